Background: an optimization exercise with open tools, aiming at small area, a short achievable clock period and few clock cycles per item. Do not read the settings as production practice.
Where RTL was checked, it was by simulation tests only, not by an equivalence proof against the original.
Runs are listed by start time; runs that overlapped did not see each other's results, and the first one shown may already differ from the original design.
The series may have gaps, and a smaller design here may also do less where the tests do not look.
No functional check of the RTL was part of runs 1 to 4, 10 and 16.

`flow/design.v`:
```
module des(ck,rst,keyin,k,datin,p,e,f,ev,rdy);
    input   ck, keyin, datin;
    input   f;
    input   [64:1]  p, k;
    output  [64:1]  e;
    input   rst;
    output  ev, rdy;
    reg ev;
    assign rdy = 1'b1;
    always @(posedge ck) begin
        if (rst) ev <= 1'b0;
        else     ev <= datin & ~keyin;
    end
    reg [4:0] kst;
    reg [48:1] KS01, KS02, KS03, KS04, KS05, KS06, KS07, KS08, KS09, KS10,
               KS11, KS12, KS13, KS14, KS15, KS16;
    reg [56:1] PC1, CD1;
    reg [64:1] IP1, IP2, IP3, IP4, IP5,IP6, IP7, IP8, IP9, IP10, IP11, IP12, IP13, IP14, IP15, IP16,IP17, LR, e;
    always @(posedge ck) begin
        if (keyin == 1) begin
            PC1[56:1] = { k[4],k[12],k[20],k[28],k[5],k[13],k[21],
                          k[29],k[37],k[45],k[53],k[61],k[6],k[14],
                          k[22],k[30],k[38],k[46],k[54],k[62],k[7],
                          k[15],k[23],k[31],k[39],k[47],k[55],k[63],
                          k[36],k[44],k[52],k[60],k[3],k[11],k[19],
                          k[27],k[35],k[43],k[51],k[59],k[2],k[10],
                          k[18],k[26],k[34],k[42],k[50],k[58],k[1],
                          k[9],k[17],k[25],k[33],k[41],k[49],k[57] };
            if (f == 1) begin  
                PC1[56:1] = { PC1[29], PC1[56:30],PC1[1],PC1[28:2] };   KS01[48:1] = PC2(PC1[56:1]);
                PC1[56:1] = { PC1[29], PC1[56:30],PC1[1],PC1[28:2] };   KS02[48:1] = PC2(PC1[56:1]);
                PC1[56:1] = { PC1[30:29], PC1[56:31],PC1[2:1],PC1[28:3] };  KS03[48:1] = PC2(PC1[56:1]);
                PC1[56:1] = { PC1[30:29], PC1[56:31],PC1[2:1],PC1[28:3] };  KS04[48:1] = PC2(PC1[56:1]);
                PC1[56:1] = { PC1[30:29], PC1[56:31],PC1[2:1],PC1[28:3] };  KS05[48:1] = PC2(PC1[56:1]);
                PC1[56:1] = { PC1[30:29], PC1[56:31],PC1[2:1],PC1[28:3] };  KS06[48:1] = PC2(PC1[56:1]);
                PC1[56:1] = { PC1[30:29], PC1[56:31],PC1[2:1],PC1[28:3] };  KS07[48:1] = PC2(PC1[56:1]);
                PC1[56:1] = { PC1[30:29], PC1[56:31],PC1[2:1],PC1[28:3] };  KS08[48:1] = PC2(PC1[56:1]);
                PC1[56:1] = { PC1[29], PC1[56:30],PC1[1],PC1[28:2] };   KS09[48:1] = PC2(PC1[56:1]);
                PC1[56:1] = { PC1[30:29], PC1[56:31],PC1[2:1],PC1[28:3] };  KS10[48:1] = PC2(PC1[56:1]);
                PC1[56:1] = { PC1[30:29], PC1[56:31],PC1[2:1],PC1[28:3] };  KS11[48:1] = PC2(PC1[56:1]);
                PC1[56:1] = { PC1[30:29], PC1[56:31],PC1[2:1],PC1[28:3] };  KS12[48:1] = PC2(PC1[56:1]);
                PC1[56:1] = { PC1[30:29], PC1[56:31],PC1[2:1],PC1[28:3] };  KS13[48:1] = PC2(PC1[56:1]);
                PC1[56:1] = { PC1[30:29], PC1[56:31],PC1[2:1],PC1[28:3] };  KS14[48:1] = PC2(PC1[56:1]);
                PC1[56:1] = { PC1[30:29], PC1[56:31],PC1[2:1],PC1[28:3] };  KS15[48:1] = PC2(PC1[56:1]);
                PC1[56:1] = { PC1[29], PC1[56:30],PC1[1],PC1[28:2] };   KS16[48:1] = PC2(PC1[56:1]);
            end else begin   
                PC1[56:1] = { PC1[29], PC1[56:30],PC1[1],PC1[28:2] };   KS16[48:1] = PC2(PC1[56:1]);
                PC1[56:1] = { PC1[29], PC1[56:30],PC1[1],PC1[28:2] };   KS15[48:1] = PC2(PC1[56:1]);
                PC1[56:1] = { PC1[30:29], PC1[56:31],PC1[2:1],PC1[28:3] };  KS14[48:1] = PC2(PC1[56:1]);
                PC1[56:1] = { PC1[30:29], PC1[56:31],PC1[2:1],PC1[28:3] };  KS13[48:1] = PC2(PC1[56:1]);
                PC1[56:1] = { PC1[30:29], PC1[56:31],PC1[2:1],PC1[28:3] };  KS12[48:1] = PC2(PC1[56:1]);
                PC1[56:1] = { PC1[30:29], PC1[56:31],PC1[2:1],PC1[28:3] };  KS11[48:1] = PC2(PC1[56:1]);
                PC1[56:1] = { PC1[30:29], PC1[56:31],PC1[2:1],PC1[28:3] };  KS10[48:1] = PC2(PC1[56:1]);
                PC1[56:1] = { PC1[30:29], PC1[56:31],PC1[2:1],PC1[28:3] };  KS09[48:1] = PC2(PC1[56:1]);
                PC1[56:1] = { PC1[29], PC1[56:30],PC1[1],PC1[28:2] };   KS08[48:1] = PC2(PC1[56:1]);
                PC1[56:1] = { PC1[30:29], PC1[56:31],PC1[2:1],PC1[28:3] };  KS07[48:1] = PC2(PC1[56:1]);
                PC1[56:1] = { PC1[30:29], PC1[56:31],PC1[2:1],PC1[28:3] };  KS06[48:1] = PC2(PC1[56:1]);
                PC1[56:1] = { PC1[30:29], PC1[56:31],PC1[2:1],PC1[28:3] };  KS05[48:1] = PC2(PC1[56:1]);
                PC1[56:1] = { PC1[30:29], PC1[56:31],PC1[2:1],PC1[28:3] };  KS04[48:1] = PC2(PC1[56:1]);
                PC1[56:1] = { PC1[30:29], PC1[56:31],PC1[2:1],PC1[28:3] };  KS03[48:1] = PC2(PC1[56:1]);
                PC1[56:1] = { PC1[30:29], PC1[56:31],PC1[2:1],PC1[28:3] };  KS02[48:1] = PC2(PC1[56:1]);
                PC1[56:1] = { PC1[29], PC1[56:30],PC1[1],PC1[28:2] };   KS01[48:1] = PC2(PC1[56:1]);
            end
        end else if (datin == 1) begin
            IP1[64:1] = { p[7],  p[15], p[23], p[31], p[39], p[47], p[55], p[63],
                          p[5],  p[13], p[21], p[29], p[37], p[45], p[53], p[61],
                          p[3],  p[11], p[19], p[27], p[35], p[43], p[51], p[59],
                          p[1],  p[9],  p[17], p[25], p[33], p[41], p[49], p[57],
                          p[8],  p[16], p[24], p[32], p[40], p[48], p[56], p[64],
                          p[6],  p[14], p[22], p[30], p[38], p[46], p[54], p[62],
                          p[4],  p[12], p[20], p[28], p[36], p[44], p[52], p[60],
                          p[2],  p[10], p[18], p[26], p[34], p[42], p[50], p[58] };
            IP2 = des1( IP1, KS01 );
            IP3 = des1( IP2, KS02 );
            IP4 = des1( IP3, KS03 );
            IP5 = des1( IP4, KS04 );
            IP6 = des1( IP5, KS05 );
            IP7 = des1( IP6, KS06 );
            IP8 = des1( IP7, KS07 );
            IP9 = des1( IP8, KS08 );
            IP10 = des1( IP9, KS09 );
            IP11 = des1( IP10, KS10 );
            IP12 = des1( IP11, KS11 );
            IP13 = des1( IP12, KS12 );
            IP14 = des1( IP13, KS13 );
            IP15 = des1( IP14, KS14 );
            IP16 = des1( IP15, KS15 );
            IP17 = des1( IP16, KS16 );
            LR = {IP17[32:1], IP17[64:33]};
            e = { LR[25], LR[57], LR[17], LR[49], LR[9], LR[41], LR[1], LR[33],
                  LR[26], LR[58], LR[18], LR[50], LR[10], LR[42], LR[2], LR[34],
                  LR[27], LR[59], LR[19], LR[51], LR[11], LR[43], LR[3], LR[35],
                  LR[28], LR[60], LR[20], LR[52], LR[12], LR[44], LR[4], LR[36],
                  LR[29], LR[61], LR[21], LR[53], LR[13], LR[45], LR[5], LR[37],
                  LR[30], LR[62], LR[22], LR[54], LR[14], LR[46], LR[6], LR[38],
                  LR[31], LR[63], LR[23], LR[55], LR[15], LR[47], LR[7], LR[39],
                  LR[32], LR[64], LR[24], LR[56], LR[16], LR[48], LR[8], LR[40] };
        end
    end
    function [63:0] des1;
        input [64:1] IP;
        input [48:1] KS;
        reg [48:1] R, RK;
        reg [32:1] RS,P;
        begin
            R[48:1] = e2(IP[64:33]);
            RK[48:1] = R^KS;
            RS[4:1]=s1(RK[6:1]);
            RS[8:5]=s2(RK[12:7]);
            RS[12:9]=s3(RK[18:13]);
            RS[16:13]=s4(RK[24:19]);
            RS[20:17]=s5(RK[30:25]);
            RS[24:21]=s6(RK[36:31]);
            RS[28:25]=s7(RK[42:37]);
            RS[32:29]=s8(RK[48:43]);
            P[32:1] = { RS[25], RS[4], RS[11], RS[22], RS[6], RS[30], RS[13], RS[19],
                        RS[9], RS[3], RS[27], RS[32], RS[14], RS[24], RS[8], RS[2],
                        RS[10], RS[31], RS[18], RS[5], RS[26], RS[23], RS[15], RS[1],
                        RS[17], RS[28], RS[12], RS[29], RS[21], RS[20], RS[7], RS[16] };
            des1 = { IP[32:1]^P , IP[64:33] };
        end
    endfunction
    function [3:0] s1;
        input [5:0] in;
        reg [3:0] s;
        begin
            case ({in[0],in[5]})
                0: begin
                    case ({in[1],in[2],in[3],in[4]})
                        0: s = 14;  1: s = 4;   2: s = 13;  3: s = 1;
                        4: s = 2;   5: s = 15;  6: s = 11;  7: s = 8;
                        8: s = 3;   9: s = 10;  10: s = 6;  11: s = 12;
                        12: s = 5;  13: s = 9;  14: s = 0;  15: s = 7;
                    endcase
                end
                1: begin
                    case ({in[1],in[2],in[3],in[4]})
                        0: s = 0;   1: s = 15;  2: s = 7;   3: s = 4;
                        4: s = 14;  5: s = 2;   6: s = 13;  7: s = 1;
                        8: s = 10;  9: s = 6;   10: s = 12;     11: s = 11;
                        12: s = 9;  13: s = 5;  14: s = 3;  15: s = 8;
                    endcase
                end
                2: begin
                    case ({in[1],in[2],in[3],in[4]})
                        0: s = 4;   1: s = 1;   2: s = 14;  3: s = 8;
                        4: s = 13;  5: s = 6;   6: s = 2;   7: s = 11;
                        8: s = 15;  9: s = 12;  10: s = 9;  11: s = 7;
                        12: s = 3;  13: s = 10;     14: s = 5;  15: s = 0;
                    endcase
                end
                3: begin
                    case ({in[1],in[2],in[3],in[4]})
                        0: s = 15;  1: s = 12;  2: s = 8;   3: s = 2;
                        4: s = 4;   5: s = 9;   6: s = 1;   7: s = 7;
                        8: s = 5;   9: s = 11;  10: s = 3;  11: s = 14;
                        12: s = 10;     13: s = 0;  14: s = 6;  15: s = 13;
                    endcase
                end
            endcase
            s1 = {s[0],s[1],s[2],s[3]};
        end
    endfunction
    function [3:0] s2;
        input [5:0] in;
        reg [3:0] s;
        begin
            case ({in[0],in[5]})
                0: begin
                    case ({in[1],in[2],in[3],in[4]})
                        0: s = 15;  1: s = 1;   2: s = 8;   3: s = 14;
                        4: s = 6;   5: s = 11;  6: s = 3;   7: s = 4;
                        8: s = 9;   9: s = 7;   10: s = 2;  11: s = 13;
                        12: s = 12;     13: s = 0;  14: s = 5;  15: s = 10;
                    endcase
                end
                1: begin
                    case ({in[1],in[2],in[3],in[4]})
                        0: s = 3;   1: s = 13;  2: s = 4;   3: s = 7;
                        4: s = 15;  5: s = 2;   6: s = 8;   7: s = 14;
                        8: s = 12;  9: s = 0;   10: s = 1;  11: s = 10;
                        12: s = 6;  13: s = 9;  14: s = 11;     15: s = 5;
                    endcase
                end
                2: begin
                    case ({in[1],in[2],in[3],in[4]})
                        0: s = 0;   1: s = 14;  2: s = 7;   3: s = 11;
                        4: s = 10;  5: s = 4;   6: s = 13;  7: s = 1;
                        8: s = 5;   9: s = 8;   10: s = 12;     11: s = 6;
                        12: s = 9;  13: s = 3;  14: s = 2;  15: s = 15;
                    endcase
                end
                3: begin
                    case ({in[1],in[2],in[3],in[4]})
                        0: s = 13;  1: s = 8;   2: s = 10;  3: s = 1;
                        4: s = 3;   5: s = 15;  6: s = 4;   7: s = 2;
                        8: s = 11;  9: s = 6;   10: s = 7;  11: s = 12;
                        12: s = 0;  13: s = 5;  14: s = 14;     15: s = 9;
                    endcase
                end
            endcase
            s2 = {s[0],s[1],s[2],s[3]};
        end
    endfunction
    function [3:0] s3;
        input [5:0] in;
        reg [3:0] s;
        begin
            case ({in[0],in[5]})
                0: begin
                    case ({in[1],in[2],in[3],in[4]})
                        0: s = 10;  1: s = 0;   2: s = 9;   3: s = 14;
                        4: s = 6;   5: s = 3;   6: s = 15;  7: s = 5;
                        8: s = 1;   9: s = 13;  10: s = 12;     11: s = 7;
                        12: s = 11;     13: s = 4;  14: s = 2;  15: s = 8;
                    endcase
                end
                1: begin
                    case ({in[1],in[2],in[3],in[4]})
                        0: s = 13;  1: s = 7;   2: s = 0;   3: s = 9;
                        4: s = 3;   5: s = 4;   6: s = 6;   7: s = 10;
                        8: s = 2;   9: s = 8;   10: s = 5;  11: s = 14;
                        12: s = 12;     13: s = 11;     14: s = 15;     15: s = 1;
                    endcase
                end
                2: begin
                    case ({in[1],in[2],in[3],in[4]})
                        0: s = 13;  1: s = 6;   2: s = 4;   3: s = 9;
                        4: s = 8;   5: s = 15;  6: s = 3;   7: s = 0;
                        8: s = 11;  9: s = 1;   10: s = 2;  11: s = 12;
                        12: s = 5;  13: s = 10;     14: s = 14;     15: s = 7;
                    endcase
                end
                3: begin
                    case ({in[1],in[2],in[3],in[4]})
                        0: s = 1;   1: s = 10;  2: s = 13;  3: s = 0;
                        4: s = 6;   5: s = 9;   6: s = 8;   7: s = 7;
                        8: s = 4;   9: s = 15;  10: s = 14;     11: s = 3;
                        12: s = 11;     13: s = 5;  14: s = 2;  15: s = 12;
                    endcase
                end
            endcase
            s3 = {s[0],s[1],s[2],s[3]};
        end
    endfunction
    function [3:0] s4;
        input [5:0] in;
        reg [3:0] s;
        begin
            case ({in[0],in[5]})
                0: begin
                    case ({in[1],in[2],in[3],in[4]})
                        0: s = 7;   1: s = 13;  2: s = 14;  3: s = 3;
                        4: s = 0;   5: s = 6;   6: s = 9;   7: s = 10;
                        8: s = 1;   9: s = 2;   10: s = 8;  11: s = 5;
                        12: s = 11;     13: s = 12;     14: s = 4;  15: s = 15;
                    endcase
                end
                1: begin
                    case ({in[1],in[2],in[3],in[4]})
                        0: s = 13;  1: s = 8;   2: s = 11;  3: s = 5;
                        4: s = 6;   5: s = 15;  6: s = 0;   7: s = 3;
                        8: s = 4;   9: s = 7;   10: s = 2;  11: s = 12;
                        12: s = 1;  13: s = 10;     14: s = 14;     15: s = 9;
                    endcase
                end
                2: begin
                    case ({in[1],in[2],in[3],in[4]})
                        0: s = 10;  1: s = 6;   2: s = 9;   3: s = 0;
                        4: s = 12;  5: s = 11;  6: s = 7;   7: s = 13;
                        8: s = 15;  9: s = 1;   10: s = 3;  11: s = 14;
                        12: s = 5;  13: s = 2;  14: s = 8;  15: s = 4;
                    endcase
                end
                3: begin
                    case ({in[1],in[2],in[3],in[4]})
                        0: s = 3;   1: s = 15;  2: s = 0;   3: s = 6;
                        4: s = 10;  5: s = 1;   6: s = 13;  7: s = 8;
                        8: s = 9;   9: s = 4;   10: s = 5;  11: s = 11;
                        12: s = 12;     13: s = 7;  14: s = 2;  15: s = 14;
                    endcase
                end
            endcase
            s4 = {s[0],s[1],s[2],s[3]};
        end
    endfunction
    function [3:0] s5;
        input [5:0] in;
        reg [3:0] s;
        begin
            case ({in[0],in[5]})
                0: begin
                    case ({in[1],in[2],in[3],in[4]})
                        0: s = 2;   1: s = 12;  2: s = 4;   3: s = 1;
                        4: s = 7;   5: s = 10;  6: s = 11;  7: s = 6;
                        8: s = 8;   9: s = 5;   10: s = 3;  11: s = 15;
                        12: s = 13;     13: s = 0;  14: s = 14;     15: s = 9;
                    endcase
                end
                1: begin
                    case ({in[1],in[2],in[3],in[4]})
                        0: s = 14;  1: s = 11;  2: s = 2;   3: s = 12;
                        4: s = 4;   5: s = 7;   6: s = 13;  7: s = 1;
                        8: s = 5;   9: s = 0;   10: s = 15;     11: s = 10;
                        12: s = 3;  13: s = 9;  14: s = 8;  15: s = 6;
                    endcase
                end
                2: begin
                    case ({in[1],in[2],in[3],in[4]})
                        0: s = 4;   1: s = 2;   2: s = 1;   3: s = 11;
                        4: s = 10;  5: s = 13;  6: s = 7;   7: s = 8;
                        8: s = 15;  9: s = 9;   10: s = 12;     11: s = 5;
                        12: s = 6;  13: s = 3;  14: s = 0;  15: s = 14;
                    endcase
                end
                3: begin
                    case ({in[1],in[2],in[3],in[4]})
                        0: s = 11;  1: s = 8;   2: s = 12;  3: s = 7;
                        4: s = 1;   5: s = 14;  6: s = 2;   7: s = 13;
                        8: s = 6;   9: s = 15;  10: s = 0;  11: s = 9;
                        12: s = 10;     13: s = 4;  14: s = 5;  15: s = 3;
                    endcase
                end
            endcase
            s5 = {s[0],s[1],s[2],s[3]};
        end
    endfunction
    function [3:0] s6;
        input [5:0] in;
        reg [3:0] s;
        begin
            case ({in[0],in[5]})
                0: begin
                    case ({in[1],in[2],in[3],in[4]})
                        0: s = 12;  1: s = 1;   2: s = 10;  3: s = 15;
                        4: s = 9;   5: s = 2;   6: s = 6;   7: s = 8;
                        8: s = 0;   9: s = 13;  10: s = 3;  11: s = 4;
                        12: s = 14;     13: s = 7;  14: s = 5;  15: s = 11;
                    endcase
                end
                1: begin
                    case ({in[1],in[2],in[3],in[4]})
                        0: s = 10;  1: s = 15;  2: s = 4;   3: s = 2;
                        4: s = 7;   5: s = 12;  6: s = 9;   7: s = 5;
                        8: s = 6;   9: s = 1;   10: s = 13;     11: s = 14;
                        12: s = 0;  13: s = 11;     14: s = 3;  15: s = 8;
                    endcase
                end
                2: begin
                    case ({in[1],in[2],in[3],in[4]})
                        0: s = 9;   1: s = 14;  2: s = 15;  3: s = 5;
                        4: s = 2;   5: s = 8;   6: s = 12;  7: s = 3;
                        8: s = 7;   9: s = 0;   10: s = 4;  11: s = 10;
                        12: s = 1;  13: s = 13;     14: s = 11;     15: s = 6;
                    endcase
                end
                3: begin
                    case ({in[1],in[2],in[3],in[4]})
                        0: s = 4;   1: s = 3;   2: s = 2;   3: s = 12;
                        4: s = 9;   5: s = 5;   6: s = 15;  7: s = 10;
                        8: s = 11;  9: s = 14;  10: s = 1;  11: s = 7;
                        12: s = 6;  13: s = 0;  14: s = 8;  15: s = 13;
                    endcase
                end
            endcase
            s6 = {s[0],s[1],s[2],s[3]};
        end
    endfunction
    function [3:0] s7;
        input [5:0] in;
        reg [3:0] s;
        begin
            case ({in[0],in[5]})
                0: begin
                    case ({in[1],in[2],in[3],in[4]})
                        0: s = 4;   1: s = 11;  2: s = 2;   3: s = 14;
                        4: s = 15;  5: s = 0;   6: s = 8;   7: s = 13;
                        8: s = 3;   9: s = 12;  10: s = 9;  11: s = 7;
                        12: s = 5;  13: s = 10;     14: s = 6;  15: s = 1;
                    endcase
                end
                1: begin
                    case ({in[1],in[2],in[3],in[4]})
                        0: s = 13;  1: s = 0;   2: s = 11;  3: s = 7;
                        4: s = 4;   5: s = 9;   6: s = 1;   7: s = 10;
                        8: s = 14;  9: s = 3;   10: s = 5;  11: s = 12;
                        12: s = 2;  13: s = 15;     14: s = 8;  15: s = 6;
                    endcase
                end
                2: begin
                    case ({in[1],in[2],in[3],in[4]})
                        0: s = 1;   1: s = 4;   2: s = 11;  3: s = 13;
                        4: s = 12;  5: s = 3;   6: s = 7;   7: s = 14;
                        8: s = 10;  9: s = 15;  10: s = 6;  11: s = 8;
                        12: s = 0;  13: s = 5;  14: s = 9;  15: s = 2;
                    endcase
                end
                3: begin
                    case ({in[1],in[2],in[3],in[4]})
                        0: s = 6;   1: s = 11;  2: s = 13;  3: s = 8;
                        4: s = 1;   5: s = 4;   6: s = 10;  7: s = 7;
                        8: s = 9;   9: s = 5;   10: s = 0;  11: s = 15;
                        12: s = 14;     13: s = 2;  14: s = 3;  15: s = 12;
                    endcase
                end
            endcase
            s7 = {s[0],s[1],s[2],s[3]};
        end
    endfunction
    function [3:0] s8;
        input [5:0] in;
        reg [3:0] s;
        begin
            case ({in[0],in[5]})
                0: begin
                    case ({in[1],in[2],in[3],in[4]})
                        0: s = 13;  1: s = 2;   2: s = 8;   3: s = 4;
                        4: s = 6;   5: s = 15;  6: s = 11;  7: s = 1;
                        8: s = 10;  9: s = 9;   10: s = 3;  11: s = 14;
                        12: s = 5;  13: s = 0;  14: s = 12;     15: s = 7;
                    endcase
                end
                1: begin
                    case ({in[1],in[2],in[3],in[4]})
                        0: s = 1;   1: s = 15;  2: s = 13;  3: s = 8;
                        4: s = 10;  5: s = 3;   6: s = 7;   7: s = 4;
                        8: s = 12;  9: s = 5;   10: s = 6;  11: s = 11;
                        12: s = 0;  13: s = 14;     14: s = 9;  15: s = 2;
                    endcase
                end
                2: begin
                    case ({in[1],in[2],in[3],in[4]})
                        0: s = 7;   1: s = 11;  2: s = 4;   3: s = 1;
                        4: s = 9;   5: s = 12;  6: s = 14;  7: s = 2;
                        8: s = 0;   9: s = 6;   10: s = 10;     11: s = 13;
                        12: s = 15;     13: s = 3;  14: s = 5;  15: s = 8;
                    endcase
                end
                3: begin
                    case ({in[1],in[2],in[3],in[4]})
                        0: s = 2;   1: s = 1;   2: s = 14;  3: s = 7;
                        4: s = 4;   5: s = 10;  6: s = 8;   7: s = 13;
                        8: s = 15;  9: s = 12;  10: s = 9;  11: s = 0;
                        12: s = 3;  13: s = 5;  14: s = 6;  15: s = 11;
                    endcase
                end
            endcase
            s8 = {s[0],s[1],s[2],s[3]};
        end
    endfunction
    function [47:0] e2;
        input [32:1] in;
        e2 = {in[1],in[32:28],in[29:24],in[25:20],in[21:16],in[17:12],in[13:8],in[9:4],in[5:1],in[32]};
    endfunction
    function [47:0] PC2;
        input [56:1] in;
        PC2 = {in[32],in[29],in[36],in[50],in[42],in[46],
               in[53],in[34],in[56],in[39],in[49],in[44],
               in[48],in[33],in[45],in[51],in[40],in[30],
               in[55],in[47],in[37],in[31],in[52],in[41],
               in[2],in[13],in[20],in[27],in[7],in[16],
               in[8],in[26],in[4],in[12],in[19],in[23],
               in[10],in[21],in[6],in[15],in[28],in[3],
               in[5],in[1],in[24],in[11],in[17],in[14] };
    endfunction
endmodule
```
`flow/run.sh`:
```
#!/bin/bash
# synth_recipe.tcl (not shown) runs the flow's synth.tcl, then flattens the netlist and writes it again
# the make line also repeats each setting of config.mk as NAME=value (left out here)
make -C /OpenROAD-flow-scripts/flow DESIGN_CONFIG=/design/flow/config.mk WORK_HOME=/design/flow/orfs CLKGATE_MAP_FILE= SYNTH_SCRIPT=/design/flow/synth_recipe.tcl finish
```
`flow/config.mk`:
```
export PLATFORM = sky130hd
export DESIGN_NAME = des
export DESIGN_NICKNAME = des
export VERILOG_FILES = /design/flow/design.v
export SDC_FILE = /design/flow/constraint.sdc
export NUM_CORES = 8
export LEC_CHECK = 0
export CAP_MARGIN = 20
export CORE_MARGIN = 2
export CORE_UTILIZATION = 40
export SLEW_MARGIN = 20
```
`flow/constraint.sdc`:
```
create_clock -name core_clock -period 60.0 [get_ports {ck}]
set_input_delay 12.0000 -clock core_clock [delete_from_list [all_inputs] [get_ports {ck}]]
set_output_delay 12.0000 -clock core_clock [all_outputs]
set_load 0.01 [all_outputs]
```
==> impl_metrics.tcl, run 1 <==
set metrics [dict create \
    worst_pin_slew_ps 1390 \
    worstPathMaxFanout 15 \
    dp_slack_ps 6560 \
    clkLatencyLatePin_ps 950 \
    root_buffer "clkbuf_16" \
    maxCapViolCount 0 \
    clk_pin_slew_worst_paths_ps 60 \
    ys_seq_elements 753 \
    vias_per_cell 6.97 \
    die_h_um 605 \
    cp-start-kind "input port" \
    io_buffers 189 \
    final_layout_size_suffix_gt1_frac 0.0943 \
    required_ps 60610 \
    max_clock_freq_ghz 0.0185 \
    wirelength_um 778000 \
    synth_top_cell_by_area "edfxtp_1" \
    grt.overflow.total 0 \
    final_area_um2 157000 \
    fillerInstances 36300 \
    cp-startpoint "p[33]" \
    syn_avg_cell_area_um2 7.97 \
    grt_start_max_net_pins 147 \
    rsz0062_at_grt "no" \
    hold_path_class "reg2reg" \
    rows 220 \
    die-area_um2 366000 \
    antenna_found_initial 62 \
    avgRoutedWirePerCell_um 33.9 \
    fin_setup_tns_ps 0 \
    fin_crit_ps 54110 \
    min_period_over_period 0.902 \
    postCtsSetupRepairBufs 0 \
    dr.pass1.iters 7 \
    arrival_ps 54720 \
    place_congestion 1.07 \
    cts_max_level 3 \
    async_flop_share 0 \
    post-synth-top-count-cell "nand2_1" \
    synth_top_area_frac 0.156 \
    dp_hpwl_um 586000 \
    yosys_most_used_dff "edfxtp_1" \
    antenna_left 0 \
    cts_max_path_buffers 4 \
    start_util 0.402 \
    worstHoldStart "KS15[9]" \
    cts_tree "yes" \
    crit_path_end_kind "flip-flop" \
    drv_slew 0 \
    fin_ws_ps 5890 \
    fin_util 0.436 \
    cpMostUsedCell "ha_1" \
    grt_pass1_wl_um 1060000 \
    timing.final.hold_violations 0 \
    vias 160000 \
    slowest_delay_ps 1060 \
    ios 199 \
    path_class "in2reg" \
    place_area_um2 152000 \
    core_area_um2 359000 \
    synth_area_leaders "edfxtp_1 (16%), ha_1 (7.8%), xnor2_1 (7.7%), nand2_1 (5.2%), mux2i_1 (3.7%)" \
    setup_viol 0 \
    cts_resized 0 \
    area_growth_pct 8.44 \
    grt_pass1_vias 136000 \
    synthCells 18100 \
    status "timing/DRC/antenna clean" \
    ys_seq_area_frac 0.156 \
    rr_startpoint "KS09[9]" \
    grtUsageTotal 0.402 \
    numCtsBuffers 114 \
    slowest_stage "xor2_1" \
    synth_warnings 1 \
    skew_ps 57.9 \
    cts_sinks 753 \
    final_net_count 19000 \
    synth_area_um2 145000 \
    synthesis.nets 19200 \
    slew-limit-headroom 0.0667 \
    synth_commonest_cells "nand2_1 (2015), xnor2_1 (1277), nor2_1 (1217)" \
    drc 0 \
    die_w_um 605 \
    synth_cell_types 163 \
    first_iter_violations 26800 \
    synth_edf_count 752 \
    hold_buffers 0 \
]
[per-layer routing]
layer / wire [µm] / up-vias / GRT usage
met3: 109000 / 2139 / 0.134
li1: - / 68900 / -
met4: 65800 / 35 / 0.312
met2: 303000 / 11700 / 0.535
met1: 300000 / 77100 / 0.526
met5: 674 / - / 0.00170
[worst paths after layout]
check	to	slack (ps)	cells past startpoint
setup / recovery	e[54]	5890	136
hold / removal	e[49]	1280	5
setup reg to reg	e[54]	17270	135
hold reg to reg	e[49]	1280	5
[area by class of cell]
| class | instances | area, µm² | area share |
|---|---|---|---|
| diodes | 106 | 265 | 0.00169 |
| well taps | 4773 | 5970 | 0.0381 |
| inverters | 664 | 2490 | 0.0159 |
| clock buffers | 121 | 2880 | 0.0184 |
| multi-input cells | 15700 | 116000 | 0.737 |
| repair buffers | 713 | 5940 | 0.0379 |
| flip-flops and latches | 753 | 22600 | 0.144 |
| clock inverters | 87 | 1010 | 0.00647 |
[registers in the layout (all words and copies together), names as in the netlist]
| name | count |
|---|---|
| KS01 | 9 |
| KS02 | 48 |
| KS03 | 48 |
| KS04 | 48 |
| KS05 | 48 |
| KS06 | 48 |
| KS07 | 48 |
| KS08 | 47 |
| KS09 | 47 |
| KS10 | 48 |
| KS11 | 48 |
| KS12 | 48 |
| KS13 | 48 |
| KS14 | 48 |
| KS15 | 48 |
| KS16 | 9 |
| e | 64 |
| ev | 1 |
[kinds of logic (layout without fill, tap and decap cells)]
kind of cell,count (synthesis),count (layout),synth area share
AOI/OAI and AO/OA,5727,5727,0.292
xor gates and xnor gates,2121,2121,0.161
adders and majority gates,909,909,0.0786
buffers and inverters,1660,1585,0.0497
DFF,753,753,0.156
muxes,693,693,0.0524
other,1,107,0.0000259
and+or+nand+nor,6268,6268,0.209
[critical path: cells and delay by family]
family                     cells  cell delay (ps)
xor gates and xnor gates      11             6330
adders and majority gates     16             6280
AOI/OAI and AO/OA             48            13190
buffers and inverters         16             4160
and+or+nand+nor               40            11540
muxes                          5             1060
[stage by stage]
step	hold WS [ps]	std cells
after floorplan	878	18100
after global placement	1220	22600
after detailed placement	1220	22600
after CTS	1280	22800
after global routing	1350	22800
final	1280	22900
[layout by cell type (no fill, tap or decap), types with 567 or more instances in the layout]
master and instances:
edfxtp_1 752, nor2_1 1216, nor3_1 669, a21oi_1 920, ha_1 904, o21ai_0 794, nand2_1 1970, inv_1 567
xnor2_1 1227, nand3_1 779
Power of run 1 is not shown: default switching activity piles up to over one toggle a cycle in this logic, so the estimate is an artifact.
==> run 2, diff against run 1 <==
==> flow/design.v (replaced) <==
module des(ck,rst,keyin,k,datin,p,e,f,ev,rdy);
    input   ck, keyin, datin;
    input   f;
    input   [64:1]  p, k;
    output  [64:1]  e;
    input   rst;
    output  ev, rdy;
    assign rdy = 1'b1;
    reg [56:1] kE, kD;
    wire [56:1] kp = {k[4],k[12],k[20],k[28],k[5],k[13],k[21],k[29],k[37],k[45],k[53],k[61],k[6],k[14],k[22],k[30],k[38],k[46],k[54],k[62],k[7],k[15],k[23],k[31],k[39],k[47],k[55],k[63],k[36],k[44],k[52],k[60],k[3],k[11],k[19],k[27],k[35],k[43],k[51],k[59],k[2],k[10],k[18],k[26],k[34],k[42],k[50],k[58],k[1],k[9],k[17],k[25],k[33],k[41],k[49],k[57]};
    always @(posedge ck) begin
        if (keyin) begin
            kE <= f ? kp : 56'd0;
            kD <= f ? 56'd0 : kp;
        end
    end
    wire [48:1] ks1 = {kE[33] | kD[32], kE[30] | kD[29], kE[37] | kD[36], kE[51] | kD[50], kE[43] | kD[42], kE[47] | kD[46], kE[54] | kD[53], kE[35] | kD[34], kE[29] | kD[56], kE[40] | kD[39], kE[50] | kD[49], kE[45] | kD[44], kE[49] | kD[48], kE[34] | kD[33], kE[46] | kD[45], kE[52] | kD[51], kE[41] | kD[40], kE[31] | kD[30], kE[56] | kD[55], kE[48] | kD[47], kE[38] | kD[37], kE[32] | kD[31], kE[53] | kD[52], kE[42] | kD[41], kE[3] | kD[2], kE[14] | kD[13], kE[21] | kD[20], kE[28] | kD[27], kE[8] | kD[7], kE[17] | kD[16], kE[9] | kD[8], kE[27] | kD[26], kE[5] | kD[4], kE[13] | kD[12], kE[20] | kD[19], kE[24] | kD[23], kE[11] | kD[10], kE[22] | kD[21], kE[7] | kD[6], kE[16] | kD[15], kE[1] | kD[28], kE[4] | kD[3], kE[6] | kD[5], kE[2] | kD[1], kE[25] | kD[24], kE[12] | kD[11], kE[18] | kD[17], kE[15] | kD[14]};
    wire [48:1] ks2 = {kE[34] | kD[31], kE[31] | kD[56], kE[38] | kD[35], kE[52] | kD[49], kE[44] | kD[41], kE[48] | kD[45], kE[55] | kD[52], kE[36] | kD[33], kE[30] | kD[55], kE[41] | kD[38], kE[51] | kD[48], kE[46] | kD[43], kE[50] | kD[47], kE[35] | kD[32], kE[47] | kD[44], kE[53] | kD[50], kE[42] | kD[39], kE[32] | kD[29], kE[29] | kD[54], kE[49] | kD[46], kE[39] | kD[36], kE[33] | kD[30], kE[54] | kD[51], kE[43] | kD[40], kE[4] | kD[1], kE[15] | kD[12], kE[22] | kD[19], kE[1] | kD[26], kE[9] | kD[6], kE[18] | kD[15], kE[10] | kD[7], kE[28] | kD[25], kE[6] | kD[3], kE[14] | kD[11], kE[21] | kD[18], kE[25] | kD[22], kE[12] | kD[9], kE[23] | kD[20], kE[8] | kD[5], kE[17] | kD[14], kE[2] | kD[27], kE[5] | kD[2], kE[7] | kD[4], kE[3] | kD[28], kE[26] | kD[23], kE[13] | kD[10], kE[19] | kD[16], kE[16] | kD[13]};
    wire [48:1] ks3 = {kE[36] | kD[29], kE[33] | kD[54], kE[40] | kD[33], kE[54] | kD[47], kE[46] | kD[39], kE[50] | kD[43], kE[29] | kD[50], kE[38] | kD[31], kE[32] | kD[53], kE[43] | kD[36], kE[53] | kD[46], kE[48] | kD[41], kE[52] | kD[45], kE[37] | kD[30], kE[49] | kD[42], kE[55] | kD[48], kE[44] | kD[37], kE[34] | kD[55], kE[31] | kD[52], kE[51] | kD[44], kE[41] | kD[34], kE[35] | kD[56], kE[56] | kD[49], kE[45] | kD[38], kE[6] | kD[27], kE[17] | kD[10], kE[24] | kD[17], kE[3] | kD[24], kE[11] | kD[4], kE[20] | kD[13], kE[12] | kD[5], kE[2] | kD[23], kE[8] | kD[1], kE[16] | kD[9], kE[23] | kD[16], kE[27] | kD[20], kE[14] | kD[7], kE[25] | kD[18], kE[10] | kD[3], kE[19] | kD[12], kE[4] | kD[25], kE[7] | kD[28], kE[9] | kD[2], kE[5] | kD[26], kE[28] | kD[21], kE[15] | kD[8], kE[21] | kD[14], kE[18] | kD[11]};
    wire [48:1] ks4 = {kE[38] | kD[55], kE[35] | kD[52], kE[42] | kD[31], kE[56] | kD[45], kE[48] | kD[37], kE[52] | kD[41], kE[31] | kD[48], kE[40] | kD[29], kE[34] | kD[51], kE[45] | kD[34], kE[55] | kD[44], kE[50] | kD[39], kE[54] | kD[43], kE[39] | kD[56], kE[51] | kD[40], kE[29] | kD[46], kE[46] | kD[35], kE[36] | kD[53], kE[33] | kD[50], kE[53] | kD[42], kE[43] | kD[32], kE[37] | kD[54], kE[30] | kD[47], kE[47] | kD[36], kE[8] | kD[25], kE[19] | kD[8], kE[26] | kD[15], kE[5] | kD[22], kE[13] | kD[2], kE[22] | kD[11], kE[14] | kD[3], kE[4] | kD[21], kE[10] | kD[27], kE[18] | kD[7], kE[25] | kD[14], kE[1] | kD[18], kE[16] | kD[5], kE[27] | kD[16], kE[12] | kD[1], kE[21] | kD[10], kE[6] | kD[23], kE[9] | kD[26], kE[11] | kD[28], kE[7] | kD[24], kE[2] | kD[19], kE[17] | kD[6], kE[23] | kD[12], kE[20] | kD[9]};
    wire [48:1] ks5 = {kE[40] | kD[53], kE[37] | kD[50], kE[44] | kD[29], kE[30] | kD[43], kE[50] | kD[35], kE[54] | kD[39], kE[33] | kD[46], kE[42] | kD[55], kE[36] | kD[49], kE[47] | kD[32], kE[29] | kD[42], kE[52] | kD[37], kE[56] | kD[41], kE[41] | kD[54], kE[53] | kD[38], kE[31] | kD[44], kE[48] | kD[33], kE[38] | kD[51], kE[35] | kD[48], kE[55] | kD[40], kE[45] | kD[30], kE[39] | kD[52], kE[32] | kD[45], kE[49] | kD[34], kE[10] | kD[23], kE[21] | kD[6], kE[28] | kD[13], kE[7] | kD[20], kE[15] | kD[28], kE[24] | kD[9], kE[16] | kD[1], kE[6] | kD[19], kE[12] | kD[25], kE[20] | kD[5], kE[27] | kD[12], kE[3] | kD[16], kE[18] | kD[3], kE[1] | kD[14], kE[14] | kD[27], kE[23] | kD[8], kE[8] | kD[21], kE[11] | kD[24], kE[13] | kD[26], kE[9] | kD[22], kE[4] | kD[17], kE[19] | kD[4], kE[25] | kD[10], kE[22] | kD[7]};
    wire [48:1] ks6 = {kE[42] | kD[51], kE[39] | kD[48], kE[46] | kD[55], kE[32] | kD[41], kE[52] | kD[33], kE[56] | kD[37], kE[35] | kD[44], kE[44] | kD[53], kE[38] | kD[47], kE[49] | kD[30], kE[31] | kD[40], kE[54] | kD[35], kE[30] | kD[39], kE[43] | kD[52], kE[55] | kD[36], kE[33] | kD[42], kE[50] | kD[31], kE[40] | kD[49], kE[37] | kD[46], kE[29] | kD[38], kE[47] | kD[56], kE[41] | kD[50], kE[34] | kD[43], kE[51] | kD[32], kE[12] | kD[21], kE[23] | kD[4], kE[2] | kD[11], kE[9] | kD[18], kE[17] | kD[26], kE[26] | kD[7], kE[18] | kD[27], kE[8] | kD[17], kE[14] | kD[23], kE[22] | kD[3], kE[1] | kD[10], kE[5] | kD[14], kE[20] | kD[1], kE[3] | kD[12], kE[16] | kD[25], kE[25] | kD[6], kE[10] | kD[19], kE[13] | kD[22], kE[15] | kD[24], kE[11] | kD[20], kE[6] | kD[15], kE[21] | kD[2], kE[27] | kD[8], kE[24] | kD[5]};
    wire [48:1] ks7 = {kE[44] | kD[49], kE[41] | kD[46], kE[48] | kD[53], kE[34] | kD[39], kE[54] | kD[31], kE[30] | kD[35], kE[37] | kD[42], kE[46] | kD[51], kE[40] | kD[45], kE[51] | kD[56], kE[33] | kD[38], kE[56] | kD[33], kE[32] | kD[37], kE[45] | kD[50], kE[29] | kD[34], kE[35] | kD[40], kE[52] | kD[29], kE[42] | kD[47], kE[39] | kD[44], kE[31] | kD[36], kE[49] | kD[54], kE[43] | kD[48], kE[36] | kD[41], kE[53] | kD[30], kE[14] | kD[19], kE[25] | kD[2], kE[4] | kD[9], kE[11] | kD[16], kE[19] | kD[24], kE[28] | kD[5], kE[20] | kD[25], kE[10] | kD[15], kE[16] | kD[21], kE[24] | kD[1], kE[3] | kD[8], kE[7] | kD[12], kE[22] | kD[27], kE[5] | kD[10], kE[18] | kD[23], kE[27] | kD[4], kE[12] | kD[17], kE[15] | kD[20], kE[17] | kD[22], kE[13] | kD[18], kE[8] | kD[13], kE[23] | kD[28], kE[1] | kD[6], kE[26] | kD[3]};
    wire [48:1] ks8 = {kE[46] | kD[47], kE[43] | kD[44], kE[50] | kD[51], kE[36] | kD[37], kE[56] | kD[29], kE[32] | kD[33], kE[39] | kD[40], kE[48] | kD[49], kE[42] | kD[43], kE[53] | kD[54], kE[35] | kD[36], kE[30] | kD[31], kE[34] | kD[35], kE[47] | kD[48], kE[31] | kD[32], kE[37] | kD[38], kE[54] | kD[55], kE[44] | kD[45], kE[41] | kD[42], kE[33] | kD[34], kE[51] | kD[52], kE[45] | kD[46], kE[38] | kD[39], kE[55] | kD[56], kE[16] | kD[17], kE[27] | kD[28], kE[6] | kD[7], kE[13] | kD[14], kE[21] | kD[22], kE[2] | kD[3], kE[22] | kD[23], kE[12] | kD[13], kE[18] | kD[19], kE[26] | kD[27], kE[5] | kD[6], kE[9] | kD[10], kE[24] | kD[25], kE[7] | kD[8], kE[20] | kD[21], kE[1] | kD[2], kE[14] | kD[15], kE[17] | kD[18], kE[19] | kD[20], kE[15] | kD[16], kE[10] | kD[11], kE[25] | kD[26], kE[3] | kD[4], kE[28] | kD[1]};
    wire [48:1] ks9 = {kE[47] | kD[46], kE[44] | kD[43], kE[51] | kD[50], kE[37] | kD[36], kE[29] | kD[56], kE[33] | kD[32], kE[40] | kD[39], kE[49] | kD[48], kE[43] | kD[42], kE[54] | kD[53], kE[36] | kD[35], kE[31] | kD[30], kE[35] | kD[34], kE[48] | kD[47], kE[32] | kD[31], kE[38] | kD[37], kE[55] | kD[54], kE[45] | kD[44], kE[42] | kD[41], kE[34] | kD[33], kE[52] | kD[51], kE[46] | kD[45], kE[39] | kD[38], kE[56] | kD[55], kE[17] | kD[16], kE[28] | kD[27], kE[7] | kD[6], kE[14] | kD[13], kE[22] | kD[21], kE[3] | kD[2], kE[23] | kD[22], kE[13] | kD[12], kE[19] | kD[18], kE[27] | kD[26], kE[6] | kD[5], kE[10] | kD[9], kE[25] | kD[24], kE[8] | kD[7], kE[21] | kD[20], kE[2] | kD[1], kE[15] | kD[14], kE[18] | kD[17], kE[20] | kD[19], kE[16] | kD[15], kE[11] | kD[10], kE[26] | kD[25], kE[4] | kD[3], kE[1] | kD[28]};
    wire [48:1] ks10 = {kE[49] | kD[44], kE[46] | kD[41], kE[53] | kD[48], kE[39] | kD[34], kE[31] | kD[54], kE[35] | kD[30], kE[42] | kD[37], kE[51] | kD[46], kE[45] | kD[40], kE[56] | kD[51], kE[38] | kD[33], kE[33] | kD[56], kE[37] | kD[32], kE[50] | kD[45], kE[34] | kD[29], kE[40] | kD[35], kE[29] | kD[52], kE[47] | kD[42], kE[44] | kD[39], kE[36] | kD[31], kE[54] | kD[49], kE[48] | kD[43], kE[41] | kD[36], kE[30] | kD[53], kE[19] | kD[14], kE[2] | kD[25], kE[9] | kD[4], kE[16] | kD[11], kE[24] | kD[19], kE[5] | kD[28], kE[25] | kD[20], kE[15] | kD[10], kE[21] | kD[16], kE[1] | kD[24], kE[8] | kD[3], kE[12] | kD[7], kE[27] | kD[22], kE[10] | kD[5], kE[23] | kD[18], kE[4] | kD[27], kE[17] | kD[12], kE[20] | kD[15], kE[22] | kD[17], kE[18] | kD[13], kE[13] | kD[8], kE[28] | kD[23], kE[6] | kD[1], kE[3] | kD[26]};
    wire [48:1] ks11 = {kE[51] | kD[42], kE[48] | kD[39], kE[55] | kD[46], kE[41] | kD[32], kE[33] | kD[52], kE[37] | kD[56], kE[44] | kD[35], kE[53] | kD[44], kE[47] | kD[38], kE[30] | kD[49], kE[40] | kD[31], kE[35] | kD[54], kE[39] | kD[30], kE[52] | kD[43], kE[36] | kD[55], kE[42] | kD[33], kE[31] | kD[50], kE[49] | kD[40], kE[46] | kD[37], kE[38] | kD[29], kE[56] | kD[47], kE[50] | kD[41], kE[43] | kD[34], kE[32] | kD[51], kE[21] | kD[12], kE[4] | kD[23], kE[11] | kD[2], kE[18] | kD[9], kE[26] | kD[17], kE[7] | kD[26], kE[27] | kD[18], kE[17] | kD[8], kE[23] | kD[14], kE[3] | kD[22], kE[10] | kD[1], kE[14] | kD[5], kE[1] | kD[20], kE[12] | kD[3], kE[25] | kD[16], kE[6] | kD[25], kE[19] | kD[10], kE[22] | kD[13], kE[24] | kD[15], kE[20] | kD[11], kE[15] | kD[6], kE[2] | kD[21], kE[8] | kD[27], kE[5] | kD[24]};
    wire [48:1] ks12 = {kE[53] | kD[40], kE[50] | kD[37], kE[29] | kD[44], kE[43] | kD[30], kE[35] | kD[50], kE[39] | kD[54], kE[46] | kD[33], kE[55] | kD[42], kE[49] | kD[36], kE[32] | kD[47], kE[42] | kD[29], kE[37] | kD[52], kE[41] | kD[56], kE[54] | kD[41], kE[38] | kD[53], kE[44] | kD[31], kE[33] | kD[48], kE[51] | kD[38], kE[48] | kD[35], kE[40] | kD[55], kE[30] | kD[45], kE[52] | kD[39], kE[45] | kD[32], kE[34] | kD[49], kE[23] | kD[10], kE[6] | kD[21], kE[13] | kD[28], kE[20] | kD[7], kE[28] | kD[15], kE[9] | kD[24], kE[1] | kD[16], kE[19] | kD[6], kE[25] | kD[12], kE[5] | kD[20], kE[12] | kD[27], kE[16] | kD[3], kE[3] | kD[18], kE[14] | kD[1], kE[27] | kD[14], kE[8] | kD[23], kE[21] | kD[8], kE[24] | kD[11], kE[26] | kD[13], kE[22] | kD[9], kE[17] | kD[4], kE[4] | kD[19], kE[10] | kD[25], kE[7] | kD[22]};
    wire [48:1] ks13 = {kE[55] | kD[38], kE[52] | kD[35], kE[31] | kD[42], kE[45] | kD[56], kE[37] | kD[48], kE[41] | kD[52], kE[48] | kD[31], kE[29] | kD[40], kE[51] | kD[34], kE[34] | kD[45], kE[44] | kD[55], kE[39] | kD[50], kE[43] | kD[54], kE[56] | kD[39], kE[40] | kD[51], kE[46] | kD[29], kE[35] | kD[46], kE[53] | kD[36], kE[50] | kD[33], kE[42] | kD[53], kE[32] | kD[43], kE[54] | kD[37], kE[47] | kD[30], kE[36] | kD[47], kE[25] | kD[8], kE[8] | kD[19], kE[15] | kD[26], kE[22] | kD[5], kE[2] | kD[13], kE[11] | kD[22], kE[3] | kD[14], kE[21] | kD[4], kE[27] | kD[10], kE[7] | kD[18], kE[14] | kD[25], kE[18] | kD[1], kE[5] | kD[16], kE[16] | kD[27], kE[1] | kD[12], kE[10] | kD[21], kE[23] | kD[6], kE[26] | kD[9], kE[28] | kD[11], kE[24] | kD[7], kE[19] | kD[2], kE[6] | kD[17], kE[12] | kD[23], kE[9] | kD[20]};
    wire [48:1] ks14 = {kE[29] | kD[36], kE[54] | kD[33], kE[33] | kD[40], kE[47] | kD[54], kE[39] | kD[46], kE[43] | kD[50], kE[50] | kD[29], kE[31] | kD[38], kE[53] | kD[32], kE[36] | kD[43], kE[46] | kD[53], kE[41] | kD[48], kE[45] | kD[52], kE[30] | kD[37], kE[42] | kD[49], kE[48] | kD[55], kE[37] | kD[44], kE[55] | kD[34], kE[52] | kD[31], kE[44] | kD[51], kE[34] | kD[41], kE[56] | kD[35], kE[49] | kD[56], kE[38] | kD[45], kE[27] | kD[6], kE[10] | kD[17], kE[17] | kD[24], kE[24] | kD[3], kE[4] | kD[11], kE[13] | kD[20], kE[5] | kD[12], kE[23] | kD[2], kE[1] | kD[8], kE[9] | kD[16], kE[16] | kD[23], kE[20] | kD[27], kE[7] | kD[14], kE[18] | kD[25], kE[3] | kD[10], kE[12] | kD[19], kE[25] | kD[4], kE[28] | kD[7], kE[2] | kD[9], kE[26] | kD[5], kE[21] | kD[28], kE[8] | kD[15], kE[14] | kD[21], kE[11] | kD[18]};
    wire [48:1] ks15 = {kE[31] | kD[34], kE[56] | kD[31], kE[35] | kD[38], kE[49] | kD[52], kE[41] | kD[44], kE[45] | kD[48], kE[52] | kD[55], kE[33] | kD[36], kE[55] | kD[30], kE[38] | kD[41], kE[48] | kD[51], kE[43] | kD[46], kE[47] | kD[50], kE[32] | kD[35], kE[44] | kD[47], kE[50] | kD[53], kE[39] | kD[42], kE[29] | kD[32], kE[54] | kD[29], kE[46] | kD[49], kE[36] | kD[39], kE[30] | kD[33], kE[51] | kD[54], kE[40] | kD[43], kE[1] | kD[4], kE[12] | kD[15], kE[19] | kD[22], kE[26] | kD[1], kE[6] | kD[9], kE[15] | kD[18], kE[7] | kD[10], kE[25] | kD[28], kE[3] | kD[6], kE[11] | kD[14], kE[18] | kD[21], kE[22] | kD[25], kE[9] | kD[12], kE[20] | kD[23], kE[5] | kD[8], kE[14] | kD[17], kE[27] | kD[2], kE[2] | kD[5], kE[4] | kD[7], kE[28] | kD[3], kE[23] | kD[26], kE[10] | kD[13], kE[16] | kD[19], kE[13] | kD[16]};
    wire [48:1] ks16 = {kE[32] | kD[33], kE[29] | kD[30], kE[36] | kD[37], kE[50] | kD[51], kE[42] | kD[43], kE[46] | kD[47], kE[53] | kD[54], kE[34] | kD[35], kE[56] | kD[29], kE[39] | kD[40], kE[49] | kD[50], kE[44] | kD[45], kE[48] | kD[49], kE[33] | kD[34], kE[45] | kD[46], kE[51] | kD[52], kE[40] | kD[41], kE[30] | kD[31], kE[55] | kD[56], kE[47] | kD[48], kE[37] | kD[38], kE[31] | kD[32], kE[52] | kD[53], kE[41] | kD[42], kE[2] | kD[3], kE[13] | kD[14], kE[20] | kD[21], kE[27] | kD[28], kE[7] | kD[8], kE[16] | kD[17], kE[8] | kD[9], kE[26] | kD[27], kE[4] | kD[5], kE[12] | kD[13], kE[19] | kD[20], kE[23] | kD[24], kE[10] | kD[11], kE[21] | kD[22], kE[6] | kD[7], kE[15] | kD[16], kE[28] | kD[1], kE[3] | kD[4], kE[5] | kD[6], kE[1] | kD[2], kE[24] | kD[25], kE[11] | kD[12], kE[17] | kD[18], kE[14] | kD[15]};
    reg [64:1] x0;
    reg v0;
    always @(posedge ck) begin
        x0 <= {p[7],p[15],p[23],p[31],p[39],p[47],p[55],p[63],p[5],p[13],p[21],p[29],p[37],p[45],p[53],p[61],p[3],p[11],p[19],p[27],p[35],p[43],p[51],p[59],p[1],p[9],p[17],p[25],p[33],p[41],p[49],p[57],p[8],p[16],p[24],p[32],p[40],p[48],p[56],p[64],p[6],p[14],p[22],p[30],p[38],p[46],p[54],p[62],p[4],p[12],p[20],p[28],p[36],p[44],p[52],p[60],p[2],p[10],p[18],p[26],p[34],p[42],p[50],p[58]};
        v0 <= datin & ~keyin & ~rst;
    end
    wire [64:1] r1;
    des_round u1(.x(x0), .ks(ks1), .y(r1));
    wire [64:1] r2;
    des_round u2(.x(r1), .ks(ks2), .y(r2));
    wire [64:1] r3;
    des_round u3(.x(r2), .ks(ks3), .y(r3));
    wire [64:1] r4;
    des_round u4(.x(r3), .ks(ks4), .y(r4));
    wire [64:1] r5;
    des_round u5(.x(r4), .ks(ks5), .y(r5));
    wire [64:1] r6;
    des_round u6(.x(r5), .ks(ks6), .y(r6));
    wire [64:1] r7;
    des_round u7(.x(r6), .ks(ks7), .y(r7));
    wire [64:1] r8;
    des_round u8(.x(r7), .ks(ks8), .y(r8));
    reg [64:1] x1;
    reg v1;
    always @(posedge ck) begin
        x1 <= r8;
        v1 <= v0 & ~rst;
    end
    wire [64:1] r9;
    des_round u9(.x(x1), .ks(ks9), .y(r9));
    wire [64:1] r10;
    des_round u10(.x(r9), .ks(ks10), .y(r10));
    wire [64:1] r11;
    des_round u11(.x(r10), .ks(ks11), .y(r11));
    wire [64:1] r12;
    des_round u12(.x(r11), .ks(ks12), .y(r12));
    wire [64:1] r13;
    des_round u13(.x(r12), .ks(ks13), .y(r13));
    wire [64:1] r14;
    des_round u14(.x(r13), .ks(ks14), .y(r14));
    wire [64:1] r15;
    des_round u15(.x(r14), .ks(ks15), .y(r15));
    wire [64:1] r16;
    des_round u16(.x(r15), .ks(ks16), .y(r16));
    reg [64:1] e;
    reg ev;
    always @(posedge ck) begin
        e <= {r16[57],r16[25],r16[49],r16[17],r16[41],r16[9],r16[33],r16[1],r16[58],r16[26],r16[50],r16[18],r16[42],r16[10],r16[34],r16[2],r16[59],r16[27],r16[51],r16[19],r16[43],r16[11],r16[35],r16[3],r16[60],r16[28],r16[52],r16[20],r16[44],r16[12],r16[36],r16[4],r16[61],r16[29],r16[53],r16[21],r16[45],r16[13],r16[37],r16[5],r16[62],r16[30],r16[54],r16[22],r16[46],r16[14],r16[38],r16[6],r16[63],r16[31],r16[55],r16[23],r16[47],r16[15],r16[39],r16[7],r16[64],r16[32],r16[56],r16[24],r16[48],r16[16],r16[40],r16[8]};
        ev <= v1 & ~rst;
    end
endmodule
module des_round(input [64:1] x, input [48:1] ks, output [64:1] y);
    wire [48:1] ex = {x[33],x[64],x[63],x[62],x[61],x[60],x[61],x[60],x[59],x[58],x[57],x[56],x[57],x[56],x[55],x[54],x[53],x[52],x[53],x[52],x[51],x[50],x[49],x[48],x[49],x[48],x[47],x[46],x[45],x[44],x[45],x[44],x[43],x[42],x[41],x[40],x[41],x[40],x[39],x[38],x[37],x[36],x[37],x[36],x[35],x[34],x[33],x[64]};
    wire [48:1] rk = ex ^ ks;
    wire [32:1] rs;
    des_sb1 s1(.i(rk[6:1]), .o(rs[4:1]));
    des_sb2 s2(.i(rk[12:7]), .o(rs[8:5]));
    des_sb3 s3(.i(rk[18:13]), .o(rs[12:9]));
    des_sb4 s4(.i(rk[24:19]), .o(rs[16:13]));
    des_sb5 s5(.i(rk[30:25]), .o(rs[20:17]));
    des_sb6 s6(.i(rk[36:31]), .o(rs[24:21]));
    des_sb7 s7(.i(rk[42:37]), .o(rs[28:25]));
    des_sb8 s8(.i(rk[48:43]), .o(rs[32:29]));
    wire [32:1] pr = {rs[25],rs[4],rs[11],rs[22],rs[6],rs[30],rs[13],rs[19],rs[9],rs[3],rs[27],rs[32],rs[14],rs[24],rs[8],rs[2],rs[10],rs[31],rs[18],rs[5],rs[26],rs[23],rs[15],rs[1],rs[17],rs[28],rs[12],rs[29],rs[21],rs[20],rs[7],rs[16]};
    assign y = {x[32:1] ^ pr, x[64:33]};
endmodule
module des_sb1(input [5:0] i, output reg [3:0] o);
    always @* begin
        case (i)
            6'd0: o = 4'd7;
            6'd1: o = 4'd2;
            6'd2: o = 4'd12;
            6'd3: o = 4'd15;
            6'd4: o = 4'd4;
            6'd5: o = 4'd11;
            6'd6: o = 4'd10;
            6'd7: o = 4'd12;
            6'd8: o = 4'd11;
            6'd9: o = 4'd7;
            6'd10: o = 4'd6;
            6'd11: o = 4'd9;
            6'd12: o = 4'd13;
            6'd13: o = 4'd4;
            6'd14: o = 4'd0;
            6'd15: o = 4'd10;
            6'd16: o = 4'd2;
            6'd17: o = 4'd8;
            6'd18: o = 4'd5;
            6'd19: o = 4'd3;
            6'd20: o = 4'd15;
            6'd21: o = 4'd6;
            6'd22: o = 4'd9;
            6'd23: o = 4'd5;
            6'd24: o = 4'd8;
            6'd25: o = 4'd1;
            6'd26: o = 4'd3;
            6'd27: o = 4'd14;
            6'd28: o = 4'd1;
            6'd29: o = 4'd13;
            6'd30: o = 4'd14;
            6'd31: o = 4'd0;
            6'd32: o = 4'd0;
            6'd33: o = 4'd15;
            6'd34: o = 4'd5;
            6'd35: o = 4'd10;
            6'd36: o = 4'd7;
            6'd37: o = 4'd2;
            6'd38: o = 4'd9;
            6'd39: o = 4'd5;
            6'd40: o = 4'd14;
            6'd41: o = 4'd1;
            6'd42: o = 4'd3;
            6'd43: o = 4'd12;
            6'd44: o = 4'd11;
            6'd45: o = 4'd8;
            6'd46: o = 4'd12;
            6'd47: o = 4'd6;
            6'd48: o = 4'd15;
            6'd49: o = 4'd3;
            6'd50: o = 4'd6;
            6'd51: o = 4'd13;
            6'd52: o = 4'd4;
            6'd53: o = 4'd9;
            6'd54: o = 4'd10;
            6'd55: o = 4'd0;
            6'd56: o = 4'd2;
            6'd57: o = 4'd4;
            6'd58: o = 4'd13;
            6'd59: o = 4'd7;
            6'd60: o = 4'd8;
            6'd61: o = 4'd14;
            6'd62: o = 4'd1;
            6'd63: o = 4'd11;
        endcase
    end
endmodule
module des_sb2(input [5:0] i, output reg [3:0] o);
    always @* begin
        case (i)
            6'd0: o = 4'd15;
            6'd1: o = 4'd0;
            6'd2: o = 4'd9;
            6'd3: o = 4'd10;
            6'd4: o = 4'd6;
            6'd5: o = 4'd5;
            6'd6: o = 4'd3;
            6'd7: o = 4'd9;
            6'd8: o = 4'd1;
            6'd9: o = 4'd14;
            6'd10: o = 4'd4;
            6'd11: o = 4'd3;
            6'd12: o = 4'd12;
            6'd13: o = 4'd11;
            6'd14: o = 4'd10;
            6'd15: o = 4'd4;
            6'd16: o = 4'd8;
            6'd17: o = 4'd7;
            6'd18: o = 4'd14;
            6'd19: o = 4'd1;
            6'd20: o = 4'd13;
            6'd21: o = 4'd2;
            6'd22: o = 4'd0;
            6'd23: o = 4'd12;
            6'd24: o = 4'd7;
            6'd25: o = 4'd13;
            6'd26: o = 4'd11;
            6'd27: o = 4'd6;
            6'd28: o = 4'd2;
            6'd29: o = 4'd8;
            6'd30: o = 4'd5;
            6'd31: o = 4'd15;
            6'd32: o = 4'd12;
            6'd33: o = 4'd11;
            6'd34: o = 4'd3;
            6'd35: o = 4'd13;
            6'd36: o = 4'd15;
            6'd37: o = 4'd12;
            6'd38: o = 4'd6;
            6'd39: o = 4'd0;
            6'd40: o = 4'd2;
            6'd41: o = 4'd5;
            6'd42: o = 4'd8;
            6'd43: o = 4'd14;
            6'd44: o = 4'd1;
            6'd45: o = 4'd2;
            6'd46: o = 4'd13;
            6'd47: o = 4'd7;
            6'd48: o = 4'd11;
            6'd49: o = 4'd1;
            6'd50: o = 4'd0;
            6'd51: o = 4'd6;
            6'd52: o = 4'd4;
            6'd53: o = 4'd15;
            6'd54: o = 4'd9;
            6'd55: o = 4'd10;
            6'd56: o = 4'd14;
            6'd57: o = 4'd8;
            6'd58: o = 4'd5;
            6'd59: o = 4'd3;
            6'd60: o = 4'd7;
            6'd61: o = 4'd4;
            6'd62: o = 4'd10;
            6'd63: o = 4'd9;
        endcase
    end
endmodule
module des_sb3(input [5:0] i, output reg [3:0] o);
    always @* begin
        case (i)
            6'd0: o = 4'd5;
            6'd1: o = 4'd11;
            6'd2: o = 4'd8;
            6'd3: o = 4'd13;
            6'd4: o = 4'd6;
            6'd5: o = 4'd1;
            6'd6: o = 4'd13;
            6'd7: o = 4'd10;
            6'd8: o = 4'd9;
            6'd9: o = 4'd2;
            6'd10: o = 4'd3;
            6'd11: o = 4'd4;
            6'd12: o = 4'd15;
            6'd13: o = 4'd12;
            6'd14: o = 4'd4;
            6'd15: o = 4'd7;
            6'd16: o = 4'd0;
            6'd17: o = 4'd6;
            6'd18: o = 4'd11;
            6'd19: o = 4'd8;
            6'd20: o = 4'd12;
            6'd21: o = 4'd15;
            6'd22: o = 4'd2;
            6'd23: o = 4'd5;
            6'd24: o = 4'd7;
            6'd25: o = 4'd9;
            6'd26: o = 4'd14;
            6'd27: o = 4'd3;
            6'd28: o = 4'd10;
            6'd29: o = 4'd0;
            6'd30: o = 4'd1;
            6'd31: o = 4'd14;
            6'd32: o = 4'd11;
            6'd33: o = 4'd8;
            6'd34: o = 4'd4;
            6'd35: o = 4'd2;
            6'd36: o = 4'd12;
            6'd37: o = 4'd6;
            6'd38: o = 4'd3;
            6'd39: o = 4'd13;
            6'd40: o = 4'd0;
            6'd41: o = 4'd11;
            6'd42: o = 4'd10;
            6'd43: o = 4'd7;
            6'd44: o = 4'd6;
            6'd45: o = 4'd1;
            6'd46: o = 4'd15;
            6'd47: o = 4'd4;
            6'd48: o = 4'd14;
            6'd49: o = 4'd5;
            6'd50: o = 4'd1;
            6'd51: o = 4'd15;
            6'd52: o = 4'd2;
            6'd53: o = 4'd9;
            6'd54: o = 4'd13;
            6'd55: o = 4'd10;
            6'd56: o = 4'd9;
            6'd57: o = 4'd0;
            6'd58: o = 4'd7;
            6'd59: o = 4'd12;
            6'd60: o = 4'd5;
            6'd61: o = 4'd14;
            6'd62: o = 4'd8;
            6'd63: o = 4'd3;
        endcase
    end
endmodule
module des_sb4(input [5:0] i, output reg [3:0] o);
    always @* begin
        case (i)
            6'd0: o = 4'd14;
            6'd1: o = 4'd5;
            6'd2: o = 4'd8;
            6'd3: o = 4'd15;
            6'd4: o = 4'd0;
            6'd5: o = 4'd3;
            6'd6: o = 4'd13;
            6'd7: o = 4'd10;
            6'd8: o = 4'd7;
            6'd9: o = 4'd9;
            6'd10: o = 4'd1;
            6'd11: o = 4'd12;
            6'd12: o = 4'd9;
            6'd13: o = 4'd14;
            6'd14: o = 4'd2;
            6'd15: o = 4'd1;
            6'd16: o = 4'd11;
            6'd17: o = 4'd6;
            6'd18: o = 4'd4;
            6'd19: o = 4'd8;
            6'd20: o = 4'd6;
            6'd21: o = 4'd13;
            6'd22: o = 4'd3;
            6'd23: o = 4'd4;
            6'd24: o = 4'd12;
            6'd25: o = 4'd0;
            6'd26: o = 4'd10;
            6'd27: o = 4'd7;
            6'd28: o = 4'd5;
            6'd29: o = 4'd11;
            6'd30: o = 4'd15;
            6'd31: o = 4'd2;
            6'd32: o = 4'd11;
            6'd33: o = 4'd12;
            6'd34: o = 4'd2;
            6'd35: o = 4'd9;
            6'd36: o = 4'd6;
            6'd37: o = 4'd5;
            6'd38: o = 4'd8;
            6'd39: o = 4'd3;
            6'd40: o = 4'd13;
            6'd41: o = 4'd0;
            6'd42: o = 4'd4;
            6'd43: o = 4'd10;
            6'd44: o = 4'd0;
            6'd45: o = 4'd11;
            6'd46: o = 4'd7;
            6'd47: o = 4'd4;
            6'd48: o = 4'd1;
            6'd49: o = 4'd15;
            6'd50: o = 4'd14;
            6'd51: o = 4'd2;
            6'd52: o = 4'd15;
            6'd53: o = 4'd8;
            6'd54: o = 4'd5;
            6'd55: o = 4'd14;
            6'd56: o = 4'd10;
            6'd57: o = 4'd6;
            6'd58: o = 4'd3;
            6'd59: o = 4'd13;
            6'd60: o = 4'd12;
            6'd61: o = 4'd1;
            6'd62: o = 4'd9;
            6'd63: o = 4'd7;
        endcase
    end
endmodule
module des_sb5(input [5:0] i, output reg [3:0] o);
    always @* begin
        case (i)
            6'd0: o = 4'd4;
            6'd1: o = 4'd2;
            6'd2: o = 4'd1;
            6'd3: o = 4'd15;
            6'd4: o = 4'd14;
            6'd5: o = 4'd5;
            6'd6: o = 4'd11;
            6'd7: o = 4'd6;
            6'd8: o = 4'd2;
            6'd9: o = 4'd8;
            6'd10: o = 4'd12;
            6'd11: o = 4'd3;
            6'd12: o = 4'd13;
            6'd13: o = 4'd14;
            6'd14: o = 4'd7;
            6'd15: o = 4'd0;
            6'd16: o = 4'd3;
            6'd17: o = 4'd4;
            6'd18: o = 4'd10;
            6'd19: o = 4'd9;
            6'd20: o = 4'd5;
            6'd21: o = 4'd11;
            6'd22: o = 4'd0;
            6'd23: o = 4'd12;
            6'd24: o = 4'd8;
            6'd25: o = 4'd13;
            6'd26: o = 4'd15;
            6'd27: o = 4'd10;
            6'd28: o = 4'd6;
            6'd29: o = 4'd1;
            6'd30: o = 4'd9;
            6'd31: o = 4'd7;
            6'd32: o = 4'd7;
            6'd33: o = 4'd13;
            6'd34: o = 4'd10;
            6'd35: o = 4'd6;
            6'd36: o = 4'd2;
            6'd37: o = 4'd8;
            6'd38: o = 4'd12;
            6'd39: o = 4'd5;
            6'd40: o = 4'd4;
            6'd41: o = 4'd3;
            6'd42: o = 4'd15;
            6'd43: o = 4'd0;
            6'd44: o = 4'd11;
            6'd45: o = 4'd4;
            6'd46: o = 4'd1;
            6'd47: o = 4'd10;
            6'd48: o = 4'd13;
            6'd49: o = 4'd1;
            6'd50: o = 4'd0;
            6'd51: o = 4'd15;
            6'd52: o = 4'd14;
            6'd53: o = 4'd7;
            6'd54: o = 4'd9;
            6'd55: o = 4'd2;
            6'd56: o = 4'd3;
            6'd57: o = 4'd14;
            6'd58: o = 4'd5;
            6'd59: o = 4'd9;
            6'd60: o = 4'd8;
            6'd61: o = 4'd11;
            6'd62: o = 4'd6;
            6'd63: o = 4'd12;
        endcase
    end
endmodule
module des_sb6(input [5:0] i, output reg [3:0] o);
    always @* begin
        case (i)
            6'd0: o = 4'd3;
            6'd1: o = 4'd9;
            6'd2: o = 4'd0;
            6'd3: o = 4'd14;
            6'd4: o = 4'd9;
            6'd5: o = 4'd4;
            6'd6: o = 4'd7;
            6'd7: o = 4'd8;
            6'd8: o = 4'd5;
            6'd9: o = 4'd15;
            6'd10: o = 4'd12;
            6'd11: o = 4'd2;
            6'd12: o = 4'd6;
            6'd13: o = 4'd3;
            6'd14: o = 4'd10;
            6'd15: o = 4'd13;
            6'd16: o = 4'd8;
            6'd17: o = 4'd7;
            6'd18: o = 4'd11;
            6'd19: o = 4'd0;
            6'd20: o = 4'd4;
            6'd21: o = 4'd1;
            6'd22: o = 4'd14;
            6'd23: o = 4'd11;
            6'd24: o = 4'd15;
            6'd25: o = 4'd10;
            6'd26: o = 4'd2;
            6'd27: o = 4'd5;
            6'd28: o = 4'd1;
            6'd29: o = 4'd12;
            6'd30: o = 4'd13;
            6'd31: o = 4'd6;
            6'd32: o = 4'd5;
            6'd33: o = 4'd2;
            6'd34: o = 4'd6;
            6'd35: o = 4'd13;
            6'd36: o = 4'd14;
            6'd37: o = 4'd9;
            6'd38: o = 4'd0;
            6'd39: o = 4'd6;
            6'd40: o = 4'd2;
            6'd41: o = 4'd4;
            6'd42: o = 4'd11;
            6'd43: o = 4'd8;
            6'd44: o = 4'd9;
            6'd45: o = 4'd15;
            6'd46: o = 4'd12;
            6'd47: o = 4'd1;
            6'd48: o = 4'd15;
            6'd49: o = 4'd12;
            6'd50: o = 4'd8;
            6'd51: o = 4'd7;
            6'd52: o = 4'd3;
            6'd53: o = 4'd10;
            6'd54: o = 4'd13;
            6'd55: o = 4'd0;
            6'd56: o = 4'd4;
            6'd57: o = 4'd3;
            6'd58: o = 4'd7;
            6'd59: o = 4'd14;
            6'd60: o = 4'd10;
            6'd61: o = 4'd5;
            6'd62: o = 4'd1;
            6'd63: o = 4'd11;
        endcase
    end
endmodule
module des_sb7(input [5:0] i, output reg [3:0] o);
    always @* begin
        case (i)
            6'd0: o = 4'd2;
            6'd1: o = 4'd8;
            6'd2: o = 4'd12;
            6'd3: o = 4'd5;
            6'd4: o = 4'd15;
            6'd5: o = 4'd3;
            6'd6: o = 4'd10;
            6'd7: o = 4'd0;
            6'd8: o = 4'd4;
            6'd9: o = 4'd13;
            6'd10: o = 4'd9;
            6'd11: o = 4'd6;
            6'd12: o = 4'd1;
            6'd13: o = 4'd14;
            6'd14: o = 4'd6;
            6'd15: o = 4'd9;
            6'd16: o = 4'd13;
            6'd17: o = 4'd2;
            6'd18: o = 4'd3;
            6'd19: o = 4'd15;
            6'd20: o = 4'd0;
            6'd21: o = 4'd12;
            6'd22: o = 4'd5;
            6'd23: o = 4'd10;
            6'd24: o = 4'd7;
            6'd25: o = 4'd11;
            6'd26: o = 4'd14;
            6'd27: o = 4'd1;
            6'd28: o = 4'd11;
            6'd29: o = 4'd7;
            6'd30: o = 4'd8;
            6'd31: o = 4'd4;
            6'd32: o = 4'd11;
            6'd33: o = 4'd6;
            6'd34: o = 4'd7;
            6'd35: o = 4'd9;
            6'd36: o = 4'd2;
            6'd37: o = 4'd8;
            6'd38: o = 4'd4;
            6'd39: o = 4'd7;
            6'd40: o = 4'd13;
            6'd41: o = 4'd11;
            6'd42: o = 4'd10;
            6'd43: o = 4'd0;
            6'd44: o = 4'd8;
            6'd45: o = 4'd5;
            6'd46: o = 4'd1;
            6'd47: o = 4'd12;
            6'd48: o = 4'd0;
            6'd49: o = 4'd13;
            6'd50: o = 4'd12;
            6'd51: o = 4'd10;
            6'd52: o = 4'd9;
            6'd53: o = 4'd2;
            6'd54: o = 4'd15;
            6'd55: o = 4'd4;
            6'd56: o = 4'd14;
            6'd57: o = 4'd1;
            6'd58: o = 4'd3;
            6'd59: o = 4'd15;
            6'd60: o = 4'd5;
            6'd61: o = 4'd14;
            6'd62: o = 4'd6;
            6'd63: o = 4'd3;
        endcase
    end
endmodule
module des_sb8(input [5:0] i, output reg [3:0] o);
    always @* begin
        case (i)
            6'd0: o = 4'd11;
            6'd1: o = 4'd14;
            6'd2: o = 4'd5;
            6'd3: o = 4'd0;
            6'd4: o = 4'd6;
            6'd5: o = 4'd9;
            6'd6: o = 4'd10;
            6'd7: o = 4'd15;
            6'd8: o = 4'd1;
            6'd9: o = 4'd2;
            6'd10: o = 4'd12;
            6'd11: o = 4'd5;
            6'd12: o = 4'd13;
            6'd13: o = 4'd7;
            6'd14: o = 4'd3;
            6'd15: o = 4'd10;
            6'd16: o = 4'd4;
            6'd17: o = 4'd13;
            6'd18: o = 4'd9;
            6'd19: o = 4'd6;
            6'd20: o = 4'd15;
            6'd21: o = 4'd3;
            6'd22: o = 4'd0;
            6'd23: o = 4'd12;
            6'd24: o = 4'd2;
            6'd25: o = 4'd8;
            6'd26: o = 4'd7;
            6'd27: o = 4'd11;
            6'd28: o = 4'd8;
            6'd29: o = 4'd4;
            6'd30: o = 4'd14;
            6'd31: o = 4'd1;
            6'd32: o = 4'd8;
            6'd33: o = 4'd4;
            6'd34: o = 4'd3;
            6'd35: o = 4'd15;
            6'd36: o = 4'd5;
            6'd37: o = 4'd2;
            6'd38: o = 4'd0;
            6'd39: o = 4'd12;
            6'd40: o = 4'd11;
            6'd41: o = 4'd7;
            6'd42: o = 4'd6;
            6'd43: o = 4'd9;
            6'd44: o = 4'd14;
            6'd45: o = 4'd1;
            6'd46: o = 4'd9;
            6'd47: o = 4'd6;
            6'd48: o = 4'd15;
            6'd49: o = 4'd8;
            6'd50: o = 4'd10;
            6'd51: o = 4'd3;
            6'd52: o = 4'd12;
            6'd53: o = 4'd5;
            6'd54: o = 4'd7;
            6'd55: o = 4'd10;
            6'd56: o = 4'd1;
            6'd57: o = 4'd14;
            6'd58: o = 4'd13;
            6'd59: o = 4'd0;
            6'd60: o = 4'd2;
            6'd61: o = 4'd11;
            6'd62: o = 4'd4;
            6'd63: o = 4'd13;
        endcase
    end
endmodule
--- a/flow/config.mk
+++ b/flow/config.mk
@@ -6,4 +6,5 @@
 export NUM_CORES = 8
 export LEC_CHECK = 0
+export ABC_AREA = 1
 export CAP_MARGIN = 20
 export CORE_MARGIN = 2
==> impl_metrics.tcl, run 2 <==
set metrics [dict create \
    status "timing/DRC/antenna clean" \
    cts_max_path_buffers 3 \
    first_iter_violations 24100 \
    finalNonFillerCells 26600 \
    synthCells 22600 \
    slowest_delay_ps 1130 \
    grt_pass1_wl_um 941000 \
    cts_sinks 307 \
    cp-start-kind "flip-flop" \
    die_w_um 548 \
    synth_area_um2 118000 \
    crit_path_end_kind "flip-flop" \
    antenna_left 0 \
    top_regs "e x64, x0 x64, x1 x64" \
    fin_ws_ps 42580 \
    synth_area_leaders "nand3_1 (30%), nand2_1 (28%), ha_1 (9.2%), inv_1 (6.2%), nand2_2 (4.8%)" \
    place_congestion 1.10 \
    grt_pass1_vias 136000 \
    fin_setup_tns_ps 0 \
    avgRoutedWirePerCell_um 25.3 \
    synth_edf_count 112 \
    post-synth-top-count-cell "nand2_1" \
    max_clock_freq_ghz 0.0574 \
    setup_viol 0 \
    syn_avg_cell_area_um2 5.23 \
    cts_tree "yes" \
    cts_max_level 2 \
    grt.overflow.total 0 \
    timing.final.hold_violations 0 \
    hold_buffers 0 \
    slowest_stage "edfxtp_1" \
    ys_seq_area_frac 0.0613 \
    grtUsageTotal 0.427 \
    place_area_um2 122000 \
    fin_crit_ps 17420 \
    die_h_um 548 \
    start_util 0.403 \
    required_ps 60340 \
    final_common_cell "nand2_1" \
    clk_pin_slew_worst_paths_ps 70 \
    synth_cell_types 51 \
    final_area_um2 124000 \
    grt_start_max_net_pins 67 \
    vias_per_cell 5.99 \
    numCtsBuffers 42 \
    final_layout_size_suffix_gt1_frac 0.0861 \
    dr.pass1.iters 7 \
    dp_hpwl_um 526000 \
    area_growth_pct 4.74 \
    postCtsSetupRepairBufs 0 \
    worstHoldStart "v0" \
    synth_top_area_frac 0.298 \
    arrival_ps 17760 \
    synth_warnings 9 \
    rsz0062_at_grt "no" \
    core_area_um2 294000 \
    ios 199 \
    drc 0 \
    die-area_um2 301000 \
    maxCapViolCount 0 \
    clkLatencyLatePin_ps 740 \
    antenna_found_initial 77 \
    ys_seq_elements 307 \
    r2r_slack_ps 42580 \
    cp-startpoint "kE[1]" \
    final_net_count 23500 \
    synthesis.nets 23600 \
    cts_resized 0 \
    synth_top_cell_by_area "nand3_1" \
    rr_startpoint "kE[1]" \
    drv_slew 0 \
    rows 199 \
    hold_path_class "reg2reg" \
    slew-limit-headroom 0.200 \
    async_flop_share 0 \
    synth_commonest_cells "nand2_1 (8705), nand3_1 (7058), inv_1 (1943)" \
    path_class "reg2reg" \
    final_cell_mix "nand2_1 (8705), nand3_1 (7058), inv_1 (1943)" \
    cpMostUsedCell "nand2_1" \
    worstPathMaxFanout 16 \
    vias 160000 \
    placed_cells 26400 \
    skew_ps 88.8 \
    root_buffer "clkbuf_16" \
    min_period_over_period 0.290 \
    wirelength_um 675000 \
    yosys_most_used_dff "dfxtp_1" \
    worst_pin_slew_ps 1200 \
    io_buffers 189 \
    dp_slack_ps 43640 \
]
[run 2: cell count changes after synthesis, sizes merged, moves of 702 or more]
cell / delta
nand2: +7693
nand3: +6475
inv: +1554
xnor2: -1289
a21oi: -842
nor3: -702
[run 2: logic make-up after synthesis]
kind of cell	count (synthesis)	synth area share
AND/OR/NAND/NOR	18100	0.690
other	1	0.0000317
XOR/XNOR	223	0.0334
AO/OA/AOI/OAI	371	0.0173
adder cells (fa/ha/maj)	869	0.0918
flip-flops	307	0.0613
buffers and inverters	2759	0.107
[run 2: metrics by stage]
step                hold slack (ps)   util
floorplan                       388      -
global placement                391  0.415
detailed placement              399  0.415
CTS                             405  0.420
global route                    439  0.421
finish                          402  0.422
[run 2: per-layer routing]
metal | share of wire | global-route usage | wire (µm) | vias to the layer above
met2 | 0.39 | 0.604 | 266000 | 11000
met4 | 0.12 | 0.428 | 78300 | 20
met1 | 0.36 | 0.500 | 243000 | 72200
met5 | 0.00022 | 0 | 146 | -
li1 | - | - | - | 73800
met3 | 0.13 | 0.132 | 87200 | 2550
[run 2: worst paths after layout]
| check | endpoint | cells after the start |
|---|---|---|
| setup / recovery | x1[59] | 86 |
| hold / removal | v1 | 2 |
| setup reg to reg | x1[59] | 86 |
| hold reg to reg | v1 | 2 |
[run 2: area by class of cell]
type | count | area (µm²)
multi-input cells | 19600 | 98600
diodes | 190 | 475
flip-flops and latches | 307 | 7270
clock inverters | 26 | 277
repair buffers | 347 | 3100
well taps | 3919 | 4900
clock buffers | 50 | 1110
fillers | 33500 | 170000
inverters | 2222 | 8370
[run 2: worst max-delay path: cells and delay by family, from the launching register on]
kind | cells | cell delay, ps
adders and majority gates | 7 | 2730
buffers and inverters | 5 | 860
and+or+nand+nor | 74 | 12180
DFF | 1 | 1130
Power of run 2 is left out for the same reason.
## Run 3: large edit since run 2, in outline
flow/design.v: 658 -> 3053 lines; modules unchanged: 0
  des: edited, 83 -> 140 lines, shown in part
  des_f: new, 15 lines
  des_sb1: edited, 70 -> 390 lines, not shown
  des_sb2: edited, 70 -> 380 lines, not shown
  des_sb3: edited, 70 -> 340 lines, not shown
  des_sb4: edited, 70 -> 278 lines
  des_sb5: edited, 70 -> 422 lines, not shown
  des_sb6: edited, 70 -> 376 lines, not shown
  des_sb7: edited, 70 -> 380 lines, not shown
  des_sb8: edited, 70 -> 332 lines
  removed: des_round
==> module des, changes in run 3, first 16 of 172 lines <==
@@ -7,28 +7,47 @@
     output  ev, rdy;
     assign rdy = 1'b1;
-    reg [56:1] kE, kD;
+    reg [56:1] cd;
+    reg fr;
     wire [56:1] kp = {k[4],k[12],k[20],k[28],k[5],k[13],k[21],k[29],k[37],k[45],k[53],k[61],k[6],k[14],k[22],k[30],k[38],k[46],k[54],k[62],k[7],k[15],k[23],k[31],k[39],k[47],k[55],k[63],k[36],k[44],k[52],k[60],k[3],k[11],k[19],k[27],k[35],k[43],k[51],k[59],k[2],k[10],k[18],k[26],k[34],k[42],k[50],k[58],k[1],k[9],k[17],k[25],k[33],k[41],k[49],k[57]};
     always @(posedge ck) begin
         if (keyin) begin
-            kE <= f ? kp : 56'd0;
-            kD <= f ? 56'd0 : kp;
+            cd <= kp;
+            fr <= f;
         end
     end
-    wire [48:1] ks1 = {kE[33] | kD[32], kE[30] | kD[29], kE[37] | kD[36], kE[51] | kD[50], kE[43] | kD[42], kE[47] | kD[46], kE[54] | kD[53], kE[35] | kD[34], kE[29] | kD[56], kE[40] | kD[39], kE[50] | kD[49], kE[45] | kD[44], kE[49] | kD[48], kE[34] | kD[33], kE[46] | kD[45], kE[52] | kD[51], kE[41] | kD[40], kE[31] | kD[30], kE[56] | kD[55], kE[48] | kD[47], kE[38] | kD[37], kE[32] | kD[31], kE[53] | kD[52], kE[42] | kD[41], kE[3] | kD[2], kE[14] | kD[13], kE[21] | kD[20], kE[28] | kD[27], kE[8] | kD[7], kE[17] | kD[16], kE[9] | kD[8], kE[27] | kD[26], kE[5] | kD[4], kE[13] | kD[12], kE[20] | kD[19], kE[24] | kD[23], kE[11] | kD[10], kE[22] | kD[21], kE[7] | kD[6], kE[16] | kD[15], kE[1] | kD[28], kE[4] | kD[3], kE[6] | kD[5], kE[2] | kD[1], kE[25] | kD[24], kE[12] | kD[11], kE[18] | kD[17], kE[15] | kD[14]};
==> module des_f as of run 3 <==
module des_f(input [32:1] r, input [32:1] l, input [48:1] ka, input [48:1] kb, output [32:1] y);
    wire [48:1] ex = {r[1],r[32],r[31],r[30],r[29],r[28],r[29],r[28],r[27],r[26],r[25],r[24],r[25],r[24],r[23],r[22],r[21],r[20],r[21],r[20],r[19],r[18],r[17],r[16],r[17],r[16],r[15],r[14],r[13],r[12],r[13],r[12],r[11],r[10],r[9],r[8],r[9],r[8],r[7],r[6],r[5],r[4],r[5],r[4],r[3],r[2],r[1],r[32]};
    wire [48:1] rk = ex ^ ~(ka & kb);
    wire [32:1] rs;
    des_sb1 s1(.i(rk[6:1]), .o(rs[4:1]));
    des_sb2 s2(.i(rk[12:7]), .o(rs[8:5]));
    des_sb3 s3(.i(rk[18:13]), .o(rs[12:9]));
    des_sb4 s4(.i(rk[24:19]), .o(rs[16:13]));
    des_sb5 s5(.i(rk[30:25]), .o(rs[20:17]));
    des_sb6 s6(.i(rk[36:31]), .o(rs[24:21]));
    des_sb7 s7(.i(rk[42:37]), .o(rs[28:25]));
    des_sb8 s8(.i(rk[48:43]), .o(rs[32:29]));
    wire [32:1] pr = {rs[25],rs[4],rs[11],rs[22],rs[6],rs[30],rs[13],rs[19],rs[9],rs[3],rs[27],rs[32],rs[14],rs[24],rs[8],rs[2],rs[10],rs[31],rs[18],rs[5],rs[26],rs[23],rs[15],rs[1],rs[17],rs[28],rs[12],rs[29],rs[21],rs[20],rs[7],rs[16]};
    assign y = l ^ pr;
endmodule
==> module des_sb4 as of run 3 <==
module des_sb4(i, o);
  input [5:0] i;
  wire [5:0] i;
  output [3:0] o;
  wire [3:0] o;
  wire _000_;
  wire _001_;
  wire _002_;
  wire _003_;
  wire _004_;
  wire _005_;
  wire _006_;
  wire _007_;
  wire _008_;
  wire _009_;
  wire _010_;
  wire _011_;
  wire _012_;
  wire _013_;
  wire _014_;
  wire _015_;
  wire _016_;
  wire _017_;
  wire _018_;
  wire _019_;
  wire _020_;
  wire _021_;
  wire _022_;
  wire _023_;
  wire _024_;
  wire _025_;
  wire _026_;
  wire _027_;
  wire _028_;
  wire _029_;
  wire _030_;
  wire _031_;
  wire _032_;
  wire _033_;
  wire _034_;
  wire _035_;
  wire _036_;
  wire _037_;
  wire _038_;
  wire _039_;
  wire _040_;
  wire _041_;
  wire _042_;
  wire _043_;
  wire _044_;
  wire _045_;
  wire _046_;
  wire _047_;
  wire _048_;
  wire _049_;
  wire _050_;
  wire _051_;
  wire _052_;
  wire _053_;
  wire _054_;
  wire _055_;
  wire _056_;
  wire _057_;
  wire _058_;
  wire _059_;
  wire _060_;
  wire _061_;
  wire _062_;
  wire _063_;
  wire _064_;
  wire _065_;
  wire _066_;
  wire _067_;
  wire _068_;
  wire _069_;
  wire _070_;
  wire _071_;
  wire _072_;
  wire _073_;
  wire _074_;
  wire _075_;
  wire _076_;
  wire _077_;
  wire _078_;
  wire _079_;
  wire _080_;
  wire _081_;
  wire _082_;
  wire _083_;
  wire _084_;
  wire _085_;
  wire _086_;
  wire _087_;
  wire _088_;
  wire _089_;
  wire _090_;
  wire _091_;
  wire _092_;
  wire _093_;
  wire _094_;
  wire _095_;
  wire _096_;
  wire _097_;
  wire _098_;
  wire _099_;
  wire _100_;
  wire _101_;
  wire _102_;
  wire _103_;
  wire _104_;
  wire _105_;
  wire _106_;
  wire _107_;
  wire _108_;
  wire _109_;
  wire _110_;
  wire _111_;
  wire _112_;
  wire _113_;
  wire _114_;
  wire _115_;
  wire _116_;
  wire _117_;
  wire _118_;
  wire _119_;
  wire _120_;
  wire _121_;
  wire _122_;
  wire _123_;
  wire _124_;
  wire _125_;
  wire _126_;
  wire _127_;
  wire _128_;
  wire _129_;
  wire _130_;
  wire _131_;
  wire _132_;
  wire _133_;
  assign _000_ = ~i[1];
  assign _001_ = _004_ & i[1];
  assign _004_ = ~i[2];
  assign _009_ = _001_ | i[0];
  assign _010_ = _002_ | _003_;
  assign _005_ = _000_ & i[2];
  assign _007_ = _013_ & _048_;
  assign _048_ = ~_005_;
  assign _006_ = _000_ & _004_;
  assign _008_ = _015_ | _003_;
  assign _011_ = _049_ | _050_;
  assign _049_ = ~_007_;
  assign _054_ = _051_ & _052_;
  assign _055_ = _053_ & _052_;
  assign _012_ = _054_ | _055_;
  assign _057_ = _013_ & _056_;
  assign _058_ = _051_ & _056_;
  assign _059_ = _053_ & _056_;
  assign _060_ = _057_ | _058_;
  assign _021_ = _060_ | _059_;
  assign _051_ = ~_009_;
  assign _053_ = ~_010_;
  assign _056_ = ~_012_;
  assign _061_ = i[3] & _056_;
  assign _062_ = _015_ & _056_;
  assign _018_ = _061_ | _062_;
  assign _015_ = ~_006_;
  assign _014_ = i[1] & i[2];
  assign _017_ = _006_ | i[0];
  assign _064_ = _014_ | _063_;
  assign _065_ = _064_ | _013_;
  assign _020_ = _065_ | _050_;
  assign _063_ = ~_017_;
  assign _013_ = ~i[3];
  assign _050_ = ~_008_;
  assign _068_ = _066_ | i[4];
  assign _022_ = _068_ | _067_;
  assign _066_ = ~_018_;
  assign _067_ = ~_020_;
  assign _071_ = i[4] & _069_;
  assign _031_ = _071_ | _070_;
  assign _069_ = ~_021_;
  assign _070_ = ~_022_;
  assign _072_ = _063_ | i[3];
  assign _023_ = _072_ | _050_;
  assign _027_ = _016_ & _073_;
  assign _073_ = ~_023_;
  assign _074_ = i[0] & _048_;
  assign _075_ = _003_ & _005_;
  assign _024_ = _074_ | _075_;
  assign _003_ = ~i[0];
  assign _028_ = i[3] & _076_;
  assign _076_ = ~_024_;
  assign _025_ = i[0] & _016_;
  assign _016_ = ~_014_;
  assign _078_ = _048_ & _077_;
  assign _026_ = _078_ | _013_;
  assign _077_ = ~_025_;
  assign _080_ = _079_ | i[4];
  assign _029_ = _080_ | _052_;
  assign _052_ = ~_011_;
  assign _084_ = i[4] & _081_;
  assign _085_ = _084_ & _082_;
  assign _030_ = _085_ | _083_;
  assign _081_ = ~_027_;
  assign _082_ = ~_028_;
  assign _083_ = ~_029_;
  assign _032_ = _086_ | _087_;
  assign _086_ = ~_030_;
  assign _087_ = ~i[5];
  assign _090_ = _087_ & _088_;
  assign o[2] = _090_ | _089_;
  assign _088_ = ~_031_;
  assign _089_ = ~_032_;
  assign _033_ = _082_ | _001_;
  assign _092_ = _091_ & _015_;
  assign _093_ = _079_ & _015_;
  assign _034_ = _092_ | _093_;
  assign _079_ = ~_026_;
  assign _094_ = _013_ & _002_;
  assign _095_ = _094_ & _076_;
  assign _096_ = _095_ | _019_;
  assign _043_ = _096_ | _034_;
  assign _002_ = ~_001_;
  assign _019_ = ~i[4];
  assign _036_ = _003_ & _014_;
  assign _037_ = _077_ & _097_;
  assign _097_ = ~_036_;
  assign _099_ = _098_ & _019_;
  assign _100_ = _013_ & _019_;
  assign _038_ = _099_ | _100_;
  assign _098_ = ~_037_;
  assign _102_ = _098_ & _035_;
  assign _044_ = _102_ | _101_;
  assign _035_ = ~_034_;
  assign _101_ = ~_038_;
  assign _039_ = _051_ | _006_;
  assign _104_ = _000_ & i[3];
  assign _040_ = _104_ | _103_;
  assign _103_ = ~_039_;
  assign _105_ = _051_ & i[4];
  assign _106_ = _013_ & i[4];
  assign _107_ = _006_ & i[4];
  assign _108_ = _105_ | _106_;
  assign _041_ = _108_ | _107_;
  assign _111_ = _091_ & _109_;
  assign _112_ = _091_ & _110_;
  assign _113_ = i[4] & _109_;
  assign _114_ = _073_ & _109_;
  assign _115_ = i[4] & _110_;
  assign _116_ = _073_ & _110_;
  assign _117_ = _111_ | _112_;
  assign _118_ = _117_ | _113_;
  assign _119_ = _118_ | _114_;
  assign _120_ = _119_ | _115_;
  assign _042_ = _120_ | _116_;
  assign _109_ = ~_040_;
  assign _091_ = ~_033_;
  assign _110_ = ~_041_;
  assign _045_ = _087_ & _121_;
  assign _121_ = ~_042_;
  assign _125_ = _122_ & _123_;
  assign _126_ = _087_ & _123_;
  assign _127_ = _124_ & _123_;
  assign _128_ = _125_ | _126_;
  assign o[1] = _128_ | _127_;
  assign _122_ = ~_043_;
  assign _123_ = ~_045_;
  assign _124_ = ~_044_;
  assign _046_ = _122_ | _124_;
  assign _047_ = _121_ | _087_;
  assign _131_ = _087_ & _129_;
  assign o[0] = _131_ | _130_;
  assign _129_ = ~_046_;
  assign _130_ = ~_047_;
  assign _132_ = _086_ & _087_;
  assign _133_ = _088_ & i[5];
  assign o[3] = _132_ | _133_;
endmodule
==> module des_sb8 as of run 3 <==
module des_sb8(i, o);
  input [5:0] i;
  wire [5:0] i;
  output [3:0] o;
  wire [3:0] o;
  wire _000_;
  wire _001_;
  wire _002_;
  wire _003_;
  wire _004_;
  wire _005_;
  wire _006_;
  wire _007_;
  wire _008_;
  wire _009_;
  wire _010_;
  wire _011_;
  wire _012_;
  wire _013_;
  wire _014_;
  wire _015_;
  wire _016_;
  wire _017_;
  wire _018_;
  wire _019_;
  wire _020_;
  wire _021_;
  wire _022_;
  wire _023_;
  wire _024_;
  wire _025_;
  wire _026_;
  wire _027_;
  wire _028_;
  wire _029_;
  wire _030_;
  wire _031_;
  wire _032_;
  wire _033_;
  wire _034_;
  wire _035_;
  wire _036_;
  wire _037_;
  wire _038_;
  wire _039_;
  wire _040_;
  wire _041_;
  wire _042_;
  wire _043_;
  wire _044_;
  wire _045_;
  wire _046_;
  wire _047_;
  wire _048_;
  wire _049_;
  wire _050_;
  wire _051_;
  wire _052_;
  wire _053_;
  wire _054_;
  wire _055_;
  wire _056_;
  wire _057_;
  wire _058_;
  wire _059_;
  wire _060_;
  wire _061_;
  wire _062_;
  wire _063_;
  wire _064_;
  wire _065_;
  wire _066_;
  wire _067_;
  wire _068_;
  wire _069_;
  wire _070_;
  wire _071_;
  wire _072_;
  wire _073_;
  wire _074_;
  wire _075_;
  wire _076_;
  wire _077_;
  wire _078_;
  wire _079_;
  wire _080_;
  wire _081_;
  wire _082_;
  wire _083_;
  wire _084_;
  wire _085_;
  wire _086_;
  wire _087_;
  wire _088_;
  wire _089_;
  wire _090_;
  wire _091_;
  wire _092_;
  wire _093_;
  wire _094_;
  wire _095_;
  wire _096_;
  wire _097_;
  wire _098_;
  wire _099_;
  wire _100_;
  wire _101_;
  wire _102_;
  wire _103_;
  wire _104_;
  wire _105_;
  wire _106_;
  wire _107_;
  wire _108_;
  wire _109_;
  wire _110_;
  wire _111_;
  wire _112_;
  wire _113_;
  wire _114_;
  wire _115_;
  wire _116_;
  wire _117_;
  wire _118_;
  wire _119_;
  wire _120_;
  wire _121_;
  wire _122_;
  wire _123_;
  wire _124_;
  wire _125_;
  wire _126_;
  wire _127_;
  wire _128_;
  wire _129_;
  wire _130_;
  wire _131_;
  wire _132_;
  wire _133_;
  wire _134_;
  wire _135_;
  wire _136_;
  wire _137_;
  wire _138_;
  wire _139_;
  wire _140_;
  wire _141_;
  wire _142_;
  wire _143_;
  wire _144_;
  wire _145_;
  wire _146_;
  wire _147_;
  wire _148_;
  wire _149_;
  wire _150_;
  wire _151_;
  wire _152_;
  wire _153_;
  wire _154_;
  wire _155_;
  wire _156_;
  wire _157_;
  wire _158_;
  wire _159_;
  wire _160_;
  assign _002_ = _001_ & i[2];
  assign _003_ = _000_ & i[0];
  assign _012_ = _063_ & _064_;
  assign _064_ = ~_003_;
  assign _007_ = _001_ & i[1];
  assign _005_ = _000_ & i[1];
  assign _006_ = _004_ & i[2];
  assign _008_ = _010_ & _065_;
  assign _065_ = ~_006_;
  assign _013_ = _066_ & _067_;
  assign _010_ = i[0] & _009_;
  assign _011_ = _001_ & _005_;
  assign _070_ = _068_ & _069_;
  assign _014_ = _070_ | _025_;
  assign _068_ = ~_010_;
  assign _069_ = ~_011_;
  assign _073_ = _071_ & _032_;
  assign _074_ = _025_ & _072_;
  assign _015_ = _073_ | _074_;
  assign _072_ = ~_012_;
  assign _075_ = _009_ & _065_;
  assign _016_ = _075_ | i[0];
  assign _076_ = _068_ & _016_;
  assign _077_ = _004_ & _016_;
  assign _018_ = _076_ | _077_;
  assign _021_ = _015_ | _078_;
  assign _078_ = ~_018_;
  assign _079_ = _065_ & _066_;
  assign _080_ = _001_ & _066_;
  assign _019_ = _079_ | _080_;
  assign _066_ = ~_007_;
  assign _028_ = ~_019_;
  assign _022_ = ~_020_;
  assign _082_ = _081_ & _041_;
  assign _083_ = _020_ & _041_;
  assign _036_ = _082_ | _083_;
  assign _081_ = ~_021_;
  assign _041_ = ~i[4];
  assign _023_ = _025_ & _009_;
  assign _009_ = ~_005_;
  assign _024_ = ~_023_;
  assign _084_ = _067_ & _023_;
  assign _026_ = _084_ | _041_;
  assign _027_ = i[3] & _071_;
  assign _071_ = ~_013_;
  assign _087_ = _085_ & _086_;
  assign _037_ = _087_ | _031_;
  assign _085_ = ~_026_;
  assign _086_ = ~_027_;
  assign _031_ = ~i[5];
  assign _029_ = i[3] & _019_;
  assign _089_ = _022_ & _088_;
  assign _030_ = _089_ | _041_;
  assign _088_ = ~_029_;
  assign _038_ = _090_ | i[5];
  assign _090_ = ~_030_;
  assign _034_ = _081_ | _023_;
  assign _032_ = ~_014_;
  assign _091_ = _024_ & _014_;
  assign _092_ = _028_ & _014_;
  assign _033_ = _091_ | _092_;
  assign _035_ = _093_ | i[1];
  assign _093_ = ~_033_;
  assign _097_ = _096_ & _016_;
  assign _098_ = _001_ & _041_;
  assign _099_ = _098_ & _016_;
  assign _101_ = _100_ & _016_;
  assign _102_ = _097_ | _099_;
  assign _039_ = _102_ | _101_;
  assign _094_ = ~_034_;
  assign _001_ = ~i[0];
  assign _095_ = ~_035_;
  assign _107_ = _103_ & _104_;
  assign _108_ = _105_ & _106_;
  assign o[2] = _107_ | _108_;
  assign _103_ = ~_038_;
  assign _104_ = ~_039_;
  assign _105_ = ~_036_;
  assign _106_ = ~_037_;
  assign _109_ = _001_ & _000_;
  assign _040_ = _109_ | i[1];
  assign _000_ = ~i[2];
  assign _112_ = i[3] & _040_;
  assign _042_ = _111_ | _112_;
  assign _043_ = i[4] & _067_;
  assign _067_ = ~_008_;
  assign _115_ = _064_ & _113_;
  assign _046_ = _115_ | _114_;
  assign _113_ = ~_042_;
  assign _114_ = ~_043_;
  assign _116_ = _095_ & _031_;
  assign _117_ = i[4] & _031_;
  assign _118_ = _005_ & _031_;
  assign _119_ = _116_ | _117_;
  assign _047_ = _119_ | _118_;
  assign _120_ = i[4] & _113_;
  assign _044_ = _120_ | _031_;
  assign _096_ = _094_ & _041_;
  assign _100_ = _095_ & _041_;
  assign _045_ = _096_ | _100_;
  assign _048_ = _121_ & _122_;
  assign _121_ = ~_044_;
  assign _122_ = ~_045_;
  assign _126_ = _123_ & _124_;
  assign _127_ = _125_ & _124_;
  assign o[1] = _126_ | _127_;
  assign _123_ = ~_046_;
  assign _124_ = ~_048_;
  assign _125_ = ~_047_;
  assign _049_ = i[1] & _063_;
  assign _063_ = ~_002_;
  assign _129_ = i[3] & _128_;
  assign _050_ = _129_ | _041_;
  assign _128_ = ~_049_;
  assign _131_ = i[3] & _130_;
  assign _132_ = _017_ & _130_;
  assign _133_ = _110_ & _130_;
  assign _134_ = _131_ | _132_;
  assign _051_ = _134_ | _133_;
  assign _130_ = ~_050_;
  assign _017_ = ~_016_;
  assign _110_ = ~_040_;
  assign _136_ = _015_ & _135_;
  assign _137_ = i[4] & _135_;
  assign _057_ = _136_ | _137_;
  assign _135_ = ~_051_;
  assign _138_ = i[3] & _078_;
  assign _139_ = _023_ & _016_;
  assign _140_ = _138_ | _139_;
  assign _054_ = _140_ | i[4];
  assign _052_ = _025_ & i[1];
  assign _141_ = _072_ & i[4];
  assign _142_ = _004_ & i[4];
  assign _143_ = i[3] & i[4];
  assign _144_ = _141_ | _142_;
  assign _053_ = _144_ | _143_;
  assign _004_ = ~i[1];
  assign _147_ = _072_ & _145_;
  assign _055_ = _147_ | _146_;
  assign _145_ = ~_052_;
  assign _146_ = ~_053_;
  assign _056_ = _148_ | _149_;
  assign _148_ = ~_054_;
  assign _149_ = ~_055_;
  assign _058_ = _150_ | _031_;
  assign _153_ = _031_ & _151_;
  assign o[0] = _153_ | _152_;
  assign _151_ = ~_057_;
  assign _152_ = ~_058_;
  assign _060_ = _093_ | _146_;
  assign _020_ = _028_ & _025_;
  assign _111_ = _110_ & _025_;
  assign _059_ = _020_ | _111_;
  assign _025_ = ~i[3];
  assign _155_ = _154_ & _014_;
  assign _061_ = _155_ | i[4];
  assign _154_ = ~_059_;
  assign _158_ = _156_ | _157_;
  assign _062_ = _158_ | _031_;
  assign _156_ = ~_060_;
  assign _157_ = ~_061_;
  assign _160_ = _031_ & _150_;
  assign o[3] = _160_ | _159_;
  assign _150_ = ~_056_;
  assign _159_ = ~_062_;
endmodule
removed: flow/run.sh
==> flow/flow/run.sh (new file) <==
#!/bin/bash
# Own flow: the standard layout, with synthesis mapping combinational logic for area
# (ABC "strash; dch; map -a") and without half-adder extraction. Registers come out of the
# standard synthesis steps unchanged.
set -euo pipefail
W=$PWD
rm -rf "$W/scripts_own"
cp -r "$FLOW_HOME/scripts" "$W/scripts_own"
cp "$W/flow/abc_own.script" "$W/scripts_own/abc_area.script"
bash standard.sh synth SCRIPTS_DIR="$W/scripts_own" ABC_AREA=1 ADDER_MAP_FILE= > "$W/own_synth.log" 2>&1
bash standard.sh > "$W/own_layout.log" 2>&1
==> flow/flow/abc_own.script (new file) <==
strash
dch
map -a
topo
==> flow/standard.sh (new file) <==
#!/bin/bash
# synth_recipe.tcl (not shown) runs the flow's synth.tcl, then flattens the netlist and writes it again
# the make line also repeats each setting of config.mk as NAME=value (left out here)
make -C /OpenROAD-flow-scripts/flow DESIGN_CONFIG=/design/flow/config.mk WORK_HOME=/design/flow/orfs CLKGATE_MAP_FILE= SYNTH_SCRIPT=/design/flow/synth_recipe.tcl "${@:-finish}"
--- a/flow/config.mk
+++ b/flow/config.mk
@@ -11,2 +11,3 @@
 export CORE_UTILIZATION = 40
 export SLEW_MARGIN = 20
+export SYNTH_HIERARCHICAL = 1
==> impl_metrics.tcl, run 3 <==
set metrics [dict create \
    status "timing/DRC/antenna clean" \
    slew-limit-headroom 0.137 \
    final_layout_size_suffix_gt1_frac 0.0295 \
    cp-startpoint "fr" \
    vias_per_cell 6.00 \
    synth_cell_types 32 \
    cts_tree "yes" \
    postCtsSetupRepairBufs 0 \
    dp_hpwl_um 271000 \
    grt_pass1_wl_um 499000 \
    rsz0062_at_grt "no" \
    start_util 0.404 \
    antenna_left 0 \
    synth_top_area_frac 0.188 \
    cts_resized 0 \
    numCtsBuffers 45 \
    required_ps 60480 \
    hold_path_class "reg2reg" \
    cts_max_path_buffers 3 \
    rows 146 \
    slowest_delay_ps 990 \
    max_clock_freq_ghz 0.0513 \
    synth_top_cell_by_area "xor2_1" \
    final_area_um2 71900 \
    fin_crit_ps 19480 \
    cpMostUsedCell "nor2_1" \
    cts_max_level 2 \
    synth_warnings 7 \
    timing.final.hold_violations 0 \
    hold_buffers 0 \
    cp-start-kind "flip-flop" \
    io_buffers 189 \
    die-area_um2 163000 \
    synth_area_um2 64100 \
    crit_family "compound AO/OA/AOI/OAI gates" \
    grt_pass1_vias 76400 \
    setup_viol 0 \
    grt_start_max_net_pins 59 \
    antenna_found_initial 9 \
    clkLatencyLatePin_ps 680 \
    critPathBufInv 18 \
    placed_cells 14100 \
    synth_area_leaders "xor2_1 (19%), nor2_1 (14%), nand2_1 (11%), clkinv_1 (11%), a21oi_1 (10%)" \
    path_class "reg2reg" \
    place_area_um2 70200 \
    die_w_um 404 \
    vias 85200 \
    rr_startpoint "fr" \
    skew_ps 49.3 \
    synthesis.nets 11800 \
    synth_commonest_cells "nor2_1 (2339), nand2_1 (1904), clkinv_1 (1796)" \
    clk_pin_slew_worst_paths_ps 60 \
    ys_seq_area_frac 0.108 \
    syn_avg_cell_area_um2 5.50 \
    fin_setup_tns_ps 0 \
    maxCapViolCount 0 \
    drv_slew 0 \
    first_iter_violations 10700 \
    async_flop_share 0 \
    min_period_over_period 0.325 \
    fin_ws_ps 40520 \
    ios 199 \
    dp_slack_ps 41080 \
    final_common_cell "nor2_1" \
    final_net_count 12200 \
    root_buffer "clkbuf_16" \
    dr.pass1.iters 12 \
    final_cell_mix "nor2_1 (2339), nand2_1 (1904), clkinv_1 (1797)" \
    ys_seq_elements 317 \
    slowest_stage "o32ai_1" \
    yosys_most_used_dff "dfxtp_1" \
    arrival_ps 19960 \
    finalNonFillerCells 14200 \
    synth_edf_count 57 \
    worst_pin_slew_ps 1280 \
    cts_sinks 317 \
    area_growth_pct 12.2 \
    wirelength_um 351000 \
    die_h_um 404 \
    path_depth 88 \
    core_area_um2 159000 \
    rr_worst_depth 88 \
    crit_path_end_kind "flip-flop" \
    grt.overflow.total 0 \
    worstHoldStart "v0" \
    grtUsageTotal 0.413 \
    place_congestion 1.09 \
    post-synth-top-count-cell "nor2_1" \
    avgRoutedWirePerCell_um 24.7 \
    whs_path_depth 2 \
    drc 0 \
    worstPathMaxFanout 53 \
    synthCells 11700 \
]
==> run 3: metrics by stage <==
stage / utilization / hold slack, ps
2_1_floorplan: - / 383
5_1_grt: 0.453 / 415
6_report: 0.453 / 397
3_5_place_dp: 0.442 / 391
4_1_cts: 0.452 / 400
3_3_place_gp: 0.442 / 394
==> run 3: cells by family after synthesis <==
kind of cell,Yosys count,synth area share
muxes,16,0.00250
and+or+nand+nor,4740,0.288
buffers and inverters,1797,0.105
xor gates and xnor gates,1392,0.190
AOI/OAI and AO/OA,3392,0.306
other,1,0.0000585
DFF,317,0.108
==> run 3: modules after synthesis (local to each module, per instance) <==
| module | copies in the design | cells inside | area (µm²) |
|---|---|---|---|
| des_sb8 | 16 | 68 | 315 |
| des_f | 16 | 128 | 881 |
| des_sb2 | 16 | 73 | 340 |
| des | 1 | 439 | 7380 |
| des_sb3 | 16 | 76 | 330 |
| des_sb5 | 16 | 76 | 364 |
| des_sb4 | 16 | 53 | 255 |
| des_sb7 | 16 | 74 | 352 |
| des_sb1 | 16 | 74 | 343 |
| des_sb6 | 16 | 79 | 362 |
==> run 3: worst reg2reg max path, delay by kind of cell (launching register included) <==
| kind | cells | cell delay, ps |
|---|---|---|
| AOI/OAI and AO/OA | 28 | 6810 |
| xor gates and xnor gates | 12 | 4920 |
| and+or+nand+nor | 30 | 4210 |
| buffers and inverters | 18 | 3010 |
| DFF | 1 | 370 |
==> run 3: worst paths after layout <==
check	slack, ps	endpoint
setup / recovery	40520	x1[60]
hold reg to reg	400	v1
hold / removal	400	v1
setup reg to reg	40520	x1[60]
==> run 3: routing by layer <==
| metal | global-route usage | part of all wire |
|---|---|---|
| met1 | 0.465 | 0.36 |
| met2 | 0.613 | 0.41 |
| met3 | 0.0991 | 0.10 |
| met4 | 0.443 | 0.13 |
| met5 | 0 | 0.000040 |
==> run 3: area by class of cell <==
cell class	instances	area, µm²
well taps	2072	2590
multi-input cells	9541	50500
flip-flops and latches	317	6920
clock inverters	33	434
repair buffers	400	3470
inverters	1796	6740
fillers	17000	86800
diodes	4	10.0
clock buffers	51	1210
Power of run 3 is left out for the same reason.
==> run 4, diff against run 3 <==
--- a/flow/design.v
+++ b/flow/design.v
@@ -72,30 +72,36 @@
     des_f u4(.r(r3[64:33]), .l(r3[32:1]), .ka(ka4), .kb(kb4), .y(fo4));
     assign r4 = {fo4, r3[64:33]};
+    reg [64:1] x1;
+    reg v1;
+    always @(posedge ck) begin
+        x1 <= r4;
+        v1 <= v0 & ~rst;
+    end
     wire [64:1] r5;
     wire [32:1] fo5;
-    des_f u5(.r(r4[64:33]), .l(r4[32:1]), .ka(ka5), .kb(kb5), .y(fo5));
-    assign r5 = {fo5, r4[64:33]};
+    des_f u5(.r(x1[64:33]), .l(x1[32:1]), .ka(ka5), .kb(kb5), .y(fo5));
+    assign r5 = {fo5, x1[64:33]};
     wire [64:1] r6;
     wire [32:1] fo6;
     des_f u6(.r(r5[64:33]), .l(r5[32:1]), .ka(ka6), .kb(kb6), .y(fo6));
     assign r6 = {fo6, r5[64:33]};
-    reg [64:1] x1;
-    reg v1;
-    always @(posedge ck) begin
-        x1 <= r6;
-        v1 <= v0 & ~rst;
-    end
     wire [64:1] r7;
     wire [32:1] fo7;
-    des_f u7(.r(x1[64:33]), .l(x1[32:1]), .ka(ka7), .kb(kb7), .y(fo7));
-    assign r7 = {fo7, x1[64:33]};
+    des_f u7(.r(r6[64:33]), .l(r6[32:1]), .ka(ka7), .kb(kb7), .y(fo7));
+    assign r7 = {fo7, r6[64:33]};
     wire [64:1] r8;
     wire [32:1] fo8;
     des_f u8(.r(r7[64:33]), .l(r7[32:1]), .ka(ka8), .kb(kb8), .y(fo8));
     assign r8 = {fo8, r7[64:33]};
+    reg [64:1] x2;
+    reg v2;
+    always @(posedge ck) begin
+        x2 <= r8;
+        v2 <= v1 & ~rst;
+    end
     wire [64:1] r9;
     wire [32:1] fo9;
-    des_f u9(.r(r8[64:33]), .l(r8[32:1]), .ka(ka9), .kb(kb9), .y(fo9));
-    assign r9 = {fo9, r8[64:33]};
+    des_f u9(.r(x2[64:33]), .l(x2[32:1]), .ka(ka9), .kb(kb9), .y(fo9));
+    assign r9 = {fo9, x2[64:33]};
     wire [64:1] r10;
     wire [32:1] fo10;
@@ -106,18 +112,18 @@
     des_f u11(.r(r10[64:33]), .l(r10[32:1]), .ka(ka11), .kb(kb11), .y(fo11));
     assign r11 = {fo11, r10[64:33]};
-    reg [64:1] x2;
-    reg v2;
-    always @(posedge ck) begin
-        x2 <= r11;
-        v2 <= v1 & ~rst;
-    end
     wire [64:1] r12;
     wire [32:1] fo12;
-    des_f u12(.r(x2[64:33]), .l(x2[32:1]), .ka(ka12), .kb(kb12), .y(fo12));
-    assign r12 = {fo12, x2[64:33]};
+    des_f u12(.r(r11[64:33]), .l(r11[32:1]), .ka(ka12), .kb(kb12), .y(fo12));
+    assign r12 = {fo12, r11[64:33]};
+    reg [64:1] x3;
+    reg v3;
+    always @(posedge ck) begin
+        x3 <= r12;
+        v3 <= v2 & ~rst;
+    end
     wire [64:1] r13;
     wire [32:1] fo13;
-    des_f u13(.r(r12[64:33]), .l(r12[32:1]), .ka(ka13), .kb(kb13), .y(fo13));
-    assign r13 = {fo13, r12[64:33]};
+    des_f u13(.r(x3[64:33]), .l(x3[32:1]), .ka(ka13), .kb(kb13), .y(fo13));
+    assign r13 = {fo13, x3[64:33]};
     wire [64:1] r14;
     wire [32:1] fo14;
@@ -136,5 +142,5 @@
     always @(posedge ck) begin
         e <= {r16[57],r16[25],r16[49],r16[17],r16[41],r16[9],r16[33],r16[1],r16[58],r16[26],r16[50],r16[18],r16[42],r16[10],r16[34],r16[2],r16[59],r16[27],r16[51],r16[19],r16[43],r16[11],r16[35],r16[3],r16[60],r16[28],r16[52],r16[20],r16[44],r16[12],r16[36],r16[4],r16[61],r16[29],r16[53],r16[21],r16[45],r16[13],r16[37],r16[5],r16[62],r16[30],r16[54],r16[22],r16[46],r16[14],r16[38],r16[6],r16[63],r16[31],r16[55],r16[23],r16[47],r16[15],r16[39],r16[7],r16[64],r16[32],r16[56],r16[24],r16[48],r16[16],r16[40],r16[8]};
-        ev <= v2 & ~rst;
+        ev <= v3 & ~rst;
     end
 endmodule
@@ -1086,181 +1092,165 @@
   wire _155_;
   wire _156_;
-  wire _157_;
-  wire _158_;
-  wire _159_;
-  wire _160_;
-  wire _161_;
-  wire _162_;
-  wire _163_;
-  wire _164_;
-  assign _001_ = ~i[0];
-  assign _005_ = ~i[2];
-  assign _002_ = _001_ & i[1];
-  assign _003_ = _000_ & i[0];
-  assign _004_ = _066_ & _067_;
-  assign _066_ = ~_002_;
-  assign _007_ = i[2] & _004_;
-  assign _008_ = _009_ & _068_;
-  assign _023_ = _003_ | _069_;
-  assign _000_ = ~i[1];
-  assign _012_ = i[2] & i[0];
-  assign _010_ = _005_ & _001_;
-  assign _011_ = i[3] & _070_;
-  assign _070_ = ~_010_;
-  assign _014_ = _071_ & _011_;
-  assign _015_ = _011_ & _006_;
-  assign _074_ = _022_ & _072_;
-  assign _024_ = _074_ & _073_;
-  assign _073_ = ~_015_;
-  assign _075_ = _000_ & _071_;
-  assign _076_ = _070_ & _071_;
-  assign _016_ = _075_ | _076_;
-  assign _020_ = _069_ | _077_;
-  assign _017_ = _005_ & _000_;
-  assign _018_ = i[2] & i[1];
-  assign _019_ = _078_ & _079_;
-  assign _079_ = ~_018_;
-  assign _021_ = _080_ | _009_;
-  assign _080_ = ~_019_;
-  assign _009_ = ~i[3];
-  assign _083_ = _081_ & i[5];
-  assign _084_ = _082_ & i[5];
-  assign _025_ = _083_ | _084_;
-  assign _082_ = ~_021_;
-  assign _088_ = _085_ & _086_;
-  assign _089_ = _087_ & _086_;
-  assign _032_ = _088_ | _089_;
-  assign _085_ = ~_023_;
-  assign _086_ = ~_025_;
-  assign _087_ = ~_024_;
-  assign _026_ = _005_ & _006_;
+  assign _002_ = _000_ & _001_;
+  assign _003_ = i[2] & i[4];
+  assign _004_ = _011_ & _001_;
+  assign _011_ = ~i[0];
+  assign _001_ = ~i[4];
   assign _006_ = ~_004_;
-  assign _090_ = _077_ & _013_;
-  assign _091_ = i[3] & _013_;
-  assign _027_ = _090_ | _091_;
-  assign _013_ = ~_011_;
-  assign _094_ = _022_ & _092_;
-  assign _029_ = _094_ & _093_;
-  assign _092_ = ~_026_;
-  assign _093_ = ~_027_;
-  assign _095_ = _081_ & _072_;
-  assign _096_ = _082_ & _072_;
-  assign _028_ = _095_ | _096_;
+  assign _008_ = _026_ | _004_;
+  assign _030_ = _066_ | _067_;
+  assign _067_ = ~_008_;
+  assign _017_ = i[3] & i[5];
+  assign _068_ = i[1] & i[5];
+  assign _026_ = _009_ & i[5];
+  assign _014_ = _068_ | _026_;
+  assign _012_ = _011_ & i[1];
+  assign _013_ = _010_ & i[0];
+  assign _015_ = _069_ & _070_;
+  assign _069_ = ~_012_;
+  assign _070_ = ~_013_;
+  assign _073_ = _014_ & _071_;
+  assign _074_ = _072_ & _015_;
+  assign _016_ = _073_ | _074_;
+  assign _071_ = ~_015_;
   assign _072_ = ~_014_;
-  assign _098_ = i[5] & _078_;
-  assign _030_ = _098_ & _097_;
-  assign _078_ = ~_017_;
-  assign _097_ = ~_028_;
-  assign _101_ = _099_ & _100_;
-  assign _033_ = _101_ | i[4];
-  assign _099_ = ~_029_;
-  assign _100_ = ~_030_;
-  assign _104_ = i[4] & _102_;
-  assign o[2] = _104_ | _103_;
-  assign _102_ = ~_032_;
-  assign _103_ = ~_033_;
-  assign _035_ = _026_ | _007_;
-  assign _034_ = i[3] & _071_;
-  assign _071_ = ~_012_;
-  assign _106_ = _004_ & _031_;
-  assign _107_ = _105_ & _031_;
-  assign _036_ = _106_ | _107_;
-  assign _031_ = ~i[4];
-  assign _105_ = ~_034_;
-  assign _038_ = _110_ | _109_;
-  assign _108_ = ~_035_;
-  assign _109_ = ~_036_;
-  assign _111_ = _006_ & i[4];
-  assign _112_ = i[3] & i[4];
-  assign _037_ = _111_ | _112_;
-  assign _113_ = i[3] & _077_;
-  assign _039_ = _113_ | _040_;
-  assign _077_ = ~_016_;
-  assign _040_ = ~_037_;
-  assign _116_ = _072_ & _114_;
-  assign _117_ = _116_ | _022_;
-  assign _043_ = _117_ | _115_;
-  assign _114_ = ~_038_;
-  assign _022_ = ~i[5];
-  assign _115_ = ~_039_;
-  assign _118_ = _085_ | i[4];
-  assign _041_ = _118_ | _108_;
-  assign _120_ = _073_ & _037_;
-  assign _042_ = _120_ | _119_;
-  assign _119_ = ~_041_;
-  assign _044_ = _121_ | i[5];
-  assign _121_ = ~_042_;
-  assign o[1] = _122_ | _123_;
-  assign _122_ = ~_043_;
-  assign _123_ = ~_044_;
-  assign _046_ = _070_ & _068_;
-  assign _045_ = _046_ | _009_;
-  assign _068_ = ~_007_;
-  assign _048_ = _124_ | i[4];
-  assign _110_ = _009_ & _108_;
-  assign _049_ = _110_ | _081_;
-  assign _081_ = ~_020_;
-  assign _047_ = _093_ & _125_;
+  assign _018_ = ~_016_;
+  assign _076_ = i[1] & _075_;
+  assign _029_ = _076_ & _016_;
+  assign _075_ = ~_017_;
+  assign _077_ = _005_ & _064_;
+  assign _019_ = _077_ | i[1];
+  assign _079_ = _078_ | _009_;
+  assign _024_ = _079_ | _004_;
+  assign _078_ = ~_019_;
+  assign _020_ = i[0] & i[4];
+  assign _021_ = _006_ & _080_;
+  assign _080_ = ~_020_;
+  assign _022_ = _005_ & _044_;
+  assign _044_ = ~_021_;
+  assign _023_ = _065_ & _081_;
+  assign _081_ = ~_022_;
+  assign _025_ = _082_ & _023_;
+  assign _082_ = ~_024_;
+  assign _027_ = _005_ & i[3];
+  assign _028_ = _083_ & _084_;
+  assign _083_ = ~_026_;
+  assign _084_ = ~_027_;
+  assign _086_ = _023_ | i[1];
+  assign _031_ = _086_ | _085_;
+  assign _085_ = ~_028_;
+  assign _007_ = _065_ & _064_;
+  assign _032_ = _007_ | _087_;
+  assign _064_ = ~_002_;
+  assign _087_ = ~_029_;
+  assign _091_ = _088_ & _087_;
+  assign _092_ = _091_ | _025_;
+  assign _093_ = _092_ | _089_;
+  assign o[2] = _093_ | _090_;
+  assign _088_ = ~_030_;
+  assign _089_ = ~_031_;
+  assign _090_ = ~_032_;
+  assign _033_ = _011_ & _005_;
+  assign _005_ = ~i[5];
+  assign _095_ = _066_ & _094_;
+  assign _096_ = _095_ & _081_;
+  assign _097_ = _009_ & i[4];
+  assign _034_ = _096_ | _097_;
+  assign _094_ = ~_033_;
+  assign _009_ = ~i[3];
+  assign _035_ = _018_ | _000_;
+  assign _000_ = ~i[2];
+  assign _098_ = _071_ | _001_;
+  assign _036_ = _098_ | _084_;
+  assign _099_ = _069_ | i[2];
+  assign _037_ = _099_ | _009_;
+  assign _038_ = _016_ | _100_;
+  assign _100_ = ~_034_;
+  assign _105_ = _100_ & _101_;
+  assign _106_ = _105_ | _102_;
+  assign _107_ = _106_ | _103_;
+  assign o[1] = _107_ | _104_;
+  assign _101_ = ~_035_;
+  assign _102_ = ~_036_;
+  assign _103_ = ~_037_;
+  assign _104_ = ~_038_;
+  assign _039_ = _099_ | i[3];
+  assign _109_ = _102_ & _066_;
+  assign _110_ = _108_ & _066_;
+  assign _048_ = _109_ | _110_;
+  assign _066_ = ~_007_;
+  assign _108_ = ~_039_;
+  assign _040_ = i[1] & _065_;
+  assign _065_ = ~_003_;
+  assign _112_ = i[1] & _111_;
+  assign _113_ = i[1] & _084_;
+  assign _114_ = i[3] & _111_;
+  assign _115_ = i[3] & _084_;
+  assign _116_ = _112_ | _113_;
+  assign _117_ = _116_ | _114_;
+  assign _041_ = _117_ | _115_;
+  assign _111_ = ~_040_;
+  assign _119_ = _011_ & _064_;
+  assign _049_ = _119_ & _118_;
+  assign _118_ = ~_041_;
+  assign _042_ = i[2] & i[1];
+  assign _045_ = _080_ | i[2];
+  assign _121_ = _042_ & _021_;
+  assign _046_ = _121_ | _120_;
+  assign _120_ = ~_045_;
+  assign _122_ = _017_ & _044_;
+  assign _123_ = _122_ & _043_;
+  assign _124_ = _046_ & _028_;
+  assign _050_ = _123_ | _124_;
+  assign _047_ = i[4] & _118_;
+  assign _127_ = i[0] & _085_;
+  assign _128_ = _127_ & _125_;
+  assign _051_ = _128_ & _126_;
   assign _125_ = ~_046_;
-  assign _127_ = _126_ & _097_;
-  assign _050_ = _127_ | _031_;
   assign _126_ = ~_047_;
-  assign _131_ = _128_ & _129_;
-  assign _055_ = _131_ | _130_;
-  assign _129_ = ~_049_;
-  assign _130_ = ~_050_;
-  assign _132_ = i[3] & _128_;
-  assign _133_ = _067_ & _128_;
-  assign _052_ = _132_ | _133_;
-  assign _128_ = ~_048_;
-  assign _067_ = ~_003_;
-  assign _053_ = _080_ | i[3];
-  assign _051_ = _047_ | _069_;
-  assign _069_ = ~_008_;
-  assign _135_ = _134_ & i[4];
-  assign _136_ = _124_ & i[4];
-  assign _054_ = _135_ | _136_;
-  assign _134_ = ~_051_;
-  assign _124_ = ~_045_;
-  assign _140_ = _137_ & i[5];
-  assign _141_ = _140_ & _138_;
-  assign _142_ = _139_ & i[5];
-  assign _143_ = _142_ & _138_;
-  assign _056_ = _141_ | _143_;
-  assign _137_ = ~_052_;
+  assign _133_ = _129_ & _130_;
+  assign _134_ = _133_ & _131_;
+  assign o[0] = _134_ & _132_;
+  assign _129_ = ~_048_;
+  assign _130_ = ~_049_;
+  assign _131_ = ~_050_;
+  assign _132_ = ~_051_;
+  assign _052_ = _000_ & _010_;
+  assign _010_ = ~i[1];
+  assign _054_ = _135_ & _043_;
+  assign _135_ = ~_052_;
+  assign _043_ = ~_042_;
+  assign _053_ = i[0] & _084_;
+  assign _055_ = _094_ & _136_;
+  assign _136_ = ~_053_;
+  assign _139_ = _054_ & _137_;
+  assign _140_ = _138_ & _055_;
+  assign _056_ = _139_ | _140_;
+  assign _137_ = ~_055_;
   assign _138_ = ~_054_;
-  assign _139_ = ~_053_;
-  assign _146_ = _144_ & _145_;
-  assign _147_ = i[5] & _145_;
-  assign o[0] = _146_ | _147_;
-  assign _144_ = ~_055_;
-  assign _145_ = ~_056_;
-  assign _148_ = _000_ & i[3];
-  assign _059_ = _148_ & _092_;
-  assign _149_ = _000_ & _092_;
-  assign _057_ = _149_ | i[3];
-  assign _060_ = _150_ | i[4];
-  assign _150_ = ~_057_;
-  assign _151_ = _108_ & i[4];
-  assign _152_ = _009_ & i[4];
-  assign _058_ = _151_ | _152_;
-  assign _061_ = _153_ | _139_;
-  assign _153_ = ~_058_;
-  assign _157_ = _154_ & _155_;
-  assign _064_ = _157_ | _156_;
-  assign _154_ = ~_059_;
-  assign _155_ = ~_060_;
-  assign _156_ = ~_061_;
-  assign _158_ = _078_ & _068_;
-  assign _062_ = _158_ | i[3];
-  assign _063_ = _130_ | _037_;
-  assign _159_ = _063_ & _035_;
-  assign _160_ = _036_ & _062_;
-  assign _161_ = _159_ | _160_;
-  assign _065_ = _161_ | _022_;
-  assign _164_ = _022_ & _162_;
-  assign o[3] = _164_ | _163_;
-  assign _162_ = ~_064_;
-  assign _163_ = ~_065_;
+  assign _057_ = _013_ & _141_;
+  assign _141_ = ~_056_;
+  assign _143_ = _025_ & _142_;
+  assign _144_ = _010_ & _142_;
+  assign _145_ = _085_ & _142_;
+  assign _146_ = _143_ | _144_;
+  assign _062_ = _146_ | _145_;
+  assign _142_ = ~_057_;
+  assign _058_ = _004_ & _085_;
+  assign _059_ = _067_ | _043_;
+  assign _060_ = _147_ | i[1];
+  assign _147_ = ~_058_;
+  assign _150_ = _147_ & _148_;
+  assign _061_ = _150_ | _149_;
+  assign _148_ = ~_059_;
+  assign _149_ = ~_060_;
+  assign _152_ = _141_ & _151_;
+  assign _153_ = _001_ & _151_;
+  assign _063_ = _152_ | _153_;
+  assign _151_ = ~_061_;
+  assign _156_ = _001_ & _154_;
+  assign o[3] = _156_ | _155_;
+  assign _154_ = ~_062_;
+  assign _155_ = ~_063_;
 endmodule
 module des_sb4(i, o);
@@ -1388,157 +1378,127 @@
   wire _117_;
   wire _118_;
-  wire _119_;
-  wire _120_;
-  wire _121_;
-  wire _122_;
-  wire _123_;
-  wire _124_;
-  wire _125_;
-  wire _126_;
-  wire _127_;
-  wire _128_;
-  wire _129_;
-  wire _130_;
-  wire _131_;
-  wire _132_;
-  wire _133_;
-  assign _000_ = ~i[1];
-  assign _001_ = _004_ & i[1];
-  assign _004_ = ~i[2];
-  assign _009_ = _001_ | i[0];
-  assign _010_ = _002_ | _003_;
-  assign _005_ = _000_ & i[2];
-  assign _007_ = _013_ & _048_;
-  assign _048_ = ~_005_;
-  assign _006_ = _000_ & _004_;
-  assign _008_ = _015_ | _003_;
-  assign _011_ = _049_ | _050_;
-  assign _049_ = ~_007_;
-  assign _054_ = _051_ & _052_;
-  assign _055_ = _053_ & _052_;
-  assign _012_ = _054_ | _055_;
-  assign _057_ = _013_ & _056_;
-  assign _058_ = _051_ & _056_;
-  assign _059_ = _053_ & _056_;
-  assign _060_ = _057_ | _058_;
-  assign _021_ = _060_ | _059_;
-  assign _051_ = ~_009_;
-  assign _053_ = ~_010_;
-  assign _056_ = ~_012_;
-  assign _061_ = i[3] & _056_;
-  assign _062_ = _015_ & _056_;
-  assign _018_ = _061_ | _062_;
-  assign _015_ = ~_006_;
-  assign _014_ = i[1] & i[2];
-  assign _017_ = _006_ | i[0];
-  assign _064_ = _014_ | _063_;
-  assign _065_ = _064_ | _013_;
-  assign _020_ = _065_ | _050_;
-  assign _063_ = ~_017_;
-  assign _013_ = ~i[3];
-  assign _050_ = ~_008_;
-  assign _068_ = _066_ | i[4];
-  assign _022_ = _068_ | _067_;
-  assign _066_ = ~_018_;
-  assign _067_ = ~_020_;
-  assign _071_ = i[4] & _069_;
-  assign _031_ = _071_ | _070_;
-  assign _069_ = ~_021_;
-  assign _070_ = ~_022_;
-  assign _072_ = _063_ | i[3];
-  assign _023_ = _072_ | _050_;
-  assign _027_ = _016_ & _073_;
-  assign _073_ = ~_023_;
-  assign _074_ = i[0] & _048_;
-  assign _075_ = _003_ & _005_;
-  assign _024_ = _074_ | _075_;
-  assign _003_ = ~i[0];
-  assign _028_ = i[3] & _076_;
-  assign _076_ = ~_024_;
-  assign _025_ = i[0] & _016_;
-  assign _016_ = ~_014_;
-  assign _078_ = _048_ & _077_;
-  assign _026_ = _078_ | _013_;
-  assign _077_ = ~_025_;
-  assign _080_ = _079_ | i[4];
-  assign _029_ = _080_ | _052_;
-  assign _052_ = ~_011_;
-  assign _084_ = i[4] & _081_;
-  assign _085_ = _084_ & _082_;
-  assign _030_ = _085_ | _083_;
-  assign _081_ = ~_027_;
-  assign _082_ = ~_028_;
-  assign _083_ = ~_029_;
-  assign _032_ = _086_ | _087_;
-  assign _086_ = ~_030_;
-  assign _087_ = ~i[5];
-  assign _090_ = _087_ & _088_;
-  assign o[2] = _090_ | _089_;
-  assign _088_ = ~_031_;
-  assign _089_ = ~_032_;
-  assign _033_ = _082_ | _001_;
-  assign _092_ = _091_ & _015_;
-  assign _093_ = _079_ & _015_;
-  assign _034_ = _092_ | _093_;
-  assign _079_ = ~_026_;
-  assign _094_ = _013_ & _002_;
-  assign _095_ = _094_ & _076_;
-  assign _096_ = _095_ | _019_;
-  assign _043_ = _096_ | _034_;
-  assign _002_ = ~_001_;
-  assign _019_ = ~i[4];
-  assign _036_ = _003_ & _014_;
-  assign _037_ = _077_ & _097_;
-  assign _097_ = ~_036_;
-  assign _099_ = _098_ & _019_;
-  assign _100_ = _013_ & _019_;
-  assign _038_ = _099_ | _100_;
-  assign _098_ = ~_037_;
-  assign _102_ = _098_ & _035_;
-  assign _044_ = _102_ | _101_;
-  assign _035_ = ~_034_;
-  assign _101_ = ~_038_;
-  assign _039_ = _051_ | _006_;
-  assign _104_ = _000_ & i[3];
-  assign _040_ = _104_ | _103_;
-  assign _103_ = ~_039_;
-  assign _105_ = _051_ & i[4];
-  assign _106_ = _013_ & i[4];
-  assign _107_ = _006_ & i[4];
-  assign _108_ = _105_ | _106_;
-  assign _041_ = _108_ | _107_;
-  assign _111_ = _091_ & _109_;
-  assign _112_ = _091_ & _110_;
-  assign _113_ = i[4] & _109_;
-  assign _114_ = _073_ & _109_;
-  assign _115_ = i[4] & _110_;
-  assign _116_ = _073_ & _110_;
-  assign _117_ = _111_ | _112_;
-  assign _118_ = _117_ | _113_;
-  assign _119_ = _118_ | _114_;
-  assign _120_ = _119_ | _115_;
-  assign _042_ = _120_ | _116_;
-  assign _109_ = ~_040_;
-  assign _091_ = ~_033_;
-  assign _110_ = ~_041_;
-  assign _045_ = _087_ & _121_;
-  assign _121_ = ~_042_;
-  assign _125_ = _122_ & _123_;
-  assign _126_ = _087_ & _123_;
-  assign _127_ = _124_ & _123_;
-  assign _128_ = _125_ | _126_;
-  assign o[1] = _128_ | _127_;
-  assign _122_ = ~_043_;
-  assign _123_ = ~_045_;
-  assign _124_ = ~_044_;
-  assign _046_ = _122_ | _124_;
-  assign _047_ = _121_ | _087_;
-  assign _131_ = _087_ & _129_;
-  assign o[0] = _131_ | _130_;
-  assign _129_ = ~_046_;
-  assign _130_ = ~_047_;
-  assign _132_ = _086_ & _087_;
-  assign _133_ = _088_ & i[5];
-  assign o[3] = _132_ | _133_;
+  assign _008_ = i[2] & _038_;
+  assign _000_ = i[2] & _039_;
+  assign _001_ = i[0] & _040_;
+  assign _002_ = _000_ | _001_;
+  assign _043_ = _041_ & _042_;
+  assign _009_ = _043_ | i[3];
+  assign _042_ = ~_003_;
+  assign _005_ = _038_ & _041_;
+  assign _041_ = ~_002_;
+  assign _006_ = i[1] & _001_;
+  assign _007_ = _005_ | _006_;
+  assign _010_ = _004_ | _044_;
+  assign _044_ = ~_007_;
+  assign _048_ = _045_ & _046_;
+  assign _016_ = _048_ | _047_;
+  assign _046_ = ~_009_;
+  assign _047_ = ~_010_;
+  assign _011_ = _039_ & _040_;
+  assign _040_ = ~i[2];
+  assign _012_ = _038_ & _049_;
+  assign _049_ = ~_011_;
+  assign _014_ = _050_ & _046_;
+  assign _050_ = ~_012_;
+  assign _013_ = i[1] & _002_;
+  assign _052_ = i[3] & _042_;
+  assign _015_ = _052_ & _051_;
+  assign _051_ = ~_013_;
+  assign _056_ = _053_ & _054_;
+  assign _017_ = _056_ | _055_;
+  assign _053_ = ~_014_;
+  assign _054_ = ~_015_;
+  assign _055_ = ~i[4];
+  assign _059_ = _055_ & _057_;
+  assign _024_ = _059_ | _058_;
+  assign _057_ = ~_016_;
+  assign _058_ = ~_017_;
+  assign _061_ = i[3] & _060_;
+  assign _020_ = _061_ & _045_;
+  assign _060_ = ~_001_;
+  assign _045_ = ~_008_;
+  assign _062_ = _038_ & _004_;
+  assign _021_ = _062_ & _049_;
+  assign _004_ = ~i[3];
+  assign _065_ = _038_ & _063_;
+  assign _066_ = _064_ & _063_;
+  assign _018_ = _065_ | _066_;
+  assign _063_ = ~_005_;
+  assign _064_ = ~_000_;
+  assign _019_ = _004_ | _067_;
+  assign _067_ = ~_018_;
+  assign _069_ = _044_ & _004_;
+  assign _070_ = _049_ & _068_;
+  assign _071_ = _069_ | _070_;
+  assign _022_ = _071_ | _055_;
+  assign _068_ = ~_019_;
+  assign _072_ = i[4] & _022_;
+  assign _073_ = _020_ & _022_;
+  assign _074_ = _021_ & _022_;
+  assign _075_ = _072_ | _073_;
+  assign _023_ = _075_ | _074_;
+  assign _025_ = _076_ | _077_;
+  assign _077_ = ~_023_;
+  assign _080_ = _076_ & _078_;
+  assign o[2] = _080_ | _079_;
+  assign _078_ = ~_024_;
+  assign _079_ = ~_025_;
+  assign _003_ = _039_ & _038_;
+  assign _081_ = _040_ & _038_;
+  assign _026_ = _003_ | _081_;
+  assign _038_ = ~i[1];
+  assign _084_ = _082_ & i[3];
+  assign _085_ = _083_ & _046_;
+  assign _028_ = _084_ | _085_;
+  assign _082_ = ~_026_;
+  assign _083_ = ~_006_;
+  assign _086_ = _039_ & _004_;
+  assign _087_ = _086_ & _044_;
+  assign _088_ = _040_ & _004_;
+  assign _089_ = _088_ & _044_;
+  assign _027_ = _087_ | _089_;
+  assign _091_ = _004_ & _090_;
+  assign _092_ = _091_ & _055_;
+  assign _093_ = _067_ & _090_;
+  assign _094_ = _093_ & _055_;
+  assign _029_ = _092_ | _094_;
+  assign _090_ = ~_027_;
+  assign _097_ = _055_ & _095_;
+  assign _098_ = _096_ & _095_;
+  assign _036_ = _097_ | _098_;
+  assign _095_ = ~_029_;
+  assign _096_ = ~_028_;
+  assign _099_ = _041_ & _045_;
+  assign _031_ = _099_ | _003_;
+  assign _039_ = ~i[0];
+  assign _100_ = _045_ & _051_;
+  assign _030_ = _100_ | _004_;
+  assign _032_ = _042_ & _101_;
+  assign _101_ = ~_030_;
+  assign _104_ = i[3] & _102_;
+  assign _105_ = _103_ & _102_;
+  assign _033_ = _104_ | _105_;
+  assign _102_ = ~_032_;
+  assign _103_ = ~_031_;
+  assign _106_ = _004_ & _067_;
+  assign _107_ = _106_ | _101_;
+  assign _034_ = _107_ | _055_;
+  assign _110_ = _055_ & _108_;
+  assign _035_ = _110_ | _109_;
+  assign _108_ = ~_033_;
+  assign _109_ = ~_034_;
+  assign _037_ = _076_ | _111_;
+  assign _111_ = ~_035_;
+  assign _114_ = _076_ & _112_;
+  assign o[1] = _114_ | _113_;
+  assign _112_ = ~_036_;
+  assign _113_ = ~_037_;
+  assign _115_ = _111_ & _076_;
+  assign _116_ = _112_ & i[5];
+  assign o[0] = _115_ | _116_;
+  assign _076_ = ~i[5];
+  assign _117_ = _077_ & _076_;
+  assign _118_ = _078_ & i[5];
+  assign o[3] = _117_ | _118_;
 endmodule
 module des_sb5(i, o);
@@ -1750,217 +1710,211 @@
   wire _201_;
   wire _202_;
-  wire _203_;
-  wire _204_;
-  wire _205_;
-  assign _000_ = ~i[2];
-  assign _006_ = i[2] & i[1];
-  assign _004_ = _001_ & i[0];
-  assign _005_ = _067_ & _068_;
-  assign _007_ = _000_ & _020_;
-  assign _008_ = _069_ & _070_;
-  assign _072_ = _071_ & i[4];
-  assign _073_ = _015_ & i[4];
-  assign _010_ = _072_ | _073_;
-  assign _071_ = ~_008_;
-  assign _015_ = ~i[3];
-  assign _075_ = _015_ & _071_;
-  assign _027_ = _075_ | _074_;
-  assign _074_ = ~_010_;
-  assign _011_ = _001_ & i[2];
-  assign _013_ = _002_ & i[2];
-  assign _076_ = _011_ & _043_;
-  assign _077_ = _002_ & _043_;
-  assign _016_ = _076_ | _077_;
-  assign _002_ = ~i[0];
-  assign _043_ = ~_013_;
-  assign _014_ = _015_ & _069_;
-  assign _017_ = _031_ | _078_;
-  assign _078_ = ~_014_;
-  assign _080_ = i[3] & _018_;
-  assign _081_ = _080_ | i[4];
-  assign _028_ = _081_ | _079_;
-  assign _079_ = ~_017_;
-  assign _018_ = ~_016_;
-  assign _019_ = _015_ & _016_;
-  assign _023_ = ~_019_;
-  assign _020_ = ~_005_;
-  assign _021_ = i[2] & _005_;
-  assign _022_ = _070_ & _082_;
-  assign _082_ = ~_021_;
-  assign _083_ = _019_ | _022_;
-  assign _029_ = _083_ | _009_;
-  assign _084_ = _005_ & _009_;
-  assign _085_ = i[3] & _009_;
-  assign _025_ = _084_ | _085_;
-  assign _009_ = ~i[4];
-  assign _003_ = _002_ & i[1];
-  assign _026_ = _003_ | _015_;
-  assign _089_ = i[4] & _086_;
-  assign _090_ = _089_ & _087_;
-  assign _091_ = i[4] & _088_;
-  assign _092_ = _091_ & _087_;
-  assign _093_ = _012_ & _086_;
-  assign _094_ = _093_ & _087_;
-  assign _095_ = _012_ & _088_;
-  assign _096_ = _095_ & _087_;
-  assign _097_ = _090_ | _092_;
-  assign _098_ = _097_ | _094_;
-  assign _030_ = _098_ | _096_;
-  assign _086_ = ~_025_;
-  assign _087_ = ~i[5];
-  assign _088_ = ~_026_;
-  assign _012_ = ~_011_;
-  assign _103_ = _087_ & _099_;
-  assign _104_ = _087_ & _100_;
-  assign _105_ = _101_ & _099_;
-  assign _106_ = _102_ & _099_;
-  assign _107_ = _101_ & _100_;
-  assign _108_ = _102_ & _100_;
-  assign _109_ = _103_ | _104_;
-  assign _110_ = _109_ | _105_;
-  assign _111_ = _110_ | _106_;
-  assign _112_ = _111_ | _107_;
-  assign o[2] = _112_ | _108_;
-  assign _099_ = ~_029_;
-  assign _100_ = ~_030_;
-  assign _101_ = ~_027_;
-  assign _102_ = ~_028_;
-  assign _031_ = _000_ & _067_;
+  assign _000_ = i[0] | i[1];
+  assign _001_ = _062_ | _006_;
+  assign _002_ = _063_ | _064_;
+  assign _004_ = i[2] & _002_;
+  assign _003_ = _062_ & _007_;
+  assign _005_ = _012_ & _067_;
   assign _067_ = ~_003_;
-  assign _032_ = _113_ & _024_;
-  assign _113_ = ~_031_;
-  assign _024_ = ~_022_;
-  assign _033_ = i[0] & i[1];
-  assign _034_ = ~_033_;
-  assign _114_ = _032_ & i[3];
-  assign _115_ = _033_ & i[3];
-  assign _035_ = _114_ | _115_;
-  assign _117_ = _023_ & _116_;
-  assign _039_ = _117_ | _009_;
-  assign _116_ = ~_035_;
-  assign _036_ = _022_ | _015_;
-  assign _119_ = _118_ & _087_;
-  assign _120_ = i[4] & _087_;
-  assign _121_ = _019_ & _087_;
-  assign _122_ = _119_ | _120_;
-  assign _040_ = _122_ | _121_;
-  assign _123_ = i[3] & _116_;
-  assign _124_ = _011_ & _116_;
-  assign _125_ = _033_ & _116_;
-  assign _126_ = _123_ | _124_;
-  assign _037_ = _126_ | _125_;
-  assign _127_ = _015_ & _068_;
-  assign _128_ = _127_ & _069_;
-  assign _129_ = _128_ | i[4];
-  assign _038_ = _129_ | _118_;
+  assign _071_ = _068_ & _069_;
+  assign _024_ = _071_ | _070_;
   assign _068_ = ~_004_;
-  assign _069_ = ~_006_;
-  assign _118_ = ~_036_;
-  assign _132_ = i[4] & _130_;
-  assign _041_ = _132_ | _131_;
-  assign _130_ = ~_037_;
-  assign _131_ = ~_038_;
-  assign _136_ = _133_ & _134_;
-  assign _137_ = _133_ & _087_;
-  assign _138_ = _135_ & _134_;
-  assign _139_ = _135_ & _087_;
-  assign _140_ = _136_ | _137_;
-  assign _141_ = _140_ | _138_;
-  assign o[1] = _141_ | _139_;
-  assign _134_ = ~_041_;
-  assign _133_ = ~_039_;
-  assign _135_ = ~_040_;
-  assign _142_ = _032_ & i[4];
-  assign _143_ = i[3] & i[4];
-  assign _042_ = _142_ | _143_;
-  assign _053_ = _144_ | _068_;
-  assign _144_ = ~_042_;
-  assign _044_ = _034_ | i[2];
-  assign _146_ = _079_ | _013_;
-  assign _045_ = _146_ | _145_;
-  assign _145_ = ~_044_;
-  assign _147_ = _078_ & _009_;
-  assign _148_ = _043_ & _009_;
-  assign _046_ = _147_ | _148_;
-  assign _151_ = _149_ & _087_;
-  assign _152_ = _150_ & _087_;
-  assign _054_ = _151_ | _152_;
-  assign _149_ = ~_045_;
-  assign _150_ = ~_046_;
-  assign _049_ = _130_ | _069_;
-  assign _153_ = _043_ & _070_;
-  assign _050_ = _153_ | _015_;
-  assign _070_ = ~_007_;
-  assign _154_ = _000_ & _001_;
-  assign _047_ = _154_ & _015_;
-  assign _001_ = ~i[1];
-  assign _051_ = _009_ & _155_;
-  assign _155_ = ~_047_;
-  assign _048_ = _016_ | _145_;
-  assign _052_ = _156_ | _015_;
-  assign _156_ = ~_048_;
-  assign _157_ = _049_ & _050_;
-  assign _158_ = _157_ & _051_;
-  assign _159_ = _052_ & _042_;
-  assign _055_ = _158_ | _159_;
-  assign _163_ = _101_ & _160_;
-  assign _164_ = _101_ & _087_;
-  assign _165_ = _161_ & _160_;
-  assign _166_ = _162_ & _160_;
-  assign _167_ = _161_ & _087_;
-  assign _168_ = _162_ & _087_;
-  assign _169_ = _163_ | _164_;
-  assign _170_ = _169_ | _165_;
-  assign _171_ = _170_ | _166_;
-  assign _172_ = _171_ | _167_;
-  assign o[0] = _172_ | _168_;
-  assign _160_ = ~_055_;
-  assign _161_ = ~_053_;
-  assign _162_ = ~_054_;
-  assign _056_ = _145_ | _013_;
-  assign _057_ = _015_ & _173_;
-  assign _173_ = ~_056_;
-  assign _058_ = i[0] | i[1];
-  assign _176_ = i[0] & _174_;
-  assign _177_ = i[0] & _175_;
-  assign _178_ = _015_ & _174_;
-  assign _179_ = _011_ & _174_;
-  assign _180_ = _015_ & _175_;
-  assign _181_ = _011_ & _175_;
-  assign _182_ = _176_ | _177_;
-  assign _183_ = _182_ | _178_;
-  assign _184_ = _183_ | _179_;
-  assign _185_ = _184_ | _180_;
-  assign _059_ = _185_ | _181_;
-  assign _174_ = ~_057_;
-  assign _175_ = ~_058_;
-  assign _186_ = _113_ & _118_;
-  assign _060_ = _186_ | _086_;
-  assign _189_ = i[4] & _187_;
-  assign _065_ = _189_ | _188_;
-  assign _187_ = ~_059_;
-  assign _188_ = ~_060_;
-  assign _061_ = i[2] & _088_;
-  assign _191_ = _143_ & _155_;
-  assign _192_ = _191_ & _190_;
-  assign _193_ = _043_ & i[4];
-  assign _194_ = _193_ & _155_;
-  assign _195_ = _194_ & _190_;
-  assign _063_ = _192_ | _195_;
-  assign _190_ = ~_061_;
-  assign _196_ = i[3] & _012_;
-  assign _062_ = _196_ & _070_;
-  assign _198_ = _009_ & _174_;
-  assign _064_ = _198_ & _197_;
-  assign _197_ = ~_062_;
-  assign _201_ = _087_ & _199_;
-  assign _066_ = _201_ & _200_;
-  assign _199_ = ~_063_;
-  assign _200_ = ~_064_;
-  assign _204_ = _202_ & _203_;
-  assign _205_ = _087_ & _203_;
-  assign o[3] = _204_ | _205_;
-  assign _202_ = ~_065_;
-  assign _203_ = ~_066_;
+  assign _069_ = ~_005_;
+  assign _070_ = ~i[4];
+  assign _072_ = _062_ & i[1];
+  assign _009_ = _072_ | _007_;
+  assign _007_ = ~i[3];
+  assign _073_ = i[3] & _070_;
+  assign _074_ = _063_ & _070_;
+  assign _075_ = _064_ & _070_;
+  assign _076_ = _073_ | _074_;
+  assign _010_ = _076_ | _075_;
+  assign _063_ = ~_000_;
+  assign _064_ = ~_001_;
+  assign _008_ = _065_ | i[1];
+  assign _011_ = _070_ & _077_;
+  assign _077_ = ~_008_;
+  assign _082_ = _078_ & _079_;
+  assign _083_ = _082_ & _080_;
+  assign _084_ = _081_ & _079_;
+  assign _085_ = _084_ & _080_;
+  assign _025_ = _083_ | _085_;
+  assign _079_ = ~_011_;
+  assign _080_ = ~i[5];
+  assign _081_ = ~_010_;
+  assign _012_ = _065_ & _066_;
+  assign _066_ = ~_002_;
+  assign _087_ = _065_ & _086_;
+  assign _088_ = _006_ & _086_;
+  assign _013_ = _087_ | _088_;
+  assign _086_ = ~_012_;
+  assign _006_ = ~i[1];
+  assign _090_ = _007_ & _089_;
+  assign _021_ = _090_ | _070_;
+  assign _089_ = ~_013_;
+  assign _014_ = _012_ | _007_;
+  assign _092_ = _065_ & _091_;
+  assign _093_ = _006_ & _091_;
+  assign _022_ = _092_ | _093_;
+  assign _091_ = ~_014_;
+  assign _015_ = i[2] & _062_;
+  assign _096_ = _077_ & _094_;
+  assign _019_ = _095_ | _096_;
+  assign _094_ = ~_015_;
+  assign _017_ = i[2] & _006_;
+  assign _016_ = i[2] | _006_;
+  assign _018_ = _062_ & _097_;
+  assign _097_ = ~_016_;
+  assign _100_ = _098_ & _099_;
+  assign _020_ = _100_ | i[3];
+  assign _099_ = ~_018_;
+  assign _103_ = i[3] & _101_;
+  assign _023_ = _103_ | _102_;
+  assign _101_ = ~_019_;
+  assign _102_ = ~_020_;
+  assign _104_ = _021_ & _023_;
+  assign _105_ = _104_ & i[5];
+  assign _106_ = _022_ & _023_;
+  assign _107_ = _106_ & i[5];
+  assign _108_ = _021_ & i[4];
+  assign _109_ = _108_ & i[5];
+  assign _110_ = _022_ & i[4];
+  assign _111_ = _110_ & i[5];
+  assign _112_ = _105_ | _107_;
+  assign _113_ = _112_ | _109_;
+  assign _026_ = _113_ | _111_;
+  assign _117_ = _114_ & _115_;
+  assign _118_ = _116_ & _115_;
+  assign o[2] = _117_ | _118_;
+  assign _114_ = ~_024_;
+  assign _115_ = ~_026_;
+  assign _116_ = ~_025_;
+  assign _027_ = _065_ & i[1];
+  assign _028_ = _007_ & _119_;
+  assign _119_ = ~_027_;
+  assign _029_ = _068_ & _091_;
+  assign _122_ = _063_ & _120_;
+  assign _123_ = _121_ & _120_;
+  assign _031_ = _122_ | _123_;
+  assign _120_ = ~_029_;
+  assign _121_ = ~_028_;
+  assign _124_ = _064_ & _007_;
+  assign _125_ = _077_ & _007_;
+  assign _032_ = _124_ | _125_;
+  assign _030_ = _007_ | _097_;
+  assign _127_ = _068_ & _126_;
+  assign _033_ = _127_ | _070_;
+  assign _126_ = ~_030_;
+  assign _131_ = _128_ & _129_;
+  assign _132_ = _070_ & _130_;
+  assign _037_ = _131_ | _132_;
+  assign _128_ = ~_032_;
+  assign _129_ = ~_033_;
+  assign _130_ = ~_031_;
+  assign _034_ = _007_ & _101_;
+  assign _035_ = _120_ & _133_;
+  assign _133_ = ~_034_;
+  assign _135_ = _134_ & _070_;
+  assign _136_ = _129_ & _133_;
+  assign _036_ = _135_ | _136_;
+  assign _134_ = ~_035_;
+  assign _038_ = _080_ & _137_;
+  assign _137_ = ~_036_;
+  assign _140_ = _080_ & _138_;
+  assign _141_ = _139_ & _138_;
+  assign o[1] = _140_ | _141_;
+  assign _138_ = ~_038_;
+  assign _139_ = ~_037_;
+  assign _039_ = _068_ & _099_;
+  assign _143_ = _142_ & _007_;
+  assign _144_ = _101_ & _126_;
+  assign _145_ = _143_ | _144_;
+  assign _049_ = _145_ | _070_;
+  assign _040_ = i[3] | _097_;
+  assign _043_ = _064_ & _146_;
+  assign _146_ = ~_040_;
+  assign _147_ = i[3] & _062_;
+  assign _148_ = _065_ & _006_;
+  assign _044_ = _147_ | _148_;
+  assign _062_ = ~i[0];
+  assign _065_ = ~i[2];
+  assign _041_ = i[2] | _007_;
+  assign _042_ = _063_ & _149_;
+  assign _149_ = ~_041_;
+  assign _045_ = _070_ & _150_;
+  assign _150_ = ~_042_;
+  assign _154_ = _151_ & _152_;
+  assign _050_ = _154_ | _153_;
+  assign _151_ = ~_043_;
+  assign _152_ = ~_044_;
+  assign _153_ = ~_045_;
+  assign _095_ = _062_ & _094_;
+  assign _155_ = _119_ & _094_;
+  assign _046_ = _095_ | _155_;
+  assign _157_ = _067_ & _102_;
+  assign _158_ = _157_ & _070_;
+  assign _159_ = _067_ & _156_;
+  assign _160_ = _159_ & _070_;
+  assign _161_ = _098_ & _102_;
+  assign _162_ = _161_ & _070_;
+  assign _163_ = _098_ & _156_;
+  assign _164_ = _163_ & _070_;
+  assign _165_ = _158_ | _160_;
+  assign _166_ = _165_ | _162_;
+  assign _047_ = _166_ | _164_;
+  assign _156_ = ~_046_;
+  assign _098_ = ~_017_;
+  assign _169_ = _066_ & _167_;
+  assign _170_ = _168_ & _167_;
+  assign _048_ = _169_ | _170_;
+  assign _167_ = ~_021_;
+  assign _168_ = ~_022_;
+  assign _173_ = _080_ & _171_;
+  assign _051_ = _173_ & _172_;
+  assign _171_ = ~_047_;
+  assign _172_ = ~_048_;
+  assign _177_ = _080_ & _174_;
+  assign _178_ = _175_ & _174_;
+  assign _179_ = _176_ & _174_;
+  assign _180_ = _177_ | _178_;
+  assign o[0] = _180_ | _179_;
+  assign _174_ = ~_051_;
+  assign _175_ = ~_049_;
+  assign _176_ = ~_050_;
+  assign _052_ = _062_ & _098_;
+  assign _053_ = _121_ & _181_;
+  assign _181_ = ~_052_;
+  assign _182_ = _062_ & _146_;
+  assign _054_ = _182_ | _070_;
+  assign _183_ = i[3] & _142_;
+  assign _055_ = _183_ | _081_;
+  assign _142_ = ~_039_;
+  assign _187_ = _184_ & _185_;
+  assign _060_ = _187_ | _186_;
+  assign _184_ = ~_053_;
+  assign _185_ = ~_054_;
+  assign _186_ = ~_055_;
+  assign _056_ = _098_ & _091_;
+  assign _189_ = i[3] & _188_;
+  assign _190_ = _189_ & _070_;
+  assign _191_ = _156_ & _188_;
+  assign _192_ = _191_ & _070_;
+  assign _058_ = _190_ | _192_;
+  assign _188_ = ~_056_;
+  assign _057_ = _148_ | _078_;
+  assign _078_ = ~_009_;
+  assign _194_ = _149_ & _185_;
+  assign _195_ = _193_ & _185_;
+  assign _059_ = _194_ | _195_;
+  assign _193_ = ~_057_;
+  assign _198_ = _080_ & _196_;
+  assign _061_ = _198_ & _197_;
+  assign _196_ = ~_058_;
+  assign _197_ = ~_059_;
+  assign _201_ = _080_ & _199_;
+  assign _202_ = _200_ & _199_;
+  assign o[3] = _201_ | _202_;
+  assign _199_ = ~_061_;
+  assign _200_ = ~_060_;
 endmodule
 module des_sb6(i, o);
@@ -2152,191 +2106,227 @@
   wire _181_;
   wire _182_;
-  assign _002_ = _000_ & _001_;
-  assign _001_ = ~i[2];
-  assign _003_ = i[1] & i[2];
-  assign _004_ = _008_ & _073_;
-  assign _011_ = _030_ | _005_;
-  assign _030_ = ~_004_;
-  assign _074_ = i[0] & i[3];
-  assign _075_ = i[2] & i[3];
-  assign _012_ = _074_ | _075_;
-  assign _076_ = _001_ & i[0];
-  assign _009_ = _076_ & i[1];
-  assign _007_ = _073_ | i[0];
-  assign _073_ = ~_003_;
-  assign _010_ = _077_ | _002_;
-  assign _013_ = _046_ & _078_;
-  assign _082_ = _079_ & _080_;
-  assign _083_ = _079_ & i[3];
-  assign _084_ = _081_ & _080_;
-  assign _085_ = _081_ & i[3];
-  assign _086_ = _082_ | _083_;
-  assign _087_ = _086_ | _084_;
-  assign _023_ = _087_ | _085_;
-  assign _079_ = ~_011_;
-  assign _014_ = i[0] & _002_;
-  assign _016_ = _014_ | i[1];
-  assign _017_ = i[0] & _088_;
-  assign _088_ = ~_016_;
-  assign _018_ = _078_ & _042_;
-  assign _042_ = ~_017_;
-  assign _089_ = i[0] & _020_;
-  assign _090_ = i[2] & _020_;
-  assign _019_ = _089_ | _090_;
-  assign _020_ = ~_018_;
-  assign _091_ = ~_019_;
-  assign _021_ = _018_ | _081_;
-  assign _081_ = ~_012_;
-  assign _025_ = _092_ | i[4];
-  assign _092_ = ~_021_;
-  assign _096_ = _093_ & _094_;
-  assign _097_ = i[4] & _095_;
-  assign _040_ = _096_ | _097_;
-  assign _093_ = ~_024_;
-  assign _094_ = ~_025_;
-  assign _095_ = ~_023_;
-  assign _098_ = i[2] & _005_;
-  assign _099_ = _000_ & _005_;
-  assign _026_ = _098_ | _099_;
-  assign _005_ = ~i[0];
+  wire _183_;
+  wire _184_;
+  wire _185_;
+  wire _186_;
+  wire _187_;
+  wire _188_;
+  wire _189_;
+  wire _190_;
+  wire _191_;
+  wire _192_;
+  wire _193_;
+  wire _194_;
+  wire _195_;
+  wire _196_;
+  wire _197_;
+  wire _198_;
+  wire _199_;
+  wire _200_;
+  assign _011_ = i[1] | _060_;
+  assign _001_ = i[0] & i[2];
+  assign _002_ = _006_ & _060_;
+  assign _003_ = _061_ & _062_;
+  assign _004_ = _000_ & _061_;
+  assign _061_ = ~_001_;
+  assign _005_ = _063_ & _064_;
+  assign _066_ = _006_ & _065_;
+  assign _067_ = i[1] & _065_;
+  assign _012_ = _066_ | _067_;
+  assign _065_ = ~_005_;
+  assign _068_ = i[0] | _000_;
+  assign _008_ = _068_ | _060_;
   assign _000_ = ~i[1];
-  assign _027_ = _100_ & _046_;
-  assign _100_ = ~_026_;
-  assign _046_ = ~_009_;
-  assign _102_ = _006_ & _101_;
-  assign _103_ = i[3] & _027_;
-  assign _028_ = _102_ | _103_;
-  assign _101_ = ~_027_;
-  assign _029_ = ~_028_;
-  assign _032_ = i[2] & _028_;
-  assign _104_ = _005_ & _004_;
-  assign _031_ = _104_ | _014_;
-  assign _106_ = _105_ & i[4];
-  assign _107_ = _006_ & i[4];
-  assign _033_ = _106_ | _107_;
-  assign _105_ = ~_031_;
-  assign _006_ = ~i[3];
-  assign _044_ = _006_ & _015_;
-  assign _110_ = _044_ & _108_;
-  assign _037_ = _110_ | _109_;
-  assign _015_ = ~_014_;
-  assign _108_ = ~_032_;
-  assign _109_ = ~_033_;
-  assign _111_ = _079_ & _006_;
-  assign _112_ = _077_ & _006_;
-  assign _035_ = _111_ | _112_;
-  assign _077_ = ~_007_;
-  assign _113_ = _079_ | _006_;
-  assign _034_ = _113_ | _077_;
-  assign _036_ = ~_034_;
-  assign _115_ = _114_ & _034_;
-  assign _038_ = _115_ | i[4];
-  assign _114_ = ~_035_;
-  assign _039_ = _116_ | _117_;
-  assign _116_ = ~_037_;
-  assign _117_ = ~_038_;
-  assign _041_ = _057_ & _118_;
-  assign _118_ = ~_039_;
-  assign _121_ = _057_ & _119_;
-  assign _122_ = _120_ & _119_;
-  assign o[2] = _121_ | _122_;
-  assign _119_ = ~_041_;
-  assign _120_ = ~_040_;
-  assign _043_ = _093_ | _080_;
-  assign _080_ = ~_013_;
-  assign _125_ = _081_ & _123_;
-  assign _126_ = _081_ & _124_;
-  assign _127_ = _017_ & _123_;
-  assign _128_ = _017_ & _124_;
+  assign _060_ = ~i[2];
+  assign _007_ = _000_ & _030_;
+  assign _030_ = ~i[3];
+  assign _009_ = _063_ | _069_;
+  assign _069_ = ~_007_;
+  assign _010_ = _030_ | _061_;
+  assign _074_ = _070_ | _071_;
+  assign _075_ = _074_ | _072_;
+  assign _013_ = _075_ | _073_;
+  assign _071_ = ~_008_;
+  assign _072_ = ~_009_;
+  assign _073_ = ~_010_;
+  assign _079_ = _030_ & _076_;
+  assign _080_ = _077_ & _076_;
+  assign _081_ = _078_ & _076_;
+  assign _082_ = _079_ | _080_;
+  assign _022_ = _082_ | _081_;
+  assign _076_ = ~_013_;
+  assign _077_ = ~_011_;
+  assign _078_ = ~_012_;
+  assign _083_ = i[0] & _000_;
+  assign _014_ = _083_ | _071_;
+  assign _015_ = _005_ | _077_;
+  assign _064_ = ~_004_;
+  assign _086_ = _030_ & _084_;
+  assign _016_ = _086_ | _085_;
+  assign _084_ = ~_014_;
+  assign _085_ = ~_015_;
+  assign _017_ = i[1] | _030_;
+  assign _088_ = _001_ & _087_;
+  assign _089_ = _016_ & _017_;
+  assign _018_ = _088_ | _089_;
+  assign _087_ = ~_017_;
+  assign _091_ = i[1] & _030_;
+  assign _092_ = _091_ & _061_;
+  assign _093_ = _092_ & _062_;
+  assign _019_ = _093_ | _090_;
+  assign _062_ = ~_002_;
+  assign _090_ = ~_018_;
+  assign _027_ = _070_ & _094_;
+  assign _094_ = ~_019_;
+  assign _020_ = _000_ | _030_;
+  assign _096_ = _003_ | _007_;
+  assign _021_ = _096_ | _095_;
+  assign _095_ = ~_020_;
+  assign _097_ = i[4] & _021_;
+  assign _023_ = _097_ | _022_;
+  assign _099_ = _085_ & _030_;
+  assign _101_ = _099_ | _100_;
+  assign _025_ = _101_ | _098_;
+  assign _098_ = ~_023_;
+  assign _102_ = _030_ & _070_;
+  assign _103_ = _084_ & _070_;
+  assign _024_ = _102_ | _103_;
+  assign _070_ = ~i[4];
+  assign _026_ = _086_ | _104_;
+  assign _104_ = ~_024_;
+  assign _108_ = _105_ | _106_;
+  assign _028_ = _108_ | _107_;
+  assign _106_ = ~_025_;
+  assign _107_ = ~_026_;
+  assign _112_ = _105_ & _109_;
+  assign _113_ = _112_ & _110_;
+  assign o[2] = _113_ | _111_;
+  assign _109_ = ~_022_;
+  assign _110_ = ~_027_;
+  assign _111_ = ~_028_;
+  assign _029_ = i[2] & _000_;
+  assign _035_ = _114_ & _090_;
+  assign _115_ = i[3] | _015_;
+  assign _031_ = _115_ | _014_;
+  assign _117_ = i[3] | _077_;
+  assign _032_ = _117_ | _116_;
+  assign _116_ = ~_031_;
+  assign _036_ = _070_ | _118_;
+  assign _118_ = ~_032_;
+  assign _033_ = _119_ | _072_;
+  assign _121_ = _030_ & _120_;
+  assign _122_ = _062_ & _120_;
+  assign _034_ = _121_ | _122_;
+  assign _120_ = ~_033_;
+  assign _037_ = _001_ | _123_;
+  assign _125_ = _035_ & _104_;
+  assign _126_ = _035_ & _124_;
+  assign _127_ = _036_ & _104_;
+  assign _128_ = _036_ & _124_;
   assign _129_ = _125_ | _126_;
   assign _130_ = _129_ | _127_;
-  assign _045_ = _130_ | _128_;
-  assign _123_ = ~_043_;
-  assign _124_ = ~_044_;
-  assign _049_ = _101_ & _131_;
-  assign _131_ = ~_045_;
-  assign _047_ = _088_ | _009_;
-  assign _048_ = _006_ & _132_;
-  assign _132_ = ~_047_;
-  assign _050_ = i[4] & _133_;
-  assign _133_ = ~_048_;
-  assign _136_ = _036_ & _134_;
-  assign _051_ = _136_ | _135_;
-  assign _134_ = ~_049_;
-  assign _135_ = ~_050_;
-  assign _138_ = _094_ & _134_;
-  assign _056_ = _138_ | _137_;
-  assign _137_ = ~_051_;
-  assign _139_ = i[0] & _018_;
-  assign _140_ = i[2] & _018_;
-  assign _052_ = _139_ | _140_;
-  assign _053_ = _052_ | _006_;
-  assign _142_ = _105_ & _141_;
-  assign _054_ = _142_ | _135_;
-  assign _141_ = ~_053_;
-  assign _055_ = _143_ | _057_;
-  assign _143_ = ~_054_;
-  assign _057_ = ~i[5];
-  assign _145_ = _131_ & _144_;
-  assign _146_ = i[4] & _144_;
-  assign _058_ = _145_ | _146_;
-  assign _144_ = ~_055_;
+  assign _039_ = _130_ | _128_;
+  assign _124_ = ~_037_;
+  assign _038_ = _119_ | _071_;
+  assign _133_ = _131_ & _132_;
+  assign _134_ = _070_ & _123_;
+  assign _135_ = _133_ | _134_;
+  assign _040_ = _135_ | _105_;
+  assign _131_ = ~_036_;
+  assign _132_ = ~_038_;
+  assign _123_ = ~_034_;
+  assign _105_ = ~i[5];
+  assign _136_ = i[5] & _040_;
+  assign _137_ = _039_ & _040_;
+  assign o[1] = _136_ | _137_;
+  assign _138_ = _030_ & _078_;
+  assign _041_ = _138_ | _070_;
+  assign _140_ = _030_ & _139_;
+  assign _141_ = _071_ & _139_;
+  assign _142_ = _078_ & _139_;
+  assign _143_ = _140_ | _141_;
+  assign _042_ = _143_ | _142_;
+  assign _139_ = ~_041_;
+  assign _145_ = _144_ & _070_;
+  assign _146_ = _116_ & _070_;
+  assign _043_ = _145_ | _146_;
+  assign _144_ = ~_016_;
   assign _149_ = _147_ & _148_;
-  assign _150_ = i[5] & _148_;
-  assign o[1] = _149_ | _150_;
-  assign _147_ = ~_056_;
-  assign _148_ = ~_058_;
-  assign _151_ = _022_ & _008_;
-  assign _061_ = _151_ & _108_;
-  assign _008_ = ~_002_;
-  assign _152_ = i[4] & _028_;
-  assign _062_ = _152_ | i[5];
-  assign _059_ = _092_ | _022_;
-  assign _022_ = ~i[4];
-  assign _154_ = _029_ & _153_;
-  assign _063_ = _154_ | _057_;
-  assign _153_ = ~_059_;
-  assign _024_ = _006_ & _091_;
-  assign _060_ = _024_ | _013_;
-  assign _078_ = ~_010_;
-  assign _156_ = _123_ & _022_;
-  assign _157_ = _155_ & _022_;
-  assign _064_ = _156_ | _157_;
-  assign _155_ = ~_060_;
-  assign _162_ = _158_ & _159_;
-  assign _163_ = _160_ & _161_;
-  assign o[0] = _162_ | _163_;
-  assign _158_ = ~_063_;
-  assign _159_ = ~_064_;
-  assign _160_ = ~_061_;
-  assign _161_ = ~_062_;
-  assign _065_ = _124_ & _132_;
-  assign _067_ = _006_ & _052_;
-  assign _164_ = _077_ & _133_;
-  assign _165_ = _004_ & _133_;
-  assign _066_ = _164_ | _165_;
-  assign _068_ = _166_ & _167_;
-  assign _167_ = ~_066_;
-  assign _170_ = _022_ & _166_;
-  assign _171_ = _170_ & _168_;
-  assign _172_ = _169_ & _153_;
-  assign _071_ = _171_ | _172_;
-  assign _166_ = ~_065_;
-  assign _168_ = ~_067_;
-  assign _169_ = ~_068_;
-  assign _069_ = _141_ | _022_;
-  assign _070_ = _168_ & _173_;
-  assign _173_ = ~_069_;
-  assign _175_ = i[4] & i[5];
-  assign _176_ = _175_ & _174_;
-  assign _177_ = _167_ & i[5];
-  assign _178_ = _177_ & _174_;
-  assign _072_ = _176_ | _178_;
-  assign _174_ = ~_070_;
-  assign _181_ = _179_ & _180_;
-  assign _182_ = i[5] & _180_;
-  assign o[3] = _181_ | _182_;
-  assign _179_ = ~_071_;
-  assign _180_ = ~_072_;
+  assign _048_ = _149_ | _105_;
+  assign _147_ = ~_042_;
+  assign _148_ = ~_043_;
+  assign _045_ = _030_ | _070_;
+  assign _044_ = _060_ | _094_;
+  assign _151_ = _114_ & _150_;
+  assign _152_ = _114_ & _000_;
+  assign _153_ = _094_ & _150_;
+  assign _154_ = _094_ & _000_;
+  assign _155_ = _151_ | _152_;
+  assign _156_ = _155_ | _153_;
+  assign _046_ = _156_ | _154_;
+  assign _150_ = ~_044_;
+  assign _114_ = ~_029_;
+  assign _157_ = i[3] & _105_;
+  assign _158_ = _070_ & _105_;
+  assign _159_ = _078_ & _105_;
+  assign _160_ = _157_ | _158_;
+  assign _047_ = _160_ | _159_;
+  assign _164_ = _161_ & _070_;
+  assign _165_ = _078_ & _162_;
+  assign _166_ = _164_ | _165_;
+  assign _049_ = _166_ | _163_;
+  assign _161_ = ~_046_;
+  assign _162_ = ~_045_;
+  assign _163_ = ~_047_;
+  assign o[0] = _167_ | _168_;
+  assign _167_ = ~_048_;
+  assign _168_ = ~_049_;
+  assign _100_ = _060_ & _095_;
+  assign _050_ = _100_ | _077_;
+  assign _170_ = _000_ & _169_;
+  assign _171_ = _170_ & _070_;
+  assign _172_ = _063_ & _169_;
+  assign _173_ = _172_ & _070_;
+  assign _174_ = _150_ & _169_;
+  assign _175_ = _174_ & _070_;
+  assign _176_ = _171_ | _173_;
+  assign _057_ = _176_ | _175_;
+  assign _169_ = ~_050_;
+  assign _063_ = ~_003_;
+  assign _051_ = _062_ & _084_;
+  assign _178_ = i[3] | _070_;
+  assign _052_ = _178_ | _177_;
+  assign _177_ = ~_051_;
+  assign _180_ = _162_ & _177_;
+  assign _181_ = _180_ | _179_;
+  assign _058_ = _181_ | _105_;
+  assign _179_ = ~_052_;
+  assign _054_ = _070_ | _119_;
+  assign _119_ = ~_021_;
+  assign _055_ = _124_ & _177_;
+  assign _182_ = _000_ & _006_;
+  assign _183_ = _030_ & _006_;
+  assign _053_ = _182_ | _183_;
+  assign _006_ = ~i[0];
+  assign _185_ = _006_ & _184_;
+  assign _186_ = _006_ & _072_;
+  assign _187_ = _169_ & _184_;
+  assign _188_ = _169_ & _072_;
+  assign _189_ = _185_ | _186_;
+  assign _190_ = _189_ | _187_;
+  assign _056_ = _190_ | _188_;
+  assign _184_ = ~_053_;
+  assign _194_ = _191_ & _070_;
+  assign _195_ = _192_ & _193_;
+  assign _059_ = _194_ | _195_;
+  assign _191_ = ~_056_;
+  assign _192_ = ~_054_;
+  assign _193_ = ~_055_;
+  assign _199_ = _196_ & _105_;
+  assign _200_ = _197_ & _198_;
+  assign o[3] = _199_ | _200_;
+  assign _196_ = ~_059_;
+  assign _197_ = ~_057_;
+  assign _198_ = ~_058_;
 endmodule
 module des_sb7(i, o);
@@ -2530,193 +2520,211 @@
   wire _183_;
   wire _184_;
-  assign _000_ = ~i[1];
-  assign _002_ = _001_ & i[1];
-  assign _003_ = _000_ & i[2];
-  assign _016_ = _063_ & _064_;
-  assign _063_ = ~_002_;
-  assign _007_ = _004_ & i[2];
-  assign _065_ = _001_ & _000_;
-  assign _005_ = _065_ & i[0];
-  assign _067_ = _063_ & _066_;
-  assign _068_ = i[0] & _066_;
-  assign _006_ = _067_ | _068_;
-  assign _066_ = ~_005_;
-  assign _009_ = _069_ & _006_;
-  assign _013_ = ~_009_;
-  assign _011_ = i[1] & i[3];
-  assign _012_ = ~_011_;
-  assign _070_ = i[2] & _011_;
-  assign _071_ = _004_ & _011_;
-  assign _014_ = _070_ | _071_;
-  assign _072_ = _009_ & _027_;
-  assign _073_ = _010_ & _027_;
-  assign _017_ = _072_ | _073_;
-  assign _027_ = ~_014_;
-  assign _074_ = i[1] & _030_;
-  assign _075_ = i[3] & _030_;
-  assign _076_ = _004_ & _030_;
-  assign _077_ = _074_ | _075_;
-  assign _018_ = _077_ | _076_;
-  assign _015_ = i[2] & i[0];
-  assign _080_ = i[3] & _078_;
-  assign _019_ = _080_ | _079_;
-  assign _083_ = _079_ & _058_;
-  assign _084_ = _083_ | _081_;
-  assign _039_ = _084_ | _082_;
-  assign _058_ = ~_017_;
-  assign _081_ = ~_018_;
-  assign _082_ = ~_019_;
-  assign _020_ = _001_ & _004_;
-  assign _004_ = ~i[0];
-  assign _021_ = ~_020_;
-  assign _024_ = _000_ & _020_;
-  assign _022_ = i[0] & _079_;
-  assign _079_ = ~_016_;
-  assign _086_ = _000_ & _085_;
-  assign _087_ = _069_ & _085_;
-  assign _023_ = _086_ | _087_;
-  assign _085_ = ~_022_;
-  assign _069_ = ~_007_;
-  assign _089_ = _088_ & _023_;
-  assign _090_ = _089_ | _030_;
-  assign _040_ = _090_ | _011_;
-  assign _030_ = ~i[4];
-  assign _091_ = _007_ & _012_;
-  assign _092_ = _069_ & _011_;
-  assign _026_ = _091_ | _092_;
-  assign _093_ = _066_ & _052_;
-  assign _028_ = _093_ | _030_;
-  assign _052_ = ~_026_;
-  assign _029_ = _014_ & _094_;
-  assign _094_ = ~_028_;
-  assign _041_ = _036_ & _095_;
-  assign _095_ = ~_029_;
-  assign _031_ = i[4] | _010_;
-  assign _010_ = ~i[3];
-  assign _032_ = _078_ & _088_;
-  assign _088_ = ~_024_;
-  assign _096_ = i[3] | _003_;
-  assign _033_ = _096_ | _022_;
-  assign _100_ = _088_ & _097_;
+  wire _185_;
+  wire _186_;
+  wire _187_;
+  wire _188_;
+  wire _189_;
+  wire _190_;
+  wire _191_;
+  wire _192_;
+  wire _193_;
+  assign _002_ = i[2] & _055_;
+  assign _000_ = i[2] | i[0];
+  assign _007_ = _001_ & _056_;
+  assign _005_ = _001_ | _055_;
+  assign _055_ = ~i[0];
+  assign _003_ = i[2] | _055_;
+  assign _059_ = i[1] & _057_;
+  assign _004_ = _059_ | _058_;
+  assign _057_ = ~_002_;
+  assign _058_ = ~_003_;
+  assign _060_ = _001_ & _055_;
+  assign _006_ = _060_ | _004_;
+  assign _063_ = _061_ & _062_;
+  assign _008_ = _063_ | _037_;
+  assign _061_ = ~i[2];
+  assign _062_ = ~_005_;
+  assign _037_ = ~_006_;
+  assign _065_ = ~_008_;
+  assign _010_ = _002_ | _009_;
+  assign _011_ = _066_ & _010_;
+  assign _021_ = _060_ | _067_;
+  assign _067_ = ~_011_;
+  assign _068_ = i[2] & i[0];
+  assign _012_ = _068_ | _007_;
+  assign _072_ = _069_ | _070_;
+  assign _013_ = _072_ | _071_;
+  assign _070_ = ~_004_;
+  assign _071_ = ~_010_;
+  assign _075_ = _069_ & _073_;
+  assign _076_ = _075_ | _074_;
+  assign _022_ = _076_ | _066_;
+  assign _073_ = ~_012_;
+  assign _074_ = ~_013_;
+  assign _066_ = ~i[3];
+  assign _014_ = _066_ | _058_;
+  assign _078_ = _057_ & _077_;
+  assign _015_ = _078_ | _069_;
+  assign _077_ = ~_014_;
+  assign _069_ = ~i[4];
+  assign _080_ = _066_ & _079_;
+  assign _019_ = _080_ | _015_;
+  assign _079_ = ~_009_;
+  assign _081_ = _001_ & _057_;
+  assign _082_ = i[1] & _002_;
+  assign _016_ = _081_ | _082_;
+  assign _017_ = i[3] & _008_;
+  assign _085_ = _066_ & _083_;
+  assign _086_ = _085_ & _069_;
+  assign _087_ = _066_ & _001_;
+  assign _088_ = _087_ & _069_;
+  assign _089_ = _084_ & _083_;
+  assign _090_ = _089_ & _069_;
+  assign _091_ = _084_ & _001_;
+  assign _092_ = _091_ & _069_;
+  assign _093_ = _086_ | _088_;
+  assign _094_ = _093_ | _090_;
+  assign _018_ = _094_ | _092_;
+  assign _083_ = ~_017_;
+  assign _001_ = ~i[1];
+  assign _084_ = ~_016_;
+  assign _096_ = _066_ & _084_;
+  assign _097_ = _096_ & _073_;
+  assign _020_ = _097_ | _095_;
+  assign _095_ = ~_018_;
   assign _101_ = _098_ & _099_;
-  assign _037_ = _100_ | _101_;
-  assign _097_ = ~_033_;
-  assign _098_ = ~_031_;
-  assign _099_ = ~_032_;
-  assign _034_ = _089_ | _010_;
-  assign _035_ = _069_ | _010_;
-  assign _104_ = _102_ & i[4];
-  assign _105_ = _103_ & i[4];
-  assign _038_ = _104_ | _105_;
-  assign _102_ = ~_034_;
-  assign _103_ = ~_035_;
-  assign _108_ = i[5] & _106_;
-  assign _042_ = _108_ & _107_;
-  assign _106_ = ~_037_;
-  assign _107_ = ~_038_;
-  assign _113_ = _109_ & _110_;
-  assign _114_ = _111_ & _110_;
-  assign _115_ = _112_ & _110_;
-  assign _116_ = _113_ | _114_;
-  assign o[2] = _116_ | _115_;
-  assign _109_ = ~_039_;
-  assign _110_ = ~_042_;
-  assign _111_ = ~_040_;
-  assign _112_ = ~_041_;
-  assign _117_ = _023_ | i[3];
-  assign _043_ = _117_ | i[4];
-  assign _118_ = _102_ | _030_;
-  assign _119_ = _118_ | _011_;
-  assign _044_ = _119_ | _025_;
-  assign _025_ = ~_023_;
-  assign _122_ = _006_ & _098_;
-  assign _123_ = _122_ | _120_;
-  assign _049_ = _123_ | _121_;
-  assign _120_ = ~_043_;
-  assign _121_ = ~_044_;
-  assign _124_ = i[0] & _064_;
-  assign _045_ = _124_ | i[3];
-  assign _064_ = ~_003_;
-  assign _046_ = _063_ & _125_;
-  assign _125_ = ~_045_;
-  assign _126_ = _021_ & _011_;
-  assign _047_ = _126_ | _030_;
-  assign _128_ = _023_ & _127_;
-  assign _129_ = _010_ & _127_;
-  assign _048_ = _128_ | _129_;
-  assign _127_ = ~_046_;
-  assign _130_ = _046_ & i[4];
-  assign _131_ = _130_ & _036_;
-  assign _132_ = _047_ & i[4];
-  assign _133_ = _132_ & _036_;
-  assign _134_ = _046_ & _048_;
-  assign _135_ = _134_ & _036_;
-  assign _136_ = _047_ & _048_;
-  assign _137_ = _136_ & _036_;
-  assign _138_ = _131_ | _133_;
-  assign _139_ = _138_ | _135_;
-  assign _050_ = _139_ | _137_;
-  assign _142_ = _140_ & _141_;
-  assign _143_ = _036_ & _141_;
-  assign o[1] = _142_ | _143_;
-  assign _140_ = ~_049_;
-  assign _141_ = ~_050_;
-  assign _036_ = ~i[5];
-  assign _144_ = _102_ | i[4];
-  assign _053_ = _144_ | _097_;
-  assign _145_ = i[1] & _078_;
-  assign _146_ = _145_ | i[3];
-  assign _051_ = _146_ | _020_;
-  assign _078_ = ~_015_;
-  assign _148_ = _014_ | _030_;
-  assign _054_ = _148_ | _147_;
-  assign _147_ = ~_051_;
-  assign _149_ = _026_ & i[5];
-  assign _150_ = _081_ & i[5];
-  assign _055_ = _149_ | _150_;
-  assign _154_ = _151_ & _094_;
-  assign _155_ = _151_ & _152_;
-  assign _156_ = i[5] & _094_;
-  assign _157_ = _153_ & _094_;
-  assign _158_ = i[5] & _152_;
-  assign _159_ = _153_ & _152_;
-  assign _160_ = _154_ | _155_;
-  assign _161_ = _160_ | _156_;
-  assign _162_ = _161_ | _157_;
-  assign _163_ = _162_ | _158_;
-  assign o[0] = _163_ | _159_;
-  assign _151_ = ~_053_;
-  assign _152_ = ~_055_;
-  assign _153_ = ~_054_;
-  assign _164_ = _010_ & _013_;
-  assign _165_ = i[3] & _009_;
-  assign _056_ = _164_ | _165_;
-  assign _166_ = _010_ & _099_;
-  assign _057_ = _166_ | _036_;
-  assign _169_ = _167_ & _017_;
-  assign _170_ = _036_ & _168_;
-  assign _061_ = _169_ | _170_;
-  assign _168_ = ~_056_;
-  assign _059_ = _168_ | _001_;
-  assign _001_ = ~i[2];
-  assign _172_ = i[5] & _088_;
-  assign _173_ = _172_ & _097_;
-  assign _174_ = _167_ & _171_;
-  assign _060_ = _173_ | _174_;
-  assign _167_ = ~_057_;
-  assign _171_ = ~_048_;
-  assign _177_ = _175_ & _030_;
-  assign _178_ = _177_ & _176_;
-  assign _179_ = i[5] & _030_;
-  assign _180_ = _179_ & _176_;
-  assign _181_ = _008_ & _030_;
-  assign _182_ = _181_ & _176_;
-  assign _183_ = _178_ | _180_;
-  assign _062_ = _183_ | _182_;
-  assign _175_ = ~_059_;
-  assign _176_ = ~_060_;
-  assign _008_ = ~_006_;
-  assign _184_ = i[4] & _061_;
-  assign o[3] = _184_ | _062_;
+  assign _102_ = _100_ & _099_;
+  assign _023_ = _101_ | _102_;
+  assign _098_ = ~_019_;
+  assign _099_ = ~i[5];
+  assign _100_ = ~_020_;
+  assign _106_ = _099_ & _103_;
+  assign _107_ = _104_ & _103_;
+  assign _108_ = _105_ & _103_;
+  assign _109_ = _106_ | _107_;
+  assign o[2] = _109_ | _108_;
+  assign _103_ = ~_023_;
+  assign _104_ = ~_021_;
+  assign _105_ = ~_022_;
+  assign _110_ = _061_ & _064_;
+  assign _111_ = _055_ & _064_;
+  assign _024_ = _110_ | _111_;
+  assign _064_ = ~_007_;
+  assign _025_ = _062_ | _112_;
+  assign _112_ = ~_024_;
+  assign _114_ = _061_ & _113_;
+  assign _026_ = _114_ | _115_;
+  assign _113_ = ~_025_;
+  assign _027_ = i[3] & _026_;
+  assign _028_ = _066_ & _065_;
+  assign _119_ = _069_ & _116_;
+  assign _120_ = _119_ & _117_;
+  assign _121_ = _065_ & _118_;
+  assign _034_ = _120_ | _121_;
+  assign _116_ = ~_027_;
+  assign _117_ = ~_028_;
+  assign _118_ = ~_015_;
+  assign _029_ = _066_ & _070_;
+  assign _030_ = _083_ & _122_;
+  assign _122_ = ~_029_;
+  assign _032_ = _069_ & _123_;
+  assign _123_ = ~_030_;
+  assign _031_ = _029_ | _069_;
+  assign _125_ = _001_ & _124_;
+  assign _126_ = _066_ & _124_;
+  assign _127_ = _056_ & _124_;
+  assign _128_ = _125_ | _126_;
+  assign _033_ = _128_ | _127_;
+  assign _124_ = ~_031_;
+  assign _056_ = ~_000_;
+  assign _131_ = _099_ & _129_;
+  assign _035_ = _131_ & _130_;
+  assign _129_ = ~_032_;
+  assign _130_ = ~_033_;
+  assign _134_ = _099_ & _132_;
+  assign _135_ = _133_ & _132_;
+  assign o[1] = _134_ | _135_;
+  assign _132_ = ~_035_;
+  assign _133_ = ~_034_;
+  assign _009_ = _064_ & _065_;
+  assign _041_ = _009_ | _066_;
+  assign _036_ = _066_ & _056_;
+  assign _042_ = _069_ & _136_;
+  assign _136_ = ~_036_;
+  assign _137_ = _062_ & _066_;
+  assign _038_ = _137_ | _036_;
+  assign _139_ = _064_ & _006_;
+  assign _039_ = _139_ & _138_;
+  assign _138_ = ~_038_;
+  assign _141_ = _061_ & _140_;
+  assign _142_ = _055_ & _140_;
+  assign _040_ = _141_ | _142_;
+  assign _140_ = ~_039_;
+  assign _143_ = _001_ & _040_;
+  assign _144_ = _143_ & i[4];
+  assign _145_ = _014_ & _040_;
+  assign _146_ = _145_ & i[4];
+  assign _147_ = _001_ & i[3];
+  assign _148_ = _147_ & i[4];
+  assign _149_ = _014_ & i[3];
+  assign _150_ = _149_ & i[4];
+  assign _151_ = _144_ | _146_;
+  assign _152_ = _151_ | _148_;
+  assign _043_ = _152_ | _150_;
+  assign _156_ = _104_ & _153_;
+  assign _157_ = _154_ & _153_;
+  assign _158_ = _155_ & _153_;
+  assign _159_ = _156_ | _157_;
+  assign _047_ = _159_ | _158_;
+  assign _153_ = ~_043_;
+  assign _154_ = ~_041_;
+  assign _155_ = ~_042_;
+  assign _115_ = _066_ & _113_;
+  assign _044_ = _115_ | _069_;
+  assign _045_ = _130_ & _044_;
+  assign _160_ = i[3] & _016_;
+  assign _161_ = _160_ | _038_;
+  assign _046_ = _161_ | i[4];
+  assign _164_ = _140_ & _162_;
+  assign _165_ = _164_ | _163_;
+  assign _048_ = _165_ | _099_;
+  assign _162_ = ~_045_;
+  assign _163_ = ~_046_;
+  assign _168_ = _099_ & _166_;
+  assign o[0] = _168_ | _167_;
+  assign _166_ = ~_047_;
+  assign _167_ = ~_048_;
+  assign _170_ = _061_ & _169_;
+  assign _171_ = _055_ & _169_;
+  assign _172_ = _066_ & _169_;
+  assign _173_ = _170_ | _171_;
+  assign _049_ = _173_ | _172_;
+  assign _169_ = ~_026_;
+  assign _051_ = _069_ & _174_;
+  assign _174_ = ~_049_;
+  assign _176_ = _066_ & _175_;
+  assign _177_ = _113_ & _175_;
+  assign _052_ = _176_ | _177_;
+  assign _175_ = ~_044_;
+  assign _178_ = _066_ & _112_;
+  assign _050_ = _178_ | _069_;
+  assign _180_ = _066_ & _179_;
+  assign _181_ = _071_ & _179_;
+  assign _053_ = _180_ | _181_;
+  assign _179_ = ~_050_;
+  assign _182_ = _069_ & _083_;
+  assign _183_ = _182_ & _067_;
+  assign _054_ = _183_ | _099_;
+  assign _184_ = i[5] & _053_;
+  assign _185_ = i[5] & _054_;
+  assign _186_ = _051_ & _053_;
+  assign _187_ = _052_ & _053_;
+  assign _188_ = _051_ & _054_;
+  assign _189_ = _052_ & _054_;
+  assign _190_ = _184_ | _185_;
+  assign _191_ = _190_ | _186_;
+  assign _192_ = _191_ | _187_;
+  assign _193_ = _192_ | _188_;
+  assign o[3] = _193_ | _189_;
 endmodule
 module des_sb8(i, o);
==> impl_metrics.tcl, run 4 <==
set metrics [dict create \
    synth_edf_count 57 \
    crit_path_end_kind "flip-flop" \
    die_h_um 408 \
    hold_buffers 0 \
    final_common_cell "nor2_1" \
    grt.overflow.total 0 \
    cts_sinks 382 \
    skew_ps 38.7 \
    ys_seq_area_frac 0.126 \
    synth_area_leaders "xor2_1 (17%), nor2_1 (14%), nand2_1 (11%), dfxtp_1 (10%), clkinv_1 (9.8%)" \
    postCtsSetupRepairBufs 0 \
    vias_per_cell 6.08 \
    start_util 0.402 \
    root_buffer "clkbuf_16" \
    rr_worst_depth 45 \
    fin_crit_ps 15420 \
    grt_pass1_vias 78100 \
    drc 0 \
    async_flop_share 0 \
    finalNonFillerCells 14300 \
    place_congestion 1.08 \
    core_area_um2 162000 \
    drv_slew 0 \
    r2r_end "x2[64]" \
    slowest_stage "xor2_1" \
    avgRoutedWirePerCell_um 24.8 \
    synth_warnings 7 \
    fin_util 0.453 \
    required_ps 60590 \
    slew-limit-headroom 0.0982 \
    min_period_over_period 0.257 \
    vias 86900 \
    synthesis.nets 11700 \
    die-area_um2 166000 \
    dp_hpwl_um 270000 \
    final_layout_size_suffix_gt1_frac 0.0319 \
    clk_pin_slew_worst_paths_ps 60 \
    final_cell_mix "nor2_1 (2388), nand2_1 (1854), clkinv_1 (1702)" \
    timing.final.hold_violations 0 \
    synth_cell_types 37 \
    synth_top_cell_by_area "xor2_1" \
    clkLatencyLatePin_ps 760 \
    grt_pass1_wl_um 506000 \
    numCtsBuffers 59 \
    hold_end "v1" \
    ios 199 \
    maxCapViolCount 0 \
    worst_pin_slew_ps 1350 \
    synth_top_area_frac 0.174 \
    io_buffers 189 \
    antenna_found_initial 12 \
    fillerInstances 17300 \
    rr_startpoint "fr" \
    arrival_ps 16010 \
    r2r_slack_ps 44580 \
    area_growth_pct 12.8 \
    cp-start-kind "flip-flop" \
    dr.pass1.iters 10 \
    cpMostUsedCell "clkinv_1" \
    synth_commonest_cells "nor2_1 (2388), nand2_1 (1856), clkinv_1 (1701)" \
    fin_setup_tns_ps 0 \
    worstHoldStart "v0" \
    setup_viol 0 \
    whs_ps 399 \
    hold_path_class "reg2reg" \
    rows 148 \
    ys_seq_elements 382 \
    synthCells 11600 \
    antenna_left 0 \
    yosys_most_used_dff "dfxtp_1" \
    multi_input_area_um2 50700 \
    status "timing/DRC/antenna clean" \
    rsz0062_at_grt "no" \
    wirelength_um 355000 \
    grtUsageTotal 0.406 \
    cts_max_path_buffers 3 \
    placed_cells 14200 \
    max_clock_freq_ghz 0.0649 \
    whs_path_depth 2 \
    worstPathMaxFanout 29 \
    slowest_delay_ps 1160 \
    syn_avg_cell_area_um2 5.62 \
    cts_tree "yes" \
    synth_area_um2 65200 \
    post-synth-top-count-cell "nor2_1" \
    path_class "reg2reg" \
    first_iter_violations 12000 \
    grt_start_max_net_pins 59 \
    cts_resized 0 \
    final_net_count 12200 \
    cts_max_level 2 \
    die_w_um 408 \
    seq_area_um2 8220 \
]
[run 4: changes by cell type after synthesis, sizes merged, moves of 65 or more]
| cell | change |
|---|---|
| dfxtp | +65 |
| a31oi | -80 |
| clkinv | -95 |
| xor2 | -80 |
| a21oi | -144 |
[run 4: stage by stage]
stage | cell area (µm²) | setup slack (ps)
5_1_grt | 73500 | 44230
3_5_place_dp | 71400 | 45550
6_report | 73600 | 44580
3_3_place_gp | 71400 | 45500
4_1_cts | 73500 | 45460
2_1_floorplan | 65200 | 47670
[run 4: cells by family after synthesis]
kind of cell / Yosys count / share of synthesized area
XOR/XNOR: 1296 / 0.174
multiplexers: 32 / 0.00522
AND/OR/NAND/NOR: 4837 / 0.291
other: 1 / 0.0000575
AO/OA/AOI/OAI: 3360 / 0.306
flip-flops: 382 / 0.126
buffers and inverters: 1702 / 0.0980
[run 4: how the worst max path moves through the flow]
stage,from,end,slack [ps],cells after the start
finish,fr,x2[64],44580,45
global route,fr,x2[64],44230,45
CTS,fr,x2[64],45460,45
detailed placement,fr,x2[64],45550,45
global placement,fr,x2[64],45500,45
floorplan,e[10],e[10],47670,0
[run 4: final cells by class]
class / instances / area share
clock buffer: 74 / 0.0214
clock inverter: 37 / 0.00619
tap: 2175 / 0.0370
antenna: 13 / 0.000442
timing repair buffer: 394 / 0.0466
sequential: 382 / 0.112
multi-input combinational: 9526 / 0.690
inverter: 1701 / 0.0868
[run 4: worst max-delay path: cells and delay by family (launching register included)]
family | cells | cell delay [ps]
xor gates and xnor gates | 8 | 5240
buffers and inverters | 10 | 3360
DFF | 1 | 630
and+or+nand+nor | 13 | 2580
AOI/OAI and AO/OA | 14 | 3370
[run 4: Yosys stat by module (local to each module, per instance), a selection]
| module | flops+latches | times used | area, µm² | cells inside |
|---|---|---|---|---|
| des_f | 0 | 16 | 881 | 128 |
| des_sb7 | 0 | 16 | 345 | 74 |
| des_sb5 | 0 | 16 | 347 | 73 |
| des_sb1 | 0 | 16 | 343 | 74 |
| des_sb6 | 0 | 16 | 383 | 82 |
| des_sb2 | 0 | 16 | 340 | 73 |
| des_sb3 | 0 | 16 | 327 | 68 |
| des_sb4 | 0 | 16 | 253 | 54 |
| des_sb8 | 0 | 16 | 315 | 68 |
[run 4: per-layer routing]
metal,wire (µm),global-route usage
met1,125000,0.455
met2,147000,0.615
met3,37600,0.0980
met4,44500,0.419
met5,31,0
Power of run 4 is left out for the same reason.
==> run 5, diff against run 4 <==
--- a/flow/design.v
+++ b/flow/design.v
@@ -7,15 +7,12 @@
     output  ev, rdy;
     assign rdy = 1'b1;
-    reg [56:1] cd;
-    reg fr;
     wire [56:1] kp = {k[4],k[12],k[20],k[28],k[5],k[13],k[21],k[29],k[37],k[45],k[53],k[61],k[6],k[14],k[22],k[30],k[38],k[46],k[54],k[62],k[7],k[15],k[23],k[31],k[39],k[47],k[55],k[63],k[36],k[44],k[52],k[60],k[3],k[11],k[19],k[27],k[35],k[43],k[51],k[59],k[2],k[10],k[18],k[26],k[34],k[42],k[50],k[58],k[1],k[9],k[17],k[25],k[33],k[41],k[49],k[57]};
+    reg [56:1] ne, nd;
     always @(posedge ck) begin
         if (keyin) begin
-            cd <= kp;
-            fr <= f;
+            ne <= ~(kp & {56{f}});
+            nd <= ~(kp & {56{~f}});
         end
     end
-    wire [56:1] ne = ~(cd & {56{fr}});
-    wire [56:1] nd = ~(cd & {56{~fr}});
     wire [48:1] ka1 = {ne[33], ne[30], ne[37], ne[51], ne[43], ne[47], ne[54], ne[35], ne[29], ne[40], ne[50], ne[45], ne[49], ne[34], ne[46], ne[52], ne[41], ne[31], ne[56], ne[48], ne[38], ne[32], ne[53], ne[42], ne[3], ne[14], ne[21], ne[28], ne[8], ne[17], ne[9], ne[27], ne[5], ne[13], ne[20], ne[24], ne[11], ne[22], ne[7], ne[16], ne[1], ne[4], ne[6], ne[2], ne[25], ne[12], ne[18], ne[15]};
     wire [48:1] kb1 = {nd[32], nd[29], nd[36], nd[50], nd[42], nd[46], nd[53], nd[34], nd[56], nd[39], nd[49], nd[44], nd[48], nd[33], nd[45], nd[51], nd[40], nd[30], nd[55], nd[47], nd[37], nd[31], nd[52], nd[41], nd[2], nd[13], nd[20], nd[27], nd[7], nd[16], nd[8], nd[26], nd[4], nd[12], nd[19], nd[23], nd[10], nd[21], nd[6], nd[15], nd[28], nd[3], nd[5], nd[1], nd[24], nd[11], nd[17], nd[14]};
==> impl_metrics.tcl, run 5 <==
set metrics [dict create \
    die_w_um 413 \
    antenna_found_initial 17 \
    timing.final.hold_violations 0 \
    cts_resized 0 \
    numCtsBuffers 61 \
    synth_edf_count 112 \
    slew-limit-headroom 0.119 \
    worst_pin_slew_ps 1310 \
    rr_startpoint "nd[45]" \
    first_iter_violations 10700 \
    hold_path_class "reg2reg" \
    required_ps 48000 \
    dr.pass1.iters 9 \
    post-synth-top-count-cell "nor2_1" \
    r2r_slack_ps 46660 \
    synth_top_cell_by_area "xor2_1" \
    grt_start_max_net_pins 73 \
    arrival_ps 1650 \
    whs_path_depth 2 \
    ys_seq_area_frac 0.148 \
    maxCapViolCount 0 \
    clk_pin_slew_worst_paths_ps 70 \
    synth_top_area_frac 0.170 \
    vias_per_cell 6.04 \
    skew_ps 74.4 \
    synthesis.nets 11800 \
    grt_pass1_wl_um 511000 \
    die-area_um2 170000 \
    area_growth_pct 12.7 \
    synth_commonest_cells "nor2_1 (2388), nand2_1 (1856), clkinv_1 (1701)" \
    synthCells 11700 \
    final_net_count 12300 \
    avgRoutedWirePerCell_um 25.1 \
    grt_pass1_vias 77600 \
    final_cell_mix "nor2_1 (2388), nand2_1 (1856), clkinv_1 (1705)" \
    antenna_left 0 \
    setup_viol 0 \
    synth_area_leaders "xor2_1 (17%), nor2_1 (13%), nand2_1 (10%), dfxtp_1 (9.7%), clkinv_1 (9.5%)" \
    r2r_end "x1[50]" \
    core_area_um2 167000 \
    path_class "reg2out" \
    synth_fa_ha_area_frac 0 \
    synth_top_family_by_area "compound AO/OA/AOI/OAI gates" \
    synth_mux_area_frac 0.00509 \
    drv_slew 0 \
    start_util 0.401 \
    fin_setup_tns_ps 0 \
    slowest_delay_ps 560 \
    rows 150 \
    final_layout_size_suffix_gt1_frac 0.0332 \
    cts_max_level 2 \
    critPathBufInv 1 \
    status "timing/DRC/antenna clean" \
    synthXorXnorAreaFrac 0.170 \
    grt.overflow.total 0 \
    dp_hpwl_um 273000 \
    yosys_most_used_dff "dfxtp_1" \
    clkLatencyLatePin_ps 800 \
    fin_crit_ps 13650 \
    drc 0 \
    die_h_um 413 \
    synth-simple-area-share 0.284 \
    cts_sinks 437 \
    postCtsSetupRepairBufs 0 \
    root_buffer "clkbuf_16" \
    slowest_stage "clkdlybuf4s50_1" \
    cts_tree "yes" \
    cts_max_path_buffers 3 \
    grtUsageTotal 0.405 \
    wirelength_um 361000 \
    final_common_cell "nor2_1" \
    place_congestion 1.08 \
    ys_seq_elements 437 \
    syn_avg_cell_area_um2 5.73 \
    synth_warnings 7 \
    ios 199 \
    rr_worst_depth 44 \
    cp-start-kind "flip-flop" \
    max_clock_freq_ghz 0.0732 \
    crit_family "buffers and inverters" \
    hold_end "ev" \
    io_buffers 189 \
    synth_cell_types 37 \
    worstPathMaxFanout 1 \
    hold_buffers 0 \
    async_flop_share 0 \
    rsz0062_at_grt "no" \
    synth_area_um2 66900 \
    min_period_over_period 0.228 \
    vias 87000 \
    crit_path_end_kind "output port" \
    synth_compound_area_frac 0.298 \
    worstHoldStart "v3" \
    worstPathCellList "clkdlybuf4s50_1" \
]
-- run 5: cell count changes after synthesis, sizes merged --
cell / previous run / this run
edfxtp: 57 / 112
-- run 5: per-module statistics from Yosys (local to each module, per instance) --
module,cells inside,times used
des_sb2,73,16
des,561,1
des_sb3,68,16
des_sb7,74,16
des_sb5,73,16
des_sb1,74,16
des_sb4,54,16
des_f,128,16
des_sb6,82,16
des_sb8,68,16
-- run 5: tightest hold or removal path: stages, from the launching register on --
cell and delay, ps:
dfxtp_1 300, clkinv_1 40, nor2_1 30
-- run 5: stage by stage --
stage	util	instance area [µm²]	setup WS, ps	cells	hold slack, ps
3_5_place_dp	0.440	73300	46190	14300	392
3_3_place_gp	0.439	73200	46210	14300	391
6_report	0.452	75400	46350	14400	394
4_1_cts	0.452	75300	46310	14400	398
2_1_floorplan	-	66900	46870	11700	383
5_1_grt	0.452	75400	46260	14400	412
-- run 5: cell type report --
cell class	instances	area [µm²]
repair buffers	408	3530
well taps	2204	2760
clock inverters	43	488
flip-flops and latches	437	9870
fillers	17800	91300
multi-input cells	9526	50700
inverters	1701	6380
diodes	4	10.0
clock buffers	72	1580
-- run 5: routing by layer --
metal,vias up,share of wire,GRT usage
li1,40600,-,-
met1,39500,0.36,0.458
met2,5466,0.42,0.613
met3,1358,0.10,0.0998
met4,7,0.12,0.403
met5,-,0.00054,0.00678
-- run 5: how the worst max path moves through the flow --
| stage | from | to | depth (start not counted) |
|---|---|---|---|
| final | e[47] | e[47] | 1 |
| after global routing | nd[45] | x1[50] | 44 |
| after CTS | e[47] | e[47] | 1 |
| after detailed placement | keyin | nd[41] | 2 |
| after global placement | keyin | nd[31] | 2 |
| after floorplan | f | nd[10] | 2 |
-- run 5: cell families (layout without fill, tap and decap cells) --
logic type	after synthesis	count (layout)
other	1	5
muxes	32	32
DFF	437	437
AOI/OAI and AO/OA	3360	3360
xor gates and xnor gates	1296	1296
and+or+nand+nor	4837	4837
buffers and inverters	1702	2224
Testbench counts for the RTL of run 5, summed over its fixed seeds: cycles 4,256, items 4,096.
Power of run 5 is left out for the same reason.
==> run 6, diff against run 5 <==
==> flow/flow/run.sh (replaced) <==
#!/bin/bash
# Own flow: the standard layout (standard.sh), with two changes:
#  - synthesis maps combinational logic for area with ABC "strash; dch; map -a"
#    (flow/abc_own.script) and skips half-adder extraction; registers come out of the
#    standard synthesis steps unchanged;
#  - extra ORFS make variables from flow/make_args.txt (one NAME=value per line), for
#    example the cell used to buffer the ports.
set -euo pipefail
W=$PWD
rm -rf "$W/scripts_own"
cp -r "$FLOW_HOME/scripts" "$W/scripts_own"
cp "$W/flow/abc_own.script" "$W/scripts_own/abc_area.script"
ARGS=()
if [[ -f "$W/flow/make_args.txt" ]]; then
  while IFS= read -r line; do
    [[ -z "$line" || "$line" == \#* ]] && continue
    ARGS+=("$line")
  done < "$W/flow/make_args.txt"
fi
bash standard.sh synth SCRIPTS_DIR="$W/scripts_own" ABC_AREA=1 ADDER_MAP_FILE= "${ARGS[@]}" > "$W/own_synth.log" 2>&1
bash standard.sh finish "${ARGS[@]}" > "$W/own_layout.log" 2>&1
==> flow/flow/make_args.txt (new file) <==
BUFFER_PORTS_ARGS=-buffer_cell sky130_fd_sc_hd__buf_2
SETUP_SLACK_MARGIN=47
--- a/flow/config.mk
+++ b/flow/config.mk
@@ -9,5 +9,5 @@
 export CAP_MARGIN = 20
 export CORE_MARGIN = 2
-export CORE_UTILIZATION = 40
+export CORE_UTILIZATION = 60
 export SLEW_MARGIN = 20
 export SYNTH_HIERARCHICAL = 1
==> impl_metrics.tcl, run 6 <==
set metrics [dict create \
    status "timing/DRC/antenna clean" \
    hold_buffers 0 \
    worst_pin_slew_ps 1340 \
    cts_tree "yes" \
    die_h_um 338 \
    path_class "reg2out" \
    fin_crit_ps 13180 \
    synthesis.nets 11800 \
    wirelength_um 330000 \
    syn_avg_cell_area_um2 5.73 \
    vias_per_cell 6.66 \
    synth_edf_count 112 \
    synth_commonest_cells "nor2_1 (2388), nand2_1 (1856), clkinv_1 (1701)" \
    drv_slew 0 \
    final_layout_size_suffix_gt1_frac 0.0497 \
    crit_family "flip-flops" \
    root_buffer "clkbuf_16" \
    slew-limit-headroom 0.102 \
    synthCells 11700 \
    dp_hpwl_um 239000 \
    crit_path_end_kind "output port" \
    critPathBufInv 1 \
    core_area_um2 111000 \
    cts_sinks 437 \
    hold_path_class "reg2reg" \
    cts_max_path_buffers 3 \
    maxCapViolCount 0 \
    worstPathMaxFanout 1 \
    drc 0 \
    synth_top_cell_by_area "xor2_1" \
    fin_setup_tns_ps 0 \
    skew_ps 37.2 \
    start_util 0.604 \
    yosys_most_used_dff "dfxtp_1" \
    ios 199 \
    grt_start_max_net_pins 59 \
    async_flop_share 0 \
    grtUsageTotal 0.557 \
    die_w_um 338 \
    setup_viol 0 \
    ys_seq_elements 437 \
    synth_cell_types 37 \
    timing.final.hold_violations 0 \
    min_period_over_period 0.220 \
    first_iter_violations 15800 \
    final_cell_mix "nor2_1 (2388), nand2_1 (1856), clkinv_1 (1700)" \
    whs_ps 407 \
    vias 90700 \
    die-area_um2 114000 \
    slowest_delay_ps 360 \
    synth_top_area_frac 0.170 \
    place_congestion 1.16 \
    antenna_left 0 \
    rsz0062_at_grt "yes" \
    numCtsBuffers 54 \
    synth_area_um2 66900 \
    cp-start-kind "flip-flop" \
    required_ps 48000 \
    avgRoutedWirePerCell_um 24.2 \
    io_buffers 189 \
    dr.pass1.iters 14 \
    cts_max_level 2 \
    area_growth_pct 9.80 \
    final_net_count 12200 \
    clkLatencyLatePin_ps 740 \
    grt_pass1_vias 79700 \
    grt_pass1_wl_um 483000 \
    synth_area_leaders "xor2_1 (17%), nor2_1 (13%), nand2_1 (10%), dfxtp_1 (9.7%), clkinv_1 (9.5%)" \
    rows 122 \
    final_common_cell "nor2_1" \
    worstPathCellList "buf_6" \
    antenna_found_initial 18 \
    max_clock_freq_ghz 0.0759 \
    grt.overflow.total 0 \
    slowest_stage "dfxtp_4" \
    clk_pin_slew_worst_paths_ps 70 \
    ys_seq_area_frac 0.148 \
    post-synth-top-count-cell "nor2_1" \
    synth_warnings 7 \
    arrival_ps 1180 \
]
[run 6: cell types whose count changed in the layout (fill, tap and decap cells not counted), sizes merged]
cell           previous run  this run
clkdlybuf4s50           187         0
buf                     221       357
diode                     4        16
clkinv                 1724      1714
inv                       3        11
clkbuf                   72        65
bufinv                    5         2
clkinvlp                 12        10
[run 6: worst paths after layout]
kind / end / from / depth (start not counted) / slack [ps]
setup / recovery: e[18] / e[18] / 1 / 46820
hold reg to reg: v1 / v0 / 2 / 410
hold / removal: v1 / v0 / 2 / 410
setup reg to reg: x2[64] / ne[50] / 49 / 47180
[run 6: per-module statistics from Yosys, one instance, submodules excluded, a selection]
| module | copies in the design | cell area [µm²] | cells | flip-flops and latches |
|---|---|---|---|---|
| des_sb5 | 16 | 347 | 73 | 0 |
| des | 1 | 10300 | 561 | 437 |
| des_sb3 | 16 | 327 | 68 | 0 |
| des_sb7 | 16 | 345 | 74 | 0 |
| des_f | 16 | 881 | 128 | 0 |
| des_sb8 | 16 | 315 | 68 | 0 |
| des_sb2 | 16 | 340 | 73 | 0 |
[run 6: cell type report]
type                       count  area [µm²]
clock inverter                36         314
antenna                       16        40.0
inverter                    1701        6390
multi-input combinational   9526       51000
sequential                   437        9920
clock buffer                  65        1460
tap                         1488        1860
fill                       10200       37200
timing repair buffer         357        2480
[run 6: cell families (layout without fill, tap and decap cells)]
| logic type | Yosys count | count (layout) | share of synthesized area |
|---|---|---|---|
| flip-flops | 437 | 437 | 0.148 |
| AO/OA/AOI/OAI | 3360 | 3360 | 0.298 |
| buffers and inverters | 1702 | 2159 | 0.0956 |
| multiplexers | 32 | 32 | 0.00509 |
| XOR/XNOR | 1296 | 1296 | 0.170 |
| other | 1 | 17 | 0.0000561 |
| AND/OR/NAND/NOR | 4837 | 4837 | 0.284 |
[run 6: timing repair]
item,CTS,global route
pin swaps,0,1
setup endpoints to repair,137,106
resized for setup,24,88
setup buffers,0,0
[run 6: layer usage]
metal,global-route usage,part of all wire
met3,0.249,0.17
met1,0.605,0.31
met2,0.778,0.38
met5,0.0119,0.00074
met4,0.575,0.14
[run 6: per-stage QoR]
step | util | area, µm² | setup slack (ps) | instances
after floorplan | - | 66900 | 47320 | 11700
after global placement | 0.641 | 71000 | 46290 | 13500
after detailed placement | 0.641 | 71000 | 46190 | 13500
after CTS | 0.658 | 72800 | 46830 | 13600
after global routing | 0.663 | 73400 | 46810 | 13600
final | 0.663 | 73400 | 46820 | 13600
Power of run 6 is left out for the same reason.
==> run 7, diff against run 6 <==
==> flow/flow/make_args.txt (replaced) <==
BUFFER_PORTS_ARGS=-buffer_cell sky130_fd_sc_hd__buf_2
==> impl_metrics.tcl, run 7 <==
set metrics [dict create \
    rsz0062_at_grt "no" \
    start_util 0.604 \
    postCtsSetupRepairBufs 0 \
    fin_setup_tns_ps 0 \
    synth_top_area_frac 0.170 \
    drc 0 \
    grtUsageTotal 0.557 \
    syn_avg_cell_area_um2 5.73 \
    grt.overflow.total 0 \
    async_flop_share 0 \
    grt_pass1_wl_um 484000 \
    place_congestion 1.15 \
    avgRoutedWirePerCell_um 24.1 \
    synth_top_cell_by_area "xor2_1" \
    clk_pin_slew_worst_paths_ps 80 \
    skew_ps 36.4 \
    dp_hpwl_um 238000 \
    synth_area_um2 66900 \
    synth_area_leaders "xor2_1 (17%), nor2_1 (13%), nand2_1 (10%), dfxtp_1 (9.7%), clkinv_1 (9.5%)" \
    final_layout_size_suffix_gt1_frac 0.0439 \
    finalNonFillerCells 13600 \
    worstPathMaxFanout 1 \
    clkLatencyLatePin_ps 740 \
    cts_max_level 2 \
    yosys_most_used_dff "dfxtp_1" \
    grt_start_max_net_pins 72 \
    vias_per_cell 6.68 \
    arrival_ps 1260 \
    rows 122 \
    final_area_um2 73000 \
    critPathBufInv 1 \
    min_period_over_period 0.221 \
    core_area_um2 111000 \
    numCtsBuffers 55 \
    required_ps 48000 \
    fin_crit_ps 13260 \
    synth_commonest_cells "nor2_1 (2388), nand2_1 (1856), clkinv_1 (1701)" \
    die_h_um 338 \
    dr.pass1.iters 15 \
    die-area_um2 114000 \
    crit_family "flip-flops" \
    post-synth-top-count-cell "nor2_1" \
    synthCells 11700 \
    slew-limit-headroom 0.103 \
    path_class "reg2out" \
    cts_tree "yes" \
    ys_seq_elements 437 \
    place_area_um2 70900 \
    hold_buffers 0 \
    placed_cells 13500 \
    cts_max_path_buffers 3 \
    area_growth_pct 9.13 \
    final_cell_mix "nor2_1 (2388), nand2_1 (1856), clkinv_1 (1703)" \
    slowest_stage "dfxtp_1" \
    timing.final.hold_violations 0 \
    die_w_um 338 \
    antenna_found_initial 19 \
    synth_cell_types 37 \
    drv_slew 0 \
    status "timing/DRC/antenna clean" \
    cts_resized 0 \
    cts_sinks 437 \
    synth_warnings 7 \
    whs_path_depth 2 \
    io_buffers 189 \
    crit_path_end_kind "output port" \
    setup_viol 0 \
    worst_pin_slew_ps 1330 \
    worstHoldStart "v0" \
    synthesis.nets 11800 \
    max_clock_freq_ghz 0.0754 \
    path_depth 1 \
    cp-start-kind "flip-flop" \
    final_common_cell "nor2_1" \
    slowest_delay_ps 370 \
    antenna_left 0 \
    rr_worst_depth 50 \
    root_buffer "clkbuf_16" \
    ios 199 \
    final_net_count 12200 \
    whs_ps 400 \
    vias 91100 \
    ys_seq_area_frac 0.148 \
    maxCapViolCount 0 \
    first_iter_violations 16000 \
    wirelength_um 328000 \
    grt_pass1_vias 80000 \
    hold_path_class "reg2reg" \
    synth_edf_count 112 \
    rr_startpoint "ne[45]" \
    cp-startpoint "e[31]" \
    worstPathCellList "buf_2" \
]
run 7: kinds of logic (layout without fill, tap and decap cells):
| family | after synthesis | count (layout) | share of synthesized area |
|---|---|---|---|
| AND/OR/NAND/NOR | 4837 | 4837 | 0.284 |
| multiplexers | 32 | 32 | 0.00509 |
| AO/OA/AOI/OAI | 3360 | 3360 | 0.298 |
| other | 1 | 28 | 0.0000561 |
| buffers and inverters | 1702 | 2152 | 0.0956 |
| XOR/XNOR | 1296 | 1296 | 0.170 |
| flip-flops | 437 | 437 | 0.148 |
run 7: layout make-up:
class	instances	area, µm²
Multi-Input combinational cell	9526	50800
Fill cell	10200	37700
Sequential cell	437	9870
Inverter	1701	6380
Timing Repair Buffer	349	2160
Tap cell	1488	1860
Clock buffer	63	1480
Clock inverter	39	362
Antenna cell	27	67.6
run 7: layer usage:
layer  up-vias  GRT usage  part of all wire
met5         -    0.00638          0.000034
met4         2      0.572              0.14
met3      2497      0.263              0.17
met2      8237      0.776              0.38
met1     39900      0.602              0.31
li1      40500          -                 -
run 7: Yosys stat by module (local to each module, per instance):
module   flip-flops and latches  area, µm²
des                         437      10300
des_f                         0        881
des_sb6                       0        383
des_sb5                       0        347
des_sb7                       0        345
des_sb1                       0        343
des_sb2                       0        340
des_sb3                       0        327
des_sb8                       0        315
des_sb4                       0        253
run 7: worst paths after layout:
check                 to  slack (ps)
setup / recovery   e[31]       46740
hold / removal        v1         400
setup reg to reg  x3[54]       46860
hold reg to reg       v1         400
run 7: through the flow:
step	setup WS, ps	utilization
after floorplan	46870	-
after global placement	46310	0.640
after detailed placement	46230	0.640
after CTS	46780	0.657
after global routing	46410	0.659
final	46740	0.659
Power of run 7 is left out for the same reason.
==> run 8, diff against run 7 <==
--- a/flow/config.mk
+++ b/flow/config.mk
@@ -10,4 +10,6 @@
 export CORE_MARGIN = 2
 export CORE_UTILIZATION = 60
+export CTS_CLUSTER_DIAMETER = 100
+export CTS_CLUSTER_SIZE = 24
 export SLEW_MARGIN = 20
 export SYNTH_HIERARCHICAL = 1
==> impl_metrics.tcl, run 8 <==
set metrics [dict create \
    hold_path_class "reg2reg" \
    ys_seq_area_frac 0.148 \
    maxCapViolCount 0 \
    antenna_found_initial 21 \
    worstPathMaxFanout 12 \
    rr_startpoint "ne[50]" \
    avgRoutedWirePerCell_um 24.2 \
    min_period_over_period 0.222 \
    cts_tree "yes" \
    post-synth-top-count-cell "nor2_1" \
    grt_start_max_net_pins 72 \
    synth_edf_count 112 \
    final_layout_size_suffix_gt1_frac 0.0420 \
    die_w_um 338 \
    first_iter_violations 15900 \
    hold_buffers 0 \
    rsz0062_at_grt "no" \
    fin_setup_tns_ps 0 \
    setup_viol 0 \
    cp-start-kind "flip-flop" \
    final_common_cell "nor2_1" \
    synth_area_leaders "xor2_1 (17%), nor2_1 (13%), nand2_1 (10%), dfxtp_1 (9.7%), clkinv_1 (9.5%)" \
    grtUsageTotal 0.556 \
    rows 122 \
    place_congestion 1.15 \
    grt_pass1_wl_um 482000 \
    start_util 0.604 \
    grt.overflow.total 0 \
    synth_warnings 7 \
    synth_commonest_cells "nor2_1 (2388), nand2_1 (1856), clkinv_1 (1701)" \
    dp_hpwl_um 238000 \
    whs_ps 399 \
    ys_seq_elements 437 \
    syn_avg_cell_area_um2 5.73 \
    required_ps 60540 \
    yosys_most_used_dff "dfxtp_1" \
    postCtsSetupRepairBufs 0 \
    final_cell_mix "nor2_1 (2388), nand2_1 (1856), clkinv_1 (1700)" \
    slowest_stage "o32ai_1" \
    placed_cells 13500 \
    synthCells 11700 \
    die-area_um2 114000 \
    drv_slew 0 \
    cts_resized 0 \
    slew-limit-headroom 0.0427 \
    endpoint "x1[43]" \
    cts_max_path_buffers 3 \
    die_h_um 338 \
    drc 0 \
    dr.pass1.iters 14 \
    timing.final.hold_violations 0 \
    worst_pin_slew_ps 1430 \
    final_net_count 12200 \
    area_growth_pct 8.58 \
    finalNonFillerCells 13600 \
    async_flop_share 0 \
    synth_cell_types 37 \
    skew_ps 47.0 \
    r2r_end "x1[43]" \
    synth_top_area_frac 0.170 \
    synth_top_cell_by_area "xor2_1" \
    clkLatencyLatePin_ps 720 \
    synth_area_um2 66900 \
    grt_pass1_vias 79600 \
    fin_crit_ps 13340 \
    cts_max_level 2 \
    slowest_delay_ps 1000 \
    path_class "reg2reg" \
    antenna_left 0 \
    io_buffers 189 \
    max_clock_freq_ghz 0.0750 \
    arrival_ps 13880 \
    synthesis.nets 11800 \
    ios 199 \
    vias 90900 \
    wirelength_um 328000 \
    clk_pin_slew_worst_paths_ps 100 \
    cpMostUsedCell "nor2_1" \
    vias_per_cell 6.69 \
    cp-startpoint "ne[50]" \
    core_area_um2 111000 \
    r2r_slack_ps 46660 \
    numCtsBuffers 37 \
    status "timing/DRC/antenna clean" \
    root_buffer "clkbuf_16" \
    cts_sinks 437 \
    crit_path_end_kind "flip-flop" \
    rr_worst_depth 46 \
]
[run 8: how the worst min path moves through the flow]
stage,from,depth (start not counted),endpoint,slack (ps)
CTS,v1,2,v2,400
floorplan,v3,2,ev,380
detailed placement,v1,2,v2,390
global route,v1,2,v2,410
finish,v1,2,v2,400
global placement,v1,2,v2,390
[run 8: layer usage]
metal  vias to the layer above  share of wire  track usage
li1                      40400              -            -
met1                     39600           0.31        0.602
met2                      8338           0.38        0.776
met3                      2536           0.17        0.257
met4                        12           0.14        0.569
met5                         -        0.00020      0.00383
[run 8: cells by family (layout without fill, tap and decap cells)]
logic type / after synthesis / count (layout) / synth area share
AND/OR/NAND/NOR: 4837 / 4837 / 0.284
AO/OA/AOI/OAI: 3360 / 3360 / 0.298
buffers and inverters: 1702 / 2118 / 0.0956
XOR/XNOR: 1296 / 1296 / 0.170
flip-flops: 437 / 437 / 0.148
multiplexers: 32 / 32 / 0.00509
other: 1 / 20 / 0.0000561
[run 8: area by class of cell]
| cell class | count | area [µm²] |
|---|---|---|
| clock inverters | 27 | 449 |
| clock buffers | 41 | 983 |
| inverters | 1701 | 6380 |
| flip-flops and latches | 437 | 9870 |
| fillers | 10300 | 38100 |
| multi-input cells | 9526 | 50900 |
| diodes | 19 | 47.5 |
| well taps | 1488 | 1860 |
| repair buffers | 349 | 2160 |
[run 8: Yosys stat by module, one instance, submodules excluded]
| module | cell area, µm² | cells inside |
|---|---|---|
| des_sb4 | 253 | 54 |
| des_sb7 | 345 | 74 |
| des_sb6 | 383 | 82 |
| des_f | 881 | 128 |
| des_sb5 | 347 | 73 |
| des_sb2 | 340 | 73 |
| des_sb3 | 327 | 68 |
| des_sb1 | 343 | 74 |
| des | 10300 | 561 |
| des_sb8 | 315 | 68 |
[run 8: through the flow]
step | utilization | instance area (µm²) | setup WS [ps]
6_report | 0.656 | 72600 | 46660
5_1_grt | 0.656 | 72600 | 46430
4_1_cts | 0.653 | 72300 | 46820
3_5_place_dp | 0.640 | 70900 | 46230
3_3_place_gp | 0.640 | 70900 | 46310
2_1_floorplan | - | 66900 | 46870
[run 8: worst max-delay path: cells and delay by family (launching register included)]
family	cells	cell delay, ps
buf+inv	8	1470
flops	1	870
compound gates	11	3540
xor+xnor	8	4550
simple gates	19	2680
Power of run 8 is left out for the same reason.
==> run 9: too many edits to list; what changed since run 8 <==
flow/design.v: 3058 -> 3653 lines; modules unchanged: 2
  des_sb1: edited, 390 -> 460 lines, not shown
  des_sb2: edited, 380 -> 460 lines, not shown
  des_sb3: edited, 324 -> 425 lines, not shown
  des_sb4: edited, 248 -> 320 lines
  des_sb5: edited, 416 -> 495 lines, shown in part
  des_sb6: edited, 412 -> 445 lines, not shown
  des_sb7: edited, 398 -> 450 lines, not shown
  des_sb8: edited, 332 -> 440 lines, not shown
==> module des_sb4 as of run 9 <==
module des_sb4(i, o);
  input [5:0] i;
  output [3:0] o;
  wire [1:0] _000_;
  wire [1:0] _001_;
  wire [1:0] _002_;
  wire [1:0] _003_;
  wire [1:0] _004_;
  wire [1:0] _005_;
  wire [1:0] _006_;
  wire [1:0] _007_;
  wire [1:0] _008_;
  wire [1:0] _009_;
  wire [1:0] _010_;
  wire [1:0] _011_;
  wire [1:0] _012_;
  wire [1:0] _013_;
  wire [1:0] _014_;
  wire [1:0] _015_;
  wire [1:0] _016_;
  wire [1:0] _017_;
  wire [1:0] _018_;
  wire [1:0] _019_;
  wire [1:0] _020_;
  wire [1:0] _021_;
  wire [1:0] _022_;
  wire [1:0] _023_;
  wire [1:0] _024_;
  wire [1:0] _025_;
  wire [1:0] _026_;
  wire [1:0] _027_;
  wire [1:0] _028_;
  wire [1:0] _029_;
  wire [1:0] _030_;
  wire [1:0] _031_;
  wire [1:0] _032_;
  wire [1:0] _033_;
  wire [1:0] _034_;
  wire [1:0] _035_;
  wire [1:0] _036_;
  wire [1:0] _037_;
  wire [1:0] _038_;
  wire [1:0] _039_;
  wire [1:0] _040_;
  wire [1:0] _041_;
  wire [1:0] _042_;
  wire [1:0] _043_;
  wire [1:0] _044_;
  wire [1:0] _045_;
  wire [1:0] _046_;
  wire [1:0] _047_;
  wire [1:0] _048_;
  wire [1:0] _049_;
  wire [1:0] _050_;
  wire [1:0] _051_;
  wire [1:0] _052_;
  wire [1:0] _053_;
  wire [1:0] _054_;
  wire [1:0] _055_;
  wire [1:0] _056_;
  wire [1:0] _057_;
  wire [1:0] _058_;
  wire [1:0] _059_;
  wire [1:0] _060_;
  wire [1:0] _061_;
  wire [1:0] _062_;
  wire [1:0] _063_;
  wire new_n11;
  wire new_n12;
  wire new_n13;
  wire new_n14;
  wire new_n15;
  wire new_n16;
  wire new_n17;
  wire new_n18;
  wire new_n19;
  wire new_n20;
  wire new_n21;
  wire new_n22;
  wire new_n23;
  wire new_n24;
  wire new_n25;
  wire new_n26;
  wire new_n27;
  wire new_n28;
  wire new_n29;
  wire new_n30;
  wire new_n31;
  wire new_n32;
  wire new_n33;
  wire new_n34;
  wire new_n35;
  wire new_n36;
  wire new_n37;
  wire new_n38;
  wire new_n39;
  wire new_n40;
  wire new_n41;
  wire new_n42;
  wire new_n43;
  wire new_n44;
  wire new_n45;
  wire new_n46;
  wire new_n47;
  wire new_n48;
  wire new_n49;
  wire new_n50;
  wire new_n51;
  wire new_n52;
  wire new_n53;
  wire new_n54;
  wire new_n55;
  wire new_n56;
  wire new_n57;
  wire new_n58;
  wire new_n59;
  wire new_n60;
  wire new_n61;
  wire new_n63;
  wire new_n64;
  wire new_n66;
  wire new_n67;
  wire new_n68;
  wire new_n69;
  wire new_n70;
  wire new_n72;
  wire new_n73;
  assign _000_[0] = new_n72 ? 1'h1 : 1'h0;
  assign _000_[1] = new_n72 ? 1'h1 : 1'h1;
  assign o[3] = new_n73 ? _000_[1] : _000_[0];
  assign _001_[0] = i[5] ? 1'h0 : 1'h1;
  assign _001_[1] = i[5] ? 1'h0 : 1'h0;
  assign new_n73 = new_n38 ? _001_[1] : _001_[0];
  assign _002_[0] = i[5] ? 1'h1 : 1'h0;
  assign _002_[1] = i[5] ? 1'h0 : 1'h0;
  assign new_n72 = new_n68 ? _002_[1] : _002_[0];
  assign _003_[0] = new_n69 ? 1'h0 : 1'h1;
  assign _003_[1] = new_n69 ? 1'h0 : 1'h0;
  assign o[2] = new_n70 ? _003_[1] : _003_[0];
  assign _004_[0] = i[5] ? 1'h1 : 1'h0;
  assign _004_[1] = i[5] ? 1'h0 : 1'h0;
  assign new_n70 = new_n38 ? _004_[1] : _004_[0];
  assign _005_[0] = i[5] ? 1'h0 : 1'h0;
  assign _005_[1] = i[5] ? 1'h0 : 1'h1;
  assign new_n69 = new_n68 ? _005_[1] : _005_[0];
  assign _006_[0] = new_n41 ? 1'h0 : 1'h0;
  assign _006_[1] = new_n41 ? 1'h0 : 1'h1;
  assign new_n68 = new_n67 ? _006_[1] : _006_[0];
  assign _007_[0] = new_n48 ? 1'h1 : 1'h0;
  assign _007_[1] = new_n48 ? 1'h0 : 1'h0;
  assign new_n67 = new_n66 ? _007_[1] : _007_[0];
  assign _008_[0] = i[1] ? 1'h0 : 1'h1;
  assign _008_[1] = i[1] ? 1'h0 : 1'h0;
  assign new_n66 = new_n27 ? _008_[1] : _008_[0];
  assign _009_[0] = new_n63 ? 1'h0 : 1'h1;
  assign _009_[1] = new_n63 ? 1'h0 : 1'h0;
  assign o[1] = new_n64 ? _009_[1] : _009_[0];
  assign _010_[0] = i[5] ? 1'h0 : 1'h0;
  assign _010_[1] = i[5] ? 1'h1 : 1'h0;
  assign new_n64 = new_n53 ? _010_[1] : _010_[0];
  assign _011_[0] = i[5] ? 1'h0 : 1'h1;
  assign _011_[1] = i[5] ? 1'h0 : 1'h0;
  assign new_n63 = new_n60 ? _011_[1] : _011_[0];
  assign _012_[0] = new_n54 ? 1'h0 : 1'h1;
  assign _012_[1] = new_n54 ? 1'h0 : 1'h0;
  assign o[0] = new_n61 ? _012_[1] : _012_[0];
  assign _013_[0] = i[5] ? 1'h1 : 1'h0;
  assign _013_[1] = i[5] ? 1'h0 : 1'h0;
  assign new_n61 = new_n60 ? _013_[1] : _013_[0];
  assign _014_[0] = new_n55 ? 1'h0 : 1'h0;
  assign _014_[1] = new_n55 ? 1'h0 : 1'h1;
  assign new_n60 = new_n59 ? _014_[1] : _014_[0];
  assign _015_[0] = new_n56 ? 1'h0 : 1'h0;
  assign _015_[1] = new_n56 ? 1'h0 : 1'h1;
  assign new_n59 = new_n58 ? _015_[1] : _015_[0];
  assign _016_[0] = new_n31 ? 1'h0 : 1'h1;
  assign _016_[1] = new_n31 ? 1'h0 : 1'h0;
  assign new_n58 = new_n57 ? _016_[1] : _016_[0];
  assign _017_[0] = new_n11 ? 1'h0 : 1'h0;
  assign _017_[1] = new_n11 ? 1'h1 : 1'h0;
  assign new_n57 = new_n34 ? _017_[1] : _017_[0];
  assign _018_[0] = new_n18 ? 1'h0 : 1'h0;
  assign _018_[1] = new_n18 ? 1'h1 : 1'h0;
  assign new_n56 = new_n27 ? _018_[1] : _018_[0];
  assign _019_[0] = new_n12 ? 1'h0 : 1'h0;
  assign _019_[1] = new_n12 ? 1'h0 : 1'h1;
  assign new_n55 = new_n21 ? _019_[1] : _019_[0];
  assign _020_[0] = i[5] ? 1'h0 : 1'h1;
  assign _020_[1] = i[5] ? 1'h0 : 1'h0;
  assign new_n54 = new_n53 ? _020_[1] : _020_[0];
  assign _021_[0] = new_n41 ? 1'h0 : 1'h0;
  assign _021_[1] = new_n41 ? 1'h0 : 1'h1;
  assign new_n53 = new_n52 ? _021_[1] : _021_[0];
  assign _022_[0] = new_n49 ? 1'h0 : 1'h0;
  assign _022_[1] = new_n49 ? 1'h0 : 1'h1;
  assign new_n52 = new_n51 ? _022_[1] : _022_[0];
  assign _023_[0] = new_n24 ? 1'h0 : 1'h1;
  assign _023_[1] = new_n24 ? 1'h0 : 1'h0;
  assign new_n51 = new_n50 ? _023_[1] : _023_[0];
  assign _024_[0] = new_n12 ? 1'h0 : 1'h0;
  assign _024_[1] = new_n12 ? 1'h1 : 1'h0;
  assign new_n50 = new_n15 ? _024_[1] : _024_[0];
  assign _025_[0] = new_n19 ? 1'h0 : 1'h0;
  assign _025_[1] = new_n19 ? 1'h1 : 1'h0;
  assign new_n49 = new_n48 ? _025_[1] : _025_[0];
  assign _026_[0] = new_n43 ? 1'h0 : 1'h0;
  assign _026_[1] = new_n43 ? 1'h0 : 1'h1;
  assign new_n48 = new_n47 ? _026_[1] : _026_[0];
  assign _027_[0] = new_n33 ? 1'h1 : 1'h0;
  assign _027_[1] = new_n33 ? 1'h0 : 1'h0;
  assign new_n47 = new_n46 ? _027_[1] : _027_[0];
  assign _028_[0] = new_n42 ? 1'h0 : 1'h0;
  assign _028_[1] = new_n42 ? 1'h0 : 1'h1;
  assign new_n46 = new_n45 ? _028_[1] : _028_[0];
  assign _029_[0] = new_n17 ? 1'h0 : 1'h0;
  assign _029_[1] = new_n17 ? 1'h0 : 1'h1;
  assign new_n45 = new_n44 ? _029_[1] : _029_[0];
  assign _030_[0] = i[0] ? 1'h1 : 1'h0;
  assign _030_[1] = i[0] ? 1'h0 : 1'h0;
  assign new_n44 = i[2] ? _030_[1] : _030_[0];
  assign _031_[0] = new_n20 ? 1'h0 : 1'h0;
  assign _031_[1] = new_n20 ? 1'h1 : 1'h0;
  assign new_n43 = new_n42 ? _031_[1] : _031_[0];
  assign _032_[0] = i[1] ? 1'h0 : 1'h0;
  assign _032_[1] = i[1] ? 1'h0 : 1'h1;
  assign new_n42 = i[3] ? _032_[1] : _032_[0];
  assign _033_[0] = new_n12 ? 1'h0 : 1'h1;
  assign _033_[1] = new_n12 ? 1'h0 : 1'h0;
  assign new_n41 = new_n40 ? _033_[1] : _033_[0];
  assign _034_[0] = new_n16 ? 1'h0 : 1'h1;
  assign _034_[1] = new_n16 ? 1'h0 : 1'h0;
  assign new_n40 = new_n39 ? _034_[1] : _034_[0];
  assign _035_[0] = new_n17 ? 1'h0 : 1'h0;
  assign _035_[1] = new_n17 ? 1'h1 : 1'h0;
  assign new_n39 = new_n38 ? _035_[1] : _035_[0];
  assign _036_[0] = new_n24 ? 1'h0 : 1'h0;
  assign _036_[1] = new_n24 ? 1'h0 : 1'h1;
  assign new_n38 = new_n37 ? _036_[1] : _036_[0];
  assign _037_[0] = new_n30 ? 1'h0 : 1'h0;
  assign _037_[1] = new_n30 ? 1'h0 : 1'h1;
  assign new_n37 = new_n36 ? _037_[1] : _037_[0];
  assign _038_[0] = new_n33 ? 1'h1 : 1'h0;
  assign _038_[1] = new_n33 ? 1'h0 : 1'h0;
  assign new_n36 = new_n35 ? _038_[1] : _038_[0];
  assign _039_[0] = i[1] ? 1'h0 : 1'h0;
  assign _039_[1] = i[1] ? 1'h1 : 1'h0;
  assign new_n35 = new_n34 ? _039_[1] : _039_[0];
  assign _040_[0] = i[3] ? 1'h0 : 1'h1;
  assign _040_[1] = i[3] ? 1'h0 : 1'h0;
  assign new_n34 = i[4] ? _040_[1] : _040_[0];
  assign _041_[0] = new_n31 ? 1'h0 : 1'h1;
  assign _041_[1] = new_n31 ? 1'h0 : 1'h0;
  assign new_n33 = new_n32 ? _041_[1] : _041_[0];
  assign _042_[0] = new_n12 ? 1'h0 : 1'h0;
  assign _042_[1] = new_n12 ? 1'h1 : 1'h0;
  assign new_n32 = new_n19 ? _042_[1] : _042_[0];
  assign _043_[0] = new_n14 ? 1'h0 : 1'h0;
  assign _043_[1] = new_n14 ? 1'h1 : 1'h0;
  assign new_n31 = new_n17 ? _043_[1] : _043_[0];
  assign _044_[0] = new_n27 ? 1'h1 : 1'h0;
  assign _044_[1] = new_n27 ? 1'h0 : 1'h0;
  assign new_n30 = new_n29 ? _044_[1] : _044_[0];
  assign _045_[0] = new_n25 ? 1'h0 : 1'h1;
  assign _045_[1] = new_n25 ? 1'h0 : 1'h0;
  assign new_n29 = new_n28 ? _045_[1] : _045_[0];
  assign _046_[0] = i[3] ? 1'h1 : 1'h0;
  assign _046_[1] = i[3] ? 1'h0 : 1'h0;
  assign new_n28 = new_n19 ? _046_[1] : _046_[0];
  assign _047_[0] = i[1] ? 1'h0 : 1'h1;
  assign _047_[1] = i[1] ? 1'h0 : 1'h0;
  assign new_n27 = new_n26 ? _047_[1] : _047_[0];
  assign _048_[0] = i[4] ? 1'h0 : 1'h0;
  assign _048_[1] = i[4] ? 1'h0 : 1'h1;
  assign new_n26 = new_n25 ? _048_[1] : _048_[0];
  assign _049_[0] = i[0] ? 1'h0 : 1'h1;
  assign _049_[1] = i[0] ? 1'h0 : 1'h0;
  assign new_n25 = i[2] ? _049_[1] : _049_[0];
  assign _050_[0] = i[2] ? 1'h0 : 1'h1;
  assign _050_[1] = i[2] ? 1'h0 : 1'h0;
  assign new_n24 = new_n23 ? _050_[1] : _050_[0];
  assign _051_[0] = new_n20 ? 1'h0 : 1'h1;
  assign _051_[1] = new_n20 ? 1'h0 : 1'h0;
  assign new_n23 = new_n22 ? _051_[1] : _051_[0];
  assign _052_[0] = i[0] ? 1'h0 : 1'h0;
  assign _052_[1] = i[0] ? 1'h1 : 1'h0;
  assign new_n22 = new_n21 ? _052_[1] : _052_[0];
  assign _053_[0] = i[1] ? 1'h1 : 1'h0;
  assign _053_[1] = i[1] ? 1'h0 : 1'h0;
  assign new_n21 = new_n19 ? _053_[1] : _053_[0];
  assign _054_[0] = i[0] ? 1'h0 : 1'h0;
  assign _054_[1] = i[0] ? 1'h0 : 1'h1;
  assign new_n20 = new_n19 ? _054_[1] : _054_[0];
  assign _055_[0] = new_n15 ? 1'h0 : 1'h0;
  assign _055_[1] = new_n15 ? 1'h0 : 1'h1;
  assign new_n19 = new_n18 ? _055_[1] : _055_[0];
  assign _056_[0] = new_n14 ? 1'h0 : 1'h1;
  assign _056_[1] = new_n14 ? 1'h0 : 1'h0;
  assign new_n18 = new_n17 ? _056_[1] : _056_[0];
  assign _057_[0] = i[3] ? 1'h0 : 1'h0;
  assign _057_[1] = i[3] ? 1'h0 : 1'h1;
  assign new_n17 = i[4] ? _057_[1] : _057_[0];
  assign _058_[0] = new_n14 ? 1'h0 : 1'h0;
  assign _058_[1] = new_n14 ? 1'h1 : 1'h0;
  assign new_n16 = new_n15 ? _058_[1] : _058_[0];
  assign _059_[0] = i[3] ? 1'h1 : 1'h0;
  assign _059_[1] = i[3] ? 1'h0 : 1'h0;
  assign new_n15 = i[4] ? _059_[1] : _059_[0];
  assign _060_[0] = i[2] ? 1'h0 : 1'h0;
  assign _060_[1] = i[2] ? 1'h1 : 1'h0;
  assign new_n14 = new_n13 ? _060_[1] : _060_[0];
  assign _061_[0] = i[0] ? 1'h1 : 1'h0;
  assign _061_[1] = i[0] ? 1'h0 : 1'h0;
  assign new_n13 = i[1] ? _061_[1] : _061_[0];
  assign _062_[0] = i[2] ? 1'h0 : 1'h0;
  assign _062_[1] = i[2] ? 1'h1 : 1'h0;
  assign new_n12 = new_n11 ? _062_[1] : _062_[0];
  assign _063_[0] = i[0] ? 1'h0 : 1'h0;
  assign _063_[1] = i[0] ? 1'h0 : 1'h1;
  assign new_n11 = i[1] ? _063_[1] : _063_[0];
endmodule
==> module des_sb5 as of run 9, first 90 of 495 lines <==
module des_sb5(i, o);
  input [5:0] i;
  output [3:0] o;
  wire [1:0] _000_;
  wire [1:0] _001_;
  wire [1:0] _002_;
  wire [1:0] _003_;
  wire [1:0] _004_;
  wire [1:0] _005_;
  wire [1:0] _006_;
  wire [1:0] _007_;
  wire [1:0] _008_;
  wire [1:0] _009_;
  wire [1:0] _010_;
  wire [1:0] _011_;
  wire [1:0] _012_;
  wire [1:0] _013_;
  wire [1:0] _014_;
  wire [1:0] _015_;
  wire [1:0] _016_;
  wire [1:0] _017_;
  wire [1:0] _018_;
  wire [1:0] _019_;
  wire [1:0] _020_;
  wire [1:0] _021_;
  wire [1:0] _022_;
  wire [1:0] _023_;
  wire [1:0] _024_;
  wire [1:0] _025_;
  wire [1:0] _026_;
  wire [1:0] _027_;
  wire [1:0] _028_;
  wire [1:0] _029_;
  wire [1:0] _030_;
  wire [1:0] _031_;
  wire [1:0] _032_;
  wire [1:0] _033_;
  wire [1:0] _034_;
  wire [1:0] _035_;
  wire [1:0] _036_;
  wire [1:0] _037_;
  wire [1:0] _038_;
  wire [1:0] _039_;
  wire [1:0] _040_;
  wire [1:0] _041_;
  wire [1:0] _042_;
  wire [1:0] _043_;
  wire [1:0] _044_;
  wire [1:0] _045_;
  wire [1:0] _046_;
  wire [1:0] _047_;
  wire [1:0] _048_;
  wire [1:0] _049_;
  wire [1:0] _050_;
  wire [1:0] _051_;
  wire [1:0] _052_;
  wire [1:0] _053_;
  wire [1:0] _054_;
  wire [1:0] _055_;
  wire [1:0] _056_;
  wire [1:0] _057_;
  wire [1:0] _058_;
  wire [1:0] _059_;
  wire [1:0] _060_;
  wire [1:0] _061_;
  wire [1:0] _062_;
  wire [1:0] _063_;
  wire [1:0] _064_;
  wire [1:0] _065_;
  wire [1:0] _066_;
  wire [1:0] _067_;
  wire [1:0] _068_;
  wire [1:0] _069_;
  wire [1:0] _070_;
  wire [1:0] _071_;
  wire [1:0] _072_;
  wire [1:0] _073_;
  wire [1:0] _074_;
  wire [1:0] _075_;
  wire [1:0] _076_;
  wire [1:0] _077_;
  wire [1:0] _078_;
  wire [1:0] _079_;
  wire [1:0] _080_;
  wire [1:0] _081_;
  wire [1:0] _082_;
  wire [1:0] _083_;
  wire [1:0] _084_;
  wire [1:0] _085_;
  wire [1:0] _086_;
==> flow/flow/make_args.txt (replaced) <==
BUFFER_PORTS_ARGS=-buffer_cell sky130_fd_sc_hd__buf_2
SETUP_SLACK_MARGIN=47
SYNTH_ARGS=-noabc
--- a/flow/config.mk
+++ b/flow/config.mk
@@ -10,6 +10,4 @@
 export CORE_MARGIN = 2
 export CORE_UTILIZATION = 60
-export CTS_CLUSTER_DIAMETER = 100
-export CTS_CLUSTER_SIZE = 24
 export SLEW_MARGIN = 20
 export SYNTH_HIERARCHICAL = 1
==> impl_metrics.tcl, run 9 <==
set metrics [dict create \
    synth_top_area_frac 0.191 \
    final_net_count 11000 \
    final_common_cell "nand2_1" \
    synth_area_um2 61600 \
    synthXorXnorAreaFrac 0.200 \
    synth_warnings 7 \
    ios 199 \
    timing.final.hold_violations 0 \
    synth_edf_count 112 \
    die_h_um 324 \
    crit_path_end_kind "output port" \
    dp_hpwl_um 232000 \
    vias 84700 \
    fin_crit_ps 13180 \
    maxCapViolCount 0 \
    whs_ps 401 \
    synth_top_cell_by_area "xor2_1" \
    final_layout_size_suffix_gt1_frac 0.0462 \
    worst_pin_slew_ps 1350 \
    arrival_ps 1180 \
    syn_avg_cell_area_um2 5.89 \
    ys_seq_elements 437 \
    slowest_stage "dfxtp_2" \
    antenna_left 0 \
    synth_fa_ha_area_frac 0 \
    synth-simple-area-share 0.282 \
    yosys_most_used_dff "dfxtp_1" \
    worstPathMaxFanout 1 \
    slowest_delay_ps 360 \
    setup_viol 0 \
    required_ps 48000 \
    cts_max_level 2 \
    drc 0 \
    crit_family "flip-flops" \
    slew-limit-headroom 0.0977 \
    grt_pass1_vias 72800 \
    cp-startpoint "e[55]" \
    die_w_um 324 \
    skew_ps 60.3 \
    io_buffers 189 \
    synth_compound_area_frac 0.284 \
    cp-start-kind "flip-flop" \
    cts_sinks 437 \
    synthCells 10400 \
    final_area_um2 67900 \
    rr_startpoint "ne[48]" \
    worstPathCellList "buf_6" \
    first_iter_violations 17000 \
    status "timing/DRC/antenna clean" \
    synthesis.nets 10600 \
    clk_pin_slew_worst_paths_ps 70 \
    die-area_um2 105000 \
    dr.pass1.iters 19 \
    avgRoutedWirePerCell_um 25.9 \
    worstHoldStart "v1" \
    max_clock_freq_ghz 0.0759 \
    root_buffer "clkbuf_16" \
    grtUsageTotal 0.575 \
    async_flop_share 0 \
    fillerInstances 9295 \
    synth_area_leaders "xor2_1 (19%), nand2_1 (12%), nor2_1 (11%), dfxtp_1 (11%), a21oi_1 (8.5%)" \
    wirelength_um 320000 \
    hold_path_class "reg2reg" \
    ys_seq_area_frac 0.160 \
    fin_setup_tns_ps 0 \
    synth_cell_types 33 \
    fin_ws_ps 46820 \
    numCtsBuffers 49 \
    clkLatencyLatePin_ps 720 \
    grt.overflow.total 0 \
    cts_max_path_buffers 3 \
    synth_mux_area_frac 0.00260 \
    vias_per_cell 6.86 \
    area_growth_pct 10.2 \
    grt_start_max_net_pins 79 \
    place_area_um2 65500 \
    critPathBufInv 1 \
    grt_pass1_wl_um 458000 \
    min_period_over_period 0.220 \
    final_cell_mix "nand2_1 (1984), nor2_1 (1844), xor2_1 (1334)" \
    synth_commonest_cells "nand2_1 (1984), nor2_1 (1844), xor2_1 (1344)" \
    synth_top_family_by_area "compound AO/OA/AOI/OAI gates" \
    drv_slew 0 \
    antenna_found_initial 39 \
    cts_tree "yes" \
    post-synth-top-count-cell "nand2_1" \
    rsz0062_at_grt "yes" \
    rows 117 \
    dp_slack_ps 45920 \
    start_util 0.605 \
    path_class "reg2out" \
    core_area_um2 102000 \
    place_congestion 1.21 \
]
==> run 9: area by class of cell <==
| type | count | area [µm²] | area share |
|---|---|---|---|
| multi-input cells | 8854 | 47400 | 0.699 |
| flip-flops and latches | 437 | 9920 | 0.146 |
| inverters | 1157 | 4350 | 0.0641 |
| repair buffers | 366 | 2560 | 0.0377 |
| well taps | 1368 | 1710 | 0.0252 |
| clock buffers | 58 | 1320 | 0.0195 |
| clock inverters | 34 | 352 | 0.00518 |
| diodes | 77 | 193 | 0.00284 |
==> run 9: worst min-delay path: stages (launching register included) <==
cell	delay (ps)
dfxtp_1	300
clkinv_1	30
nor2_1	30
==> run 9: cells by family (layout without fill, tap and decap cells) <==
group                  count (synthesis)  count (layout)
other                                  1              78
buffers and inverters               1158            1615
XOR/XNOR                            1408            1408
multiplexers                          16              16
flip-flops                           437             437
AO/OA/AOI/OAI                       3008            3008
AND/OR/NAND/NOR                     4421            4421
==> run 9: worst paths after layout <==
kind	endpoint	slack (ps)	cells after the start
worst max-delay path	e[55]	46820	1
worst min-delay path	v2	400	2
worst max register to register	x1[39]	47220	38
worst min register to register	v2	400	2
==> run 9: stage by stage <==
stage | cells | util
after floorplan | 10400 | -
after global placement | 12200 | 0.644
after detailed placement | 12200 | 0.644
after CTS | 12300 | 0.662
after global routing | 12300 | 0.665
final | 12400 | 0.667
==> run 9: what timing repair did <==
| action | CTS | global route |
|---|---|---|
| hold buffers | 0 | 0 |
| gates resized for setup | 32 | 62 |
| setup buffers | 0 | 4 |
| setup endpoints to repair | 199 | 147 |
==> run 9: routing by layer <==
metal / wire [µm] / up-vias / part of all wire / track usage
li1: - / 36700 / - / -
met4: 41100 / 72 / 0.13 / 0.541
met2: 116000 / 8287 / 0.36 / 0.750
met1: 99300 / 36800 / 0.31 / 0.609
met5: 1950 / - / 0.0061 / 0.111
met3: 61600 / 2853 / 0.19 / 0.372
==> run 9: Yosys stat by module, one instance, submodules excluded, a selection <==
module / flops+latches / times used
des_sb1: 0 / 16
des_f: 0 / 16
des_sb6: 0 / 16
des: 437 / 1
des_sb5: 0 / 16
des_sb4: 0 / 16
Testbench counts for the RTL of run 9, summed over its fixed seeds: cycles 4,256, items 4,096.
Power of run 9 is left out for the same reason.
## Run 10: large edit since run 9, in outline
flow/design.v: 3653 -> 3640 lines; modules unchanged: 1
  des_f: edited, 15 -> 27 lines
  des_sb1: edited, 460 -> 460 lines, not shown
  des_sb2: edited, 460 -> 485 lines, not shown
  des_sb3: edited, 425 -> 400 lines, not shown
  des_sb4: edited, 320 -> 300 lines
  des_sb5: edited, 495 -> 495 lines, shown in part
  des_sb6: edited, 445 -> 445 lines, not shown
  des_sb7: edited, 450 -> 445 lines, not shown
  des_sb8: edited, 440 -> 440 lines, not shown
==> module des_f as of run 10 <==
module des_f(input [32:1] r, input [32:1] l, input [48:1] ka, input [48:1] kb, output [32:1] y);
    wire [48:1] ex = {r[1],r[32],r[31],r[30],r[29],r[28],r[29],r[28],r[27],r[26],r[25],r[24],r[25],r[24],r[23],r[22],r[21],r[20],r[21],r[20],r[19],r[18],r[17],r[16],r[17],r[16],r[15],r[14],r[13],r[12],r[13],r[12],r[11],r[10],r[9],r[8],r[9],r[8],r[7],r[6],r[5],r[4],r[5],r[4],r[3],r[2],r[1],r[32]};
    wire [48:1] rk = ex ^ ~(ka & kb);
    wire [32:1] rs;
    des_sb1 s1(.i(rk[6:1]), .o(rs[4:1]));
    wire [3:0] so2;
    des_sb2 s2(.i(rk[12:7] ^ 6'd6), .o(so2));
    assign rs[8:5] = so2 ^ 4'd4;
    wire [3:0] so3;
    des_sb3 s3(.i(rk[18:13] ^ 6'd34), .o(so3));
    assign rs[12:9] = so3 ^ 4'd0;
    wire [3:0] so4;
    des_sb4 s4(.i(rk[24:19] ^ 6'd38), .o(so4));
    assign rs[16:13] = so4 ^ 4'd8;
    wire [3:0] so5;
    des_sb5 s5(.i(rk[30:25] ^ 6'd8), .o(so5));
    assign rs[20:17] = so5 ^ 4'd0;
    wire [3:0] so6;
    des_sb6 s6(.i(rk[36:31] ^ 6'd34), .o(so6));
    assign rs[24:21] = so6 ^ 4'd0;
    wire [3:0] so7;
    des_sb7 s7(.i(rk[42:37] ^ 6'd0), .o(so7));
    assign rs[28:25] = so7 ^ 4'd10;
    des_sb8 s8(.i(rk[48:43]), .o(rs[32:29]));
    wire [32:1] pr = {rs[25],rs[4],rs[11],rs[22],rs[6],rs[30],rs[13],rs[19],rs[9],rs[3],rs[27],rs[32],rs[14],rs[24],rs[8],rs[2],rs[10],rs[31],rs[18],rs[5],rs[26],rs[23],rs[15],rs[1],rs[17],rs[28],rs[12],rs[29],rs[21],rs[20],rs[7],rs[16]};
    assign y = l ^ pr;
endmodule
==> module des_sb4 as of run 10 <==
module des_sb4(i, o);
  input [5:0] i;
  output [3:0] o;
  wire [1:0] _000_;
  wire [1:0] _001_;
  wire [1:0] _002_;
  wire [1:0] _003_;
  wire [1:0] _004_;
  wire [1:0] _005_;
  wire [1:0] _006_;
  wire [1:0] _007_;
  wire [1:0] _008_;
  wire [1:0] _009_;
  wire [1:0] _010_;
  wire [1:0] _011_;
  wire [1:0] _012_;
  wire [1:0] _013_;
  wire [1:0] _014_;
  wire [1:0] _015_;
  wire [1:0] _016_;
  wire [1:0] _017_;
  wire [1:0] _018_;
  wire [1:0] _019_;
  wire [1:0] _020_;
  wire [1:0] _021_;
  wire [1:0] _022_;
  wire [1:0] _023_;
  wire [1:0] _024_;
  wire [1:0] _025_;
  wire [1:0] _026_;
  wire [1:0] _027_;
  wire [1:0] _028_;
  wire [1:0] _029_;
  wire [1:0] _030_;
  wire [1:0] _031_;
  wire [1:0] _032_;
  wire [1:0] _033_;
  wire [1:0] _034_;
  wire [1:0] _035_;
  wire [1:0] _036_;
  wire [1:0] _037_;
  wire [1:0] _038_;
  wire [1:0] _039_;
  wire [1:0] _040_;
  wire [1:0] _041_;
  wire [1:0] _042_;
  wire [1:0] _043_;
  wire [1:0] _044_;
  wire [1:0] _045_;
  wire [1:0] _046_;
  wire [1:0] _047_;
  wire [1:0] _048_;
  wire [1:0] _049_;
  wire [1:0] _050_;
  wire [1:0] _051_;
  wire [1:0] _052_;
  wire [1:0] _053_;
  wire [1:0] _054_;
  wire [1:0] _055_;
  wire [1:0] _056_;
  wire [1:0] _057_;
  wire [1:0] _058_;
  wire [1:0] _059_;
  wire new_n11;
  wire new_n12;
  wire new_n13;
  wire new_n14;
  wire new_n15;
  wire new_n16;
  wire new_n17;
  wire new_n18;
  wire new_n19;
  wire new_n20;
  wire new_n21;
  wire new_n22;
  wire new_n23;
  wire new_n24;
  wire new_n25;
  wire new_n26;
  wire new_n27;
  wire new_n28;
  wire new_n29;
  wire new_n30;
  wire new_n31;
  wire new_n32;
  wire new_n33;
  wire new_n34;
  wire new_n35;
  wire new_n36;
  wire new_n37;
  wire new_n38;
  wire new_n39;
  wire new_n40;
  wire new_n41;
  wire new_n42;
  wire new_n43;
  wire new_n44;
  wire new_n45;
  wire new_n46;
  wire new_n47;
  wire new_n48;
  wire new_n49;
  wire new_n50;
  wire new_n51;
  wire new_n52;
  wire new_n53;
  wire new_n54;
  wire new_n55;
  wire new_n56;
  wire new_n57;
  wire new_n58;
  wire new_n59;
  wire new_n61;
  wire new_n62;
  wire new_n64;
  wire new_n65;
  wire new_n66;
  wire new_n68;
  wire new_n69;
  assign _000_[0] = new_n68 ? 1'h0 : 1'h1;
  assign _000_[1] = new_n68 ? 1'h0 : 1'h0;
  assign o[3] = new_n69 ? _000_[1] : _000_[0];
  assign _001_[0] = new_n53 ? 1'h0 : 1'h1;
  assign _001_[1] = new_n53 ? 1'h0 : 1'h0;
  assign new_n69 = new_n64 ? _001_[1] : _001_[0];
  assign _002_[0] = i[5] ? 1'h0 : 1'h1;
  assign _002_[1] = i[5] ? 1'h0 : 1'h0;
  assign new_n68 = new_n65 ? _002_[1] : _002_[0];
  assign _003_[0] = new_n64 ? 1'h0 : 1'h1;
  assign _003_[1] = new_n64 ? 1'h0 : 1'h0;
  assign o[2] = new_n66 ? _003_[1] : _003_[0];
  assign _004_[0] = i[5] ? 1'h0 : 1'h0;
  assign _004_[1] = i[5] ? 1'h1 : 1'h0;
  assign new_n66 = new_n65 ? _004_[1] : _004_[0];
  assign _005_[0] = new_n44 ? 1'h0 : 1'h0;
  assign _005_[1] = new_n44 ? 1'h1 : 1'h0;
  assign new_n65 = new_n55 ? _005_[1] : _005_[0];
  assign _006_[0] = i[5] ? 1'h0 : 1'h1;
  assign _006_[1] = i[5] ? 1'h0 : 1'h0;
  assign new_n64 = new_n53 ? _006_[1] : _006_[0];
  assign _007_[0] = new_n61 ? 1'h1 : 1'h0;
  assign _007_[1] = new_n61 ? 1'h1 : 1'h1;
  assign o[1] = new_n62 ? _007_[1] : _007_[0];
  assign _008_[0] = new_n58 ? 1'h0 : 1'h1;
  assign _008_[1] = new_n58 ? 1'h0 : 1'h0;
  assign new_n62 = new_n59 ? _008_[1] : _008_[0];
  assign _009_[0] = i[5] ? 1'h0 : 1'h0;
  assign _009_[1] = i[5] ? 1'h1 : 1'h0;
  assign new_n61 = new_n40 ? _009_[1] : _009_[0];
  assign _010_[0] = new_n41 ? 1'h0 : 1'h1;
  assign _010_[1] = new_n41 ? 1'h0 : 1'h0;
  assign o[0] = new_n59 ? _010_[1] : _010_[0];
  assign _011_[0] = i[5] ? 1'h1 : 1'h0;
  assign _011_[1] = i[5] ? 1'h0 : 1'h0;
  assign new_n59 = new_n58 ? _011_[1] : _011_[0];
  assign _012_[0] = new_n45 ? 1'h0 : 1'h0;
  assign _012_[1] = new_n45 ? 1'h0 : 1'h1;
  assign new_n58 = new_n57 ? _012_[1] : _012_[0];
  assign _013_[0] = new_n46 ? 1'h0 : 1'h0;
  assign _013_[1] = new_n46 ? 1'h0 : 1'h1;
  assign new_n57 = new_n56 ? _013_[1] : _013_[0];
  assign _014_[0] = new_n49 ? 1'h0 : 1'h0;
  assign _014_[1] = new_n49 ? 1'h1 : 1'h0;
  assign new_n56 = new_n55 ? _014_[1] : _014_[0];
  assign _015_[0] = new_n50 ? 1'h0 : 1'h1;
  assign _015_[1] = new_n50 ? 1'h0 : 1'h0;
  assign new_n55 = new_n54 ? _015_[1] : _015_[0];
  assign _016_[0] = new_n25 ? 1'h0 : 1'h0;
  assign _016_[1] = new_n25 ? 1'h1 : 1'h0;
  assign new_n54 = new_n53 ? _016_[1] : _016_[0];
  assign _017_[0] = new_n43 ? 1'h0 : 1'h0;
  assign _017_[1] = new_n43 ? 1'h1 : 1'h0;
  assign new_n53 = new_n52 ? _017_[1] : _017_[0];
  assign _018_[0] = new_n49 ? 1'h1 : 1'h0;
  assign _018_[1] = new_n49 ? 1'h0 : 1'h0;
  assign new_n52 = new_n51 ? _018_[1] : _018_[0];
  assign _019_[0] = new_n22 ? 1'h0 : 1'h0;
  assign _019_[1] = new_n22 ? 1'h0 : 1'h1;
  assign new_n51 = new_n32 ? _019_[1] : _019_[0];
  assign _020_[0] = new_n23 ? 1'h0 : 1'h0;
  assign _020_[1] = new_n23 ? 1'h1 : 1'h0;
  assign new_n50 = new_n27 ? _020_[1] : _020_[0];
  assign _021_[0] = new_n47 ? 1'h0 : 1'h1;
  assign _021_[1] = new_n47 ? 1'h0 : 1'h0;
  assign new_n49 = new_n48 ? _021_[1] : _021_[0];
  assign _022_[0] = new_n12 ? 1'h0 : 1'h0;
  assign _022_[1] = new_n12 ? 1'h1 : 1'h0;
  assign new_n48 = new_n20 ? _022_[1] : _022_[0];
  assign _023_[0] = new_n27 ? 1'h0 : 1'h0;
  assign _023_[1] = new_n27 ? 1'h0 : 1'h1;
  assign new_n47 = new_n35 ? _023_[1] : _023_[0];
  assign _024_[0] = new_n19 ? 1'h0 : 1'h0;
  assign _024_[1] = new_n19 ? 1'h1 : 1'h0;
  assign new_n46 = new_n24 ? _024_[1] : _024_[0];
  assign _025_[0] = new_n30 ? 1'h0 : 1'h0;
  assign _025_[1] = new_n30 ? 1'h0 : 1'h1;
  assign new_n45 = new_n44 ? _025_[1] : _025_[0];
  assign _026_[0] = new_n29 ? 1'h0 : 1'h0;
  assign _026_[1] = new_n29 ? 1'h0 : 1'h1;
  assign new_n44 = new_n43 ? _026_[1] : _026_[0];
  assign _027_[0] = new_n34 ? 1'h0 : 1'h1;
  assign _027_[1] = new_n34 ? 1'h0 : 1'h0;
  assign new_n43 = new_n42 ? _027_[1] : _027_[0];
  assign _028_[0] = new_n24 ? 1'h1 : 1'h0;
  assign _028_[1] = new_n24 ? 1'h0 : 1'h0;
  assign new_n42 = new_n30 ? _028_[1] : _028_[0];
  assign _029_[0] = i[5] ? 1'h0 : 1'h1;
  assign _029_[1] = i[5] ? 1'h0 : 1'h0;
  assign new_n41 = new_n40 ? _029_[1] : _029_[0];
  assign _030_[0] = new_n33 ? 1'h0 : 1'h0;
  assign _030_[1] = new_n33 ? 1'h0 : 1'h1;
  assign new_n40 = new_n39 ? _030_[1] : _030_[0];
  assign _031_[0] = new_n36 ? 1'h1 : 1'h0;
  assign _031_[1] = new_n36 ? 1'h0 : 1'h0;
  assign new_n39 = new_n38 ? _031_[1] : _031_[0];
  assign _032_[0] = new_n18 ? 1'h1 : 1'h0;
  assign _032_[1] = new_n18 ? 1'h0 : 1'h0;
  assign new_n38 = new_n37 ? _032_[1] : _032_[0];
  assign _033_[0] = new_n13 ? 1'h0 : 1'h1;
  assign _033_[1] = new_n13 ? 1'h0 : 1'h0;
  assign new_n37 = new_n26 ? _033_[1] : _033_[0];
  assign _034_[0] = new_n34 ? 1'h0 : 1'h1;
  assign _034_[1] = new_n34 ? 1'h0 : 1'h0;
  assign new_n36 = new_n35 ? _034_[1] : _034_[0];
  assign _035_[0] = new_n21 ? 1'h1 : 1'h0;
  assign _035_[1] = new_n21 ? 1'h0 : 1'h0;
  assign new_n35 = new_n24 ? _035_[1] : _035_[0];
  assign _036_[0] = new_n16 ? 1'h0 : 1'h0;
  assign _036_[1] = new_n16 ? 1'h1 : 1'h0;
  assign new_n34 = new_n25 ? _036_[1] : _036_[0];
  assign _037_[0] = new_n11 ? 1'h0 : 1'h0;
  assign _037_[1] = new_n11 ? 1'h1 : 1'h0;
  assign new_n33 = new_n32 ? _037_[1] : _037_[0];
  assign _038_[0] = new_n21 ? 1'h0 : 1'h1;
  assign _038_[1] = new_n21 ? 1'h0 : 1'h0;
  assign new_n32 = new_n31 ? _038_[1] : _038_[0];
  assign _039_[0] = i[3] ? 1'h1 : 1'h0;
  assign _039_[1] = i[3] ? 1'h0 : 1'h0;
  assign new_n31 = new_n30 ? _039_[1] : _039_[0];
  assign _040_[0] = new_n20 ? 1'h0 : 1'h1;
  assign _040_[1] = new_n20 ? 1'h0 : 1'h0;
  assign new_n30 = new_n29 ? _040_[1] : _040_[0];
  assign _041_[0] = new_n23 ? 1'h0 : 1'h0;
  assign _041_[1] = new_n23 ? 1'h0 : 1'h1;
  assign new_n29 = new_n28 ? _041_[1] : _041_[0];
  assign _042_[0] = new_n25 ? 1'h0 : 1'h1;
  assign _042_[1] = new_n25 ? 1'h0 : 1'h0;
  assign new_n28 = new_n27 ? _042_[1] : _042_[0];
  assign _043_[0] = new_n15 ? 1'h0 : 1'h1;
  assign _043_[1] = new_n15 ? 1'h0 : 1'h0;
  assign new_n27 = new_n26 ? _043_[1] : _043_[0];
  assign _044_[0] = i[1] ? 1'h0 : 1'h0;
  assign _044_[1] = i[1] ? 1'h1 : 1'h0;
  assign new_n26 = i[4] ? _044_[1] : _044_[0];
  assign _045_[0] = new_n17 ? 1'h1 : 1'h0;
  assign _045_[1] = new_n17 ? 1'h0 : 1'h0;
  assign new_n25 = new_n24 ? _045_[1] : _045_[0];
  assign _046_[0] = new_n11 ? 1'h1 : 1'h0;
  assign _046_[1] = new_n11 ? 1'h0 : 1'h0;
  assign new_n24 = new_n12 ? _046_[1] : _046_[0];
  assign _047_[0] = new_n14 ? 1'h1 : 1'h0;
  assign _047_[1] = new_n14 ? 1'h0 : 1'h0;
  assign new_n23 = new_n22 ? _047_[1] : _047_[0];
  assign _048_[0] = i[3] ? 1'h0 : 1'h0;
  assign _048_[1] = i[3] ? 1'h0 : 1'h1;
  assign new_n22 = new_n13 ? _048_[1] : _048_[0];
  assign _049_[0] = i[1] ? 1'h0 : 1'h1;
  assign _049_[1] = i[1] ? 1'h0 : 1'h0;
  assign new_n21 = new_n20 ? _049_[1] : _049_[0];
  assign _050_[0] = new_n18 ? 1'h1 : 1'h0;
  assign _050_[1] = new_n18 ? 1'h0 : 1'h0;
  assign new_n20 = new_n19 ? _050_[1] : _050_[0];
  assign _051_[0] = i[3] ? 1'h1 : 1'h0;
  assign _051_[1] = i[3] ? 1'h0 : 1'h0;
  assign new_n19 = i[4] ? _051_[1] : _051_[0];
  assign _052_[0] = new_n16 ? 1'h0 : 1'h1;
  assign _052_[1] = new_n16 ? 1'h0 : 1'h0;
  assign new_n18 = new_n17 ? _052_[1] : _052_[0];
  assign _053_[0] = i[3] ? 1'h0 : 1'h0;
  assign _053_[1] = i[3] ? 1'h0 : 1'h1;
  assign new_n17 = i[4] ? _053_[1] : _053_[0];
  assign _054_[0] = new_n14 ? 1'h1 : 1'h0;
  assign _054_[1] = new_n14 ? 1'h0 : 1'h0;
  assign new_n16 = new_n15 ? _054_[1] : _054_[0];
  assign _055_[0] = i[2] ? 1'h1 : 1'h0;
  assign _055_[1] = i[2] ? 1'h0 : 1'h0;
  assign new_n15 = new_n11 ? _055_[1] : _055_[0];
  assign _056_[0] = i[0] ? 1'h0 : 1'h0;
  assign _056_[1] = i[0] ? 1'h1 : 1'h0;
  assign new_n14 = new_n13 ? _056_[1] : _056_[0];
  assign _057_[0] = i[1] ? 1'h1 : 1'h0;
  assign _057_[1] = i[1] ? 1'h0 : 1'h0;
  assign new_n13 = new_n12 ? _057_[1] : _057_[0];
  assign _058_[0] = i[0] ? 1'h0 : 1'h0;
  assign _058_[1] = i[0] ? 1'h0 : 1'h1;
  assign new_n12 = i[2] ? _058_[1] : _058_[0];
  assign _059_[0] = i[0] ? 1'h0 : 1'h1;
  assign _059_[1] = i[0] ? 1'h0 : 1'h0;
  assign new_n11 = i[1] ? _059_[1] : _059_[0];
endmodule
==> module des_sb5, changes in run 10, first 45 of 518 lines <==
@@ -161,5 +161,5 @@
   wire new_n60;
   wire new_n61;
-  wire new_n63;
+  wire new_n62;
   wire new_n64;
   wire new_n65;
@@ -196,58 +196,58 @@
   wire new_n98;
   wire new_n99;
-  assign _000_[0] = new_n101 ? 1'h0 : 1'h1;
-  assign _000_[1] = new_n101 ? 1'h0 : 1'h0;
+  assign _000_[0] = new_n99 ? 1'h0 : 1'h1;
+  assign _000_[1] = new_n99 ? 1'h0 : 1'h0;
   assign o[3] = new_n108 ? _000_[1] : _000_[0];
-  assign _001_[0] = i[5] ? 1'h1 : 1'h0;
-  assign _001_[1] = i[5] ? 1'h0 : 1'h0;
+  assign _001_[0] = new_n104 ? 1'h0 : 1'h0;
+  assign _001_[1] = new_n104 ? 1'h0 : 1'h1;
   assign new_n108 = new_n107 ? _001_[1] : _001_[0];
-  assign _002_[0] = new_n104 ? 1'h0 : 1'h1;
-  assign _002_[1] = new_n104 ? 1'h0 : 1'h0;
+  assign _002_[0] = i[5] ? 1'h0 : 1'h1;
+  assign _002_[1] = i[5] ? 1'h0 : 1'h0;
   assign new_n107 = new_n106 ? _002_[1] : _002_[0];
-  assign _003_[0] = new_n87 ? 1'h1 : 1'h0;
-  assign _003_[1] = new_n87 ? 1'h0 : 1'h0;
+  assign _003_[0] = new_n56 ? 1'h0 : 1'h0;
+  assign _003_[1] = new_n56 ? 1'h0 : 1'h1;
   assign new_n106 = new_n105 ? _003_[1] : _003_[0];
-  assign _004_[0] = i[3] ? 1'h1 : 1'h0;
-  assign _004_[1] = i[3] ? 1'h0 : 1'h0;
-  assign new_n105 = new_n18 ? _004_[1] : _004_[0];
-  assign _005_[0] = new_n95 ? 1'h1 : 1'h0;
-  assign _005_[1] = new_n95 ? 1'h0 : 1'h0;
+  assign _004_[0] = i[4] ? 1'h0 : 1'h1;
+  assign _004_[1] = i[4] ? 1'h0 : 1'h0;
+  assign new_n105 = new_n101 ? _004_[1] : _004_[0];
+  assign _005_[0] = new_n100 ? 1'h0 : 1'h1;
+  assign _005_[1] = new_n100 ? 1'h0 : 1'h0;
   assign new_n104 = new_n103 ? _005_[1] : _005_[0];
-  assign _006_[0] = new_n31 ? 1'h0 : 1'h1;
-  assign _006_[1] = new_n31 ? 1'h0 : 1'h0;
+  assign _006_[0] = new_n51 ? 1'h0 : 1'h1;
+  assign _006_[1] = new_n51 ? 1'h0 : 1'h0;
==> flow/flow/make_args.txt (replaced) <==
BUFFER_PORTS_ARGS=-buffer_cell sky130_fd_sc_hd__buf_2
SETUP_SLACK_MARGIN=48
SYNTH_ARGS=-noabc
--- a/flow/config.mk
+++ b/flow/config.mk
@@ -9,5 +9,7 @@
 export CAP_MARGIN = 20
 export CORE_MARGIN = 2
-export CORE_UTILIZATION = 60
+export CORE_UTILIZATION = 70
+export CTS_CLUSTER_DIAMETER = 100
+export CTS_CLUSTER_SIZE = 24
 export SLEW_MARGIN = 20
 export SYNTH_HIERARCHICAL = 1
==> impl_metrics.tcl, run 10 <==
set metrics [dict create \
    cts_sinks 437 \
    synthCells 10400 \
    numCtsBuffers 35 \
    cts_max_level 2 \
    synthesis.nets 10500 \
    synth_area_leaders "xor2_1 (16%), nand2_1 (12%), nor2_1 (11%), dfxtp_1 (11%), o21ai_0 (8.6%)" \
    yosys_most_used_dff "dfxtp_1" \
    start_util 0.706 \
    synth_commonest_cells "nand2_1 (1936), nor2_1 (1780), clkinv_1 (1221)" \
    root_buffer "clkbuf_16" \
    synth_edf_count 112 \
    synth_cell_types 37 \
    die_h_um 300 \
    ys_seq_area_frac 0.161 \
    synth_warnings 7 \
    synth_top_cell_by_area "xor2_1" \
    grt_start_max_net_pins 26 \
    async_flop_share 0 \
    hold_buffers 0 \
    cts_max_path_buffers 3 \
    place_congestion 1.29 \
    syn_avg_cell_area_um2 5.91 \
    lastStage "5_1_grt" \
    status "did not finish" \
    io_buffers 189 \
    post-synth-top-count-cell "nand2_1" \
    synth_area_um2 61300 \
    die_w_um 300 \
    rows 108 \
    firstError "[ERROR GRT-0232] Routing congestion too high. Check the congestion heatmap in the GUI." \
    dp_hpwl_um 202000 \
    ios 199 \
    synth_top_area_frac 0.160 \
    ys_seq_elements 437 \
]
-- run 10: cell count changes after synthesis, sizes merged, moves of 64 or more --
cell    before   now
a21oi     1040   944
xnor2       64   272
clkinv    1157  1221
nor2      1844  1780
o31ai       32    96
o21ai      992  1056
xor2      1344  1120
-- run 10: how the worst max path moves through the flow --
stage                     cells after the start  slack (ps)  endpoint  startpoint
after floorplan                               2       47620    nd[10]           f
after global placement                        3       46250    ne[34]           f
after detailed placement                      2       46210     nd[7]       keyin
after CTS                                     1       46920     e[49]       e[49]
-- run 10: kinds of logic after synthesis --
family	Yosys count	synth area share
buffers and inverters	1222	0.0749
and+or+nand+nor	4325	0.279
AOI/OAI and AO/OA	2992	0.285
other	1	0.0000612
xor gates and xnor gates	1392	0.199
DFF	437	0.161
-- run 10: modules after synthesis, one instance, submodules excluded --
| module | copies in the design | cells |
|---|---|---|
| des | 1 | 561 |
| des_f | 16 | 128 |
| des_sb5 | 16 | 71 |
| des_sb1 | 16 | 66 |
| des_sb2 | 16 | 62 |
| des_sb6 | 16 | 60 |
| des_sb8 | 16 | 60 |
| des_sb3 | 16 | 62 |
| des_sb7 | 16 | 60 |
| des_sb4 | 16 | 44 |
-- run 10: per-stage QoR --
| stage | area [µm²] | utilization | std cells | setup WS (ps) |
|---|---|---|---|---|
| after CTS | 68300 | 0.787 | 12000 | 46920 |
| after detailed placement | 65200 | 0.752 | 11900 | 46210 |
| after global placement | 65200 | 0.752 | 11900 | 46250 |
| after floorplan | 61800 | - | 10400 | 47620 |
-- run 10: repair_timing --
item                                    4_1_cts
resized for setup                           174
gates cloned                                 23
buffers inserted                             25
pin swaps                                    17
endpoints found under the setup margin      291
## Run 11: large edit since run 10, in outline
flow/design.v: 3640 -> 3620 lines; modules unchanged: 4
  des_sb1: edited, 460 -> 455 lines, not shown
  des_sb3: edited, 400 -> 385 lines, not shown
  des_sb4: edited, 300 -> 300 lines
  des_sb5: edited, 495 -> 495 lines, shown in part
  des_sb6: edited, 445 -> 445 lines, not shown
  des_sb8: edited, 440 -> 440 lines, not shown
==> module des_sb4 as of run 11 <==
module des_sb4(i, o);
  input [5:0] i;
  output [3:0] o;
  wire [1:0] _000_;
  wire [1:0] _001_;
  wire [1:0] _002_;
  wire [1:0] _003_;
  wire [1:0] _004_;
  wire [1:0] _005_;
  wire [1:0] _006_;
  wire [1:0] _007_;
  wire [1:0] _008_;
  wire [1:0] _009_;
  wire [1:0] _010_;
  wire [1:0] _011_;
  wire [1:0] _012_;
  wire [1:0] _013_;
  wire [1:0] _014_;
  wire [1:0] _015_;
  wire [1:0] _016_;
  wire [1:0] _017_;
  wire [1:0] _018_;
  wire [1:0] _019_;
  wire [1:0] _020_;
  wire [1:0] _021_;
  wire [1:0] _022_;
  wire [1:0] _023_;
  wire [1:0] _024_;
  wire [1:0] _025_;
  wire [1:0] _026_;
  wire [1:0] _027_;
  wire [1:0] _028_;
  wire [1:0] _029_;
  wire [1:0] _030_;
  wire [1:0] _031_;
  wire [1:0] _032_;
  wire [1:0] _033_;
  wire [1:0] _034_;
  wire [1:0] _035_;
  wire [1:0] _036_;
  wire [1:0] _037_;
  wire [1:0] _038_;
  wire [1:0] _039_;
  wire [1:0] _040_;
  wire [1:0] _041_;
  wire [1:0] _042_;
  wire [1:0] _043_;
  wire [1:0] _044_;
  wire [1:0] _045_;
  wire [1:0] _046_;
  wire [1:0] _047_;
  wire [1:0] _048_;
  wire [1:0] _049_;
  wire [1:0] _050_;
  wire [1:0] _051_;
  wire [1:0] _052_;
  wire [1:0] _053_;
  wire [1:0] _054_;
  wire [1:0] _055_;
  wire [1:0] _056_;
  wire [1:0] _057_;
  wire [1:0] _058_;
  wire [1:0] _059_;
  wire new_n11;
  wire new_n12;
  wire new_n13;
  wire new_n14;
  wire new_n15;
  wire new_n16;
  wire new_n17;
  wire new_n18;
  wire new_n19;
  wire new_n20;
  wire new_n21;
  wire new_n22;
  wire new_n23;
  wire new_n24;
  wire new_n25;
  wire new_n26;
  wire new_n27;
  wire new_n28;
  wire new_n29;
  wire new_n30;
  wire new_n31;
  wire new_n32;
  wire new_n33;
  wire new_n34;
  wire new_n35;
  wire new_n36;
  wire new_n37;
  wire new_n38;
  wire new_n39;
  wire new_n40;
  wire new_n41;
  wire new_n42;
  wire new_n43;
  wire new_n44;
  wire new_n45;
  wire new_n46;
  wire new_n47;
  wire new_n48;
  wire new_n49;
  wire new_n50;
  wire new_n51;
  wire new_n52;
  wire new_n53;
  wire new_n54;
  wire new_n55;
  wire new_n56;
  wire new_n57;
  wire new_n58;
  wire new_n59;
  wire new_n61;
  wire new_n62;
  wire new_n64;
  wire new_n65;
  wire new_n66;
  wire new_n68;
  wire new_n69;
  assign _000_[0] = new_n68 ? 1'h0 : 1'h1;
  assign _000_[1] = new_n68 ? 1'h0 : 1'h0;
  assign o[3] = new_n69 ? _000_[1] : _000_[0];
  assign _001_[0] = new_n50 ? 1'h0 : 1'h1;
  assign _001_[1] = new_n50 ? 1'h0 : 1'h0;
  assign new_n69 = new_n64 ? _001_[1] : _001_[0];
  assign _002_[0] = i[5] ? 1'h0 : 1'h1;
  assign _002_[1] = i[5] ? 1'h0 : 1'h0;
  assign new_n68 = new_n65 ? _002_[1] : _002_[0];
  assign _003_[0] = new_n64 ? 1'h0 : 1'h1;
  assign _003_[1] = new_n64 ? 1'h0 : 1'h0;
  assign o[2] = new_n66 ? _003_[1] : _003_[0];
  assign _004_[0] = i[5] ? 1'h0 : 1'h0;
  assign _004_[1] = i[5] ? 1'h1 : 1'h0;
  assign new_n66 = new_n65 ? _004_[1] : _004_[0];
  assign _005_[0] = new_n52 ? 1'h0 : 1'h0;
  assign _005_[1] = new_n52 ? 1'h1 : 1'h0;
  assign new_n65 = new_n53 ? _005_[1] : _005_[0];
  assign _006_[0] = i[5] ? 1'h0 : 1'h1;
  assign _006_[1] = i[5] ? 1'h0 : 1'h0;
  assign new_n64 = new_n50 ? _006_[1] : _006_[0];
  assign _007_[0] = new_n61 ? 1'h1 : 1'h0;
  assign _007_[1] = new_n61 ? 1'h1 : 1'h1;
  assign o[1] = new_n62 ? _007_[1] : _007_[0];
  assign _008_[0] = new_n58 ? 1'h0 : 1'h1;
  assign _008_[1] = new_n58 ? 1'h0 : 1'h0;
  assign new_n62 = new_n59 ? _008_[1] : _008_[0];
  assign _009_[0] = i[5] ? 1'h0 : 1'h0;
  assign _009_[1] = i[5] ? 1'h1 : 1'h0;
  assign new_n61 = new_n40 ? _009_[1] : _009_[0];
  assign _010_[0] = new_n41 ? 1'h0 : 1'h1;
  assign _010_[1] = new_n41 ? 1'h0 : 1'h0;
  assign o[0] = new_n59 ? _010_[1] : _010_[0];
  assign _011_[0] = i[5] ? 1'h1 : 1'h0;
  assign _011_[1] = i[5] ? 1'h0 : 1'h0;
  assign new_n59 = new_n58 ? _011_[1] : _011_[0];
  assign _012_[0] = new_n52 ? 1'h0 : 1'h0;
  assign _012_[1] = new_n52 ? 1'h1 : 1'h0;
  assign new_n58 = new_n57 ? _012_[1] : _012_[0];
  assign _013_[0] = new_n54 ? 1'h0 : 1'h0;
  assign _013_[1] = new_n54 ? 1'h0 : 1'h1;
  assign new_n57 = new_n56 ? _013_[1] : _013_[0];
  assign _014_[0] = new_n46 ? 1'h1 : 1'h0;
  assign _014_[1] = new_n46 ? 1'h0 : 1'h0;
  assign new_n56 = new_n55 ? _014_[1] : _014_[0];
  assign _015_[0] = new_n19 ? 1'h0 : 1'h0;
  assign _015_[1] = new_n19 ? 1'h1 : 1'h0;
  assign new_n55 = new_n24 ? _015_[1] : _015_[0];
  assign _016_[0] = new_n30 ? 1'h0 : 1'h0;
  assign _016_[1] = new_n30 ? 1'h0 : 1'h1;
  assign new_n54 = new_n53 ? _016_[1] : _016_[0];
  assign _017_[0] = new_n29 ? 1'h0 : 1'h0;
  assign _017_[1] = new_n29 ? 1'h0 : 1'h1;
  assign new_n53 = new_n48 ? _017_[1] : _017_[0];
  assign _018_[0] = new_n42 ? 1'h0 : 1'h1;
  assign _018_[1] = new_n42 ? 1'h0 : 1'h0;
  assign new_n52 = new_n51 ? _018_[1] : _018_[0];
  assign _019_[0] = new_n25 ? 1'h0 : 1'h0;
  assign _019_[1] = new_n25 ? 1'h1 : 1'h0;
  assign new_n51 = new_n50 ? _019_[1] : _019_[0];
  assign _020_[0] = new_n43 ? 1'h0 : 1'h0;
  assign _020_[1] = new_n43 ? 1'h0 : 1'h1;
  assign new_n50 = new_n49 ? _020_[1] : _020_[0];
  assign _021_[0] = new_n46 ? 1'h0 : 1'h0;
  assign _021_[1] = new_n46 ? 1'h1 : 1'h0;
  assign new_n49 = new_n48 ? _021_[1] : _021_[0];
  assign _022_[0] = new_n35 ? 1'h0 : 1'h1;
  assign _022_[1] = new_n35 ? 1'h0 : 1'h0;
  assign new_n48 = new_n47 ? _022_[1] : _022_[0];
  assign _023_[0] = new_n24 ? 1'h1 : 1'h0;
  assign _023_[1] = new_n24 ? 1'h0 : 1'h0;
  assign new_n47 = new_n30 ? _023_[1] : _023_[0];
  assign _024_[0] = new_n44 ? 1'h0 : 1'h1;
  assign _024_[1] = new_n44 ? 1'h0 : 1'h0;
  assign new_n46 = new_n45 ? _024_[1] : _024_[0];
  assign _025_[0] = new_n12 ? 1'h0 : 1'h0;
  assign _025_[1] = new_n12 ? 1'h1 : 1'h0;
  assign new_n45 = new_n20 ? _025_[1] : _025_[0];
  assign _026_[0] = new_n27 ? 1'h0 : 1'h0;
  assign _026_[1] = new_n27 ? 1'h0 : 1'h1;
  assign new_n44 = new_n34 ? _026_[1] : _026_[0];
  assign _027_[0] = new_n22 ? 1'h0 : 1'h0;
  assign _027_[1] = new_n22 ? 1'h0 : 1'h1;
  assign new_n43 = new_n32 ? _027_[1] : _027_[0];
  assign _028_[0] = new_n23 ? 1'h0 : 1'h0;
  assign _028_[1] = new_n23 ? 1'h1 : 1'h0;
  assign new_n42 = new_n27 ? _028_[1] : _028_[0];
  assign _029_[0] = i[5] ? 1'h0 : 1'h1;
  assign _029_[1] = i[5] ? 1'h0 : 1'h0;
  assign new_n41 = new_n40 ? _029_[1] : _029_[0];
  assign _030_[0] = new_n33 ? 1'h0 : 1'h0;
  assign _030_[1] = new_n33 ? 1'h0 : 1'h1;
  assign new_n40 = new_n39 ? _030_[1] : _030_[0];
  assign _031_[0] = new_n34 ? 1'h0 : 1'h0;
  assign _031_[1] = new_n34 ? 1'h0 : 1'h1;
  assign new_n39 = new_n38 ? _031_[1] : _031_[0];
  assign _032_[0] = new_n35 ? 1'h0 : 1'h1;
  assign _032_[1] = new_n35 ? 1'h0 : 1'h0;
  assign new_n38 = new_n37 ? _032_[1] : _032_[0];
  assign _033_[0] = new_n18 ? 1'h1 : 1'h0;
  assign _033_[1] = new_n18 ? 1'h0 : 1'h0;
  assign new_n37 = new_n36 ? _033_[1] : _033_[0];
  assign _034_[0] = new_n13 ? 1'h0 : 1'h1;
  assign _034_[1] = new_n13 ? 1'h0 : 1'h0;
  assign new_n36 = new_n26 ? _034_[1] : _034_[0];
  assign _035_[0] = new_n16 ? 1'h0 : 1'h0;
  assign _035_[1] = new_n16 ? 1'h1 : 1'h0;
  assign new_n35 = new_n25 ? _035_[1] : _035_[0];
  assign _036_[0] = new_n21 ? 1'h1 : 1'h0;
  assign _036_[1] = new_n21 ? 1'h0 : 1'h0;
  assign new_n34 = new_n24 ? _036_[1] : _036_[0];
  assign _037_[0] = new_n11 ? 1'h0 : 1'h0;
  assign _037_[1] = new_n11 ? 1'h1 : 1'h0;
  assign new_n33 = new_n32 ? _037_[1] : _037_[0];
  assign _038_[0] = new_n21 ? 1'h0 : 1'h1;
  assign _038_[1] = new_n21 ? 1'h0 : 1'h0;
  assign new_n32 = new_n31 ? _038_[1] : _038_[0];
  assign _039_[0] = i[3] ? 1'h1 : 1'h0;
  assign _039_[1] = i[3] ? 1'h0 : 1'h0;
  assign new_n31 = new_n30 ? _039_[1] : _039_[0];
  assign _040_[0] = new_n20 ? 1'h0 : 1'h1;
  assign _040_[1] = new_n20 ? 1'h0 : 1'h0;
  assign new_n30 = new_n29 ? _040_[1] : _040_[0];
  assign _041_[0] = new_n23 ? 1'h0 : 1'h0;
  assign _041_[1] = new_n23 ? 1'h0 : 1'h1;
  assign new_n29 = new_n28 ? _041_[1] : _041_[0];
  assign _042_[0] = new_n25 ? 1'h0 : 1'h1;
  assign _042_[1] = new_n25 ? 1'h0 : 1'h0;
  assign new_n28 = new_n27 ? _042_[1] : _042_[0];
  assign _043_[0] = new_n15 ? 1'h0 : 1'h1;
  assign _043_[1] = new_n15 ? 1'h0 : 1'h0;
  assign new_n27 = new_n26 ? _043_[1] : _043_[0];
  assign _044_[0] = i[1] ? 1'h0 : 1'h0;
  assign _044_[1] = i[1] ? 1'h1 : 1'h0;
  assign new_n26 = i[4] ? _044_[1] : _044_[0];
  assign _045_[0] = new_n17 ? 1'h1 : 1'h0;
  assign _045_[1] = new_n17 ? 1'h0 : 1'h0;
  assign new_n25 = new_n24 ? _045_[1] : _045_[0];
  assign _046_[0] = new_n11 ? 1'h1 : 1'h0;
  assign _046_[1] = new_n11 ? 1'h0 : 1'h0;
  assign new_n24 = new_n12 ? _046_[1] : _046_[0];
  assign _047_[0] = new_n14 ? 1'h1 : 1'h0;
  assign _047_[1] = new_n14 ? 1'h0 : 1'h0;
  assign new_n23 = new_n22 ? _047_[1] : _047_[0];
  assign _048_[0] = i[3] ? 1'h0 : 1'h0;
  assign _048_[1] = i[3] ? 1'h0 : 1'h1;
  assign new_n22 = new_n13 ? _048_[1] : _048_[0];
  assign _049_[0] = i[1] ? 1'h0 : 1'h1;
  assign _049_[1] = i[1] ? 1'h0 : 1'h0;
  assign new_n21 = new_n20 ? _049_[1] : _049_[0];
  assign _050_[0] = new_n18 ? 1'h1 : 1'h0;
  assign _050_[1] = new_n18 ? 1'h0 : 1'h0;
  assign new_n20 = new_n19 ? _050_[1] : _050_[0];
  assign _051_[0] = i[3] ? 1'h1 : 1'h0;
  assign _051_[1] = i[3] ? 1'h0 : 1'h0;
  assign new_n19 = i[4] ? _051_[1] : _051_[0];
  assign _052_[0] = new_n16 ? 1'h0 : 1'h1;
  assign _052_[1] = new_n16 ? 1'h0 : 1'h0;
  assign new_n18 = new_n17 ? _052_[1] : _052_[0];
  assign _053_[0] = i[3] ? 1'h0 : 1'h0;
  assign _053_[1] = i[3] ? 1'h0 : 1'h1;
  assign new_n17 = i[4] ? _053_[1] : _053_[0];
  assign _054_[0] = new_n14 ? 1'h1 : 1'h0;
  assign _054_[1] = new_n14 ? 1'h0 : 1'h0;
  assign new_n16 = new_n15 ? _054_[1] : _054_[0];
  assign _055_[0] = i[2] ? 1'h1 : 1'h0;
  assign _055_[1] = i[2] ? 1'h0 : 1'h0;
  assign new_n15 = new_n11 ? _055_[1] : _055_[0];
  assign _056_[0] = i[0] ? 1'h0 : 1'h0;
  assign _056_[1] = i[0] ? 1'h1 : 1'h0;
  assign new_n14 = new_n13 ? _056_[1] : _056_[0];
  assign _057_[0] = i[1] ? 1'h1 : 1'h0;
  assign _057_[1] = i[1] ? 1'h0 : 1'h0;
  assign new_n13 = new_n12 ? _057_[1] : _057_[0];
  assign _058_[0] = i[0] ? 1'h0 : 1'h0;
  assign _058_[1] = i[0] ? 1'h0 : 1'h1;
  assign new_n12 = i[2] ? _058_[1] : _058_[0];
  assign _059_[0] = i[0] ? 1'h0 : 1'h1;
  assign _059_[1] = i[0] ? 1'h0 : 1'h0;
  assign new_n11 = i[1] ? _059_[1] : _059_[0];
endmodule
==> module des_sb5, changes in run 11, first 46 of 525 lines <==
@@ -160,6 +160,6 @@
   wire new_n59;
   wire new_n60;
-  wire new_n61;
   wire new_n62;
+  wire new_n63;
   wire new_n64;
   wire new_n65;
@@ -196,58 +196,58 @@
   wire new_n98;
   wire new_n99;
-  assign _000_[0] = new_n99 ? 1'h0 : 1'h1;
-  assign _000_[1] = new_n99 ? 1'h0 : 1'h0;
+  assign _000_[0] = new_n101 ? 1'h1 : 1'h0;
+  assign _000_[1] = new_n101 ? 1'h1 : 1'h1;
   assign o[3] = new_n108 ? _000_[1] : _000_[0];
-  assign _001_[0] = new_n104 ? 1'h0 : 1'h0;
-  assign _001_[1] = new_n104 ? 1'h0 : 1'h1;
+  assign _001_[0] = new_n103 ? 1'h0 : 1'h0;
+  assign _001_[1] = new_n103 ? 1'h0 : 1'h1;
   assign new_n108 = new_n107 ? _001_[1] : _001_[0];
-  assign _002_[0] = i[5] ? 1'h0 : 1'h1;
+  assign _002_[0] = i[5] ? 1'h1 : 1'h0;
   assign _002_[1] = i[5] ? 1'h0 : 1'h0;
   assign new_n107 = new_n106 ? _002_[1] : _002_[0];
-  assign _003_[0] = new_n56 ? 1'h0 : 1'h0;
-  assign _003_[1] = new_n56 ? 1'h0 : 1'h1;
+  assign _003_[0] = new_n95 ? 1'h1 : 1'h0;
+  assign _003_[1] = new_n95 ? 1'h0 : 1'h0;
   assign new_n106 = new_n105 ? _003_[1] : _003_[0];
-  assign _004_[0] = i[4] ? 1'h0 : 1'h1;
-  assign _004_[1] = i[4] ? 1'h0 : 1'h0;
-  assign new_n105 = new_n101 ? _004_[1] : _004_[0];
-  assign _005_[0] = new_n100 ? 1'h0 : 1'h1;
-  assign _005_[1] = new_n100 ? 1'h0 : 1'h0;
-  assign new_n104 = new_n103 ? _005_[1] : _005_[0];
-  assign _006_[0] = new_n51 ? 1'h0 : 1'h1;
-  assign _006_[1] = new_n51 ? 1'h0 : 1'h0;
+  assign _004_[0] = new_n23 ? 1'h0 : 1'h1;
+  assign _004_[1] = new_n23 ? 1'h0 : 1'h0;
+  assign new_n105 = new_n104 ? _004_[1] : _004_[0];
+  assign _005_[0] = i[0] ? 1'h0 : 1'h1;
+  assign _005_[1] = i[0] ? 1'h0 : 1'h0;
+  assign new_n104 = new_n12 ? _005_[1] : _005_[0];
+  assign _006_[0] = new_n87 ? 1'h1 : 1'h0;
+  assign _006_[1] = new_n87 ? 1'h0 : 1'h0;
==> flow/flow/make_args.txt (replaced) <==
BUFFER_PORTS_ARGS=-buffer_cell sky130_fd_sc_hd__buf_2
SETUP_SLACK_MARGIN=47
SYNTH_ARGS=-noabc
--- a/flow/config.mk
+++ b/flow/config.mk
@@ -9,5 +9,5 @@
 export CAP_MARGIN = 20
 export CORE_MARGIN = 2
-export CORE_UTILIZATION = 70
+export CORE_UTILIZATION = 60
 export CTS_CLUSTER_DIAMETER = 100
 export CTS_CLUSTER_SIZE = 24
==> impl_metrics.tcl, run 11 <==
set metrics [dict create \
    antenna_found_initial 14 \
    vias_per_cell 6.82 \
    grt.overflow.total 0 \
    hold_end "ev" \
    wirelength_um 300000 \
    synth_compound_area_frac 0.280 \
    status "timing/DRC/antenna clean" \
    clkLatencyLatePin_ps 710 \
    synth_mux_area_frac 0 \
    fin_setup_tns_ps 0 \
    worst_pin_slew_ps 1350 \
    first_iter_violations 13900 \
    synth_cell_types 36 \
    maxCapViolCount 0 \
    rows 116 \
    fin_crit_ps 13150 \
    final_net_count 10800 \
    synthXorXnorAreaFrac 0.201 \
    worstHoldStart "v3" \
    grtUsageTotal 0.556 \
    io_buffers 189 \
    required_ps 48000 \
    rsz0062_at_grt "yes" \
    max_clock_freq_ghz 0.0761 \
    grt_pass1_vias 71800 \
    root_buffer "clkbuf_16" \
    slew-limit-headroom 0.0992 \
    path_class "reg2out" \
    synthCells 10300 \
    avgRoutedWirePerCell_um 25.0 \
    r2r_slack_ps 47200 \
    worstPathCellList "buf_6" \
    start_util 0.605 \
    synth_commonest_cells "nand2_1 (2160), nor2_1 (1796), xor2_1 (1120)" \
    timing.final.hold_violations 0 \
    slowest_stage "dfxtp_2" \
    ys_seq_elements 437 \
    cts_sinks 437 \
    hold_path_class "reg2reg" \
    synth-simple-area-share 0.292 \
    synth_edf_count 112 \
    die_w_um 322 \
    synth_warnings 7 \
    grt_start_max_net_pins 59 \
    ys_seq_area_frac 0.163 \
    synthesis.nets 10400 \
    vias 81700 \
    arrival_ps 1150 \
    crit_path_end_kind "output port" \
    clk_pin_slew_worst_paths_ps 100 \
    slowest_delay_ps 340 \
    rr_worst_depth 56 \
    final_common_cell "nand2_1" \
    cp-start-kind "flip-flop" \
    whs_path_depth 2 \
    dp_hpwl_um 215000 \
    crit_family "flip-flops" \
    skew_ps 48.1 \
    synth_fa_ha_area_frac 0 \
    worstPathMaxFanout 1 \
    synth_area_leaders "xor2_1 (16%), nand2_1 (13%), nor2_1 (11%), dfxtp_1 (11%), o21ai_0 (8.1%)" \
    r2r_end "x3[45]" \
    antenna_left 0 \
    cts_tree "yes" \
    core_area_um2 100000 \
    synth_area_um2 60600 \
    fillerInstances 9224 \
    setup_viol 0 \
    final_layout_size_suffix_gt1_frac 0.0515 \
    die_h_um 322 \
    rr_startpoint "nd[53]" \
    synth_top_family_by_area "simple AND/OR/NAND/NOR gates" \
    die-area_um2 104000 \
    final_cell_mix "nand2_1 (2160), nor2_1 (1796), xor2_1 (1099)" \
    drc 0 \
    cts_max_level 2 \
    synth_top_cell_by_area "xor2_1" \
    hold_buffers 0 \
    synth_top_area_frac 0.162 \
    place_congestion 1.17 \
    grt_pass1_wl_um 436000 \
    fin_util 0.660 \
    syn_avg_cell_area_um2 5.91 \
    yosys_most_used_dff "dfxtp_1" \
    drv_slew 0 \
    ios 199 \
    min_period_over_period 0.219 \
    path_depth 1 \
    async_flop_share 0 \
    area_growth_pct 9.08 \
    critPathBufInv 1 \
    cts_max_path_buffers 3 \
    dr.pass1.iters 17 \
    numCtsBuffers 35 \
    post-synth-top-count-cell "nand2_1" \
]
[run 11: cell types whose count changed after synthesis, moves of 48 or more]
cell      before   now
o21ai_0     1056   976
nand2_1     1936  2160
nor3_1       288   240
a31oi_1      160   112
clkinv_1    1221  1029
[run 11: per-layer routing]
layer	share of wire	track usage	routed length, µm
met1	0.31	0.604	92200
met2	0.38	0.777	114000
met3	0.17	0.251	51100
met4	0.14	0.570	41600
met5	0.00057	0.0132	170
[run 11: layout make-up]
cell class                      instances  area (µm²)  area share
Sequential cell                       437        9900       0.150
Multi-Input combinational cell       8790       47200       0.715
Antenna cell                           19        47.5    0.000719
Clock buffer                           40         895      0.0135
Timing Repair Buffer                  333        2220      0.0335
Tap cell                             1298        1620      0.0246
Inverter                             1029        3870      0.0586
Clock inverter                         24         309     0.00467
[run 11: how the worst max path moves through the flow]
stage / startpoint / endpoint / slack, ps
after floorplan: f / nd[10] / 47320
after global placement: f / nd[46] / 45850
after detailed placement: f / nd[39] / 45770
after CTS: e[32] / e[32] / 46880
after global routing: nd[20] / x1[36] / 46770
final: e[55] / e[55] / 46850
[run 11: cell families after synthesis]
group,after synthesis
flip-flops,437
AND/OR/NAND/NOR,4501
XOR/XNOR,1392
buffers and inverters,1030
other,1
AO/OA/AOI/OAI,2896
[run 11: repair_timing]
action	in CTS	in global routing
endpoints found under the setup margin	177	122
buffers inserted	0	1
gates resized for setup	29	66
pin swaps	0	1
[run 11: Yosys stat by module, one instance, submodules excluded]
| module | cells | flops+latches | copies in the design | area (µm²) |
|---|---|---|---|---|
| des_sb2 | 61 | 0 | 16 | 297 |
| des_sb8 | 62 | 0 | 16 | 288 |
| des_sb4 | 44 | 0 | 16 | 204 |
| des_sb3 | 56 | 0 | 16 | 260 |
| des_sb6 | 62 | 0 | 16 | 290 |
| des_sb1 | 64 | 0 | 16 | 308 |
| des_sb7 | 60 | 0 | 16 | 287 |
| des | 561 | 437 | 1 | 10300 |
| des_f | 128 | 0 | 16 | 881 |
| des_sb5 | 69 | 0 | 16 | 328 |
[run 11: stage by stage]
stage | hold WS (ps) | instance area (µm²) | worst slack (ps) | instances
final | 406 | 66100 | 46850 | 12000
after global routing | 416 | 66100 | 46770 | 12000
after CTS | 409 | 65600 | 46880 | 11900
after detailed placement | 395 | 64200 | 45770 | 11900
after global placement | 390 | 64200 | 45850 | 11900
after floorplan | 383 | 60600 | 47320 | 10300
[run 11: worst reg2reg max path, delay by kind of cell (launching register included)]
family / cells / cell delay, ps
buffers and inverters: 9 / 1530
XOR/XNOR: 9 / 3710
AND/OR/NAND/NOR: 21 / 3350
flip-flops: 1 / 350
AO/OA/AOI/OAI: 17 / 3710
Testbench counts for the RTL of run 11, summed over its fixed seeds: cycles 4,256, items 4,096.
Power of run 11 is left out for the same reason.
==> run 12, diff against run 11 <==
==> flow/flow/make_args.txt (replaced) <==
BUFFER_PORTS_ARGS=-buffer_cell sky130_fd_sc_hd__buf_2
SETUP_SLACK_MARGIN=48
SYNTH_ARGS=-noabc
==> impl_metrics.tcl, run 12 <==
set metrics [dict create \
    setup_viol 0 \
    fin_setup_tns_ps 0 \
    start_util 0.605 \
    critPathBufInv 1 \
    crit_family "flip-flops" \
    hold_path_class "reg2reg" \
    worstPathMaxFanout 1 \
    grt_start_max_net_pins 30 \
    antenna_left 0 \
    synth_warnings 7 \
    final_cell_mix "nand2_1 (2048), nor2_1 (1776), clkinv_1 (1028)" \
    ys_seq_area_frac 0.163 \
    grt_pass1_wl_um 451000 \
    antenna_found_initial 24 \
    clk_pin_slew_worst_paths_ps 100 \
    dp_slack_ps 46190 \
    worstPathCellList "buf_6" \
    core_area_um2 100000 \
    whs_ps 417 \
    die-area_um2 104000 \
    vias_per_cell 6.97 \
    fillerInstances 8396 \
    final_net_count 10800 \
    min_period_over_period 0.219 \
    grt.overflow.total 0 \
    place_congestion 1.20 \
    yosys_most_used_dff "dfxtp_1" \
    busiest_layer "met2" \
    drv_slew 0 \
    grt_use_met3 0.296 \
    vias 84100 \
    rows 116 \
    synth_edf_count 112 \
    post-synth-top-count-cell "nand2_1" \
    grtUsageTotal 0.577 \
    required_ps 48000 \
    timing.final.hold_violations 0 \
    die_h_um 322 \
    numCtsBuffers 35 \
    maxCapViolCount 0 \
    synth_cell_types 36 \
    clkLatencyLatePin_ps 710 \
    async_flop_share 0 \
    fin_ws_ps 46840 \
    worst_pin_slew_ps 1270 \
    root_buffer "clkbuf_16" \
    grt_util_met1 0.613 \
    cts_max_path_buffers 3 \
    max_clock_freq_ghz 0.0760 \
    die_w_um 322 \
    cts_tree "yes" \
    first_iter_violations 17100 \
    hold_buffers 0 \
    final_layout_size_suffix_gt1_frac 0.0975 \
    avgRoutedWirePerCell_um 26.4 \
    crit_path_end_kind "output port" \
    slowest_stage "dfxtp_2" \
    arrival_ps 1160 \
    grt_util_met2 0.784 \
    slowest_delay_ps 360 \
    seq_area_um2 9950 \
    ios 199 \
    synth_commonest_cells "nand2_1 (2160), nor2_1 (1796), xor2_1 (1120)" \
    dr.pass1.iters 22 \
    cp-start-kind "flip-flop" \
    syn_avg_cell_area_um2 5.91 \
    ys_seq_elements 437 \
    dp_hpwl_um 216000 \
    skew_ps 57.8 \
    cts_sinks 437 \
    multi_input_area_um2 50100 \
    synth_top_area_frac 0.162 \
    drc 0 \
    synthesis.nets 10400 \
    path_class "reg2out" \
    io_buffers 189 \
    rsz0062_at_grt "yes" \
    fin_crit_ps 13160 \
    synth_area_um2 60600 \
    wirelength_um 318000 \
    status "timing/DRC/antenna clean" \
    synthCells 10300 \
    final_common_cell "nand2_1" \
    cts_max_level 2 \
    synth_area_leaders "xor2_1 (16%), nand2_1 (13%), nor2_1 (11%), dfxtp_1 (11%), o21ai_0 (8.1%)" \
    synth_top_cell_by_area "xor2_1" \
    slew-limit-headroom 0.152 \
    grt_pass1_vias 73300 \
    area_growth_pct 17.0 \
]
## run 12: changes by cell type in the layout (fill, tap and decap cells not counted), moves of 31 or more
cell / delta
nand2_1: -112
xnor2_1: -41
buf_6: +55
nand2_4: +97
buf_4: +31
dfxtp_2: +39
buf_2: -40
dfxtp_1: -39
xor2_2: +148
xnor2_2: +40
xor2_1: -165
## run 12: kinds of logic (layout without fill, tap and decap cells)
group,count (synthesis),in the layout,share of synthesized area
compound gates,2896,2896,0.280
other cells,1,22,0.0000619
simple gates,4501,4501,0.292
xor+xnor,1392,1392,0.201
flops,437,437,0.163
buf+inv,1030,1515,0.0638
## run 12: area by class of cell
cell class | count | area share
multi-input combinational | 8790 | 0.707
sequential | 437 | 0.140
inverter | 1029 | 0.0548
timing repair buffer | 416 | 0.0531
tap | 1298 | 0.0229
clock buffer | 42 | 0.0136
clock inverter | 21 | 0.00506
timing repair inverter | 7 | 0.00263
antenna | 21 | 0.000741
## run 12: layer usage
metal | part of all wire | routed length (µm)
met5 | 0.0018 | 559
met4 | 0.15 | 47100
met3 | 0.18 | 56400
met2 | 0.37 | 119000
met1 | 0.30 | 95000
## run 12: what timing repair did
| action | in CTS | in global routing |
|---|---|---|
| gates cloned | 18 | 5 |
| setup endpoints to repair | 297 | 333 |
| setup buffers | 9 | 55 |
| gates resized for setup | 182 | 385 |
| pin swaps | 7 | 44 |
## run 12: stage by stage
step / utilization / instance area (µm²) / instances
final: 0.708 / 70900 / 12100
after floorplan: - / 61100 / 10300
after detailed placement: 0.647 / 64800 / 11900
after CTS: 0.675 / 67600 / 12000
after global routing: 0.708 / 70900 / 12000
after global placement: 0.647 / 64800 / 11900
## run 12: per-module statistics from Yosys, one instance, submodules excluded
module	flops+latches	cells
des	437	561
des_f	0	128
des_sb1	0	64
des_sb2	0	61
des_sb3	0	56
des_sb4	0	44
des_sb5	0	69
des_sb6	0	62
des_sb7	0	60
des_sb8	0	62
## run 12: path summary, 6_finish.rpt
path | from | end | slack, ps | depth (start not counted)
min reg2reg | v0 | v1 | 420 | 2
max | ev | ev | 46840 | 1
max reg2reg | ne[1] | x1[52] | 47990 | 53
min | v0 | v1 | 420 | 2
Power of run 12 is left out for the same reason.
==> run 13, diff against run 12 <==
==> flow/flow/make_args.txt (replaced) <==
BUFFER_PORTS_ARGS=-buffer_cell sky130_fd_sc_hd__buf_2
SETUP_SLACK_MARGIN=47
SYNTH_ARGS=-noabc
--- a/flow/config.mk
+++ b/flow/config.mk
@@ -9,5 +9,5 @@
 export CAP_MARGIN = 20
 export CORE_MARGIN = 2
-export CORE_UTILIZATION = 60
+export CORE_UTILIZATION = 65
 export CTS_CLUSTER_DIAMETER = 100
 export CTS_CLUSTER_SIZE = 24
==> impl_metrics.tcl, run 13 <==
set metrics [dict create \
    seq_area_um2 9900 \
    rows 112 \
    place_congestion 1.21 \
    maxCapViolCount 0 \
    antenna_left 0 \
    postCtsSetupRepairBufs 0 \
    syn_avg_cell_area_um2 5.91 \
    grt_pass1_vias 72600 \
    fillerInstances 8150 \
    avgRoutedWirePerCell_um 24.7 \
    cts_sinks 437 \
    drc 0 \
    slowest_stage "dfxtp_1" \
    die-area_um2 95700 \
    timing.final.hold_violations 0 \
    first_iter_violations 16600 \
    synth_top_area_frac 0.162 \
    critPathBufInv 1 \
    synth_commonest_cells "nand2_1 (2160), nor2_1 (1796), xor2_1 (1120)" \
    crit_family "flip-flops" \
    hold_path_class "reg2reg" \
    worstPathMaxFanout 1 \
    crit_path_end_kind "output port" \
    slowest_delay_ps 350 \
    min_period_over_period 0.220 \
    grt.overflow.total 0 \
    fin_crit_ps 13170 \
    final_net_count 10800 \
    required_ps 48000 \
    clkLatencyLatePin_ps 710 \
    skew_ps 40.0 \
    area_growth_pct 9.41 \
    synth_top_cell_by_area "xor2_1" \
    grt_start_max_net_pins 68 \
    antenna_found_initial 17 \
    fin_setup_tns_ps 0 \
    clk_pin_slew_worst_paths_ps 100 \
    ios 199 \
    multi_input_area_um2 47200 \
    final_layout_size_suffix_gt1_frac 0.0523 \
    start_util 0.652 \
    dp_hpwl_um 208000 \
    yosys_most_used_dff "dfxtp_1" \
    cp-start-kind "flip-flop" \
    status "timing/DRC/antenna clean" \
    wirelength_um 295000 \
    synth_area_leaders "xor2_1 (16%), nand2_1 (13%), nor2_1 (11%), dfxtp_1 (11%), o21ai_0 (8.1%)" \
    slew-limit-headroom 0.0237 \
    vias 82800 \
    io_buffers 189 \
    cts_max_level 2 \
    root_buffer "clkbuf_16" \
    synth_cell_types 36 \
    post-synth-top-count-cell "nand2_1" \
    die_h_um 309 \
    worstPathCellList "buf_2" \
    final_common_cell "nand2_1" \
    synthCells 10300 \
    numCtsBuffers 37 \
    async_flop_share 0 \
    ys_seq_area_frac 0.163 \
    ys_seq_elements 437 \
    core_area_um2 92900 \
    die_w_um 309 \
    dr.pass1.iters 17 \
    path_class "reg2out" \
    synth_edf_count 112 \
    cts_tree "yes" \
    synth_warnings 7 \
    synthesis.nets 10400 \
    final_cell_mix "nand2_1 (2160), nor2_1 (1796), xor2_1 (1101)" \
    rsz0062_at_grt "yes" \
    drv_slew 0 \
    grt_pass1_wl_um 437000 \
    arrival_ps 1170 \
    grtUsageTotal 0.601 \
    max_clock_freq_ghz 0.0759 \
    cts_max_path_buffers 3 \
    vias_per_cell 6.92 \
    synth_area_um2 60600 \
    setup_viol 0 \
    worst_pin_slew_ps 1450 \
]
## run 13: what timing repair did
action / CTS / global route
setup endpoints to repair: 187 / 113
gates cloned: 0 / 0
hold buffers: 0 / 0
resized for setup: 27 / 58
## run 13: logic make-up (layout without fill, tap and decap cells)
logic type,Yosys count,count (layout),synth area share
xor+xnor,1392,1392,0.201
flops,437,437,0.163
compound gates,2896,2896,0.280
buf+inv,1030,1432,0.0638
other cells,1,40,0.0000619
simple gates,4501,4501,0.292
## run 13: per-stage QoR
stage                     utilization  setup slack [ps]  instances  cell area (µm²)  hold WS (ps)
after floorplan                     -             47320      10300            60600           383
after global placement          0.691             45840      11800            64200           391
after detailed placement        0.691             45800      11800            64200           397
after CTS                       0.707             46870      11900            65700           412
after global routing            0.713             46760      11900            66200           424
final                           0.714             46830      12000            66300           407
## run 13: modules after synthesis, one instance, submodules excluded, a selection
| module | cells inside | flip-flops and latches |
|---|---|---|
| des_sb7 | 60 | 0 |
| des_sb1 | 64 | 0 |
| des | 561 | 437 |
| des_sb4 | 44 | 0 |
| des_sb5 | 69 | 0 |
| des_sb2 | 61 | 0 |
## run 13: tightest hold or removal path: cells and delay by family, from the launching register on
| family | cells | cell delay [ps] |
|---|---|---|
| flops | 1 | 310 |
| buf+inv | 1 | 40 |
| simple gates | 1 | 30 |
## run 13: cell type report
type / instances / area share
multi-input combinational: 8790 / 0.712
sequential: 437 / 0.149
inverter: 1029 / 0.0584
timing repair buffer: 335 / 0.0337
tap: 1254 / 0.0237
clock buffer: 42 / 0.0149
clock inverter: 26 / 0.00643
antenna: 39 / 0.00147
## run 13: final timing paths
| path | start | endpoint | slack, ps | depth (start not counted) |
|---|---|---|---|---|
| min reg2reg | v3 | ev | 410 | 2 |
| min | v3 | ev | 410 | 2 |
| max reg2reg | nd[14] | x2[55] | 47290 | 52 |
| max | e[22] | e[22] | 46830 | 1 |
## run 13: routing by layer
layer | GRT usage | vias up | wire [µm]
li1 | - | 35900 | -
met1 | 0.628 | 35700 | 88700
met2 | 0.810 | 8169 | 110000
met3 | 0.356 | 2946 | 53600
met4 | 0.606 | 14 | 42700
met5 | 0.0354 | - | 360
Power of run 13 is left out for the same reason.
==> run 14, diff against run 13 <==
--- a/flow/config.mk
+++ b/flow/config.mk
@@ -9,7 +9,8 @@
 export CAP_MARGIN = 20
 export CORE_MARGIN = 2
-export CORE_UTILIZATION = 65
-export CTS_CLUSTER_DIAMETER = 100
-export CTS_CLUSTER_SIZE = 24
+export CORE_UTILIZATION = 60
+export CTS_BUF_LIST = sky130_fd_sc_hd__clkbuf_8
+export CTS_CLUSTER_DIAMETER = 80
+export CTS_CLUSTER_SIZE = 16
 export SLEW_MARGIN = 20
 export SYNTH_HIERARCHICAL = 1
==> impl_metrics.tcl, run 14 <==
set metrics [dict create \
    dr.pass1.iters 17 \
    setup_viol 0 \
    cts_tree "yes" \
    synth_cell_types 36 \
    rows 116 \
    core_area_um2 100000 \
    grt.overflow.total 0 \
    numCtsBuffers 48 \
    synth_edf_count 112 \
    avgRoutedWirePerCell_um 24.9 \
    worst_pin_slew_ps 1300 \
    timing.final.hold_violations 0 \
    die_h_um 322 \
    drc 0 \
    final_common_cell "nand2_1" \
    root_buffer "clkbuf_8" \
    synth_warnings 7 \
    dp_hpwl_um 215000 \
    fillerInstances 9222 \
    first_iter_violations 14000 \
    slew-limit-headroom 0.133 \
    grt_pass1_wl_um 434000 \
    required_ps 48000 \
    synth_area_leaders "xor2_1 (16%), nand2_1 (13%), nor2_1 (11%), dfxtp_1 (11%), o21ai_0 (8.1%)" \
    slowest_stage "dfxtp_1" \
    cts_max_path_buffers 3 \
    grt_pass1_vias 71600 \
    synth_top_area_frac 0.162 \
    slowest_delay_ps 320 \
    status "timing/DRC/antenna clean" \
    max_clock_freq_ghz 0.0752 \
    skew_ps 71.7 \
    drv_slew 0 \
    worstPathCellList "buf_2" \
    final_cell_mix "nand2_1 (2160), nor2_1 (1796), xor2_1 (1099)" \
    clk_pin_slew_worst_paths_ps 100 \
    final_layout_size_suffix_gt1_frac 0.0533 \
    min_period_over_period 0.222 \
    cts_sinks 437 \
    vias_per_cell 6.79 \
    critPathBufInv 1 \
    grtUsageTotal 0.553 \
    ios 199 \
    cp-start-kind "flip-flop" \
    synthCells 10300 \
    antenna_left 0 \
    async_flop_share 0 \
    rsz0062_at_grt "yes" \
    synth_top_cell_by_area "xor2_1" \
    worstPathMaxFanout 1 \
    fin_setup_tns_ps 0 \
    crit_family "flip-flops" \
    grt_start_max_net_pins 59 \
    start_util 0.605 \
    path_class "reg2out" \
    hold_path_class "reg2reg" \
    synth_commonest_cells "nand2_1 (2160), nor2_1 (1796), xor2_1 (1120)" \
    postCtsSetupRepairBufs 0 \
    io_buffers 189 \
    crit_path_end_kind "output port" \
    cts_max_level 2 \
    clkLatencyLatePin_ps 860 \
    arrival_ps 1300 \
    synthesis.nets 10400 \
    syn_avg_cell_area_um2 5.91 \
    maxCapViolCount 0 \
    synth_area_um2 60600 \
    final_net_count 10800 \
    die-area_um2 104000 \
    wirelength_um 299000 \
    fin_crit_ps 13300 \
    vias 81500 \
    post-synth-top-count-cell "nand2_1" \
    ys_seq_elements 437 \
    area_growth_pct 8.92 \
    place_congestion 1.17 \
    die_w_um 322 \
    antenna_found_initial 16 \
    ys_seq_area_frac 0.163 \
    yosys_most_used_dff "dfxtp_1" \
]
-- run 14: cell counts after synthesis --
No cell type changed its count.
-- run 14: cells by family (layout without fill, tap and decap cells) --
| logic type | after synthesis | after routing | share of synthesized area |
|---|---|---|---|
| other | 1 | 30 | 0.0000619 |
| AND/OR/NAND/NOR | 4501 | 4501 | 0.292 |
| buffers and inverters | 1030 | 1450 | 0.0638 |
| XOR/XNOR | 1392 | 1392 | 0.201 |
| AO/OA/AOI/OAI | 2896 | 2896 | 0.280 |
| flip-flops | 437 | 437 | 0.163 |
-- run 14: final timing paths --
check | from | endpoint | slack, ps | cells past startpoint
worst max-delay path | ev | ev | 46700 | 1
worst min-delay path | v3 | ev | 410 | 2
worst max register to register | nd[10] | x2[64] | 47330 | 53
worst min register to register | v3 | ev | 410 | 2
-- run 14: Yosys stat by module (local to each module, per instance), excerpt --
module   times used  cells  flip-flops and latches  area (µm²)
des               1    561                     437       10300
des_f            16    128                       0         881
des_sb1          16     64                       0         308
des_sb2          16     61                       0         297
des_sb3          16     56                       0         260
des_sb5          16     69                       0         328
des_sb6          16     62                       0         290
des_sb7          16     60                       0         287
des_sb8          16     62                       0         288
-- run 14: routing by layer --
metal	GRT usage	wire length, µm	vias up
li1	-	-	35900
met5	0.00284	156	-
met3	0.246	50300	2348
met4	0.577	41100	10
met1	0.601	92900	35700
met2	0.772	115000	7556
-- run 14: timing repair --
item,4_1_cts,5_1_grt
hold endpoints to repair,0,0
setup endpoints to repair,121,199
hold buffers,0,0
gates resized for setup,27,68
-- run 14: through the flow --
| stage | setup slack [ps] | hold slack [ps] | area [µm²] | std cells | utilization |
|---|---|---|---|---|---|
| 6_report | 46700 | 409 | 66000 | 12000 | 0.659 |
| 5_1_grt | 46690 | 419 | 66000 | 12000 | 0.659 |
| 4_1_cts | 46700 | 410 | 65500 | 12000 | 0.654 |
| 3_5_place_dp | 45770 | 395 | 64200 | 11900 | 0.641 |
| 3_3_place_gp | 45850 | 390 | 64200 | 11900 | 0.641 |
| 2_1_floorplan | 47320 | 383 | 60600 | 10300 | - |
-- run 14: layout make-up --
type / count / area [µm²] / share of cell area
Inverter: 1029 / 3870 / 0.0586
Clock inverter: 41 / 442 / 0.00669
Timing Repair Buffer: 331 / 2180 / 0.0330
Antenna cell: 29 / 72.6 / 0.00110
Tap cell: 1298 / 1620 / 0.0246
Sequential cell: 437 / 9900 / 0.150
Multi-Input combinational cell: 8790 / 47300 / 0.716
Clock buffer: 49 / 674 / 0.0102
Power of run 14 is left out for the same reason.
==> run 15, diff against run 14 <==
--- a/flow/config.mk
+++ b/flow/config.mk
@@ -10,7 +10,6 @@
 export CORE_MARGIN = 2
 export CORE_UTILIZATION = 60
-export CTS_BUF_LIST = sky130_fd_sc_hd__clkbuf_8
-export CTS_CLUSTER_DIAMETER = 80
-export CTS_CLUSTER_SIZE = 16
+export CTS_CLUSTER_DIAMETER = 120
+export CTS_CLUSTER_SIZE = 32
 export SLEW_MARGIN = 20
 export SYNTH_HIERARCHICAL = 1
==> impl_metrics.tcl, run 15 <==
set metrics [dict create \
    status "timing/DRC/antenna clean" \
    grt_pass1_wl_um 437000 \
    cts_tree "yes" \
    grt_pass1_vias 71800 \
    drv_slew 0 \
    post-synth-top-count-cell "nand2_1" \
    cts_max_path_buffers 3 \
    crit_family "flip-flops" \
    fin_crit_ps 13150 \
    path_class "reg2out" \
    first_iter_violations 13900 \
    die-area_um2 104000 \
    arrival_ps 1150 \
    cts_sinks 437 \
    min_period_over_period 0.219 \
    synth_compound_area_frac 0.280 \
    dp_hpwl_um 215000 \
    critPathBufInv 1 \
    grt.overflow.total 0 \
    rsz0062_at_grt "yes" \
    worstPathMaxFanout 1 \
    final_cell_mix "nand2_1 (2160), nor2_1 (1796), xor2_1 (1094)" \
    synth-simple-area-share 0.292 \
    maxCapViolCount 0 \
    synth_mux_area_frac 0 \
    synth_area_um2 60600 \
    grtUsageTotal 0.557 \
    rows 116 \
    die_h_um 322 \
    synth_top_family_by_area "simple AND/OR/NAND/NOR gates" \
    synth_commonest_cells "nand2_1 (2160), nor2_1 (1796), xor2_1 (1120)" \
    slowest_delay_ps 320 \
    core_area_um2 100000 \
    async_flop_share 0 \
    antenna_found_initial 16 \
    hold_path_class "reg2reg" \
    synthesis.nets 10400 \
    clkLatencyLatePin_ps 720 \
    numCtsBuffers 34 \
    synth_warnings 7 \
    clk_pin_slew_worst_paths_ps 110 \
    antenna_left 0 \
    crit_path_end_kind "output port" \
    dr.pass1.iters 17 \
    avgRoutedWirePerCell_um 25.1 \
    whs_path_depth 2 \
    vias_per_cell 6.80 \
    rr_worst_depth 53 \
    yosys_most_used_dff "dfxtp_1" \
    synthCells 10300 \
    cp-start-kind "flip-flop" \
    area_growth_pct 9.39 \
    synthXorXnorAreaFrac 0.201 \
    synth_fa_ha_area_frac 0 \
    skew_ps 64.3 \
    drc 0 \
    max_clock_freq_ghz 0.0760 \
    cts_max_level 2 \
    rr_startpoint "ne[4]" \
    ys_seq_area_frac 0.163 \
    place_congestion 1.17 \
    ys_seq_elements 437 \
    synth_top_area_frac 0.162 \
    final_net_count 10800 \
    root_buffer "clkbuf_16" \
    io_buffers 189 \
    required_ps 48000 \
    die_w_um 322 \
    timing.final.hold_violations 0 \
    hold_end "ev" \
    vias 81300 \
    setup_viol 0 \
    ios 199 \
    slew-limit-headroom 0.0814 \
    worstHoldStart "v3" \
    synth_cell_types 36 \
    synth_area_leaders "xor2_1 (16%), nand2_1 (13%), nor2_1 (11%), dfxtp_1 (11%), o21ai_0 (8.1%)" \
    r2r_end "x3[64]" \
    fillerInstances 9185 \
    syn_avg_cell_area_um2 5.91 \
    start_util 0.605 \
    worst_pin_slew_ps 1370 \
    wirelength_um 300000 \
    synth_top_cell_by_area "xor2_1" \
    synth_edf_count 112 \
    r2r_slack_ps 47280 \
    final_common_cell "nand2_1" \
    grt_start_max_net_pins 59 \
    final_layout_size_suffix_gt1_frac 0.0521 \
    worstPathCellList "buf_2" \
    slowest_stage "dfxtp_1" \
    fin_setup_tns_ps 0 \
]
run 15: cell counts after synthesis:
No cell type changed its count.
run 15: logic make-up (layout without fill, tap and decap cells):
kind of cell	Yosys count	in the layout
xor+xnor	1392	1392
other cells	1	8
flops	437	437
compound gates	2896	2896
simple gates	4501	4501
buf+inv	1030	1426
run 15: metrics by stage:
stage	cell area (µm²)	util	setup WS, ps	hold slack (ps)	std cells
floorplan	60600	-	47320	383	10300
global placement	64200	0.641	45850	390	11900
detailed placement	64200	0.641	45770	395	11900
CTS	65700	0.656	46870	411	11900
global route	66300	0.662	46830	418	12000
finish	66300	0.662	46850	408	12000
run 15: worst max-delay path by stage:
stage | start | slack (ps) | to | cells after the start
after floorplan | f | 47320 | nd[10] | 2
after global placement | f | 45850 | nd[46] | 4
after detailed placement | f | 45770 | nd[39] | 4
after CTS | ev | 46870 | ev | 1
after global routing | ev | 46830 | ev | 1
final | ev | 46850 | ev | 1
run 15: modules after synthesis, one instance, submodules excluded:
module | cells | cell area [µm²]
des_sb7 | 60 | 287
des_sb6 | 62 | 290
des_f | 128 | 881
des_sb1 | 64 | 308
des_sb4 | 44 | 204
des_sb5 | 69 | 328
des_sb3 | 56 | 260
des_sb8 | 62 | 288
des | 561 | 10300
des_sb2 | 61 | 297
run 15: area by class of cell:
| type | count | area [µm²] | share of cell area |
|---|---|---|---|
| inverter | 1029 | 3870 | 0.0584 |
| tap | 1298 | 1620 | 0.0245 |
| clock inverter | 24 | 420 | 0.00634 |
| sequential | 437 | 9900 | 0.149 |
| multi-input combinational | 8790 | 47300 | 0.714 |
| clock buffer | 38 | 930 | 0.0140 |
| timing repair buffer | 335 | 2220 | 0.0335 |
| antenna | 7 | 17.5 | 0.000264 |
run 15: timing repair:
action	4_1_cts	5_1_grt
endpoints found under the setup margin	177	146
resized for setup	29	67
hold buffers	0	0
setup buffers	0	2
pin swaps	0	1
run 15: layer usage:
metal  global-route usage  vias to the layer above  share of wire
met5              0.00189                        -        0.00094
li1                     -                    35800              -
met3                0.258                     2458           0.17
met1                0.602                    35500           0.31
met4                0.577                       22           0.14
met2                0.778                     7580           0.38
Power of run 15 is left out for the same reason.
==> run 16, diff against run 15 <==
--- a/flow/design.v
+++ b/flow/design.v
@@ -17,34 +17,50 @@
     wire [48:1] ka1 = {ne[33], ne[30], ne[37], ne[51], ne[43], ne[47], ne[54], ne[35], ne[29], ne[40], ne[50], ne[45], ne[49], ne[34], ne[46], ne[52], ne[41], ne[31], ne[56], ne[48], ne[38], ne[32], ne[53], ne[42], ne[3], ne[14], ne[21], ne[28], ne[8], ne[17], ne[9], ne[27], ne[5], ne[13], ne[20], ne[24], ne[11], ne[22], ne[7], ne[16], ne[1], ne[4], ne[6], ne[2], ne[25], ne[12], ne[18], ne[15]};
     wire [48:1] kb1 = {nd[32], nd[29], nd[36], nd[50], nd[42], nd[46], nd[53], nd[34], nd[56], nd[39], nd[49], nd[44], nd[48], nd[33], nd[45], nd[51], nd[40], nd[30], nd[55], nd[47], nd[37], nd[31], nd[52], nd[41], nd[2], nd[13], nd[20], nd[27], nd[7], nd[16], nd[8], nd[26], nd[4], nd[12], nd[19], nd[23], nd[10], nd[21], nd[6], nd[15], nd[28], nd[3], nd[5], nd[1], nd[24], nd[11], nd[17], nd[14]};
+    wire [48:1] kr1 = ~(ka1 & kb1);   
     wire [48:1] ka2 = {ne[34], ne[31], ne[38], ne[52], ne[44], ne[48], ne[55], ne[36], ne[30], ne[41], ne[51], ne[46], ne[50], ne[35], ne[47], ne[53], ne[42], ne[32], ne[29], ne[49], ne[39], ne[33], ne[54], ne[43], ne[4], ne[15], ne[22], ne[1], ne[9], ne[18], ne[10], ne[28], ne[6], ne[14], ne[21], ne[25], ne[12], ne[23], ne[8], ne[17], ne[2], ne[5], ne[7], ne[3], ne[26], ne[13], ne[19], ne[16]};
     wire [48:1] kb2 = {nd[31], nd[56], nd[35], nd[49], nd[41], nd[45], nd[52], nd[33], nd[55], nd[38], nd[48], nd[43], nd[47], nd[32], nd[44], nd[50], nd[39], nd[29], nd[54], nd[46], nd[36], nd[30], nd[51], nd[40], nd[1], nd[12], nd[19], nd[26], nd[6], nd[15], nd[7], nd[25], nd[3], nd[11], nd[18], nd[22], nd[9], nd[20], nd[5], nd[14], nd[27], nd[2], nd[4], nd[28], nd[23], nd[10], nd[16], nd[13]};
+    wire [48:1] kr2 = ~(ka2 & kb2);   
     wire [48:1] ka3 = {ne[36], ne[33], ne[40], ne[54], ne[46], ne[50], ne[29], ne[38], ne[32], ne[43], ne[53], ne[48], ne[52], ne[37], ne[49], ne[55], ne[44], ne[34], ne[31], ne[51], ne[41], ne[35], ne[56], ne[45], ne[6], ne[17], ne[24], ne[3], ne[11], ne[20], ne[12], ne[2], ne[8], ne[16], ne[23], ne[27], ne[14], ne[25], ne[10], ne[19], ne[4], ne[7], ne[9], ne[5], ne[28], ne[15], ne[21], ne[18]};
     wire [48:1] kb3 = {nd[29], nd[54], nd[33], nd[47], nd[39], nd[43], nd[50], nd[31], nd[53], nd[36], nd[46], nd[41], nd[45], nd[30], nd[42], nd[48], nd[37], nd[55], nd[52], nd[44], nd[34], nd[56], nd[49], nd[38], nd[27], nd[10], nd[17], nd[24], nd[4], nd[13], nd[5], nd[23], nd[1], nd[9], nd[16], nd[20], nd[7], nd[18], nd[3], nd[12], nd[25], nd[28], nd[2], nd[26], nd[21], nd[8], nd[14], nd[11]};
+    wire [48:1] kr3 = ~(ka3 & kb3);   
     wire [48:1] ka4 = {ne[38], ne[35], ne[42], ne[56], ne[48], ne[52], ne[31], ne[40], ne[34], ne[45], ne[55], ne[50], ne[54], ne[39], ne[51], ne[29], ne[46], ne[36], ne[33], ne[53], ne[43], ne[37], ne[30], ne[47], ne[8], ne[19], ne[26], ne[5], ne[13], ne[22], ne[14], ne[4], ne[10], ne[18], ne[25], ne[1], ne[16], ne[27], ne[12], ne[21], ne[6], ne[9], ne[11], ne[7], ne[2], ne[17], ne[23], ne[20]};
     wire [48:1] kb4 = {nd[55], nd[52], nd[31], nd[45], nd[37], nd[41], nd[48], nd[29], nd[51], nd[34], nd[44], nd[39], nd[43], nd[56], nd[40], nd[46], nd[35], nd[53], nd[50], nd[42], nd[32], nd[54], nd[47], nd[36], nd[25], nd[8], nd[15], nd[22], nd[2], nd[11], nd[3], nd[21], nd[27], nd[7], nd[14], nd[18], nd[5], nd[16], nd[1], nd[10], nd[23], nd[26], nd[28], nd[24], nd[19], nd[6], nd[12], nd[9]};
+    wire [48:1] kr4 = ~(ka4 & kb4);   
     wire [48:1] ka5 = {ne[40], ne[37], ne[44], ne[30], ne[50], ne[54], ne[33], ne[42], ne[36], ne[47], ne[29], ne[52], ne[56], ne[41], ne[53], ne[31], ne[48], ne[38], ne[35], ne[55], ne[45], ne[39], ne[32], ne[49], ne[10], ne[21], ne[28], ne[7], ne[15], ne[24], ne[16], ne[6], ne[12], ne[20], ne[27], ne[3], ne[18], ne[1], ne[14], ne[23], ne[8], ne[11], ne[13], ne[9], ne[4], ne[19], ne[25], ne[22]};
     wire [48:1] kb5 = {nd[53], nd[50], nd[29], nd[43], nd[35], nd[39], nd[46], nd[55], nd[49], nd[32], nd[42], nd[37], nd[41], nd[54], nd[38], nd[44], nd[33], nd[51], nd[48], nd[40], nd[30], nd[52], nd[45], nd[34], nd[23], nd[6], nd[13], nd[20], nd[28], nd[9], nd[1], nd[19], nd[25], nd[5], nd[12], nd[16], nd[3], nd[14], nd[27], nd[8], nd[21], nd[24], nd[26], nd[22], nd[17], nd[4], nd[10], nd[7]};
+    wire [48:1] kr5 = ~(ka5 & kb5);   
     wire [48:1] ka6 = {ne[42], ne[39], ne[46], ne[32], ne[52], ne[56], ne[35], ne[44], ne[38], ne[49], ne[31], ne[54], ne[30], ne[43], ne[55], ne[33], ne[50], ne[40], ne[37], ne[29], ne[47], ne[41], ne[34], ne[51], ne[12], ne[23], ne[2], ne[9], ne[17], ne[26], ne[18], ne[8], ne[14], ne[22], ne[1], ne[5], ne[20], ne[3], ne[16], ne[25], ne[10], ne[13], ne[15], ne[11], ne[6], ne[21], ne[27], ne[24]};
     wire [48:1] kb6 = {nd[51], nd[48], nd[55], nd[41], nd[33], nd[37], nd[44], nd[53], nd[47], nd[30], nd[40], nd[35], nd[39], nd[52], nd[36], nd[42], nd[31], nd[49], nd[46], nd[38], nd[56], nd[50], nd[43], nd[32], nd[21], nd[4], nd[11], nd[18], nd[26], nd[7], nd[27], nd[17], nd[23], nd[3], nd[10], nd[14], nd[1], nd[12], nd[25], nd[6], nd[19], nd[22], nd[24], nd[20], nd[15], nd[2], nd[8], nd[5]};
+    wire [48:1] kr6 = ~(ka6 & kb6);   
     wire [48:1] ka7 = {ne[44], ne[41], ne[48], ne[34], ne[54], ne[30], ne[37], ne[46], ne[40], ne[51], ne[33], ne[56], ne[32], ne[45], ne[29], ne[35], ne[52], ne[42], ne[39], ne[31], ne[49], ne[43], ne[36], ne[53], ne[14], ne[25], ne[4], ne[11], ne[19], ne[28], ne[20], ne[10], ne[16], ne[24], ne[3], ne[7], ne[22], ne[5], ne[18], ne[27], ne[12], ne[15], ne[17], ne[13], ne[8], ne[23], ne[1], ne[26]};
     wire [48:1] kb7 = {nd[49], nd[46], nd[53], nd[39], nd[31], nd[35], nd[42], nd[51], nd[45], nd[56], nd[38], nd[33], nd[37], nd[50], nd[34], nd[40], nd[29], nd[47], nd[44], nd[36], nd[54], nd[48], nd[41], nd[30], nd[19], nd[2], nd[9], nd[16], nd[24], nd[5], nd[25], nd[15], nd[21], nd[1], nd[8], nd[12], nd[27], nd[10], nd[23], nd[4], nd[17], nd[20], nd[22], nd[18], nd[13], nd[28], nd[6], nd[3]};
+    wire [48:1] kr7 = ~(ka7 & kb7);   
     wire [48:1] ka8 = {ne[46], ne[43], ne[50], ne[36], ne[56], ne[32], ne[39], ne[48], ne[42], ne[53], ne[35], ne[30], ne[34], ne[47], ne[31], ne[37], ne[54], ne[44], ne[41], ne[33], ne[51], ne[45], ne[38], ne[55], ne[16], ne[27], ne[6], ne[13], ne[21], ne[2], ne[22], ne[12], ne[18], ne[26], ne[5], ne[9], ne[24], ne[7], ne[20], ne[1], ne[14], ne[17], ne[19], ne[15], ne[10], ne[25], ne[3], ne[28]};
     wire [48:1] kb8 = {nd[47], nd[44], nd[51], nd[37], nd[29], nd[33], nd[40], nd[49], nd[43], nd[54], nd[36], nd[31], nd[35], nd[48], nd[32], nd[38], nd[55], nd[45], nd[42], nd[34], nd[52], nd[46], nd[39], nd[56], nd[17], nd[28], nd[7], nd[14], nd[22], nd[3], nd[23], nd[13], nd[19], nd[27], nd[6], nd[10], nd[25], nd[8], nd[21], nd[2], nd[15], nd[18], nd[20], nd[16], nd[11], nd[26], nd[4], nd[1]};
+    wire [48:1] kr8 = ~(ka8 & kb8);   
     wire [48:1] ka9 = {ne[47], ne[44], ne[51], ne[37], ne[29], ne[33], ne[40], ne[49], ne[43], ne[54], ne[36], ne[31], ne[35], ne[48], ne[32], ne[38], ne[55], ne[45], ne[42], ne[34], ne[52], ne[46], ne[39], ne[56], ne[17], ne[28], ne[7], ne[14], ne[22], ne[3], ne[23], ne[13], ne[19], ne[27], ne[6], ne[10], ne[25], ne[8], ne[21], ne[2], ne[15], ne[18], ne[20], ne[16], ne[11], ne[26], ne[4], ne[1]};
     wire [48:1] kb9 = {nd[46], nd[43], nd[50], nd[36], nd[56], nd[32], nd[39], nd[48], nd[42], nd[53], nd[35], nd[30], nd[34], nd[47], nd[31], nd[37], nd[54], nd[44], nd[41], nd[33], nd[51], nd[45], nd[38], nd[55], nd[16], nd[27], nd[6], nd[13], nd[21], nd[2], nd[22], nd[12], nd[18], nd[26], nd[5], nd[9], nd[24], nd[7], nd[20], nd[1], nd[14], nd[17], nd[19], nd[15], nd[10], nd[25], nd[3], nd[28]};
+    wire [48:1] kr9 = ~(ka9 & kb9);   
     wire [48:1] ka10 = {ne[49], ne[46], ne[53], ne[39], ne[31], ne[35], ne[42], ne[51], ne[45], ne[56], ne[38], ne[33], ne[37], ne[50], ne[34], ne[40], ne[29], ne[47], ne[44], ne[36], ne[54], ne[48], ne[41], ne[30], ne[19], ne[2], ne[9], ne[16], ne[24], ne[5], ne[25], ne[15], ne[21], ne[1], ne[8], ne[12], ne[27], ne[10], ne[23], ne[4], ne[17], ne[20], ne[22], ne[18], ne[13], ne[28], ne[6], ne[3]};
     wire [48:1] kb10 = {nd[44], nd[41], nd[48], nd[34], nd[54], nd[30], nd[37], nd[46], nd[40], nd[51], nd[33], nd[56], nd[32], nd[45], nd[29], nd[35], nd[52], nd[42], nd[39], nd[31], nd[49], nd[43], nd[36], nd[53], nd[14], nd[25], nd[4], nd[11], nd[19], nd[28], nd[20], nd[10], nd[16], nd[24], nd[3], nd[7], nd[22], nd[5], nd[18], nd[27], nd[12], nd[15], nd[17], nd[13], nd[8], nd[23], nd[1], nd[26]};
+    wire [48:1] kr10 = ~(ka10 & kb10);   
     wire [48:1] ka11 = {ne[51], ne[48], ne[55], ne[41], ne[33], ne[37], ne[44], ne[53], ne[47], ne[30], ne[40], ne[35], ne[39], ne[52], ne[36], ne[42], ne[31], ne[49], ne[46], ne[38], ne[56], ne[50], ne[43], ne[32], ne[21], ne[4], ne[11], ne[18], ne[26], ne[7], ne[27], ne[17], ne[23], ne[3], ne[10], ne[14], ne[1], ne[12], ne[25], ne[6], ne[19], ne[22], ne[24], ne[20], ne[15], ne[2], ne[8], ne[5]};
     wire [48:1] kb11 = {nd[42], nd[39], nd[46], nd[32], nd[52], nd[56], nd[35], nd[44], nd[38], nd[49], nd[31], nd[54], nd[30], nd[43], nd[55], nd[33], nd[50], nd[40], nd[37], nd[29], nd[47], nd[41], nd[34], nd[51], nd[12], nd[23], nd[2], nd[9], nd[17], nd[26], nd[18], nd[8], nd[14], nd[22], nd[1], nd[5], nd[20], nd[3], nd[16], nd[25], nd[10], nd[13], nd[15], nd[11], nd[6], nd[21], nd[27], nd[24]};
+    wire [48:1] kr11 = ~(ka11 & kb11);   
     wire [48:1] ka12 = {ne[53], ne[50], ne[29], ne[43], ne[35], ne[39], ne[46], ne[55], ne[49], ne[32], ne[42], ne[37], ne[41], ne[54], ne[38], ne[44], ne[33], ne[51], ne[48], ne[40], ne[30], ne[52], ne[45], ne[34], ne[23], ne[6], ne[13], ne[20], ne[28], ne[9], ne[1], ne[19], ne[25], ne[5], ne[12], ne[16], ne[3], ne[14], ne[27], ne[8], ne[21], ne[24], ne[26], ne[22], ne[17], ne[4], ne[10], ne[7]};
     wire [48:1] kb12 = {nd[40], nd[37], nd[44], nd[30], nd[50], nd[54], nd[33], nd[42], nd[36], nd[47], nd[29], nd[52], nd[56], nd[41], nd[53], nd[31], nd[48], nd[38], nd[35], nd[55], nd[45], nd[39], nd[32], nd[49], nd[10], nd[21], nd[28], nd[7], nd[15], nd[24], nd[16], nd[6], nd[12], nd[20], nd[27], nd[3], nd[18], nd[1], nd[14], nd[23], nd[8], nd[11], nd[13], nd[9], nd[4], nd[19], nd[25], nd[22]};
+    wire [48:1] kr12 = ~(ka12 & kb12);   
     wire [48:1] ka13 = {ne[55], ne[52], ne[31], ne[45], ne[37], ne[41], ne[48], ne[29], ne[51], ne[34], ne[44], ne[39], ne[43], ne[56], ne[40], ne[46], ne[35], ne[53], ne[50], ne[42], ne[32], ne[54], ne[47], ne[36], ne[25], ne[8], ne[15], ne[22], ne[2], ne[11], ne[3], ne[21], ne[27], ne[7], ne[14], ne[18], ne[5], ne[16], ne[1], ne[10], ne[23], ne[26], ne[28], ne[24], ne[19], ne[6], ne[12], ne[9]};
     wire [48:1] kb13 = {nd[38], nd[35], nd[42], nd[56], nd[48], nd[52], nd[31], nd[40], nd[34], nd[45], nd[55], nd[50], nd[54], nd[39], nd[51], nd[29], nd[46], nd[36], nd[33], nd[53], nd[43], nd[37], nd[30], nd[47], nd[8], nd[19], nd[26], nd[5], nd[13], nd[22], nd[14], nd[4], nd[10], nd[18], nd[25], nd[1], nd[16], nd[27], nd[12], nd[21], nd[6], nd[9], nd[11], nd[7], nd[2], nd[17], nd[23], nd[20]};
+    wire [48:1] kr13 = ~(ka13 & kb13);   
     wire [48:1] ka14 = {ne[29], ne[54], ne[33], ne[47], ne[39], ne[43], ne[50], ne[31], ne[53], ne[36], ne[46], ne[41], ne[45], ne[30], ne[42], ne[48], ne[37], ne[55], ne[52], ne[44], ne[34], ne[56], ne[49], ne[38], ne[27], ne[10], ne[17], ne[24], ne[4], ne[13], ne[5], ne[23], ne[1], ne[9], ne[16], ne[20], ne[7], ne[18], ne[3], ne[12], ne[25], ne[28], ne[2], ne[26], ne[21], ne[8], ne[14], ne[11]};
     wire [48:1] kb14 = {nd[36], nd[33], nd[40], nd[54], nd[46], nd[50], nd[29], nd[38], nd[32], nd[43], nd[53], nd[48], nd[52], nd[37], nd[49], nd[55], nd[44], nd[34], nd[31], nd[51], nd[41], nd[35], nd[56], nd[45], nd[6], nd[17], nd[24], nd[3], nd[11], nd[20], nd[12], nd[2], nd[8], nd[16], nd[23], nd[27], nd[14], nd[25], nd[10], nd[19], nd[4], nd[7], nd[9], nd[5], nd[28], nd[15], nd[21], nd[18]};
+    wire [48:1] kr14 = ~(ka14 & kb14);   
     wire [48:1] ka15 = {ne[31], ne[56], ne[35], ne[49], ne[41], ne[45], ne[52], ne[33], ne[55], ne[38], ne[48], ne[43], ne[47], ne[32], ne[44], ne[50], ne[39], ne[29], ne[54], ne[46], ne[36], ne[30], ne[51], ne[40], ne[1], ne[12], ne[19], ne[26], ne[6], ne[15], ne[7], ne[25], ne[3], ne[11], ne[18], ne[22], ne[9], ne[20], ne[5], ne[14], ne[27], ne[2], ne[4], ne[28], ne[23], ne[10], ne[16], ne[13]};
     wire [48:1] kb15 = {nd[34], nd[31], nd[38], nd[52], nd[44], nd[48], nd[55], nd[36], nd[30], nd[41], nd[51], nd[46], nd[50], nd[35], nd[47], nd[53], nd[42], nd[32], nd[29], nd[49], nd[39], nd[33], nd[54], nd[43], nd[4], nd[15], nd[22], nd[1], nd[9], nd[18], nd[10], nd[28], nd[6], nd[14], nd[21], nd[25], nd[12], nd[23], nd[8], nd[17], nd[2], nd[5], nd[7], nd[3], nd[26], nd[13], nd[19], nd[16]};
+    wire [48:1] kr15 = ~(ka15 & kb15);   
     wire [48:1] ka16 = {ne[32], ne[29], ne[36], ne[50], ne[42], ne[46], ne[53], ne[34], ne[56], ne[39], ne[49], ne[44], ne[48], ne[33], ne[45], ne[51], ne[40], ne[30], ne[55], ne[47], ne[37], ne[31], ne[52], ne[41], ne[2], ne[13], ne[20], ne[27], ne[7], ne[16], ne[8], ne[26], ne[4], ne[12], ne[19], ne[23], ne[10], ne[21], ne[6], ne[15], ne[28], ne[3], ne[5], ne[1], ne[24], ne[11], ne[17], ne[14]};
     wire [48:1] kb16 = {nd[33], nd[30], nd[37], nd[51], nd[43], nd[47], nd[54], nd[35], nd[29], nd[40], nd[50], nd[45], nd[49], nd[34], nd[46], nd[52], nd[41], nd[31], nd[56], nd[48], nd[38], nd[32], nd[53], nd[42], nd[3], nd[14], nd[21], nd[28], nd[8], nd[17], nd[9], nd[27], nd[5], nd[13], nd[20], nd[24], nd[11], nd[22], nd[7], nd[16], nd[1], nd[4], nd[6], nd[2], nd[25], nd[12], nd[18], nd[15]};
+    wire [48:1] kr16 = ~(ka16 & kb16);   
     reg [64:1] x0;
     reg v0;
@@ -55,17 +71,17 @@
     wire [64:1] r1;
     wire [32:1] fo1;
-    des_f u1(.r(x0[64:33]), .l(x0[32:1]), .ka(ka1), .kb(kb1), .y(fo1));
+    des_f u1(.r(x0[64:33]), .l(x0[32:1]), .k(kr1), .y(fo1));
     assign r1 = {fo1, x0[64:33]};
     wire [64:1] r2;
     wire [32:1] fo2;
-    des_f u2(.r(r1[64:33]), .l(r1[32:1]), .ka(ka2), .kb(kb2), .y(fo2));
+    des_f u2(.r(r1[64:33]), .l(r1[32:1]), .k(kr2), .y(fo2));
     assign r2 = {fo2, r1[64:33]};
     wire [64:1] r3;
     wire [32:1] fo3;
-    des_f u3(.r(r2[64:33]), .l(r2[32:1]), .ka(ka3), .kb(kb3), .y(fo3));
+    des_f u3(.r(r2[64:33]), .l(r2[32:1]), .k(kr3), .y(fo3));
     assign r3 = {fo3, r2[64:33]};
     wire [64:1] r4;
     wire [32:1] fo4;
-    des_f u4(.r(r3[64:33]), .l(r3[32:1]), .ka(ka4), .kb(kb4), .y(fo4));
+    des_f u4(.r(r3[64:33]), .l(r3[32:1]), .k(kr4), .y(fo4));
     assign r4 = {fo4, r3[64:33]};
     reg [64:1] x1;
@@ -77,17 +93,17 @@
     wire [64:1] r5;
     wire [32:1] fo5;
-    des_f u5(.r(x1[64:33]), .l(x1[32:1]), .ka(ka5), .kb(kb5), .y(fo5));
+    des_f u5(.r(x1[64:33]), .l(x1[32:1]), .k(kr5), .y(fo5));
     assign r5 = {fo5, x1[64:33]};
     wire [64:1] r6;
     wire [32:1] fo6;
-    des_f u6(.r(r5[64:33]), .l(r5[32:1]), .ka(ka6), .kb(kb6), .y(fo6));
+    des_f u6(.r(r5[64:33]), .l(r5[32:1]), .k(kr6), .y(fo6));
     assign r6 = {fo6, r5[64:33]};
     wire [64:1] r7;
     wire [32:1] fo7;
-    des_f u7(.r(r6[64:33]), .l(r6[32:1]), .ka(ka7), .kb(kb7), .y(fo7));
+    des_f u7(.r(r6[64:33]), .l(r6[32:1]), .k(kr7), .y(fo7));
     assign r7 = {fo7, r6[64:33]};
     wire [64:1] r8;
     wire [32:1] fo8;
-    des_f u8(.r(r7[64:33]), .l(r7[32:1]), .ka(ka8), .kb(kb8), .y(fo8));
+    des_f u8(.r(r7[64:33]), .l(r7[32:1]), .k(kr8), .y(fo8));
     assign r8 = {fo8, r7[64:33]};
     reg [64:1] x2;
@@ -99,17 +115,17 @@
     wire [64:1] r9;
     wire [32:1] fo9;
-    des_f u9(.r(x2[64:33]), .l(x2[32:1]), .ka(ka9), .kb(kb9), .y(fo9));
+    des_f u9(.r(x2[64:33]), .l(x2[32:1]), .k(kr9), .y(fo9));
     assign r9 = {fo9, x2[64:33]};
     wire [64:1] r10;
     wire [32:1] fo10;
-    des_f u10(.r(r9[64:33]), .l(r9[32:1]), .ka(ka10), .kb(kb10), .y(fo10));
+    des_f u10(.r(r9[64:33]), .l(r9[32:1]), .k(kr10), .y(fo10));
     assign r10 = {fo10, r9[64:33]};
     wire [64:1] r11;
     wire [32:1] fo11;
-    des_f u11(.r(r10[64:33]), .l(r10[32:1]), .ka(ka11), .kb(kb11), .y(fo11));
+    des_f u11(.r(r10[64:33]), .l(r10[32:1]), .k(kr11), .y(fo11));
     assign r11 = {fo11, r10[64:33]};
     wire [64:1] r12;
     wire [32:1] fo12;
-    des_f u12(.r(r11[64:33]), .l(r11[32:1]), .ka(ka12), .kb(kb12), .y(fo12));
+    des_f u12(.r(r11[64:33]), .l(r11[32:1]), .k(kr12), .y(fo12));
     assign r12 = {fo12, r11[64:33]};
     reg [64:1] x3;
@@ -121,17 +137,17 @@
     wire [64:1] r13;
     wire [32:1] fo13;
-    des_f u13(.r(x3[64:33]), .l(x3[32:1]), .ka(ka13), .kb(kb13), .y(fo13));
+    des_f u13(.r(x3[64:33]), .l(x3[32:1]), .k(kr13), .y(fo13));
     assign r13 = {fo13, x3[64:33]};
     wire [64:1] r14;
     wire [32:1] fo14;
-    des_f u14(.r(r13[64:33]), .l(r13[32:1]), .ka(ka14), .kb(kb14), .y(fo14));
+    des_f u14(.r(r13[64:33]), .l(r13[32:1]), .k(kr14), .y(fo14));
     assign r14 = {fo14, r13[64:33]};
     wire [64:1] r15;
     wire [32:1] fo15;
-    des_f u15(.r(r14[64:33]), .l(r14[32:1]), .ka(ka15), .kb(kb15), .y(fo15));
+    des_f u15(.r(r14[64:33]), .l(r14[32:1]), .k(kr15), .y(fo15));
     assign r15 = {fo15, r14[64:33]};
     wire [64:1] r16;
     wire [32:1] fo16;
-    des_f u16(.r(r15[64:33]), .l(r15[32:1]), .ka(ka16), .kb(kb16), .y(fo16));
+    des_f u16(.r(r15[64:33]), .l(r15[32:1]), .k(kr16), .y(fo16));
     assign r16 = {fo16, r15[64:33]};
     reg [64:1] e;
@@ -142,7 +158,7 @@
     end
 endmodule
-module des_f(input [32:1] r, input [32:1] l, input [48:1] ka, input [48:1] kb, output [32:1] y);
+module des_f(input [32:1] r, input [32:1] l, input [48:1] k, output [32:1] y);
     wire [48:1] ex = {r[1],r[32],r[31],r[30],r[29],r[28],r[29],r[28],r[27],r[26],r[25],r[24],r[25],r[24],r[23],r[22],r[21],r[20],r[21],r[20],r[19],r[18],r[17],r[16],r[17],r[16],r[15],r[14],r[13],r[12],r[13],r[12],r[11],r[10],r[9],r[8],r[9],r[8],r[7],r[6],r[5],r[4],r[5],r[4],r[3],r[2],r[1],r[32]};
-    wire [48:1] rk = ex ^ ~(ka & kb);
+    wire [48:1] rk = ex ^ k;
     wire [32:1] rs;
     des_sb1 s1(.i(rk[6:1]), .o(rs[4:1]));
--- a/flow/config.mk
+++ b/flow/config.mk
@@ -10,6 +10,6 @@
 export CORE_MARGIN = 2
 export CORE_UTILIZATION = 60
-export CTS_CLUSTER_DIAMETER = 120
-export CTS_CLUSTER_SIZE = 32
+export CTS_CLUSTER_DIAMETER = 100
+export CTS_CLUSTER_SIZE = 24
 export SLEW_MARGIN = 20
 export SYNTH_HIERARCHICAL = 1
==> impl_metrics.tcl, run 16 <==
set metrics [dict create \
    status "timing/DRC/antenna clean" \
    setup_viol 0 \
    cts_tree "yes" \
    clkLatencyLatePin_ps 740 \
    arrival_ps 1160 \
    ys_seq_elements 437 \
    required_ps 48000 \
    post-synth-top-count-cell "nand2_1" \
    crit_family "flip-flops" \
    synth_commonest_cells "nand2_1 (2080), nor2_1 (1796), xor2_1 (1120)" \
    dr.pass1.iters 22 \
    critPathBufInv 1 \
    path_class "reg2out" \
    slew-limit-headroom 0.114 \
    grt_pass1_wl_um 439000 \
    synth_area_leaders "xor2_1 (16%), nand2_1 (13%), nor2_1 (11%), dfxtp_1 (11%), o21ai_0 (8.1%)" \
    cts_sinks 437 \
    cp-start-kind "flip-flop" \
    final_cell_mix "nand2_1 (2080), nor2_1 (1796), xor2_1 (1088)" \
    synth_warnings 7 \
    grt.overflow.total 0 \
    synth_area_um2 60300 \
    dp_hpwl_um 221000 \
    first_iter_violations 15400 \
    seq_area_um2 9890 \
    hold_path_class "reg2reg" \
    synthCells 10200 \
    synth_top_area_frac 0.163 \
    rsz0062_at_grt "yes" \
    root_buffer "clkbuf_16" \
    worst_pin_slew_ps 1320 \
    rows 116 \
    slowest_stage "dfxtp_1" \
    synth_top_cell_by_area "xor2_1" \
    timing.final.hold_violations 0 \
    grt_start_max_net_pins 68 \
    async_flop_share 0 \
    cts_max_path_buffers 3 \
    ys_seq_area_frac 0.164 \
    final_layout_size_suffix_gt1_frac 0.0534 \
    fin_crit_ps 13160 \
    grt_pass1_vias 71700 \
    slowest_delay_ps 310 \
    clk_pin_slew_worst_paths_ps 90 \
    die_w_um 321 \
    place_congestion 1.22 \
    area_growth_pct 9.57 \
    worstPathMaxFanout 1 \
    final_net_count 10700 \
    crit_path_end_kind "output port" \
    drc 0 \
    numCtsBuffers 37 \
    fillerInstances 9173 \
    worstPathCellList "buf_2" \
    grtUsageTotal 0.563 \
    synth_edf_count 112 \
    vias_per_cell 6.85 \
    vias 81700 \
    core_area_um2 99900 \
    antenna_found_initial 13 \
    maxCapViolCount 0 \
    ios 199 \
    avgRoutedWirePerCell_um 25.1 \
    die_h_um 321 \
    start_util 0.604 \
    antenna_left 0 \
    final_common_cell "nand2_1" \
    max_clock_freq_ghz 0.0760 \
    fin_setup_tns_ps 0 \
    skew_ps 72.4 \
    syn_avg_cell_area_um2 5.93 \
    io_buffers 189 \
    min_period_over_period 0.219 \
    yosys_most_used_dff "dfxtp_1" \
    die-area_um2 103000 \
    wirelength_um 300000 \
    drv_slew 0 \
    hold_buffers 0 \
    cts_max_level 2 \
    synth_cell_types 36 \
    multi_input_area_um2 47100 \
    synthesis.nets 10300 \
]
[run 16: changes by cell type in the layout (fill, tap and decap cells not counted), sizes merged, moves of 3 or more]
cell    before   now
clkinv    1039  1036
buf        334   341
nand2     2160  2080
inv         14    17
diode        7    32
[run 16: cell families after synthesis]
group                  after synthesis  share of synthesized area
AND/OR/NAND/NOR                   4421                      0.288
AO/OA/AOI/OAI                     2896                      0.281
XOR/XNOR                          1392                      0.202
buffers and inverters             1030                     0.0642
flip-flops                         437                      0.164
other                                1                  0.0000622
[run 16: final timing paths]
path	end	slack [ps]	cells past startpoint	start
worst max-delay path	ev	46840	1	ev
worst min-delay path	v1	400	2	v0
worst min register to register	v1	400	2	v0
worst max register to register	x1[36]	47230	57	nd[44]
[run 16: final cells by class]
class	instances	area share
Multi-Input combinational cell	8710	0.712
Sequential cell	437	0.150
Inverter	1029	0.0585
Timing Repair Buffer	341	0.0335
Tap cell	1298	0.0246
Clock buffer	41	0.0142
Clock inverter	27	0.00619
Antenna cell	32	0.00121
[run 16: metal layers]
| metal | global-route usage | vias up | part of all wire |
|---|---|---|---|
| met5 | 0.0156 | - | 0.00089 |
| met1 | 0.601 | 35700 | 0.31 |
| met4 | 0.553 | 18 | 0.14 |
| met2 | 0.772 | 7730 | 0.38 |
| li1 | - | 35700 | - |
| met3 | 0.308 | 2537 | 0.18 |
[run 16: timing repair]
action                                  in CTS  in global routing
pin swaps                                    0                  1
endpoints found under the setup margin     125                115
buffers inserted                             0                  2
resized for setup                           16                 56
[run 16: per-stage QoR]
step           worst slack [ps]  utilization  hold slack [ps]  instance area, µm²  cells
4_1_cts                   46850        0.655              409               65400  11900
2_1_floorplan             47320            -              383               60300  10200
6_report                  46840        0.662              405               66100  11900
3_5_place_dp              46200        0.641              394               64000  11800
5_1_grt                   46820        0.661              406               66000  11900
3_3_place_gp              46260        0.641              389               64000  11800
[run 16: modules after synthesis (local to each module, per instance), excerpt]
module   copies in the design  area, µm²  flip-flops and latches
des                         1      12900                     437
des_sb1                    16        308                       0
des_sb2                    16        297                       0
des_sb4                    16        204                       0
des_sb5                    16        328                       0
des_sb6                    16        290                       0
des_sb7                    16        287                       0
des_f                      16        701                       0
des_sb8                    16        288                       0
Power of run 16 is left out for the same reason.
==> run 17: too many edits to list; what changed since run 16 <==
flow/design.v: 3636 -> 3576 lines; modules unchanged: 6
  des_sb1: edited, 455 -> 455 lines, not shown
  des_sb2: edited, 485 -> 455 lines, not shown
  des_sb5: edited, 495 -> 495 lines, shown in part
  des_sb8: edited, 440 -> 410 lines
==> module des_sb5, changes in run 17, first 56 of 546 lines <==
@@ -160,7 +160,7 @@
   wire new_n59;
   wire new_n60;
+  wire new_n61;
   wire new_n62;
   wire new_n63;
-  wire new_n64;
   wire new_n65;
   wire new_n66;
@@ -173,9 +173,9 @@
   wire new_n73;
   wire new_n74;
-  wire new_n75;
   wire new_n76;
   wire new_n77;
   wire new_n78;
   wire new_n79;
+  wire new_n80;
   wire new_n81;
   wire new_n82;
@@ -187,5 +187,5 @@
   wire new_n88;
   wire new_n89;
-  wire new_n90;
+  wire new_n91;
   wire new_n92;
   wire new_n93;
@@ -208,288 +208,288 @@
   assign _003_[1] = new_n95 ? 1'h0 : 1'h0;
   assign new_n106 = new_n105 ? _003_[1] : _003_[0];
-  assign _004_[0] = new_n23 ? 1'h0 : 1'h1;
-  assign _004_[1] = new_n23 ? 1'h0 : 1'h0;
+  assign _004_[0] = new_n65 ? 1'h0 : 1'h1;
+  assign _004_[1] = new_n65 ? 1'h0 : 1'h0;
   assign new_n105 = new_n104 ? _004_[1] : _004_[0];
   assign _005_[0] = i[0] ? 1'h0 : 1'h1;
   assign _005_[1] = i[0] ? 1'h0 : 1'h0;
-  assign new_n104 = new_n12 ? _005_[1] : _005_[0];
-  assign _006_[0] = new_n87 ? 1'h1 : 1'h0;
-  assign _006_[1] = new_n87 ? 1'h0 : 1'h0;
+  assign new_n104 = new_n27 ? _005_[1] : _005_[0];
+  assign _006_[0] = new_n81 ? 1'h1 : 1'h0;
+  assign _006_[1] = new_n81 ? 1'h0 : 1'h0;
   assign new_n103 = new_n102 ? _006_[1] : _006_[0];
-  assign _007_[0] = new_n23 ? 1'h0 : 1'h1;
-  assign _007_[1] = new_n23 ? 1'h0 : 1'h0;
-  assign new_n102 = new_n32 ? _007_[1] : _007_[0];
+  assign _007_[0] = i[3] ? 1'h0 : 1'h1;
+  assign _007_[1] = i[3] ? 1'h0 : 1'h0;
+  assign new_n102 = new_n35 ? _007_[1] : _007_[0];
   assign _008_[0] = i[5] ? 1'h0 : 1'h1;
   assign _008_[1] = i[5] ? 1'h0 : 1'h0;
   assign new_n101 = new_n100 ? _008_[1] : _008_[0];
-  assign _009_[0] = new_n97 ? 1'h0 : 1'h1;
-  assign _009_[1] = new_n97 ? 1'h0 : 1'h0;
+  assign _009_[0] = new_n93 ? 1'h0 : 1'h1;
==> module des_sb8 as of run 17 <==
module des_sb8(i, o);
  input [5:0] i;
  output [3:0] o;
  wire [1:0] _000_;
  wire [1:0] _001_;
  wire [1:0] _002_;
  wire [1:0] _003_;
  wire [1:0] _004_;
  wire [1:0] _005_;
  wire [1:0] _006_;
  wire [1:0] _007_;
  wire [1:0] _008_;
  wire [1:0] _009_;
  wire [1:0] _010_;
  wire [1:0] _011_;
  wire [1:0] _012_;
  wire [1:0] _013_;
  wire [1:0] _014_;
  wire [1:0] _015_;
  wire [1:0] _016_;
  wire [1:0] _017_;
  wire [1:0] _018_;
  wire [1:0] _019_;
  wire [1:0] _020_;
  wire [1:0] _021_;
  wire [1:0] _022_;
  wire [1:0] _023_;
  wire [1:0] _024_;
  wire [1:0] _025_;
  wire [1:0] _026_;
  wire [1:0] _027_;
  wire [1:0] _028_;
  wire [1:0] _029_;
  wire [1:0] _030_;
  wire [1:0] _031_;
  wire [1:0] _032_;
  wire [1:0] _033_;
  wire [1:0] _034_;
  wire [1:0] _035_;
  wire [1:0] _036_;
  wire [1:0] _037_;
  wire [1:0] _038_;
  wire [1:0] _039_;
  wire [1:0] _040_;
  wire [1:0] _041_;
  wire [1:0] _042_;
  wire [1:0] _043_;
  wire [1:0] _044_;
  wire [1:0] _045_;
  wire [1:0] _046_;
  wire [1:0] _047_;
  wire [1:0] _048_;
  wire [1:0] _049_;
  wire [1:0] _050_;
  wire [1:0] _051_;
  wire [1:0] _052_;
  wire [1:0] _053_;
  wire [1:0] _054_;
  wire [1:0] _055_;
  wire [1:0] _056_;
  wire [1:0] _057_;
  wire [1:0] _058_;
  wire [1:0] _059_;
  wire [1:0] _060_;
  wire [1:0] _061_;
  wire [1:0] _062_;
  wire [1:0] _063_;
  wire [1:0] _064_;
  wire [1:0] _065_;
  wire [1:0] _066_;
  wire [1:0] _067_;
  wire [1:0] _068_;
  wire [1:0] _069_;
  wire [1:0] _070_;
  wire [1:0] _071_;
  wire [1:0] _072_;
  wire [1:0] _073_;
  wire [1:0] _074_;
  wire [1:0] _075_;
  wire [1:0] _076_;
  wire [1:0] _077_;
  wire [1:0] _078_;
  wire [1:0] _079_;
  wire [1:0] _080_;
  wire [1:0] _081_;
  wire new_n11;
  wire new_n12;
  wire new_n13;
  wire new_n14;
  wire new_n15;
  wire new_n16;
  wire new_n17;
  wire new_n18;
  wire new_n19;
  wire new_n20;
  wire new_n21;
  wire new_n22;
  wire new_n23;
  wire new_n24;
  wire new_n25;
  wire new_n26;
  wire new_n27;
  wire new_n28;
  wire new_n29;
  wire new_n30;
  wire new_n31;
  wire new_n32;
  wire new_n33;
  wire new_n34;
  wire new_n35;
  wire new_n36;
  wire new_n37;
  wire new_n38;
  wire new_n39;
  wire new_n40;
  wire new_n41;
  wire new_n42;
  wire new_n43;
  wire new_n44;
  wire new_n45;
  wire new_n46;
  wire new_n47;
  wire new_n48;
  wire new_n49;
  wire new_n50;
  wire new_n51;
  wire new_n52;
  wire new_n53;
  wire new_n54;
  wire new_n55;
  wire new_n56;
  wire new_n58;
  wire new_n59;
  wire new_n60;
  wire new_n61;
  wire new_n62;
  wire new_n63;
  wire new_n64;
  wire new_n65;
  wire new_n66;
  wire new_n67;
  wire new_n68;
  wire new_n69;
  wire new_n70;
  wire new_n71;
  wire new_n72;
  wire new_n73;
  wire new_n74;
  wire new_n75;
  wire new_n77;
  wire new_n78;
  wire new_n79;
  wire new_n80;
  wire new_n81;
  wire new_n82;
  wire new_n83;
  wire new_n84;
  wire new_n85;
  wire new_n87;
  wire new_n88;
  wire new_n89;
  wire new_n90;
  wire new_n91;
  assign _000_[0] = new_n90 ? 1'h1 : 1'h0;
  assign _000_[1] = new_n90 ? 1'h1 : 1'h1;
  assign o[3] = new_n91 ? _000_[1] : _000_[0];
  assign _001_[0] = i[5] ? 1'h0 : 1'h1;
  assign _001_[1] = i[5] ? 1'h0 : 1'h0;
  assign new_n91 = new_n38 ? _001_[1] : _001_[0];
  assign _002_[0] = i[5] ? 1'h1 : 1'h0;
  assign _002_[1] = i[5] ? 1'h0 : 1'h0;
  assign new_n90 = new_n89 ? _002_[1] : _002_[0];
  assign _003_[0] = new_n87 ? 1'h0 : 1'h1;
  assign _003_[1] = new_n87 ? 1'h0 : 1'h0;
  assign new_n89 = new_n88 ? _003_[1] : _003_[0];
  assign _004_[0] = new_n21 ? 1'h1 : 1'h0;
  assign _004_[1] = new_n21 ? 1'h0 : 1'h0;
  assign new_n88 = new_n51 ? _004_[1] : _004_[0];
  assign _005_[0] = i[4] ? 1'h0 : 1'h0;
  assign _005_[1] = i[4] ? 1'h0 : 1'h1;
  assign new_n87 = new_n50 ? _005_[1] : _005_[0];
  assign _006_[0] = new_n80 ? 1'h1 : 1'h0;
  assign _006_[1] = new_n80 ? 1'h1 : 1'h1;
  assign o[2] = new_n85 ? _006_[1] : _006_[0];
  assign _007_[0] = i[5] ? 1'h1 : 1'h0;
  assign _007_[1] = i[5] ? 1'h0 : 1'h0;
  assign new_n85 = new_n84 ? _007_[1] : _007_[0];
  assign _008_[0] = new_n66 ? 1'h0 : 1'h1;
  assign _008_[1] = new_n66 ? 1'h0 : 1'h0;
  assign new_n84 = new_n83 ? _008_[1] : _008_[0];
  assign _009_[0] = new_n29 ? 1'h1 : 1'h0;
  assign _009_[1] = new_n29 ? 1'h0 : 1'h0;
  assign new_n83 = new_n82 ? _009_[1] : _009_[0];
  assign _010_[0] = new_n48 ? 1'h0 : 1'h1;
  assign _010_[1] = new_n48 ? 1'h0 : 1'h0;
  assign new_n82 = new_n81 ? _010_[1] : _010_[0];
  assign _011_[0] = i[2] ? 1'h0 : 1'h0;
  assign _011_[1] = i[2] ? 1'h1 : 1'h0;
  assign new_n81 = new_n30 ? _011_[1] : _011_[0];
  assign _012_[0] = new_n78 ? 1'h0 : 1'h1;
  assign _012_[1] = new_n78 ? 1'h0 : 1'h0;
  assign new_n80 = new_n79 ? _012_[1] : _012_[0];
  assign _013_[0] = i[4] ? 1'h0 : 1'h0;
  assign _013_[1] = i[4] ? 1'h0 : 1'h1;
  assign new_n79 = new_n19 ? _013_[1] : _013_[0];
  assign _014_[0] = new_n33 ? 1'h0 : 1'h1;
  assign _014_[1] = new_n33 ? 1'h0 : 1'h0;
  assign new_n78 = new_n77 ? _014_[1] : _014_[0];
  assign _015_[0] = i[5] ? 1'h0 : 1'h1;
  assign _015_[1] = i[5] ? 1'h0 : 1'h0;
  assign new_n77 = new_n64 ? _015_[1] : _015_[0];
  assign _016_[0] = new_n70 ? 1'h0 : 1'h1;
  assign _016_[1] = new_n70 ? 1'h0 : 1'h0;
  assign o[1] = new_n75 ? _016_[1] : _016_[0];
  assign _017_[0] = new_n72 ? 1'h0 : 1'h0;
  assign _017_[1] = new_n72 ? 1'h0 : 1'h1;
  assign new_n75 = new_n74 ? _017_[1] : _017_[0];
  assign _018_[0] = i[5] ? 1'h1 : 1'h0;
  assign _018_[1] = i[5] ? 1'h0 : 1'h0;
  assign new_n74 = new_n73 ? _018_[1] : _018_[0];
  assign _019_[0] = new_n29 ? 1'h0 : 1'h0;
  assign _019_[1] = new_n29 ? 1'h1 : 1'h0;
  assign new_n73 = new_n59 ? _019_[1] : _019_[0];
  assign _020_[0] = new_n42 ? 1'h1 : 1'h0;
  assign _020_[1] = new_n42 ? 1'h0 : 1'h0;
  assign new_n72 = new_n71 ? _020_[1] : _020_[0];
  assign _021_[0] = i[3] ? 1'h1 : 1'h0;
  assign _021_[1] = i[3] ? 1'h0 : 1'h0;
  assign new_n71 = new_n40 ? _021_[1] : _021_[0];
  assign _022_[0] = i[5] ? 1'h0 : 1'h1;
  assign _022_[1] = i[5] ? 1'h0 : 1'h0;
  assign new_n70 = new_n69 ? _022_[1] : _022_[0];
  assign _023_[0] = new_n60 ? 1'h0 : 1'h1;
  assign _023_[1] = new_n60 ? 1'h0 : 1'h0;
  assign new_n69 = new_n68 ? _023_[1] : _023_[0];
  assign _024_[0] = new_n47 ? 1'h0 : 1'h1;
  assign _024_[1] = new_n47 ? 1'h0 : 1'h0;
  assign new_n68 = new_n67 ? _024_[1] : _024_[0];
  assign _025_[0] = new_n62 ? 1'h0 : 1'h1;
  assign _025_[1] = new_n62 ? 1'h0 : 1'h0;
  assign new_n67 = new_n66 ? _025_[1] : _025_[0];
  assign _026_[0] = new_n64 ? 1'h0 : 1'h0;
  assign _026_[1] = new_n64 ? 1'h1 : 1'h0;
  assign new_n66 = new_n65 ? _026_[1] : _026_[0];
  assign _027_[0] = new_n11 ? 1'h0 : 1'h1;
  assign _027_[1] = new_n11 ? 1'h0 : 1'h0;
  assign new_n65 = new_n50 ? _027_[1] : _027_[0];
  assign _028_[0] = i[4] ? 1'h1 : 1'h0;
  assign _028_[1] = i[4] ? 1'h0 : 1'h0;
  assign new_n64 = new_n63 ? _028_[1] : _028_[0];
  assign _029_[0] = new_n48 ? 1'h1 : 1'h0;
  assign _029_[1] = new_n48 ? 1'h0 : 1'h0;
  assign new_n63 = new_n61 ? _029_[1] : _029_[0];
  assign _030_[0] = new_n21 ? 1'h1 : 1'h0;
  assign _030_[1] = new_n21 ? 1'h0 : 1'h0;
  assign new_n62 = new_n61 ? _030_[1] : _030_[0];
  assign _031_[0] = i[3] ? 1'h1 : 1'h0;
  assign _031_[1] = i[3] ? 1'h0 : 1'h0;
  assign new_n61 = new_n15 ? _031_[1] : _031_[0];
  assign _032_[0] = new_n43 ? 1'h0 : 1'h0;
  assign _032_[1] = new_n43 ? 1'h0 : 1'h1;
  assign new_n60 = new_n59 ? _032_[1] : _032_[0];
  assign _033_[0] = new_n35 ? 1'h1 : 1'h0;
  assign _033_[1] = new_n35 ? 1'h0 : 1'h0;
  assign new_n59 = new_n58 ? _033_[1] : _033_[0];
  assign _034_[0] = i[3] ? 1'h0 : 1'h0;
  assign _034_[1] = i[3] ? 1'h0 : 1'h1;
  assign new_n58 = new_n16 ? _034_[1] : _034_[0];
  assign _035_[0] = new_n39 ? 1'h0 : 1'h1;
  assign _035_[1] = new_n39 ? 1'h0 : 1'h0;
  assign o[0] = new_n56 ? _035_[1] : _035_[0];
  assign _036_[0] = i[5] ? 1'h0 : 1'h1;
  assign _036_[1] = i[5] ? 1'h0 : 1'h0;
  assign new_n56 = new_n55 ? _036_[1] : _036_[0];
  assign _037_[0] = new_n46 ? 1'h0 : 1'h1;
  assign _037_[1] = new_n46 ? 1'h0 : 1'h0;
  assign new_n55 = new_n54 ? _037_[1] : _037_[0];
  assign _038_[0] = new_n29 ? 1'h0 : 1'h0;
  assign _038_[1] = new_n29 ? 1'h1 : 1'h0;
  assign new_n54 = new_n53 ? _038_[1] : _038_[0];
  assign _039_[0] = new_n51 ? 1'h0 : 1'h1;
  assign _039_[1] = new_n51 ? 1'h0 : 1'h0;
  assign new_n53 = new_n52 ? _039_[1] : _039_[0];
  assign _040_[0] = i[3] ? 1'h0 : 1'h1;
  assign _040_[1] = i[3] ? 1'h0 : 1'h0;
  assign new_n52 = new_n25 ? _040_[1] : _040_[0];
  assign _041_[0] = i[3] ? 1'h0 : 1'h0;
  assign _041_[1] = i[3] ? 1'h1 : 1'h0;
  assign new_n51 = new_n50 ? _041_[1] : _041_[0];
  assign _042_[0] = new_n43 ? 1'h0 : 1'h1;
  assign _042_[1] = new_n43 ? 1'h0 : 1'h0;
  assign new_n50 = new_n49 ? _042_[1] : _042_[0];
  assign _043_[0] = new_n13 ? 1'h0 : 1'h1;
  assign _043_[1] = new_n13 ? 1'h0 : 1'h0;
  assign new_n49 = new_n48 ? _043_[1] : _043_[0];
  assign _044_[0] = i[0] ? 1'h1 : 1'h0;
  assign _044_[1] = i[0] ? 1'h0 : 1'h0;
  assign new_n48 = new_n47 ? _044_[1] : _044_[0];
  assign _045_[0] = i[1] ? 1'h0 : 1'h1;
  assign _045_[1] = i[1] ? 1'h0 : 1'h0;
  assign new_n47 = new_n13 ? _045_[1] : _045_[0];
  assign _046_[0] = new_n42 ? 1'h1 : 1'h0;
  assign _046_[1] = new_n42 ? 1'h0 : 1'h0;
  assign new_n46 = new_n45 ? _046_[1] : _046_[0];
  assign _047_[0] = i[1] ? 1'h1 : 1'h0;
  assign _047_[1] = i[1] ? 1'h0 : 1'h0;
  assign new_n45 = new_n44 ? _047_[1] : _047_[0];
  assign _048_[0] = new_n17 ? 1'h0 : 1'h1;
  assign _048_[1] = new_n17 ? 1'h0 : 1'h0;
  assign new_n44 = new_n43 ? _048_[1] : _048_[0];
  assign _049_[0] = i[0] ? 1'h0 : 1'h0;
  assign _049_[1] = i[0] ? 1'h1 : 1'h0;
  assign new_n43 = new_n13 ? _049_[1] : _049_[0];
  assign _050_[0] = i[4] ? 1'h1 : 1'h0;
  assign _050_[1] = i[4] ? 1'h0 : 1'h0;
  assign new_n42 = new_n41 ? _050_[1] : _050_[0];
  assign _051_[0] = i[3] ? 1'h0 : 1'h0;
  assign _051_[1] = i[3] ? 1'h0 : 1'h1;
  assign new_n41 = new_n40 ? _051_[1] : _051_[0];
  assign _052_[0] = i[1] ? 1'h0 : 1'h1;
  assign _052_[1] = i[1] ? 1'h0 : 1'h0;
  assign new_n40 = new_n24 ? _052_[1] : _052_[0];
  assign _053_[0] = i[5] ? 1'h1 : 1'h0;
  assign _053_[1] = i[5] ? 1'h0 : 1'h0;
  assign new_n39 = new_n38 ? _053_[1] : _053_[0];
  assign _054_[0] = new_n27 ? 1'h0 : 1'h1;
  assign _054_[1] = new_n27 ? 1'h0 : 1'h0;
  assign new_n38 = new_n37 ? _054_[1] : _054_[0];
  assign _055_[0] = new_n29 ? 1'h0 : 1'h0;
  assign _055_[1] = new_n29 ? 1'h1 : 1'h0;
  assign new_n37 = new_n36 ? _055_[1] : _055_[0];
  assign _056_[0] = new_n32 ? 1'h0 : 1'h0;
  assign _056_[1] = new_n32 ? 1'h0 : 1'h1;
  assign new_n36 = new_n35 ? _056_[1] : _056_[0];
  assign _057_[0] = i[4] ? 1'h0 : 1'h1;
  assign _057_[1] = i[4] ? 1'h0 : 1'h0;
  assign new_n35 = new_n34 ? _057_[1] : _057_[0];
  assign _058_[0] = i[2] ? 1'h0 : 1'h0;
  assign _058_[1] = i[2] ? 1'h1 : 1'h0;
  assign new_n34 = new_n33 ? _058_[1] : _058_[0];
  assign _059_[0] = i[0] ? 1'h0 : 1'h0;
  assign _059_[1] = i[0] ? 1'h0 : 1'h1;
  assign new_n33 = new_n31 ? _059_[1] : _059_[0];
  assign _060_[0] = i[2] ? 1'h0 : 1'h1;
  assign _060_[1] = i[2] ? 1'h0 : 1'h0;
  assign new_n32 = new_n31 ? _060_[1] : _060_[0];
  assign _061_[0] = new_n22 ? 1'h0 : 1'h1;
  assign _061_[1] = new_n22 ? 1'h0 : 1'h0;
  assign new_n31 = new_n30 ? _061_[1] : _061_[0];
  assign _062_[0] = i[1] ? 1'h0 : 1'h0;
  assign _062_[1] = i[1] ? 1'h0 : 1'h1;
  assign new_n30 = i[3] ? _062_[1] : _062_[0];
  assign _063_[0] = i[4] ? 1'h0 : 1'h1;
  assign _063_[1] = i[4] ? 1'h0 : 1'h0;
  assign new_n29 = new_n28 ? _063_[1] : _063_[0];
  assign _064_[0] = i[0] ? 1'h0 : 1'h0;
  assign _064_[1] = i[0] ? 1'h1 : 1'h0;
  assign new_n28 = new_n17 ? _064_[1] : _064_[0];
  assign _065_[0] = new_n21 ? 1'h1 : 1'h0;
  assign _065_[1] = new_n21 ? 1'h0 : 1'h0;
  assign new_n27 = new_n26 ? _065_[1] : _065_[0];
  assign _066_[0] = new_n22 ? 1'h0 : 1'h1;
  assign _066_[1] = new_n22 ? 1'h0 : 1'h0;
  assign new_n26 = new_n25 ? _066_[1] : _066_[0];
  assign _067_[0] = new_n23 ? 1'h0 : 1'h1;
  assign _067_[1] = new_n23 ? 1'h0 : 1'h0;
  assign new_n25 = new_n24 ? _067_[1] : _067_[0];
  assign _068_[0] = i[0] ? 1'h0 : 1'h1;
  assign _068_[1] = i[0] ? 1'h0 : 1'h0;
  assign new_n24 = i[2] ? _068_[1] : _068_[0];
  assign _069_[0] = i[0] ? 1'h0 : 1'h0;
  assign _069_[1] = i[0] ? 1'h1 : 1'h0;
  assign new_n23 = i[2] ? _069_[1] : _069_[0];
  assign _070_[0] = i[1] ? 1'h1 : 1'h0;
  assign _070_[1] = i[1] ? 1'h0 : 1'h0;
  assign new_n22 = i[3] ? _070_[1] : _070_[0];
  assign _071_[0] = i[4] ? 1'h1 : 1'h0;
  assign _071_[1] = i[4] ? 1'h0 : 1'h0;
  assign new_n21 = new_n20 ? _071_[1] : _071_[0];
  assign _072_[0] = new_n13 ? 1'h0 : 1'h0;
  assign _072_[1] = new_n13 ? 1'h0 : 1'h1;
  assign new_n20 = new_n19 ? _072_[1] : _072_[0];
  assign _073_[0] = new_n17 ? 1'h0 : 1'h1;
  assign _073_[1] = new_n17 ? 1'h0 : 1'h0;
  assign new_n19 = new_n18 ? _073_[1] : _073_[0];
  assign _074_[0] = new_n14 ? 1'h0 : 1'h0;
  assign _074_[1] = new_n14 ? 1'h1 : 1'h0;
  assign new_n18 = new_n16 ? _074_[1] : _074_[0];
  assign _075_[0] = new_n14 ? 1'h0 : 1'h1;
  assign _075_[1] = new_n14 ? 1'h0 : 1'h0;
  assign new_n17 = new_n16 ? _075_[1] : _075_[0];
  assign _076_[0] = new_n11 ? 1'h0 : 1'h1;
  assign _076_[1] = new_n11 ? 1'h0 : 1'h0;
  assign new_n16 = new_n15 ? _076_[1] : _076_[0];
  assign _077_[0] = i[1] ? 1'h0 : 1'h0;
  assign _077_[1] = i[1] ? 1'h0 : 1'h1;
  assign new_n15 = i[2] ? _077_[1] : _077_[0];
  assign _078_[0] = i[0] ? 1'h1 : 1'h0;
  assign _078_[1] = i[0] ? 1'h0 : 1'h0;
  assign new_n14 = i[3] ? _078_[1] : _078_[0];
  assign _079_[0] = new_n11 ? 1'h0 : 1'h1;
  assign _079_[1] = new_n11 ? 1'h0 : 1'h0;
  assign new_n13 = new_n12 ? _079_[1] : _079_[0];
  assign _080_[0] = i[2] ? 1'h1 : 1'h0;
  assign _080_[1] = i[2] ? 1'h0 : 1'h0;
  assign new_n12 = i[3] ? _080_[1] : _080_[0];
  assign _081_[0] = i[1] ? 1'h1 : 1'h0;
  assign _081_[1] = i[1] ? 1'h0 : 1'h0;
  assign new_n11 = i[2] ? _081_[1] : _081_[0];
endmodule
==> impl_metrics.tcl, run 17 <==
set metrics [dict create \
    rsz0062_at_grt "yes" \
    slew-limit-headroom 0.143 \
    synth_area_um2 60200 \
    final_layout_size_suffix_gt1_frac 0.0469 \
    worst_pin_slew_ps 1280 \
    seq_area_um2 9910 \
    drv_slew 0 \
    io_buffers 189 \
    hold_path_class "reg2reg" \
    slowest_delay_ps 310 \
    grt.overflow.total 0 \
    syn_avg_cell_area_um2 5.88 \
    cp-start-kind "flip-flop" \
    setup_viol 0 \
    clkLatencyLatePin_ps 710 \
    max_clock_freq_ghz 0.0761 \
    grt_pass1_vias 72700 \
    min_period_over_period 0.219 \
    die-area_um2 103000 \
    die_h_um 321 \
    first_iter_violations 14300 \
    core_area_um2 99900 \
    r2r_slack_ps 47250 \
    rows 116 \
    synthCells 10200 \
    worstPathMaxFanout 1 \
    grtUsageTotal 0.568 \
    root_buffer "clkbuf_16" \
    antenna_found_initial 12 \
    die_w_um 321 \
    fillerInstances 9335 \
    cts_sinks 437 \
    fin_ws_ps 46870 \
    arrival_ps 1130 \
    synth_edf_count 112 \
    synth_top_cell_by_area "xor2_1" \
    worstPathCellList "buf_2" \
    async_flop_share 0 \
    synthesis.nets 10400 \
    ios 199 \
    vias 81700 \
    fin_setup_tns_ps 0 \
    synth_top_area_frac 0.163 \
    final_cell_mix "nand2_1 (1904), nor2_1 (1812), o21ai_0 (1165)" \
    cts_tree "yes" \
    avgRoutedWirePerCell_um 25.3 \
    required_ps 48000 \
    synth_cell_types 32 \
    dp_hpwl_um 224000 \
    maxCapViolCount 0 \
    final_net_count 10800 \
    dr.pass1.iters 15 \
    numCtsBuffers 36 \
    skew_ps 47.7 \
    synth_warnings 7 \
    final_area_um2 65800 \
    grt_start_max_net_pins 59 \
    post-synth-top-count-cell "nand2_1" \
    fin_crit_ps 13130 \
    synth_commonest_cells "nand2_1 (1904), nor2_1 (1812), o21ai_0 (1168)" \
    ys_seq_elements 437 \
    crit_family "flip-flops" \
    dp_slack_ps 46210 \
    wirelength_um 303000 \
    place_congestion 1.20 \
    status "timing/DRC/antenna clean" \
    path_class "reg2out" \
    place_area_um2 63900 \
    clk_pin_slew_worst_paths_ps 90 \
    grt_pass1_wl_um 448000 \
    drc 0 \
    timing.final.hold_violations 0 \
    vias_per_cell 6.83 \
    critPathBufInv 1 \
    area_growth_pct 9.27 \
    multi_input_area_um2 46300 \
    ys_seq_area_frac 0.164 \
    slowest_stage "dfxtp_1" \
    start_util 0.603 \
    cts_max_level 2 \
    yosys_most_used_dff "dfxtp_1" \
    antenna_left 0 \
    synth_area_leaders "xor2_1 (16%), nand2_1 (12%), nor2_1 (11%), dfxtp_1 (11%), o21ai_0 (9.7%)" \
    cts_max_path_buffers 3 \
    crit_path_end_kind "output port" \
    hold_buffers 0 \
    final_common_cell "nand2_1" \
]
[run 17: cell count changes in the layout (fill, tap and decap cells not counted), sizes merged, moves of 48 or more]
cell / delta
o21ai: +192
nand2: -176
clkinv: +116
a21oi: +96
o31ai: -80
a211oi: +64
a22oi: -48
nand3: +48
o22ai: -48
[run 17: through the flow]
stage          instances  hold slack, ps  utilization
6_report           12000             400        0.659
5_1_grt            12000             418        0.658
4_1_cts            11900             404        0.653
3_5_place_dp       11900             391        0.640
3_3_place_gp       11900             387        0.640
2_1_floorplan      10200             383            -
[run 17: per-module statistics from Yosys (local to each module, per instance), a selection]
module	flops+latches	cells
des_sb6	0	62
des_sb2	0	69
des_sb3	0	56
des	437	1249
des_f	0	80
des_sb5	0	67
des_sb8	0	58
[run 17: worst register-to-register path: cells and delay by family (launching register included)]
family / cells / cell delay [ps]
AOI/OAI and AO/OA: 15 / 4850
xor gates and xnor gates: 8 / 4360
and+or+nand+nor: 7 / 1170
DFF: 1 / 350
buffers and inverters: 9 / 1880
[run 17: timing repair]
action,CTS,global route
gates cloned,0,0
resized for setup,25,53
setup buffers,0,4
setup endpoints to repair,121,103
pin swaps,0,3
[run 17: metal layers]
| layer | track usage | part of all wire | up-vias |
|---|---|---|---|
| met1 | 0.620 | 0.31 | 35800 |
| met2 | 0.790 | 0.38 | 7680 |
| li1 | - | - | 35700 |
| met4 | 0.527 | 0.14 | 8 |
| met3 | 0.294 | 0.17 | 2473 |
| met5 | 0.0165 | 0.00036 | - |
[run 17: cell families (layout without fill, tap and decap cells)]
family                 Yosys count  in the layout  share of synthesized area
AND/OR/NAND/NOR               4261           4261                      0.279
AO/OA/AOI/OAI                 3008           3008                      0.284
XOR/XNOR                      1392           1392                      0.202
buffers and inverters         1142           1552                     0.0713
flip-flops                     437            437                      0.164
other                            1             20                  0.0000623
[run 17: layout make-up]
type                    count  area share
multi-input cells        8662       0.704
well taps                1298      0.0247
clock buffers              42      0.0145
flip-flops and latches    437       0.151
clock inverters            24     0.00502
diodes                     19    0.000723
repair buffers            345      0.0356
inverters                1141      0.0651
[run 17: worst paths after layout]
| kind | start | to | depth (start not counted) |
|---|---|---|---|
| worst max-delay path | ev | ev | 1 |
| worst min-delay path | v3 | ev | 2 |
| worst max register to register | nd[20] | x3[37] | 39 |
| worst min register to register | v3 | ev | 2 |
Testbench counts for the RTL of run 17, summed over its fixed seeds: cycles 4,256, items 4,096.
Power of run 17 is left out for the same reason.

## afterwards: timing with drivers on the ports
Ports are ideal in the flow. The routed layouts listed here were re-timed in OpenROAD. Step 1: set_driving_cell puts a clkbuf_16 on ck and a buf_2 on each other input, an assumption about the parent block. Step 2 times the ports against the registers' clock, not the clock port: input delays grow and output delays shrink by t, the midpoint of the rising clock arrivals with the driver on. Slacks: ideal ports / drivers / drivers and shift; pairs: ideal ports / drivers.
run | shift t [ns] | setup WS [ns] | clock arrival spread, ns | slew at the worst register clock pin (ns) | cell pins on the clock port's net
run 1 | 1.033 | 5.888 / 5.969 / 4.936 | 0.074 / 0.074 | 0.08 / 0.08 | 1
run 2 | 0.809 | 42.585 / 42.585 / 42.585 | 0.099 / 0.099 | 0.08 / 0.08 | 1
run 3 | 0.747 | 40.524 / 40.524 / 40.524 | 0.050 / 0.050 | 0.07 / 0.07 | 1
run 4 | 0.821 | 44.582 / 44.582 / 44.582 | 0.041 / 0.040 | 0.07 / 0.07 | 1
run 5 | 0.855 | 46.346 / 46.259 / 46.104 | 0.075 / 0.075 | 0.08 / 0.08 | 1
run 6 | 0.808 | 46.819 / 46.734 / 46.365 | 0.041 / 0.041 | 0.08 / 0.08 | 1
run 7 | 0.807 | 46.742 / 46.658 / 46.130 | 0.036 / 0.037 | 0.08 / 0.08 | 1
run 8 | 0.781 | 46.661 / 46.661 / 46.186 | 0.053 / 0.054 | 0.10 / 0.10 | 1
run 9 | 0.768 | 46.822 / 46.743 / 46.338 | 0.060 / 0.060 | 0.08 / 0.08 | 1
run 11 | 0.773 | 46.851 / 46.766 / 46.476 | 0.048 / 0.048 | 0.10 / 0.10 | 1
run 12 | 0.764 | 46.841 / 46.760 / 46.918 | 0.057 / 0.058 | 0.12 / 0.12 | 1
run 13 | 0.768 | 46.827 / 46.746 / 46.396 | 0.043 / 0.043 | 0.10 / 0.10 | 1
run 14 | 0.909 | 46.704 / 46.623 / 46.353 | 0.072 / 0.072 | 0.11 / 0.11 | 1
run 15 | 0.766 | 46.849 / 46.767 / 46.347 | 0.068 / 0.067 | 0.12 / 0.12 | 1
run 16 | 0.781 | 46.836 / 46.756 / 46.378 | 0.073 / 0.072 | 0.10 / 0.10 | 1
run 17 | 0.774 | 46.866 / 46.782 / 46.417 | 0.048 / 0.047 | 0.10 / 0.10 | 1
After both steps every run listed still meets setup and hold. For run 1, which loses most, drivers alone change the setup slack by +0.081 ns; drivers and shift together by -0.952 ns.
